This design comes from an exercise in tuning for small area, a short achievable clock period and few clock cycles per item on the open sky130 flow, not from production work.
The RTL was checked by simulation tests, not by an equivalence proof against the original design.
The runs stand in the order in which they began. Some may have run side by side, so a run need not build on the results above it, and the first need not be the original design.
Some runs may be left out. An edit can pass the tests and still lose a function that they never use.

==> design.v <==
module fft_ram_2ports (
  input clk,
  input [29:0] in,
  output [29:0] out
);
reg [30*64-1:0] dl;
assign out = dl[30*64-1 -: 30];
always @(posedge clk) dl <= {dl[30*63-1:0], in};
endmodule
module rom_w(input [5:0] t, output [31:0] w);
function [31:0] wtab; input [5:0] t; begin case (t)
  6'd0: wtab = 32'h7fff0000;
  6'd1: wtab = 32'h7fd8f9b8;
  6'd2: wtab = 32'h7f61f374;
  6'd3: wtab = 32'h7e9ced38;
  6'd4: wtab = 32'h7d89e707;
  6'd5: wtab = 32'h7c29e0e6;
  6'd6: wtab = 32'h7a7cdad8;
  6'd7: wtab = 32'h7884d4e1;
  6'd8: wtab = 32'h7641cf05;
  6'd9: wtab = 32'h73b5c946;
  6'd10: wtab = 32'h70e2c3aa;
  6'd11: wtab = 32'h6dc9be32;
  6'd12: wtab = 32'h6a6db8e4;
  6'd13: wtab = 32'h66cfb3c1;
  6'd14: wtab = 32'h62f1aecd;
  6'd15: wtab = 32'h5ed7aa0b;
  6'd16: wtab = 32'h5a82a57e;
  6'd17: wtab = 32'h55f5a129;
  6'd18: wtab = 32'h51339d0f;
  6'd19: wtab = 32'h4c3f9931;
  6'd20: wtab = 32'h471c9593;
  6'd21: wtab = 32'h41ce9237;
  6'd22: wtab = 32'h3c568f1e;
  6'd23: wtab = 32'h36ba8c4b;
  6'd24: wtab = 32'h30fb89bf;
  6'd25: wtab = 32'h2b1f877c;
  6'd26: wtab = 32'h25288584;
  6'd27: wtab = 32'h1f1a83d7;
  6'd28: wtab = 32'h18f98277;
  6'd29: wtab = 32'h12c88164;
  6'd30: wtab = 32'h0c8c809f;
  6'd31: wtab = 32'h06488028;
  6'd32: wtab = 32'h00008001;
  6'd33: wtab = 32'hf9b88028;
  6'd34: wtab = 32'hf374809f;
  6'd35: wtab = 32'hed388164;
  6'd36: wtab = 32'he7078277;
  6'd37: wtab = 32'he0e683d7;
  6'd38: wtab = 32'hdad88584;
  6'd39: wtab = 32'hd4e1877c;
  6'd40: wtab = 32'hcf0589bf;
  6'd41: wtab = 32'hc9468c4b;
  6'd42: wtab = 32'hc3aa8f1e;
  6'd43: wtab = 32'hbe329237;
  6'd44: wtab = 32'hb8e49593;
  6'd45: wtab = 32'hb3c19931;
  6'd46: wtab = 32'haecd9d0f;
  6'd47: wtab = 32'haa0ba129;
  6'd48: wtab = 32'ha57ea57e;
  6'd49: wtab = 32'ha129aa0b;
  6'd50: wtab = 32'h9d0faecd;
  6'd51: wtab = 32'h9931b3c1;
  6'd52: wtab = 32'h9593b8e4;
  6'd53: wtab = 32'h9237be32;
  6'd54: wtab = 32'h8f1ec3aa;
  6'd55: wtab = 32'h8c4bc946;
  6'd56: wtab = 32'h89bfcf05;
  6'd57: wtab = 32'h877cd4e1;
  6'd58: wtab = 32'h8584dad8;
  6'd59: wtab = 32'h83d7e0e6;
  6'd60: wtab = 32'h8277e707;
  6'd61: wtab = 32'h8164ed38;
  6'd62: wtab = 32'h809ff374;
  6'd63: wtab = 32'h8028f9b8;
  default: wtab = 32'h0; endcase end endfunction
assign w = wtab(t);
endmodule
module mult16x16_cpx #(parameter S = 2) (
  input clk,
  input [6:0] p,           
  input [31:0] in,
  output reg [31:0] out
);
function [15:0] f;
  input signed [15:0] v;
  begin
    f = v - {15'd0, (v > 0)} + {15'd0, (v == -16'sd32768)};
  end
endfunction
function [15:0] g;
  input signed [15:0] v;
  begin
    g = -v - {15'd0, v[15]};
  end
endfunction
function [15:0] sat;
  input signed [32:0] v;
  reg signed [17:0] q;
  begin
    q = v[32:15];
    if (q > 18'sd32767) sat = 16'h7fff;
    else if (q < -18'sd32768) sat = 16'h8000;
    else sat = q[15:0];
  end
endfunction
wire signed [15:0] br = in[31:16], bi = in[15:0];
generate if (S == 2) begin : s2
  always @(posedge clk)
    if (!p[5]) out <= in;
    else if (!p[6]) out <= {f(br), f(bi)};
    else out <= {f(bi), g(br)};
end else begin : s3
  reg [31:0] a1, a2, e1;
  reg [1:0] m1, m2;              
  reg signed [16:0] sum1, dif1;
  reg signed [32:0] k1, k2;
  always @(posedge clk) begin
    a1 <= in;
    e1 <= p[5] ? {f(bi), g(br)} : {f(br), f(bi)};
    m1 <= !p[4] ? 2'd0 : !p[6] ? 2'd1 : p[5] ? 2'd3 : 2'd2;
    sum1 <= br + bi;
    dif1 <= bi - br;
    a2 <= m1 == 2'd0 ? a1 : e1;
    m2 <= m1;
    k1 <= sum1 * 17'sd23170;
    k2 <= dif1 * 17'sd23170;
    if (m2 == 2'd2) out <= {sat(k1), sat(k2)};
    else if (m2 == 2'd3) out <= {sat(k2), sat(-k1)};
    else out <= a2;
  end
end endgenerate
endmodule
module fft_ram_ad #(parameter I = 0, parameter J = 6) (
  input clk,
  input [6:0] p,           
  input [31:0] in,
  output reg [31:0] out
);
localparam L = (1 << J) - (1 << I);
reg [32*L-1:0] bf;
wire [31:0] bo = bf[32*L-1 -: 32];
wire sel = p[J] & ~p[I];
always @(posedge clk) begin
  bf <= {bf[32*L-33:0], sel ? bo : in};
  out <= sel ? in : bo;
end
endmodule
module radix_2 (
  input clk,
  input [6:0] p,           
  input [31:0] in,
  output reg [31:0] out
);
wire [5:0] t = {p[1], p[2], p[3], p[4], p[5], p[6]};
wire [31:0] w;
rom_w rom(.t(t), .w(w));
wire signed [15:0] wim = w[15:0];
function [15:0] sat;
  input signed [32:0] v;
  reg signed [17:0] q;
  begin
    q = v[32:15];
    if (q > 18'sd32767) sat = 16'h7fff;
    else if (q < -18'sd32768) sat = 16'h8000;
    else sat = q[15:0];
  end
endfunction
reg [31:0] a_hold, a_r, a_r2, b_r, bh;
reg signed [15:0] y1a, y2a, y1b, y2b;
reg signed [32:0] pa, pb;
wire ph = p[0];    
wire signed [15:0] br = b_r[31:16], bi = b_r[15:0];
wire signed [15:0] y1 = ph ? y1b : y1a;
wire signed [15:0] y2 = ph ? y2b : y2a;
wire signed [32:0] mac = br * y1 + bi * y2;
wire signed [15:0] tr = sat(pa), ti = sat(pb);
wire signed [15:0] ar = a_r2[31:16], ai = a_r2[15:0];
wire signed [16:0] sr = ar + tr, si = ai + ti, dr = ar - tr, di = ai - ti;
always @(posedge clk) begin
  if (!ph) a_hold <= in;
  if (ph) begin
    b_r <= in; a_r <= a_hold;
    y1a <= w[31:16]; y2a <= -wim;
    y1b <= w[15:0];  y2b <= w[31:16];
    pb <= mac;
    a_r2 <= a_r;
  end else begin
    pa <= mac;
  end
  if (ph) out <= bh;
  else begin
    out <= {sr[16:1], si[16:1]};
    bh <= {dr[16:1], di[16:1]};
  end
end
endmodule
module tw_mult2 #(parameter S = 4) (
  input clk,
  input [6:0] p,           
  input [31:0] in,
  output reg [31:0] out
);
wire [5:0] pr6 = {p[1], p[2], p[3], p[4], p[5], p[6]};    
wire [5:0] t = (pr6 & ((6'd1 << (S - 1)) - 6'd1)) << (7 - S);
wire [31:0] w;
rom_w rom(.t(t), .w(w));
reg [31:0] r1, w1, a2;
reg b1, b2;
reg signed [32:0] pr2, pi2;
wire signed [15:0] br = r1[31:16], bi = r1[15:0];
wire signed [15:0] wr = w1[31:16], wi = w1[15:0];
function [15:0] sat;
  input signed [32:0] v;
  reg signed [17:0] q;
  begin
    q = v[32:15];
    if (q > 18'sd32767) sat = 16'h7fff;
    else if (q < -18'sd32768) sat = 16'h8000;
    else sat = q[15:0];
  end
endfunction
always @(posedge clk) begin
  r1 <= in; w1 <= w; b1 <= p[7-S];
  pr2 <= br * wr - bi * wi;
  pi2 <= br * wi + bi * wr;
  a2 <= r1; b2 <= b1;
  out <= b2 ? {sat(pr2), sat(pi2)} : a2;
end
endmodule
module butterfly2 #(parameter D = 8) (
  input clk,
  input bsel,
  input [31:0] in,
  output reg [31:0] out
);
reg [32*D-1:0] dl;
wire [31:0] a = dl[32*D-1 -: 32];
wire signed [15:0] ar = a[31:16], ai = a[15:0];
wire signed [15:0] tr = in[31:16], ti = in[15:0];
wire signed [16:0] sr = ar + tr;
wire signed [16:0] si = ai + ti;
wire signed [16:0] dr = ar - tr;
wire signed [16:0] di = ai - ti;
wire [31:0] dl_in = bsel ? {dr[16:1], di[16:1]} : in;
always @(posedge clk) begin
  if (D == 1) dl <= dl_in;
  else dl <= {dl[32*D-33:0], dl_in};
  out <= bsel ? {sr[16:1], si[16:1]} : a;
end
endmodule
module fft_128_ctr #(parameter LAST = 321, parameter OUT0 = 194) (
  input clk,
  input rst,
  input ce,
  output reg [9:0] cnt,
  output reg oe_next
);
reg running;
always @(posedge clk or negedge rst)
  if (!rst) begin
    running <= 1'b0;
    cnt <= 10'd0;
  end else if (ce) begin
    running <= 1'b1;
    cnt <= 10'd1;
  end else if (running) begin
    cnt <= cnt + 10'd1;
    if (cnt == LAST) running <= 1'b0;
  end
always @(*) oe_next = running && cnt >= OUT0 && cnt <= LAST;
endmodule
`timescale 1ns / 1ps
module fft_insert128(
  input clk,
  input rst,
  input ce,
  input [31:0] din,
  output reg oe,
  output reg [31:0] dout
);
localparam T2 = 1;              
localparam C2 = T2 + 1;         
localparam T3 = C2 + 33;
localparam C3 = T3 + 3;
localparam T4 = C3 + 17;
localparam C4 = T4 + 3;
localparam T5 = C4 + 9;
localparam C5 = T5 + 3;
localparam T6 = C5 + 5;
localparam C6 = T6 + 3;
localparam T7 = C6 + 3;
localparam R1 = T7 + 5;
localparam R2 = R1 + 64;
localparam R3 = R2 + 31;
localparam RO = R3 + 13;        
localparam LAST = RO + 127;
wire [9:0] cnt;
wire oe_next;
fft_128_ctr #(.LAST(LAST), .OUT0(RO)) ctr (
  .clk(clk), .rst(rst), .ce(ce), .cnt(cnt), .oe_next(oe_next));
function [6:0] pos;
  input [9:0] c;
  input integer t;
  reg [9:0] d;
  begin
    d = c - t;
    pos = d[6:0];
  end
endfunction
reg [31:0] xin;
always @(posedge clk) xin <= din;
wire [29:0] xh = {xin[31:17], xin[15:1]};
wire [29:0] xrep;
fft_ram_2ports replay(.clk(clk), .in(xh), .out(xrep));
wire [6:0] p2 = pos(cnt, T2);
wire [29:0] s1 = p2[6] ? xrep : xh;
wire [31:0] s1w = {s1[29], s1[29:15], s1[14], s1[14:0]};
wire [31:0] t2o, c2o, t3o, c3o, t4o, c4o, t5o, c5o, t6o, c6o, s7o, r1o, r2o, r3o;
wire [6:0] pc2 = pos(cnt, C2), pt3 = pos(cnt, T3), pc3 = pos(cnt, C3);
wire [6:0] pt4 = pos(cnt, T4), pc4 = pos(cnt, C4), pt5 = pos(cnt, T5);
wire [6:0] pc5 = pos(cnt, C5), pt6 = pos(cnt, T6), pc6 = pos(cnt, C6);
wire [6:0] pt7 = pos(cnt, T7), pr1 = pos(cnt, R1), pr2 = pos(cnt, R2);
wire [6:0] pr3 = pos(cnt, R3);
mult16x16_cpx #(.S(2)) tw2 (.clk(clk), .p(p2), .in(s1w), .out(t2o));
butterfly2 #(.D(32)) bf2 (.clk(clk), .bsel(pc2[5]), .in(t2o), .out(c2o));
mult16x16_cpx #(.S(3)) tw3 (.clk(clk), .p(pt3), .in(c2o), .out(t3o));
butterfly2 #(.D(16)) bf3 (.clk(clk), .bsel(pc3[4]), .in(t3o), .out(c3o));
tw_mult2 #(.S(4)) tw4 (.clk(clk), .p(pt4), .in(c3o), .out(t4o));
butterfly2 #(.D(8)) bf4 (.clk(clk), .bsel(pc4[3]), .in(t4o), .out(c4o));
tw_mult2 #(.S(5)) tw5 (.clk(clk), .p(pt5), .in(c4o), .out(t5o));
butterfly2 #(.D(4)) bf5 (.clk(clk), .bsel(pc5[2]), .in(t5o), .out(c5o));
tw_mult2 #(.S(6)) tw6 (.clk(clk), .p(pt6), .in(c5o), .out(t6o));
butterfly2 #(.D(2)) bf6 (.clk(clk), .bsel(pc6[1]), .in(t6o), .out(c6o));
radix_2 st7 (.clk(clk), .p(pt7), .in(c6o), .out(s7o));
fft_ram_ad #(.I(0), .J(6)) sw1 (.clk(clk), .p(pr1), .in(s7o), .out(r1o));
fft_ram_ad #(.I(1), .J(5)) sw2 (.clk(clk), .p(pr2), .in(r1o), .out(r2o));
fft_ram_ad #(.I(2), .J(4)) sw3 (.clk(clk), .p(pr3), .in(r2o), .out(r3o));
always @(posedge clk or negedge rst)
  if (!rst) oe <= 1'b0;
  else oe <= oe_next;
always @(posedge clk) dout <= r3o;
endmodule
==> run.sh <==
#!/bin/bash
# synth_recipe.tcl (not shown) runs the flow's synth.tcl, then flattens the netlist and writes it again
# the make line also repeats each setting of config.mk as NAME=value (left out here)
make -C /OpenROAD-flow-scripts/flow DESIGN_CONFIG=/design/flow/config.mk WORK_HOME=/design/flow/orfs CLKGATE_MAP_FILE= SYNTH_SCRIPT=/design/flow/synth_recipe.tcl finish
==> config.mk <==
export PLATFORM = sky130hd
export DESIGN_NAME = fft_insert128
export DESIGN_NICKNAME = fft_insert128
export VERILOG_FILES = /design/flow/design.v
export SDC_FILE = /design/flow/constraint.sdc
export NUM_CORES = 4
export LEC_CHECK = 0
export CAP_MARGIN = 20
export CORE_MARGIN = 2
export CORE_UTILIZATION = 40
export PLACE_DENSITY = 0.6
export SLEW_MARGIN = 20
export SYNTH_MEMORY_MAX_BITS = 32768
==> constraint.sdc <==
create_clock -name core_clock -period 10.0 [get_ports {clk}]
set_input_delay 2.0000 -clock core_clock [delete_from_list [all_inputs] [get_ports {clk}]]
set_output_delay 2.0000 -clock core_clock [all_outputs]
set_load 0.01 [all_outputs]
==> run summary, run 1 <==
quantity of I/O buffers inserted on ports 65; nature of the critical path startpoint flip-flop; critical path data required time 10.95 ns; top cell type by total area after synthesis dfxtp_1; Max Transition Viols Final 0; cell seen most often among critical-path stages fa_1; final hold violation count 0; average wire per standard cell 16.9 µm; Std-Cell Rows 349; root buffer cell clkbuf_16; number of filler instances in the final layout 82,547; primary flip-flop cell chosen by synthesis mapping dfxtp_1; Crit path arrival time 10.44 ns; combined flip-flop and latch cell area 0.175 mm²; count of warnings emitted by yosys 18; vias in the first global route 217,783; unrepaired setup endpoints after global routing false; number of cells produced by synthesis 31,527; cell area after synthesis 0.363 mm²; share of async-settable or async-resettable flops after synthesis 0.140%; CP max stage cell dfxtp_1; GRT Total Usage 16.6%; number of enable flip-flop cells after synthesis 243; clock insertion delay at the later pin of the skew report 1.15 ns; detailed-routing iteration count for the pre-antenna-repair pass 6; sequential share of the synthesized area 48.1%; portion of synthesized cell area occupied by the leading cell type 46.0%; worst-case clock buffer depth 5; die outline height 957 µm; ANT nets after route 0; min Tclk post-route 9.49 ns; capturing instance or port of the critical path tw4.pr2[32]$_DFF_P_; final-report setup violation count 0; violation count after the first detailed-route iteration 10,509; slowest cell delay on critical path 0.87 ns; cells resized by post-CTS repair 0; r2r worst-path depth 30; RR Startpoint tw4.w1[5]$_DFF_P_; number of hold buffers added after cts 0; top cells by instance count after synthesis dfxtp_1 (8,347), inv_1 (5,223), fa_1 (3,770), nand2_1 (2,632), ha_1 (2,215); count of unique library cells instantiated by Yosys 98; first-pass GRT wire length 1,210,000 µm; via count 204,852; Clock transition at path regs 0.07 ns; Slew Limit Headroom 20.6%; number of clock sinks seen by CTS 8,602; layout cell share with drive strength beyond 1 6.39%; maximum level of the CTS H-tree 6; initial core utilization 40.2%; GP Congestion 0.878; per-cell via count in the routed design 4.61; most frequent cell after synthesis dfxtp_1; measured slew at the worst slew-check pin 1.18 ns; worst setup path class flip-flop to flip-flop; utilization after layout 44.9%; startpoint of the most critical setup path tw4.w1[5]$_DFF_P_; multi-input combinational cell area 0.165 mm²; global route overflow 0; placed wire-length estimate after detailed placement 568,000 µm; number of buffers added by the clock tree synthesis step 804; CTS tree yes; DRC viols 0; ratio of final minimum period to clock period 94.9%; Worst Path Max Fanout 18; nature of the critical path endpoint flip-flop; number of antenna violations at the first check in global routing 51; final wirelength 753,000 µm; Total Die Area 0.915 mm²; post-synthesis register bit count 8,602; final total negative setup slack 0 ns; Setup Buffers After CTS 0; biggest area contributors in the synthesized netlist dfxtp_1 (46%), fa_1 (21%), ha_1 (7.6%); worst hold margin 0.208 ns; register-to-register setup slack 0.51 ns; Reg-to-Reg End tw4.pr2[32]$_DFF_P_; status no timing/DRC/antenna violations; Core ar. 0.904 mm²; die boundary width 957 µm; maximum clock skew at final layout 0.141 ns; boundary pin count 68; largest net degree at the start of global routing 115; syn avg cell area 11.5 µm²; # nets final 37,844; fmax 105 MHz; class of the worst hold path flip-flop to flip-flop; max-capacitance violation count 0; area growth from synthesis to layout 11.7%
-- cells by family (layout without fill, tap and decap cells) --
logic type / count (synthesis) / in the layout / share of synthesized area [%]
AND/OR/NAND/NOR: 6341 / 6341 / 8.29
adder cells (fa/ha/maj): 5986 / 5986 / 28.4
flip-flops: 8602 / 8602 / 48.1
buffers and inverters: 6185 / 7101 / 6.41
multiplexers: 285 / 285 / 0.873
other: 0 / 84 / 0
XOR/XNOR: 1026 / 1026 / 2.48
AO/OA/AOI/OAI: 3102 / 3102 / 5.41
-- final cells by class --
type / count / area share, %
multi-input combinational: 16740 / 40.8
clock inverter: 318 / 0.930
antenna: 84 / 0.0518
inverter: 5236 / 4.85
clock buffer: 1107 / 5.69
timing repair buffer: 440 / 0.885
tap: 11934 / 3.68
sequential: 8602 / 43.1
-- metal layers --
layer	global-route usage, %	wire length, µm	part of all wire, %	vias to the layer above
met5	0	14	0.0019	-
met4	6.15	29500	3.9	2
met3	2.46	33600	4.5	1235
met2	28.3	360000	48	4217
met1	21.4	329000	44	101459
li1	-	-	-	97939
-- sequential cells by signal (all words and copies together) (netlist names), 64 cells and up --
register,cells
bf6.dl,64
sw2.bf,960
bf2.dl,1024
bf4.dl,256
sw3.bf,384
sw1.bf,2016
bf3.dl,512
bf5.dl,128
replay.dl,1920
-- stage by stage --
| stage | std cells | cell area (µm²) | setup slack [ns] |
|---|---|---|---|
| finish | 44461 | 405000 | 0.509 |
| CTS | 44377 | 405000 | 0.652 |
| detailed placement | 42952 | 378000 | 0.720 |
| global placement | 42951 | 378000 | 0.755 |
| global route | 44447 | 405000 | 0.0759 |
| floorplan | 31527 | 363000 | 0.241 |
-- worst min-delay path by stage --
stage / slack, ns / depth (start not counted) / from / endpoint
after detailed placement: 0.31 / 0 / bf3.out[2]$_DFF_P_ / tw4.r1[2]$_DFF_P_
after floorplan: 0.31 / 0 / bf2.dl[968]$_DFF_P_ / bf2.dl[1000]$_DFF_P_
final: 0.21 / 0 / sw2.bf[723]$_DFF_P_ / sw2.bf[755]$_DFF_P_
after global placement: 0.31 / 0 / bf2.dl[427]$_DFF_P_ / bf2.dl[459]$_DFF_P_
after CTS: 0.22 / 0 / sw2.bf[723]$_DFF_P_ / sw2.bf[755]$_DFF_P_
after global routing: 0.22 / 0 / sw2.bf[723]$_DFF_P_ / sw2.bf[755]$_DFF_P_
-- placed cells by master (no fill, tap or decap), drive strengths merged, types with 126 or more instances in the layout --
master     n
nand3    154
xor2     236
a21oi    888
dfxtp   8347
ha      2215
and2    1308
o21bai   140
inv     5266
mux2     223
nand2   2633
buf      375
clkbuf  1107
edfxtp   243
nor2b    272
o211ai   157
nor2    1107
nor3     232
a21o     270
clkinv   190
o21ai    779
o21a     126
fa      3770
xnor2    790
nand2b   241
-- critical path: cells and delay by family (launching register included) --
family / cells / cell delay, ns
adder cells (fa/ha/maj): 8 / 3.76
AND/OR/NAND/NOR: 5 / 1.32
XOR/XNOR: 1 / 0.15
buffers and inverters: 4 / 0.57
flip-flops: 1 / 0.87
AO/OA/AOI/OAI: 12 / 2.69
Testbench counts, summed over its fixed seeds: cycles 15,544, frames 48.
Power of run 1 is left out: the tool's default activity adds up to more than one toggle a clock period on the data nets, which glitch-free logic cannot reach.
==> inputs of run 2 (changes only) <==
--- a/design.v
+++ b/design.v
@@ -156,5 +156,5 @@
 wire [31:0] w;
 rom_w rom(.t(t), .w(w));
-wire signed [15:0] wim = w[15:0];
+wire signed [15:0] wre = w[31:16], wim = w[15:0];
 function [15:0] sat;
   input signed [32:0] v;
@@ -168,11 +168,14 @@
 endfunction
 reg [31:0] a_hold, a_r, a_r2, b_r, bh;
-reg signed [15:0] y1a, y2a, y1b, y2b;
+reg signed [15:0] y1, y2, ws_r, ws_i;
+reg signed [25:0] lo;
+reg signed [24:0] hi;
 reg signed [32:0] pa, pb;
 wire ph = p[0];    
 wire signed [15:0] br = b_r[31:16], bi = b_r[15:0];
-wire signed [15:0] y1 = ph ? y1b : y1a;
-wire signed [15:0] y2 = ph ? y2b : y2a;
-wire signed [32:0] mac = br * y1 + bi * y2;
+wire signed [8:0] y1l = {1'b0, y1[7:0]}, y2l = {1'b0, y2[7:0]};
+wire signed [7:0] y1h = y1[15:8], y2h = y2[15:8];
+wire signed [32:0] hs = {hi, 8'd0};
+wire signed [32:0] mac = hs + lo;
 wire signed [15:0] tr = sat(pa), ti = sat(pb);
 wire signed [15:0] ar = a_r2[31:16], ai = a_r2[15:0];
@@ -182,16 +185,21 @@
   if (ph) begin
     b_r <= in; a_r <= a_hold;
-    y1a <= w[31:16]; y2a <= -wim;
-    y1b <= w[15:0];  y2b <= w[31:16];
-    pb <= mac;
-    a_r2 <= a_r;
+    ws_r <= wre; ws_i <= wim;
+    y1 <= wre; y2 <= -wim;
   end else begin
-    pa <= mac;
+    y1 <= ws_i; y2 <= ws_r;
   end
-  if (ph) out <= bh;
-  else begin
+  lo <= br * y1l + bi * y2l;
+  hi <= br * y1h + bi * y2h;
+  if (ph) begin
+    pa <= mac;
+    a_r2 <= a_r;
+  end else
+    pb <= mac;
+  if (ph) begin
     out <= {sr[16:1], si[16:1]};
     bh <= {dr[16:1], di[16:1]};
-  end
+  end else
+    out <= bh;
 end
 endmodule
@@ -200,15 +208,14 @@
   input [6:0] p,           
   input [31:0] in,
-  output reg [31:0] out
+  output [31:0] out
 );
+localparam DB = 7 - S;
+localparam D = 1 << DB;
+localparam L = D + 4;
 wire [5:0] pr6 = {p[1], p[2], p[3], p[4], p[5], p[6]};    
 wire [5:0] t = (pr6 & ((6'd1 << (S - 1)) - 6'd1)) << (7 - S);
 wire [31:0] w;
 rom_w rom(.t(t), .w(w));
-reg [31:0] r1, w1, a2;
-reg b1, b2;
-reg signed [32:0] pr2, pi2;
-wire signed [15:0] br = r1[31:16], bi = r1[15:0];
-wire signed [15:0] wr = w1[31:16], wi = w1[15:0];
+wire signed [15:0] wre = w[31:16], wim = w[15:0];
 function [15:0] sat;
   input signed [32:0] v;
@@ -221,10 +228,39 @@
   end
 endfunction
+wire [DB:0] r = {~p[DB], p[DB-1:0]};
+wire [DB-1:0] k = r[DB:1];                  
+wire [DB-1:0] kw = r[DB:1] - 2'd2;          
+reg [32*L-1:0] line;
+assign out = line[32*L-1 -: 32];
+wire [31:0] bsrc = (k == 0) ? in : line[32*(k-1) +: 32];
+reg [31:0] b_r;
+reg signed [15:0] y1, y2, ws_r, ws_i, ws_n;
+reg signed [25:0] lo;
+reg signed [24:0] hi;
+reg signed [32:0] pa, pb;
+wire signed [15:0] br = b_r[31:16], bi = b_r[15:0];
+wire signed [8:0] y1l = {1'b0, y1[7:0]}, y2l = {1'b0, y2[7:0]};
+wire signed [7:0] y1h = y1[15:8], y2h = y2[15:8];
+wire signed [32:0] hs = {hi, 8'd0};
+wire signed [32:0] mac = hs + lo;
+wire [31:0] res = {sat(pa), sat(pb)};
+integer m;
 always @(posedge clk) begin
-  r1 <= in; w1 <= w; b1 <= p[7-S];
-  pr2 <= br * wr - bi * wi;
-  pi2 <= br * wi + bi * wr;
-  a2 <= r1; b2 <= b1;
-  out <= b2 ? {sat(pr2), sat(pi2)} : a2;
+  if (!r[0]) b_r <= bsrc;
+  if (r == 0) begin
+    ws_r <= wre; ws_i <= wim; ws_n <= -wim;
+    y1 <= wre; y2 <= -wim;
+  end else if (r[0]) begin
+    y1 <= ws_i; y2 <= ws_r;
+  end else begin
+    y1 <= ws_r; y2 <= ws_n;
+  end
+  lo <= br * y1l + bi * y2l;
+  hi <= br * y1h + bi * y2h;
+  if (r[0]) pb <= mac;
+  else pa <= mac;
+  line[31:0] <= in;
+  for (m = 1; m < L; m = m + 1)
+    line[32*m +: 32] <= (!r[0] && m == kw + 4) ? res : line[32*(m-1) +: 32];
 end
 endmodule
@@ -262,10 +298,13 @@
     running <= 1'b0;
     cnt <= 10'd0;
-  end else if (ce) begin
+  end else if (ce && !running) begin
     running <= 1'b1;
     cnt <= 10'd1;
   end else if (running) begin
     cnt <= cnt + 10'd1;
-    if (cnt == LAST) running <= 1'b0;
+    if (cnt == LAST) begin
+      running <= 1'b0;
+      cnt <= 10'd0;
+    end
   end
 always @(*) oe_next = running && cnt >= OUT0 && cnt <= LAST;
@@ -285,11 +324,11 @@
 localparam C3 = T3 + 3;
 localparam T4 = C3 + 17;
-localparam C4 = T4 + 3;
+localparam C4 = T4 + 12;
 localparam T5 = C4 + 9;
-localparam C5 = T5 + 3;
+localparam C5 = T5 + 8;
 localparam T6 = C5 + 5;
-localparam C6 = T6 + 3;
+localparam C6 = T6 + 6;
 localparam T7 = C6 + 3;
-localparam R1 = T7 + 5;
+localparam R1 = T7 + 6;
 localparam R2 = R1 + 64;
 localparam R3 = R2 + 31;
@@ -314,13 +353,17 @@
 wire [29:0] xrep;
 fft_ram_2ports replay(.clk(clk), .in(xh), .out(xrep));
-wire [6:0] p2 = pos(cnt, T2);
+reg [6:0] p2;
 wire [29:0] s1 = p2[6] ? xrep : xh;
 wire [31:0] s1w = {s1[29], s1[29:15], s1[14], s1[14:0]};
 wire [31:0] t2o, c2o, t3o, c3o, t4o, c4o, t5o, c5o, t6o, c6o, s7o, r1o, r2o, r3o;
-wire [6:0] pc2 = pos(cnt, C2), pt3 = pos(cnt, T3), pc3 = pos(cnt, C3);
-wire [6:0] pt4 = pos(cnt, T4), pc4 = pos(cnt, C4), pt5 = pos(cnt, T5);
-wire [6:0] pc5 = pos(cnt, C5), pt6 = pos(cnt, T6), pc6 = pos(cnt, C6);
-wire [6:0] pt7 = pos(cnt, T7), pr1 = pos(cnt, R1), pr2 = pos(cnt, R2);
-wire [6:0] pr3 = pos(cnt, R3);
+reg [6:0] pc2, pt3, pc3, pt4, pc4, pt5, pc5, pt6, pc6, pt7, pr1, pr2, pr3;
+always @(posedge clk) begin
+  p2 <= pos(cnt, T2 - 1);
+  pc2 <= pos(cnt, C2 - 1); pt3 <= pos(cnt, T3 - 1); pc3 <= pos(cnt, C3 - 1);
+  pt4 <= pos(cnt, T4 - 1); pc4 <= pos(cnt, C4 - 1); pt5 <= pos(cnt, T5 - 1);
+  pc5 <= pos(cnt, C5 - 1); pt6 <= pos(cnt, T6 - 1); pc6 <= pos(cnt, C6 - 1);
+  pt7 <= pos(cnt, T7 - 1); pr1 <= pos(cnt, R1 - 1); pr2 <= pos(cnt, R2 - 1);
+  pr3 <= pos(cnt, R3 - 1);
+end
 mult16x16_cpx #(.S(2)) tw2 (.clk(clk), .p(p2), .in(s1w), .out(t2o));
 butterfly2 #(.D(32)) bf2 (.clk(clk), .bsel(pc2[5]), .in(t2o), .out(c2o));
--- a/config.mk
+++ b/config.mk
@@ -10,4 +10,5 @@
 export CORE_UTILIZATION = 40
 export PLACE_DENSITY = 0.6
+export SETUP_SLACK_MARGIN = 4.5
 export SLEW_MARGIN = 20
 export SYNTH_MEMORY_MAX_BITS = 32768
==> run 2 against run 1 <==
- cell area shrank 2.4%
- first-iteration DRC count shrank 5.1%
- critical path type unchanged
- sequential cell count grew 1093
==> run summary, run 2 <==
status no timing/DRC/antenna violations; final hold violation count 0; number of filler instances in the final layout 75,504; number of buffers added by the clock tree synthesis step 852; Crit path buffers/inverters 5; final total negative setup slack 0 ns; critical path data required time 11.04 ns; register-to-register setup slack 3.56 ns; Total Die Area 0.859 mm²; violation count after the first detailed-route iteration 9,971; final wirelength 679,000 µm; boundary pin count 68; fmax 155 MHz; flip-flop count of the largest register, all copies and words added 2,016; final-report setup violation count 0; worst-case clock buffer depth 4; max-capacitance violation count 0; cell area after synthesis 0.340 mm²; number of hold buffers added after cts 0; count of warnings emitted by yosys 18; area growth from synthesis to layout 16.2%; Worst Path Max Fanout 4; measured slew at the worst slew-check pin 1.04 ns; most common library cell in the layout ignoring fill and taps dfxtp_1; ANT nets after route 0; die boundary width 927 µm; combined flip-flop and latch cell area 0.200 mm²; GRT Total Usage 15.5%; vias in the first global route 193,529; first-pass GRT wire length 1,070,000 µm; per-cell via count in the routed design 4.59; cell depth of the worst min-delay path 0; post-synthesis register bit count 9,695; multi-input combinational cell area 0.131 mm²; CP max stage cell fa_2; quantity of I/O buffers inserted on ports 65; ratio of final minimum period to clock period 64.4%; # nets final 33,232; average wire per standard cell 16.3 µm; maximum clock skew at final layout 0.129 ns; top cells by instance count after synthesis dfxtp_1 (9,122), inv_1 (3,317), nand2_1 (2,409), ha_1 (1,878), fa_1 (1,796); initial core utilization 40.2%; unrepaired setup endpoints after global routing true; Crit path arrival time 7.48 ns; Max Transition Viols Final 0; r2r worst-path depth 31; register with the most flip-flops sw1.bf; cell seen most often among critical-path stages ha_4; sequential share of the synthesized area 58.7%; via count 190,655; slowest cell delay on critical path 0.56 ns; largest net degree at the start of global routing 91; start point of the worst min-delay path sw3.bf[209]$_DFF_P_; number of placed instances, taps included 39,299; number of cells produced by synthesis 28,692; detailed-routing iteration count for the pre-antenna-repair pass 5; layout cell share with drive strength beyond 1 11.8%; maximum level of the CTS H-tree 6; leading cell types in the layout, fill and taps excluded dfxtp_1 (8,991), inv_1 (3,245), nand2_1 (2,357); DRC viols 0; CTS tree yes; number of enable flip-flop cells after synthesis 561; biggest area contributors in the synthesized netlist dfxtp_1 (54%), fa_1 (11%), ha_1 (6.9%); worst min-delay path endpoint sw3.bf[241]$_DFF_P_; clock insertion delay at the later pin of the skew report 1.18 ns; RR Startpoint tw4.b_r[19]$_DFFE_PN_; die outline height 927 µm; worst setup path class flip-flop to flip-flop; global route overflow 0; class of the worst hold path flip-flop to flip-flop; GP Congestion 0.858; most frequent cell after synthesis dfxtp_1; Slew Limit Headroom 28.8%; primary flip-flop cell chosen by synthesis mapping dfxtp_1; number of antenna violations at the first check in global routing 30; number of clock sinks seen by CTS 9,695; Core ar. 0.848 mm²; nature of the critical path startpoint flip-flop; top cell type by total area after synthesis dfxtp_1; Clock transition at path regs 0.06 ns; root buffer cell clkbuf_16; placed wire-length estimate after detailed placement 470,000 µm; critical path's top delay family adder cells; min Tclk post-route 6.44 ns; nature of the critical path endpoint flip-flop; registers with the most flip-flops sw1.bf: 2016 flops, replay.dl: 1920 flops, bf2.dl: 1024 flops; count of unique library cells instantiated by Yosys 93; Std-Cell Rows 338; Reg-to-Reg End tw4.lo[22]$_DFF_P_; Layout Cells excl Fill 41,574; portion of synthesized cell area occupied by the leading cell type 53.6%; syn avg cell area 11.9 µm²; share of async-settable or async-resettable flops after synthesis 0.124%
-- run 2: cell count changes in the layout (fill, tap and decap cells not counted), sizes merged, moves of 224 or more --
cell,delta
dfxtp,+775
inv,-1908
buf,+342
edfxtp,+318
nand2,-224
o21ai,+355
ha,-337
fa,-1974
-- run 2: metrics by stage --
step                      utilization [%]  hold WS [ns]  cell area (µm²)  setup WS, ns
final                                46.7         0.235           396000          3.56
after global routing                 46.7         0.226           396000          3.28
after CTS                            46.3         0.224           392000          3.62
after detailed placement             41.8         0.312           354000          2.83
after global placement               41.8         0.309           354000          2.80
after floorplan                         -         0.310           342000          4.05
-- run 2: worst max-delay path by stage --
| stage | startpoint | end | slack, ns | depth (start not counted) |
|---|---|---|---|---|
| after floorplan | tw6.b_r[5]$_DFFE_PN_ | tw6.lo[25]$_DFF_P_ | 4.05 | 27 |
| after global placement | tw6.y2[1]$_DFF_P_ | tw6.lo[25]$_DFF_P_ | 2.80 | 27 |
| after detailed placement | tw6.y2[1]$_DFF_P_ | tw6.lo[25]$_DFF_P_ | 2.83 | 26 |
| after CTS | tw6.b_r[5]$_DFFE_PN_ | tw6.lo[22]$_DFF_P_ | 3.62 | 28 |
| after global routing | tw4.b_r[19]$_DFFE_PN_ | tw4.lo[23]$_DFF_P_ | 3.28 | 31 |
| final | tw4.b_r[19]$_DFFE_PN_ | tw4.lo[22]$_DFF_P_ | 3.56 | 31 |
-- run 2: cells by family after synthesis --
group                      count (synthesis)  synth area share, %
buffers and inverters                   4135                 4.56
and+or+nand+nor                         6261                 8.71
DFF                                     9695                 58.7
muxes                                    513                 1.93
xor gates and xnor gates                1006                 2.59
adders and majority gates               3674                 17.5
AOI/OAI and AO/OA                       3408                 6.07
-- run 2: layout make-up --
cell class	instances	area share, %
Antenna cell	97	0.0613
Clock buffer	1153	6.16
Multi-Input combinational cell	14862	33.1
Clock inverter	435	1.57
Sequential cell	9695	50.6
Inverter	3325	3.16
Tap cell	11220	3.55
Timing Repair Buffer	787	1.89
-- run 2: repair_timing --
item                       4_1_cts  5_1_grt
cloned                           5        3
buffers inserted               463      117
pin swaps                      361      324
resized for setup              750      408
setup endpoints to repair      121      127
-- run 2: metal layers --
| metal | vias up | track usage (%) | wire, µm |
|---|---|---|---|
| met5 | - | 0 | 13 |
| met4 | 2 | 6.21 | 30700 |
| met3 | 1158 | 1.92 | 25700 |
| met2 | 3395 | 26.2 | 320000 |
| met1 | 92621 | 20.2 | 303000 |
| li1 | 93479 | - | - |
Testbench counts for the RTL of run 2, summed over its fixed seeds: cycles 16,408, frames 48.
Power of run 2 is left out for the same reason.
==> inputs of run 3 (changes only) <==
--- a/design.v
+++ b/design.v
@@ -114,22 +114,147 @@
   reg [31:0] a1, a2, e1;
   reg [1:0] m1, m2;              
-  reg signed [16:0] sum1, dif1;
-  reg signed [32:0] k1, k2;
+  reg signed [17:0] u1, v1;
+  reg [32:0] us, uc, vs, vc;
+  wire signed [17:0] sm = br + bi, df = bi - br;
+  wire signed [17:0] nsm = -sm;
+  wire [32:0] ue = {{15{u1[17]}}, u1};
+  wire [32:0] ve = {{15{v1[17]}}, v1};
+  wire [32:0] ua = ue << 14, ub = ue << 13, ucn = ~(ue << 11), ud = ue << 9, uf = ue << 7, ug = ue << 1;
+  wire [32:0] va = ve << 14, vb = ve << 13, vcn = ~(ve << 11), vd = ve << 9, vf = ve << 7, vg = ve << 1;
+  wire [32:0] one = 33'd1;
+  wire [32:0] ux1 = ua ^ ub ^ ucn, uy1 = ((ua & ub) | (ua & ucn) | (ub & ucn)) << 1;
+  wire [32:0] ux2 = ud ^ uf ^ ug, uy2 = ((ud & uf) | (ud & ug) | (uf & ug)) << 1;
+  wire [32:0] ux3 = ux1 ^ uy1 ^ ux2, uy3 = ((ux1 & uy1) | (ux1 & ux2) | (uy1 & ux2)) << 1;
+  wire [32:0] ux4 = ux3 ^ uy3 ^ uy2, uy4 = ((ux3 & uy3) | (ux3 & uy2) | (uy3 & uy2)) << 1;
+  wire [32:0] ux5 = ux4 ^ uy4 ^ one, uy5 = ((ux4 & uy4) | (ux4 & one) | (uy4 & one)) << 1;
+  wire [32:0] vx1 = va ^ vb ^ vcn, vy1 = ((va & vb) | (va & vcn) | (vb & vcn)) << 1;
+  wire [32:0] vx2 = vd ^ vf ^ vg, vy2 = ((vd & vf) | (vd & vg) | (vf & vg)) << 1;
+  wire [32:0] vx3 = vx1 ^ vy1 ^ vx2, vy3 = ((vx1 & vy1) | (vx1 & vx2) | (vy1 & vx2)) << 1;
+  wire [32:0] vx4 = vx3 ^ vy3 ^ vy2, vy4 = ((vx3 & vy3) | (vx3 & vy2) | (vy3 & vy2)) << 1;
+  wire [32:0] vx5 = vx4 ^ vy4 ^ one, vy5 = ((vx4 & vy4) | (vx4 & one) | (vy4 & one)) << 1;
+  wire signed [32:0] ku = us + uc, kv = vs + vc;
   always @(posedge clk) begin
     a1 <= in;
     e1 <= p[5] ? {f(bi), g(br)} : {f(br), f(bi)};
     m1 <= !p[4] ? 2'd0 : !p[6] ? 2'd1 : p[5] ? 2'd3 : 2'd2;
-    sum1 <= br + bi;
-    dif1 <= bi - br;
+    u1 <= p[5] ? df : sm;
+    v1 <= p[5] ? nsm : df;
     a2 <= m1 == 2'd0 ? a1 : e1;
     m2 <= m1;
-    k1 <= sum1 * 17'sd23170;
-    k2 <= dif1 * 17'sd23170;
-    if (m2 == 2'd2) out <= {sat(k1), sat(k2)};
-    else if (m2 == 2'd3) out <= {sat(k2), sat(-k1)};
+    us <= ux5; uc <= uy5; vs <= vx5; vc <= vy5;
+    if (m2[1]) out <= {sat(ku), sat(kv)};
     else out <= a2;
   end
 end endgenerate
 endmodule
+module macc2 (
+  input clk,
+  input [15:0] x1, input s1, input [14:0] m1,
+  input [15:0] x2, input s2, input [14:0] m2,
+  output [32:0] mac
+);
+wire [15:0] xa = x1;    
+wire [15:0] xb = x2;
+wire [32:0] tar1 = {1'b0, 1'b0, 1'b0, 1'b0, 1'b0, 1'b0, 1'b0, 1'b0, 1'b0, 1'b0, 1'b0, 1'b0, 1'b0, 1'b0, 1'b0, 1'b0, 1'b0, ~(m1[0] & xa[15]), (m1[0] & xa[14]), (m1[0] & xa[13]), (m1[0] & xa[12]), (m1[0] & xa[11]), (m1[0] & xa[10]), (m1[0] & xa[9]), (m1[0] & xa[8]), (m1[0] & xa[7]), (m1[0] & xa[6]), (m1[0] & xa[5]), (m1[0] & xa[4]), (m1[0] & xa[3]), (m1[0] & xa[2]), (m1[0] & xa[1]), (m1[0] & xa[0])};
+wire [32:0] tar2 = {1'b0, 1'b0, 1'b0, 1'b0, 1'b0, 1'b0, 1'b0, 1'b0, 1'b0, 1'b0, 1'b0, 1'b0, 1'b0, 1'b0, 1'b0, 1'b0, ~(m1[1] & xa[15]), (m1[1] & xa[14]), (m1[1] & xa[13]), (m1[1] & xa[12]), (m1[1] & xa[11]), (m1[1] & xa[10]), (m1[1] & xa[9]), (m1[1] & xa[8]), (m1[1] & xa[7]), (m1[1] & xa[6]), (m1[1] & xa[5]), (m1[1] & xa[4]), (m1[1] & xa[3]), (m1[1] & xa[2]), (m1[1] & xa[1]), (m1[1] & xa[0]), 1'b0};
+wire [32:0] tar3 = {1'b0, 1'b0, 1'b0, 1'b0, 1'b0, 1'b0, 1'b0, 1'b0, 1'b0, 1'b0, 1'b0, 1'b0, 1'b0, 1'b0, 1'b0, ~(m1[2] & xa[15]), (m1[2] & xa[14]), (m1[2] & xa[13]), (m1[2] & xa[12]), (m1[2] & xa[11]), (m1[2] & xa[10]), (m1[2] & xa[9]), (m1[2] & xa[8]), (m1[2] & xa[7]), (m1[2] & xa[6]), (m1[2] & xa[5]), (m1[2] & xa[4]), (m1[2] & xa[3]), (m1[2] & xa[2]), (m1[2] & xa[1]), (m1[2] & xa[0]), 1'b0, 1'b0};
+wire [32:0] tar4 = {1'b0, 1'b0, 1'b0, 1'b0, 1'b0, 1'b0, 1'b0, 1'b0, 1'b0, 1'b0, 1'b0, 1'b0, 1'b0, 1'b0, ~(m1[3] & xa[15]), (m1[3] & xa[14]), (m1[3] & xa[13]), (m1[3] & xa[12]), (m1[3] & xa[11]), (m1[3] & xa[10]), (m1[3] & xa[9]), (m1[3] & xa[8]), (m1[3] & xa[7]), (m1[3] & xa[6]), (m1[3] & xa[5]), (m1[3] & xa[4]), (m1[3] & xa[3]), (m1[3] & xa[2]), (m1[3] & xa[1]), (m1[3] & xa[0]), 1'b0, 1'b0, 1'b0};
+wire [32:0] tar5 = {1'b0, 1'b0, 1'b0, 1'b0, 1'b0, 1'b0, 1'b0, 1'b0, 1'b0, 1'b0, 1'b0, 1'b0, 1'b0, ~(m1[4] & xa[15]), (m1[4] & xa[14]), (m1[4] & xa[13]), (m1[4] & xa[12]), (m1[4] & xa[11]), (m1[4] & xa[10]), (m1[4] & xa[9]), (m1[4] & xa[8]), (m1[4] & xa[7]), (m1[4] & xa[6]), (m1[4] & xa[5]), (m1[4] & xa[4]), (m1[4] & xa[3]), (m1[4] & xa[2]), (m1[4] & xa[1]), (m1[4] & xa[0]), 1'b0, 1'b0, 1'b0, 1'b0};
+wire [32:0] tar6 = {1'b0, 1'b0, 1'b0, 1'b0, 1'b0, 1'b0, 1'b0, 1'b0, 1'b0, 1'b0, 1'b0, 1'b0, ~(m1[5] & xa[15]), (m1[5] & xa[14]), (m1[5] & xa[13]), (m1[5] & xa[12]), (m1[5] & xa[11]), (m1[5] & xa[10]), (m1[5] & xa[9]), (m1[5] & xa[8]), (m1[5] & xa[7]), (m1[5] & xa[6]), (m1[5] & xa[5]), (m1[5] & xa[4]), (m1[5] & xa[3]), (m1[5] & xa[2]), (m1[5] & xa[1]), (m1[5] & xa[0]), 1'b0, 1'b0, 1'b0, 1'b0, 1'b0};
+wire [32:0] tar7 = {1'b0, 1'b0, 1'b0, 1'b0, 1'b0, 1'b0, 1'b0, 1'b0, 1'b0, 1'b0, 1'b0, ~(m1[6] & xa[15]), (m1[6] & xa[14]), (m1[6] & xa[13]), (m1[6] & xa[12]), (m1[6] & xa[11]), (m1[6] & xa[10]), (m1[6] & xa[9]), (m1[6] & xa[8]), (m1[6] & xa[7]), (m1[6] & xa[6]), (m1[6] & xa[5]), (m1[6] & xa[4]), (m1[6] & xa[3]), (m1[6] & xa[2]), (m1[6] & xa[1]), (m1[6] & xa[0]), 1'b0, 1'b0, 1'b0, 1'b0, 1'b0, 1'b0};
+wire [32:0] tar8 = {1'b0, 1'b0, 1'b0, 1'b0, 1'b0, 1'b0, 1'b0, 1'b0, 1'b0, 1'b0, ~(m1[7] & xa[15]), (m1[7] & xa[14]), (m1[7] & xa[13]), (m1[7] & xa[12]), (m1[7] & xa[11]), (m1[7] & xa[10]), (m1[7] & xa[9]), (m1[7] & xa[8]), (m1[7] & xa[7]), (m1[7] & xa[6]), (m1[7] & xa[5]), (m1[7] & xa[4]), (m1[7] & xa[3]), (m1[7] & xa[2]), (m1[7] & xa[1]), (m1[7] & xa[0]), 1'b0, 1'b0, 1'b0, 1'b0, 1'b0, 1'b0, 1'b0};
+wire [32:0] tar9 = {1'b0, 1'b0, 1'b0, 1'b0, 1'b0, 1'b0, 1'b0, 1'b0, 1'b0, 1'b0, 1'b0, 1'b0, 1'b0, 1'b0, 1'b0, 1'b0, 1'b0, ~(m2[0] & xb[15]), (m2[0] & xb[14]), (m2[0] & xb[13]), (m2[0] & xb[12]), (m2[0] & xb[11]), (m2[0] & xb[10]), (m2[0] & xb[9]), (m2[0] & xb[8]), (m2[0] & xb[7]), (m2[0] & xb[6]), (m2[0] & xb[5]), (m2[0] & xb[4]), (m2[0] & xb[3]), (m2[0] & xb[2]), (m2[0] & xb[1]), (m2[0] & xb[0])};
+wire [32:0] tar10 = {1'b0, 1'b0, 1'b0, 1'b0, 1'b0, 1'b0, 1'b0, 1'b0, 1'b0, 1'b0, 1'b0, 1'b0, 1'b0, 1'b0, 1'b0, 1'b0, ~(m2[1] & xb[15]), (m2[1] & xb[14]), (m2[1] & xb[13]), (m2[1] & xb[12]), (m2[1] & xb[11]), (m2[1] & xb[10]), (m2[1] & xb[9]), (m2[1] & xb[8]), (m2[1] & xb[7]), (m2[1] & xb[6]), (m2[1] & xb[5]), (m2[1] & xb[4]), (m2[1] & xb[3]), (m2[1] & xb[2]), (m2[1] & xb[1]), (m2[1] & xb[0]), 1'b0};
+wire [32:0] tar11 = {1'b0, 1'b0, 1'b0, 1'b0, 1'b0, 1'b0, 1'b0, 1'b0, 1'b0, 1'b0, 1'b0, 1'b0, 1'b0, 1'b0, 1'b0, ~(m2[2] & xb[15]), (m2[2] & xb[14]), (m2[2] & xb[13]), (m2[2] & xb[12]), (m2[2] & xb[11]), (m2[2] & xb[10]), (m2[2] & xb[9]), (m2[2] & xb[8]), (m2[2] & xb[7]), (m2[2] & xb[6]), (m2[2] & xb[5]), (m2[2] & xb[4]), (m2[2] & xb[3]), (m2[2] & xb[2]), (m2[2] & xb[1]), (m2[2] & xb[0]), 1'b0, 1'b0};
+wire [32:0] tar12 = {1'b0, 1'b0, 1'b0, 1'b0, 1'b0, 1'b0, 1'b0, 1'b0, 1'b0, 1'b0, 1'b0, 1'b0, 1'b0, 1'b0, ~(m2[3] & xb[15]), (m2[3] & xb[14]), (m2[3] & xb[13]), (m2[3] & xb[12]), (m2[3] & xb[11]), (m2[3] & xb[10]), (m2[3] & xb[9]), (m2[3] & xb[8]), (m2[3] & xb[7]), (m2[3] & xb[6]), (m2[3] & xb[5]), (m2[3] & xb[4]), (m2[3] & xb[3]), (m2[3] & xb[2]), (m2[3] & xb[1]), (m2[3] & xb[0]), 1'b0, 1'b0, 1'b0};
+wire [32:0] tar13 = {1'b0, 1'b0, 1'b0, 1'b0, 1'b0, 1'b0, 1'b0, 1'b0, 1'b0, 1'b0, 1'b0, 1'b0, 1'b0, ~(m2[4] & xb[15]), (m2[4] & xb[14]), (m2[4] & xb[13]), (m2[4] & xb[12]), (m2[4] & xb[11]), (m2[4] & xb[10]), (m2[4] & xb[9]), (m2[4] & xb[8]), (m2[4] & xb[7]), (m2[4] & xb[6]), (m2[4] & xb[5]), (m2[4] & xb[4]), (m2[4] & xb[3]), (m2[4] & xb[2]), (m2[4] & xb[1]), (m2[4] & xb[0]), 1'b0, 1'b0, 1'b0, 1'b0};
+wire [32:0] tar14 = {1'b0, 1'b0, 1'b0, 1'b0, 1'b0, 1'b0, 1'b0, 1'b0, 1'b0, 1'b0, 1'b0, 1'b0, ~(m2[5] & xb[15]), (m2[5] & xb[14]), (m2[5] & xb[13]), (m2[5] & xb[12]), (m2[5] & xb[11]), (m2[5] & xb[10]), (m2[5] & xb[9]), (m2[5] & xb[8]), (m2[5] & xb[7]), (m2[5] & xb[6]), (m2[5] & xb[5]), (m2[5] & xb[4]), (m2[5] & xb[3]), (m2[5] & xb[2]), (m2[5] & xb[1]), (m2[5] & xb[0]), 1'b0, 1'b0, 1'b0, 1'b0, 1'b0};
+wire [32:0] tar15 = {1'b0, 1'b0, 1'b0, 1'b0, 1'b0, 1'b0, 1'b0, 1'b0, 1'b0, 1'b0, 1'b0, ~(m2[6] & xb[15]), (m2[6] & xb[14]), (m2[6] & xb[13]), (m2[6] & xb[12]), (m2[6] & xb[11]), (m2[6] & xb[10]), (m2[6] & xb[9]), (m2[6] & xb[8]), (m2[6] & xb[7]), (m2[6] & xb[6]), (m2[6] & xb[5]), (m2[6] & xb[4]), (m2[6] & xb[3]), (m2[6] & xb[2]), (m2[6] & xb[1]), (m2[6] & xb[0]), 1'b0, 1'b0, 1'b0, 1'b0, 1'b0, 1'b0};
+wire [32:0] tar16 = {1'b0, 1'b0, 1'b0, 1'b0, 1'b0, 1'b0, 1'b0, 1'b0, 1'b0, 1'b0, ~(m2[7] & xb[15]), (m2[7] & xb[14]), (m2[7] & xb[13]), (m2[7] & xb[12]), (m2[7] & xb[11]), (m2[7] & xb[10]), (m2[7] & xb[9]), (m2[7] & xb[8]), (m2[7] & xb[7]), (m2[7] & xb[6]), (m2[7] & xb[5]), (m2[7] & xb[4]), (m2[7] & xb[3]), (m2[7] & xb[2]), (m2[7] & xb[1]), (m2[7] & xb[0]), 1'b0, 1'b0, 1'b0, 1'b0, 1'b0, 1'b0, 1'b0};
+wire [32:0] tar17 = {18'd0, {15{s1}} & m1};
+wire [32:0] tar18 = {18'd0, {15{s2}} & m2};
+wire [32:0] tar19 = 33'h180010000;
+wire [32:0] tas20 = tar1 ^ tar2 ^ tar3;
+wire [32:0] tac21 = ((tar1 & tar2) | (tar1 & tar3) | (tar2 & tar3)) << 1;
+wire [32:0] tas22 = tar4 ^ tar5 ^ tar6;
+wire [32:0] tac23 = ((tar4 & tar5) | (tar4 & tar6) | (tar5 & tar6)) << 1;
+wire [32:0] tas24 = tar7 ^ tar8 ^ tar9;
+wire [32:0] tac25 = ((tar7 & tar8) | (tar7 & tar9) | (tar8 & tar9)) << 1;
+wire [32:0] tas26 = tar10 ^ tar11 ^ tar12;
+wire [32:0] tac27 = ((tar10 & tar11) | (tar10 & tar12) | (tar11 & tar12)) << 1;
+wire [32:0] tas28 = tar13 ^ tar14 ^ tar15;
+wire [32:0] tac29 = ((tar13 & tar14) | (tar13 & tar15) | (tar14 & tar15)) << 1;
+wire [32:0] tas30 = tar16 ^ tar17 ^ tar18;
+wire [32:0] tac31 = ((tar16 & tar17) | (tar16 & tar18) | (tar17 & tar18)) << 1;
+wire [32:0] tas32 = tas20 ^ tac21 ^ tas22;
+wire [32:0] tac33 = ((tas20 & tac21) | (tas20 & tas22) | (tac21 & tas22)) << 1;
+wire [32:0] tas34 = tac23 ^ tas24 ^ tac25;
+wire [32:0] tac35 = ((tac23 & tas24) | (tac23 & tac25) | (tas24 & tac25)) << 1;
+wire [32:0] tas36 = tas26 ^ tac27 ^ tas28;
+wire [32:0] tac37 = ((tas26 & tac27) | (tas26 & tas28) | (tac27 & tas28)) << 1;
+wire [32:0] tas38 = tac29 ^ tas30 ^ tac31;
+wire [32:0] tac39 = ((tac29 & tas30) | (tac29 & tac31) | (tas30 & tac31)) << 1;
+wire [32:0] tas40 = tas32 ^ tac33 ^ tas34;
+wire [32:0] tac41 = ((tas32 & tac33) | (tas32 & tas34) | (tac33 & tas34)) << 1;
+wire [32:0] tas42 = tac35 ^ tas36 ^ tac37;
+wire [32:0] tac43 = ((tac35 & tas36) | (tac35 & tac37) | (tas36 & tac37)) << 1;
+wire [32:0] tas44 = tas38 ^ tac39 ^ tar19;
+wire [32:0] tac45 = ((tas38 & tac39) | (tas38 & tar19) | (tac39 & tar19)) << 1;
+wire [32:0] tas46 = tas40 ^ tac41 ^ tas42;
+wire [32:0] tac47 = ((tas40 & tac41) | (tas40 & tas42) | (tac41 & tas42)) << 1;
+wire [32:0] tas48 = tac43 ^ tas44 ^ tac45;
+wire [32:0] tac49 = ((tac43 & tas44) | (tac43 & tac45) | (tas44 & tac45)) << 1;
+wire [32:0] tas50 = tas46 ^ tac47 ^ tas48;
+wire [32:0] tac51 = ((tas46 & tac47) | (tas46 & tas48) | (tac47 & tas48)) << 1;
+wire [32:0] tas52 = tas50 ^ tac51 ^ tac49;
+wire [32:0] tac53 = ((tas50 & tac51) | (tas50 & tac49) | (tac51 & tac49)) << 1;
+wire [32:0] tbr54 = {1'b0, 1'b0, 1'b0, 1'b0, 1'b0, 1'b0, 1'b0, 1'b0, 1'b0, ~(m1[8] & xa[15]), (m1[8] & xa[14]), (m1[8] & xa[13]), (m1[8] & xa[12]), (m1[8] & xa[11]), (m1[8] & xa[10]), (m1[8] & xa[9]), (m1[8] & xa[8]), (m1[8] & xa[7]), (m1[8] & xa[6]), (m1[8] & xa[5]), (m1[8] & xa[4]), (m1[8] & xa[3]), (m1[8] & xa[2]), (m1[8] & xa[1]), (m1[8] & xa[0]), 1'b0, 1'b0, 1'b0, 1'b0, 1'b0, 1'b0, 1'b0, 1'b0};
+wire [32:0] tbr55 = {1'b0, 1'b0, 1'b0, 1'b0, 1'b0, 1'b0, 1'b0, 1'b0, ~(m1[9] & xa[15]), (m1[9] & xa[14]), (m1[9] & xa[13]), (m1[9] & xa[12]), (m1[9] & xa[11]), (m1[9] & xa[10]), (m1[9] & xa[9]), (m1[9] & xa[8]), (m1[9] & xa[7]), (m1[9] & xa[6]), (m1[9] & xa[5]), (m1[9] & xa[4]), (m1[9] & xa[3]), (m1[9] & xa[2]), (m1[9] & xa[1]), (m1[9] & xa[0]), 1'b0, 1'b0, 1'b0, 1'b0, 1'b0, 1'b0, 1'b0, 1'b0, 1'b0};
+wire [32:0] tbr56 = {1'b0, 1'b0, 1'b0, 1'b0, 1'b0, 1'b0, 1'b0, ~(m1[10] & xa[15]), (m1[10] & xa[14]), (m1[10] & xa[13]), (m1[10] & xa[12]), (m1[10] & xa[11]), (m1[10] & xa[10]), (m1[10] & xa[9]), (m1[10] & xa[8]), (m1[10] & xa[7]), (m1[10] & xa[6]), (m1[10] & xa[5]), (m1[10] & xa[4]), (m1[10] & xa[3]), (m1[10] & xa[2]), (m1[10] & xa[1]), (m1[10] & xa[0]), 1'b0, 1'b0, 1'b0, 1'b0, 1'b0, 1'b0, 1'b0, 1'b0, 1'b0, 1'b0};
+wire [32:0] tbr57 = {1'b0, 1'b0, 1'b0, 1'b0, 1'b0, 1'b0, ~(m1[11] & xa[15]), (m1[11] & xa[14]), (m1[11] & xa[13]), (m1[11] & xa[12]), (m1[11] & xa[11]), (m1[11] & xa[10]), (m1[11] & xa[9]), (m1[11] & xa[8]), (m1[11] & xa[7]), (m1[11] & xa[6]), (m1[11] & xa[5]), (m1[11] & xa[4]), (m1[11] & xa[3]), (m1[11] & xa[2]), (m1[11] & xa[1]), (m1[11] & xa[0]), 1'b0, 1'b0, 1'b0, 1'b0, 1'b0, 1'b0, 1'b0, 1'b0, 1'b0, 1'b0, 1'b0};
+wire [32:0] tbr58 = {1'b0, 1'b0, 1'b0, 1'b0, 1'b0, ~(m1[12] & xa[15]), (m1[12] & xa[14]), (m1[12] & xa[13]), (m1[12] & xa[12]), (m1[12] & xa[11]), (m1[12] & xa[10]), (m1[12] & xa[9]), (m1[12] & xa[8]), (m1[12] & xa[7]), (m1[12] & xa[6]), (m1[12] & xa[5]), (m1[12] & xa[4]), (m1[12] & xa[3]), (m1[12] & xa[2]), (m1[12] & xa[1]), (m1[12] & xa[0]), 1'b0, 1'b0, 1'b0, 1'b0, 1'b0, 1'b0, 1'b0, 1'b0, 1'b0, 1'b0, 1'b0, 1'b0};
+wire [32:0] tbr59 = {1'b0, 1'b0, 1'b0, 1'b0, ~(m1[13] & xa[15]), (m1[13] & xa[14]), (m1[13] & xa[13]), (m1[13] & xa[12]), (m1[13] & xa[11]), (m1[13] & xa[10]), (m1[13] & xa[9]), (m1[13] & xa[8]), (m1[13] & xa[7]), (m1[13] & xa[6]), (m1[13] & xa[5]), (m1[13] & xa[4]), (m1[13] & xa[3]), (m1[13] & xa[2]), (m1[13] & xa[1]), (m1[13] & xa[0]), 1'b0, 1'b0, 1'b0, 1'b0, 1'b0, 1'b0, 1'b0, 1'b0, 1'b0, 1'b0, 1'b0, 1'b0, 1'b0};
+wire [32:0] tbr60 = {1'b0, 1'b0, 1'b0, ~(m1[14] & xa[15]), (m1[14] & xa[14]), (m1[14] & xa[13]), (m1[14] & xa[12]), (m1[14] & xa[11]), (m1[14] & xa[10]), (m1[14] & xa[9]), (m1[14] & xa[8]), (m1[14] & xa[7]), (m1[14] & xa[6]), (m1[14] & xa[5]), (m1[14] & xa[4]), (m1[14] & xa[3]), (m1[14] & xa[2]), (m1[14] & xa[1]), (m1[14] & xa[0]), 1'b0, 1'b0, 1'b0, 1'b0, 1'b0, 1'b0, 1'b0, 1'b0, 1'b0, 1'b0, 1'b0, 1'b0, 1'b0, 1'b0};
+wire [32:0] tbr61 = {1'b0, 1'b0, 1'b0, 1'b0, 1'b0, 1'b0, 1'b0, 1'b0, 1'b0, ~(m2[8] & xb[15]), (m2[8] & xb[14]), (m2[8] & xb[13]), (m2[8] & xb[12]), (m2[8] & xb[11]), (m2[8] & xb[10]), (m2[8] & xb[9]), (m2[8] & xb[8]), (m2[8] & xb[7]), (m2[8] & xb[6]), (m2[8] & xb[5]), (m2[8] & xb[4]), (m2[8] & xb[3]), (m2[8] & xb[2]), (m2[8] & xb[1]), (m2[8] & xb[0]), 1'b0, 1'b0, 1'b0, 1'b0, 1'b0, 1'b0, 1'b0, 1'b0};
+wire [32:0] tbr62 = {1'b0, 1'b0, 1'b0, 1'b0, 1'b0, 1'b0, 1'b0, 1'b0, ~(m2[9] & xb[15]), (m2[9] & xb[14]), (m2[9] & xb[13]), (m2[9] & xb[12]), (m2[9] & xb[11]), (m2[9] & xb[10]), (m2[9] & xb[9]), (m2[9] & xb[8]), (m2[9] & xb[7]), (m2[9] & xb[6]), (m2[9] & xb[5]), (m2[9] & xb[4]), (m2[9] & xb[3]), (m2[9] & xb[2]), (m2[9] & xb[1]), (m2[9] & xb[0]), 1'b0, 1'b0, 1'b0, 1'b0, 1'b0, 1'b0, 1'b0, 1'b0, 1'b0};
+wire [32:0] tbr63 = {1'b0, 1'b0, 1'b0, 1'b0, 1'b0, 1'b0, 1'b0, ~(m2[10] & xb[15]), (m2[10] & xb[14]), (m2[10] & xb[13]), (m2[10] & xb[12]), (m2[10] & xb[11]), (m2[10] & xb[10]), (m2[10] & xb[9]), (m2[10] & xb[8]), (m2[10] & xb[7]), (m2[10] & xb[6]), (m2[10] & xb[5]), (m2[10] & xb[4]), (m2[10] & xb[3]), (m2[10] & xb[2]), (m2[10] & xb[1]), (m2[10] & xb[0]), 1'b0, 1'b0, 1'b0, 1'b0, 1'b0, 1'b0, 1'b0, 1'b0, 1'b0, 1'b0};
+wire [32:0] tbr64 = {1'b0, 1'b0, 1'b0, 1'b0, 1'b0, 1'b0, ~(m2[11] & xb[15]), (m2[11] & xb[14]), (m2[11] & xb[13]), (m2[11] & xb[12]), (m2[11] & xb[11]), (m2[11] & xb[10]), (m2[11] & xb[9]), (m2[11] & xb[8]), (m2[11] & xb[7]), (m2[11] & xb[6]), (m2[11] & xb[5]), (m2[11] & xb[4]), (m2[11] & xb[3]), (m2[11] & xb[2]), (m2[11] & xb[1]), (m2[11] & xb[0]), 1'b0, 1'b0, 1'b0, 1'b0, 1'b0, 1'b0, 1'b0, 1'b0, 1'b0, 1'b0, 1'b0};
+wire [32:0] tbr65 = {1'b0, 1'b0, 1'b0, 1'b0, 1'b0, ~(m2[12] & xb[15]), (m2[12] & xb[14]), (m2[12] & xb[13]), (m2[12] & xb[12]), (m2[12] & xb[11]), (m2[12] & xb[10]), (m2[12] & xb[9]), (m2[12] & xb[8]), (m2[12] & xb[7]), (m2[12] & xb[6]), (m2[12] & xb[5]), (m2[12] & xb[4]), (m2[12] & xb[3]), (m2[12] & xb[2]), (m2[12] & xb[1]), (m2[12] & xb[0]), 1'b0, 1'b0, 1'b0, 1'b0, 1'b0, 1'b0, 1'b0, 1'b0, 1'b0, 1'b0, 1'b0, 1'b0};
+wire [32:0] tbr66 = {1'b0, 1'b0, 1'b0, 1'b0, ~(m2[13] & xb[15]), (m2[13] & xb[14]), (m2[13] & xb[13]), (m2[13] & xb[12]), (m2[13] & xb[11]), (m2[13] & xb[10]), (m2[13] & xb[9]), (m2[13] & xb[8]), (m2[13] & xb[7]), (m2[13] & xb[6]), (m2[13] & xb[5]), (m2[13] & xb[4]), (m2[13] & xb[3]), (m2[13] & xb[2]), (m2[13] & xb[1]), (m2[13] & xb[0]), 1'b0, 1'b0, 1'b0, 1'b0, 1'b0, 1'b0, 1'b0, 1'b0, 1'b0, 1'b0, 1'b0, 1'b0, 1'b0};
+wire [32:0] tbr67 = {1'b0, 1'b0, 1'b0, ~(m2[14] & xb[15]), (m2[14] & xb[14]), (m2[14] & xb[13]), (m2[14] & xb[12]), (m2[14] & xb[11]), (m2[14] & xb[10]), (m2[14] & xb[9]), (m2[14] & xb[8]), (m2[14] & xb[7]), (m2[14] & xb[6]), (m2[14] & xb[5]), (m2[14] & xb[4]), (m2[14] & xb[3]), (m2[14] & xb[2]), (m2[14] & xb[1]), (m2[14] & xb[0]), 1'b0, 1'b0, 1'b0, 1'b0, 1'b0, 1'b0, 1'b0, 1'b0, 1'b0, 1'b0, 1'b0, 1'b0, 1'b0, 1'b0};
+wire [32:0] tbs68 = tbr54 ^ tbr55 ^ tbr56;
+wire [32:0] tbc69 = ((tbr54 & tbr55) | (tbr54 & tbr56) | (tbr55 & tbr56)) << 1;
+wire [32:0] tbs70 = tbr57 ^ tbr58 ^ tbr59;
+wire [32:0] tbc71 = ((tbr57 & tbr58) | (tbr57 & tbr59) | (tbr58 & tbr59)) << 1;
+wire [32:0] tbs72 = tbr60 ^ tbr61 ^ tbr62;
+wire [32:0] tbc73 = ((tbr60 & tbr61) | (tbr60 & tbr62) | (tbr61 & tbr62)) << 1;
+wire [32:0] tbs74 = tbr63 ^ tbr64 ^ tbr65;
+wire [32:0] tbc75 = ((tbr63 & tbr64) | (tbr63 & tbr65) | (tbr64 & tbr65)) << 1;
+wire [32:0] tbs76 = tbs68 ^ tbc69 ^ tbs70;
+wire [32:0] tbc77 = ((tbs68 & tbc69) | (tbs68 & tbs70) | (tbc69 & tbs70)) << 1;
+wire [32:0] tbs78 = tbc71 ^ tbs72 ^ tbc73;
+wire [32:0] tbc79 = ((tbc71 & tbs72) | (tbc71 & tbc73) | (tbs72 & tbc73)) << 1;
+wire [32:0] tbs80 = tbs74 ^ tbc75 ^ tbr66;
+wire [32:0] tbc81 = ((tbs74 & tbc75) | (tbs74 & tbr66) | (tbc75 & tbr66)) << 1;
+wire [32:0] tbs82 = tbs76 ^ tbc77 ^ tbs78;
+wire [32:0] tbc83 = ((tbs76 & tbc77) | (tbs76 & tbs78) | (tbc77 & tbs78)) << 1;
+wire [32:0] tbs84 = tbc79 ^ tbs80 ^ tbc81;
+wire [32:0] tbc85 = ((tbc79 & tbs80) | (tbc79 & tbc81) | (tbs80 & tbc81)) << 1;
+wire [32:0] tbs86 = tbs82 ^ tbc83 ^ tbs84;
+wire [32:0] tbc87 = ((tbs82 & tbc83) | (tbs82 & tbs84) | (tbc83 & tbs84)) << 1;
+wire [32:0] tbs88 = tbs86 ^ tbc87 ^ tbc85;
+wire [32:0] tbc89 = ((tbs86 & tbc87) | (tbs86 & tbc85) | (tbc87 & tbc85)) << 1;
+wire [32:0] tbs90 = tbs88 ^ tbc89 ^ tbr67;
+wire [32:0] tbc91 = ((tbs88 & tbc89) | (tbs88 & tbr67) | (tbc89 & tbr67)) << 1;
+reg [32:0] va, vb, vc, vd;
+always @(posedge clk) begin
+  va <= tas52; vb <= tac53; vc <= tbs90; vd <= tbc91;
+end
+wire [32:0] u1 = va ^ vb ^ vc;
+wire [32:0] u2 = ((va & vb) | (va & vc) | (vb & vc)) << 1;
+wire [32:0] v1 = u1 ^ u2 ^ vd;
+wire [32:0] v2 = ((u1 & u2) | (u1 & vd) | (u2 & vd)) << 1;
+assign mac = v1 + v2;
+endmodule
 module fft_ram_ad #(parameter I = 0, parameter J = 6) (
   input clk,
@@ -168,14 +293,16 @@
 endfunction
 reg [31:0] a_hold, a_r, a_r2, b_r, bh;
-reg signed [15:0] y1, y2, ws_r, ws_i;
-reg signed [25:0] lo;
-reg signed [24:0] hi;
+reg [15:0] xa, xb;      
+reg y1s, y2s, wsr, wsi;
+reg [14:0] y1m, y2m, wmr, wmi;
 reg signed [32:0] pa, pb;
 wire ph = p[0];    
 wire signed [15:0] br = b_r[31:16], bi = b_r[15:0];
-wire signed [8:0] y1l = {1'b0, y1[7:0]}, y2l = {1'b0, y2[7:0]};
-wire signed [7:0] y1h = y1[15:8], y2h = y2[15:8];
-wire signed [32:0] hs = {hi, 8'd0};
-wire signed [32:0] mac = hs + lo;
+wire signed [32:0] mac;
+macc2 mc(.clk(clk), .x1(xa), .s1(y1s), .m1(y1m),
+         .x2(xb), .s2(y2s), .m2(y2m), .mac(mac));
+wire [15:0] nre = -wre, nim = -wim;
+wire [14:0] amr = wre[15] ? nre[14:0] : wre[14:0];
+wire [14:0] ami = wim[15] ? nim[14:0] : wim[14:0];
 wire signed [15:0] tr = sat(pa), ti = sat(pb);
 wire signed [15:0] ar = a_r2[31:16], ai = a_r2[15:0];
@@ -184,12 +311,15 @@
   if (!ph) a_hold <= in;
   if (ph) begin
+    xa <= in[31:16] ^ {16{wre[15]}}; xb <= in[15:0] ^ {16{~wim[15]}};
+  end else begin
+    xa <= b_r[31:16] ^ {16{wsi}}; xb <= b_r[15:0] ^ {16{wsr}};
+  end
+  if (ph) begin
     b_r <= in; a_r <= a_hold;
-    ws_r <= wre; ws_i <= wim;
-    y1 <= wre; y2 <= -wim;
+    wsr <= wre[15]; wmr <= amr; wsi <= wim[15]; wmi <= ami;
+    y1s <= wre[15]; y1m <= amr; y2s <= ~wim[15]; y2m <= ami;
   end else begin
-    y1 <= ws_i; y2 <= ws_r;
+    y1s <= wsi; y1m <= wmi; y2s <= wsr; y2m <= wmr;
   end
-  lo <= br * y1l + bi * y2l;
-  hi <= br * y1h + bi * y2h;
   if (ph) begin
     pa <= mac;
@@ -235,13 +365,15 @@
 wire [31:0] bsrc = (k == 0) ? in : line[32*(k-1) +: 32];
 reg [31:0] b_r;
-reg signed [15:0] y1, y2, ws_r, ws_i, ws_n;
-reg signed [25:0] lo;
-reg signed [24:0] hi;
+reg [15:0] xa, xb;      
+reg y1s, y2s, wsr, wsi;
+reg [14:0] y1m, y2m, wmr, wmi;
 reg signed [32:0] pa, pb;
 wire signed [15:0] br = b_r[31:16], bi = b_r[15:0];
-wire signed [8:0] y1l = {1'b0, y1[7:0]}, y2l = {1'b0, y2[7:0]};
-wire signed [7:0] y1h = y1[15:8], y2h = y2[15:8];
-wire signed [32:0] hs = {hi, 8'd0};
-wire signed [32:0] mac = hs + lo;
+wire signed [32:0] mac;
+macc2 mc(.clk(clk), .x1(xa), .s1(y1s), .m1(y1m),
+         .x2(xb), .s2(y2s), .m2(y2m), .mac(mac));
+wire [15:0] nre = -wre, nim = -wim;
+wire [14:0] amr = wre[15] ? nre[14:0] : wre[14:0];
+wire [14:0] ami = wim[15] ? nim[14:0] : wim[14:0];
 wire [31:0] res = {sat(pa), sat(pb)};
 integer m;
@@ -249,13 +381,18 @@
   if (!r[0]) b_r <= bsrc;
   if (r == 0) begin
-    ws_r <= wre; ws_i <= wim; ws_n <= -wim;
-    y1 <= wre; y2 <= -wim;
+    xa <= bsrc[31:16] ^ {16{wre[15]}}; xb <= bsrc[15:0] ^ {16{~wim[15]}};
+  end else if (r[0]) begin
+    xa <= b_r[31:16] ^ {16{wsi}}; xb <= b_r[15:0] ^ {16{wsr}};
+  end else begin
+    xa <= bsrc[31:16] ^ {16{wsr}}; xb <= bsrc[15:0] ^ {16{~wsi}};
+  end
+  if (r == 0) begin
+    wsr <= wre[15]; wmr <= amr; wsi <= wim[15]; wmi <= ami;
+    y1s <= wre[15]; y1m <= amr; y2s <= ~wim[15]; y2m <= ami;
   end else if (r[0]) begin
-    y1 <= ws_i; y2 <= ws_r;
+    y1s <= wsi; y1m <= wmi; y2s <= wsr; y2m <= wmr;
   end else begin
-    y1 <= ws_r; y2 <= ws_n;
+    y1s <= wsr; y1m <= wmr; y2s <= ~wsi; y2m <= wmi;
   end
-  lo <= br * y1l + bi * y2l;
-  hi <= br * y1h + bi * y2h;
   if (r[0]) pb <= mac;
   else pa <= mac;
--- a/config.mk
+++ b/config.mk
@@ -8,7 +8,7 @@
 export CAP_MARGIN = 20
 export CORE_MARGIN = 2
-export CORE_UTILIZATION = 40
-export PLACE_DENSITY = 0.6
-export SETUP_SLACK_MARGIN = 4.5
+export CORE_UTILIZATION = 55
+export PLACE_DENSITY = 0.65
+export SETUP_SLACK_MARGIN = 5
 export SLEW_MARGIN = 20
 export SYNTH_MEMORY_MAX_BITS = 32768
==> run 3 against run 2 <==
- synthesized area decreased by 3.2%
- maximum frequency rose by 33%
- via count fell by 9.8%
- still clean on timing, DRC and antenna
- setup slack gained 1.6 ns
- critical endpoint is now tw2.out[30]$_DFF_P_
- largest cell class unchanged
- critical path depth down 8
==> run summary, run 3 <==
per-cell via count in the routed design 4.88; CTS tree yes; worst setup path class flip-flop to flip-flop; number of buffers added by the clock tree synthesis step 897; GP Congestion 0.874; placed wire-length estimate after detailed placement 430,000 µm; Std-Cell Rows 284; boundary pin count 68; final total negative setup slack 0 ns; leading cell types in the layout, fill and taps excluded dfxtp_1 (9,498), nand2_1 (2,722), inv_1 (2,403); start point of the worst min-delay path sw1.bf[1122]$_DFF_P_; measured slew at the worst slew-check pin 1.34 ns; clock insertion delay at the later pin of the skew report 1.16 ns; die boundary width 778 µm; most common library cell in the layout ignoring fill and taps dfxtp_1; Reg-to-Reg End tw2.out[30]$_DFF_P_; Total Die Area 0.605 mm²; maximum clock skew at final layout 0.114 ns; count of warnings emitted by yosys 19; top cell type by total area after synthesis dfxtp_1; number of antenna violations at the first check in global routing 40; number of placed instances, taps included 33,410; Core ar. 0.597 mm²; worst min-delay path endpoint sw1.bf[1154]$_DFF_P_; Crit path arrival time 5.78 ns; final worst slack 5.14 ns; violation count after the first detailed-route iteration 9,317; root buffer cell clkbuf_16; number of clock sinks seen by CTS 10,049; initial core utilization 55.2%; Layout Cells excl Fill 35,206; Setup WS pre-CTS 4.04 ns; count of unique library cells instantiated by Yosys 94; number of cells produced by synthesis 26,094; largest net degree at the start of global routing 116; fmax 206 MHz; quantity of I/O buffers inserted on ports 65; ratio of final minimum period to clock period 48.6%; sequential share of the synthesized area 62.7%; area growth from synthesis to layout 12.6%; nature of the critical path startpoint flip-flop; global route overflow 0; max-capacitance violation count 0; maximum level of the CTS H-tree 6; unrepaired setup endpoints after global routing true; nature of the critical path endpoint flip-flop; first-pass GRT wire length 1,000,000 µm; die outline height 778 µm; critical path data required time 10.93 ns; share of async-settable or async-resettable flops after synthesis 0.119%; vias in the first global route 178,367; biggest area contributors in the synthesized netlist dfxtp_1 (58%), fa_1 (12%), ha_1 (5.2%); Worst Path Max Fanout 40; layout cell share with drive strength beyond 1 7.67%; sequence of cells on the critical path buf_16, mux2_2, inv_1, ha_1, nand2_1, nor4_1, nand2b_1, inv_1, ha_1, inv_1, fa_1, nand2b_1, a21oi_1, o21ai_1, a21oi_1, o21ai_0, a21oi_1, o21ai_1, a21oi_2, o221ai_2, o21ai_1, xor2_1, mux4_2; ANT nets after route 0; r2r worst-path depth 23; GRT Total Usage 20.9%; number of enable flip-flop cells after synthesis 527; RR Startpoint p2[6]$_DFF_P_; min Tclk post-route 4.86 ns; portion of synthesized cell area occupied by the leading cell type 57.8%; CP max stage cell mux4_2; cell depth of the worst min-delay path 0; worst-case clock buffer depth 4; Clock transition at path regs 0.07 ns; final wirelength 633,000 µm; primary flip-flop cell chosen by synthesis mapping dfxtp_1; register with the most flip-flops sw1.bf; class of the worst hold path flip-flop to flip-flop; slowest cell delay on critical path 0.45 ns; status no timing/DRC/antenna violations; final hold violation count 0; cell area after synthesis 0.330 mm²; syn avg cell area 12.6 µm²; Slew Limit Headroom 10.8%; post-synthesis register bit count 10,049; via count 171,891; flip-flop count of the largest register, all copies and words added 2,016; # nets final 29,668; register-to-register setup slack 5.14 ns; top cells by instance count after synthesis dfxtp_1 (9,510), nand2_1 (2,729), inv_1 (2,407), fa_1 (1,962), ha_1 (1,362); DRC viols 0; average wire per standard cell 18.0 µm; Max Transition Viols Final 0; registers with the most flip-flops sw1.bf: 2016 flops, replay.dl: 1920 flops, bf2.dl: 1024 flops; most frequent cell after synthesis dfxtp_1; final-report setup violation count 0; utilization after layout 62.1%; detailed-routing iteration count for the pre-antenna-repair pass 5
==> run 3: cell count changes in the layout (fill, tap and decap cells not counted), sizes merged, moves of 76 or more <==
cell | before | now
nor2 | 1237 | 891
clkbuf | 1157 | 1237
fa | 1796 | 1962
and2 | 1333 | 1087
a21oi | 1023 | 812
nand2 | 2409 | 2729
nor3 | 291 | 109
nand3 | 245 | 106
xnor2 | 769 | 693
buf | 717 | 142
dfxtp | 9122 | 9510
inv | 3358 | 2456
ha | 1878 | 1362
a21o | 207 | 92
==> run 3: how the worst max path moves through the flow <==
stage | from | end | slack (ns) | cells past startpoint
after floorplan | p2[6]$_DFF_P_ | tw2.out[30]$_DFF_P_ | 5.15 | 22
after global placement | p2[6]$_DFF_P_ | tw2.out[30]$_DFF_P_ | 4.13 | 22
after detailed placement | p2[6]$_DFF_P_ | tw2.out[30]$_DFF_P_ | 4.04 | 22
after CTS | p2[6]$_DFF_P_ | tw2.out[30]$_DFF_P_ | 4.98 | 23
after global routing | p2[6]$_DFF_P_ | tw2.out[30]$_DFF_P_ | 4.77 | 23
final | p2[6]$_DFF_P_ | tw2.out[30]$_DFF_P_ | 5.14 | 23
==> run 3: worst max-delay path: cells and delay by family (launching register included) <==
family	cells	cell delay [ns]
fa+ha+maj	3	0.59
compound gates	9	1.52
buf+inv	4	0.58
xor+xnor	1	0.16
flops	1	0.43
simple gates	4	0.56
mux	2	0.89
==> run 3: stage by stage <==
stage | hold slack [ns] | instance area [µm²]
after floorplan | 0.310 | 330000
after global placement | 0.310 | 338000
after detailed placement | 0.312 | 338000
final | 0.225 | 371000
after CTS | 0.212 | 371000
after global routing | 0.231 | 371000
==> run 3: kinds of logic after synthesis <==
kind of cell	share of synthesized area [%]
buffers and inverters	3.78
AOI/OAI and AO/OA	4.94
and+or+nand+nor	7.24
xor gates and xnor gates	2.42
DFF	62.7
adders and majority gates	17.1
muxes	1.86
==> run 3: area by class of cell <==
cell class	count	area, µm²
inverters	2415	9070
diodes	97	243
clock inverters	454	6260
repair buffers	207	1790
fillers	45623	226000
clock buffers	1237	26000
flip-flops and latches	10049	207000
well taps	8008	10000
multi-input cells	12739	111000
==> run 3: per-layer routing <==
metal / vias up / part of all wire [%] / track usage [%]
met5: - / 0.0036 / 0
met4: 4 / 4.5 / 8.86
met3: 1104 / 4.3 / 2.83
met2: 3415 / 48 / 35.5
met1: 84308 / 43 / 27.1
li1: 83060 / - / -
==> run 3: what timing repair did <==
item	in CTS	in global routing
resized for setup	34	33
setup buffers	6	1
hold buffers	0	0
pin swaps	0	3
endpoints found under the setup margin	11	43
gates cloned	0	0
Testbench counts for the RTL of run 3, summed over its fixed seeds: cycles 16,408, frames 48.
Power of run 3 is left out for the same reason.
==> inputs of run 4 (changes only) <==
==> design.v (replaced) <==
module fft_ram_2ports (
  input clk,
  input [29:0] in,
  output [29:0] out
);
reg [30*64-1:0] dl;
assign out = dl[30*64-1 -: 30];
always @(posedge clk) dl <= {dl[30*63-1:0], in};
endmodule
module rom_w(input [5:0] t, output [31:0] w);
function [31:0] wtab; input [5:0] t; begin case (t)
  6'd0: wtab = 32'h7fff0000;
  6'd1: wtab = 32'h7fd88648;
  6'd2: wtab = 32'h7f618c8c;
  6'd3: wtab = 32'h7e9c92c8;
  6'd4: wtab = 32'h7d8998f9;
  6'd5: wtab = 32'h7c299f1a;
  6'd6: wtab = 32'h7a7ca528;
  6'd7: wtab = 32'h7884ab1f;
  6'd8: wtab = 32'h7641b0fb;
  6'd9: wtab = 32'h73b5b6ba;
  6'd10: wtab = 32'h70e2bc56;
  6'd11: wtab = 32'h6dc9c1ce;
  6'd12: wtab = 32'h6a6dc71c;
  6'd13: wtab = 32'h66cfcc3f;
  6'd14: wtab = 32'h62f1d133;
  6'd15: wtab = 32'h5ed7d5f5;
  6'd16: wtab = 32'h5a82da82;
  6'd17: wtab = 32'h55f5ded7;
  6'd18: wtab = 32'h5133e2f1;
  6'd19: wtab = 32'h4c3fe6cf;
  6'd20: wtab = 32'h471cea6d;
  6'd21: wtab = 32'h41ceedc9;
  6'd22: wtab = 32'h3c56f0e2;
  6'd23: wtab = 32'h36baf3b5;
  6'd24: wtab = 32'h30fbf641;
  6'd25: wtab = 32'h2b1ff884;
  6'd26: wtab = 32'h2528fa7c;
  6'd27: wtab = 32'h1f1afc29;
  6'd28: wtab = 32'h18f9fd89;
  6'd29: wtab = 32'h12c8fe9c;
  6'd30: wtab = 32'h0c8cff61;
  6'd31: wtab = 32'h0648ffd8;
  6'd32: wtab = 32'h0000ffff;
  6'd33: wtab = 32'h8648ffd8;
  6'd34: wtab = 32'h8c8cff61;
  6'd35: wtab = 32'h92c8fe9c;
  6'd36: wtab = 32'h98f9fd89;
  6'd37: wtab = 32'h9f1afc29;
  6'd38: wtab = 32'ha528fa7c;
  6'd39: wtab = 32'hab1ff884;
  6'd40: wtab = 32'hb0fbf641;
  6'd41: wtab = 32'hb6baf3b5;
  6'd42: wtab = 32'hbc56f0e2;
  6'd43: wtab = 32'hc1ceedc9;
  6'd44: wtab = 32'hc71cea6d;
  6'd45: wtab = 32'hcc3fe6cf;
  6'd46: wtab = 32'hd133e2f1;
  6'd47: wtab = 32'hd5f5ded7;
  6'd48: wtab = 32'hda82da82;
  6'd49: wtab = 32'hded7d5f5;
  6'd50: wtab = 32'he2f1d133;
  6'd51: wtab = 32'he6cfcc3f;
  6'd52: wtab = 32'hea6dc71c;
  6'd53: wtab = 32'hedc9c1ce;
  6'd54: wtab = 32'hf0e2bc56;
  6'd55: wtab = 32'hf3b5b6ba;
  6'd56: wtab = 32'hf641b0fb;
  6'd57: wtab = 32'hf884ab1f;
  6'd58: wtab = 32'hfa7ca528;
  6'd59: wtab = 32'hfc299f1a;
  6'd60: wtab = 32'hfd8998f9;
  6'd61: wtab = 32'hfe9c92c8;
  6'd62: wtab = 32'hff618c8c;
  6'd63: wtab = 32'hffd88648;
  default: wtab = 32'h0; endcase end endfunction
assign w = wtab(t);
endmodule
module mult16x16_cpx #(parameter S = 2) (
  input clk,
  input [6:0] p,           
  input [31:0] in,
  input [31:0] ine,        
  input [31:0] ino,        
  output reg [31:0] out
);
function [15:0] f;
  input [15:0] v;
  integer i;
  begin
    if (!v[15] && v[14:0] != 15'd0)
      for (i = 0; i < 16; i = i + 1) f[i] = v[i] ^ ((v & ((16'd1 << i) - 16'd1)) == 16'd0);
    else if (v == 16'h8000) f = 16'h8001;
    else f = v;
  end
endfunction
function [15:0] g;
  input [15:0] v;
  integer i;
  begin
    if (v[15]) g = ~v;
    else for (i = 0; i < 16; i = i + 1) g[i] = ~v[i] ^ ((v & ((16'd1 << i) - 16'd1)) == 16'd0);
  end
endfunction
function [15:0] sat;
  input [32:0] v;
  begin
    if (v[32:30] == 3'b000 || v[32:30] == 3'b111) sat = v[30:15];
    else sat = v[32] ? 16'h8000 : 16'h7fff;
  end
endfunction
wire [15:0] br = in[31:16], bi = in[15:0];
generate if (S == 2) begin : s2
  wire [31:0] te = {f(ine[31:16]), f(ine[15:0])};
  wire [31:0] to = {f(ino[15:0]), g(ino[31:16])};
  always @(posedge clk)
    if (!p[5]) out <= in;
    else if (!p[6]) out <= te;
    else out <= to;
end else begin : s3
  reg [31:0] a1, a2, a3;
  reg m3;
  reg [32:0] ku3, kv3;
  reg [1:0] m1, m2;              
  reg w32;
  reg signed [17:0] u1, v1;
  reg [32:0] us, uc, vs, vc;
  wire signed [15:0] sbr = br, sbi = bi;
  wire signed [17:0] sm = sbr + sbi, df = sbi - sbr;
  wire signed [17:0] nsm = -sm;
  wire [32:0] ue = {{15{u1[17]}}, u1};
  wire [32:0] ve = {{15{v1[17]}}, v1};
  wire [32:0] ua = ue << 14, ub = ue << 13, ucn = ~(ue << 11), ud = ue << 9, uf = ue << 7, ug = ue << 1;
  wire [32:0] va = ve << 14, vb = ve << 13, vcn = ~(ve << 11), vd = ve << 9, vf = ve << 7, vg = ve << 1;
  wire [32:0] one = 33'd1;
  wire [32:0] ux1 = ua ^ ub ^ ucn, uy1 = ((ua & ub) | (ua & ucn) | (ub & ucn)) << 1;
  wire [32:0] ux2 = ud ^ uf ^ ug, uy2 = ((ud & uf) | (ud & ug) | (uf & ug)) << 1;
  wire [32:0] ux3 = ux1 ^ uy1 ^ ux2, uy3 = ((ux1 & uy1) | (ux1 & ux2) | (uy1 & ux2)) << 1;
  wire [32:0] ux4 = ux3 ^ uy3 ^ uy2, uy4 = ((ux3 & uy3) | (ux3 & uy2) | (uy3 & uy2)) << 1;
  wire [32:0] ux5 = ux4 ^ uy4 ^ one, uy5 = ((ux4 & uy4) | (ux4 & one) | (uy4 & one)) << 1;
  wire [32:0] vx1 = va ^ vb ^ vcn, vy1 = ((va & vb) | (va & vcn) | (vb & vcn)) << 1;
  wire [32:0] vx2 = vd ^ vf ^ vg, vy2 = ((vd & vf) | (vd & vg) | (vf & vg)) << 1;
  wire [32:0] vx3 = vx1 ^ vy1 ^ vx2, vy3 = ((vx1 & vy1) | (vx1 & vx2) | (vy1 & vx2)) << 1;
  wire [32:0] vx4 = vx3 ^ vy3 ^ vy2, vy4 = ((vx3 & vy3) | (vx3 & vy2) | (vy3 & vy2)) << 1;
  wire [32:0] vx5 = vx4 ^ vy4 ^ one, vy5 = ((vx4 & vy4) | (vx4 & one) | (vy4 & one)) << 1;
  wire [32:0] ku = us + uc, kv = vs + vc;
  wire [15:0] ar1 = a1[31:16], ai1 = a1[15:0];
  always @(posedge clk) begin
    a1 <= in;
    m1 <= !p[4] ? 2'd0 : !p[6] ? 2'd1 : p[5] ? 2'd3 : 2'd2;
    w32 <= p[5];
    u1 <= p[5] ? df : sm;
    v1 <= p[5] ? nsm : df;
    if (m1 == 2'd0) a2 <= a1;
    else if (!w32) a2 <= {f(ar1), f(ai1)};
    else a2 <= {f(ai1), g(ar1)};
    m2 <= m1;
    us <= ux5; uc <= uy5; vs <= vx5; vc <= vy5;
    a3 <= a2; m3 <= m2[1];
    ku3 <= ku; kv3 <= kv;
    if (m3) out <= {sat(ku3), sat(kv3)};
    else out <= a3;
  end
end endgenerate
endmodule
module macc2 (
  input clk,
  input [15:0] x1, input s1, input [14:0] m1,
  input [15:0] x2, input s2, input [14:0] m2,
  output [32:0] mac
);
wire [15:0] xa = x1;    
wire [15:0] xb = x2;
wire [32:0] t0r1 = {1'b0, 1'b0, 1'b0, 1'b0, 1'b0, 1'b0, 1'b0, 1'b0, 1'b0, 1'b0, 1'b0, 1'b0, 1'b0, 1'b0, 1'b0, 1'b0, 1'b0, ~(m1[0] & xa[15]), (m1[0] & xa[14]), (m1[0] & xa[13]), (m1[0] & xa[12]), (m1[0] & xa[11]), (m1[0] & xa[10]), (m1[0] & xa[9]), (m1[0] & xa[8]), (m1[0] & xa[7]), (m1[0] & xa[6]), (m1[0] & xa[5]), (m1[0] & xa[4]), (m1[0] & xa[3]), (m1[0] & xa[2]), (m1[0] & xa[1]), (m1[0] & xa[0])};
wire [32:0] t0r2 = {1'b0, 1'b0, 1'b0, 1'b0, 1'b0, 1'b0, 1'b0, 1'b0, 1'b0, 1'b0, 1'b0, 1'b0, 1'b0, 1'b0, 1'b0, 1'b0, ~(m1[1] & xa[15]), (m1[1] & xa[14]), (m1[1] & xa[13]), (m1[1] & xa[12]), (m1[1] & xa[11]), (m1[1] & xa[10]), (m1[1] & xa[9]), (m1[1] & xa[8]), (m1[1] & xa[7]), (m1[1] & xa[6]), (m1[1] & xa[5]), (m1[1] & xa[4]), (m1[1] & xa[3]), (m1[1] & xa[2]), (m1[1] & xa[1]), (m1[1] & xa[0]), 1'b0};
wire [32:0] t0r3 = {1'b0, 1'b0, 1'b0, 1'b0, 1'b0, 1'b0, 1'b0, 1'b0, 1'b0, 1'b0, 1'b0, 1'b0, 1'b0, 1'b0, 1'b0, ~(m1[2] & xa[15]), (m1[2] & xa[14]), (m1[2] & xa[13]), (m1[2] & xa[12]), (m1[2] & xa[11]), (m1[2] & xa[10]), (m1[2] & xa[9]), (m1[2] & xa[8]), (m1[2] & xa[7]), (m1[2] & xa[6]), (m1[2] & xa[5]), (m1[2] & xa[4]), (m1[2] & xa[3]), (m1[2] & xa[2]), (m1[2] & xa[1]), (m1[2] & xa[0]), 1'b0, 1'b0};
wire [32:0] t0r4 = {1'b0, 1'b0, 1'b0, 1'b0, 1'b0, 1'b0, 1'b0, 1'b0, 1'b0, 1'b0, 1'b0, 1'b0, 1'b0, 1'b0, ~(m1[3] & xa[15]), (m1[3] & xa[14]), (m1[3] & xa[13]), (m1[3] & xa[12]), (m1[3] & xa[11]), (m1[3] & xa[10]), (m1[3] & xa[9]), (m1[3] & xa[8]), (m1[3] & xa[7]), (m1[3] & xa[6]), (m1[3] & xa[5]), (m1[3] & xa[4]), (m1[3] & xa[3]), (m1[3] & xa[2]), (m1[3] & xa[1]), (m1[3] & xa[0]), 1'b0, 1'b0, 1'b0};
wire [32:0] t0r5 = {1'b0, 1'b0, 1'b0, 1'b0, 1'b0, 1'b0, 1'b0, 1'b0, 1'b0, 1'b0, 1'b0, 1'b0, 1'b0, 1'b0, 1'b0, 1'b0, 1'b0, ~(m2[0] & xb[15]), (m2[0] & xb[14]), (m2[0] & xb[13]), (m2[0] & xb[12]), (m2[0] & xb[11]), (m2[0] & xb[10]), (m2[0] & xb[9]), (m2[0] & xb[8]), (m2[0] & xb[7]), (m2[0] & xb[6]), (m2[0] & xb[5]), (m2[0] & xb[4]), (m2[0] & xb[3]), (m2[0] & xb[2]), (m2[0] & xb[1]), (m2[0] & xb[0])};
wire [32:0] t0r6 = {1'b0, 1'b0, 1'b0, 1'b0, 1'b0, 1'b0, 1'b0, 1'b0, 1'b0, 1'b0, 1'b0, 1'b0, 1'b0, 1'b0, 1'b0, 1'b0, ~(m2[1] & xb[15]), (m2[1] & xb[14]), (m2[1] & xb[13]), (m2[1] & xb[12]), (m2[1] & xb[11]), (m2[1] & xb[10]), (m2[1] & xb[9]), (m2[1] & xb[8]), (m2[1] & xb[7]), (m2[1] & xb[6]), (m2[1] & xb[5]), (m2[1] & xb[4]), (m2[1] & xb[3]), (m2[1] & xb[2]), (m2[1] & xb[1]), (m2[1] & xb[0]), 1'b0};
wire [32:0] t0r7 = {1'b0, 1'b0, 1'b0, 1'b0, 1'b0, 1'b0, 1'b0, 1'b0, 1'b0, 1'b0, 1'b0, 1'b0, 1'b0, 1'b0, 1'b0, ~(m2[2] & xb[15]), (m2[2] & xb[14]), (m2[2] & xb[13]), (m2[2] & xb[12]), (m2[2] & xb[11]), (m2[2] & xb[10]), (m2[2] & xb[9]), (m2[2] & xb[8]), (m2[2] & xb[7]), (m2[2] & xb[6]), (m2[2] & xb[5]), (m2[2] & xb[4]), (m2[2] & xb[3]), (m2[2] & xb[2]), (m2[2] & xb[1]), (m2[2] & xb[0]), 1'b0, 1'b0};
wire [32:0] t0r8 = {1'b0, 1'b0, 1'b0, 1'b0, 1'b0, 1'b0, 1'b0, 1'b0, 1'b0, 1'b0, 1'b0, 1'b0, 1'b0, 1'b0, ~(m2[3] & xb[15]), (m2[3] & xb[14]), (m2[3] & xb[13]), (m2[3] & xb[12]), (m2[3] & xb[11]), (m2[3] & xb[10]), (m2[3] & xb[9]), (m2[3] & xb[8]), (m2[3] & xb[7]), (m2[3] & xb[6]), (m2[3] & xb[5]), (m2[3] & xb[4]), (m2[3] & xb[3]), (m2[3] & xb[2]), (m2[3] & xb[1]), (m2[3] & xb[0]), 1'b0, 1'b0, 1'b0};
wire [32:0] t0s9 = t0r1 ^ t0r2 ^ t0r3;
wire [32:0] t0c10 = ((t0r1 & t0r2) | (t0r1 & t0r3) | (t0r2 & t0r3)) << 1;
wire [32:0] t0s11 = t0r4 ^ t0r5 ^ t0r6;
wire [32:0] t0c12 = ((t0r4 & t0r5) | (t0r4 & t0r6) | (t0r5 & t0r6)) << 1;
wire [32:0] t0s13 = t0s9 ^ t0c10 ^ t0s11;
wire [32:0] t0c14 = ((t0s9 & t0c10) | (t0s9 & t0s11) | (t0c10 & t0s11)) << 1;
wire [32:0] t0s15 = t0c12 ^ t0r7 ^ t0r8;
wire [32:0] t0c16 = ((t0c12 & t0r7) | (t0c12 & t0r8) | (t0r7 & t0r8)) << 1;
wire [32:0] t0s17 = t0s13 ^ t0c14 ^ t0s15;
wire [32:0] t0c18 = ((t0s13 & t0c14) | (t0s13 & t0s15) | (t0c14 & t0s15)) << 1;
wire [32:0] t0s19 = t0s17 ^ t0c18 ^ t0c16;
wire [32:0] t0c20 = ((t0s17 & t0c18) | (t0s17 & t0c16) | (t0c18 & t0c16)) << 1;
wire [32:0] t1r21 = {1'b0, 1'b0, 1'b0, 1'b0, 1'b0, 1'b0, 1'b0, 1'b0, 1'b0, 1'b0, 1'b0, 1'b0, 1'b0, ~(m1[4] & xa[15]), (m1[4] & xa[14]), (m1[4] & xa[13]), (m1[4] & xa[12]), (m1[4] & xa[11]), (m1[4] & xa[10]), (m1[4] & xa[9]), (m1[4] & xa[8]), (m1[4] & xa[7]), (m1[4] & xa[6]), (m1[4] & xa[5]), (m1[4] & xa[4]), (m1[4] & xa[3]), (m1[4] & xa[2]), (m1[4] & xa[1]), (m1[4] & xa[0]), 1'b0, 1'b0, 1'b0, 1'b0};
wire [32:0] t1r22 = {1'b0, 1'b0, 1'b0, 1'b0, 1'b0, 1'b0, 1'b0, 1'b0, 1'b0, 1'b0, 1'b0, 1'b0, ~(m1[5] & xa[15]), (m1[5] & xa[14]), (m1[5] & xa[13]), (m1[5] & xa[12]), (m1[5] & xa[11]), (m1[5] & xa[10]), (m1[5] & xa[9]), (m1[5] & xa[8]), (m1[5] & xa[7]), (m1[5] & xa[6]), (m1[5] & xa[5]), (m1[5] & xa[4]), (m1[5] & xa[3]), (m1[5] & xa[2]), (m1[5] & xa[1]), (m1[5] & xa[0]), 1'b0, 1'b0, 1'b0, 1'b0, 1'b0};
wire [32:0] t1r23 = {1'b0, 1'b0, 1'b0, 1'b0, 1'b0, 1'b0, 1'b0, 1'b0, 1'b0, 1'b0, 1'b0, ~(m1[6] & xa[15]), (m1[6] & xa[14]), (m1[6] & xa[13]), (m1[6] & xa[12]), (m1[6] & xa[11]), (m1[6] & xa[10]), (m1[6] & xa[9]), (m1[6] & xa[8]), (m1[6] & xa[7]), (m1[6] & xa[6]), (m1[6] & xa[5]), (m1[6] & xa[4]), (m1[6] & xa[3]), (m1[6] & xa[2]), (m1[6] & xa[1]), (m1[6] & xa[0]), 1'b0, 1'b0, 1'b0, 1'b0, 1'b0, 1'b0};
wire [32:0] t1r24 = {1'b0, 1'b0, 1'b0, 1'b0, 1'b0, 1'b0, 1'b0, 1'b0, 1'b0, 1'b0, ~(m1[7] & xa[15]), (m1[7] & xa[14]), (m1[7] & xa[13]), (m1[7] & xa[12]), (m1[7] & xa[11]), (m1[7] & xa[10]), (m1[7] & xa[9]), (m1[7] & xa[8]), (m1[7] & xa[7]), (m1[7] & xa[6]), (m1[7] & xa[5]), (m1[7] & xa[4]), (m1[7] & xa[3]), (m1[7] & xa[2]), (m1[7] & xa[1]), (m1[7] & xa[0]), 1'b0, 1'b0, 1'b0, 1'b0, 1'b0, 1'b0, 1'b0};
wire [32:0] t1r25 = {1'b0, 1'b0, 1'b0, 1'b0, 1'b0, 1'b0, 1'b0, 1'b0, 1'b0, 1'b0, 1'b0, 1'b0, 1'b0, ~(m2[4] & xb[15]), (m2[4] & xb[14]), (m2[4] & xb[13]), (m2[4] & xb[12]), (m2[4] & xb[11]), (m2[4] & xb[10]), (m2[4] & xb[9]), (m2[4] & xb[8]), (m2[4] & xb[7]), (m2[4] & xb[6]), (m2[4] & xb[5]), (m2[4] & xb[4]), (m2[4] & xb[3]), (m2[4] & xb[2]), (m2[4] & xb[1]), (m2[4] & xb[0]), 1'b0, 1'b0, 1'b0, 1'b0};
wire [32:0] t1r26 = {1'b0, 1'b0, 1'b0, 1'b0, 1'b0, 1'b0, 1'b0, 1'b0, 1'b0, 1'b0, 1'b0, 1'b0, ~(m2[5] & xb[15]), (m2[5] & xb[14]), (m2[5] & xb[13]), (m2[5] & xb[12]), (m2[5] & xb[11]), (m2[5] & xb[10]), (m2[5] & xb[9]), (m2[5] & xb[8]), (m2[5] & xb[7]), (m2[5] & xb[6]), (m2[5] & xb[5]), (m2[5] & xb[4]), (m2[5] & xb[3]), (m2[5] & xb[2]), (m2[5] & xb[1]), (m2[5] & xb[0]), 1'b0, 1'b0, 1'b0, 1'b0, 1'b0};
wire [32:0] t1r27 = {1'b0, 1'b0, 1'b0, 1'b0, 1'b0, 1'b0, 1'b0, 1'b0, 1'b0, 1'b0, 1'b0, ~(m2[6] & xb[15]), (m2[6] & xb[14]), (m2[6] & xb[13]), (m2[6] & xb[12]), (m2[6] & xb[11]), (m2[6] & xb[10]), (m2[6] & xb[9]), (m2[6] & xb[8]), (m2[6] & xb[7]), (m2[6] & xb[6]), (m2[6] & xb[5]), (m2[6] & xb[4]), (m2[6] & xb[3]), (m2[6] & xb[2]), (m2[6] & xb[1]), (m2[6] & xb[0]), 1'b0, 1'b0, 1'b0, 1'b0, 1'b0, 1'b0};
wire [32:0] t1r28 = {1'b0, 1'b0, 1'b0, 1'b0, 1'b0, 1'b0, 1'b0, 1'b0, 1'b0, 1'b0, ~(m2[7] & xb[15]), (m2[7] & xb[14]), (m2[7] & xb[13]), (m2[7] & xb[12]), (m2[7] & xb[11]), (m2[7] & xb[10]), (m2[7] & xb[9]), (m2[7] & xb[8]), (m2[7] & xb[7]), (m2[7] & xb[6]), (m2[7] & xb[5]), (m2[7] & xb[4]), (m2[7] & xb[3]), (m2[7] & xb[2]), (m2[7] & xb[1]), (m2[7] & xb[0]), 1'b0, 1'b0, 1'b0, 1'b0, 1'b0, 1'b0, 1'b0};
wire [32:0] t1s29 = t1r21 ^ t1r22 ^ t1r23;
wire [32:0] t1c30 = ((t1r21 & t1r22) | (t1r21 & t1r23) | (t1r22 & t1r23)) << 1;
wire [32:0] t1s31 = t1r24 ^ t1r25 ^ t1r26;
wire [32:0] t1c32 = ((t1r24 & t1r25) | (t1r24 & t1r26) | (t1r25 & t1r26)) << 1;
wire [32:0] t1s33 = t1s29 ^ t1c30 ^ t1s31;
wire [32:0] t1c34 = ((t1s29 & t1c30) | (t1s29 & t1s31) | (t1c30 & t1s31)) << 1;
wire [32:0] t1s35 = t1c32 ^ t1r27 ^ t1r28;
wire [32:0] t1c36 = ((t1c32 & t1r27) | (t1c32 & t1r28) | (t1r27 & t1r28)) << 1;
wire [32:0] t1s37 = t1s33 ^ t1c34 ^ t1s35;
wire [32:0] t1c38 = ((t1s33 & t1c34) | (t1s33 & t1s35) | (t1c34 & t1s35)) << 1;
wire [32:0] t1s39 = t1s37 ^ t1c38 ^ t1c36;
wire [32:0] t1c40 = ((t1s37 & t1c38) | (t1s37 & t1c36) | (t1c38 & t1c36)) << 1;
wire [32:0] t2r41 = {1'b0, 1'b0, 1'b0, 1'b0, 1'b0, 1'b0, 1'b0, 1'b0, 1'b0, ~(m1[8] & xa[15]), (m1[8] & xa[14]), (m1[8] & xa[13]), (m1[8] & xa[12]), (m1[8] & xa[11]), (m1[8] & xa[10]), (m1[8] & xa[9]), (m1[8] & xa[8]), (m1[8] & xa[7]), (m1[8] & xa[6]), (m1[8] & xa[5]), (m1[8] & xa[4]), (m1[8] & xa[3]), (m1[8] & xa[2]), (m1[8] & xa[1]), (m1[8] & xa[0]), 1'b0, 1'b0, 1'b0, 1'b0, 1'b0, 1'b0, 1'b0, 1'b0};
wire [32:0] t2r42 = {1'b0, 1'b0, 1'b0, 1'b0, 1'b0, 1'b0, 1'b0, 1'b0, ~(m1[9] & xa[15]), (m1[9] & xa[14]), (m1[9] & xa[13]), (m1[9] & xa[12]), (m1[9] & xa[11]), (m1[9] & xa[10]), (m1[9] & xa[9]), (m1[9] & xa[8]), (m1[9] & xa[7]), (m1[9] & xa[6]), (m1[9] & xa[5]), (m1[9] & xa[4]), (m1[9] & xa[3]), (m1[9] & xa[2]), (m1[9] & xa[1]), (m1[9] & xa[0]), 1'b0, 1'b0, 1'b0, 1'b0, 1'b0, 1'b0, 1'b0, 1'b0, 1'b0};
wire [32:0] t2r43 = {1'b0, 1'b0, 1'b0, 1'b0, 1'b0, 1'b0, 1'b0, ~(m1[10] & xa[15]), (m1[10] & xa[14]), (m1[10] & xa[13]), (m1[10] & xa[12]), (m1[10] & xa[11]), (m1[10] & xa[10]), (m1[10] & xa[9]), (m1[10] & xa[8]), (m1[10] & xa[7]), (m1[10] & xa[6]), (m1[10] & xa[5]), (m1[10] & xa[4]), (m1[10] & xa[3]), (m1[10] & xa[2]), (m1[10] & xa[1]), (m1[10] & xa[0]), 1'b0, 1'b0, 1'b0, 1'b0, 1'b0, 1'b0, 1'b0, 1'b0, 1'b0, 1'b0};
wire [32:0] t2r44 = {1'b0, 1'b0, 1'b0, 1'b0, 1'b0, 1'b0, ~(m1[11] & xa[15]), (m1[11] & xa[14]), (m1[11] & xa[13]), (m1[11] & xa[12]), (m1[11] & xa[11]), (m1[11] & xa[10]), (m1[11] & xa[9]), (m1[11] & xa[8]), (m1[11] & xa[7]), (m1[11] & xa[6]), (m1[11] & xa[5]), (m1[11] & xa[4]), (m1[11] & xa[3]), (m1[11] & xa[2]), (m1[11] & xa[1]), (m1[11] & xa[0]), 1'b0, 1'b0, 1'b0, 1'b0, 1'b0, 1'b0, 1'b0, 1'b0, 1'b0, 1'b0, 1'b0};
wire [32:0] t2r45 = {1'b0, 1'b0, 1'b0, 1'b0, 1'b0, 1'b0, 1'b0, 1'b0, 1'b0, ~(m2[8] & xb[15]), (m2[8] & xb[14]), (m2[8] & xb[13]), (m2[8] & xb[12]), (m2[8] & xb[11]), (m2[8] & xb[10]), (m2[8] & xb[9]), (m2[8] & xb[8]), (m2[8] & xb[7]), (m2[8] & xb[6]), (m2[8] & xb[5]), (m2[8] & xb[4]), (m2[8] & xb[3]), (m2[8] & xb[2]), (m2[8] & xb[1]), (m2[8] & xb[0]), 1'b0, 1'b0, 1'b0, 1'b0, 1'b0, 1'b0, 1'b0, 1'b0};
wire [32:0] t2r46 = {1'b0, 1'b0, 1'b0, 1'b0, 1'b0, 1'b0, 1'b0, 1'b0, ~(m2[9] & xb[15]), (m2[9] & xb[14]), (m2[9] & xb[13]), (m2[9] & xb[12]), (m2[9] & xb[11]), (m2[9] & xb[10]), (m2[9] & xb[9]), (m2[9] & xb[8]), (m2[9] & xb[7]), (m2[9] & xb[6]), (m2[9] & xb[5]), (m2[9] & xb[4]), (m2[9] & xb[3]), (m2[9] & xb[2]), (m2[9] & xb[1]), (m2[9] & xb[0]), 1'b0, 1'b0, 1'b0, 1'b0, 1'b0, 1'b0, 1'b0, 1'b0, 1'b0};
wire [32:0] t2r47 = {1'b0, 1'b0, 1'b0, 1'b0, 1'b0, 1'b0, 1'b0, ~(m2[10] & xb[15]), (m2[10] & xb[14]), (m2[10] & xb[13]), (m2[10] & xb[12]), (m2[10] & xb[11]), (m2[10] & xb[10]), (m2[10] & xb[9]), (m2[10] & xb[8]), (m2[10] & xb[7]), (m2[10] & xb[6]), (m2[10] & xb[5]), (m2[10] & xb[4]), (m2[10] & xb[3]), (m2[10] & xb[2]), (m2[10] & xb[1]), (m2[10] & xb[0]), 1'b0, 1'b0, 1'b0, 1'b0, 1'b0, 1'b0, 1'b0, 1'b0, 1'b0, 1'b0};
wire [32:0] t2r48 = {1'b0, 1'b0, 1'b0, 1'b0, 1'b0, 1'b0, ~(m2[11] & xb[15]), (m2[11] & xb[14]), (m2[11] & xb[13]), (m2[11] & xb[12]), (m2[11] & xb[11]), (m2[11] & xb[10]), (m2[11] & xb[9]), (m2[11] & xb[8]), (m2[11] & xb[7]), (m2[11] & xb[6]), (m2[11] & xb[5]), (m2[11] & xb[4]), (m2[11] & xb[3]), (m2[11] & xb[2]), (m2[11] & xb[1]), (m2[11] & xb[0]), 1'b0, 1'b0, 1'b0, 1'b0, 1'b0, 1'b0, 1'b0, 1'b0, 1'b0, 1'b0, 1'b0};
wire [32:0] t2s49 = t2r41 ^ t2r42 ^ t2r43;
wire [32:0] t2c50 = ((t2r41 & t2r42) | (t2r41 & t2r43) | (t2r42 & t2r43)) << 1;
wire [32:0] t2s51 = t2r44 ^ t2r45 ^ t2r46;
wire [32:0] t2c52 = ((t2r44 & t2r45) | (t2r44 & t2r46) | (t2r45 & t2r46)) << 1;
wire [32:0] t2s53 = t2s49 ^ t2c50 ^ t2s51;
wire [32:0] t2c54 = ((t2s49 & t2c50) | (t2s49 & t2s51) | (t2c50 & t2s51)) << 1;
wire [32:0] t2s55 = t2c52 ^ t2r47 ^ t2r48;
wire [32:0] t2c56 = ((t2c52 & t2r47) | (t2c52 & t2r48) | (t2r47 & t2r48)) << 1;
wire [32:0] t2s57 = t2s53 ^ t2c54 ^ t2s55;
wire [32:0] t2c58 = ((t2s53 & t2c54) | (t2s53 & t2s55) | (t2c54 & t2s55)) << 1;
wire [32:0] t2s59 = t2s57 ^ t2c58 ^ t2c56;
wire [32:0] t2c60 = ((t2s57 & t2c58) | (t2s57 & t2c56) | (t2c58 & t2c56)) << 1;
wire [32:0] t3r61 = {1'b0, 1'b0, 1'b0, 1'b0, 1'b0, ~(m1[12] & xa[15]), (m1[12] & xa[14]), (m1[12] & xa[13]), (m1[12] & xa[12]), (m1[12] & xa[11]), (m1[12] & xa[10]), (m1[12] & xa[9]), (m1[12] & xa[8]), (m1[12] & xa[7]), (m1[12] & xa[6]), (m1[12] & xa[5]), (m1[12] & xa[4]), (m1[12] & xa[3]), (m1[12] & xa[2]), (m1[12] & xa[1]), (m1[12] & xa[0]), 1'b0, 1'b0, 1'b0, 1'b0, 1'b0, 1'b0, 1'b0, 1'b0, 1'b0, 1'b0, 1'b0, 1'b0};
wire [32:0] t3r62 = {1'b0, 1'b0, 1'b0, 1'b0, ~(m1[13] & xa[15]), (m1[13] & xa[14]), (m1[13] & xa[13]), (m1[13] & xa[12]), (m1[13] & xa[11]), (m1[13] & xa[10]), (m1[13] & xa[9]), (m1[13] & xa[8]), (m1[13] & xa[7]), (m1[13] & xa[6]), (m1[13] & xa[5]), (m1[13] & xa[4]), (m1[13] & xa[3]), (m1[13] & xa[2]), (m1[13] & xa[1]), (m1[13] & xa[0]), 1'b0, 1'b0, 1'b0, 1'b0, 1'b0, 1'b0, 1'b0, 1'b0, 1'b0, 1'b0, 1'b0, 1'b0, 1'b0};
wire [32:0] t3r63 = {1'b0, 1'b0, 1'b0, ~(m1[14] & xa[15]), (m1[14] & xa[14]), (m1[14] & xa[13]), (m1[14] & xa[12]), (m1[14] & xa[11]), (m1[14] & xa[10]), (m1[14] & xa[9]), (m1[14] & xa[8]), (m1[14] & xa[7]), (m1[14] & xa[6]), (m1[14] & xa[5]), (m1[14] & xa[4]), (m1[14] & xa[3]), (m1[14] & xa[2]), (m1[14] & xa[1]), (m1[14] & xa[0]), 1'b0, 1'b0, 1'b0, 1'b0, 1'b0, 1'b0, 1'b0, 1'b0, 1'b0, 1'b0, 1'b0, 1'b0, 1'b0, 1'b0};
wire [32:0] t3r64 = {1'b0, 1'b0, 1'b0, 1'b0, 1'b0, ~(m2[12] & xb[15]), (m2[12] & xb[14]), (m2[12] & xb[13]), (m2[12] & xb[12]), (m2[12] & xb[11]), (m2[12] & xb[10]), (m2[12] & xb[9]), (m2[12] & xb[8]), (m2[12] & xb[7]), (m2[12] & xb[6]), (m2[12] & xb[5]), (m2[12] & xb[4]), (m2[12] & xb[3]), (m2[12] & xb[2]), (m2[12] & xb[1]), (m2[12] & xb[0]), 1'b0, 1'b0, 1'b0, 1'b0, 1'b0, 1'b0, 1'b0, 1'b0, 1'b0, 1'b0, 1'b0, 1'b0};
wire [32:0] t3r65 = {1'b0, 1'b0, 1'b0, 1'b0, ~(m2[13] & xb[15]), (m2[13] & xb[14]), (m2[13] & xb[13]), (m2[13] & xb[12]), (m2[13] & xb[11]), (m2[13] & xb[10]), (m2[13] & xb[9]), (m2[13] & xb[8]), (m2[13] & xb[7]), (m2[13] & xb[6]), (m2[13] & xb[5]), (m2[13] & xb[4]), (m2[13] & xb[3]), (m2[13] & xb[2]), (m2[13] & xb[1]), (m2[13] & xb[0]), 1'b0, 1'b0, 1'b0, 1'b0, 1'b0, 1'b0, 1'b0, 1'b0, 1'b0, 1'b0, 1'b0, 1'b0, 1'b0};
wire [32:0] t3r66 = {1'b0, 1'b0, 1'b0, ~(m2[14] & xb[15]), (m2[14] & xb[14]), (m2[14] & xb[13]), (m2[14] & xb[12]), (m2[14] & xb[11]), (m2[14] & xb[10]), (m2[14] & xb[9]), (m2[14] & xb[8]), (m2[14] & xb[7]), (m2[14] & xb[6]), (m2[14] & xb[5]), (m2[14] & xb[4]), (m2[14] & xb[3]), (m2[14] & xb[2]), (m2[14] & xb[1]), (m2[14] & xb[0]), 1'b0, 1'b0, 1'b0, 1'b0, 1'b0, 1'b0, 1'b0, 1'b0, 1'b0, 1'b0, 1'b0, 1'b0, 1'b0, 1'b0};
wire [32:0] t3r67 = {18'd0, {15{s1}} & m1};
wire [32:0] t3r68 = {18'd0, {15{s2}} & m2};
wire [32:0] t3s69 = t3r61 ^ t3r62 ^ t3r63;
wire [32:0] t3c70 = ((t3r61 & t3r62) | (t3r61 & t3r63) | (t3r62 & t3r63)) << 1;
wire [32:0] t3s71 = t3r64 ^ t3r65 ^ t3r66;
wire [32:0] t3c72 = ((t3r64 & t3r65) | (t3r64 & t3r66) | (t3r65 & t3r66)) << 1;
wire [32:0] t3s73 = t3s69 ^ t3c70 ^ t3s71;
wire [32:0] t3c74 = ((t3s69 & t3c70) | (t3s69 & t3s71) | (t3c70 & t3s71)) << 1;
wire [32:0] t3s75 = t3c72 ^ t3r67 ^ t3r68;
wire [32:0] t3c76 = ((t3c72 & t3r67) | (t3c72 & t3r68) | (t3r67 & t3r68)) << 1;
wire [32:0] t3s77 = t3s73 ^ t3c74 ^ t3s75;
wire [32:0] t3c78 = ((t3s73 & t3c74) | (t3s73 & t3s75) | (t3c74 & t3s75)) << 1;
wire [32:0] t3s79 = t3s77 ^ t3c78 ^ t3c76;
wire [32:0] t3c80 = ((t3s77 & t3c78) | (t3s77 & t3c76) | (t3c78 & t3c76)) << 1;
reg [32:0] q0, q1, q2, q3, q4, q5, q6, q7;
always @(posedge clk) begin
  q0 <= t0s19;
  q1 <= t0c20;
  q2 <= t1s39;
  q3 <= t1c40;
  q4 <= t2s59;
  q5 <= t2c60;
  q6 <= t3s79;
  q7 <= t3c80;
end
wire [32:0] mr81 = q0;
wire [32:0] mr82 = q1;
wire [32:0] mr83 = q2;
wire [32:0] mr84 = q3;
wire [32:0] mr85 = q4;
wire [32:0] mr86 = q5;
wire [32:0] mr87 = q6;
wire [32:0] mr88 = q7;
wire [32:0] mr89 = 33'h180010000;
wire [32:0] ms90 = mr81 ^ mr82 ^ mr83;
wire [32:0] mc91 = ((mr81 & mr82) | (mr81 & mr83) | (mr82 & mr83)) << 1;
wire [32:0] ms92 = mr84 ^ mr85 ^ mr86;
wire [32:0] mc93 = ((mr84 & mr85) | (mr84 & mr86) | (mr85 & mr86)) << 1;
wire [32:0] ms94 = mr87 ^ mr88 ^ mr89;
wire [32:0] mc95 = ((mr87 & mr88) | (mr87 & mr89) | (mr88 & mr89)) << 1;
wire [32:0] ms96 = ms90 ^ mc91 ^ ms92;
wire [32:0] mc97 = ((ms90 & mc91) | (ms90 & ms92) | (mc91 & ms92)) << 1;
wire [32:0] ms98 = mc93 ^ ms94 ^ mc95;
wire [32:0] mc99 = ((mc93 & ms94) | (mc93 & mc95) | (ms94 & mc95)) << 1;
wire [32:0] ms100 = ms96 ^ mc97 ^ ms98;
wire [32:0] mc101 = ((ms96 & mc97) | (ms96 & ms98) | (mc97 & ms98)) << 1;
wire [32:0] ms102 = ms100 ^ mc101 ^ mc99;
wire [32:0] mc103 = ((ms100 & mc101) | (ms100 & mc99) | (mc101 & mc99)) << 1;
reg [32:0] z1, z2;
always @(posedge clk) begin
  z1 <= ms102; z2 <= mc103;
end
assign mac = z1 + z2;
endmodule
module fft_ram_ad #(parameter I = 0, parameter J = 6) (
  input clk,
  input [6:0] p,           
  input [31:0] in,
  output [31:0] out
);
localparam L = (1 << J) - (1 << I);
reg [32*L-1:0] bf;
wire [31:0] bo = bf[32*L-1 -: 32];
wire sel = p[J] & ~p[I];
assign out = sel ? in : bo;
always @(posedge clk) begin
  bf <= {bf[32*L-33:0], sel ? bo : in};
end
endmodule
module radix_2 (
  input clk,
  input [6:0] p,           
  input [31:0] in,
  output reg [31:0] out
);
function [15:0] sat;
  input [32:0] v;
  begin
    if (v[32:30] == 3'b000 || v[32:30] == 3'b111) sat = v[30:15];
    else sat = v[32] ? 16'h8000 : 16'h7fff;
  end
endfunction
wire [6:0] pn = p + 7'd1;
wire [5:0] t = {pn[1], pn[2], pn[3], pn[4], pn[5], pn[6]};
wire [31:0] wn;
rom_w rom(.t(t), .w(wn));
reg [31:0] w;            
reg ph;                  
always @(posedge clk) begin
  w <= wn;
  ph <= pn[0];
end
reg [31:0] a_hold, a_r, a_r2, a_r3, b_r, bh;
reg [15:0] xa, xb;       
reg y1s, y2s, wsr, wsi;
reg [14:0] y1m, y2m, wmr, wmi;
reg [32:0] pa, pb;
wire [32:0] mac;
macc2 mc(.clk(clk), .x1(xa), .s1(y1s), .m1(y1m),
         .x2(xb), .s2(y2s), .m2(y2m), .mac(mac));
wire signed [15:0] tr = sat(pa), ti = sat(pb);
wire signed [15:0] ar = a_r3[31:16], ai = a_r3[15:0];
wire signed [16:0] sr = ar + tr, si = ai + ti, dr = ar - tr, di = ai - ti;
always @(posedge clk) begin
  if (!ph) a_hold <= in;
  if (ph) begin
    xa <= in[31:16] ^ {16{w[31]}}; xb <= in[15:0] ^ {16{~w[15]}};
    wsr <= w[31]; wmr <= w[30:16]; wsi <= w[15]; wmi <= w[14:0];
    y1s <= w[31]; y1m <= w[30:16]; y2s <= ~w[15]; y2m <= w[14:0];
  end else begin
    xa <= b_r[31:16] ^ {16{wsi}}; xb <= b_r[15:0] ^ {16{wsr}};
    y1s <= wsi; y1m <= wmi; y2s <= wsr; y2m <= wmr;
  end
  if (ph) begin
    b_r <= in; a_r <= a_hold;
    a_r2 <= a_r; a_r3 <= a_r2;
    pb <= mac;
  end else
    pa <= mac;
  if (!ph) begin
    out <= {sr[16:1], si[16:1]};
    bh <= {dr[16:1], di[16:1]};
  end else
    out <= bh;
end
endmodule
module tw_mult2 #(parameter S = 4) (
  input clk,
  input [6:0] p,           
  input [31:0] in,
  output [31:0] out
);
localparam DB = 7 - S;
localparam D = 1 << DB;
localparam L = D + 5;
function [15:0] sat;
  input [32:0] v;
  begin
    if (v[32:30] == 3'b000 || v[32:30] == 3'b111) sat = v[30:15];
    else sat = v[32] ? 16'h8000 : 16'h7fff;
  end
endfunction
wire [6:0] pn = p + 7'd1;
wire [DB:0] rn = {~pn[DB], pn[DB-1:0]};
wire [DB-1:0] kn = rn[DB:1];                
wire [DB-1:0] kwn = rn[DB:1] - 2'd2;        
wire [5:0] pr6 = {pn[1], pn[2], pn[3], pn[4], pn[5], pn[6]};
wire [5:0] t = (pr6 & ((6'd1 << (S - 1)) - 6'd1)) << (7 - S);
wire [31:0] wn;
rom_w rom(.t(t), .w(wn));
reg r0, rodd;                  
reg [D-1:0] rsel;              
reg [L-1:0] wsel;              
reg [31:0] w;                  
integer m;
always @(posedge clk) begin
  r0 <= rn == 0;
  rodd <= rn[0];
  for (m = 0; m < D; m = m + 1) rsel[m] <= !rn[0] && kn == m;
  for (m = 0; m < L; m = m + 1) wsel[m] <= rn[0] && m == kwn + 5;
  w <= wn;
end
reg [32*L-1:0] line;
assign out = line[32*L-1 -: 32];
reg [31:0] bsrc;
always @(*) begin
  bsrc = in;
  for (m = 1; m < D; m = m + 1)
    if (rsel[m]) bsrc = line[32*(m-1) +: 32];
end
reg [31:0] b_r;
reg [15:0] xa, xb;       
reg y1s, y2s, wsr, wsi;
reg [14:0] y1m, y2m, wmr, wmi;
reg [32:0] pa, pb;
wire [32:0] mac;
macc2 mc(.clk(clk), .x1(xa), .s1(y1s), .m1(y1m),
         .x2(xb), .s2(y2s), .m2(y2m), .mac(mac));
wire [31:0] res = {sat(pa), sat(pb)};
always @(posedge clk) begin
  if (!rodd) b_r <= bsrc;
  if (r0) begin
    xa <= bsrc[31:16] ^ {16{w[31]}}; xb <= bsrc[15:0] ^ {16{~w[15]}};
    wsr <= w[31]; wmr <= w[30:16]; wsi <= w[15]; wmi <= w[14:0];
    y1s <= w[31]; y1m <= w[30:16]; y2s <= ~w[15]; y2m <= w[14:0];
  end else if (rodd) begin
    xa <= b_r[31:16] ^ {16{wsi}}; xb <= b_r[15:0] ^ {16{wsr}};
    y1s <= wsi; y1m <= wmi; y2s <= wsr; y2m <= wmr;
  end else begin
    xa <= bsrc[31:16] ^ {16{wsr}}; xb <= bsrc[15:0] ^ {16{~wsi}};
    y1s <= wsr; y1m <= wmr; y2s <= ~wsi; y2m <= wmi;
  end
  if (rodd) pa <= mac;
  else pb <= mac;
  line[31:0] <= in;
  for (m = 1; m < L; m = m + 1)
    line[32*m +: 32] <= wsel[m] ? res : line[32*(m-1) +: 32];
end
endmodule
module butterfly2 #(parameter D = 8, parameter R = 1) (
  input clk,
  input bsel,
  input [31:0] in,
  output [31:0] out
);
reg [32*D-1:0] dl;
wire [31:0] a = dl[32*D-1 -: 32];
wire signed [15:0] ar = a[31:16], ai = a[15:0];
wire signed [15:0] tr = in[31:16], ti = in[15:0];
wire signed [16:0] sr = ar + tr;
wire signed [16:0] si = ai + ti;
wire signed [16:0] dr = ar - tr;
wire signed [16:0] di = ai - ti;
wire [31:0] dl_in = bsel ? {dr[16:1], di[16:1]} : in;
wire [31:0] o = bsel ? {sr[16:1], si[16:1]} : a;
reg [31:0] o_r;
assign out = R ? o_r : o;
always @(posedge clk) begin
  if (D == 1) dl <= dl_in;
  else dl <= {dl[32*D-33:0], dl_in};
  o_r <= o;
end
endmodule
module fft_128_ctr #(parameter LAST = 321, parameter OUT0 = 194) (
  input clk,
  input rst,
  input ce,
  output reg [9:0] cnt,
  output reg oe
);
reg running;
always @(posedge clk or negedge rst)
  if (!rst) begin
    running <= 1'b0;
    cnt <= 10'd0;
  end else if (ce && !running) begin
    running <= 1'b1;
    cnt <= 10'd1;
  end else if (running) begin
    cnt <= cnt + 10'd1;
    if (cnt == LAST) begin
      running <= 1'b0;
      cnt <= 10'd0;
    end
  end
always @(posedge clk or negedge rst)
  if (!rst) oe <= 1'b0;
  else if (!running) oe <= 1'b0;
  else if (cnt == OUT0) oe <= 1'b1;
endmodule
`timescale 1ns / 1ps
module fft_insert128(
  input clk,
  input rst,
  input ce,
  input [31:0] din,
  output oe,
  output reg [31:0] dout
);
localparam T2 = 1;              
localparam C2 = T2 + 1;         
localparam T3 = C2 + 33;
localparam C3 = T3 + 4;
localparam T4 = C3 + 16;
localparam C4 = T4 + 13;
localparam T5 = C4 + 8;
localparam C5 = T5 + 9;
localparam T6 = C5 + 4;
localparam C6 = T6 + 7;
localparam T7 = C6 + 2;
localparam R1 = T7 + 7;
localparam R2 = R1 + 63;
localparam R3 = R2 + 30;
localparam RO = R3 + 12;        
localparam LAST = RO + 127;
wire [9:0] cnt;
fft_128_ctr #(.LAST(LAST), .OUT0(RO)) ctr (
  .clk(clk), .rst(rst), .ce(ce), .cnt(cnt), .oe(oe));
function [6:0] pos;
  input [9:0] c;
  input integer t;
  reg [9:0] d;
  begin
    d = c - t;
    pos = d[6:0];
  end
endfunction
reg [31:0] xin;
always @(posedge clk) xin <= din;
wire [29:0] xh = {xin[31:17], xin[15:1]};
wire [29:0] xrep;
fft_ram_2ports replay(.clk(clk), .in(xh), .out(xrep));
reg [6:0] p2;
wire [29:0] s1 = p2[6] ? xrep : xh;
wire [31:0] s1w = {s1[29], s1[29:15], s1[14], s1[14:0]};
wire [31:0] xhw = {xh[29], xh[29:15], xh[14], xh[14:0]};
wire [31:0] xrw = {xrep[29], xrep[29:15], xrep[14], xrep[14:0]};
wire [31:0] t2o, c2o, t3o, c3o, t4o, c4o, t5o, c5o, t6o, c6o, s7o, r1o, r2o, r3o;
reg [6:0] pc2, pt3, pc3, pt4, pc4, pt5, pc5, pt6, pc6, pt7, pr1, pr2, pr3;
always @(posedge clk) begin
  p2 <= pos(cnt, T2 - 1);
  pc2 <= pos(cnt, C2 - 1); pt3 <= pos(cnt, T3 - 1); pc3 <= pos(cnt, C3 - 1);
  pt4 <= pos(cnt, T4 - 1); pc4 <= pos(cnt, C4 - 1); pt5 <= pos(cnt, T5 - 1);
  pc5 <= pos(cnt, C5 - 1); pt6 <= pos(cnt, T6 - 1); pc6 <= pos(cnt, C6 - 1);
  pt7 <= pos(cnt, T7 - 1); pr1 <= pos(cnt, R1 - 1); pr2 <= pos(cnt, R2 - 1);
  pr3 <= pos(cnt, R3 - 1);
end
mult16x16_cpx #(.S(2)) tw2 (.clk(clk), .p(p2), .in(s1w), .ine(xhw), .ino(xrw), .out(t2o));
butterfly2 #(.D(32)) bf2 (.clk(clk), .bsel(pc2[5]), .in(t2o), .out(c2o));
mult16x16_cpx #(.S(3)) tw3 (.clk(clk), .p(pt3), .in(c2o), .ine(32'd0), .ino(32'd0), .out(t3o));
butterfly2 #(.D(16), .R(0)) bf3 (.clk(clk), .bsel(pc3[4]), .in(t3o), .out(c3o));
tw_mult2 #(.S(4)) tw4 (.clk(clk), .p(pt4), .in(c3o), .out(t4o));
butterfly2 #(.D(8), .R(0)) bf4 (.clk(clk), .bsel(pc4[3]), .in(t4o), .out(c4o));
tw_mult2 #(.S(5)) tw5 (.clk(clk), .p(pt5), .in(c4o), .out(t5o));
butterfly2 #(.D(4), .R(0)) bf5 (.clk(clk), .bsel(pc5[2]), .in(t5o), .out(c5o));
tw_mult2 #(.S(6)) tw6 (.clk(clk), .p(pt6), .in(c5o), .out(t6o));
butterfly2 #(.D(2), .R(0)) bf6 (.clk(clk), .bsel(pc6[1]), .in(t6o), .out(c6o));
radix_2 st7 (.clk(clk), .p(pt7), .in(c6o), .out(s7o));
fft_ram_ad #(.I(0), .J(6)) sw1 (.clk(clk), .p(pr1), .in(s7o), .out(r1o));
fft_ram_ad #(.I(1), .J(5)) sw2 (.clk(clk), .p(pr2), .in(r1o), .out(r2o));
fft_ram_ad #(.I(2), .J(4)) sw3 (.clk(clk), .p(pr3), .in(r2o), .out(r3o));
always @(posedge clk) dout <= r3o;
endmodule
==> run 4 against run 3 <==
- still clean on timing, DRC and antenna
- critical path depth down 22
- register-to-register slack better by 0.49 ns
- maximum frequency up 8.0%
- clock skew up 0.0064 ns
- cell area up 3.7%
- critical path type is now flip-flop to output pin
==> run summary, run 4 <==
status no timing/DRC/antenna violations; syn avg cell area 13.0 µm²; final hold violation count 0; critical path's top delay family buffers and inverters; Total Die Area 0.627 mm²; violation count after the first detailed-route iteration 9,486; nature of the critical path startpoint flip-flop; number of placed instances, taps included 33,926; measured slew at the worst slew-check pin 1.30 ns; number of antenna violations at the first check in global routing 31; ratio of final minimum period to clock period 44.9%; slowest cell delay on critical path 0.98 ns; min Tclk post-route 4.49 ns; clock insertion delay at the later pin of the skew report 1.19 ns; nature of the critical path endpoint output pin; fmax 222 MHz; final total negative setup slack 0 ns; Crit path buffers/inverters 1; post-synthesis register bit count 10,590; portion of synthesized cell area occupied by the leading cell type 58.8%; number of buffers added by the clock tree synthesis step 948; area growth from synthesis to layout 12.7%; most common library cell in the layout ignoring fill and taps dfxtp_1; GRT Total Usage 20.8%; cell area after synthesis 0.341 mm²; vias in the first global route 181,027; Layout Cells excl Fill 35,819; Max Transition Viols Final 0; per-cell via count in the routed design 4.85; CP max stage cell clkdlybuf4s50_1; top cell type by total area after synthesis dfxtp_1; register-to-register setup slack 5.63 ns; register with the most flip-flops sw1.bf; ANT nets after route 0; count of warnings emitted by yosys 19; global route overflow 0; leading cell types in the layout, fill and taps excluded dfxtp_1 (10,007), inv_1 (2,853), fa_1 (1,938); max-capacitance violation count 0; detailed-routing iteration count for the pre-antenna-repair pass 6; number of enable flip-flop cells after synthesis 545; Worst Path Max Fanout 2; number of clock sinks seen by CTS 10,590; maximum level of the CTS H-tree 6; class of the worst hold path flip-flop to flip-flop; first-pass GRT wire length 1,030,000 µm; die outline height 792 µm; maximum clock skew at final layout 0.120 ns; Crit path arrival time 2.49 ns; placed wire-length estimate after detailed placement 444,000 µm; most frequent cell after synthesis dfxtp_1; sequence of cells on the critical path clkdlybuf4s50_1; Std-Cell Rows 289; boundary pin count 68; GP Congestion 0.862; worst-case clock buffer depth 4; flip-flop count of the largest register, all copies and words added 2,016; worst hold margin 0.232 ns; top cells by instance count after synthesis dfxtp_1 (10,033), inv_1 (2,854), fa_1 (1,938), nand2_1 (1,404), and2_1 (1,331); Clock transition at path regs 0.06 ns; CTS tree yes; via count 173,642; die boundary width 792 µm; initial core utilization 55.2%; Core ar. 0.619 mm²; final-report setup violation count 0; largest net degree at the start of global routing 196; unrepaired setup endpoints after global routing false; root buffer cell clkbuf_16; number of filler instances in the final layout 47,235; registers with the most flip-flops sw1.bf: 2016 flops, replay.dl: 1920 flops, bf2.dl: 1024 flops; count of unique library cells instantiated by Yosys 101; average wire per standard cell 18.2 µm; # nets final 29,860; number of hold buffers added after cts 0; Slew Limit Headroom 12.4%; final wirelength 651,000 µm; sequential share of the synthesized area 63.7%; primary flip-flop cell chosen by synthesis mapping dfxtp_1; critical path data required time 8.00 ns; layout cell share with drive strength beyond 1 9.25%; share of async-settable or async-resettable flops after synthesis 0.113%; quantity of I/O buffers inserted on ports 65; worst setup path class flip-flop to output pin; biggest area contributors in the synthesized netlist dfxtp_1 (59%), fa_1 (11%), edfxtp_1 (4.8%); number of cells produced by synthesis 26,306; DRC viols 0
==> run 4: cell types whose count changed after synthesis, sizes merged, moves of 72 or more <==
cell,change
nand2,-1325
dfxtp,+523
mux2,+511
inv,+444
o21ai,-405
and2,+244
nor2,+152
xnor2,-136
mux2i,+116
mux4,-97
a21oi,-79
nor3,+72
==> run 4: what timing repair did <==
item | CTS | global route
setup buffers | 0 | 0
setup endpoints to repair | 0 | 2
gates resized for setup | 0 | 1
==> run 4: cell families after synthesis <==
family	after synthesis	synth area share, %
other	1	0.00110
muxes	999	3.18
buffers and inverters	3712	4.08
xor gates and xnor gates	795	2.04
DFF	10590	63.7
AOI/OAI and AO/OA	2414	4.38
adders and majority gates	3241	16.1
and+or+nand+nor	4554	6.48
==> run 4: final timing paths <==
check	end	cells past startpoint	start
max	oe	1	ctr.oe$_DFFE_PN0P_
min	replay.dl[974]$_DFF_P_	0	replay.dl[944]$_DFF_P_
max in group asynchronous	ctr.cnt[3]$_DFFE_PN0P_	1	rst
min reg2reg	replay.dl[974]$_DFF_P_	0	replay.dl[944]$_DFF_P_
min in group asynchronous	ctr.cnt[6]$_DFFE_PN0P_	1	rst
max reg2reg	st7.bh[31]$_DFFE_PN_	15	st7.pa[32]$_DFFE_PN_
==> run 4: layout make-up <==
cell class,count,area (µm²),share of cell area (%)
antenna,98,245,0.0637
clock buffer,1303,27200,7.08
clock inverter,491,6860,1.78
inverter,2864,10800,2.80
multi-input combinational,12008,110000,28.6
sequential,10590,218000,56.6
tap,8293,10400,2.70
timing repair buffer,172,1490,0.386
==> run 4: layer usage <==
metal | GRT usage [%] | vias up | share of wire (%)
li1 | - | 83985 | -
met1 | 27.4 | 85321 | 44
met2 | 35.2 | 3156 | 48
met5 | 0 | - | 0.0034
met4 | 7.80 | 4 | 4.0
met3 | 2.82 | 1176 | 4.0
==> run 4: per-stage QoR <==
stage               util [%]  instance area, µm²  setup slack (ns)
CTS                     62.1              384000              5.12
floorplan                  -              342000              5.45
global route            62.1              385000              5.25
finish                  62.1              385000              5.51
detailed placement      56.6              350000              5.19
global placement        56.6              350000              5.18
Testbench counts for the RTL of run 4, summed over its fixed seeds: cycles 16,312, frames 48.
Power of run 4 is left out for the same reason.
==> inputs of run 5 (changes only) <==
==> design.v (replaced) <==
module fft_ram_2ports (
  input clk,
  input [29:0] in,
  output [29:0] out
);
reg [30*64-1:0] dl;
assign out = dl[30*64-1 -: 30];
always @(posedge clk) dl <= {dl[30*63-1:0], in};
endmodule
module rom_w(input [5:0] t, output [31:0] w);
function [31:0] wtab; input [5:0] t; begin case (t)
  6'd0: wtab = 32'h7fff0000;
  6'd1: wtab = 32'h7fd88648;
  6'd2: wtab = 32'h7f618c8c;
  6'd3: wtab = 32'h7e9c92c8;
  6'd4: wtab = 32'h7d8998f9;
  6'd5: wtab = 32'h7c299f1a;
  6'd6: wtab = 32'h7a7ca528;
  6'd7: wtab = 32'h7884ab1f;
  6'd8: wtab = 32'h7641b0fb;
  6'd9: wtab = 32'h73b5b6ba;
  6'd10: wtab = 32'h70e2bc56;
  6'd11: wtab = 32'h6dc9c1ce;
  6'd12: wtab = 32'h6a6dc71c;
  6'd13: wtab = 32'h66cfcc3f;
  6'd14: wtab = 32'h62f1d133;
  6'd15: wtab = 32'h5ed7d5f5;
  6'd16: wtab = 32'h5a82da82;
  6'd17: wtab = 32'h55f5ded7;
  6'd18: wtab = 32'h5133e2f1;
  6'd19: wtab = 32'h4c3fe6cf;
  6'd20: wtab = 32'h471cea6d;
  6'd21: wtab = 32'h41ceedc9;
  6'd22: wtab = 32'h3c56f0e2;
  6'd23: wtab = 32'h36baf3b5;
  6'd24: wtab = 32'h30fbf641;
  6'd25: wtab = 32'h2b1ff884;
  6'd26: wtab = 32'h2528fa7c;
  6'd27: wtab = 32'h1f1afc29;
  6'd28: wtab = 32'h18f9fd89;
  6'd29: wtab = 32'h12c8fe9c;
  6'd30: wtab = 32'h0c8cff61;
  6'd31: wtab = 32'h0648ffd8;
  6'd32: wtab = 32'h0000ffff;
  6'd33: wtab = 32'h8648ffd8;
  6'd34: wtab = 32'h8c8cff61;
  6'd35: wtab = 32'h92c8fe9c;
  6'd36: wtab = 32'h98f9fd89;
  6'd37: wtab = 32'h9f1afc29;
  6'd38: wtab = 32'ha528fa7c;
  6'd39: wtab = 32'hab1ff884;
  6'd40: wtab = 32'hb0fbf641;
  6'd41: wtab = 32'hb6baf3b5;
  6'd42: wtab = 32'hbc56f0e2;
  6'd43: wtab = 32'hc1ceedc9;
  6'd44: wtab = 32'hc71cea6d;
  6'd45: wtab = 32'hcc3fe6cf;
  6'd46: wtab = 32'hd133e2f1;
  6'd47: wtab = 32'hd5f5ded7;
  6'd48: wtab = 32'hda82da82;
  6'd49: wtab = 32'hded7d5f5;
  6'd50: wtab = 32'he2f1d133;
  6'd51: wtab = 32'he6cfcc3f;
  6'd52: wtab = 32'hea6dc71c;
  6'd53: wtab = 32'hedc9c1ce;
  6'd54: wtab = 32'hf0e2bc56;
  6'd55: wtab = 32'hf3b5b6ba;
  6'd56: wtab = 32'hf641b0fb;
  6'd57: wtab = 32'hf884ab1f;
  6'd58: wtab = 32'hfa7ca528;
  6'd59: wtab = 32'hfc299f1a;
  6'd60: wtab = 32'hfd8998f9;
  6'd61: wtab = 32'hfe9c92c8;
  6'd62: wtab = 32'hff618c8c;
  6'd63: wtab = 32'hffd88648;
  default: wtab = 32'h0; endcase end endfunction
assign w = wtab(t);
endmodule
module mult16x16_cpx #(parameter S = 2) (
  input clk,
  input [6:0] p,           
  input [31:0] in,
  input [31:0] ine,        
  input [31:0] ino,        
  output reg [31:0] out
);
function [15:0] f;
  input [15:0] v;
  integer i;
  begin
    if (!v[15] && v[14:0] != 15'd0)
      for (i = 0; i < 16; i = i + 1) f[i] = v[i] ^ ((v & ((16'd1 << i) - 16'd1)) == 16'd0);
    else if (v == 16'h8000) f = 16'h8001;
    else f = v;
  end
endfunction
function [15:0] g;
  input [15:0] v;
  integer i;
  begin
    if (v[15]) g = ~v;
    else for (i = 0; i < 16; i = i + 1) g[i] = ~v[i] ^ ((v & ((16'd1 << i) - 16'd1)) == 16'd0);
  end
endfunction
function [15:0] sat;
  input [32:0] v;
  begin
    if (v[32:30] == 3'b000 || v[32:30] == 3'b111) sat = v[30:15];
    else sat = v[32] ? 16'h8000 : 16'h7fff;
  end
endfunction
wire [15:0] br = in[31:16], bi = in[15:0];
generate if (S == 2) begin : s2
  wire [31:0] te = {f(ine[31:16]), f(ine[15:0])};
  wire [31:0] to = {f(ino[15:0]), g(ino[31:16])};
  always @(posedge clk)
    if (!p[5]) out <= in;
    else if (!p[6]) out <= te;
    else out <= to;
end else begin : s3
  reg [31:0] a1, a2, a3;
  reg m3;
  reg [32:0] ku3, kv3;
  reg [1:0] m1, m2;              
  reg w32;
  reg signed [17:0] u1, v1;
  reg [32:0] us, uc, vs, vc;
  wire signed [15:0] sbr = br, sbi = bi;
  wire signed [17:0] sm = sbr + sbi, df = sbi - sbr;
  wire signed [17:0] nsm = -sm;
  wire [32:0] ue = {{15{u1[17]}}, u1};
  wire [32:0] ve = {{15{v1[17]}}, v1};
  wire [32:0] ua = ue << 14, ub = ue << 13, ucn = ~(ue << 11), ud = ue << 9, uf = ue << 7, ug = ue << 1;
  wire [32:0] va = ve << 14, vb = ve << 13, vcn = ~(ve << 11), vd = ve << 9, vf = ve << 7, vg = ve << 1;
  wire [32:0] one = 33'd1;
  wire [32:0] ux1 = ua ^ ub ^ ucn, uy1 = ((ua & ub) | (ua & ucn) | (ub & ucn)) << 1;
  wire [32:0] ux2 = ud ^ uf ^ ug, uy2 = ((ud & uf) | (ud & ug) | (uf & ug)) << 1;
  wire [32:0] ux3 = ux1 ^ uy1 ^ ux2, uy3 = ((ux1 & uy1) | (ux1 & ux2) | (uy1 & ux2)) << 1;
  wire [32:0] ux4 = ux3 ^ uy3 ^ uy2, uy4 = ((ux3 & uy3) | (ux3 & uy2) | (uy3 & uy2)) << 1;
  wire [32:0] ux5 = ux4 ^ uy4 ^ one, uy5 = ((ux4 & uy4) | (ux4 & one) | (uy4 & one)) << 1;
  wire [32:0] vx1 = va ^ vb ^ vcn, vy1 = ((va & vb) | (va & vcn) | (vb & vcn)) << 1;
  wire [32:0] vx2 = vd ^ vf ^ vg, vy2 = ((vd & vf) | (vd & vg) | (vf & vg)) << 1;
  wire [32:0] vx3 = vx1 ^ vy1 ^ vx2, vy3 = ((vx1 & vy1) | (vx1 & vx2) | (vy1 & vx2)) << 1;
  wire [32:0] vx4 = vx3 ^ vy3 ^ vy2, vy4 = ((vx3 & vy3) | (vx3 & vy2) | (vy3 & vy2)) << 1;
  wire [32:0] vx5 = vx4 ^ vy4 ^ one, vy5 = ((vx4 & vy4) | (vx4 & one) | (vy4 & one)) << 1;
  wire [32:0] ku = us + uc, kv = vs + vc;
  wire [15:0] ar1 = a1[31:16], ai1 = a1[15:0];
  always @(posedge clk) begin
    a1 <= in;
    m1 <= !p[4] ? 2'd0 : !p[6] ? 2'd1 : p[5] ? 2'd3 : 2'd2;
    w32 <= p[5];
    u1 <= p[5] ? df : sm;
    v1 <= p[5] ? nsm : df;
    if (m1 == 2'd0) a2 <= a1;
    else if (!w32) a2 <= {f(ar1), f(ai1)};
    else a2 <= {f(ai1), g(ar1)};
    m2 <= m1;
    us <= ux5; uc <= uy5; vs <= vx5; vc <= vy5;
    a3 <= a2; m3 <= m2[1];
    ku3 <= ku; kv3 <= kv;
    if (m3) out <= {sat(ku3), sat(kv3)};
    else out <= a3;
  end
end endgenerate
endmodule
module macc2 (
  input clk,
  input [15:0] x1, input [23:0] d1,
  input [15:0] x2, input [23:0] d2,
  output [32:0] mac
);
wire [16:0] xe1 = {x1[15], x1};
wire [16:0] pp1_0 = (({17{d1[1]}} & xe1) | ({17{d1[0]}} & {x1, 1'b0})) ^ {17{d1[2]}};
wire [16:0] pp1_1 = (({17{d1[4]}} & xe1) | ({17{d1[3]}} & {x1, 1'b0})) ^ {17{d1[5]}};
wire [16:0] pp1_2 = (({17{d1[7]}} & xe1) | ({17{d1[6]}} & {x1, 1'b0})) ^ {17{d1[8]}};
wire [16:0] pp1_3 = (({17{d1[10]}} & xe1) | ({17{d1[9]}} & {x1, 1'b0})) ^ {17{d1[11]}};
wire [16:0] pp1_4 = (({17{d1[13]}} & xe1) | ({17{d1[12]}} & {x1, 1'b0})) ^ {17{d1[14]}};
wire [16:0] pp1_5 = (({17{d1[16]}} & xe1) | ({17{d1[15]}} & {x1, 1'b0})) ^ {17{d1[17]}};
wire [16:0] pp1_6 = (({17{d1[19]}} & xe1) | ({17{d1[18]}} & {x1, 1'b0})) ^ {17{d1[20]}};
wire [16:0] pp1_7 = (({17{d1[22]}} & xe1) | ({17{d1[21]}} & {x1, 1'b0})) ^ {17{d1[23]}};
wire [16:0] xe2 = {x2[15], x2};
wire [16:0] pp2_0 = (({17{d2[1]}} & xe2) | ({17{d2[0]}} & {x2, 1'b0})) ^ {17{d2[2]}};
wire [16:0] pp2_1 = (({17{d2[4]}} & xe2) | ({17{d2[3]}} & {x2, 1'b0})) ^ {17{d2[5]}};
wire [16:0] pp2_2 = (({17{d2[7]}} & xe2) | ({17{d2[6]}} & {x2, 1'b0})) ^ {17{d2[8]}};
wire [16:0] pp2_3 = (({17{d2[10]}} & xe2) | ({17{d2[9]}} & {x2, 1'b0})) ^ {17{d2[11]}};
wire [16:0] pp2_4 = (({17{d2[13]}} & xe2) | ({17{d2[12]}} & {x2, 1'b0})) ^ {17{d2[14]}};
wire [16:0] pp2_5 = (({17{d2[16]}} & xe2) | ({17{d2[15]}} & {x2, 1'b0})) ^ {17{d2[17]}};
wire [16:0] pp2_6 = (({17{d2[19]}} & xe2) | ({17{d2[18]}} & {x2, 1'b0})) ^ {17{d2[20]}};
wire [16:0] pp2_7 = (({17{d2[22]}} & xe2) | ({17{d2[21]}} & {x2, 1'b0})) ^ {17{d2[23]}};
wire [32:0] tar1 = {1'b0, 1'b0, 1'b0, 1'b0, 1'b0, 1'b0, 1'b0, 1'b0, 1'b0, 1'b0, 1'b0, 1'b0, 1'b0, 1'b0, 1'b0, 1'b0, ~pp1_0[16], pp1_0[15], pp1_0[14], pp1_0[13], pp1_0[12], pp1_0[11], pp1_0[10], pp1_0[9], pp1_0[8], pp1_0[7], pp1_0[6], pp1_0[5], pp1_0[4], pp1_0[3], pp1_0[2], pp1_0[1], pp1_0[0]};
wire [32:0] tar2 = {1'b0, 1'b0, 1'b0, 1'b0, 1'b0, 1'b0, 1'b0, 1'b0, 1'b0, 1'b0, 1'b0, 1'b0, 1'b0, 1'b0, ~pp1_1[16], pp1_1[15], pp1_1[14], pp1_1[13], pp1_1[12], pp1_1[11], pp1_1[10], pp1_1[9], pp1_1[8], pp1_1[7], pp1_1[6], pp1_1[5], pp1_1[4], pp1_1[3], pp1_1[2], pp1_1[1], pp1_1[0], 1'b0, d1[2]};
wire [32:0] tar3 = {1'b0, 1'b0, 1'b0, 1'b0, 1'b0, 1'b0, 1'b0, 1'b0, 1'b0, 1'b0, 1'b0, 1'b0, ~pp1_2[16], pp1_2[15], pp1_2[14], pp1_2[13], pp1_2[12], pp1_2[11], pp1_2[10], pp1_2[9], pp1_2[8], pp1_2[7], pp1_2[6], pp1_2[5], pp1_2[4], pp1_2[3], pp1_2[2], pp1_2[1], pp1_2[0], 1'b0, d1[5], 1'b0, 1'b0};
wire [32:0] tar4 = {1'b0, 1'b0, 1'b0, 1'b0, 1'b0, 1'b0, 1'b0, 1'b0, 1'b0, 1'b0, ~pp1_3[16], pp1_3[15], pp1_3[14], pp1_3[13], pp1_3[12], pp1_3[11], pp1_3[10], pp1_3[9], pp1_3[8], pp1_3[7], pp1_3[6], pp1_3[5], pp1_3[4], pp1_3[3], pp1_3[2], pp1_3[1], pp1_3[0], 1'b0, d1[8], 1'b0, 1'b0, 1'b0, 1'b0};
wire [32:0] tar5 = {1'b0, 1'b0, 1'b0, 1'b0, 1'b0, 1'b0, 1'b0, 1'b0, ~pp1_4[16], pp1_4[15], pp1_4[14], pp1_4[13], pp1_4[12], pp1_4[11], pp1_4[10], pp1_4[9], pp1_4[8], pp1_4[7], pp1_4[6], pp1_4[5], pp1_4[4], pp1_4[3], pp1_4[2], pp1_4[1], pp1_4[0], 1'b0, d1[11], 1'b0, 1'b0, 1'b0, 1'b0, 1'b0, 1'b0};
wire [32:0] tar6 = {1'b0, 1'b0, 1'b0, 1'b0, 1'b0, 1'b0, ~pp1_5[16], pp1_5[15], pp1_5[14], pp1_5[13], pp1_5[12], pp1_5[11], pp1_5[10], pp1_5[9], pp1_5[8], pp1_5[7], pp1_5[6], pp1_5[5], pp1_5[4], pp1_5[3], pp1_5[2], pp1_5[1], pp1_5[0], 1'b0, d1[14], 1'b0, 1'b0, 1'b0, 1'b0, 1'b0, 1'b0, 1'b0, 1'b0};
wire [32:0] tar7 = {1'b0, 1'b0, 1'b0, 1'b0, ~pp1_6[16], pp1_6[15], pp1_6[14], pp1_6[13], pp1_6[12], pp1_6[11], pp1_6[10], pp1_6[9], pp1_6[8], pp1_6[7], pp1_6[6], pp1_6[5], pp1_6[4], pp1_6[3], pp1_6[2], pp1_6[1], pp1_6[0], 1'b0, d1[17], 1'b0, 1'b0, 1'b0, 1'b0, 1'b0, 1'b0, 1'b0, 1'b0, 1'b0, 1'b0};
wire [32:0] tar8 = {1'b0, 1'b0, ~pp1_7[16], pp1_7[15], pp1_7[14], pp1_7[13], pp1_7[12], pp1_7[11], pp1_7[10], pp1_7[9], pp1_7[8], pp1_7[7], pp1_7[6], pp1_7[5], pp1_7[4], pp1_7[3], pp1_7[2], pp1_7[1], pp1_7[0], 1'b0, d1[20], 1'b0, 1'b0, 1'b0, 1'b0, 1'b0, 1'b0, 1'b0, 1'b0, 1'b0, 1'b0, 1'b0, 1'b0};
wire [32:0] tar9 = {1'b0, 1'b0, 1'b0, 1'b0, 1'b0, 1'b0, 1'b0, 1'b0, 1'b0, 1'b0, 1'b0, 1'b0, 1'b0, 1'b0, 1'b0, 1'b0, 1'b0, 1'b0, d1[23], 1'b0, 1'b0, 1'b0, 1'b0, 1'b0, 1'b0, 1'b0, 1'b0, 1'b0, 1'b0, 1'b0, 1'b0, 1'b0, 1'b0};
wire [32:0] tas10 = tar1 ^ tar2 ^ tar3;
wire [32:0] tac11 = ((tar1 & tar2) | (tar1 & tar3) | (tar2 & tar3)) << 1;
wire [32:0] tas12 = tar4 ^ tar5 ^ tar6;
wire [32:0] tac13 = ((tar4 & tar5) | (tar4 & tar6) | (tar5 & tar6)) << 1;
wire [32:0] tas14 = tar7 ^ tar8 ^ tar9;
wire [32:0] tac15 = ((tar7 & tar8) | (tar7 & tar9) | (tar8 & tar9)) << 1;
wire [32:0] tas16 = tas10 ^ tac11 ^ tas12;
wire [32:0] tac17 = ((tas10 & tac11) | (tas10 & tas12) | (tac11 & tas12)) << 1;
wire [32:0] tas18 = tac13 ^ tas14 ^ tac15;
wire [32:0] tac19 = ((tac13 & tas14) | (tac13 & tac15) | (tas14 & tac15)) << 1;
wire [32:0] tas20 = tas16 ^ tac17 ^ tas18;
wire [32:0] tac21 = ((tas16 & tac17) | (tas16 & tas18) | (tac17 & tas18)) << 1;
wire [32:0] tas22 = tas20 ^ tac21 ^ tac19;
wire [32:0] tac23 = ((tas20 & tac21) | (tas20 & tac19) | (tac21 & tac19)) << 1;
wire [32:0] tbr24 = {1'b0, 1'b0, 1'b0, 1'b0, 1'b0, 1'b0, 1'b0, 1'b0, 1'b0, 1'b0, 1'b0, 1'b0, 1'b0, 1'b0, 1'b0, 1'b0, ~pp2_0[16], pp2_0[15], pp2_0[14], pp2_0[13], pp2_0[12], pp2_0[11], pp2_0[10], pp2_0[9], pp2_0[8], pp2_0[7], pp2_0[6], pp2_0[5], pp2_0[4], pp2_0[3], pp2_0[2], pp2_0[1], pp2_0[0]};
wire [32:0] tbr25 = {1'b0, 1'b0, 1'b0, 1'b0, 1'b0, 1'b0, 1'b0, 1'b0, 1'b0, 1'b0, 1'b0, 1'b0, 1'b0, 1'b0, ~pp2_1[16], pp2_1[15], pp2_1[14], pp2_1[13], pp2_1[12], pp2_1[11], pp2_1[10], pp2_1[9], pp2_1[8], pp2_1[7], pp2_1[6], pp2_1[5], pp2_1[4], pp2_1[3], pp2_1[2], pp2_1[1], pp2_1[0], 1'b0, d2[2]};
wire [32:0] tbr26 = {1'b0, 1'b0, 1'b0, 1'b0, 1'b0, 1'b0, 1'b0, 1'b0, 1'b0, 1'b0, 1'b0, 1'b0, ~pp2_2[16], pp2_2[15], pp2_2[14], pp2_2[13], pp2_2[12], pp2_2[11], pp2_2[10], pp2_2[9], pp2_2[8], pp2_2[7], pp2_2[6], pp2_2[5], pp2_2[4], pp2_2[3], pp2_2[2], pp2_2[1], pp2_2[0], 1'b0, d2[5], 1'b0, 1'b0};
wire [32:0] tbr27 = {1'b0, 1'b0, 1'b0, 1'b0, 1'b0, 1'b0, 1'b0, 1'b0, 1'b0, 1'b0, ~pp2_3[16], pp2_3[15], pp2_3[14], pp2_3[13], pp2_3[12], pp2_3[11], pp2_3[10], pp2_3[9], pp2_3[8], pp2_3[7], pp2_3[6], pp2_3[5], pp2_3[4], pp2_3[3], pp2_3[2], pp2_3[1], pp2_3[0], 1'b0, d2[8], 1'b0, 1'b0, 1'b0, 1'b0};
wire [32:0] tbr28 = {1'b0, 1'b0, 1'b0, 1'b0, 1'b0, 1'b0, 1'b0, 1'b0, ~pp2_4[16], pp2_4[15], pp2_4[14], pp2_4[13], pp2_4[12], pp2_4[11], pp2_4[10], pp2_4[9], pp2_4[8], pp2_4[7], pp2_4[6], pp2_4[5], pp2_4[4], pp2_4[3], pp2_4[2], pp2_4[1], pp2_4[0], 1'b0, d2[11], 1'b0, 1'b0, 1'b0, 1'b0, 1'b0, 1'b0};
wire [32:0] tbr29 = {1'b0, 1'b0, 1'b0, 1'b0, 1'b0, 1'b0, ~pp2_5[16], pp2_5[15], pp2_5[14], pp2_5[13], pp2_5[12], pp2_5[11], pp2_5[10], pp2_5[9], pp2_5[8], pp2_5[7], pp2_5[6], pp2_5[5], pp2_5[4], pp2_5[3], pp2_5[2], pp2_5[1], pp2_5[0], 1'b0, d2[14], 1'b0, 1'b0, 1'b0, 1'b0, 1'b0, 1'b0, 1'b0, 1'b0};
wire [32:0] tbr30 = {1'b0, 1'b0, 1'b0, 1'b0, ~pp2_6[16], pp2_6[15], pp2_6[14], pp2_6[13], pp2_6[12], pp2_6[11], pp2_6[10], pp2_6[9], pp2_6[8], pp2_6[7], pp2_6[6], pp2_6[5], pp2_6[4], pp2_6[3], pp2_6[2], pp2_6[1], pp2_6[0], 1'b0, d2[17], 1'b0, 1'b0, 1'b0, 1'b0, 1'b0, 1'b0, 1'b0, 1'b0, 1'b0, 1'b0};
wire [32:0] tbr31 = {1'b0, 1'b0, ~pp2_7[16], pp2_7[15], pp2_7[14], pp2_7[13], pp2_7[12], pp2_7[11], pp2_7[10], pp2_7[9], pp2_7[8], pp2_7[7], pp2_7[6], pp2_7[5], pp2_7[4], pp2_7[3], pp2_7[2], pp2_7[1], pp2_7[0], 1'b0, d2[20], 1'b0, 1'b0, 1'b0, 1'b0, 1'b0, 1'b0, 1'b0, 1'b0, 1'b0, 1'b0, 1'b0, 1'b0};
wire [32:0] tbr32 = {1'b0, 1'b0, 1'b0, 1'b0, 1'b0, 1'b0, 1'b0, 1'b0, 1'b0, 1'b0, 1'b0, 1'b0, 1'b0, 1'b0, 1'b0, 1'b0, 1'b0, 1'b0, d2[23], 1'b0, 1'b0, 1'b0, 1'b0, 1'b0, 1'b0, 1'b0, 1'b0, 1'b0, 1'b0, 1'b0, 1'b0, 1'b0, 1'b0};
wire [32:0] tbs33 = tbr24 ^ tbr25 ^ tbr26;
wire [32:0] tbc34 = ((tbr24 & tbr25) | (tbr24 & tbr26) | (tbr25 & tbr26)) << 1;
wire [32:0] tbs35 = tbr27 ^ tbr28 ^ tbr29;
wire [32:0] tbc36 = ((tbr27 & tbr28) | (tbr27 & tbr29) | (tbr28 & tbr29)) << 1;
wire [32:0] tbs37 = tbr30 ^ tbr31 ^ tbr32;
wire [32:0] tbc38 = ((tbr30 & tbr31) | (tbr30 & tbr32) | (tbr31 & tbr32)) << 1;
wire [32:0] tbs39 = tbs33 ^ tbc34 ^ tbs35;
wire [32:0] tbc40 = ((tbs33 & tbc34) | (tbs33 & tbs35) | (tbc34 & tbs35)) << 1;
wire [32:0] tbs41 = tbc36 ^ tbs37 ^ tbc38;
wire [32:0] tbc42 = ((tbc36 & tbs37) | (tbc36 & tbc38) | (tbs37 & tbc38)) << 1;
wire [32:0] tbs43 = tbs39 ^ tbc40 ^ tbs41;
wire [32:0] tbc44 = ((tbs39 & tbc40) | (tbs39 & tbs41) | (tbc40 & tbs41)) << 1;
wire [32:0] tbs45 = tbs43 ^ tbc44 ^ tbc42;
wire [32:0] tbc46 = ((tbs43 & tbc44) | (tbs43 & tbc42) | (tbc44 & tbc42)) << 1;
reg [32:0] q0, q1, q2, q3;
always @(posedge clk) begin
  q0 <= tas22;
  q1 <= tac23;
  q2 <= tbs45;
  q3 <= tbc46;
end
wire [32:0] mr47 = q0;
wire [32:0] mr48 = q1;
wire [32:0] mr49 = q2;
wire [32:0] mr50 = q3;
wire [32:0] mr51 = 33'h155560000;
wire [32:0] ms52 = mr47 ^ mr48 ^ mr49;
wire [32:0] mc53 = ((mr47 & mr48) | (mr47 & mr49) | (mr48 & mr49)) << 1;
wire [32:0] ms54 = ms52 ^ mc53 ^ mr50;
wire [32:0] mc55 = ((ms52 & mc53) | (ms52 & mr50) | (mc53 & mr50)) << 1;
wire [32:0] ms56 = ms54 ^ mc55 ^ mr51;
wire [32:0] mc57 = ((ms54 & mc55) | (ms54 & mr51) | (mc55 & mr51)) << 1;
reg [32:0] z1, z2;
always @(posedge clk) begin
  z1 <= ms56; z2 <= mc57;
end
assign mac = z1 + z2;
endmodule
module booth_enc (input s, input [14:0] m, output [23:0] d);
wire [17:0] e = {2'b00, m, 1'b0};
genvar j;
generate for (j = 0; j < 8; j = j + 1) begin : g
  wire b0 = e[2*j], b1 = e[2*j+1], b2 = e[2*j+2];
  wire one = b1 ^ b0;
  wire two = (b2 & ~b1 & ~b0) | (~b2 & b1 & b0);
  wire ng = b2 & ~(b1 & b0);
  assign d[3*j+2 -: 3] = {(one | two) & (ng ^ s), one, two};
end endgenerate
endmodule
module fft_ram_ad #(parameter I = 0, parameter J = 6) (
  input clk,
  input [6:0] p,           
  input [31:0] in,
  output [31:0] out
);
localparam L = (1 << J) - (1 << I);
reg [32*L-1:0] bf;
wire [31:0] bo = bf[32*L-1 -: 32];
wire sel = p[J] & ~p[I];
assign out = sel ? in : bo;
always @(posedge clk) begin
  bf <= {bf[32*L-33:0], sel ? bo : in};
end
endmodule
module radix_2 (
  input clk,
  input [6:0] p,           
  input [31:0] in,
  output reg [31:0] out
);
function [15:0] sat;
  input [32:0] v;
  begin
    if (v[32:30] == 3'b000 || v[32:30] == 3'b111) sat = v[30:15];
    else sat = v[32] ? 16'h8000 : 16'h7fff;
  end
endfunction
wire [6:0] pn = p + 7'd1;
wire [5:0] t = {pn[1], pn[2], pn[3], pn[4], pn[5], pn[6]};
wire [31:0] wn;
rom_w rom(.t(t), .w(wn));
reg [31:0] w;            
reg ph;                  
always @(posedge clk) begin
  w <= wn;
  ph <= pn[0];
end
reg [31:0] a_hold, a_r, a_r2, a_r3, b_r, bh;
reg [15:0] xa, xb;       
reg wsr, wsi;
reg [14:0] wmr, wmi;
reg [23:0] y1d, y2d;     
reg n1s, n2s;
reg [14:0] n1m, n2m;     
wire [23:0] n1d, n2d;
booth_enc be1(.s(n1s), .m(n1m), .d(n1d));
booth_enc be2(.s(n2s), .m(n2m), .d(n2d));
reg [32:0] pa, pb;
wire [32:0] mac;
macc2 mc(.clk(clk), .x1(xa), .d1(y1d), .x2(xb), .d2(y2d), .mac(mac));
wire signed [15:0] tr = sat(pa), ti = sat(pb);
wire signed [15:0] ar = a_r3[31:16], ai = a_r3[15:0];
wire signed [16:0] sr = ar + tr, si = ai + ti, dr = ar - tr, di = ai - ti;
always @(*)
  if (ph) begin
    n1s = w[31]; n1m = w[30:16]; n2s = ~w[15]; n2m = w[14:0];
  end else begin
    n1s = wsi; n1m = wmi; n2s = wsr; n2m = wmr;
  end
always @(posedge clk) begin
  if (!ph) a_hold <= in;
  if (ph) begin
    xa <= in[31:16]; xb <= in[15:0];
    wsr <= w[31]; wmr <= w[30:16]; wsi <= w[15]; wmi <= w[14:0];
  end else begin
    xa <= b_r[31:16]; xb <= b_r[15:0];
  end
  y1d <= n1d; y2d <= n2d;
  if (ph) begin
    b_r <= in; a_r <= a_hold;
    a_r2 <= a_r; a_r3 <= a_r2;
    pb <= mac;
  end else
    pa <= mac;
  if (!ph) begin
    out <= {sr[16:1], si[16:1]};
    bh <= {dr[16:1], di[16:1]};
  end else
    out <= bh;
end
endmodule
module tw_mult2 #(parameter S = 4) (
  input clk,
  input [6:0] p,           
  input [31:0] in,
  output [31:0] out
);
localparam DB = 7 - S;
localparam D = 1 << DB;
localparam L = D + 5;
function [15:0] sat;
  input [32:0] v;
  begin
    if (v[32:30] == 3'b000 || v[32:30] == 3'b111) sat = v[30:15];
    else sat = v[32] ? 16'h8000 : 16'h7fff;
  end
endfunction
wire [6:0] pn = p + 7'd1;
wire [DB:0] rn = {~pn[DB], pn[DB-1:0]};
wire [DB-1:0] kn = rn[DB:1];                
wire [DB-1:0] kwn = rn[DB:1] - 2'd2;        
wire [5:0] pr6 = {pn[1], pn[2], pn[3], pn[4], pn[5], pn[6]};
wire [5:0] t = (pr6 & ((6'd1 << (S - 1)) - 6'd1)) << (7 - S);
wire [31:0] wn;
rom_w rom(.t(t), .w(wn));
reg r0, rodd;                  
reg [D-1:0] rsel;              
reg [L-1:0] wsel;              
reg [31:0] w;                  
integer m;
always @(posedge clk) begin
  r0 <= rn == 0;
  rodd <= rn[0];
  for (m = 0; m < D; m = m + 1) rsel[m] <= !rn[0] && kn == m;
  for (m = 0; m < L; m = m + 1) wsel[m] <= rn[0] && m == kwn + 5;
  w <= wn;
end
reg [32*L-1:0] line;
assign out = line[32*L-1 -: 32];
reg [31:0] bsrc;
always @(*) begin
  bsrc = in;
  for (m = 1; m < D; m = m + 1)
    if (rsel[m]) bsrc = line[32*(m-1) +: 32];
end
reg [31:0] b_r;
reg [15:0] xa, xb;       
reg wsr, wsi;
reg [14:0] wmr, wmi;
reg [23:0] y1d, y2d;     
reg n1s, n2s;
reg [14:0] n1m, n2m;     
wire [23:0] n1d, n2d;
booth_enc be1(.s(n1s), .m(n1m), .d(n1d));
booth_enc be2(.s(n2s), .m(n2m), .d(n2d));
reg [32:0] pa, pb;
wire [32:0] mac;
macc2 mc(.clk(clk), .x1(xa), .d1(y1d), .x2(xb), .d2(y2d), .mac(mac));
wire [31:0] res = {sat(pa), sat(pb)};
always @(*)
  if (r0) begin
    n1s = w[31]; n1m = w[30:16]; n2s = ~w[15]; n2m = w[14:0];
  end else if (rodd) begin
    n1s = wsi; n1m = wmi; n2s = wsr; n2m = wmr;
  end else begin
    n1s = wsr; n1m = wmr; n2s = ~wsi; n2m = wmi;
  end
always @(posedge clk) begin
  if (!rodd) b_r <= bsrc;
  if (r0) begin
    xa <= bsrc[31:16]; xb <= bsrc[15:0];
    wsr <= w[31]; wmr <= w[30:16]; wsi <= w[15]; wmi <= w[14:0];
  end else if (rodd) begin
    xa <= b_r[31:16]; xb <= b_r[15:0];
  end else begin
    xa <= bsrc[31:16]; xb <= bsrc[15:0];
  end
  y1d <= n1d; y2d <= n2d;
  if (rodd) pa <= mac;
  else pb <= mac;
  line[31:0] <= in;
  for (m = 1; m < L; m = m + 1)
    line[32*m +: 32] <= wsel[m] ? res : line[32*(m-1) +: 32];
end
endmodule
module butterfly2 #(parameter D = 8, parameter R = 1) (
  input clk,
  input bsel,
  input [31:0] in,
  output [31:0] out
);
reg [32*D-1:0] dl;
wire [31:0] a = dl[32*D-1 -: 32];
wire signed [15:0] ar = a[31:16], ai = a[15:0];
wire signed [15:0] tr = in[31:16], ti = in[15:0];
wire signed [16:0] sr = ar + tr;
wire signed [16:0] si = ai + ti;
wire signed [16:0] dr = ar - tr;
wire signed [16:0] di = ai - ti;
wire [31:0] dl_in = bsel ? {dr[16:1], di[16:1]} : in;
wire [31:0] o = bsel ? {sr[16:1], si[16:1]} : a;
reg [31:0] o_r;
assign out = R ? o_r : o;
always @(posedge clk) begin
  if (D == 1) dl <= dl_in;
  else dl <= {dl[32*D-33:0], dl_in};
  o_r <= o;
end
endmodule
module fft_128_ctr #(parameter LAST = 321, parameter OUT0 = 194) (
  input clk,
  input rst,
  input ce,
  output reg [9:0] cnt,
  output reg oe
);
reg running;
always @(posedge clk or negedge rst)
  if (!rst) begin
    running <= 1'b0;
    cnt <= 10'd0;
  end else if (ce && !running) begin
    running <= 1'b1;
    cnt <= 10'd1;
  end else if (running) begin
    cnt <= cnt + 10'd1;
    if (cnt == LAST) begin
      running <= 1'b0;
      cnt <= 10'd0;
    end
  end
always @(posedge clk or negedge rst)
  if (!rst) oe <= 1'b0;
  else if (!running) oe <= 1'b0;
  else if (cnt == OUT0) oe <= 1'b1;
endmodule
`timescale 1ns / 1ps
module fft_insert128(
  input clk,
  input rst,
  input ce,
  input [31:0] din,
  output oe,
  output reg [31:0] dout
);
localparam T2 = 1;              
localparam C2 = T2 + 1;         
localparam T3 = C2 + 33;
localparam C3 = T3 + 4;
localparam T4 = C3 + 16;
localparam C4 = T4 + 13;
localparam T5 = C4 + 8;
localparam C5 = T5 + 9;
localparam T6 = C5 + 4;
localparam C6 = T6 + 7;
localparam T7 = C6 + 2;
localparam R1 = T7 + 7;
localparam R2 = R1 + 63;
localparam R3 = R2 + 30;
localparam RO = R3 + 12;        
localparam LAST = RO + 127;
wire [9:0] cnt;
fft_128_ctr #(.LAST(LAST), .OUT0(RO)) ctr (
  .clk(clk), .rst(rst), .ce(ce), .cnt(cnt), .oe(oe));
function [6:0] pos;
  input [9:0] c;
  input integer t;
  reg [9:0] d;
  begin
    d = c - t;
    pos = d[6:0];
  end
endfunction
reg [31:0] xin;
always @(posedge clk) xin <= din;
wire [29:0] xh = {xin[31:17], xin[15:1]};
wire [29:0] xrep;
fft_ram_2ports replay(.clk(clk), .in(xh), .out(xrep));
reg [6:0] p2;
wire [29:0] s1 = p2[6] ? xrep : xh;
wire [31:0] s1w = {s1[29], s1[29:15], s1[14], s1[14:0]};
wire [31:0] xhw = {xh[29], xh[29:15], xh[14], xh[14:0]};
wire [31:0] xrw = {xrep[29], xrep[29:15], xrep[14], xrep[14:0]};
wire [31:0] t2o, c2o, t3o, c3o, t4o, c4o, t5o, c5o, t6o, c6o, s7o, r1o, r2o, r3o;
reg [6:0] pc2, pt3, pc3, pt4, pc4, pt5, pc5, pt6, pc6, pt7, pr1, pr2, pr3;
always @(posedge clk) begin
  p2 <= pos(cnt, T2 - 1);
  pc2 <= pos(cnt, C2 - 1); pt3 <= pos(cnt, T3 - 1); pc3 <= pos(cnt, C3 - 1);
  pt4 <= pos(cnt, T4 - 1); pc4 <= pos(cnt, C4 - 1); pt5 <= pos(cnt, T5 - 1);
  pc5 <= pos(cnt, C5 - 1); pt6 <= pos(cnt, T6 - 1); pc6 <= pos(cnt, C6 - 1);
  pt7 <= pos(cnt, T7 - 1); pr1 <= pos(cnt, R1 - 1); pr2 <= pos(cnt, R2 - 1);
  pr3 <= pos(cnt, R3 - 1);
end
mult16x16_cpx #(.S(2)) tw2 (.clk(clk), .p(p2), .in(s1w), .ine(xhw), .ino(xrw), .out(t2o));
butterfly2 #(.D(32)) bf2 (.clk(clk), .bsel(pc2[5]), .in(t2o), .out(c2o));
mult16x16_cpx #(.S(3)) tw3 (.clk(clk), .p(pt3), .in(c2o), .ine(32'd0), .ino(32'd0), .out(t3o));
butterfly2 #(.D(16), .R(0)) bf3 (.clk(clk), .bsel(pc3[4]), .in(t3o), .out(c3o));
tw_mult2 #(.S(4)) tw4 (.clk(clk), .p(pt4), .in(c3o), .out(t4o));
butterfly2 #(.D(8), .R(0)) bf4 (.clk(clk), .bsel(pc4[3]), .in(t4o), .out(c4o));
tw_mult2 #(.S(5)) tw5 (.clk(clk), .p(pt5), .in(c4o), .out(t5o));
butterfly2 #(.D(4), .R(0)) bf5 (.clk(clk), .bsel(pc5[2]), .in(t5o), .out(c5o));
tw_mult2 #(.S(6)) tw6 (.clk(clk), .p(pt6), .in(c5o), .out(t6o));
butterfly2 #(.D(2), .R(0)) bf6 (.clk(clk), .bsel(pc6[1]), .in(t6o), .out(c6o));
radix_2 st7 (.clk(clk), .p(pt7), .in(c6o), .out(s7o));
fft_ram_ad #(.I(0), .J(6)) sw1 (.clk(clk), .p(pr1), .in(s7o), .out(r1o));
fft_ram_ad #(.I(1), .J(5)) sw2 (.clk(clk), .p(pr2), .in(r1o), .out(r2o));
fft_ram_ad #(.I(2), .J(4)) sw3 (.clk(clk), .p(pr3), .in(r2o), .out(r3o));
always @(posedge clk) dout <= r3o;
endmodule
--- a/config.mk
+++ b/config.mk
@@ -9,4 +9,6 @@
 export CORE_MARGIN = 2
 export CORE_UTILIZATION = 55
+export CTS_CLUSTER_DIAMETER = 120
+export CTS_CLUSTER_SIZE = 24
 export PLACE_DENSITY = 0.65
 export SETUP_SLACK_MARGIN = 5
==> run 5 against run 4 <==
- still clean on timing, DRC and antenna
- sequential share of layout area up 5.8 points
- die area down 5.4%
- wire length down 11%
==> run summary, run 5 <==
status no timing/DRC/antenna violations; start point of the worst min-delay path sw2.bf[297]$_DFF_P_; number of cells produced by synthesis 24,705; vias in the first global route 162,696; maximum clock skew at final layout 0.105 ns; boundary pin count 68; top cells by instance count after synthesis dfxtp_1 (9,877), inv_1 (1,639), ha_1 (1,411), nor2_1 (1,299), xnor2_1 (1,089); GRT Total Usage 19.3%; number of filler instances in the final layout 46,454; GP Congestion 0.858; r2r worst-path depth 15; post-synthesis register bit count 10,434; register-to-register setup slack 5.34 ns; most frequent cell after synthesis dfxtp_1; measured slew at the worst slew-check pin 1.26 ns; placed wire-length estimate after detailed placement 400,000 µm; proportion of synthesized area in mux cells 3.55%; Total Die Area 0.593 mm²; Worst Path Max Fanout 13; portion of synthesized cell area occupied by the leading cell type 61.2%; DRC viols 0; critical path data required time 10.92 ns; final instance area 0.344 mm²; Std-Cell Rows 281; layout cell share with drive strength beyond 1 6.45%; parity-gate share of the synthesized area counting xor and xnor cells 4.31%; CTS tree yes; global route overflow 0; quantity of I/O buffers inserted on ports 65; die boundary width 770 µm; total cell area at the placement stage 0.330 mm²; first-pass GRT wire length 914,000 µm; number of hold buffers added after cts 0; max-capacitance violation count 0; Slew Limit Headroom 15.1%; register with the most flip-flops sw1.bf; min Tclk post-route 4.66 ns; number of antenna violations at the first check in global routing 27; per-cell via count in the routed design 5.02; class of the worst hold path flip-flop to flip-flop; die outline height 770 µm; syn avg cell area 13.1 µm²; fraction of the mapped netlist area in simple logic gates 4.16%; Setup Buffers After CTS 0; main combinational cell family by area after synthesis adder cells; clock insertion delay at the later pin of the skew report 1.08 ns; worst min-delay path endpoint sw2.bf[329]$_DFF_P_; final hold violation count 0; # nets final 26,735; number of enable flip-flop cells after synthesis 545; fmax 215 MHz; ANT nets after route 0; sequential share of the synthesized area 66.4%; top cell type by total area after synthesis dfxtp_1; Crit path arrival time 5.58 ns; maximum level of the CTS H-tree 5; registers with the most flip-flops sw1.bf: 2016 flops, replay.dl: 1920 flops, bf2.dl: 1024 flops; Synth Area in Compound Gates 6.74%; unrepaired setup endpoints after global routing false; worst setup path class flip-flop to flip-flop; root buffer cell clkbuf_16; utilization after layout 58.7%; nature of the critical path endpoint flip-flop; nature of the critical path startpoint flip-flop; Core ar. 0.585 mm²; biggest area contributors in the synthesized netlist dfxtp_1 (61%), fa_1 (6.2%), ha_1 (5.5%); initial core utilization 55.2%; ratio of final minimum period to clock period 46.6%; cell area after synthesis 0.323 mm²; final total negative setup slack 0 ns; share of async-settable or async-resettable flops after synthesis 0.115%; RR Startpoint st7.pb[32]$_DFFE_PP_; violation count after the first detailed-route iteration 9,766; leading cell types in the layout, fill and taps excluded dfxtp_1 (9,846), inv_1 (1,637), ha_1 (1,411); flip-flop count of the largest register, all copies and words added 2,016; largest net degree at the start of global routing 152; via count 161,872; Reg-to-Reg End st7.out[13]$_DFF_P_; worst-case clock buffer depth 4; most common library cell in the layout ignoring fill and taps dfxtp_1; final wirelength 578,000 µm; Clock transition at path regs 0.10 ns; primary flip-flop cell chosen by synthesis mapping dfxtp_1; detailed-routing iteration count for the pre-antenna-repair pass 6; number of buffers added by the clock tree synthesis step 476; cell depth of the worst min-delay path 0; area growth from synthesis to layout 6.44%; average wire per standard cell 17.9 µm; count of unique library cells instantiated by Yosys 103; count of warnings emitted by yosys 19; final-report setup violation count 0; Post-Synth Adder-Cell Area 11.6%; cells resized by post-CTS repair 0; number of clock sinks seen by CTS 10,434; Max Transition Viols Final 0
-- run 5: cell count changes after synthesis, sizes merged, moves of 349 or more --
cell / before / now
inv: 2857 / 1650
fa: 1938 / 996
a22oi: 23 / 949
xnor2: 557 / 1090
nand2: 1404 / 1055
and2: 1331 / 30
-- run 5: how the worst max path moves through the flow --
stage / cells after the start / to / from / slack [ns]
finish: 15 / st7.out[13]$_DFF_P_ / st7.pb[32]$_DFFE_PP_ / 5.34
global route: 15 / st7.bh[15]$_DFFE_PN_ / st7.pb[32]$_DFFE_PP_ / 5.07
detailed placement: 15 / st7.out[13]$_DFF_P_ / st7.pb[32]$_DFFE_PP_ / 5.40
CTS: 15 / st7.out[13]$_DFF_P_ / st7.pb[32]$_DFFE_PP_ / 5.37
global placement: 15 / st7.out[14]$_DFF_P_ / st7.pb[32]$_DFFE_PP_ / 5.44
floorplan: 8 / tw5.xb[6]$_DFF_P_ / st7.ph$_DFF_P_ / 4.78
-- run 5: cells by family (layout without fill, tap and decap cells) --
group / Yosys count / count (layout)
fa+ha+maj: 2407 / 2407
other cells: 1 / 36
buf+inv: 2750 / 2458
compound gates: 3357 / 3357
flops: 10434 / 10434
simple gates: 3124 / 3124
mux: 1044 / 1044
xor+xnor: 1588 / 1588
-- run 5: worst max-delay path, stage by stage (launching register included) --
cell and delay [ns]:
edfxtp_1 0.53, inv_1 0.17, a21oi_1 0.74, nor2_1 0.22, fa_1 0.48, a21o_1 0.21
a21oi_1 0.26, o21bai_1 0.11, a21oi_1 0.22, o21bai_1 0.10, a21oi_1 0.23, nor2b_1 0.10
o31ai_1 0.41, a2111oi_0 0.25, o21a_1 0.23, o31ai_1 0.29
-- run 5: area by class of cell --
class,instances,area (µm²),share of cell area (%)
clock inverter,37,931,0.271
multi-input combinational,11525,98300,28.6
sequential,10434,214000,62.4
tap,7782,9740,2.83
clock buffer,565,12300,3.57
timing repair buffer,197,1680,0.489
inverter,1659,6230,1.81
antenna,31,77.6,0.0226
-- run 5: metal layers --
metal	wire [µm]	GRT usage, %	vias to the layer above
li1	-	-	79749
met1	260000	25.5	78259
met5	7	0	-
met2	277000	33.0	2873
met4	20800	6.85	2
met3	20700	1.98	989
-- run 5: stage by stage --
step                hold WS [ns]  instances  worst slack [ns]
floorplan                  0.310      24709              4.78
global placement           0.310      31594              5.44
detailed placement         0.312      31594              5.40
CTS                        0.239      32196              5.37
global route               0.256      32224              5.07
finish                     0.253      32230              5.34
Testbench counts for the RTL of run 5, summed over its fixed seeds: cycles 16,312, frames 48.
Power of run 5 is left out for the same reason.
==> inputs of run 6 (changes only) <==
--- a/design.v
+++ b/design.v
@@ -320,5 +320,5 @@
 wire [32:0] mac;
 macc2 mc(.clk(clk), .x1(xa), .d1(y1d), .x2(xb), .d2(y2d), .mac(mac));
-wire signed [15:0] tr = sat(pa), ti = sat(pb);
+reg signed [15:0] tr, ti;
 wire signed [15:0] ar = a_r3[31:16], ai = a_r3[15:0];
 wire signed [16:0] sr = ar + tr, si = ai + ti, dr = ar - tr, di = ai - ti;
@@ -342,7 +342,10 @@
     a_r2 <= a_r; a_r3 <= a_r2;
     pb <= mac;
-  end else
+    tr <= sat(pa);
+  end else begin
     pa <= mac;
-  if (!ph) begin
+    ti <= sat(pb);
+  end
+  if (ph) begin
     out <= {sr[16:1], si[16:1]};
     bh <= {dr[16:1], di[16:1]};
@@ -408,5 +411,5 @@
 wire [32:0] mac;
 macc2 mc(.clk(clk), .x1(xa), .d1(y1d), .x2(xb), .d2(y2d), .mac(mac));
-wire [31:0] res = {sat(pa), sat(pb)};
+wire [31:0] res = {sat(pb), sat(pa)};    
 always @(*)
   if (r0) begin
@@ -428,6 +431,6 @@
   end
   y1d <= n1d; y2d <= n2d;
-  if (rodd) pa <= mac;
-  else pb <= mac;
+  pa <= mac;
+  pb <= pa;
   line[31:0] <= in;
   for (m = 1; m < L; m = m + 1)
@@ -481,7 +484,6 @@
     end
   end
-always @(posedge clk or negedge rst)
-  if (!rst) oe <= 1'b0;
-  else if (!running) oe <= 1'b0;
+always @(posedge clk)
+  if (!running) oe <= 1'b0;
   else if (cnt == OUT0) oe <= 1'b1;
 endmodule
@@ -506,5 +508,5 @@
 localparam C6 = T6 + 7;
 localparam T7 = C6 + 2;
-localparam R1 = T7 + 7;
+localparam R1 = T7 + 8;
 localparam R2 = R1 + 63;
 localparam R3 = R2 + 30;
==> run 6 against run 5 <==
- still clean on timing, DRC and antenna
- non-clock buffer count down 4
- setup slack improved by 0.42 ns
- critical path depth unchanged
- global-route usage is 0.28 points higher
- register-to-register slack gained 0.42 ns
- first-iteration DRC count shrank 10%
- cell count increased by 0.29%
- count of clock-buffer cells in the layout decreased by 10
- hold slack improved by 0.0044 ns
- critical path type unchanged
- critical endpoint is now tw3.s3.a2[17]$_DFF_P_
- highest routed layer is now met4
==> run summary, run 6 <==
status no timing/DRC/antenna violations; initial core utilization 55.3%; final-report setup violation count 0; register-to-register setup slack 5.76 ns; die outline height 771 µm; area growth from synthesis to layout 6.38%; Worst Path Max Fanout 15; ANT nets after route 0; maximum clock skew at final layout 0.115 ns; boundary pin count 68; average wire per standard cell 18.2 µm; Total Die Area 0.595 mm²; biggest area contributors in the synthesized netlist dfxtp_1 (62%), fa_1 (6.2%), ha_1 (5.5%); top cells by instance count after synthesis dfxtp_1 (9,984), inv_1 (1,611), ha_1 (1,411), nor2_1 (1,255), xnor2_1 (1,103); leading cell types in the layout, fill and taps excluded dfxtp_1 (9,951), inv_1 (1,609), ha_1 (1,411); CP max stage cell nor3b_1; per-cell via count in the routed design 5.02; top cell type by total area after synthesis dfxtp_1; Std-Cell Rows 281; r2r worst-path depth 15; primary flip-flop cell chosen by synthesis mapping dfxtp_1; GRT Total Usage 19.6%; nature of the critical path endpoint flip-flop; first-pass GRT wire length 920,000 µm; start point of the worst min-delay path bf4.dl[181]$_DFF_P_; most frequent cell after synthesis dfxtp_1; violation count after the first detailed-route iteration 8,772; nature of the critical path startpoint flip-flop; registers with the most flip-flops sw1.bf: 2016 flops, replay.dl: 1920 flops, bf2.dl: 1024 flops; max-capacitance violation count 0; number of cells produced by synthesis 24,824; Slew Limit Headroom 21.2%; final total negative setup slack 0 ns; worst setup path class flip-flop to flip-flop; DRC viols 0; sequential share of the synthesized area 66.1%; number of enable flip-flop cells after synthesis 469; detailed-routing iteration count for the pre-antenna-repair pass 9; Setup Buffers After CTS 0; maximum level of the CTS H-tree 5; number of buffers added by the clock tree synthesis step 478; cell area after synthesis 0.324 mm²; cell depth of the worst min-delay path 0; Crit path arrival time 5.19 ns; Clock transition at path regs 0.10 ns; critical path data required time 10.95 ns; final wirelength 589,000 µm; GP Congestion 0.857; CTS tree yes; cells resized by post-CTS repair 0; ratio of final minimum period to clock period 42.4%; global route overflow 0; Max Transition Viols Final 0; unrepaired setup endpoints after global routing false; class of the worst hold path flip-flop to flip-flop; sequence of cells on the critical path inv_1, ha_1, nor3b_1, and4b_1, nor2b_1, nand2b_1, or3_1, nor2_1, inv_1, ha_1, nor2b_1, buf_4, a22oi_1, a21oi_1, o21ai_0; number of clock sinks seen by CTS 10,464; count of unique library cells instantiated by Yosys 104; register with the most flip-flops sw1.bf; vias in the first global route 161,080; placed wire-length estimate after detailed placement 413,000 µm; min Tclk post-route 4.24 ns; largest net degree at the start of global routing 99; worst-case clock buffer depth 4; layout cell share with drive strength beyond 1 6.35%; die boundary width 771 µm; portion of synthesized cell area occupied by the leading cell type 61.7%; root buffer cell clkbuf_16; most common library cell in the layout ignoring fill and taps dfxtp_1; count of warnings emitted by yosys 19; number of hold buffers added after cts 0; # nets final 26,830; flip-flop count of the largest register, all copies and words added 2,016; share of async-settable or async-resettable flops after synthesis 0.105%; worst min-delay path endpoint bf4.dl[213]$_DFF_P_; RR Startpoint tw3.s3.a1[16]$_DFF_P_; Reg-to-Reg End tw3.s3.a2[17]$_DFF_P_; number of antenna violations at the first check in global routing 27; slowest cell delay on critical path 0.53 ns; via count 162,417; Core ar. 0.586 mm²; clock insertion delay at the later pin of the skew report 1.12 ns; fmax 236 MHz; syn avg cell area 13.0 µm²; measured slew at the worst slew-check pin 1.18 ns; number of filler instances in the final layout 46,593; post-synthesis register bit count 10,464; final hold violation count 0; quantity of I/O buffers inserted on ports 65
-- run 6: cell types whose count changed in the layout (fill, tap and decap cells not counted), moves of 29 or more --
cell | previous run | this run
edfxtp_1 | 545 | 469
a21oi_1 | 788 | 817
o31ai_1 | 114 | 83
dfxtp_1 | 9846 | 9951
nor2_1 | 1297 | 1251
mux2i_1 | 252 | 300
o21ai_1 | 58 | 18
nor2b_1 | 73 | 104
nand2_1 | 1054 | 1024
-- run 6: cells by family (layout without fill, tap and decap cells) --
group	after synthesis	count (layout)	synth area share [%]
adders and majority gates	2407	2407	11.6
buffers and inverters	2738	2413	3.18
DFF	10464	10464	66.1
xor gates and xnor gates	1622	1622	4.39
muxes	1075	1075	3.63
and+or+nand+nor	3124	3124	4.22
AOI/OAI and AO/OA	3393	3393	6.84
other	1	44	0.00116
-- run 6: stage by stage --
stage | util, % | instance area (µm²) | std cells | setup WS (ns) | hold slack [ns]
2_1_floorplan | - | 324000 | 24828 | 5.26 | 0.310
3_3_place_gp | 56.5 | 331000 | 31688 | 5.84 | 0.309
3_5_place_dp | 56.5 | 331000 | 31688 | 5.83 | 0.312
4_1_cts | 58.8 | 344000 | 32283 | 5.61 | 0.249
5_1_grt | 58.8 | 345000 | 32316 | 5.43 | 0.253
6_report | 58.8 | 345000 | 32324 | 5.76 | 0.257
-- run 6: area by class of cell --
cell class | instances | area [µm²] | area share, %
timing repair buffer | 193 | 1640 | 0.477
sequential | 10464 | 214000 | 62.2
tap | 7782 | 9740 | 2.83
clock buffer | 555 | 12300 | 3.56
inverter | 1625 | 6100 | 1.77
multi-input combinational | 11626 | 99500 | 28.9
antenna | 39 | 97.6 | 0.0283
clock inverter | 40 | 912 | 0.265
-- run 6: routing by layer --
layer	vias to the layer above	GRT usage (%)	part of all wire (%)
li1	80164	-	-
met1	78372	26.0	45
met2	2910	33.5	48
met3	971	2.03	3.7
met4	0	6.70	3.5
met5	-	0	0
-- run 6: worst max-delay path by stage --
stage / to / slack (ns) / from
2_1_floorplan: tw5.xb[13]$_DFF_P_ / 5.26 / st7.ph$_DFF_P_
3_3_place_gp: st7.w[19]$_DFF_P_ / 5.84 / pr1[0]$_DFF_P_
3_5_place_dp: st7.w[19]$_DFF_P_ / 5.83 / pr1[0]$_DFF_P_
4_1_cts: oe / 5.61 / ctr.oe$_SDFFE_PN0N_
5_1_grt: tw3.s3.a2[17]$_DFF_P_ / 5.43 / tw3.s3.a1[16]$_DFF_P_
6_report: tw3.s3.a2[17]$_DFF_P_ / 5.76 / tw3.s3.a1[16]$_DFF_P_
-- run 6: critical path: cells and delay by family (launching register included) --
| family | cells | cell delay, ns |
|---|---|---|
| flops | 1 | 0.38 |
| fa+ha+maj | 2 | 0.59 |
| simple gates | 7 | 2.23 |
| compound gates | 3 | 0.49 |
| buf+inv | 3 | 0.42 |
Testbench counts for the RTL of run 6, summed over its fixed seeds: cycles 16,360, frames 48.
Power of run 6 is left out for the same reason.
==> inputs of run 7 (changes only) <==
--- a/design.v
+++ b/design.v
@@ -288,5 +288,5 @@
   input [6:0] p,           
   input [31:0] in,
-  output reg [31:0] out
+  output [31:0] out
 );
 function [15:0] sat;
@@ -323,4 +323,5 @@
 wire signed [15:0] ar = a_r3[31:16], ai = a_r3[15:0];
 wire signed [16:0] sr = ar + tr, si = ai + ti, dr = ar - tr, di = ai - ti;
+assign out = ph ? {sr[16:1], si[16:1]} : bh;
 always @(*)
   if (ph) begin
@@ -347,9 +348,5 @@
     ti <= sat(pb);
   end
-  if (ph) begin
-    out <= {sr[16:1], si[16:1]};
-    bh <= {dr[16:1], di[16:1]};
-  end else
-    out <= bh;
+  if (ph) bh <= {dr[16:1], di[16:1]};
 end
 endmodule
@@ -438,5 +435,5 @@
 end
 endmodule
-module butterfly2 #(parameter D = 8, parameter R = 1) (
+module butterfly2 #(parameter D = 8, parameter R = 1, parameter NB = 16) (
   input clk,
   input bsel,
@@ -444,6 +441,8 @@
   output [31:0] out
 );
-reg [32*D-1:0] dl;
-wire [31:0] a = dl[32*D-1 -: 32];
+localparam WB = 2 * NB;
+reg [WB*D-1:0] dl;
+wire [WB-1:0] at = dl[WB*D-1 -: WB];
+wire [31:0] a = {{(16-NB){at[WB-1]}}, at[WB-1:NB], {(16-NB){at[NB-1]}}, at[NB-1:0]};
 wire signed [15:0] ar = a[31:16], ai = a[15:0];
 wire signed [15:0] tr = in[31:16], ti = in[15:0];
@@ -452,5 +451,6 @@
 wire signed [16:0] dr = ar - tr;
 wire signed [16:0] di = ai - ti;
-wire [31:0] dl_in = bsel ? {dr[16:1], di[16:1]} : in;
+wire [31:0] dl_w = bsel ? {dr[16:1], di[16:1]} : in;
+wire [WB-1:0] dl_in = {dl_w[16+NB-1:16], dl_w[NB-1:0]};
 wire [31:0] o = bsel ? {sr[16:1], si[16:1]} : a;
 reg [31:0] o_r;
@@ -458,5 +458,5 @@
 always @(posedge clk) begin
   if (D == 1) dl <= dl_in;
-  else dl <= {dl[32*D-33:0], dl_in};
+  else dl <= {dl[WB*D-WB-1:0], dl_in};
   o_r <= o;
 end
@@ -508,5 +508,5 @@
 localparam C6 = T6 + 7;
 localparam T7 = C6 + 2;
-localparam R1 = T7 + 8;
+localparam R1 = T7 + 7;
 localparam R2 = R1 + 63;
 localparam R3 = R2 + 30;
@@ -546,5 +546,5 @@
 end
 mult16x16_cpx #(.S(2)) tw2 (.clk(clk), .p(p2), .in(s1w), .ine(xhw), .ino(xrw), .out(t2o));
-butterfly2 #(.D(32)) bf2 (.clk(clk), .bsel(pc2[5]), .in(t2o), .out(c2o));
+butterfly2 #(.D(32), .NB(15)) bf2 (.clk(clk), .bsel(pc2[5]), .in(t2o), .out(c2o));
 mult16x16_cpx #(.S(3)) tw3 (.clk(clk), .p(pt3), .in(c2o), .ine(32'd0), .ino(32'd0), .out(t3o));
 butterfly2 #(.D(16), .R(0)) bf3 (.clk(clk), .bsel(pc3[4]), .in(t3o), .out(c3o));
==> flow/run.sh (new file) <==
#!/bin/bash
# The standard layout (standard.sh, all steps, standard synthesis),
# with two changes to how the layout is optimised:
#  - repair_timing aims at 6.7 ns of setup slack (SETUP_SLACK_MARGIN), so
#    paths are sized for a shorter period than the 10 ns constraint;
#  - the port buffers that buffer_ports inserts on every input and output
#    are sky130_fd_sc_hd__buf_4 (BUFFER_PORTS_ARGS).
# The full output of the flow goes to standard.log in this folder (ORFS
# also keeps each step's log under orfs/logs/).
set -euo pipefail
export SETUP_SLACK_MARGIN=6.7
export BUFFER_PORTS_ARGS="-buffer_cell sky130_fd_sc_hd__buf_4"
bash standard.sh > standard.log 2>&1
==> standard.sh (new file) <==
#!/bin/bash
# synth_recipe.tcl (not shown) runs the flow's synth.tcl, then flattens the netlist and writes it again
# the make line also repeats each setting of config.mk as NAME=value (left out here)
make -C /OpenROAD-flow-scripts/flow DESIGN_CONFIG=/design/flow/config.mk WORK_HOME=/design/flow/orfs CLKGATE_MAP_FILE= SYNTH_SCRIPT=/design/flow/synth_recipe.tcl "${@:-finish}"
--- a/config.mk
+++ b/config.mk
@@ -12,5 +12,4 @@
 export CTS_CLUSTER_SIZE = 24
 export PLACE_DENSITY = 0.65
-export SETUP_SLACK_MARGIN = 5
 export SLEW_MARGIN = 20
 export SYNTH_MEMORY_MAX_BITS = 32768
removed: run.sh
==> run 7 against run 6 <==
- die area is 0.66% lower
- critical path depth is 14 lower
- the layout now fails its checks (antenna rules)
- cell count is 0.12% lower
- clock skew is 0.022 ns lower
- non-clock buffer count is 74 higher
- utilization is 0.55 points higher
==> run summary, run 7 <==
root buffer cell clkbuf_16; initial core utilization 55.3%; ratio of final minimum period to clock period 35.6%; average wire per standard cell 18.7 µm; Crit path buffers/inverters 1; CP max stage cell dfxtp_2; final hold violation count 0; measured slew at the worst slew-check pin 1.26 ns; global route overflow 0; area growth from synthesis to layout 7.38%; largest net degree at the start of global routing 99; register-to-register setup slack 6.64 ns; quantity of I/O buffers inserted on ports 65; Slew Limit Headroom 15.8%; critical path data required time 8.00 ns; layout cell share with drive strength beyond 1 9.47%; Crit path arrival time 1.56 ns; count of unique library cells instantiated by Yosys 99; slowest cell delay on critical path 0.35 ns; first-pass GRT wire length 937,000 µm; share of async-settable or async-resettable flops after synthesis 0.106%; min Tclk post-route 3.56 ns; count of warnings emitted by yosys 19; most frequent cell after synthesis dfxtp_1; maximum clock skew at final layout 0.0924 ns; Worst Path Max Fanout 2; violation count after the first detailed-route iteration 9,114; leading cell types in the layout, fill and taps excluded dfxtp_1 (9,521), inv_1 (1,624), ha_1 (1,365); Std-Cell Rows 280; number of hold buffers added after cts 0; placed wire-length estimate after detailed placement 418,000 µm; Violated Checks antenna rules; detailed-routing iteration count for the pre-antenna-repair pass 7; top cell type by total area after synthesis dfxtp_1; most common library cell in the layout ignoring fill and taps dfxtp_1; RR Startpoint tw3.s3.a1[17]$_DFF_P_; portion of synthesized cell area occupied by the leading cell type 61.5%; biggest area contributors in the synthesized netlist dfxtp_1 (62%), fa_1 (6.2%), ha_1 (5.5%); via count 162,810; final-report setup violation count 0; flip-flop count of the largest register, all copies and words added 2,016; per-cell via count in the routed design 5.04; number of buffers added by the clock tree synthesis step 473; die boundary width 769 µm; number of placed instances, taps included 31,567; boundary pin count 68; nature of the critical path startpoint flip-flop; Total Die Area 0.591 mm²; top cells by instance count after synthesis dfxtp_1 (9,890), inv_1 (1,631), ha_1 (1,409), nor2_1 (1,243), xnor2_1 (1,079); maximum level of the CTS H-tree 5; register with the most flip-flops sw1.bf; cell area after synthesis 0.322 mm²; Max Transition Viols Final 0; start point of the worst min-delay path bf2.dl[652]$_DFF_P_; clock insertion delay at the later pin of the skew report 1.08 ns; worst-case clock buffer depth 4; Clock transition at path regs 0.10 ns; critical path's top delay family flip-flops; worst min-delay path endpoint bf2.dl[682]$_DFF_P_; status finished with violations; max-capacitance violation count 0; final wirelength 605,000 µm; GRT Total Usage 20.1%; cell depth of the worst min-delay path 0; registers with the most flip-flops sw1.bf: 2016 flops, replay.dl: 1920 flops; fmax 281 MHz; vias in the first global route 161,673; unrepaired setup endpoints after global routing true; GP Congestion 0.870; nature of the critical path endpoint output pin; ANT nets after route 1; Core ar. 0.582 mm²; worst hold margin 0.265 ns; final total negative setup slack 0 ns; Reg-to-Reg End tw3.s3.a2[22]$_DFF_P_; sequence of cells on the critical path buf_6; primary flip-flop cell chosen by synthesis mapping dfxtp_1; number of cells produced by synthesis 24,710; CTS tree yes; post-synthesis register bit count 10,370; DRC viols 0; number of enable flip-flop cells after synthesis 469; number of filler instances in the final layout 46,245; number of antenna violations at the first check in global routing 30; r2r worst-path depth 15; syn avg cell area 13.0 µm²; sequential share of the synthesized area 66.0%; worst setup path class flip-flop to output pin; number of clock sinks seen by CTS 10,370; die outline height 769 µm; class of the worst hold path flip-flop to flip-flop; # nets final 26,788; Layout Cells excl Fill 32,284
## run 7: final cells by class
cell class	count	area, µm²	area share (%)
antenna	67	168	0.0485
sequential	10370	213000	61.7
clock buffer	554	12200	3.52
timing repair buffer	267	2350	0.680
clock inverter	35	757	0.219
inverter	1649	6200	1.80
tap	7755	9700	2.81
multi-input combinational	11587	101000	29.3
## run 7: metal layers
layer	share of wire, %	up-vias	GRT usage [%]
met2	47	2981	33.9
met3	3.8	939	2.12
met5	0.0033	-	0
li1	-	80033	-
met1	45	78855	27.0
met4	3.8	2	6.93
## run 7: kinds of logic after synthesis
logic type	count (synthesis)	synth area share, %
XOR/XNOR	1618	4.40
AO/OA/AOI/OAI	3410	6.89
buffers and inverters	2758	3.22
AND/OR/NAND/NOR	3097	4.22
flip-flops	10370	66.0
multiplexers	1051	3.58
other	1	0.00117
adder cells (fa/ha/maj)	2405	11.7
## run 7: stage by stage
stage	utilization [%]	area [µm²]	worst slack [ns]
after CTS	59.1	344000	6.31
final	59.3	345000	6.44
after global routing	59.3	345000	6.34
after floorplan	-	322000	6.35
after global placement	56.5	329000	5.97
after detailed placement	56.5	329000	5.99
## run 7: what timing repair did
action / 4_1_cts / 5_1_grt
gates resized for setup: 499 / 345
gates cloned: 1 / 1
pin swaps: 42 / 71
setup buffers: 33 / 26
endpoints found under the setup margin: 465 / 441
hold endpoints to repair: 0 / 0
## run 7: worst max-delay path by stage
stage,start,slack (ns),depth (start not counted),end
2_1_floorplan,st7.ph$_DFF_P_,6.35,11,tw5.y2d[5]$_DFF_P_
3_3_place_gp,tw3.out[18]$_DFF_P_,5.97,12,tw4.xa[13]$_DFF_P_
3_5_place_dp,tw3.out[18]$_DFF_P_,5.99,12,tw4.xa[13]$_DFF_P_
4_1_cts,ctr.oe$_SDFFE_PN0N_,6.31,1,oe
5_1_grt,ctr.oe$_SDFFE_PN0N_,6.34,1,oe
6_report,ctr.oe$_SDFFE_PN0N_,6.44,1,oe
Testbench counts for the RTL of run 7, summed over its fixed seeds: cycles 16,312, frames 48.
Power of run 7 is left out for the same reason.
==> inputs of run 8 (changes only) <==
--- a/design.v
+++ b/design.v
@@ -119,7 +119,5 @@
     else out <= to;
 end else begin : s3
-  reg [31:0] a1, a2, a3;
-  reg m3;
-  reg [32:0] ku3, kv3;
+  reg [31:0] a1, a2;
   reg [1:0] m1, m2;              
   reg w32;
@@ -157,8 +155,6 @@
     m2 <= m1;
     us <= ux5; uc <= uy5; vs <= vx5; vc <= vy5;
-    a3 <= a2; m3 <= m2[1];
-    ku3 <= ku; kv3 <= kv;
-    if (m3) out <= {sat(ku3), sat(kv3)};
-    else out <= a3;
+    if (m2[1]) out <= {sat(ku), sat(kv)};
+    else out <= a2;
   end
 end endgenerate
@@ -320,8 +316,8 @@
 wire [32:0] mac;
 macc2 mc(.clk(clk), .x1(xa), .d1(y1d), .x2(xb), .d2(y2d), .mac(mac));
-reg signed [15:0] tr, ti;
+wire signed [15:0] tr = sat(pa), ti = sat(pb);
 wire signed [15:0] ar = a_r3[31:16], ai = a_r3[15:0];
 wire signed [16:0] sr = ar + tr, si = ai + ti, dr = ar - tr, di = ai - ti;
-assign out = ph ? {sr[16:1], si[16:1]} : bh;
+assign out = ph ? bh : {sr[16:1], si[16:1]};
 always @(*)
   if (ph) begin
@@ -343,10 +339,7 @@
     a_r2 <= a_r; a_r3 <= a_r2;
     pb <= mac;
-    tr <= sat(pa);
-  end else begin
+  end else
     pa <= mac;
-    ti <= sat(pb);
-  end
-  if (ph) bh <= {dr[16:1], di[16:1]};
+  if (!ph) bh <= {dr[16:1], di[16:1]};
 end
 endmodule
@@ -500,5 +493,5 @@
 localparam C2 = T2 + 1;         
 localparam T3 = C2 + 33;
-localparam C3 = T3 + 4;
+localparam C3 = T3 + 3;
 localparam T4 = C3 + 16;
 localparam C4 = T4 + 13;
@@ -508,5 +501,5 @@
 localparam C6 = T6 + 7;
 localparam T7 = C6 + 2;
-localparam R1 = T7 + 7;
+localparam R1 = T7 + 6;
 localparam R2 = R1 + 63;
 localparam R3 = R2 + 30;
==> run 8 against run 7 <==
- the run now finishes clean
- via count down 0.14%
- die area shrank 0.92%
- synthesized cell count fell by 0.48%
- first-iteration DRC count is 10% higher
- register-to-register slack lost 0.53 ns
- sequential cell count down 102
- sequential share of layout area is 0.69 points lower
- hold slack got worse by 0.0078 ns
- clock skew increased by 0.0020 ns
- setup slack lost 0.33 ns
- cell area about the same
- critical endpoint is now tw3.s3.v1[16]$_DFF_P_
- largest cell class unchanged
==> run summary, run 8 <==
portion of synthesized cell area occupied by the leading cell type 61.7%; sequence of cells on the critical path ha_4, inv_2, fa_2, o21bai_4, a21oi_4, o21ai_2, a21oi_2, o41ai_2, buf_4, xnor2_4, nand2b_4, or4b_4, or3_4, or4_4, a31o_1; class of the worst hold path flip-flop to flip-flop; maximum level of the CTS H-tree 5; number of clock sinks seen by CTS 10,268; Worst Path Max Fanout 3; cell area after synthesis 0.319 mm²; number of placed instances, taps included 31,435; initial core utilization 55.2%; most frequent cell after synthesis dfxtp_1; die boundary width 765 µm; number of buffers added by the clock tree synthesis step 471; Clock transition at path regs 0.09 ns; clock insertion delay at the later pin of the skew report 1.08 ns; critical path's top delay family simple AND/OR/NAND/NOR gates; sequential share of the synthesized area 65.9%; Max Transition Viols Final 0; worst setup path class flip-flop to flip-flop; fmax 257 MHz; register-to-register setup slack 6.11 ns; largest net degree at the start of global routing 103; GRT Total Usage 19.6%; final total negative setup slack 0 ns; Core ar. 0.577 mm²; Layout Cells excl Fill 32,249; most common library cell in the layout ignoring fill and taps dfxtp_1; CTS tree yes; maximum clock skew at final layout 0.0945 ns; share of async-settable or async-resettable flops after synthesis 0.107%; number of hold buffers added after cts 0; nature of the critical path startpoint flip-flop; nature of the critical path endpoint flip-flop; worst-case clock buffer depth 4; Crit path buffers/inverters 2; ratio of final minimum period to clock period 38.9%; ANT nets after route 0; boundary pin count 68; utilization after layout 59.8%; registers with the most flip-flops sw1.bf: 2016 flops, replay.dl: 1920 flops; final worst slack 6.11 ns; GP Congestion 0.878; CP max stage cell or4b_4; placed wire-length estimate after detailed placement 404,000 µm; Setup WS pre-CTS 5.15 ns; slowest cell delay on critical path 0.54 ns; register with the most flip-flops sw1.bf; Total Die Area 0.586 mm²; # nets final 26,826; max-capacitance violation count 0; final wirelength 589,000 µm; top cells by instance count after synthesis dfxtp_1 (9,820), inv_1 (1,633), ha_1 (1,405), nor2_1 (1,329), xnor2_1 (1,070); count of warnings emitted by yosys 19; biggest area contributors in the synthesized netlist dfxtp_1 (62%), fa_1 (6.3%), ha_1 (5.5%); primary flip-flop cell chosen by synthesis mapping dfxtp_1; final hold violation count 0; average wire per standard cell 18.2 µm; measured slew at the worst slew-check pin 1.26 ns; syn avg cell area 13.0 µm²; final-report setup violation count 0; status no timing/DRC/antenna violations; min Tclk post-route 3.89 ns; quantity of I/O buffers inserted on ports 65; leading cell types in the layout, fill and taps excluded dfxtp_1 (9,457), inv_1 (1,613), ha_1 (1,365); area growth from synthesis to layout 8.37%; Std-Cell Rows 279; number of cells produced by synthesis 24,592; post-synthesis register bit count 10,268; global route overflow 0; detailed-routing iteration count for the pre-antenna-repair pass 9; vias in the first global route 161,010; number of enable flip-flop cells after synthesis 437; DRC viols 0; critical path data required time 10.90 ns; via count 162,590; root buffer cell clkbuf_16; first-pass GRT wire length 914,000 µm; unrepaired setup endpoints after global routing true; count of unique library cells instantiated by Yosys 92; Slew Limit Headroom 16.0%; flip-flop count of the largest register, all copies and words added 2,016; per-cell via count in the routed design 5.04; violation count after the first detailed-route iteration 10,022; layout cell share with drive strength beyond 1 11.0%; die outline height 765 µm; Crit path arrival time 4.79 ns; top cell type by total area after synthesis dfxtp_1; number of antenna violations at the first check in global routing 15
==> run 8: cell types whose count changed in the layout (fill, tap and decap cells not counted), moves of 36 or more <==
cell      delta
dfxtp_1     -64
o21ai_0     -49
a21oi_2     +46
buf_4       +95
o211ai_1    -40
buf_6       +36
nor2_1      +43
diode_2     -41
==> run 8: metal layers <==
metal | track usage [%] | routed length, µm
met5 | 0 | 0
met4 | 6.83 | 21600
met3 | 2.19 | 24700
met2 | 32.6 | 272000
met1 | 26.9 | 270000
==> run 8: final timing paths <==
path,from,endpoint,cells past startpoint
max,bf2.o_r[0]$_DFF_P_,tw3.s3.v1[16]$_DFF_P_,15
min,bf4.dl[1]$_DFF_P_,bf4.dl[33]$_DFF_P_,0
max reg2reg,bf2.o_r[0]$_DFF_P_,tw3.s3.v1[16]$_DFF_P_,15
min reg2reg,bf4.dl[1]$_DFF_P_,bf4.dl[33]$_DFF_P_,0
max in group asynchronous,rst,ctr.cnt[2]$_DFFE_PN0P_,1
min in group asynchronous,rst,ctr.cnt[7]$_DFFE_PN0P_,1
==> run 8: metrics by stage <==
| step | area, µm² | hold slack, ns |
|---|---|---|
| 6_report | 345000 | 0.258 |
| 5_1_grt | 345000 | 0.260 |
| 4_1_cts | 343000 | 0.255 |
| 3_5_place_dp | 326000 | 0.312 |
| 3_3_place_gp | 326000 | 0.309 |
| 2_1_floorplan | 319000 | 0.310 |
==> run 8: kinds of logic after synthesis <==
kind of cell | Yosys count | synth area share, %
xor gates and xnor gates | 1594 | 4.38
buffers and inverters | 2732 | 3.22
DFF | 10268 | 65.9
and+or+nand+nor | 3176 | 4.32
AOI/OAI and AO/OA | 3381 | 6.86
muxes | 1039 | 3.57
adders and majority gates | 2401 | 11.8
other | 1 | 0.00118
==> run 8: what timing repair did <==
item | CTS | global route
buffers inserted | 124 | 79
setup endpoints to repair | 606 | 540
pin swaps | 125 | 231
gates cloned | 3 | 2
gates resized for setup | 687 | 553
==> run 8: worst reg2reg max path, cell delays in order (launching register included) <==
cell and delay, ns:
dfxtp_4 0.39, ha_4 0.14, inv_2 0.04, fa_2 0.36, o21bai_4 0.18, a21oi_4 0.11, o21ai_2 0.21, a21oi_2 0.10
o41ai_2 0.21, buf_4 0.19, xnor2_4 0.07, nand2b_4 0.15, or4b_4 0.54, or3_4 0.35, or4_4 0.48, a31o_1 0.23
==> run 8: cell type report <==
| type | instances | area [µm²] |
|---|---|---|
| multi-input cells | 11599 | 102000 |
| diodes | 26 | 65.1 |
| clock inverters | 38 | 893 |
| repair inverters | 1 | 7.51 |
| flip-flops and latches | 10268 | 211000 |
| repair buffers | 402 | 3560 |
| inverters | 1647 | 6200 |
| well taps | 7727 | 9670 |
| clock buffers | 541 | 12100 |
| fillers | 45316 | 232000 |
Testbench counts for the RTL of run 8, summed over its fixed seeds: cycles 16,216, frames 48.
Power of run 8 is left out for the same reason.
==> inputs of run 9 (changes only) <==
--- a/design.v
+++ b/design.v
@@ -192,5 +192,5 @@
 wire [32:0] tar7 = {1'b0, 1'b0, 1'b0, 1'b0, ~pp1_6[16], pp1_6[15], pp1_6[14], pp1_6[13], pp1_6[12], pp1_6[11], pp1_6[10], pp1_6[9], pp1_6[8], pp1_6[7], pp1_6[6], pp1_6[5], pp1_6[4], pp1_6[3], pp1_6[2], pp1_6[1], pp1_6[0], 1'b0, d1[17], 1'b0, 1'b0, 1'b0, 1'b0, 1'b0, 1'b0, 1'b0, 1'b0, 1'b0, 1'b0};
 wire [32:0] tar8 = {1'b0, 1'b0, ~pp1_7[16], pp1_7[15], pp1_7[14], pp1_7[13], pp1_7[12], pp1_7[11], pp1_7[10], pp1_7[9], pp1_7[8], pp1_7[7], pp1_7[6], pp1_7[5], pp1_7[4], pp1_7[3], pp1_7[2], pp1_7[1], pp1_7[0], 1'b0, d1[20], 1'b0, 1'b0, 1'b0, 1'b0, 1'b0, 1'b0, 1'b0, 1'b0, 1'b0, 1'b0, 1'b0, 1'b0};
-wire [32:0] tar9 = {1'b0, 1'b0, 1'b0, 1'b0, 1'b0, 1'b0, 1'b0, 1'b0, 1'b0, 1'b0, 1'b0, 1'b0, 1'b0, 1'b0, 1'b0, 1'b0, 1'b0, 1'b0, d1[23], 1'b0, 1'b0, 1'b0, 1'b0, 1'b0, 1'b0, 1'b0, 1'b0, 1'b0, 1'b0, 1'b0, 1'b0, 1'b0, 1'b0};
+wire [32:0] tar9 = {1'b1, 1'b0, 1'b1, 1'b0, 1'b1, 1'b0, 1'b1, 1'b0, 1'b1, 1'b0, 1'b1, 1'b0, 1'b1, 1'b0, 1'b1, 1'b1, 1'b0, 1'b0, d1[23], 1'b0, 1'b0, 1'b0, 1'b0, 1'b0, 1'b0, 1'b0, 1'b0, 1'b0, 1'b0, 1'b0, 1'b0, 1'b0, 1'b0};
 wire [32:0] tas10 = tar1 ^ tar2 ^ tar3;
 wire [32:0] tac11 = ((tar1 & tar2) | (tar1 & tar3) | (tar2 & tar3)) << 1;
@@ -241,16 +241,9 @@
 wire [32:0] mr49 = q2;
 wire [32:0] mr50 = q3;
-wire [32:0] mr51 = 33'h155560000;
-wire [32:0] ms52 = mr47 ^ mr48 ^ mr49;
-wire [32:0] mc53 = ((mr47 & mr48) | (mr47 & mr49) | (mr48 & mr49)) << 1;
-wire [32:0] ms54 = ms52 ^ mc53 ^ mr50;
-wire [32:0] mc55 = ((ms52 & mc53) | (ms52 & mr50) | (mc53 & mr50)) << 1;
-wire [32:0] ms56 = ms54 ^ mc55 ^ mr51;
-wire [32:0] mc57 = ((ms54 & mc55) | (ms54 & mr51) | (mc55 & mr51)) << 1;
-reg [32:0] z1, z2;
-always @(posedge clk) begin
-  z1 <= ms56; z2 <= mc57;
-end
-assign mac = z1 + z2;
+wire [32:0] ms51 = mr47 ^ mr48 ^ mr49;
+wire [32:0] mc52 = ((mr47 & mr48) | (mr47 & mr49) | (mr48 & mr49)) << 1;
+wire [32:0] ms53 = ms51 ^ mc52 ^ mr50;
+wire [32:0] mc54 = ((ms51 & mc52) | (ms51 & mr50) | (mc52 & mr50)) << 1;
+assign mac = ms53 + mc54;
 endmodule
 module booth_enc (input s, input [14:0] m, output [23:0] d);
@@ -294,14 +287,12 @@
 endfunction
 wire [6:0] pn = p + 7'd1;
-wire [5:0] t = {pn[1], pn[2], pn[3], pn[4], pn[5], pn[6]};
-wire [31:0] wn;
-rom_w rom(.t(t), .w(wn));
-reg [31:0] w;            
+wire [5:0] t = {p[1], p[2], p[3], p[4], p[5], p[6]};
+wire [31:0] w;           
+rom_w rom(.t(t), .w(w));
 reg ph;                  
 always @(posedge clk) begin
-  w <= wn;
   ph <= pn[0];
 end
-reg [31:0] a_hold, a_r, a_r2, a_r3, b_r, bh;
+reg [31:0] a_hold, a_r, a_r2, b_r, bh;
 reg [15:0] xa, xb;       
 reg wsr, wsi;
@@ -316,8 +307,8 @@
 wire [32:0] mac;
 macc2 mc(.clk(clk), .x1(xa), .d1(y1d), .x2(xb), .d2(y2d), .mac(mac));
-wire signed [15:0] tr = sat(pa), ti = sat(pb);
-wire signed [15:0] ar = a_r3[31:16], ai = a_r3[15:0];
+wire signed [15:0] tr = sat(pb), ti = sat(pa);    
+wire signed [15:0] ar = a_r2[31:16], ai = a_r2[15:0];
 wire signed [16:0] sr = ar + tr, si = ai + ti, dr = ar - tr, di = ai - ti;
-assign out = ph ? bh : {sr[16:1], si[16:1]};
+assign out = ph ? {sr[16:1], si[16:1]} : bh;
 always @(*)
   if (ph) begin
@@ -337,9 +328,9 @@
   if (ph) begin
     b_r <= in; a_r <= a_hold;
-    a_r2 <= a_r; a_r3 <= a_r2;
-    pb <= mac;
-  end else
-    pa <= mac;
-  if (!ph) bh <= {dr[16:1], di[16:1]};
+    a_r2 <= a_r;
+  end
+  pa <= mac;
+  pb <= pa;
+  if (ph) bh <= {dr[16:1], di[16:1]};
 end
 endmodule
@@ -352,5 +343,5 @@
 localparam DB = 7 - S;
 localparam D = 1 << DB;
-localparam L = D + 5;
+localparam L = D + 4;
 function [15:0] sat;
   input [32:0] v;
@@ -364,12 +355,11 @@
 wire [DB-1:0] kn = rn[DB:1];                
 wire [DB-1:0] kwn = rn[DB:1] - 2'd2;        
-wire [5:0] pr6 = {pn[1], pn[2], pn[3], pn[4], pn[5], pn[6]};
+wire [5:0] pr6 = {p[1], p[2], p[3], p[4], p[5], p[6]};
 wire [5:0] t = (pr6 & ((6'd1 << (S - 1)) - 6'd1)) << (7 - S);
-wire [31:0] wn;
-rom_w rom(.t(t), .w(wn));
+wire [31:0] w;           
+rom_w rom(.t(t), .w(w));
 reg r0, rodd;                  
 reg [D-1:0] rsel;              
 reg [L-1:0] wsel;              
-reg [31:0] w;                  
 integer m;
 always @(posedge clk) begin
@@ -377,6 +367,5 @@
   rodd <= rn[0];
   for (m = 0; m < D; m = m + 1) rsel[m] <= !rn[0] && kn == m;
-  for (m = 0; m < L; m = m + 1) wsel[m] <= rn[0] && m == kwn + 5;
-  w <= wn;
+  for (m = 0; m < L; m = m + 1) wsel[m] <= !rn[0] && m == kwn + 4;
 end
 reg [32*L-1:0] line;
@@ -495,11 +484,11 @@
 localparam C3 = T3 + 3;
 localparam T4 = C3 + 16;
-localparam C4 = T4 + 13;
+localparam C4 = T4 + 12;
 localparam T5 = C4 + 8;
-localparam C5 = T5 + 9;
+localparam C5 = T5 + 8;
 localparam T6 = C5 + 4;
-localparam C6 = T6 + 7;
+localparam C6 = T6 + 6;
 localparam T7 = C6 + 2;
-localparam R1 = T7 + 6;
+localparam R1 = T7 + 5;
 localparam R2 = R1 + 63;
 localparam R3 = R2 + 30;
--- a/config.mk
+++ b/config.mk
@@ -8,8 +8,8 @@
 export CAP_MARGIN = 20
 export CORE_MARGIN = 2
-export CORE_UTILIZATION = 55
+export CORE_UTILIZATION = 50
 export CTS_CLUSTER_DIAMETER = 120
 export CTS_CLUSTER_SIZE = 24
-export PLACE_DENSITY = 0.65
+export PLACE_DENSITY = 0.6
 export SLEW_MARGIN = 20
 export SYNTH_MEMORY_MAX_BITS = 32768
==> run 9 against run 8 <==
- clock skew grew 0.0063 ns
- cell count decreased by 1.7%
- first-iteration DRC count is 6.4% lower
- count of clock-buffer cells in the layout shrank 12
- sequential cell count fell by 394
- sequential share of layout area fell by 0.23 points
- hold slack better by 0.0072 ns
- synthesized cell count shrank 4.1%
- critical endpoint is now tw4.pa[31]$_DFF_P_
==> run summary, run 9 <==
fmax 256 MHz; nature of the critical path endpoint flip-flop; sequential share of the synthesized area 65.9%; placed wire-length estimate after detailed placement 403,000 µm; max-capacitance violation count 0; GP Congestion 0.838; Total Die Area 0.618 mm²; boundary pin count 68; Worst Path Max Fanout 3; average wire per standard cell 18.5 µm; syn avg cell area 13.0 µm²; global route overflow 0; min Tclk post-route 3.91 ns; Std-Cell Rows 287; layout cell share with drive strength beyond 1 10.8%; die outline height 786 µm; initial core utilization 50.1%; number of buffers added by the clock tree synthesis step 452; final-report setup violation count 0; Crit path arrival time 4.94 ns; ratio of final minimum period to clock period 39.1%; count of warnings emitted by yosys 19; first-pass GRT wire length 906,000 µm; leading cell types in the layout, fill and taps excluded dfxtp_1 (9,136), inv_1 (1,401), nor2_1 (1,297); final total negative setup slack 0 ns; largest net degree at the start of global routing 99; per-cell via count in the routed design 4.95; final hold violation count 0; post-synthesis register bit count 9,874; number of cells produced by synthesis 23,585; Core ar. 0.610 mm²; clock insertion delay at the later pin of the skew report 1.09 ns; registers with the most flip-flops sw1.bf: 2016 flops, replay.dl: 1920 flops; Clock transition at path regs 0.10 ns; cell area after synthesis 0.306 mm²; biggest area contributors in the synthesized netlist dfxtp_1 (62%), fa_1 (6.5%), ha_1 (5.3%); most common library cell in the layout ignoring fill and taps dfxtp_1; maximum level of the CTS H-tree 5; # nets final 25,717; most frequent cell after synthesis dfxtp_1; number of enable flip-flop cells after synthesis 369; number of antenna violations at the first check in global routing 31; class of the worst hold path flip-flop to flip-flop; top cell type by total area after synthesis dfxtp_1; register with the most flip-flops sw1.bf; final wirelength 587,000 µm; nature of the critical path startpoint flip-flop; measured slew at the worst slew-check pin 1.12 ns; ANT nets after route 0; root buffer cell clkbuf_16; number of hold buffers added after cts 0; status no timing/DRC/antenna violations; worst-case clock buffer depth 4; critical path data required time 11.03 ns; GRT Total Usage 18.6%; Max Transition Viols Final 0; DRC viols 0; unrepaired setup endpoints after global routing true; violation count after the first detailed-route iteration 9,379; flip-flop count of the largest register, all copies and words added 2,016; share of async-settable or async-resettable flops after synthesis 0.111%; maximum clock skew at final layout 0.101 ns; CTS tree yes; vias in the first global route 155,380; number of clock sinks seen by CTS 9,874; count of unique library cells instantiated by Yosys 91; area growth from synthesis to layout 8.86%; via count 156,818; top cells by instance count after synthesis dfxtp_1 (9,494), inv_1 (1,417), nor2_1 (1,345), ha_1 (1,290), xnor2_1 (1,000); worst setup path class flip-flop to flip-flop; detailed-routing iteration count for the pre-antenna-repair pass 6; Slew Limit Headroom 24.4%; primary flip-flop cell chosen by synthesis mapping dfxtp_1; quantity of I/O buffers inserted on ports 65; portion of synthesized cell area occupied by the leading cell type 62.1%; die boundary width 786 µm
-- run 9: cell types whose count changed in the layout (fill, tap and decap cells not counted), sizes merged, moves of 34 or more --
cell    before   now
a211oi      60    94
dfxtp     9820  9494
diode       26    98
edfxtp     437   369
ha        1405  1290
inv       1651  1438
mux2       776   628
nand2      996   878
xnor2     1070  1000
xor2       524   561
-- run 9: final timing paths --
check	startpoint	to	slack, ns	depth (start not counted)
worst max-delay path	tw4.mc.q0[13]$_DFF_P_	tw4.pa[31]$_DFF_P_	6.09	15
worst min-delay path	bf5.dl[74]$_DFF_P_	bf5.dl[106]$_DFF_P_	0.26	0
worst max register to register	tw4.mc.q0[13]$_DFF_P_	tw4.pa[31]$_DFF_P_	6.09	15
worst min register to register	bf5.dl[74]$_DFF_P_	bf5.dl[106]$_DFF_P_	0.26	0
max in group asynchronous	rst	ctr.cnt[1]$_DFFE_PN0P_	9.02	1
min in group asynchronous	rst	ctr.cnt[6]$_DFFE_PN0P_	0.75	1
-- run 9: timing repair --
action / CTS / global route
gates cloned: 2 / 1
pin swaps: 166 / 248
resized for setup: 775 / 596
setup endpoints to repair: 704 / 544
hold endpoints to repair: 0 / 0
setup buffers: 111 / 114
-- run 9: per-layer routing --
metal | global-route usage, % | vias up | routed length, µm
li1 | - | 76913 | -
met1 | 24.8 | 76066 | 265000
met2 | 31.2 | 2895 | 275000
met3 | 2.11 | 934 | 22900
met4 | 7.00 | 10 | 23800
met5 | 0 | - | 60
-- run 9: worst max-delay path: stages, from the launching register on --
cell	delay, ns
dfxtp_2	0.34
fa_1	0.55
fa_1	0.47
ha_4	0.26
a211oi_4	0.26
o21ai_2	0.10
a221o_1	0.35
or3_1	0.33
o211ai_1	0.18
buf_4	0.16
a31oi_4	0.08
o21a_1	0.23
o2111ai_2	0.19
nand3b_1	0.15
a21oi_2	0.16
xnor2_1	0.12
-- run 9: layout make-up --
cell class / instances / area (µm²)
inverters: 1435 / 5420
well taps: 8092 / 10100
clock inverters: 34 / 679
fillers: 50423 / 277000
flip-flops and latches: 9874 / 202000
diodes: 98 / 245
clock buffers: 529 / 11600
repair buffers: 420 / 3710
multi-input cells: 11213 / 98800
-- run 9: metrics by stage --
| stage | cells | instance area, µm² | setup slack [ns] | hold slack (ns) | util (%) |
|---|---|---|---|---|---|
| after CTS | 31481 | 329000 | 6.12 | 0.253 | 54.0 |
| after global routing | 31689 | 333000 | 5.83 | 0.268 | 54.6 |
| after floorplan | 23585 | 306000 | 6.37 | 0.310 | - |
| after detailed placement | 30805 | 314000 | 5.24 | 0.312 | 51.4 |
| after global placement | 30805 | 314000 | 5.28 | 0.310 | 51.4 |
| final | 31695 | 333000 | 6.09 | 0.265 | 54.6 |
-- run 9: kinds of logic (layout without fill, tap and decap cells) --
group / Yosys count / in the layout / share of synthesized area, %
flip-flops: 9874 / 9874 / 65.9
AO/OA/AOI/OAI: 3437 / 3438 / 7.34
AND/OR/NAND/NOR: 3063 / 3063 / 4.38
buffers and inverters: 2499 / 2418 / 3.07
adder cells (fa/ha/maj): 2286 / 2286 / 11.8
XOR/XNOR: 1561 / 1561 / 4.47
multiplexers: 865 / 865 / 3.09
other: 0 / 98 / 0
Testbench counts for the RTL of run 9, summed over its fixed seeds: cycles 16,024, frames 48.
Power of run 9 is left out for the same reason.
==> inputs of run 10 (changes only) <==
--- a/design.v
+++ b/design.v
@@ -123,12 +123,14 @@
   reg w32;
   reg signed [17:0] u1, v1;
+  reg vn;                        
   reg [32:0] us, uc, vs, vc;
   wire signed [15:0] sbr = br, sbi = bi;
   wire signed [17:0] sm = sbr + sbi, df = sbi - sbr;
-  wire signed [17:0] nsm = -sm;
   wire [32:0] ue = {{15{u1[17]}}, u1};
   wire [32:0] ve = {{15{v1[17]}}, v1};
   wire [32:0] ua = ue << 14, ub = ue << 13, ucn = ~(ue << 11), ud = ue << 9, uf = ue << 7, ug = ue << 1;
-  wire [32:0] va = ve << 14, vb = ve << 13, vcn = ~(ve << 11), vd = ve << 9, vf = ve << 7, vg = ve << 1;
+  wire [32:0] vx = {33{vn}};
+  wire [32:0] va = (ve << 14) ^ vx, vb = (ve << 13) ^ vx, vcn = ~(ve << 11) ^ vx, vd = (ve << 9) ^ vx, vf = (ve << 7) ^ vx, vg = (ve << 1) ^ vx;
+  wire [32:0] vone = vn ? 33'd5 : 33'd1;
   wire [32:0] one = 33'd1;
   wire [32:0] ux1 = ua ^ ub ^ ucn, uy1 = ((ua & ub) | (ua & ucn) | (ub & ucn)) << 1;
@@ -141,5 +143,5 @@
   wire [32:0] vx3 = vx1 ^ vy1 ^ vx2, vy3 = ((vx1 & vy1) | (vx1 & vx2) | (vy1 & vx2)) << 1;
   wire [32:0] vx4 = vx3 ^ vy3 ^ vy2, vy4 = ((vx3 & vy3) | (vx3 & vy2) | (vy3 & vy2)) << 1;
-  wire [32:0] vx5 = vx4 ^ vy4 ^ one, vy5 = ((vx4 & vy4) | (vx4 & one) | (vy4 & one)) << 1;
+  wire [32:0] vx5 = vx4 ^ vy4 ^ vone, vy5 = ((vx4 & vy4) | (vx4 & vone) | (vy4 & vone)) << 1;
   wire [32:0] ku = us + uc, kv = vs + vc;
   wire [15:0] ar1 = a1[31:16], ai1 = a1[15:0];
@@ -149,5 +151,6 @@
     w32 <= p[5];
     u1 <= p[5] ? df : sm;
-    v1 <= p[5] ? nsm : df;
+    v1 <= p[5] ? sm : df;
+    vn <= p[5];
     if (m1 == 2'd0) a2 <= a1;
     else if (!w32) a2 <= {f(ar1), f(ai1)};
@@ -245,5 +248,9 @@
 wire [32:0] ms53 = ms51 ^ mc52 ^ mr50;
 wire [32:0] mc54 = ((ms51 & mc52) | (ms51 & mr50) | (mc52 & mr50)) << 1;
-assign mac = ms53 + mc54;
+reg [32:0] z1, z2;
+always @(posedge clk) begin
+  z1 <= ms53; z2 <= mc54;
+end
+assign mac = z1 + z2;
 endmodule
 module booth_enc (input s, input [14:0] m, output [23:0] d);
@@ -287,12 +294,14 @@
 endfunction
 wire [6:0] pn = p + 7'd1;
-wire [5:0] t = {p[1], p[2], p[3], p[4], p[5], p[6]};
-wire [31:0] w;           
-rom_w rom(.t(t), .w(w));
+wire [5:0] t = {pn[1], pn[2], pn[3], pn[4], pn[5], pn[6]};
+wire [31:0] wn;
+rom_w rom(.t(t), .w(wn));
+reg [31:0] w;            
 reg ph;                  
 always @(posedge clk) begin
+  w <= wn;
   ph <= pn[0];
 end
-reg [31:0] a_hold, a_r, a_r2, b_r, bh;
+reg [31:0] a_hold, a_r, a_r2, a_r3, b_r, bh;
 reg [15:0] xa, xb;       
 reg wsr, wsi;
@@ -308,7 +317,7 @@
 macc2 mc(.clk(clk), .x1(xa), .d1(y1d), .x2(xb), .d2(y2d), .mac(mac));
 wire signed [15:0] tr = sat(pb), ti = sat(pa);    
-wire signed [15:0] ar = a_r2[31:16], ai = a_r2[15:0];
+wire signed [15:0] ar = a_r3[31:16], ai = a_r3[15:0];
 wire signed [16:0] sr = ar + tr, si = ai + ti, dr = ar - tr, di = ai - ti;
-assign out = ph ? {sr[16:1], si[16:1]} : bh;
+assign out = ph ? bh : {sr[16:1], si[16:1]};
 always @(*)
   if (ph) begin
@@ -328,9 +337,9 @@
   if (ph) begin
     b_r <= in; a_r <= a_hold;
-    a_r2 <= a_r;
+    a_r2 <= a_r; a_r3 <= a_r2;
   end
   pa <= mac;
   pb <= pa;
-  if (ph) bh <= {dr[16:1], di[16:1]};
+  if (!ph) bh <= {dr[16:1], di[16:1]};
 end
 endmodule
@@ -343,5 +352,5 @@
 localparam DB = 7 - S;
 localparam D = 1 << DB;
-localparam L = D + 4;
+localparam L = D + 5;
 function [15:0] sat;
   input [32:0] v;
@@ -355,11 +364,12 @@
 wire [DB-1:0] kn = rn[DB:1];                
 wire [DB-1:0] kwn = rn[DB:1] - 2'd2;        
-wire [5:0] pr6 = {p[1], p[2], p[3], p[4], p[5], p[6]};
+wire [5:0] pr6 = {pn[1], pn[2], pn[3], pn[4], pn[5], pn[6]};
 wire [5:0] t = (pr6 & ((6'd1 << (S - 1)) - 6'd1)) << (7 - S);
-wire [31:0] w;           
-rom_w rom(.t(t), .w(w));
+wire [31:0] wn;
+rom_w rom(.t(t), .w(wn));
 reg r0, rodd;                  
 reg [D-1:0] rsel;              
 reg [L-1:0] wsel;              
+reg [31:0] w;                  
 integer m;
 always @(posedge clk) begin
@@ -367,5 +377,6 @@
   rodd <= rn[0];
   for (m = 0; m < D; m = m + 1) rsel[m] <= !rn[0] && kn == m;
-  for (m = 0; m < L; m = m + 1) wsel[m] <= !rn[0] && m == kwn + 4;
+  for (m = 0; m < L; m = m + 1) wsel[m] <= rn[0] && m == kwn + 5;
+  w <= wn;
 end
 reg [32*L-1:0] line;
@@ -484,11 +495,11 @@
 localparam C3 = T3 + 3;
 localparam T4 = C3 + 16;
-localparam C4 = T4 + 12;
+localparam C4 = T4 + 13;
 localparam T5 = C4 + 8;
-localparam C5 = T5 + 8;
+localparam C5 = T5 + 9;
 localparam T6 = C5 + 4;
-localparam C6 = T6 + 6;
+localparam C6 = T6 + 7;
 localparam T7 = C6 + 2;
-localparam R1 = T7 + 5;
+localparam R1 = T7 + 6;
 localparam R2 = R1 + 63;
 localparam R3 = R2 + 30;
--- a/config.mk
+++ b/config.mk
@@ -8,8 +8,8 @@
 export CAP_MARGIN = 20
 export CORE_MARGIN = 2
-export CORE_UTILIZATION = 50
+export CORE_UTILIZATION = 55
 export CTS_CLUSTER_DIAMETER = 120
 export CTS_CLUSTER_SIZE = 24
-export PLACE_DENSITY = 0.6
+export PLACE_DENSITY = 0.65
 export SLEW_MARGIN = 20
 export SYNTH_MEMORY_MAX_BITS = 32768
==> run 10 against run 9 <==
- clock skew increased by 0.027 ns
- register-to-register slack better by 0.53 ns
- maximum frequency is 8.2% higher
- highest routed layer unchanged
- first-iteration DRC count grew 7.9%
- wire length rose by 1.9%
- die area shrank 5.6%
- cell count increased by 0.75%
- critical endpoint is now dout[15]
- still clean
- utilization rose by 4.9 points
- sequential share of layout area is 0.74 points higher
- count of clock-buffer cells in the layout up 9
- sequential cell count increased by 407
- largest cell class unchanged
- critical path depth decreased by 14
==> run summary, run 10 <==
Total Die Area 0.584 mm²; final total negative setup slack 0 ns; leading cell types in the layout, fill and taps excluded dfxtp_1 (9,496), inv_1 (1,440), ha_1 (1,258); registers with the most flip-flops sw1.bf: 2016 flops, replay.dl: 1920 flops; initial core utilization 55.1%; number of hold buffers added after cts 0; CTS tree yes; number of enable flip-flop cells after synthesis 401; maximum clock skew at final layout 0.128 ns; worst setup path class flip-flop to output pin; area growth from synthesis to layout 7.85%; cell area after synthesis 0.318 mm²; unrepaired setup endpoints after global routing true; GP Congestion 0.880; count of unique library cells instantiated by Yosys 100; flip-flop count of the largest register, all copies and words added 2,016; nature of the critical path endpoint output pin; GRT Total Usage 20.1%; final hold violation count 0; share of async-settable or async-resettable flops after synthesis 0.107%; primary flip-flop cell chosen by synthesis mapping dfxtp_1; Slew Limit Headroom 20.7%; largest net degree at the start of global routing 99; global route overflow 0; critical path data required time 8.00 ns; critical path's top delay family flip-flops; vias in the first global route 159,886; Core ar. 0.576 mm²; root buffer cell clkbuf_16; Worst Path Max Fanout 1; number of clock sinks seen by CTS 10,281; Max Transition Viols Final 0; min Tclk post-route 3.61 ns; biggest area contributors in the synthesized netlist dfxtp_1 (62%), fa_1 (6.3%), ha_1 (5.1%); CP max stage cell dfxtp_4; syn avg cell area 13.0 µm²; via count 161,634; status no timing/DRC/antenna violations; final-report setup violation count 0; fmax 277 MHz; Std-Cell Rows 279; number of cells produced by synthesis 24,376; measured slew at the worst slew-check pin 1.19 ns; ANT nets after route 0; top cells by instance count after synthesis dfxtp_1 (9,869), inv_1 (1,453), ha_1 (1,299), nor2_1 (1,265), xnor2_1 (1,055); quantity of I/O buffers inserted on ports 65; most frequent cell after synthesis dfxtp_1; boundary pin count 68; number of buffers added by the clock tree synthesis step 470; class of the worst hold path flip-flop to flip-flop; Crit path arrival time 1.61 ns; placed wire-length estimate after detailed placement 413,000 µm; sequence of cells on the critical path buf_6; DRC viols 0; sequential share of the synthesized area 66.1%; Clock transition at path regs 0.10 ns; post-synthesis register bit count 10,281; slowest cell delay on critical path 0.43 ns; layout cell share with drive strength beyond 1 10.1%; most common library cell in the layout ignoring fill and taps dfxtp_1; detailed-routing iteration count for the pre-antenna-repair pass 6; per-cell via count in the routed design 5.06; maximum level of the CTS H-tree 5; number of antenna violations at the first check in global routing 29; ratio of final minimum period to clock period 36.1%; first-pass GRT wire length 924,000 µm; average wire per standard cell 18.7 µm; worst-case clock buffer depth 4; final wirelength 597,000 µm; violation count after the first detailed-route iteration 10,122; die boundary width 764 µm; top cell type by total area after synthesis dfxtp_1; count of warnings emitted by yosys 19; max-capacitance violation count 0; clock insertion delay at the later pin of the skew report 1.09 ns; nature of the critical path startpoint flip-flop; portion of synthesized cell area occupied by the leading cell type 62.2%; die outline height 764 µm; Crit path buffers/inverters 1; # nets final 26,382; register with the most flip-flops sw1.bf
run 10: stage by stage:
stage               cells  util, %  hold WS, ns  setup slack, ns  instance area (µm²)
detailed placement  31195     56.4        0.312             5.25               325000
finish              31933     59.4        0.248             6.39               343000
global placement    31194     56.4        0.309             4.89               325000
CTS                 31837     59.0        0.250             6.24               340000
global route        31918     59.4        0.266             6.29               342000
floorplan           24380        -        0.310             6.70               318000
run 10: logic make-up after synthesis:
| logic type | share of synthesized area, % |
|---|---|
| xor+xnor | 4.53 |
| buf+inv | 3.07 |
| compound gates | 7.03 |
| flops | 66.1 |
| fa+ha+maj | 11.4 |
| mux | 3.64 |
| simple gates | 4.25 |
| other cells | 0.00118 |
run 10: worst paths after layout:
kind,start,to,slack [ns],cells after the start
worst max-delay path,dout[15]$_DFF_P_,dout[15],6.39,1
worst max register to register,tw3.s3.vc[3]$_DFF_P_,tw3.out[10]$_DFF_P_,6.62,13
min in group asynchronous,rst,ctr.cnt[8]$_DFFE_PN0P_,0.77,1
worst min register to register,replay.dl[861]$_DFF_P_,replay.dl[891]$_DFF_P_,0.25,0
max in group asynchronous,rst,ctr.running$_DFF_PN0_,9.07,1
worst min-delay path,replay.dl[861]$_DFF_P_,replay.dl[891]$_DFF_P_,0.25,0
run 10: timing repair:
item                       4_1_cts  5_1_grt
setup buffers                   61       49
pin swaps                       69      101
cloned                           2        1
setup endpoints to repair      645      481
gates resized for setup        596      428
run 10: cell type report:
cell class                      count  area, µm²
Antenna cell                       46        115
Clock buffer                      538      12100
Clock inverter                     41        878
Fill cell                       45438     234000
Inverter                         1471       5550
Multi-Input combinational cell  11514     101000
Sequential cell                 10281     211000
Tap cell                         7727       9670
Timing Repair Buffer              314       2760
Timing Repair inverter              1       5.00
run 10: per-layer routing:
metal  track usage [%]  vias up  share of wire (%)
met4              7.06        4                3.6
li1                  -    79131                  -
met2              32.8     3082                 46
met3              2.40      947                4.3
met5                 0        -             0.0039
met1              27.8    78470                 46
Testbench counts for the RTL of run 10, summed over its fixed seeds: cycles 16,216, frames 48.
Power of run 10 is left out for the same reason.
==> inputs of run 11 (changes only) <==
--- a/design.v
+++ b/design.v
@@ -248,9 +248,69 @@
 wire [32:0] ms53 = ms51 ^ mc52 ^ mr50;
 wire [32:0] mc54 = ((ms51 & mc52) | (ms51 & mr50) | (mc52 & mr50)) << 1;
-reg [32:0] z1, z2;
-always @(posedge clk) begin
-  z1 <= ms53; z2 <= mc54;
-end
-assign mac = z1 + z2;
+kadd33 fa(.a(ms53), .b(mc54), .s(mac));
+endmodule
+module kadd33 (input [32:0] a, input [32:0] b, output [32:0] s);
+wire [32:0] g0 = a & b, p0 = a ^ b;
+wire [32:0] g1, p1;
+genvar i1;
+generate for (i1 = 0; i1 < 33; i1 = i1 + 1) begin : l1
+  if (i1 < 1) begin
+    assign g1[i1] = g0[i1]; assign p1[i1] = p0[i1];
+  end else begin
+    assign g1[i1] = g0[i1] | (p0[i1] & g0[i1-1]);
+    assign p1[i1] = p0[i1] & p0[i1-1];
+  end
+end endgenerate
+wire [32:0] g2, p2;
+genvar i2;
+generate for (i2 = 0; i2 < 33; i2 = i2 + 1) begin : l2
+  if (i2 < 2) begin
+    assign g2[i2] = g1[i2]; assign p2[i2] = p1[i2];
+  end else begin
+    assign g2[i2] = g1[i2] | (p1[i2] & g1[i2-2]);
+    assign p2[i2] = p1[i2] & p1[i2-2];
+  end
+end endgenerate
+wire [32:0] g4, p4;
+genvar i4;
+generate for (i4 = 0; i4 < 33; i4 = i4 + 1) begin : l4
+  if (i4 < 4) begin
+    assign g4[i4] = g2[i4]; assign p4[i4] = p2[i4];
+  end else begin
+    assign g4[i4] = g2[i4] | (p2[i4] & g2[i4-4]);
+    assign p4[i4] = p2[i4] & p2[i4-4];
+  end
+end endgenerate
+wire [32:0] g8, p8;
+genvar i8;
+generate for (i8 = 0; i8 < 33; i8 = i8 + 1) begin : l8
+  if (i8 < 8) begin
+    assign g8[i8] = g4[i8]; assign p8[i8] = p4[i8];
+  end else begin
+    assign g8[i8] = g4[i8] | (p4[i8] & g4[i8-8]);
+    assign p8[i8] = p4[i8] & p4[i8-8];
+  end
+end endgenerate
+wire [32:0] g16, p16;
+genvar i16;
+generate for (i16 = 0; i16 < 33; i16 = i16 + 1) begin : l16
+  if (i16 < 16) begin
+    assign g16[i16] = g8[i16]; assign p16[i16] = p8[i16];
+  end else begin
+    assign g16[i16] = g8[i16] | (p8[i16] & g8[i16-16]);
+    assign p16[i16] = p8[i16] & p8[i16-16];
+  end
+end endgenerate
+wire [32:0] g32, p32;
+genvar i32;
+generate for (i32 = 0; i32 < 33; i32 = i32 + 1) begin : l32
+  if (i32 < 32) begin
+    assign g32[i32] = g16[i32]; assign p32[i32] = p16[i32];
+  end else begin
+    assign g32[i32] = g16[i32] | (p16[i32] & g16[i32-32]);
+    assign p32[i32] = p16[i32] & p16[i32-32];
+  end
+end endgenerate
+assign s = p0 ^ {g32[31:0], 1'b0};
 endmodule
 module booth_enc (input s, input [14:0] m, output [23:0] d);
@@ -294,14 +354,12 @@
 endfunction
 wire [6:0] pn = p + 7'd1;
-wire [5:0] t = {pn[1], pn[2], pn[3], pn[4], pn[5], pn[6]};
-wire [31:0] wn;
-rom_w rom(.t(t), .w(wn));
-reg [31:0] w;            
+wire [5:0] t = {p[1], p[2], p[3], p[4], p[5], p[6]};
+wire [31:0] w;           
+rom_w rom(.t(t), .w(w));
 reg ph;                  
 always @(posedge clk) begin
-  w <= wn;
   ph <= pn[0];
 end
-reg [31:0] a_hold, a_r, a_r2, a_r3, b_r, bh;
+reg [31:0] a_hold, a_r, a_r2, b_r, bh;
 reg [15:0] xa, xb;       
 reg wsr, wsi;
@@ -317,7 +375,7 @@
 macc2 mc(.clk(clk), .x1(xa), .d1(y1d), .x2(xb), .d2(y2d), .mac(mac));
 wire signed [15:0] tr = sat(pb), ti = sat(pa);    
-wire signed [15:0] ar = a_r3[31:16], ai = a_r3[15:0];
+wire signed [15:0] ar = a_r2[31:16], ai = a_r2[15:0];
 wire signed [16:0] sr = ar + tr, si = ai + ti, dr = ar - tr, di = ai - ti;
-assign out = ph ? bh : {sr[16:1], si[16:1]};
+assign out = ph ? {sr[16:1], si[16:1]} : bh;
 always @(*)
   if (ph) begin
@@ -337,9 +395,9 @@
   if (ph) begin
     b_r <= in; a_r <= a_hold;
-    a_r2 <= a_r; a_r3 <= a_r2;
+    a_r2 <= a_r;
   end
   pa <= mac;
   pb <= pa;
-  if (!ph) bh <= {dr[16:1], di[16:1]};
+  if (ph) bh <= {dr[16:1], di[16:1]};
 end
 endmodule
@@ -352,5 +410,5 @@
 localparam DB = 7 - S;
 localparam D = 1 << DB;
-localparam L = D + 5;
+localparam L = D + 4;
 function [15:0] sat;
   input [32:0] v;
@@ -364,12 +422,11 @@
 wire [DB-1:0] kn = rn[DB:1];                
 wire [DB-1:0] kwn = rn[DB:1] - 2'd2;        
-wire [5:0] pr6 = {pn[1], pn[2], pn[3], pn[4], pn[5], pn[6]};
+wire [5:0] pr6 = {p[1], p[2], p[3], p[4], p[5], p[6]};
 wire [5:0] t = (pr6 & ((6'd1 << (S - 1)) - 6'd1)) << (7 - S);
-wire [31:0] wn;
-rom_w rom(.t(t), .w(wn));
+wire [31:0] w;           
+rom_w rom(.t(t), .w(w));
 reg r0, rodd;                  
 reg [D-1:0] rsel;              
 reg [L-1:0] wsel;              
-reg [31:0] w;                  
 integer m;
 always @(posedge clk) begin
@@ -377,6 +434,5 @@
   rodd <= rn[0];
   for (m = 0; m < D; m = m + 1) rsel[m] <= !rn[0] && kn == m;
-  for (m = 0; m < L; m = m + 1) wsel[m] <= rn[0] && m == kwn + 5;
-  w <= wn;
+  for (m = 0; m < L; m = m + 1) wsel[m] <= !rn[0] && m == kwn + 4;
 end
 reg [32*L-1:0] line;
@@ -495,11 +551,11 @@
 localparam C3 = T3 + 3;
 localparam T4 = C3 + 16;
-localparam C4 = T4 + 13;
+localparam C4 = T4 + 12;
 localparam T5 = C4 + 8;
-localparam C5 = T5 + 9;
+localparam C5 = T5 + 8;
 localparam T6 = C5 + 4;
-localparam C6 = T6 + 7;
+localparam C6 = T6 + 6;
 localparam T7 = C6 + 2;
-localparam R1 = T7 + 6;
+localparam R1 = T7 + 5;
 localparam R2 = R1 + 63;
 localparam R3 = R2 + 30;
--- a/config.mk
+++ b/config.mk
@@ -8,8 +8,8 @@
 export CAP_MARGIN = 20
 export CORE_MARGIN = 2
-export CORE_UTILIZATION = 55
+export CORE_UTILIZATION = 50
 export CTS_CLUSTER_DIAMETER = 120
 export CTS_CLUSTER_SIZE = 24
-export PLACE_DENSITY = 0.65
+export PLACE_DENSITY = 0.6
 export SLEW_MARGIN = 20
 export SYNTH_MEMORY_MAX_BITS = 32768
==> run 11 against run 10 <==
- still clean
- synthesized cell count decreased by 3.1%
- count of clock-buffer cells in the layout is 12 lower
- critical path depth is 16 higher
==> run summary, run 11 <==
status no timing/DRC/antenna violations; RR Startpoint tw5.mc.q0[4]$_DFF_P_; Reg-to-Reg End tw5.pa[22]$_DFF_P_; number of buffers added by the clock tree synthesis step 455; number of clock sinks seen by CTS 9,875; nature of the critical path startpoint flip-flop; cell depth of the worst min-delay path 0; Crit path arrival time 4.73 ns; number of enable flip-flop cells after synthesis 369; share of async-settable or async-resettable flops after synthesis 0.111%; final total negative setup slack 0 ns; combined flip-flop and latch cell area 0.202 mm²; class of the worst hold path flip-flop to flip-flop; CTS tree yes; CP max stage cell fa_1; placed wire-length estimate after detailed placement 407,000 µm; sequence of cells on the critical path fa_1, inv_1, fa_1, inv_2, ha_4, a2111oi_4, o21ai_2, a31oi_4, a21oi_2, a211oi_4, buf_4, buf_6, nor2_2, o21a_1, o21a_1, nor2_1, xnor2_1; area growth from synthesis to layout 9.02%; ratio of final minimum period to clock period 37.5%; detailed-routing iteration count for the pre-antenna-repair pass 8; DRC viols 0; biggest area contributors in the synthesized netlist dfxtp_1 (62%), fa_1 (6.5%), ha_1 (5.3%); maximum clock skew at final layout 0.0849 ns; number of placed instances, taps included 30,833; root buffer cell clkbuf_16; min Tclk post-route 3.75 ns; quantity of I/O buffers inserted on ports 65; first-pass GRT wire length 908,000 µm; global route overflow 0; per-cell via count in the routed design 4.95; violation count after the first detailed-route iteration 9,523; final-report setup violation count 0; die boundary width 787 µm; Std-Cell Rows 287; layout cell share with drive strength beyond 1 11.1%; most common library cell in the layout ignoring fill and taps dfxtp_1; Core ar. 0.611 mm²; unrepaired setup endpoints after global routing true; number of antenna violations at the first check in global routing 26; number of filler instances in the final layout 50,728; die outline height 787 µm; boundary pin count 68; portion of synthesized cell area occupied by the leading cell type 62.0%; flip-flop count of the largest register, all copies and words added 2,016; largest net degree at the start of global routing 97; worst-case clock buffer depth 4; Slew Limit Headroom 25.7%; start point of the worst min-delay path replay.dl[1608]$_DFF_P_; maximum level of the CTS H-tree 5; via count 157,004; Setup WS pre-CTS 5.48 ns; final worst slack 6.25 ns; nature of the critical path endpoint flip-flop; number of cells produced by synthesis 23,615; critical path's top delay family compound AO/OA/AOI/OAI gates; sequential share of the synthesized area 65.7%; critical path data required time 10.98 ns; register-to-register setup slack 6.25 ns; fmax 267 MHz; Layout Cells excl Fill 31,718; leading cell types in the layout, fill and taps excluded dfxtp_1 (9,132), inv_1 (1,399), ha_1 (1,236); GP Congestion 0.838; primary flip-flop cell chosen by synthesis mapping dfxtp_1; r2r worst-path depth 17; register with the most flip-flops sw1.bf; cell area after synthesis 0.306 mm²; # nets final 25,779; count of unique library cells instantiated by Yosys 95; worst setup path class flip-flop to flip-flop; average wire per standard cell 18.4 µm; count of warnings emitted by yosys 19; Total Die Area 0.619 mm²; clock insertion delay at the later pin of the skew report 1.07 ns; registers with the most flip-flops sw1.bf: 2016 flops, replay.dl: 1920 flops; ANT nets after route 0; initial core utilization 50.2%; number of hold buffers added after cts 0; Worst Path Max Fanout 3; measured slew at the worst slew-check pin 1.11 ns; Max Transition Viols Final 0; post-synthesis register bit count 9,875; slowest cell delay on critical path 0.52 ns; most frequent cell after synthesis dfxtp_1; vias in the first global route 156,204; GRT Total Usage 18.4%; max-capacitance violation count 0; top cell type by total area after synthesis dfxtp_1; worst min-delay path endpoint replay.dl[1638]$_DFF_P_; final wirelength 584,000 µm; top cells by instance count after synthesis dfxtp_1 (9,495), inv_1 (1,437), ha_1 (1,296), nor2_1 (1,253), xnor2_1 (1,018); final hold violation count 0; Crit. path cell count 17; Clock transition at path regs 0.10 ns; multi-input combinational cell area 0.0995 mm²; syn avg cell area 13.0 µm²; Crit path buffers/inverters 4
## run 11: changes by cell type after synthesis, sizes merged, moves of 32 or more
| cell | previous run | this run |
|---|---|---|
| a21oi | 805 | 745 |
| clkbuf | 987 | 950 |
| dfxtp | 9869 | 9495 |
| edfxtp | 401 | 369 |
| mux2 | 793 | 641 |
| nand2 | 970 | 938 |
| xnor2 | 1055 | 1018 |
## run 11: layer usage
layer,track usage [%],share of wire (%),vias up
met1,24.3,45,76288
met4,6.65,3.7,0
met3,1.93,3.5,913
met5,0,0,-
met2,31.5,48,2776
li1,-,-,77027
## run 11: worst max path at each step
| stage | startpoint | endpoint | slack [ns] |
|---|---|---|---|
| global route | tw5.mc.q0[4]$_DFF_P_ | tw5.pa[25]$_DFF_P_ | 6.09 |
| detailed placement | st7.pb[32]$_DFF_P_ | dout[27]$_DFF_P_ | 5.48 |
| global placement | st7.pb[32]$_DFF_P_ | dout[27]$_DFF_P_ | 5.55 |
| finish | tw5.mc.q0[4]$_DFF_P_ | tw5.pa[22]$_DFF_P_ | 6.25 |
| CTS | tw5.mc.q0[4]$_DFF_P_ | tw5.pa[32]$_DFF_P_ | 6.20 |
| floorplan | tw5.mc.q0[4]$_DFF_P_ | tw5.pa[32]$_DFF_P_ | 6.49 |
## run 11: what timing repair did
action / 4_1_cts / 5_1_grt
gates cloned: 4 / 3
setup buffers: 136 / 112
endpoints found under the setup margin: 673 / 510
gates resized for setup: 759 / 544
pin swaps: 165 / 227
## run 11: logic make-up (layout without fill, tap and decap cells)
group / count (synthesis) / after routing / synth area share [%]
adders and majority gates: 2291 / 2291 / 11.8
AOI/OAI and AO/OA: 3370 / 3372 / 7.24
xor gates and xnor gates: 1606 / 1606 / 4.59
other: 0 / 61 / 0
muxes: 910 / 910 / 3.23
DFF: 9875 / 9875 / 65.7
buffers and inverters: 2522 / 2470 / 3.09
and+or+nand+nor: 3041 / 3041 / 4.33
## run 11: metrics by stage
stage	hold slack, ns	instance area [µm²]	utilization, %
after floorplan	0.310	307000	-
after global placement	0.309	315000	51.5
after detailed placement	0.312	315000	51.5
after CTS	0.263	331000	54.2
after global routing	0.262	334000	54.7
final	0.270	334000	54.7
## run 11: area by class of cell
type,instances,area share (%)
Tap cell,8092,3.03
Sequential cell,9875,60.5
Timing Repair Buffer,447,1.18
Inverter,1451,1.64
Antenna cell,61,0.0457
Clock buffer,526,3.50
Multi-Input combinational cell,11220,29.8
Timing Repair inverter,3,0.00599
Clock inverter,43,0.288
Testbench counts for the RTL of run 11, summed over its fixed seeds: cycles 16,024, frames 48.
Power of run 11 is left out for the same reason.
==> inputs of run 12 (changes only) <==
--- a/design.v
+++ b/design.v
@@ -1,10 +1,30 @@
 module fft_ram_2ports (
   input clk,
-  input [29:0] in,
-  output [29:0] out
+  input rmode,
+  input [29:0] in,           
+  output [29:0] out,         
+  input [6:0] pa,            
+  input [31:0] ina,          
+  output [31:0] outa,
+  input [6:0] pb,            
+  input [31:0] inb,          
+  output [31:0] outb
 );
-reg [30*64-1:0] dl;
-assign out = dl[30*64-1 -: 30];
-always @(posedge clk) dl <= {dl[30*63-1:0], in};
+reg [31:0] e [0:41];         
+reg [29:0] f [42:63];        
+assign out = f[63];
+wire sela = pa[5] & ~pa[1];
+wire selb = pb[4] & ~pb[2];
+assign outa = sela ? ina : e[29];
+assign outb = selb ? inb : e[41];
+integer k;
+always @(posedge clk) begin
+  e[0] <= rmode ? {2'b00, in} : sela ? e[29] : ina;
+  for (k = 1; k < 30; k = k + 1) e[k] <= e[k-1];
+  e[30] <= rmode ? e[29] : selb ? e[41] : inb;
+  for (k = 31; k < 42; k = k + 1) e[k] <= e[k-1];
+  f[42] <= e[41][29:0];
+  for (k = 43; k < 64; k = k + 1) f[k] <= f[k-1];
+end
 endmodule
 module rom_w(input [5:0] t, output [31:0] w);
@@ -248,69 +268,9 @@
 wire [32:0] ms53 = ms51 ^ mc52 ^ mr50;
 wire [32:0] mc54 = ((ms51 & mc52) | (ms51 & mr50) | (mc52 & mr50)) << 1;
-kadd33 fa(.a(ms53), .b(mc54), .s(mac));
-endmodule
-module kadd33 (input [32:0] a, input [32:0] b, output [32:0] s);
-wire [32:0] g0 = a & b, p0 = a ^ b;
-wire [32:0] g1, p1;
-genvar i1;
-generate for (i1 = 0; i1 < 33; i1 = i1 + 1) begin : l1
-  if (i1 < 1) begin
-    assign g1[i1] = g0[i1]; assign p1[i1] = p0[i1];
-  end else begin
-    assign g1[i1] = g0[i1] | (p0[i1] & g0[i1-1]);
-    assign p1[i1] = p0[i1] & p0[i1-1];
-  end
-end endgenerate
-wire [32:0] g2, p2;
-genvar i2;
-generate for (i2 = 0; i2 < 33; i2 = i2 + 1) begin : l2
-  if (i2 < 2) begin
-    assign g2[i2] = g1[i2]; assign p2[i2] = p1[i2];
-  end else begin
-    assign g2[i2] = g1[i2] | (p1[i2] & g1[i2-2]);
-    assign p2[i2] = p1[i2] & p1[i2-2];
-  end
-end endgenerate
-wire [32:0] g4, p4;
-genvar i4;
-generate for (i4 = 0; i4 < 33; i4 = i4 + 1) begin : l4
-  if (i4 < 4) begin
-    assign g4[i4] = g2[i4]; assign p4[i4] = p2[i4];
-  end else begin
-    assign g4[i4] = g2[i4] | (p2[i4] & g2[i4-4]);
-    assign p4[i4] = p2[i4] & p2[i4-4];
-  end
-end endgenerate
-wire [32:0] g8, p8;
-genvar i8;
-generate for (i8 = 0; i8 < 33; i8 = i8 + 1) begin : l8
-  if (i8 < 8) begin
-    assign g8[i8] = g4[i8]; assign p8[i8] = p4[i8];
-  end else begin
-    assign g8[i8] = g4[i8] | (p4[i8] & g4[i8-8]);
-    assign p8[i8] = p4[i8] & p4[i8-8];
-  end
-end endgenerate
-wire [32:0] g16, p16;
-genvar i16;
-generate for (i16 = 0; i16 < 33; i16 = i16 + 1) begin : l16
-  if (i16 < 16) begin
-    assign g16[i16] = g8[i16]; assign p16[i16] = p8[i16];
-  end else begin
-    assign g16[i16] = g8[i16] | (p8[i16] & g8[i16-16]);
-    assign p16[i16] = p8[i16] & p8[i16-16];
-  end
-end endgenerate
-wire [32:0] g32, p32;
-genvar i32;
-generate for (i32 = 0; i32 < 33; i32 = i32 + 1) begin : l32
-  if (i32 < 32) begin
-    assign g32[i32] = g16[i32]; assign p32[i32] = p16[i32];
-  end else begin
-    assign g32[i32] = g16[i32] | (p16[i32] & g16[i32-32]);
-    assign p32[i32] = p16[i32] & p16[i32-32];
-  end
-end endgenerate
-assign s = p0 ^ {g32[31:0], 1'b0};
+reg [32:0] z1, z2;
+always @(posedge clk) begin
+  z1 <= ms53; z2 <= mc54;
+end
+assign mac = z1 + z2;
 endmodule
 module booth_enc (input s, input [14:0] m, output [23:0] d);
@@ -344,5 +304,5 @@
   input [6:0] p,           
   input [31:0] in,
-  output [31:0] out
+  output reg [31:0] out
 );
 function [15:0] sat;
@@ -354,12 +314,14 @@
 endfunction
 wire [6:0] pn = p + 7'd1;
-wire [5:0] t = {p[1], p[2], p[3], p[4], p[5], p[6]};
-wire [31:0] w;           
-rom_w rom(.t(t), .w(w));
+wire [5:0] t = {pn[1], pn[2], pn[3], pn[4], pn[5], pn[6]};
+wire [31:0] wn;
+rom_w rom(.t(t), .w(wn));
+reg [31:0] w;            
 reg ph;                  
 always @(posedge clk) begin
+  w <= wn;
   ph <= pn[0];
 end
-reg [31:0] a_hold, a_r, a_r2, b_r, bh;
+reg [31:0] a_hold, a_r, a_r2, a_r3, b_r, bh;
 reg [15:0] xa, xb;       
 reg wsr, wsi;
@@ -375,7 +337,6 @@
 macc2 mc(.clk(clk), .x1(xa), .d1(y1d), .x2(xb), .d2(y2d), .mac(mac));
 wire signed [15:0] tr = sat(pb), ti = sat(pa);    
-wire signed [15:0] ar = a_r2[31:16], ai = a_r2[15:0];
+wire signed [15:0] ar = a_r3[31:16], ai = a_r3[15:0];
 wire signed [16:0] sr = ar + tr, si = ai + ti, dr = ar - tr, di = ai - ti;
-assign out = ph ? {sr[16:1], si[16:1]} : bh;
 always @(*)
   if (ph) begin
@@ -395,9 +356,13 @@
   if (ph) begin
     b_r <= in; a_r <= a_hold;
-    a_r2 <= a_r;
+    a_r2 <= a_r; a_r3 <= a_r2;
   end
   pa <= mac;
   pb <= pa;
-  if (ph) bh <= {dr[16:1], di[16:1]};
+  if (!ph) begin
+    out <= {sr[16:1], si[16:1]};
+    bh <= {dr[16:1], di[16:1]};
+  end else
+    out <= bh;
 end
 endmodule
@@ -410,5 +375,5 @@
 localparam DB = 7 - S;
 localparam D = 1 << DB;
-localparam L = D + 4;
+localparam L = D + 5;
 function [15:0] sat;
   input [32:0] v;
@@ -422,11 +387,12 @@
 wire [DB-1:0] kn = rn[DB:1];                
 wire [DB-1:0] kwn = rn[DB:1] - 2'd2;        
-wire [5:0] pr6 = {p[1], p[2], p[3], p[4], p[5], p[6]};
+wire [5:0] pr6 = {pn[1], pn[2], pn[3], pn[4], pn[5], pn[6]};
 wire [5:0] t = (pr6 & ((6'd1 << (S - 1)) - 6'd1)) << (7 - S);
-wire [31:0] w;           
-rom_w rom(.t(t), .w(w));
+wire [31:0] wn;
+rom_w rom(.t(t), .w(wn));
 reg r0, rodd;                  
 reg [D-1:0] rsel;              
 reg [L-1:0] wsel;              
+reg [31:0] w;                  
 integer m;
 always @(posedge clk) begin
@@ -434,5 +400,6 @@
   rodd <= rn[0];
   for (m = 0; m < D; m = m + 1) rsel[m] <= !rn[0] && kn == m;
-  for (m = 0; m < L; m = m + 1) wsel[m] <= !rn[0] && m == kwn + 4;
+  for (m = 0; m < L; m = m + 1) wsel[m] <= rn[0] && m == kwn + 5;
+  w <= wn;
 end
 reg [32*L-1:0] line;
@@ -551,11 +518,11 @@
 localparam C3 = T3 + 3;
 localparam T4 = C3 + 16;
-localparam C4 = T4 + 12;
+localparam C4 = T4 + 13;
 localparam T5 = C4 + 8;
-localparam C5 = T5 + 8;
+localparam C5 = T5 + 9;
 localparam T6 = C5 + 4;
-localparam C6 = T6 + 6;
+localparam C6 = T6 + 7;
 localparam T7 = C6 + 2;
-localparam R1 = T7 + 5;
+localparam R1 = T7 + 7;
 localparam R2 = R1 + 63;
 localparam R3 = R2 + 30;
@@ -578,5 +545,4 @@
 wire [29:0] xh = {xin[31:17], xin[15:1]};
 wire [29:0] xrep;
-fft_ram_2ports replay(.clk(clk), .in(xh), .out(xrep));
 reg [6:0] p2;
 wire [29:0] s1 = p2[6] ? xrep : xh;
@@ -606,6 +572,8 @@
 radix_2 st7 (.clk(clk), .p(pt7), .in(c6o), .out(s7o));
 fft_ram_ad #(.I(0), .J(6)) sw1 (.clk(clk), .p(pr1), .in(s7o), .out(r1o));
-fft_ram_ad #(.I(1), .J(5)) sw2 (.clk(clk), .p(pr2), .in(r1o), .out(r2o));
-fft_ram_ad #(.I(2), .J(4)) sw3 (.clk(clk), .p(pr3), .in(r2o), .out(r3o));
+reg rmode;
+always @(posedge clk) rmode <= cnt < 10'd128;
+fft_ram_2ports replay(.clk(clk), .rmode(rmode), .in(xh), .out(xrep),
+  .pa(pr2), .ina(r1o), .outa(r2o), .pb(pr3), .inb(r2o), .outb(r3o));
 always @(posedge clk) dout <= r3o;
 endmodule
==> run 12 against run 11 <==
- die area decreased by 4.4%
- via count decreased by 1.7%
- critical path type is now flip-flop to output pin
- clock skew increased by 0.0032 ns
- synthesized area decreased by 4.5%
- hold slack improved by 0.0060 ns
- cell area decreased by 5.0%
- first-iteration DRC count increased by 2.6%
==> run summary, run 12 <==
status no timing/DRC/antenna violations; most frequent cell after synthesis dfxtp_1; per-cell via count in the routed design 5.02; DRC viols 0; ratio of final minimum period to clock period 36.1%; Core ar. 0.584 mm²; critical path data required time 8.00 ns; number of enable flip-flop cells after synthesis 401; ANT nets after route 0; Crit path arrival time 1.61 ns; primary flip-flop cell chosen by synthesis mapping dfxtp_1; number of antenna violations at the first check in global routing 27; violation count after the first detailed-route iteration 9,768; portion of synthesized cell area occupied by the leading cell type 59.1%; register-to-register setup slack 6.61 ns; number of clock sinks seen by CTS 9,055; multi-input combinational cell area 0.101 mm²; top cells by instance count after synthesis dfxtp_1 (8,643), inv_1 (1,441), ha_1 (1,300), nor2_1 (1,285), xnor2_1 (1,051); max-capacitance violation count 0; Clock transition at path regs 0.09 ns; clock insertion delay at the later pin of the skew report 1.04 ns; critical path's top delay family flip-flops; Std-Cell Rows 281; # nets final 25,181; maximum clock skew at final layout 0.0882 ns; placed wire-length estimate after detailed placement 390,000 µm; min Tclk post-route 3.61 ns; Crit path buffers/inverters 1; number of buffers added by the clock tree synthesis step 420; count of unique library cells instantiated by Yosys 106; biggest area contributors in the synthesized netlist dfxtp_1 (59%), fa_1 (6.8%), ha_1 (5.6%); number of filler instances in the final layout 48,926; Slew Limit Headroom 19.8%; largest net degree at the start of global routing 168; class of the worst hold path flip-flop to flip-flop; initial core utilization 50.1%; registers with the most flip-flops sw1.bf: 2016 flops, replay.e: 1344 flops, bf2.dl: 960 flops; leading cell types in the layout, fill and taps excluded dfxtp_1 (8,258), inv_1 (1,416), nor2_1 (1,264); die outline height 769 µm; final wirelength 572,000 µm; fmax 277 MHz; GP Congestion 0.829; measured slew at the worst slew-check pin 1.20 ns; worst-case clock buffer depth 4; average wire per standard cell 18.6 µm; flip-flop count of the largest register, all copies and words added 2,016; boundary pin count 68; area growth from synthesis to layout 8.45%; maximum level of the CTS H-tree 5; first-pass GRT wire length 886,000 µm; die boundary width 769 µm; layout cell share with drive strength beyond 1 11.4%; sequential share of the synthesized area 63.3%; worst setup path class flip-flop to output pin; top cell type by total area after synthesis dfxtp_1; cell area after synthesis 0.293 mm²; number of cells produced by synthesis 23,128; register with the most flip-flops sw1.bf; unrepaired setup endpoints after global routing true; post-synthesis register bit count 9,055; vias in the first global route 152,657; most common library cell in the layout ignoring fill and taps dfxtp_1; final hold violation count 0; share of async-settable or async-resettable flops after synthesis 0.121%; Worst Path Max Fanout 1; Max Transition Viols Final 0; worst hold margin 0.276 ns; final total negative setup slack 0 ns; syn avg cell area 12.7 µm²; Total Die Area 0.592 mm²; detailed-routing iteration count for the pre-antenna-repair pass 6; final-report setup violation count 0; nature of the critical path endpoint output pin; count of warnings emitted by yosys 19; GRT Total Usage 18.8%; slowest cell delay on critical path 0.45 ns; sequence of cells on the critical path buf_6; nature of the critical path startpoint flip-flop; global route overflow 0; combined flip-flop and latch cell area 0.186 mm²; CTS tree yes; via count 154,331; CP max stage cell dfxtp_4; root buffer cell clkbuf_16; quantity of I/O buffers inserted on ports 65
run 12: layout make-up:
type                       instances  area share (%)
clock inverter                    40           0.235
tap                             7782            3.07
sequential                      9055            58.6
clock buffer                     500            3.42
timing repair inverter             1         0.00236
multi-input combinational      11519            31.8
timing repair buffer             398            1.09
inverter                        1456            1.74
antenna                           20          0.0158
run 12: final timing paths:
check	from	to	cells past startpoint
hold / removal	sw1.bf[186]$_DFF_P_	sw1.bf[218]$_DFF_P_	0
setup reg to reg	tw3.s3.vs[10]$_DFF_P_	tw3.out[11]$_DFF_P_	14
min in group asynchronous	rst	ctr.cnt[4]$_DFFE_PN0P_	1
max in group asynchronous	rst	ctr.cnt[8]$_DFFE_PN0P_	1
setup / recovery	dout[23]$_DFF_P_	dout[23]	1
hold reg to reg	sw1.bf[186]$_DFF_P_	sw1.bf[218]$_DFF_P_	0
run 12: cell families (layout without fill, tap and decap cells):
group	count (synthesis)	in the layout	share of synthesized area, %
flops	9055	9055	63.3
compound gates	3412	3414	7.52
simple gates	3071	3071	4.51
buf+inv	2561	2395	3.31
fa+ha+maj	2295	2295	12.4
xor+xnor	1629	1630	4.87
mux	1104	1104	4.13
other cells	1	25	0.00128
run 12: layer usage:
metal	share of wire [%]	GRT usage, %	vias to the layer above
met1	49	27.4	75394
met3	4.2	2.11	829
met2	45	30.1	2856
li1	-	-	75246
met4	2.6	4.78	6
met5	0.0059	0	-
run 12: metrics by stage:
| stage | area (µm²) | util, % | setup slack, ns | cells |
|---|---|---|---|---|
| floorplan | 293000 | - | 6.70 | 23132 |
| CTS | 315000 | 53.8 | 6.24 | 30643 |
| finish | 318000 | 54.3 | 6.39 | 30771 |
| global route | 318000 | 54.3 | 6.29 | 30753 |
| global placement | 300000 | 51.4 | 5.68 | 30010 |
| detailed placement | 300000 | 51.4 | 5.71 | 30010 |
run 12: timing repair:
action	4_1_cts	5_1_grt
setup endpoints to repair	644	454
setup buffers	89	103
endpoints found under the hold margin	0	0
pin swaps	110	235
gates cloned	4	3
hold buffers	0	0
gates resized for setup	648	530
Testbench counts for the RTL of run 12, summed over its fixed seeds: cycles 16,264, frames 48.
Power of run 12 is left out for the same reason.
==> inputs of run 13 (changes only) <==
--- a/design.v
+++ b/design.v
@@ -285,18 +285,29 @@
 end endgenerate
 endmodule
-module fft_ram_ad #(parameter I = 0, parameter J = 6) (
+module fft_ram_ad #(parameter I = 0, parameter J = 6, parameter HS = 0, parameter HN = 0) (
   input clk,
   input [6:0] p,           
   input [31:0] in,
-  output [31:0] out
+  output [31:0] out,
+  output [31:0] hout,
+  input [31:0] hin
 );
 localparam L = (1 << J) - (1 << I);
-reg [32*L-1:0] bf;
-wire [31:0] bo = bf[32*L-1 -: 32];
+localparam LO = L - HN;    
+reg [32*LO-1:0] bf;
+wire [31:0] bo = bf[32*LO-1 -: 32];
 wire sel = p[J] & ~p[I];
+wire [31:0] bin = sel ? bo : in;
 assign out = sel ? in : bo;
-always @(posedge clk) begin
-  bf <= {bf[32*L-33:0], sel ? bo : in};
-end
+generate if (HN == 0) begin : plain
+  assign hout = 32'd0;
+  always @(posedge clk) bf <= {bf[32*LO-33:0], bin};
+end else begin : lent
+  assign hout = bf[32*HS-1 -: 32];
+  always @(posedge clk) begin
+    bf[32*HS-1:0] <= {bf[32*HS-33:0], bin};
+    bf[32*LO-1:32*HS] <= {bf[32*LO-33:32*HS], hin};
+  end
+end endgenerate
 endmodule
 module radix_2 (
@@ -314,11 +325,9 @@
 endfunction
 wire [6:0] pn = p + 7'd1;
-wire [5:0] t = {pn[1], pn[2], pn[3], pn[4], pn[5], pn[6]};
-wire [31:0] wn;
-rom_w rom(.t(t), .w(wn));
-reg [31:0] w;            
+wire [5:0] t = {p[1], p[2], p[3], p[4], p[5], p[6]};
+wire [31:0] w;           
+rom_w rom(.t(t), .w(w));
 reg ph;                  
 always @(posedge clk) begin
-  w <= wn;
   ph <= pn[0];
 end
@@ -387,12 +396,11 @@
 wire [DB-1:0] kn = rn[DB:1];                
 wire [DB-1:0] kwn = rn[DB:1] - 2'd2;        
-wire [5:0] pr6 = {pn[1], pn[2], pn[3], pn[4], pn[5], pn[6]};
+wire [5:0] pr6 = {p[1], p[2], p[3], p[4], p[5], p[6]};
 wire [5:0] t = (pr6 & ((6'd1 << (S - 1)) - 6'd1)) << (7 - S);
-wire [31:0] wn;
-rom_w rom(.t(t), .w(wn));
+wire [31:0] w;           
+rom_w rom(.t(t), .w(w));
 reg r0, rodd;                  
 reg [D-1:0] rsel;              
 reg [L-1:0] wsel;              
-reg [31:0] w;                  
 integer m;
 always @(posedge clk) begin
@@ -401,5 +409,4 @@
   for (m = 0; m < D; m = m + 1) rsel[m] <= !rn[0] && kn == m;
   for (m = 0; m < L; m = m + 1) wsel[m] <= rn[0] && m == kwn + 5;
-  w <= wn;
 end
 reg [32*L-1:0] line;
@@ -455,5 +462,8 @@
   input bsel,
   input [31:0] in,
-  output [31:0] out
+  output [31:0] out,
+  input hmode,
+  input [31:0] hin,
+  output [31:0] hout
 );
 localparam WB = 2 * NB;
@@ -468,5 +478,7 @@
 wire signed [16:0] di = ai - ti;
 wire [31:0] dl_w = bsel ? {dr[16:1], di[16:1]} : in;
-wire [WB-1:0] dl_in = {dl_w[16+NB-1:16], dl_w[NB-1:0]};
+wire [WB-1:0] dl_w2 = {dl_w[16+NB-1:16], dl_w[NB-1:0]};
+wire [WB-1:0] dl_in = hmode ? dl_w2 : hin[WB-1:0];
+assign hout = a;
 wire [31:0] o = bsel ? {sr[16:1], si[16:1]} : a;
 reg [31:0] o_r;
@@ -561,15 +573,24 @@
 end
 mult16x16_cpx #(.S(2)) tw2 (.clk(clk), .p(p2), .in(s1w), .ine(xhw), .ino(xrw), .out(t2o));
-butterfly2 #(.D(32), .NB(15)) bf2 (.clk(clk), .bsel(pc2[5]), .in(t2o), .out(c2o));
+reg hmode;
+always @(posedge clk) hmode <= cnt < 10'd131;
+wire [31:0] h_to2, h_from2;
+butterfly2 #(.D(32)) bf2 (.clk(clk), .bsel(pc2[5]), .in(t2o), .out(c2o),
+  .hmode(hmode), .hin(h_to2), .hout(h_from2));
 mult16x16_cpx #(.S(3)) tw3 (.clk(clk), .p(pt3), .in(c2o), .ine(32'd0), .ino(32'd0), .out(t3o));
-butterfly2 #(.D(16), .R(0)) bf3 (.clk(clk), .bsel(pc3[4]), .in(t3o), .out(c3o));
+butterfly2 #(.D(16), .R(0)) bf3 (.clk(clk), .bsel(pc3[4]), .in(t3o), .out(c3o),
+  .hmode(1'b1), .hin(32'd0), .hout());
 tw_mult2 #(.S(4)) tw4 (.clk(clk), .p(pt4), .in(c3o), .out(t4o));
-butterfly2 #(.D(8), .R(0)) bf4 (.clk(clk), .bsel(pc4[3]), .in(t4o), .out(c4o));
+butterfly2 #(.D(8), .R(0)) bf4 (.clk(clk), .bsel(pc4[3]), .in(t4o), .out(c4o),
+  .hmode(1'b1), .hin(32'd0), .hout());
 tw_mult2 #(.S(5)) tw5 (.clk(clk), .p(pt5), .in(c4o), .out(t5o));
-butterfly2 #(.D(4), .R(0)) bf5 (.clk(clk), .bsel(pc5[2]), .in(t5o), .out(c5o));
+butterfly2 #(.D(4), .R(0)) bf5 (.clk(clk), .bsel(pc5[2]), .in(t5o), .out(c5o),
+  .hmode(1'b1), .hin(32'd0), .hout());
 tw_mult2 #(.S(6)) tw6 (.clk(clk), .p(pt6), .in(c5o), .out(t6o));
-butterfly2 #(.D(2), .R(0)) bf6 (.clk(clk), .bsel(pc6[1]), .in(t6o), .out(c6o));
+butterfly2 #(.D(2), .R(0)) bf6 (.clk(clk), .bsel(pc6[1]), .in(t6o), .out(c6o),
+  .hmode(1'b1), .hin(32'd0), .hout());
 radix_2 st7 (.clk(clk), .p(pt7), .in(c6o), .out(s7o));
-fft_ram_ad #(.I(0), .J(6)) sw1 (.clk(clk), .p(pr1), .in(s7o), .out(r1o));
+fft_ram_ad #(.I(0), .J(6), .HS(29), .HN(32)) sw1 (.clk(clk), .p(pr1), .in(s7o), .out(r1o),
+  .hout(h_to2), .hin(h_from2));
 reg rmode;
 always @(posedge clk) rmode <= cnt < 10'd128;
==> run 13 against run 12 <==
- cell count fell by 4.4%
- non-clock buffer count shrank 30
- first-iteration DRC count grew 4.3%
- setup slack better by 0.065 ns
- sequential share of layout area decreased by 2.5 points
- cell area fell by 6.6%
- critical path depth is the same
- wire length fell by 0.19%
- synthesized cell count down 3.3%
- global-route usage is 1.3 points higher
- synthesized area fell by 6.2%
- hold slack worse by 0.013 ns
==> run summary, run 13 <==
Total Die Area 0.555 mm²; initial core utilization 50.1%; number of clock sinks seen by CTS 8,078; per-cell via count in the routed design 5.12; final worst slack 6.46 ns; critical path data required time 8.00 ns; quantity of I/O buffers inserted on ports 65; max-capacitance violation count 0; class of the worst hold path flip-flop to flip-flop; Std-Cell Rows 272; parity-gate share of the synthesized area counting xor and xnor cells 5.06%; number of buffers added by the clock tree synthesis step 379; GRT Total Usage 20.2%; placed wire-length estimate after detailed placement 401,000 µm; unrepaired setup endpoints after global routing true; maximum clock skew at final layout 0.0852 ns; start point of the worst min-delay path bf5.dl[73]$_DFF_P_; root buffer cell clkbuf_16; CP max stage cell dfxtp_4; die outline height 745 µm; area growth from synthesis to layout 8.05%; # nets final 24,336; average wire per standard cell 19.4 µm; ratio of final minimum period to clock period 35.4%; critical path's top delay family flip-flops; Clock transition at path regs 0.10 ns; fraction of the mapped netlist area in simple logic gates 5.03%; largest net degree at the start of global routing 89; first-pass GRT wire length 876,000 µm; Core ar. 0.548 mm²; status no timing/DRC/antenna violations; measured slew at the worst slew-check pin 1.28 ns; Synth Area in Compound Gates 8.42%; Crit path arrival time 1.54 ns; Max Transition Viols Final 0; GP Congestion 0.838; clock insertion delay at the later pin of the skew report 1.05 ns; primary flip-flop cell chosen by synthesis mapping dfxtp_1; Setup WS pre-CTS 5.55 ns; worst setup path class flip-flop to output pin; post-synthesis register bit count 8,078; layout cell share with drive strength beyond 1 10.9%; worst hold margin 0.263 ns; final-report setup violation count 0; slowest cell delay on critical path 0.40 ns; final total negative setup slack 0 ns; most frequent cell after synthesis dfxtp_1; nature of the critical path endpoint output pin; min Tclk post-route 3.54 ns; final wirelength 571,000 µm; nature of the critical path startpoint flip-flop; boundary pin count 68; violation count after the first detailed-route iteration 10,186; Post-Synth Adder-Cell Area 13.2%; share of async-settable or async-resettable flops after synthesis 0.136%; RR Startpoint tw3.s3.a1[16]$_DFF_P_; detailed-routing iteration count for the pre-antenna-repair pass 6; flip-flop count of the largest register, all copies and words added 1,344; register with the most flip-flops replay.e; Worst Path Max Fanout 1; number of enable flip-flop cells after synthesis 401; CTS tree yes; count of unique library cells instantiated by Yosys 96; biggest area contributors in the synthesized netlist dfxtp_1 (56%), fa_1 (7.3%), ha_1 (5.9%); count of warnings emitted by yosys 19; number of cells produced by synthesis 22,375; maximum level of the CTS H-tree 5; fmax 282 MHz; top cells by instance count after synthesis dfxtp_1 (7,666), inv_1 (1,463), nor2_1 (1,351), ha_1 (1,301), xnor2_1 (1,026); vias in the first global route 148,344; die boundary width 745 µm; portion of synthesized cell area occupied by the leading cell type 55.9%; registers with the most flip-flops replay.e: 1344 flops, bf2.dl: 1024 flops, sw1.bf: 992 flops; Slew Limit Headroom 14.2%; final hold violation count 0; DRC viols 0; syn avg cell area 12.3 µm²; worst-case clock buffer depth 4; leading cell types in the layout, fill and taps excluded dfxtp_1 (7,303), inv_1 (1,441), nor2_1 (1,330); via count 150,495; Crit path buffers/inverters 1; sequential share of the synthesized area 60.4%; cell area after synthesis 0.275 mm²; number of antenna violations at the first check in global routing 33; ANT nets after route 0; main combinational cell family by area after synthesis adder cells; startpoint of the most critical setup path dout[13]$_DFF_P_; top cell type by total area after synthesis dfxtp_1; proportion of synthesized area in mux cells 4.35%; sequence of cells on the critical path buf_6; most common library cell in the layout ignoring fill and taps dfxtp_1; global route overflow 0
## run 13: cell count changes after synthesis, sizes merged, moves of 19 or more
cell | previous run | this run
a211oi | 65 | 88
dfxtp | 8643 | 7666
inv | 1450 | 1476
nand2 | 1011 | 971
nor2 | 1285 | 1351
o21a | 89 | 128
or3 | 65 | 87
xnor2 | 1051 | 1026
xor2 | 578 | 559
## run 13: cells by family (layout without fill, tap and decap cells)
kind of cell,after synthesis,in the layout
flip-flops,8078,8078
AO/OA/AOI/OAI,3545,3546
AND/OR/NAND/NOR,3171,3171
buffers and inverters,2608,2348
adder cells (fa/ha/maj),2296,2296
XOR/XNOR,1585,1585
multiplexers,1091,1091
other,1,26
## run 13: through the flow
stage	utilization, %	instance area, µm²	std cells
detailed placement	51.3	281000	28724
CTS	53.7	294000	29297
finish	54.1	297000	29402
global route	54.1	297000	29382
global placement	51.3	281000	28723
floorplan	-	275000	22379
## run 13: worst paths after layout
kind | endpoint | depth (start not counted) | slack [ns]
max | dout[13] | 1 | 6.46
min | bf5.dl[105]$_DFF_P_ | 0 | 0.26
max reg2reg | tw3.s3.a2[16]$_DFF_P_ | 16 | 6.72
min reg2reg | bf5.dl[105]$_DFF_P_ | 0 | 0.26
max in group asynchronous | ctr.cnt[3]$_DFFE_PN0P_ | 1 | 9.00
min in group asynchronous | ctr.cnt[2]$_DFFE_PN0P_ | 1 | 0.83
## run 13: final cells by class
type,instances,area (µm²)
fill,46135,251000
sequential,8078,167000
multi-input combinational,11694,102000
clock buffer,458,9830
tap,7261,9080
inverter,1484,5610
timing repair buffer,368,3180
clock inverter,38,712
antenna,21,52.6
## run 13: metal layers
metal,GRT usage [%],part of all wire (%),wire length (µm)
met5,0,0.0023,13
met4,5.21,2.6,14600
met3,2.53,4.5,25800
met2,31.4,44,250000
met1,29.7,49,280000
## run 13: what timing repair did
item | in CTS | in global routing
setup buffers | 76 | 82
gates resized for setup | 582 | 484
pin swaps | 60 | 153
gates cloned | 1 | 2
setup endpoints to repair | 610 | 454
hold buffers | 0 | 0
Testbench counts for the RTL of run 13, summed over its fixed seeds: cycles 16,264, frames 48.
Power of run 13 is left out for the same reason.
==> inputs of run 14 (changes only) <==
--- a/design.v
+++ b/design.v
@@ -2,4 +2,7 @@
   input clk,
   input rmode,
+  input fmode,
+  input [31:0] fin,          
+  output [31:0] fout,        
   input [29:0] in,           
   output [29:0] out,         
@@ -12,6 +15,7 @@
 );
 reg [31:0] e [0:41];         
-reg [29:0] f [42:63];        
-assign out = f[63];
+reg [31:0] f [42:63];
+assign out = f[63][29:0];
+assign fout = f[63];
 wire sela = pa[5] & ~pa[1];
 wire selb = pb[4] & ~pb[2];
@@ -24,5 +28,5 @@
   e[30] <= rmode ? e[29] : selb ? e[41] : inb;
   for (k = 31; k < 42; k = k + 1) e[k] <= e[k-1];
-  f[42] <= e[41][29:0];
+  f[42] <= fmode ? e[41] : fin;
   for (k = 43; k < 64; k = k + 1) f[k] <= f[k-1];
 end
@@ -285,29 +289,32 @@
 end endgenerate
 endmodule
-module fft_ram_ad #(parameter I = 0, parameter J = 6, parameter HS = 0, parameter HN = 0) (
+module fft_ram_ad #(parameter I = 0, parameter J = 6,
+                    parameter HA = 0, parameter NA = 0,
+                    parameter HB = 0, parameter NB = 0) (
   input clk,
   input [6:0] p,           
   input [31:0] in,
   output [31:0] out,
-  output [31:0] hout,
-  input [31:0] hin
+  output [31:0] ha_out,
+  input [31:0] ha_in,
+  output [31:0] hb_out,
+  input [31:0] hb_in
 );
 localparam L = (1 << J) - (1 << I);
-localparam LO = L - HN;    
-reg [32*LO-1:0] bf;
-wire [31:0] bo = bf[32*LO-1 -: 32];
+localparam N1 = HA, N2 = HB - HA - NA, N3 = L - HB - NB;
+reg [32*N1-1:0] s1;
+reg [32*N2-1:0] s2;
+reg [32*N3-1:0] s3;
+wire [31:0] bo = s3[32*N3-1 -: 32];
 wire sel = p[J] & ~p[I];
 wire [31:0] bin = sel ? bo : in;
 assign out = sel ? in : bo;
-generate if (HN == 0) begin : plain
-  assign hout = 32'd0;
-  always @(posedge clk) bf <= {bf[32*LO-33:0], bin};
-end else begin : lent
-  assign hout = bf[32*HS-1 -: 32];
-  always @(posedge clk) begin
-    bf[32*HS-1:0] <= {bf[32*HS-33:0], bin};
-    bf[32*LO-1:32*HS] <= {bf[32*LO-33:32*HS], hin};
-  end
-end endgenerate
+assign ha_out = s1[32*N1-1 -: 32];
+assign hb_out = s2[32*N2-1 -: 32];
+always @(posedge clk) begin
+  s1 <= N1 == 1 ? bin : {s1[32*N1-33:0], bin};
+  s2 <= N2 == 1 ? ha_in : {s2[32*N2-33:0], ha_in};
+  s3 <= N3 == 1 ? hb_in : {s3[32*N3-33:0], hb_in};
+end
 endmodule
 module radix_2 (
@@ -591,9 +598,14 @@
   .hmode(1'b1), .hin(32'd0), .hout());
 radix_2 st7 (.clk(clk), .p(pt7), .in(c6o), .out(s7o));
-fft_ram_ad #(.I(0), .J(6), .HS(29), .HN(32)) sw1 (.clk(clk), .p(pr1), .in(s7o), .out(r1o),
-  .hout(h_to2), .hin(h_from2));
-reg rmode;
-always @(posedge clk) rmode <= cnt < 10'd128;
+fft_ram_ad #(.I(0), .J(6), .HA(5), .NA(22), .HB(29), .NB(32)) sw1 (.clk(clk), .p(pr1), .in(s7o), .out(r1o),
+  .ha_out(h_to1), .ha_in(h_from1), .hb_out(h_to2), .hb_in(h_from2));
+reg rmode, fmode;
+always @(posedge clk) begin
+  rmode <= cnt < 10'd128;
+  fmode <= cnt < 10'd107;
+end
+wire [31:0] h_to1, h_from1;
 fft_ram_2ports replay(.clk(clk), .rmode(rmode), .in(xh), .out(xrep),
+  .fmode(fmode), .fin(h_to1), .fout(h_from1),
   .pa(pr2), .ina(r1o), .outa(r2o), .pb(pr3), .inb(r2o), .outb(r3o));
 always @(posedge clk) dout <= r3o;
==> run 14 against run 13 <==
- die area down 5.0%
- synthesized cell count down 3.5%
- synthesized area down 5.0%
- still clean on timing, DRC and antenna
- sequential cell count down 659
==> run summary, run 14 <==
status no timing/DRC/antenna violations; count of warnings emitted by yosys 19; count of unique library cells instantiated by Yosys 96; flip-flop count of the largest register, all copies and words added 1,344; initial core utilization 50.1%; root buffer cell clkbuf_16; Std-Cell Rows 265; area growth from synthesis to layout 7.85%; maximum level of the CTS H-tree 5; global route overflow 0; Crit path buffers/inverters 1; Synth Area in Compound Gates 8.65%; violation count after the first detailed-route iteration 9,376; Clock transition at path regs 0.09 ns; Core ar. 0.520 mm²; unrepaired setup endpoints after global routing true; slowest cell delay on critical path 0.40 ns; Total Die Area 0.527 mm²; critical path data required time 8.00 ns; number of antenna violations at the first check in global routing 24; via count 144,093; ANT nets after route 0; cell depth of the worst min-delay path 0; final wirelength 548,000 µm; Slew Limit Headroom 28.0%; max-capacitance violation count 0; primary flip-flop cell chosen by synthesis mapping dfxtp_1; most frequent cell after synthesis dfxtp_1; number of buffers added by the clock tree synthesis step 351; average wire per standard cell 19.4 µm; die outline height 726 µm; Worst Path Max Fanout 1; Post-Synth Adder-Cell Area 13.9%; min Tclk post-route 3.52 ns; start point of the worst min-delay path replay.f[56][0]$_DFF_P_; per-cell via count in the routed design 5.11; number of enable flip-flop cells after synthesis 401; sequence of cells on the critical path buf_6; CP max stage cell dfxtp_4; cell area after synthesis 0.261 mm²; CTS tree yes; top cell type by total area after synthesis dfxtp_1; die boundary width 726 µm; RR Startpoint tw3.s3.vs[13]$_DFF_P_; worst setup path class flip-flop to output pin; critical path's top delay family flip-flops; biggest area contributors in the synthesized netlist dfxtp_1 (54%), fa_1 (7.6%), ha_1 (6.2%); class of the worst hold path flip-flop to flip-flop; r2r worst-path depth 12; quantity of I/O buffers inserted on ports 65; clock insertion delay at the later pin of the skew report 1.01 ns; number of clock sinks seen by CTS 7,419; sequential share of the synthesized area 58.5%; parity-gate share of the synthesized area counting xor and xnor cells 5.43%; Max Transition Viols Final 0; first-pass GRT wire length 847,000 µm; fmax 284 MHz; DRC viols 0; top cells by instance count after synthesis dfxtp_1 (7,007), inv_1 (1,480), nor2_1 (1,332), ha_1 (1,302), xnor2_1 (1,059); worst min-delay path endpoint replay.f[57][0]$_DFF_P_; layout cell share with drive strength beyond 1 11.3%; GRT Total Usage 20.4%; number of cells produced by synthesis 21,586; registers with the most flip-flops replay.e: 1344 flops, bf2.dl: 1024 flops, replay.f: 704 flops; # nets final 23,482; post-synthesis register bit count 7,419; final-report setup violation count 0; register-to-register setup slack 6.50 ns; vias in the first global route 141,157; final hold violation count 0; Crit path arrival time 1.52 ns; boundary pin count 68; worst-case clock buffer depth 4; detailed-routing iteration count for the pre-antenna-repair pass 6; maximum clock skew at final layout 0.110 ns; nature of the critical path startpoint flip-flop; Reg-to-Reg End tw3.out[1]$_DFF_P_; placed wire-length estimate after detailed placement 388,000 µm; leading cell types in the layout, fill and taps excluded dfxtp_1 (6,644), inv_1 (1,463), nor2_1 (1,316); proportion of synthesized area in mux cells 4.72%; portion of synthesized cell area occupied by the leading cell type 53.8%; most common library cell in the layout ignoring fill and taps dfxtp_1; ratio of final minimum period to clock period 35.2%; register with the most flip-flops replay.e; main combinational cell family by area after synthesis adder cells; largest net degree at the start of global routing 99; syn avg cell area 12.1 µm²; final total negative setup slack 0 ns; measured slew at the worst slew-check pin 1.08 ns; GP Congestion 0.849; nature of the critical path endpoint output pin; Crit. path cell count 1; share of async-settable or async-resettable flops after synthesis 0.148%; fraction of the mapped netlist area in simple logic gates 5.01%
## run 14: cell count changes after synthesis, moves of 25 or more
cell	change
xnor2_1	+33
a21oi_1	+31
nand2_1	-43
mux2_2	+30
dfxtp_1	-659
o21a_1	-42
o211ai_1	-26
buf_1	+25
or3_1	-25
## run 14: through the flow
stage / instances / hold WS [ns] / worst slack [ns] / instance area (µm²) / utilization, %
detailed placement: 27624 / 0.312 / 5.55 / 267000 / 51.4
finish: 28220 / 0.224 / 6.48 / 281000 / 54.1
global route: 28203 / 0.230 / 6.34 / 281000 / 54.0
CTS: 28152 / 0.221 / 6.34 / 279000 / 53.7
floorplan: 21590 / 0.310 / 5.57 / 261000 / -
global placement: 27624 / 0.310 / 5.54 / 267000 / 51.3
## run 14: logic make-up (layout without fill, tap and decap cells)
| family | Yosys count | in the layout |
|---|---|---|
| xor+xnor | 1616 | 1616 |
| buf+inv | 2619 | 2283 |
| compound gates | 3479 | 3481 |
| simple gates | 3031 | 3031 |
| flops | 7419 | 7419 |
| mux | 1123 | 1123 |
| fa+ha+maj | 2298 | 2298 |
| other cells | 1 | 27 |
## run 14: how the worst max path moves through the flow
stage,from,end,slack (ns)
6_report,dout[23]$_DFF_P_,dout[23],6.48
3_3_place_gp,tw3.s3.a1[16]$_DFF_P_,tw3.s3.a2[19]$_DFF_P_,5.54
5_1_grt,tw3.s3.vs[8]$_DFF_P_,tw3.out[1]$_DFF_P_,6.34
3_5_place_dp,tw3.s3.a1[16]$_DFF_P_,tw3.s3.a2[19]$_DFF_P_,5.55
4_1_cts,tw3.s3.vc[13]$_DFF_P_,tw3.out[1]$_DFF_P_,6.34
2_1_floorplan,st7.ph$_DFF_P_,tw5.xb[14]$_DFF_P_,5.57
## run 14: worst register-to-register path, stage by stage (launching register included)
cell	delay (ns)
dfxtp_2	0.34
ha_4	0.24
a211oi_4	0.21
o211ai_1	0.12
or3_4	0.43
a41oi_4	0.26
a211oi_4	0.12
a211oi_2	0.33
nor3_2	0.11
a21oi_2	0.16
o32ai_2	0.13
a311o_2	0.41
a311o_2	0.46
## run 14: timing repair
action / in CTS / in global routing
gates cloned: 5 / 2
setup endpoints to repair: 582 / 472
pin swaps: 107 / 149
buffers inserted: 64 / 43
resized for setup: 598 / 445
hold buffers: 0 / 0
## run 14: metal layers
metal | share of wire [%] | vias to the layer above | wire (µm) | GRT usage [%]
met3 | 4.0 | 604 | 22000 | 2.21
li1 | - | 70372 | - | -
met5 | 0.0049 | - | 27 | 0
met4 | 2.3 | 4 | 12600 | 4.75
met2 | 46 | 2743 | 254000 | 33.5
met1 | 47 | 70370 | 259000 | 29.0
## run 14: cell type report
cell class / instances / area, µm²
diodes: 22 / 55.1
clock buffers: 430 / 9170
clock inverters: 29 / 517
fillers: 44099 / 239000
inverters: 1495 / 5640
multi-input cells: 11554 / 101000
flip-flops and latches: 7419 / 153000
well taps: 6942 / 8690
repair buffers: 327 / 2860
repair inverters: 2 / 10.0
Testbench counts for the RTL of run 14, summed over its fixed seeds: cycles 16,264, frames 48.
Power of run 14 is left out for the same reason.

## separate check: timing with driven ports
In the flow no input, the clock included, has a driving cell. The finished layouts below were timed again as built, in two steps. Step 1, drivers: a clkbuf_16 drives clk and a buf_2 each remaining input, both assumed. Step 2 moves the port delays by t, midway between the first and last clock arrival at a register: inputs arrive t later, outputs are due t later. That takes back most of the time a late clock gives input paths. Three values: no drivers, after step 1, after step 2; two values: the first two.
run | t, ns | slack for setup (ns) | cell pins on the clock port's net
run 1 | 1.188 | 0.509 / 0.509 / 0.509 | 1
run 2 | 1.281 | 3.561 / 3.561 / 3.561 | 1
run 3 | 1.244 | 5.144 / 5.144 / 5.144 | 1
run 4 | 1.256 | 5.506 / 5.377 / 5.630 | 1
run 5 | 1.168 | 5.343 / 5.343 / 5.343 | 1
run 6 | 1.188 | 5.762 / 5.669 / 5.762 | 1
run 7 | 1.163 | 6.444 / 6.316 / 6.644 | 1
run 8 | 1.155 | 6.114 / 6.114 / 6.114 | 1
run 9 | 1.171 | 6.091 / 6.091 / 6.091 | 1
run 10 | 1.153 | 6.385 / 6.261 / 6.624 | 1
run 11 | 1.167 | 6.248 / 6.248 / 6.248 | 1
run 12 | 1.121 | 6.393 / 6.267 / 6.612 | 1
run 13 | 1.121 | 6.458 / 6.333 / 6.720 | 1
run 14 | 1.079 | 6.475 / 6.356 / 6.503 | 1
